Source: an optimization exercise on an open RTL-to-GDS flow (aim: small area, a short achievable clock period and few clock cycles per item). Production flows keep margins and buffers that such runs may drop. Where RTL was checked, it was by simulation tests only, not by an equivalence proof against the original. The runs stand in the order in which they began. Some may have run side by side, so a run need not build on the results above it, and the first need not be the original design. Not every run is shown, and edits may drop behaviour that the tests do not exercise. Function not checked in runs 9 to 15: the RTL went through the layout flow alone. Power is estimated from default activity; no workload was simulated.

$ cat design.v
module Milestone1 (
		input logic Clock,
		input logic Resetn,
		input logic Start,
		output logic Stop,
		output logic   [17:0]   SRAM_address,
		output logic   [15:0]   SRAM_write_data,
		output logic            SRAM_we_n,
		input  logic   [15:0]   SRAM_read_data
);
typedef enum logic [5:0]{
	S_M1IDLE,
	S_LEADIN_0,
	S_LEADIN_1,
	S_LEADIN_2,
	S_LEADIN_3,
	S_LEADIN_4,
	S_LEADIN_5,
	S_LEADIN_6,
	S_LEADIN_7,
	S_LEADIN_8,
	S_LEADIN_9,
	S_LEADIN_10,
	S_LEADIN_11,
	S_LEADIN_12,
	S_CC_0,
	S_CC_1,
	S_CC_2,
	S_CC_3,
	S_CC_4,
	S_CC_5,
	S_LEADOUT_0,
	S_LEADOUT_1,
	S_LEADOUT_2,
	S_LEADOUT_3,
	S_LEADOUT_4,
	S_LEADOUT_5,
	S_FINISH,
	S_LEADOUT_6,
	S_LEADOUT_7
}M1_state_type;
M1_state_type M1_state;
logic [31:0] U_even_up;
logic [31:0] U_odd_up;
logic [31:0] V_even_up;
logic [31:0] V_odd_up;
logic [7:0] Y_even;
logic [7:0] Y_odd;
logic [31:0] RED;
logic [31:0] GREEN;
logic [31:0] BLUE;
logic [8:0]tempblue;
logic [7:0] red_even;
logic [7:0] green_even;
logic [7:0] blue_even;
logic [7:0] red_odd;
logic [7:0] green_odd;
logic [7:0] blue_odd;
logic [47:0] U_shift_register;
logic [47:0] V_shift_register;
logic [7:0] U_nextplacement;
logic [7:0] V_nextplacement;
logic flag1, flag2;  
logic [9:0] colcounter, rowcounter;
logic[31:0] Mult1_op1, Mult1_op2, Mult2_op1, Mult2_op2, Mult3_op1, Mult3_op2;
logic [63:0] Mult1_result_long, Mult2_result_long, Mult3_result_long;
logic [31:0] Mult1_result, Mult2_result, Mult3_result;
assign Mult1_result_long=Mult1_op1*Mult1_op2;
assign Mult1_result=Mult1_result_long[31:0];
assign Mult2_result_long=Mult2_op1*Mult2_op2;
assign Mult2_result=Mult2_result_long[31:0];
assign Mult3_result_long=Mult3_op1*Mult3_op2;
assign Mult3_result=Mult3_result_long[31:0];
logic[17:0] Y_base_address;
logic[17:0] U_base_address;
logic[17:0] V_base_address;
logic[17:0] RGB_base_address;
always @(posedge Clock or negedge Resetn) begin
	if (~Resetn) begin
		M1_state <= S_M1IDLE;
		SRAM_address<=18'd38400;  
		SRAM_write_data<=1'd0;
		SRAM_we_n<=1'd1;
		U_shift_register<=48'd0;
		V_shift_register<=48'd0;
		U_nextplacement<=8'd0;
		V_nextplacement<=8'd0;
		Y_base_address<=18'd0;
		U_base_address<=18'd38400;
		V_base_address<=18'd57600;
		RGB_base_address<=18'd146944;
		tempblue<=1'd0;
		flag1<=1'd0;
		flag2<=1'd0;
		colcounter<=10'd0;
		rowcounter<=10'd0;
		U_even_up<=32'd0;
		U_odd_up<=32'd0;
		V_even_up<=32'd0;
		V_odd_up<=32'd0;
		Y_even<=8'd0;
		Y_odd<=8'd0;
		RED<=32'd0;
		GREEN<=32'd0;
		BLUE<=32'd0;
		Stop<=1'd0;
	end else begin
		case (M1_state)
		S_M1IDLE: begin
				if(Start==1'd1)begin  
					SRAM_address<=U_base_address;
					U_base_address<=U_base_address+18'd1;
					M1_state <= S_LEADIN_0;
				end else begin
					M1_state <= S_M1IDLE;
				end
			end
			S_LEADIN_0: begin  
				SRAM_address<=U_base_address;
				U_base_address<=U_base_address+18'd1;
				M1_state<=S_LEADIN_1;
			end
			S_LEADIN_1: begin  
				SRAM_address <= V_base_address;
				V_base_address<=V_base_address+18'd1;
				M1_state <= S_LEADIN_2;
			end
			S_LEADIN_2: begin  
				U_shift_register[47:40]<=SRAM_read_data[15:8];
				U_shift_register[39:32]<=SRAM_read_data[15:8];
				U_shift_register[31:24]<=SRAM_read_data[15:8];
				U_shift_register[23:16]<=SRAM_read_data[15:8];
				U_shift_register[15:8]<=SRAM_read_data[15:8];
				U_shift_register[7:0]<=SRAM_read_data[7:0];
				SRAM_address <= V_base_address;
				V_base_address<=V_base_address+18'd1;
				M1_state <= S_LEADIN_3;
			end
			S_LEADIN_3:begin
				U_shift_register<= {U_shift_register[31:0],SRAM_read_data};  
				SRAM_address <= Y_base_address;
				Y_base_address<=Y_base_address+18'd1;
				M1_state <= S_LEADIN_4;
			end
			S_LEADIN_4:begin  
				V_shift_register[47:40]<=SRAM_read_data[15:8];
				V_shift_register[39:32]<=SRAM_read_data[15:8];
				V_shift_register[31:24]<=SRAM_read_data[15:8];
				V_shift_register[23:16]<=SRAM_read_data[15:8];
				V_shift_register[15:8]<=SRAM_read_data[15:8];
				V_shift_register[7:0]<=SRAM_read_data[7:0];
				M1_state <= S_LEADIN_5;
			end
			S_LEADIN_5:begin
				V_shift_register<= {V_shift_register[31:0],SRAM_read_data};  
				M1_state <= S_LEADIN_6;
			end
			S_LEADIN_6:begin
				Y_even<=SRAM_read_data[15:8];
				Y_odd<=SRAM_read_data[7:0];
				M1_state <= S_LEADIN_7;
			end
			S_LEADIN_7:begin  
				U_odd_up<=Mult1_result-Mult2_result+Mult3_result+32'd128;
				U_even_up<={24'd0,U_shift_register[31:24]};
				M1_state <= S_LEADIN_8;
				M1_state<=S_LEADIN_8;
			end
			S_LEADIN_8:begin  
				U_odd_up<={8'd0,U_odd_up[31:8]};  
				V_odd_up<=Mult1_result-Mult2_result+Mult3_result+32'd128;
				V_even_up<={24'd0,V_shift_register[31:24]};
				SRAM_address<=U_base_address;
				U_base_address<=U_base_address+18'd1;
				M1_state<=S_LEADIN_9;
			end
			S_LEADIN_9:begin  
				V_odd_up<={8'd0,V_odd_up[31:8]};
				RED <= Mult1_result+Mult2_result;
				GREEN <= Mult1_result-Mult3_result;
				BLUE <= Mult1_result;
				SRAM_address<=V_base_address;
				V_base_address<=V_base_address+18'd1;
				M1_state<=S_LEADIN_10;
			end
			S_LEADIN_10:begin
				GREEN <= GREEN - Mult2_result;
				BLUE<=BLUE +Mult3_result;
				SRAM_address<=Y_base_address;
				Y_base_address<=Y_base_address+18'd1;
				M1_state <=S_LEADIN_11;
			end
			S_LEADIN_11:begin  
				tempblue<=blue_even;
				SRAM_write_data<={red_even,green_even};
				SRAM_address<=RGB_base_address;
				RGB_base_address<=RGB_base_address+18'd1;
				U_shift_register<={U_shift_register[39:0], SRAM_read_data[15:8]};
				U_nextplacement<=SRAM_read_data[7:0];
				RED <= Mult1_result+Mult2_result;
				GREEN <= Mult1_result - Mult3_result;
				BLUE <= Mult1_result;
				SRAM_we_n<=1'd0;	
				M1_state<=S_LEADIN_12;
			end
			S_LEADIN_12:begin  
				SRAM_write_data<={tempblue,red_odd};
				SRAM_address<=RGB_base_address;
				RGB_base_address<=RGB_base_address+18'd1;
				GREEN <= GREEN - Mult2_result;
				BLUE <= BLUE + Mult3_result;
				V_shift_register<={V_shift_register[39:0], SRAM_read_data[15:8]};
				V_nextplacement<=SRAM_read_data[7:0];
				colcounter<=colcounter+10'd1;
				M1_state <= S_CC_0;
			end
			S_CC_0: begin  
				SRAM_write_data<={green_odd,blue_odd};
				SRAM_address<=RGB_base_address;
				RGB_base_address<=RGB_base_address+18'd1;
				U_odd_up<=Mult1_result-Mult2_result+Mult3_result+32'd128;
				U_even_up<={24'd0,U_shift_register[31:24]};
				Y_even<=SRAM_read_data[15:8];
				Y_odd<=SRAM_read_data[7:0];
				M1_state<=S_CC_1;  
			end
			S_CC_1: begin  
				U_odd_up<={8'd0,U_odd_up[31:8]};  
				V_odd_up<=Mult1_result-Mult2_result+Mult3_result+32'd128;
				V_even_up<={24'd0,V_shift_register[31:24]};
				if (flag1==1'd1) begin
				if(colcounter<10'd156) begin
				SRAM_address<=U_base_address;
				U_base_address<=U_base_address+18'd1;
				end
				end
				SRAM_we_n<=1'b1;
				M1_state<=S_CC_2; 
			end
			S_CC_2: begin
				V_odd_up<={8'd0,V_odd_up[31:8]};
				RED <= Mult1_result+Mult2_result;
				GREEN <= Mult1_result-Mult3_result;
				BLUE <= Mult1_result;
				if (flag1==1'd1) begin
				if (colcounter<10'd156) begin
				SRAM_address<=V_base_address;
				V_base_address<=V_base_address+18'd1;
				end
				end
				M1_state<=S_CC_3; 
			end
			S_CC_3: begin
				GREEN <= GREEN - Mult2_result;
				BLUE<=BLUE +Mult3_result;
				SRAM_address<=Y_base_address;
				Y_base_address<=Y_base_address+18'd1;
				M1_state<=S_CC_4; 
			end
			S_CC_4: begin
				tempblue<=blue_even;
				SRAM_write_data<={red_even,green_even};
				SRAM_we_n<=1'd0;
				SRAM_address<=RGB_base_address;
				RGB_base_address<=RGB_base_address+18'd1;
				RED <= Mult1_result+Mult2_result;
				GREEN <= Mult1_result - Mult3_result;
				BLUE <= Mult1_result;
				if (flag1==1'd1)begin
				if(colcounter<10'd156) begin
				U_shift_register<={U_shift_register[39:0], SRAM_read_data[15:8]};
				U_nextplacement<=SRAM_read_data[7:0];
				end
				end else begin
					U_shift_register<={U_shift_register[39:0], U_nextplacement};
				end
				M1_state<=S_CC_5; 
			end
			S_CC_5: begin
				SRAM_write_data<={tempblue,red_odd};
				SRAM_address<=RGB_base_address;
				RGB_base_address<=RGB_base_address+18'd1;
				GREEN <= GREEN - Mult2_result;
				BLUE <= BLUE + Mult3_result;
				if (flag1==1'd1)begin
					if (colcounter<10'd156) begin
					V_shift_register<={V_shift_register[39:0], SRAM_read_data[15:8]};
					V_nextplacement<=SRAM_read_data[7:0];
					flag1<=1'd0;		
					end
				end else begin
					V_shift_register<={V_shift_register[39:0], V_nextplacement};
					flag1<=1'd1;
				end
				colcounter<=colcounter+10'd1;
				if (colcounter<10'd155) begin 
					M1_state<= S_CC_0;
				end else begin
					M1_state <= S_LEADOUT_0; 
				end
			end
			S_LEADOUT_0: begin
				SRAM_address<=RGB_base_address;  
				RGB_base_address<=RGB_base_address+18'd1;
				SRAM_write_data<={green_odd,blue_odd};
				Y_even<=SRAM_read_data[15:8];
				Y_odd<=SRAM_read_data[7:0];
				U_odd_up<=Mult1_result-Mult2_result+Mult3_result+32'd128;
				U_even_up<={24'd0,U_shift_register[31:24]};
				M1_state<=S_LEADOUT_1;
			end
			S_LEADOUT_1: begin
				U_odd_up<={8'd0,U_odd_up[31:8]};  
				V_odd_up<=Mult1_result-Mult2_result+Mult3_result+32'd128;
				V_even_up<={24'd0,V_shift_register[31:24]};
				SRAM_we_n<=1'b1;
				M1_state<=S_LEADOUT_2;
			end
			S_LEADOUT_2: begin
				V_odd_up<={8'd0,V_odd_up[31:8]};
				RED <= Mult1_result+Mult2_result;
				GREEN <= Mult1_result-Mult3_result;
				BLUE <= Mult1_result;
				M1_state<=S_LEADOUT_3;
			end
			S_LEADOUT_3: begin
				GREEN <= GREEN - Mult2_result;
				BLUE<=BLUE +Mult3_result;
				if(colcounter<10'd159) begin
				SRAM_address<=Y_base_address;
				Y_base_address<=Y_base_address+18'd1;
				end
				M1_state<=S_LEADOUT_4;
			end
			S_LEADOUT_4: begin
				tempblue<=blue_even;
				SRAM_write_data<={red_even,green_even};
				SRAM_address<=RGB_base_address;
				RGB_base_address<=RGB_base_address+18'd1;
				RED <= Mult1_result+Mult2_result;
				GREEN <= Mult1_result - Mult3_result;
				BLUE <= Mult1_result;
				SRAM_we_n<=1'd0;	
				U_shift_register<={U_shift_register[39:0],U_shift_register[7:0]};
				M1_state<=S_LEADOUT_5;
			end
			S_LEADOUT_5: begin
				SRAM_write_data<={tempblue,red_odd};
				SRAM_address<=RGB_base_address;
				RGB_base_address<=RGB_base_address+18'd1;
				GREEN <= GREEN - Mult2_result;
				BLUE <= BLUE + Mult3_result;
				V_shift_register<={V_shift_register[39:0], V_shift_register[7:0]};
				colcounter<=colcounter+10'd1;
				if(colcounter==10'd159) begin
					M1_state<=S_LEADOUT_6;
				end else begin
					M1_state<=S_LEADOUT_0;
				end
			end
			S_LEADOUT_6: begin
				SRAM_write_data<={green_odd,blue_odd};
				SRAM_address<=RGB_base_address;
				RGB_base_address<=RGB_base_address+18'd1;
				M1_state<=S_LEADOUT_7;
			end
			S_LEADOUT_7: begin
			SRAM_we_n<=1'd1;
			flag1<=1'd0;
			if(rowcounter==18'd239) begin
				Stop<=1'd1;
				M1_state<=S_FINISH;
			end else begin
				U_shift_register<=48'd0;
				V_shift_register<=48'd0;
				RED<=32'd0;
				BLUE<=32'd0;
				GREEN<=32'd0;
				Y_even<=8'd0;
				Y_odd<=8'd0;
				U_even_up<=32'd0;
				U_odd_up<=32'd0;
				V_even_up<=32'd0;
				V_odd_up<=32'd0;
				rowcounter<=rowcounter+10'd1;
				colcounter<=10'd0;
				SRAM_address<=U_base_address;
				U_base_address<=U_base_address+18'd1;
				M1_state<=S_LEADIN_0;
			end
			end
			S_FINISH: begin
		SRAM_address<=18'd38400;  
		SRAM_write_data<=1'd0;
		SRAM_we_n<=1'd1;
		U_shift_register<=48'd0;
		V_shift_register<=48'd0;
		U_nextplacement<=8'd0;
		V_nextplacement<=8'd0;
		Y_base_address<=18'd0;
		U_base_address<=18'd38400;
		V_base_address<=18'd57600;
		RGB_base_address<=18'd146944;
		tempblue<=1'd0;
		flag1<=1'd0;
		flag2<=1'd0;
		colcounter<=10'd0;
		rowcounter<=10'd0;
		U_even_up<=32'd0;
		U_odd_up<=32'd0;
		V_even_up<=32'd0;
		V_odd_up<=32'd0;
		Y_even<=8'd0;
		Y_odd<=8'd0;
		RED<=32'd0;
		GREEN<=32'd0;
		BLUE<=32'd0;
		Stop<=1'd0;
				M1_state<=S_M1IDLE;
			end
		default: M1_state<=S_M1IDLE;
		endcase
	end
end
always_comb begin
	Mult1_op1=32'd0;
	Mult1_op2=32'd0;
	Mult2_op1=32'd0;
	Mult2_op2=32'd0;
	Mult3_op1=32'd0;
	Mult3_op2=32'd0;
	red_even=8'd0;
	red_odd=8'd0;
	green_even=8'd0;
	green_odd=8'd0;
	blue_even=8'd0;
	blue_odd=8'd0;
	case(M1_state)
	S_LEADIN_7: begin  
	Mult1_op1= U_shift_register[47:40]+U_shift_register[7:0];
	Mult1_op2= 32'd21;
	Mult2_op1=U_shift_register[39:32]+U_shift_register[15:8];
	Mult2_op2=32'd52;
	Mult3_op1=U_shift_register[31:24]+U_shift_register[23:16];
	Mult3_op2=32'd159;
	end
	S_LEADIN_8: begin  
	Mult1_op1= V_shift_register[47:40]+V_shift_register[7:0];
	Mult1_op2= 32'd21;
	Mult2_op1=V_shift_register[39:32]+V_shift_register[15:8];
	Mult2_op2=32'd52;
	Mult3_op1=V_shift_register[31:24]+V_shift_register[23:16];
	Mult3_op2=32'd159;
	end
	S_LEADIN_9: begin  
	Mult1_op1=32'd76284;
	Mult1_op2=Y_even-8'd16;
	Mult2_op1=32'd104595;
	Mult2_op2= V_even_up-32'd128;
	Mult3_op1=32'd25624; 
	Mult3_op2= U_even_up-32'd128;
	end
	S_LEADIN_10: begin  
	Mult2_op1=32'd53281;
	Mult2_op2= V_even_up-32'd128;
	Mult3_op1=32'd132251; 
	Mult3_op2= U_even_up-32'd128;
	end
	S_LEADIN_11: begin  
	if(RED[31])begin
		red_even = 8'd0;
	end else begin
		if(|RED[30:24])begin
			red_even = 8'b11111111;
		end else begin
			red_even = RED[23:16];
		end
	end
	if(GREEN[31])begin
		green_even = 8'd0;
	end else begin
		if(|GREEN[30:24])begin
			green_even = 8'b11111111;
		end else begin
			green_even = GREEN[23:16];
		end
	end
	if(BLUE[31])begin
		blue_even = 8'd0;
	end else begin
		if(|BLUE[30:24])begin
			blue_even = 8'b11111111;
		end else begin
			blue_even = BLUE[23:16];
		end
	end
	Mult1_op1=32'd76284;
	Mult1_op2=Y_odd-8'd16;
	Mult2_op1=32'd104595;
	Mult2_op2= $signed(V_odd_up)-32'd128;
	Mult3_op1=32'd25624; 
	Mult3_op2= $signed(U_odd_up)-32'd128;
	end
	S_LEADIN_12: begin  
	if(RED[31])begin
		red_odd = 8'd0;
	end else begin
		if(|RED[30:24])begin
			red_odd = 8'b11111111;
		end else begin
			red_odd = RED[23:16];
		end
	end
	Mult2_op1=32'd53281;
	Mult2_op2= $signed(V_odd_up)-32'd128;
	Mult3_op1=32'd132251; 
	Mult3_op2= $signed(U_odd_up)-32'd128;
	end
	S_CC_0: begin  
	if(GREEN[31])begin
		green_odd = 8'd0;
	end else begin
		if(|GREEN[30:24])begin
			green_odd = 8'b11111111;
		end else begin
			green_odd = GREEN[23:16];
		end
	end
	if(BLUE[31])begin
		blue_odd = 8'd0;
	end else begin
		if(|BLUE[30:24])begin
			blue_odd = 8'b11111111;
		end else begin
			blue_odd = BLUE[23:16];
		end
	end
	Mult1_op1= U_shift_register[47:40]+U_shift_register[7:0];
	Mult1_op2= 32'd21;
	Mult2_op1=U_shift_register[39:32]+U_shift_register[15:8];
	Mult2_op2=32'd52;
	Mult3_op1=U_shift_register[31:24]+U_shift_register[23:16];
	Mult3_op2=32'd159;
	end
	S_CC_1: begin  
	Mult1_op1= V_shift_register[47:40]+V_shift_register[7:0];
	Mult1_op2= 32'd21;
	Mult2_op1=V_shift_register[39:32]+V_shift_register[15:8];
	Mult2_op2=32'd52;
	Mult3_op1=V_shift_register[31:24]+V_shift_register[23:16];
	Mult3_op2=32'd159;
	end
	S_CC_2: begin  
	Mult1_op1=32'd76284;
	Mult1_op2= Y_even-8'd16;
	Mult2_op1=32'd104595;
	Mult2_op2= V_even_up-32'd128;
	Mult3_op1=32'd25624; 
	Mult3_op2= U_even_up-32'd128;
	end
	S_CC_3: begin  
	Mult2_op1=32'd53281;
	Mult2_op2= V_even_up-32'd128;
	Mult3_op1=32'd132251; 
	Mult3_op2= U_even_up-32'd128;
	end
	S_CC_4: begin  
	if(RED[31])begin
		red_even = 8'd0;
	end else begin
		if(|RED[30:24])begin
			red_even = 8'b11111111;
		end else begin
			red_even = RED[23:16];
		end
	end
	if(GREEN[31])begin
		green_even = 8'd0;
	end else begin
		if(|GREEN[30:24])begin
			green_even = 8'b11111111;
		end else begin
			green_even = GREEN[23:16];
		end
	end
	if(BLUE[31])begin
		blue_even = 8'd0;
	end else begin
		if(|BLUE[30:24])begin
			blue_even = 8'b11111111;
		end else begin
			blue_even = BLUE[23:16];
		end
	end
	Mult1_op1=32'd76284;
	Mult1_op2=Y_odd-8'd16;
	Mult2_op1=32'd104595;
	Mult2_op2= $signed(V_odd_up)-32'd128;
	Mult3_op1=32'd25624; 
	Mult3_op2= $signed(U_odd_up)-32'd128;
	end
	S_CC_5: begin  
	if(RED[31])begin
		red_odd = 8'd0;
	end else begin
		if(|RED[30:24])begin
			red_odd = 8'b11111111;
		end else begin
			red_odd = RED[23:16];
		end
	end
	Mult2_op1=32'd53281;
	Mult2_op2= $signed(V_odd_up)-32'd128;
	Mult3_op1=32'd132251; 
	Mult3_op2= $signed(U_odd_up)-32'd128;
	end
	S_LEADOUT_0: begin  
	if(GREEN[31])begin
		green_odd = 8'd0;
	end else begin
		if(|GREEN[30:24])begin
			green_odd = 8'b11111111;
		end else begin
			green_odd = GREEN[23:16];
		end
	end
	if(BLUE[31])begin
		blue_odd = 8'd0;
	end else begin
		if(|BLUE[30:24])begin
			blue_odd = 8'b11111111;
		end else begin
			blue_odd = BLUE[23:16];
		end
	end
	Mult1_op1= U_shift_register[47:40]+U_shift_register[7:0];
	Mult1_op2= 32'd21;
	Mult2_op1=U_shift_register[39:32]+U_shift_register[15:8];
	Mult2_op2=32'd52;
	Mult3_op1=U_shift_register[31:24]+U_shift_register[23:16];
	Mult3_op2=32'd159;
	end
	S_LEADOUT_1: begin  
	Mult1_op1= V_shift_register[47:40]+V_shift_register[7:0];
	Mult1_op2= 32'd21;
	Mult2_op1=V_shift_register[39:32]+V_shift_register[15:8];
	Mult2_op2=32'd52;
	Mult3_op1=V_shift_register[31:24]+V_shift_register[23:16];
	Mult3_op2=32'd159;
	end
	S_LEADOUT_2: begin  
	Mult1_op1=32'd76284;
	Mult1_op2= Y_even-8'd16;
	Mult2_op1=32'd104595;
	Mult2_op2= V_even_up-32'd128;
	Mult3_op1=32'd25624; 
	Mult3_op2= U_even_up-32'd128;
	end
	S_LEADOUT_3: begin  
	Mult2_op1=32'd53281;
	Mult2_op2= V_even_up-32'd128;
	Mult3_op1=32'd132251; 
	Mult3_op2= U_even_up-32'd128;
	end
	S_LEADOUT_4: begin  
	if(RED[31])begin
		red_even = 8'd0;
	end else begin
		if(|RED[30:24])begin
			red_even = 8'b11111111;
		end else begin
			red_even = RED[23:16];
		end
	end
	if(GREEN[31])begin
		green_even = 8'd0;
	end else begin
		if(|GREEN[30:24])begin
			green_even = 8'b11111111;
		end else begin
			green_even = GREEN[23:16];
		end
	end
	if(BLUE[31])begin
		blue_even = 8'd0;
	end else begin
		if(|BLUE[30:24])begin
			blue_even = 8'b11111111;
		end else begin
			blue_even = BLUE[23:16];
		end
	end
	Mult1_op1=32'd76284;
	Mult1_op2=Y_odd-8'd16;
	Mult2_op1=32'd104595;
	Mult2_op2= $signed(V_odd_up)-32'd128;
	Mult3_op1=32'd25624; 
	Mult3_op2= $signed(U_odd_up)-32'd128;
	end
	S_LEADOUT_5: begin  
	if(RED[31])begin
		red_odd = 8'd0;
	end else begin
		if(|RED[30:24])begin
			red_odd = 8'b11111111;
		end else begin
			red_odd = RED[23:16];
		end
	end
	Mult2_op1=32'd53281;
	Mult2_op2= $signed(V_odd_up)-32'd128;
	Mult3_op1=32'd132251; 
	Mult3_op2= $signed(U_odd_up)-32'd128;
	end
	S_LEADOUT_6: begin
		if(GREEN[31])begin
		green_odd = 8'd0;
	end else begin
		if(|GREEN[30:24])begin
			green_odd = 8'b11111111;
		end else begin
			green_odd = GREEN[23:16];
		end
	end
	if(BLUE[31])begin
		blue_odd = 8'd0;
	end else begin
		if(|BLUE[30:24])begin
			blue_odd = 8'b11111111;
		end else begin
			blue_odd = BLUE[23:16];
		end
	end
	end
	endcase
end
endmodule
$ cat run.sh
#!/bin/bash
# synth_recipe.tcl (not shown) runs the flow's synth.tcl, then flattens the netlist and writes it again
# the make line also repeats each setting of config.mk as NAME=value (left out here)
make -C /OpenROAD-flow-scripts/flow DESIGN_CONFIG=/design/flow/config.mk WORK_HOME=/design/flow/orfs CLKGATE_MAP_FILE= SYNTH_SCRIPT=/design/flow/synth_recipe.tcl finish
$ cat config.mk
export PLATFORM = sky130hd
export DESIGN_NAME = Milestone1
export DESIGN_NICKNAME = Milestone1
export VERILOG_FILES = /design/flow/design.v
export SDC_FILE = /design/flow/constraint.sdc
export NUM_CORES = 4
export LEC_CHECK = 0
export CAP_MARGIN = 20
export CORE_MARGIN = 2
export CORE_UTILIZATION = 30
export PLACE_DENSITY = 0.5
export SLEW_MARGIN = 20
$ cat constraint.sdc
create_clock -name core_clock -period 13.0 [get_ports {Clock}]
set_input_delay 2.6000 -clock core_clock [delete_from_list [all_inputs] [get_ports {Clock}]]
set_output_delay 2.6000 -clock core_clock [all_outputs]
set_load 0.01 [all_outputs]
==> results.toml, run 1 <==
[outcome]
status = "no timing/DRC/antenna violations"

[drt]
drtIter0Drc = 3445
avgViaCountPerCell = 5.01
vias = 46796
drc = 0
detail-route-antenna-nets = 0
drtPass1Iterations = 6
postRouteWirelength_um = 198000
wire_per_inst_um = 21.2

[placed_design]
placed_cell_area_mm2 = 0.0615
dp_hpwl_um = 163000
io_buffers = 54
place_congestion = 0.954

[sta]
tightestPinTransition_ps = 1210
finalSetupViolCount = 0
rsz0062_at_grt = "no"
post-route-period-util_pct = 92.8
clock_skew_ps = 55.3
slew_headroom_pct = 18.4
fin_crit_ps = 12060
hold_violations = 0
slew_violations = 0
max_freq_mhz = 82.9
tns_ps = 0
timing.hold.ws_ps = 463

[worst_setup_path]
cp.arrival_ps = 12600
cp_slowest_cell = "o21ai_0"
crit_start = "M1_state[4]$_DFF_PN0_"
critPathMaxFanout = 34
reg2reg_depth = 42
reg2reg_to = "V_odd_up[28]$_DFFE_PN0P_"
crit_path_frequent_cell = "fa_1"
required_ps = 13530
cp-start-kind = "flip-flop"
critPathKind = "flip-flop to flip-flop"
reg2reg_slack_ps = 940
r2r_start = "M1_state[4]$_DFF_PN0_"
max_stage_delay_ps = 940
cp-end-kind = "flip-flop"

[layout]
multiInputGateArea_mm2 = 0.0414
area_delta_synth_final_pct = 11.5
drive_gt1_share_pct = 5.12
seqCellArea_mm2 = 0.0108
fin_nets = 8047
fill_cells = 19619
stdcell_area_mm2 = 0.0634

[synth]
synth-seq-cells = 430
yosysWarnings = 1
yosys.area_share.simple_pct = 13.3
avgSynthCellArea_um2 = 8.60
yosysSeqAreaShare_pct = 19.0
yosys.cell_types.count = 105
netlist_instances = 6611
synthXorXnorAreaFrac_pct = 5.52
synth_largest_area_cell = "fa_1"
yosysTopAreaCellShare_pct = 23.5
synth_area_mm2 = 0.0568
synth-compound-area-share_pct = 16.3
synth_adder_area_share_pct = 35.6
ys_top_cells_by_count = "inv_1, fa_1, nor2_1"
async_reset_ff_share_pct = 100
synth_top_family_by_area = "adder cells"
muxShareOfSynthArea_pct = 0.493
synth.most_common_cell = "inv_1"
synth_top_cells_by_area = "fa_1, dfrtp_1, ha_1"
ys.flop_type = "dfrtp_1"
synth_edf_count = 0

[floorplanning]
design.die.area_mm2 = 0.193
num_rows = 159
die_h_um = 439
die_x_um = 439
ios = 55
initial_core_util_pct = 30.2
design.core.area_mm2 = 0.188

[clock_tree]
cts_tree = "built"
cts_max_level = 2
clk_pin_slew_ps = 60
clockRootBuffer = "clkbuf_16"
cts_setup_buffers = 0
hold_buffers = 0
cts_max_path_buffers = 3
cts.repair.resized = 0
numCtsBuffers = 53
clock-sinks = 430
clk_latency_ps = 680

[grt]
globalRoute.totalOverflow = 0
grt_pass1_wl_um = 304000
grt_start_max_net_pins = 156
track_usage_pct = 20.6
first_global_vias = 48622
antenna_found_initial = 2

[min_path]
min_path_cells = 2
hold_end = "Y_odd[4]$_DFFE_PN0P_"
hold_class = "flip-flop to flip-flop"
min_from = "Y_odd[4]$_DFFE_PN0P_"

[flow_run]
max_cap_violations = 0
## cells by family (layout without fill, tap and decap cells)
logic type                 Yosys count  after routing
adders and majority gates         1218           1218
and+or+nand+nor                   1686           1686
muxes                               27             27
DFF                                430            430
AOI/OAI and AO/OA                 1416           1416
other                                2            194
xor gates and xnor gates           356            356
buffers and inverters             1476           1527
## critical path: cells and delay by family, from the launching register on
family	cells	cell delay (ps)
fa+ha+maj	11	4800
compound gates	12	3260
simple gates	11	2390
buf+inv	7	850
flops	1	400
xor+xnor	1	220
## routing by layer
metal,vias to the layer above,wire [um],global-route usage (%),part of all wire (%)
met5,-,13,0,0.0066
met4,2,7220,6.43,3.6
met3,257,8310,1.73,4.2
met2,1169,96200,35.6,49
met1,23467,86600,27.2,44
li1,21901,-,-,-
## area by class of cell
type                       count  share of cell area, %
timing repair buffer         179                   2.38
sequential                   430                   17.0
antenna                        1                0.00395
multi-input combinational   4896                   65.2
clock buffer                  67                   2.33
tap                         2495                   4.92
clock inverter                29                  0.683
inverter                    1252                   7.41
## through the flow
step	setup slack, ps	util [%]	std cells
after detailed placement	1120	32.7	9252
after global placement	1160	32.7	9252
after CTS	1110	33.7	9348
after global routing	115	33.7	9348
final	936	33.7	9349
after floorplan	2160	-	6802
## worst max path at each step
stage          slack (ps)  cells after the start                  endpoint
4_1_cts              1110                     42  V_odd_up[28]$_DFFE_PN0P_
3_5_place_dp         1120                     42  V_odd_up[28]$_DFFE_PN0P_
3_3_place_gp         1160                     41  V_odd_up[31]$_DFFE_PN0P_
6_report              940                     42  V_odd_up[28]$_DFFE_PN0P_
2_1_floorplan        2160                     48  U_odd_up[28]$_DFFE_PN0P_
5_1_grt               120                     42  U_odd_up[28]$_DFFE_PN0P_
## sequential cells by signal (all words and copies together) (netlist names), 5 cells and up
signal and flops:
Y_even 8, RGB_base_address 18, GREEN 32, Y_odd 8, U_nextplacement 8, BLUE 32, V_even_up 8, RED 16
V_nextplacement 8, SRAM_write_data 16, rowcounter 10, V_odd_up 32, M1_state 5, Y_base_address 18, tempblue 8, U_even_up 8
SRAM_address 18, colcounter 10, U_base_address 18, V_shift_register 48, U_shift_register 48, U_odd_up 32, V_base_address 18
## cell usage in the layout, fill, tap and decap left out, types with 193 or more instances in the layout
cell / Yosys / routed
a21oi_1: 395 / 394
conb_1: 2 / 193
dfrtp_1: 411 / 410
fa_1: 667 / 667
ha_1: 549 / 549
inv_1: 1252 / 1251
nand2_1: 542 / 540
nor2_1: 619 / 611
o21ai_0: 321 / 318
xnor2_1: 235 / 235
Testbench counts, summed over its fixed seeds: cycles 930,248, frames 4.
Power of run 1 is not shown: default switching activity piles up to over one toggle a cycle in this logic, so the estimate is an artifact.
==> inputs of run 2 (changes only) <==
==> design.v (replaced) <==
module Milestone1 (
		input logic Clock,
		input logic Resetn,
		input logic Start,
		output logic Stop,
		output logic   [17:0]   SRAM_address,
		output logic   [15:0]   SRAM_write_data,
		output logic            SRAM_we_n,
		input  logic   [15:0]   SRAM_read_data
);
logic        running;       
logic        vrow;          
logic [4:0]  ph;            
logic [6:0]  c;             
logic [14:0] w;             
logic [2:0]  rdp;           
logic [17:0] rgb;           
wire adv     = running | Start;
wire real_r  = ~vrow;
wire lastrow = real_r & (w >= 15'd19120);
wire c76     = (c <= 7'd76);
wire c77     = (c == 7'd77);
wire c78     = (c == 7'd78);
wire c79     = (c == 7'd79);
wire bnd     = c79 & (ph >= 5'd6);    
wire upre    = (real_r & (c76 | c77)) | (c78 & ~lastrow);        
wire vpre    = (real_r & c76) | (c77 & ~lastrow);                
logic        n_rd, n_wr, n_isy, n_isv, n_yb;
logic [1:0]  n_k;
always_comb begin
	n_rd = 1'b0; n_wr = 1'b0; n_isy = 1'b0; n_isv = 1'b0; n_yb = 1'b0; n_k = 2'd0;
	case (ph)
		5'd0: begin n_rd = upre; n_k = 2'd2; end                         
		5'd1: begin n_rd = real_r; n_isy = 1'b1; n_yb = 1'b1; end         
		5'd2, 5'd3, 5'd7, 5'd8: n_wr = real_r;                            
		5'd4: n_wr = real_r;                                              
		5'd5: begin n_rd = vpre; n_isv = 1'b1; n_k = 2'd3; end            
		5'd6: begin
			if (c79) begin n_rd = ~lastrow; n_isv = 1'b1; n_k = 2'd2; end  
			else begin n_rd = real_r; n_isy = 1'b1; n_k = 2'd1; end       
		end
		5'd9: n_wr = real_r;                                              
		5'd10: begin n_rd = ~lastrow; n_k = 2'd2; end                      
		5'd12: begin n_rd = ~lastrow; n_isv = 1'b1; n_k = 2'd3; end        
		5'd13: begin n_rd = ~lastrow; n_isy = 1'b1; n_k = 2'd1; end        
		default: ;
	endcase
end
wire [14:0] wk   = w + {13'd0, n_k};
wire [17:0] a_uv = (n_isv ? 18'd57600 : 18'd38400) + {3'd0, wk};
wire [17:0] a_rd = n_isy ? {2'd0, wk, n_yb} : a_uv;
wire last_wr = lastrow & c79 & (ph == 5'd10);
always_ff @(posedge Clock or negedge Resetn) begin
	if (~Resetn) begin
		running <= 1'b0; vrow <= 1'b1; ph <= 5'd5; c <= 7'd77; w <= 15'h7ffd;
		rdp <= 3'd0; rgb <= 18'd146944;
		SRAM_address <= 18'd0; SRAM_we_n <= 1'b1; Stop <= 1'b0;
	end else begin
		Stop <= 1'b0;
		rdp <= {rdp[1:0], 1'b0};
		SRAM_we_n <= 1'b1;
		if (adv) begin
			running <= 1'b1;
			if (last_wr) begin
				running <= 1'b0; vrow <= 1'b1; ph <= 5'd5; c <= 7'd77; w <= 15'h7ffd;
				rgb <= 18'd146944;
			end else if ((ph == 5'd9 & ~c79) | ph == 5'd16) begin
				ph <= 5'd0;
				w <= w + 15'd1;
				if (c79) begin c <= 7'd0; vrow <= 1'b0; end
				else c <= c + 7'd1;
			end else ph <= ph + 5'd1;
			if (n_wr) begin
				SRAM_address <= rgb; rgb <= rgb + 18'd1; SRAM_we_n <= 1'b0;
			end else if (n_rd) begin
				SRAM_address <= a_rd;
			end
			rdp[0] <= n_rd & ~n_wr;
			if (lastrow & c79 & (ph == 5'd9)) Stop <= 1'b1;
		end
	end
end
logic [15:0] D;                  
logic [7:0]  pu_hi, pu_lo, pv_hi, pv_lo;
logic [7:0]  ch [0:10];          
logic [9:0]  vhold;              
logic [22:0] yt;                 
logic [8:0]  cu, cv;             
logic        nu, nv;
logic [23:0] o;                  
logic [7:0]  b0;
always_ff @(posedge Clock) begin
	if (rdp[2]) D <= SRAM_read_data;
end
logic        sh;
logic [2:0]  src;    
always_comb begin
	sh = 1'b0; src = 3'd0;
	if (bnd) begin
		sh = 1'b1;
		case (ph)
			5'd6:  src = 3'd3;
			5'd7:  src = 3'd2;
			5'd12: src = 3'd4;
			5'd13: src = 3'd1;
			5'd14: src = 3'd3;
			5'd15: src = 3'd2;
			5'd16: src = 3'd4;
			default: src = 3'd0;
		endcase
	end else begin
		case (ph)
			5'd0: begin sh = 1'b1; src = c79 ? 3'd0 : 3'd1; end
			5'd4: begin sh = 1'b1; src = (c78 | c79) ? 3'd0 : 3'd3; end
			5'd5: begin sh = 1'b1; src = (c78 | c79) ? 3'd0 : 3'd2; end
			5'd9: begin sh = 1'b1; src = (c78 | c79) ? 3'd0 : 3'd4; end
			default: ;
		endcase
	end
end
logic [7:0] chin;
always_comb begin
	case (src)
		3'd1: chin = pu_lo;
		3'd2: chin = pu_hi;
		3'd3: chin = pv_hi;
		3'd4: chin = pv_lo;
		default: chin = ch[1];
	endcase
end
wire ldu = ((ph == 5'd4) & upre) | (bnd & (ph == 5'd14));
wire ldv = ((ph == 5'd9) & vpre & ~c79) | (bnd & ((ph == 5'd12) | (ph == 5'd16)));
integer i;
always_ff @(posedge Clock) begin
	if (adv & sh) begin
		ch[0] <= chin;
		for (i = 1; i <= 10; i = i + 1) ch[i] <= ch[i-1];
	end
	if (adv & ldu) begin pu_hi <= D[15:8]; pu_lo <= D[7:0]; end
	if (adv & ldv) begin pv_hi <= D[15:8]; pv_lo <= D[7:0]; end
end
wire [7:0] ta = ch[10], tb = ch[8], tc = ch[6], td = ch[4], te = ch[2], tf = ch[0];
wire signed [18:0] fs = $signed({11'd0, ta} + {11'd0, tf}) * 19'sd21
                      - $signed({11'd0, tb} + {11'd0, te}) * 19'sd52
                      + $signed({11'd0, tc} + {11'd0, td}) * 19'sd159 + 19'sd128;
wire [9:0] fout = {fs[18], fs[16:8]};
wire odd = (ph == 5'd1) | (ph == 5'd6);
wire [7:0] Yv = odd ? D[7:0] : D[15:8];
always_ff @(posedge Clock) begin
	vhold <= fout;
	yt <= 23'd19071 * Yv;
	if (odd) begin
		cu <= fout[8:0]; nu <= fout[9];
		cv <= vhold[8:0]; nv <= vhold[9];
	end else begin
		cu <= {1'b0, ch[5]}; nu <= 1'b0;
		cv <= {1'b0, ch[6]}; nv <= 1'b0;
	end
end
function automatic [7:0] clip(input logic signed [27:0] x);
	clip = x[27] ? 8'd0 : (|x[26:24]) ? 8'd255 : x[23:16];
endfunction
wire signed [27:0] ys = $signed({3'd0, yt, 2'd0});
wire signed [27:0] us = $signed({19'd0, cu});
wire signed [27:0] vs = $signed({19'd0, cv});
wire signed [27:0] Rs = ys + vs * 28'sd104595 - 28'sd14608704;
wire signed [27:0] Gs = ys - us * 28'sd25624 - vs * 28'sd53281 + 28'sd8879296;
wire signed [27:0] Bs = ys + us * 28'sd132251 - 28'sd18148672;
wire [7:0] R8 = nv ? 8'd0 : clip(Rs);
wire [7:0] G8 = (nu | nv) ? 8'd0 : clip(Gs);
wire [7:0] B8 = nu ? 8'd0 : clip(Bs);
wire ldo = (ph == 5'd1) | (ph == 5'd2) | (ph == 5'd6) | (ph == 5'd7);
always_ff @(posedge Clock) begin
	if (ldo) o <= {R8, G8, B8};
	case (ph)
		5'd2, 5'd7: begin SRAM_write_data <= o[23:8]; b0 <= o[7:0]; end
		5'd3, 5'd8: SRAM_write_data <= {b0, o[23:16]};
		5'd4, 5'd9: SRAM_write_data <= o[15:0];
		default: ;
	endcase
end
endmodule
==> run 2 against run 1 <==
Against the previous run:
- fmax is 54% higher
- first-iteration DRC count is 68% lower
- global-route usage is 6.2 points lower
- clock skew is 21 ps lower
- worst setup slack better by 4200 ps
- largest cell class unchanged
- highest routed layer is now met4
==> results.toml, run 2 <==
[clock_tree]
cts_max_level = 2
numCtsBuffers = 37
cts_setup_buffers = 0
clk_pin_slew_ps = 70
cts_max_path_buffers = 3
cts_tree = "built"
clk_latency_ps = 590
clock-sinks = 307
cts.repair.resized = 0
hold_buffers = 0
clockRootBuffer = "clkbuf_16"

[sta]
tns_ps = 0
slew_violations = 0
post-route-period-util_pct = 60.1
clock_skew_ps = 34.0
rsz0062_at_grt = "no"
fin_crit_ps = 7820
hold_violations = 0
setup_ws_ps = 5180
slew_headroom_pct = 30.4
max_freq_mhz = 128
tightestPinTransition_ps = 1040
finalSetupViolCount = 0

[synth]
synth_largest_area_cell = "ha_1"
synth.most_common_cell = "ha_1"
avgSynthCellArea_um2 = 10.0
synth_edf_count = 184
ys.flop_type = "edfxtp_1"
yosysSeqAreaShare_pct = 28.4
ys_top_cells_by_count = "ha_1, inv_1, fa_1"
synth-seq-cells = 307
synth_area_mm2 = 0.0295
yosysTopAreaCellShare_pct = 23.2
netlist_instances = 2946
yosysWarnings = 2
yosys.cell_types.count = 84
synth_top_cells_by_area = "ha_1, edfxtp_1, fa_1"
async_reset_ff_share_pct = 22.8

[flow_run]
max_cap_violations = 0

[layout]
stdcell_count = 4326
seqCellArea_mm2 = 0.00837
final_cell_mix = "ha_1, inv_1, fa_1"
largest_reg_flops = 88
antennaDiodeCount = 0
regMostFlops = "ch"
reg.largest.list = "ch (88), o (24), yt (23)"
fill_cells = 9976
drive_gt1_share_pct = 6.12
final_common_cell = "ha_1"
fin_nets = 3762
final_util_pct = 33.6
area_delta_synth_final_pct = 11.7
multiInputGateArea_mm2 = 0.0191

[worst_setup_path]
critPathMaxFanout = 5
cp-start-kind = "flip-flop"
cp.arrival_ps = 8280
critPathKind = "flip-flop to flip-flop"
cp-end-kind = "flip-flop"
cp_slowest_cell = "o41ai_1"
max_stage_delay_ps = 580
crit_path_frequent_cell = "ha_1"
required_ps = 13460

[grt]
antenna_found_initial = 2
grt_start_max_net_pins = 78
grt_pass1_wl_um = 116000
globalRoute.totalOverflow = 0
track_usage_pct = 14.4
first_global_vias = 21205

[floorplanning]
die_h_um = 318
ios = 55
initial_core_util_pct = 30.1
die_x_um = 318
num_rows = 115
design.die.area_mm2 = 0.101
design.core.area_mm2 = 0.0980

[placed_design]
io_buffers = 54
dp_hpwl_um = 58500
dp_cells = 4258
place_congestion = 0.851
dp_slack_ps = 5190

[min_path]
hold_class = "flip-flop to flip-flop"

[drt]
wire_per_inst_um = 16.5
drtIter0Drc = 1107
avgViaCountPerCell = 4.73
detail-route-antenna-nets = 0
drc = 0
vias = 20464
drtPass1Iterations = 5
postRouteWirelength_um = 71400

[outcome]
status = "no timing/DRC/antenna violations"
run 2: cell families after synthesis:
kind of cell / after synthesis / share of synthesized area (%)
compound gates: 577 / 12.6
xor+xnor: 166 / 4.93
fa+ha+maj: 733 / 35.8
buf+inv: 531 / 6.88
flops: 307 / 28.4
mux: 54 / 2.08
simple gates: 578 / 9.31
run 2: final cells by class:
| class | instances | share of cell area, % |
|---|---|---|
| inverter | 489 | 5.57 |
| tap | 1287 | 4.88 |
| timing repair buffer | 67 | 1.93 |
| sequential | 307 | 25.4 |
| clock inverter | 24 | 1.12 |
| clock buffer | 44 | 3.04 |
| multi-input combinational | 2108 | 58.1 |
run 2: worst max-delay path: cells and delay by family (launching register included):
kind | cells | cell delay, ps
mux | 1 | 220
xor+xnor | 2 | 590
fa+ha+maj | 9 | 3480
compound gates | 7 | 1520
simple gates | 6 | 1070
buf+inv | 4 | 370
flops | 1 | 420
run 2: final timing paths:
path                       slack, ps                           to  depth (start not counted)               start
max                             5180                nu$_SDFF_PP0_                         29  ch[6][0]$_DFFE_PP_
min                              350             rdp[1]$_DFF_PN0_                          0    rdp[0]$_DFF_PN0_
max reg2reg                     5180                nu$_SDFF_PP0_                         29  ch[6][0]$_DFFE_PP_
min reg2reg                      350             rdp[1]$_DFF_PN0_                          0    rdp[0]$_DFF_PN0_
max in group asynchronous      10220            ph[1]$_DFFE_PN0P_                          1              Resetn
min in group asynchronous       2180  SRAM_address[6]$_DFFE_PN0P_                          1              Resetn
run 2: layer usage:
metal | wire [um] | track usage, % | vias up
met1 | 34700 | 19.7 | 9786
met3 | 2440 | 1.87 | 71
met4 | 1530 | 3.37 | 0
met2 | 32700 | 24.2 | 279
li1 | - | - | 10328
met5 | 0 | 0 | -
run 2: through the flow:
step           cell area [um^2]  hold WS, ps
3_5_place_dp              31600          335
3_3_place_gp              31600          334
2_1_floorplan             29500          331
5_1_grt                   33000          369
4_1_cts                   33000          357
6_report                  33000          354
Testbench counts for the RTL of run 2, summed over its fixed seeds: cycles 774,824, frames 4.
Power of run 2 is left out for the same reason.
==> inputs of run 3 (changes only) <==
--- a/design.v
+++ b/design.v
@@ -141,13 +141,332 @@
 end
 wire [7:0] ta = ch[10], tb = ch[8], tc = ch[6], td = ch[4], te = ch[2], tf = ch[0];
-wire signed [18:0] fs = $signed({11'd0, ta} + {11'd0, tf}) * 19'sd21
-                      - $signed({11'd0, tb} + {11'd0, te}) * 19'sd52
-                      + $signed({11'd0, tc} + {11'd0, td}) * 19'sd159 + 19'sd128;
+wire fl_1 = ta[5] ^ ta[3];
+wire fl_2 = ta[5] & ta[3];
+wire fl_3 = ta[6] ^ ta[4] ^ ta[2];
+wire fl_4 = (ta[6] & ta[4]) | (ta[6] & ta[2]) | (ta[4] & ta[2]);
+wire fl_5 = tf[6] ^ tf[4] ^ tf[2];
+wire fl_6 = (tf[6] & tf[4]) | (tf[6] & tf[2]) | (tf[4] & tf[2]);
+wire fl_7 = ta[7] ^ ta[5] ^ ta[3];
+wire fl_8 = (ta[7] & ta[5]) | (ta[7] & ta[3]) | (ta[5] & ta[3]);
+wire fl_9 = tf[7] ^ tf[5] ^ tf[3];
+wire fl_10 = (tf[7] & tf[5]) | (tf[7] & tf[3]) | (tf[5] & tf[3]);
+wire fl_11 = ~tb[5] ^ tb[3] ^ ~tb[1];
+wire fl_12 = (~tb[5] & tb[3]) | (~tb[5] & ~tb[1]) | (tb[3] & ~tb[1]);
+wire fl_13 = ~te[5] ^ te[3];
+wire fl_14 = ~te[5] & te[3];
+wire fl_15 = ta[6] ^ ta[4] ^ tf[6];
+wire fl_16 = (ta[6] & ta[4]) | (ta[6] & tf[6]) | (ta[4] & tf[6]);
+wire fl_17 = tf[4] ^ ~tb[6] ^ tb[4];
+wire fl_18 = (tf[4] & ~tb[6]) | (tf[4] & tb[4]) | (~tb[6] & tb[4]);
+wire fl_19 = ~tb[2] ^ ~te[6] ^ te[4];
+wire fl_20 = (~tb[2] & ~te[6]) | (~tb[2] & te[4]) | (~te[6] & te[4]);
+wire fl_21 = ta[7] ^ ta[5] ^ tf[7];
+wire fl_22 = (ta[7] & ta[5]) | (ta[7] & tf[7]) | (ta[5] & tf[7]);
+wire fl_23 = tf[5] ^ ~tb[7] ^ tb[5];
+wire fl_24 = (tf[5] & ~tb[7]) | (tf[5] & tb[5]) | (~tb[7] & tb[5]);
+wire fl_25 = ~tb[3] ^ ~te[7];
+wire fl_26 = ~tb[3] & ~te[7];
+wire fl_27 = ta[6] ^ tf[6];
+wire fl_28 = ta[6] & tf[6];
+wire fl_29 = ta[4] ^ ta[2] ^ ta[0];
+wire fl_30 = (ta[4] & ta[2]) | (ta[4] & ta[0]) | (ta[2] & ta[0]);
+wire fl_31 = tf[4] ^ tf[2];
+wire fl_32 = tf[4] & tf[2];
+wire fl_33 = fl_1 ^ ta[1] ^ tf[5];
+wire fl_34 = (fl_1 & ta[1]) | (fl_1 & tf[5]) | (ta[1] & tf[5]);
+wire fl_35 = tf[3] ^ tf[1] ^ ~tb[3];
+wire fl_36 = (tf[3] & tf[1]) | (tf[3] & ~tb[3]) | (tf[1] & ~tb[3]);
+wire fl_37 = tb[1] ^ ~te[3] ^ te[1];
+wire fl_38 = (tb[1] & ~te[3]) | (tb[1] & te[1]) | (~te[3] & te[1]);
+wire fl_39 = fl_2 ^ fl_3 ^ fl_5;
+wire fl_40 = (fl_2 & fl_3) | (fl_2 & fl_5) | (fl_3 & fl_5);
+wire fl_41 = ~tb[4] ^ tb[2] ^ ~tb[0];
+wire fl_42 = (~tb[4] & tb[2]) | (~tb[4] & ~tb[0]) | (tb[2] & ~tb[0]);
+wire fl_43 = ~te[4] ^ te[2] ^ ~te[0];
+wire fl_44 = (~te[4] & te[2]) | (~te[4] & ~te[0]) | (te[2] & ~te[0]);
+wire fl_45 = ~tc[6] ^ tc[1];
+wire fl_46 = ~tc[6] & tc[1];
+wire fl_47 = fl_4 ^ fl_6 ^ fl_7;
+wire fl_48 = (fl_4 & fl_6) | (fl_4 & fl_7) | (fl_6 & fl_7);
+wire fl_49 = fl_9 ^ fl_11 ^ fl_13;
+wire fl_50 = (fl_9 & fl_11) | (fl_9 & fl_13) | (fl_11 & fl_13);
+wire fl_51 = ~te[1] ^ ~tc[7] ^ tc[2];
+wire fl_52 = (~te[1] & ~tc[7]) | (~te[1] & tc[2]) | (~tc[7] & tc[2]);
+wire fl_53 = tc[0] ^ ~td[7] ^ td[2];
+wire fl_54 = (tc[0] & ~td[7]) | (tc[0] & td[2]) | (~td[7] & td[2]);
+wire fl_55 = fl_8 ^ fl_10 ^ fl_12;
+wire fl_56 = (fl_8 & fl_10) | (fl_8 & fl_12) | (fl_10 & fl_12);
+wire fl_57 = fl_14 ^ fl_15 ^ fl_17;
+wire fl_58 = (fl_14 & fl_15) | (fl_14 & fl_17) | (fl_15 & fl_17);
+wire fl_59 = fl_19 ^ ~te[2] ^ tc[3];
+wire fl_60 = (fl_19 & ~te[2]) | (fl_19 & tc[3]) | (~te[2] & tc[3]);
+wire fl_61 = tc[1] ^ td[3] ^ td[1];
+wire fl_62 = (tc[1] & td[3]) | (tc[1] & td[1]) | (td[3] & td[1]);
+wire fl_63 = fl_16 ^ fl_18 ^ fl_20;
+wire fl_64 = (fl_16 & fl_18) | (fl_16 & fl_20) | (fl_18 & fl_20);
+wire fl_65 = fl_21 ^ fl_23 ^ fl_25;
+wire fl_66 = (fl_21 & fl_23) | (fl_21 & fl_25) | (fl_23 & fl_25);
+wire fl_67 = te[5] ^ ~te[3] ^ tc[4];
+wire fl_68 = (te[5] & ~te[3]) | (te[5] & tc[4]) | (~te[3] & tc[4]);
+wire fl_69 = tc[2] ^ td[4] ^ td[2];
+wire fl_70 = (tc[2] & td[4]) | (tc[2] & td[2]) | (td[4] & td[2]);
+wire fl_71 = fl_22 ^ fl_24 ^ fl_26;
+wire fl_72 = (fl_22 & fl_24) | (fl_22 & fl_26) | (fl_24 & fl_26);
+wire fl_73 = fl_27 ^ tb[6] ^ ~tb[4];
+wire fl_74 = (fl_27 & tb[6]) | (fl_27 & ~tb[4]) | (tb[6] & ~tb[4]);
+wire fl_75 = te[6] ^ ~te[4] ^ tc[5];
+wire fl_76 = (te[6] & ~te[4]) | (te[6] & tc[5]) | (~te[4] & tc[5]);
+wire fl_77 = tc[3] ^ td[5] ^ td[3];
+wire fl_78 = (tc[3] & td[5]) | (tc[3] & td[3]) | (td[5] & td[3]);
+wire fl_79 = fl_28 ^ ta[7] ^ tf[7];
+wire fl_80 = (fl_28 & ta[7]) | (fl_28 & tf[7]) | (ta[7] & tf[7]);
+wire fl_81 = tb[7] ^ ~tb[5] ^ te[7];
+wire fl_82 = (tb[7] & ~tb[5]) | (tb[7] & te[7]) | (~tb[5] & te[7]);
+wire fl_83 = ~te[5] ^ tc[6] ^ tc[4];
+wire fl_84 = (~te[5] & tc[6]) | (~te[5] & tc[4]) | (tc[6] & tc[4]);
+wire fl_85 = ~tb[6] ^ ~te[6];
+wire fl_86 = ~tb[6] & ~te[6];
+wire fl_87 = ta[2] ^ ta[0] ^ tf[2];
+wire fl_88 = (ta[2] & ta[0]) | (ta[2] & tf[2]) | (ta[0] & tf[2]);
+wire fl_89 = ta[3] ^ ta[1] ^ tf[3];
+wire fl_90 = (ta[3] & ta[1]) | (ta[3] & tf[3]) | (ta[1] & tf[3]);
+wire fl_91 = tf[1] ^ ~tb[1] ^ ~te[1];
+wire fl_92 = (tf[1] & ~tb[1]) | (tf[1] & ~te[1]) | (~tb[1] & ~te[1]);
+wire fl_93 = fl_29 ^ fl_31 ^ tf[0];
+wire fl_94 = (fl_29 & fl_31) | (fl_29 & tf[0]) | (fl_31 & tf[0]);
+wire fl_95 = ~tb[2] ^ tb[0] ^ ~te[2];
+wire fl_96 = (~tb[2] & tb[0]) | (~tb[2] & ~te[2]) | (tb[0] & ~te[2]);
+wire fl_97 = te[0] ^ ~tc[4];
+wire fl_98 = te[0] & ~tc[4];
+wire fl_99 = fl_30 ^ fl_32 ^ fl_33;
+wire fl_100 = (fl_30 & fl_32) | (fl_30 & fl_33) | (fl_32 & fl_33);
+wire fl_101 = fl_35 ^ fl_37 ^ ~tc[5];
+wire fl_102 = (fl_35 & fl_37) | (fl_35 & ~tc[5]) | (fl_37 & ~tc[5]);
+wire fl_103 = tc[0] ^ ~td[5] ^ td[0];
+wire fl_104 = (tc[0] & ~td[5]) | (tc[0] & td[0]) | (~td[5] & td[0]);
+wire fl_105 = fl_34 ^ fl_36 ^ fl_38;
+wire fl_106 = (fl_34 & fl_36) | (fl_34 & fl_38) | (fl_36 & fl_38);
+wire fl_107 = fl_39 ^ fl_41 ^ fl_43;
+wire fl_108 = (fl_39 & fl_41) | (fl_39 & fl_43) | (fl_41 & fl_43);
+wire fl_109 = fl_45 ^ ~td[6] ^ td[1];
+wire fl_110 = (fl_45 & ~td[6]) | (fl_45 & td[1]) | (~td[6] & td[1]);
+wire fl_111 = fl_40 ^ fl_42 ^ fl_44;
+wire fl_112 = (fl_40 & fl_42) | (fl_40 & fl_44) | (fl_42 & fl_44);
+wire fl_113 = fl_46 ^ fl_47 ^ fl_49;
+wire fl_114 = (fl_46 & fl_47) | (fl_46 & fl_49) | (fl_47 & fl_49);
+wire fl_115 = fl_51 ^ fl_53 ^ td[0];
+wire fl_116 = (fl_51 & fl_53) | (fl_51 & td[0]) | (fl_53 & td[0]);
+wire fl_117 = fl_48 ^ fl_50 ^ fl_52;
+wire fl_118 = (fl_48 & fl_50) | (fl_48 & fl_52) | (fl_50 & fl_52);
+wire fl_119 = fl_54 ^ fl_55 ^ fl_57;
+wire fl_120 = (fl_54 & fl_55) | (fl_54 & fl_57) | (fl_55 & fl_57);
+wire fl_121 = fl_59 ^ fl_61 ^ 1'b1;
+wire fl_122 = (fl_59 & fl_61) | (fl_59 & 1'b1) | (fl_61 & 1'b1);
+wire fl_123 = fl_56 ^ fl_58 ^ fl_60;
+wire fl_124 = (fl_56 & fl_58) | (fl_56 & fl_60) | (fl_58 & fl_60);
+wire fl_125 = fl_62 ^ fl_63 ^ fl_65;
+wire fl_126 = (fl_62 & fl_63) | (fl_62 & fl_65) | (fl_63 & fl_65);
+wire fl_127 = fl_67 ^ fl_69 ^ 1'b1;
+wire fl_128 = (fl_67 & fl_69) | (fl_67 & 1'b1) | (fl_69 & 1'b1);
+wire fl_129 = fl_64 ^ fl_66 ^ fl_68;
+wire fl_130 = (fl_64 & fl_66) | (fl_64 & fl_68) | (fl_66 & fl_68);
+wire fl_131 = fl_70 ^ fl_71 ^ fl_73;
+wire fl_132 = (fl_70 & fl_71) | (fl_70 & fl_73) | (fl_71 & fl_73);
+wire fl_133 = fl_75 ^ fl_77 ^ 1'b1;
+wire fl_134 = (fl_75 & fl_77) | (fl_75 & 1'b1) | (fl_77 & 1'b1);
+wire fl_135 = fl_72 ^ fl_74 ^ fl_76;
+wire fl_136 = (fl_72 & fl_74) | (fl_72 & fl_76) | (fl_74 & fl_76);
+wire fl_137 = fl_78 ^ fl_79 ^ fl_81;
+wire fl_138 = (fl_78 & fl_79) | (fl_78 & fl_81) | (fl_79 & fl_81);
+wire fl_139 = fl_83 ^ td[6] ^ td[4];
+wire fl_140 = (fl_83 & td[6]) | (fl_83 & td[4]) | (td[6] & td[4]);
+wire fl_141 = fl_80 ^ fl_82 ^ fl_84;
+wire fl_142 = (fl_80 & fl_82) | (fl_80 & fl_84) | (fl_82 & fl_84);
+wire fl_143 = fl_85 ^ tc[7] ^ tc[5];
+wire fl_144 = (fl_85 & tc[7]) | (fl_85 & tc[5]) | (tc[7] & tc[5]);
+wire fl_145 = td[7] ^ td[5] ^ 1'b1;
+wire fl_146 = (td[7] & td[5]) | (td[7] & 1'b1) | (td[5] & 1'b1);
+wire fl_147 = fl_86 ^ ~tb[7] ^ ~te[7];
+wire fl_148 = (fl_86 & ~tb[7]) | (fl_86 & ~te[7]) | (~tb[7] & ~te[7]);
+wire fl_149 = tc[6] ^ td[6];
+wire fl_150 = tc[6] & td[6];
+wire fl_151 = ta[1] ^ tf[1];
+wire fl_152 = ta[1] & tf[1];
+wire fl_153 = fl_87 ^ tf[0] ^ ~tb[0];
+wire fl_154 = (fl_87 & tf[0]) | (fl_87 & ~tb[0]) | (tf[0] & ~tb[0]);
+wire fl_155 = ~te[0] ^ ~tc[2];
+wire fl_156 = ~te[0] & ~tc[2];
+wire fl_157 = fl_88 ^ fl_89 ^ fl_91;
+wire fl_158 = (fl_88 & fl_89) | (fl_88 & fl_91) | (fl_89 & fl_91);
+wire fl_159 = ~tc[3] ^ ~td[3] ^ 1'b1;
+wire fl_160 = (~tc[3] & ~td[3]) | (~tc[3] & 1'b1) | (~td[3] & 1'b1);
+wire fl_161 = fl_90 ^ fl_92 ^ fl_93;
+wire fl_162 = (fl_90 & fl_92) | (fl_90 & fl_93) | (fl_92 & fl_93);
+wire fl_163 = fl_95 ^ fl_97 ^ ~td[4];
+wire fl_164 = (fl_95 & fl_97) | (fl_95 & ~td[4]) | (fl_97 & ~td[4]);
+wire fl_165 = fl_94 ^ fl_96 ^ fl_98;
+wire fl_166 = (fl_94 & fl_96) | (fl_94 & fl_98) | (fl_96 & fl_98);
+wire fl_167 = fl_99 ^ fl_101 ^ fl_103;
+wire fl_168 = (fl_99 & fl_101) | (fl_99 & fl_103) | (fl_101 & fl_103);
+wire fl_169 = fl_100 ^ fl_102 ^ fl_104;
+wire fl_170 = (fl_100 & fl_102) | (fl_100 & fl_104) | (fl_102 & fl_104);
+wire fl_171 = fl_105 ^ fl_107 ^ fl_109;
+wire fl_172 = (fl_105 & fl_107) | (fl_105 & fl_109) | (fl_107 & fl_109);
+wire fl_173 = fl_106 ^ fl_108 ^ fl_110;
+wire fl_174 = (fl_106 & fl_108) | (fl_106 & fl_110) | (fl_108 & fl_110);
+wire fl_175 = fl_111 ^ fl_113 ^ fl_115;
+wire fl_176 = (fl_111 & fl_113) | (fl_111 & fl_115) | (fl_113 & fl_115);
+wire fl_177 = fl_112 ^ fl_114 ^ fl_116;
+wire fl_178 = (fl_112 & fl_114) | (fl_112 & fl_116) | (fl_114 & fl_116);
+wire fl_179 = fl_117 ^ fl_119 ^ fl_121;
+wire fl_180 = (fl_117 & fl_119) | (fl_117 & fl_121) | (fl_119 & fl_121);
+wire fl_181 = fl_118 ^ fl_120 ^ fl_122;
+wire fl_182 = (fl_118 & fl_120) | (fl_118 & fl_122) | (fl_120 & fl_122);
+wire fl_183 = fl_123 ^ fl_125 ^ fl_127;
+wire fl_184 = (fl_123 & fl_125) | (fl_123 & fl_127) | (fl_125 & fl_127);
+wire fl_185 = fl_124 ^ fl_126 ^ fl_128;
+wire fl_186 = (fl_124 & fl_126) | (fl_124 & fl_128) | (fl_126 & fl_128);
+wire fl_187 = fl_129 ^ fl_131 ^ fl_133;
+wire fl_188 = (fl_129 & fl_131) | (fl_129 & fl_133) | (fl_131 & fl_133);
+wire fl_189 = fl_130 ^ fl_132 ^ fl_134;
+wire fl_190 = (fl_130 & fl_132) | (fl_130 & fl_134) | (fl_132 & fl_134);
+wire fl_191 = fl_135 ^ fl_137 ^ fl_139;
+wire fl_192 = (fl_135 & fl_137) | (fl_135 & fl_139) | (fl_137 & fl_139);
+wire fl_193 = fl_136 ^ fl_138 ^ fl_140;
+wire fl_194 = (fl_136 & fl_138) | (fl_136 & fl_140) | (fl_138 & fl_140);
+wire fl_195 = fl_141 ^ fl_143 ^ fl_145;
+wire fl_196 = (fl_141 & fl_143) | (fl_141 & fl_145) | (fl_143 & fl_145);
+wire fl_197 = fl_142 ^ fl_144 ^ fl_146;
+wire fl_198 = (fl_142 & fl_144) | (fl_142 & fl_146) | (fl_144 & fl_146);
+wire fl_199 = fl_147 ^ fl_149 ^ 1'b1;
+wire fl_200 = (fl_147 & fl_149) | (fl_147 & 1'b1) | (fl_149 & 1'b1);
+wire fl_201 = fl_148 ^ fl_150 ^ tc[7];
+wire fl_202 = (fl_148 & fl_150) | (fl_148 & tc[7]) | (fl_150 & tc[7]);
+wire fl_203 = td[7] ^ 1'b1;
+wire fl_204 = td[7] & 1'b1;
+wire fl_205 = ta[0] ^ tf[0];
+wire fl_206 = ta[0] & tf[0];
+wire fl_207 = fl_151 ^ ~tc[1] ^ ~td[1];
+wire fl_208 = (fl_151 & ~tc[1]) | (fl_151 & ~td[1]) | (~tc[1] & ~td[1]);
+wire fl_209 = fl_152 ^ fl_153 ^ fl_155;
+wire fl_210 = (fl_152 & fl_153) | (fl_152 & fl_155) | (fl_153 & fl_155);
+wire fl_211 = fl_154 ^ fl_156 ^ fl_157;
+wire fl_212 = (fl_154 & fl_156) | (fl_154 & fl_157) | (fl_156 & fl_157);
+wire fl_213 = fl_158 ^ fl_160 ^ fl_161;
+wire fl_214 = (fl_158 & fl_160) | (fl_158 & fl_161) | (fl_160 & fl_161);
+wire fl_215 = fl_162 ^ fl_164 ^ fl_165;
+wire fl_216 = (fl_162 & fl_164) | (fl_162 & fl_165) | (fl_164 & fl_165);
+wire fl_217 = fl_166 ^ fl_168 ^ fl_169;
+wire fl_218 = (fl_166 & fl_168) | (fl_166 & fl_169) | (fl_168 & fl_169);
+wire fl_219 = fl_170 ^ fl_172 ^ fl_173;
+wire fl_220 = (fl_170 & fl_172) | (fl_170 & fl_173) | (fl_172 & fl_173);
+wire fl_221 = fl_174 ^ fl_176 ^ fl_177;
+wire fl_222 = (fl_174 & fl_176) | (fl_174 & fl_177) | (fl_176 & fl_177);
+wire fl_223 = fl_178 ^ fl_180 ^ fl_181;
+wire fl_224 = (fl_178 & fl_180) | (fl_178 & fl_181) | (fl_180 & fl_181);
+wire fl_225 = fl_182 ^ fl_184 ^ fl_185;
+wire fl_226 = (fl_182 & fl_184) | (fl_182 & fl_185) | (fl_184 & fl_185);
+wire fl_227 = fl_186 ^ fl_188 ^ fl_189;
+wire fl_228 = (fl_186 & fl_188) | (fl_186 & fl_189) | (fl_188 & fl_189);
+wire fl_229 = fl_190 ^ fl_192 ^ fl_193;
+wire fl_230 = (fl_190 & fl_192) | (fl_190 & fl_193) | (fl_192 & fl_193);
+wire fl_231 = fl_194 ^ fl_196 ^ fl_197;
+wire fl_232 = (fl_194 & fl_196) | (fl_194 & fl_197) | (fl_196 & fl_197);
+wire fl_233 = fl_198 ^ fl_200 ^ fl_201;
+wire fl_234 = (fl_198 & fl_200) | (fl_198 & fl_201) | (fl_200 & fl_201);
+wire fl_235 = fl_205 ^ ~tc[0];
+wire fl_236 = fl_205 & ~tc[0];
+wire fl_237 = fl_206 ^ fl_207 ^ 1'b1;
+wire fl_238 = (fl_206 & fl_207) | (fl_206 & 1'b1) | (fl_207 & 1'b1);
+wire fl_239 = fl_208 ^ fl_209 ^ ~td[2];
+wire fl_240 = (fl_208 & fl_209) | (fl_208 & ~td[2]) | (fl_209 & ~td[2]);
+wire fl_241 = fl_210 ^ fl_211 ^ fl_159;
+wire fl_242 = (fl_210 & fl_211) | (fl_210 & fl_159) | (fl_211 & fl_159);
+wire fl_243 = fl_212 ^ fl_213 ^ fl_163;
+wire fl_244 = (fl_212 & fl_213) | (fl_212 & fl_163) | (fl_213 & fl_163);
+wire fl_245 = fl_214 ^ fl_215 ^ fl_167;
+wire fl_246 = (fl_214 & fl_215) | (fl_214 & fl_167) | (fl_215 & fl_167);
+wire fl_247 = fl_216 ^ fl_217 ^ fl_171;
+wire fl_248 = (fl_216 & fl_217) | (fl_216 & fl_171) | (fl_217 & fl_171);
+wire fl_249 = fl_218 ^ fl_219 ^ fl_175;
+wire fl_250 = (fl_218 & fl_219) | (fl_218 & fl_175) | (fl_219 & fl_175);
+wire fl_251 = fl_220 ^ fl_221 ^ fl_179;
+wire fl_252 = (fl_220 & fl_221) | (fl_220 & fl_179) | (fl_221 & fl_179);
+wire fl_253 = fl_222 ^ fl_223 ^ fl_183;
+wire fl_254 = (fl_222 & fl_223) | (fl_222 & fl_183) | (fl_223 & fl_183);
+wire fl_255 = fl_224 ^ fl_225 ^ fl_187;
+wire fl_256 = (fl_224 & fl_225) | (fl_224 & fl_187) | (fl_225 & fl_187);
+wire fl_257 = fl_226 ^ fl_227 ^ fl_191;
+wire fl_258 = (fl_226 & fl_227) | (fl_226 & fl_191) | (fl_227 & fl_191);
+wire fl_259 = fl_228 ^ fl_229 ^ fl_195;
+wire fl_260 = (fl_228 & fl_229) | (fl_228 & fl_195) | (fl_229 & fl_195);
+wire fl_261 = fl_230 ^ fl_231 ^ fl_199;
+wire fl_262 = (fl_230 & fl_231) | (fl_230 & fl_199) | (fl_231 & fl_199);
+wire fl_263 = fl_232 ^ fl_233 ^ fl_203;
+wire fl_264 = (fl_232 & fl_233) | (fl_232 & fl_203) | (fl_233 & fl_203);
+wire fl_265 = fl_234 ^ fl_202 ^ fl_204;
+wire fl_266 = (fl_234 & fl_202) | (fl_234 & fl_204) | (fl_202 & fl_204);
+wire [18:0] fl_a = {1'b1, 1'b1, fl_266, fl_264, fl_262, fl_260, fl_258, fl_256, fl_254, fl_252, fl_250, fl_248, fl_246, fl_244, fl_242, fl_240, fl_238, fl_236, fl_235};
+wire [18:0] fl_b = {1'b0, 1'b0, 1'b1, fl_265, fl_263, fl_261, fl_259, fl_257, fl_255, fl_253, fl_251, fl_249, fl_247, fl_245, fl_243, fl_241, fl_239, fl_237, ~td[0]};
+wire [18:0] fs = fl_a + fl_b;
 wire [9:0] fout = {fs[18], fs[16:8]};
 wire odd = (ph == 5'd1) | (ph == 5'd6);
 wire [7:0] Yv = odd ? D[7:0] : D[15:8];
+wire [22:0] ytn;
+wire ym_1 = Yv[7] ^ Yv[5];
+wire ym_2 = Yv[7] & Yv[5];
+wire ym_3 = Yv[6] ^ Yv[4];
+wire ym_4 = Yv[6] & Yv[4];
+wire ym_5 = Yv[7] ^ Yv[5];
+wire ym_6 = Yv[7] & Yv[5];
+wire ym_7 = Yv[4] ^ Yv[2];
+wire ym_8 = Yv[4] & Yv[2];
+wire ym_9 = Yv[5] ^ Yv[3] ^ Yv[1];
+wire ym_10 = (Yv[5] & Yv[3]) | (Yv[5] & Yv[1]) | (Yv[3] & Yv[1]);
+wire ym_11 = Yv[6] ^ Yv[4] ^ Yv[2];
+wire ym_12 = (Yv[6] & Yv[4]) | (Yv[6] & Yv[2]) | (Yv[4] & Yv[2]);
+wire ym_13 = ym_1 ^ Yv[3] ^ Yv[0];
+wire ym_14 = (ym_1 & Yv[3]) | (ym_1 & Yv[0]) | (Yv[3] & Yv[0]);
+wire ym_15 = ym_2 ^ ym_3 ^ Yv[1];
+wire ym_16 = (ym_2 & ym_3) | (ym_2 & Yv[1]) | (ym_3 & Yv[1]);
+wire ym_17 = ym_4 ^ ym_5 ^ Yv[2];
+wire ym_18 = (ym_4 & ym_5) | (ym_4 & Yv[2]) | (ym_5 & Yv[2]);
+wire ym_19 = ym_6 ^ Yv[6] ^ Yv[3];
+wire ym_20 = (ym_6 & Yv[6]) | (ym_6 & Yv[3]) | (Yv[6] & Yv[3]);
+wire ym_21 = Yv[7] ^ Yv[4];
+wire ym_22 = Yv[7] & Yv[4];
+wire ym_23 = Yv[2] ^ Yv[0];
+wire ym_24 = Yv[2] & Yv[0];
+wire ym_25 = Yv[3] ^ Yv[1] ^ 1'b1;
+wire ym_26 = (Yv[3] & Yv[1]) | (Yv[3] & 1'b1) | (Yv[1] & 1'b1);
+wire ym_27 = ym_7 ^ Yv[0] ^ 1'b1;
+wire ym_28 = (ym_7 & Yv[0]) | (ym_7 & 1'b1) | (Yv[0] & 1'b1);
+wire ym_29 = ym_8 ^ ym_9 ^ 1'b1;
+wire ym_30 = (ym_8 & ym_9) | (ym_8 & 1'b1) | (ym_9 & 1'b1);
+wire ym_31 = ym_10 ^ ym_11 ^ 1'b1;
+wire ym_32 = (ym_10 & ym_11) | (ym_10 & 1'b1) | (ym_11 & 1'b1);
+wire ym_33 = ym_12 ^ ym_13 ^ 1'b1;
+wire ym_34 = (ym_12 & ym_13) | (ym_12 & 1'b1) | (ym_13 & 1'b1);
+wire ym_35 = ym_14 ^ ym_15 ^ 1'b1;
+wire ym_36 = (ym_14 & ym_15) | (ym_14 & 1'b1) | (ym_15 & 1'b1);
+wire ym_37 = ym_16 ^ ym_17 ^ 1'b1;
+wire ym_38 = (ym_16 & ym_17) | (ym_16 & 1'b1) | (ym_17 & 1'b1);
+wire ym_39 = ym_18 ^ ym_19 ^ 1'b1;
+wire ym_40 = (ym_18 & ym_19) | (ym_18 & 1'b1) | (ym_19 & 1'b1);
+wire ym_41 = ym_20 ^ ym_21 ^ 1'b1;
+wire ym_42 = (ym_20 & ym_21) | (ym_20 & 1'b1) | (ym_21 & 1'b1);
+wire ym_43 = ym_22 ^ Yv[5] ^ 1'b1;
+wire ym_44 = (ym_22 & Yv[5]) | (ym_22 & 1'b1) | (Yv[5] & 1'b1);
+wire ym_45 = Yv[6] ^ 1'b1;
+wire ym_46 = Yv[6] & 1'b1;
+wire ym_47 = Yv[7] ^ 1'b1;
+wire ym_48 = Yv[7] & 1'b1;
+wire [22:0] ym_a = {ym_48, ym_46, ym_44, ym_42, ym_40, ym_38, ym_36, ym_34, ym_32, ym_30, ym_28, ym_26, ym_24, ym_23, Yv[1], ~Yv[7], ~Yv[6], ~Yv[5], ~Yv[4], ~Yv[3], ~Yv[2], ~Yv[1], ~Yv[0]};
+wire [22:0] ym_b = {1'b1, ym_47, ym_45, ym_43, ym_41, ym_39, ym_37, ym_35, ym_33, ym_31, ym_29, ym_27, ym_25, 1'b1, 1'b1, Yv[0], 1'b0, 1'b0, 1'b0, 1'b0, 1'b0, 1'b0, 1'b1};
+wire [22:0] ytn_w = ym_a + ym_b;
+assign ytn = ytn_w;
 always_ff @(posedge Clock) begin
 	vhold <= fout;
-	yt <= 23'd19071 * Yv;
+	yt <= ytn;
 	if (odd) begin
 		cu <= fout[8:0]; nu <= fout[9];
@@ -158,13 +477,422 @@
 	end
 end
-function automatic [7:0] clip(input logic signed [27:0] x);
+function automatic [7:0] clip(input logic [27:0] x);
 	clip = x[27] ? 8'd0 : (|x[26:24]) ? 8'd255 : x[23:16];
 endfunction
-wire signed [27:0] ys = $signed({3'd0, yt, 2'd0});
-wire signed [27:0] us = $signed({19'd0, cu});
-wire signed [27:0] vs = $signed({19'd0, cv});
-wire signed [27:0] Rs = ys + vs * 28'sd104595 - 28'sd14608704;
-wire signed [27:0] Gs = ys - us * 28'sd25624 - vs * 28'sd53281 + 28'sd8879296;
-wire signed [27:0] Bs = ys + us * 28'sd132251 - 28'sd18148672;
+wire clr_1 = yt[4] ^ ~cv[6];
+wire clr_2 = yt[4] & ~cv[6];
+wire clr_3 = yt[5] ^ ~cv[7] ^ cv[5];
+wire clr_4 = (yt[5] & ~cv[7]) | (yt[5] & cv[5]) | (~cv[7] & cv[5]);
+wire clr_5 = cv[3] ^ cv[0];
+wire clr_6 = cv[3] & cv[0];
+wire clr_7 = yt[6] ^ ~cv[8] ^ cv[6];
+wire clr_8 = (yt[6] & ~cv[8]) | (yt[6] & cv[6]) | (~cv[8] & cv[6]);
+wire clr_9 = cv[4] ^ cv[1];
+wire clr_10 = cv[4] & cv[1];
+wire clr_11 = yt[7] ^ cv[7] ^ cv[5];
+wire clr_12 = (yt[7] & cv[7]) | (yt[7] & cv[5]) | (cv[7] & cv[5]);
+wire clr_13 = yt[8] ^ cv[8] ^ cv[6];
+wire clr_14 = (yt[8] & cv[8]) | (yt[8] & cv[6]) | (cv[8] & cv[6]);
+wire clr_15 = yt[9] ^ cv[7] ^ cv[4];
+wire clr_16 = (yt[9] & cv[7]) | (yt[9] & cv[4]) | (cv[7] & cv[4]);
+wire clr_17 = yt[10] ^ cv[8] ^ cv[5];
+wire clr_18 = (yt[10] & cv[8]) | (yt[10] & cv[5]) | (cv[8] & cv[5]);
+wire clr_19 = yt[11] ^ cv[6];
+wire clr_20 = yt[11] & cv[6];
+wire clr_21 = yt[12] ^ cv[7];
+wire clr_22 = yt[12] & cv[7];
+wire clr_23 = yt[13] ^ cv[8] ^ ~cv[4];
+wire clr_24 = (yt[13] & cv[8]) | (yt[13] & ~cv[4]) | (cv[8] & ~cv[4]);
+wire clr_25 = cv[2] ^ ~cv[0];
+wire clr_26 = cv[2] & ~cv[0];
+wire clr_27 = yt[14] ^ ~cv[5] ^ cv[3];
+wire clr_28 = (yt[14] & ~cv[5]) | (yt[14] & cv[3]) | (~cv[5] & cv[3]);
+wire clr_29 = ~cv[1] ^ 1'b1;
+wire clr_30 = ~cv[1] & 1'b1;
+wire clr_31 = yt[15] ^ ~cv[6] ^ cv[4];
+wire clr_32 = (yt[15] & ~cv[6]) | (yt[15] & cv[4]) | (~cv[6] & cv[4]);
+wire clr_33 = ~cv[2] ^ cv[0];
+wire clr_34 = ~cv[2] & cv[0];
+wire clr_35 = yt[16] ^ ~cv[7] ^ cv[5];
+wire clr_36 = (yt[16] & ~cv[7]) | (yt[16] & cv[5]) | (~cv[7] & cv[5]);
+wire clr_37 = ~cv[3] ^ cv[1];
+wire clr_38 = ~cv[3] & cv[1];
+wire clr_39 = yt[17] ^ ~cv[8] ^ cv[6];
+wire clr_40 = (yt[17] & ~cv[8]) | (yt[17] & cv[6]) | (~cv[8] & cv[6]);
+wire clr_41 = ~cv[4] ^ cv[2];
+wire clr_42 = ~cv[4] & cv[2];
+wire clr_43 = yt[18] ^ cv[7] ^ ~cv[5];
+wire clr_44 = (yt[18] & cv[7]) | (yt[18] & ~cv[5]) | (cv[7] & ~cv[5]);
+wire clr_45 = cv[3] ^ 1'b1;
+wire clr_46 = cv[3] & 1'b1;
+wire clr_47 = yt[19] ^ cv[8] ^ ~cv[6];
+wire clr_48 = (yt[19] & cv[8]) | (yt[19] & ~cv[6]) | (cv[8] & ~cv[6]);
+wire clr_49 = yt[2] ^ ~cv[4];
+wire clr_50 = yt[2] & ~cv[4];
+wire clr_51 = yt[3] ^ ~cv[5] ^ cv[3];
+wire clr_52 = (yt[3] & ~cv[5]) | (yt[3] & cv[3]) | (~cv[5] & cv[3]);
+wire clr_53 = clr_1 ^ cv[4] ^ cv[2];
+wire clr_54 = (clr_1 & cv[4]) | (clr_1 & cv[2]) | (cv[4] & cv[2]);
+wire clr_55 = clr_2 ^ clr_3 ^ clr_5;
+wire clr_56 = (clr_2 & clr_3) | (clr_2 & clr_5) | (clr_3 & clr_5);
+wire clr_57 = clr_4 ^ clr_6 ^ clr_7;
+wire clr_58 = (clr_4 & clr_6) | (clr_4 & clr_7) | (clr_6 & clr_7);
+wire clr_59 = clr_8 ^ clr_10 ^ clr_11;
+wire clr_60 = (clr_8 & clr_10) | (clr_8 & clr_11) | (clr_10 & clr_11);
+wire clr_61 = clr_12 ^ clr_13 ^ cv[3];
+wire clr_62 = (clr_12 & clr_13) | (clr_12 & cv[3]) | (clr_13 & cv[3]);
+wire clr_63 = clr_14 ^ clr_15 ^ ~cv[0];
+wire clr_64 = (clr_14 & clr_15) | (clr_14 & ~cv[0]) | (clr_15 & ~cv[0]);
+wire clr_65 = clr_16 ^ clr_17 ^ ~cv[1];
+wire clr_66 = (clr_16 & clr_17) | (clr_16 & ~cv[1]) | (clr_17 & ~cv[1]);
+wire clr_67 = clr_18 ^ clr_19 ^ ~cv[2];
+wire clr_68 = (clr_18 & clr_19) | (clr_18 & ~cv[2]) | (clr_19 & ~cv[2]);
+wire clr_69 = clr_20 ^ clr_21 ^ ~cv[3];
+wire clr_70 = (clr_20 & clr_21) | (clr_20 & ~cv[3]) | (clr_21 & ~cv[3]);
+wire clr_71 = clr_22 ^ clr_23 ^ clr_25;
+wire clr_72 = (clr_22 & clr_23) | (clr_22 & clr_25) | (clr_23 & clr_25);
+wire clr_73 = clr_24 ^ clr_26 ^ clr_27;
+wire clr_74 = (clr_24 & clr_26) | (clr_24 & clr_27) | (clr_26 & clr_27);
+wire clr_75 = clr_28 ^ clr_30 ^ clr_31;
+wire clr_76 = (clr_28 & clr_30) | (clr_28 & clr_31) | (clr_30 & clr_31);
+wire clr_77 = clr_32 ^ clr_34 ^ clr_35;
+wire clr_78 = (clr_32 & clr_34) | (clr_32 & clr_35) | (clr_34 & clr_35);
+wire clr_79 = clr_36 ^ clr_38 ^ clr_39;
+wire clr_80 = (clr_36 & clr_38) | (clr_36 & clr_39) | (clr_38 & clr_39);
+wire clr_81 = clr_40 ^ clr_42 ^ clr_43;
+wire clr_82 = (clr_40 & clr_42) | (clr_40 & clr_43) | (clr_42 & clr_43);
+wire clr_83 = clr_44 ^ clr_46 ^ clr_47;
+wire clr_84 = (clr_44 & clr_46) | (clr_44 & clr_47) | (clr_46 & clr_47);
+wire clr_85 = clr_48 ^ yt[20] ^ ~cv[7];
+wire clr_86 = (clr_48 & yt[20]) | (clr_48 & ~cv[7]) | (yt[20] & ~cv[7]);
+wire clr_87 = yt[21] ^ ~cv[8];
+wire clr_88 = yt[21] & ~cv[8];
+wire clr_89 = yt[0] ^ ~cv[2];
+wire clr_90 = yt[0] & ~cv[2];
+wire clr_91 = yt[1] ^ ~cv[3] ^ cv[1];
+wire clr_92 = (yt[1] & ~cv[3]) | (yt[1] & cv[1]) | (~cv[3] & cv[1]);
+wire clr_93 = clr_49 ^ cv[2] ^ cv[0];
+wire clr_94 = (clr_49 & cv[2]) | (clr_49 & cv[0]) | (cv[2] & cv[0]);
+wire clr_95 = clr_50 ^ clr_51 ^ cv[1];
+wire clr_96 = (clr_50 & clr_51) | (clr_50 & cv[1]) | (clr_51 & cv[1]);
+wire clr_97 = clr_52 ^ clr_53 ^ 1'b1;
+wire clr_98 = (clr_52 & clr_53) | (clr_52 & 1'b1) | (clr_53 & 1'b1);
+wire clr_99 = clr_54 ^ clr_55 ^ 1'b1;
+wire clr_100 = (clr_54 & clr_55) | (clr_54 & 1'b1) | (clr_55 & 1'b1);
+wire clr_101 = clr_56 ^ clr_57 ^ clr_9;
+wire clr_102 = (clr_56 & clr_57) | (clr_56 & clr_9) | (clr_57 & clr_9);
+wire clr_103 = clr_58 ^ clr_59 ^ cv[2];
+wire clr_104 = (clr_58 & clr_59) | (clr_58 & cv[2]) | (clr_59 & cv[2]);
+wire clr_105 = clr_60 ^ clr_61 ^ 1'b1;
+wire clr_106 = (clr_60 & clr_61) | (clr_60 & 1'b1) | (clr_61 & 1'b1);
+wire clr_107 = clr_62 ^ clr_63 ^ 1'b1;
+wire clr_108 = (clr_62 & clr_63) | (clr_62 & 1'b1) | (clr_63 & 1'b1);
+wire clr_109 = clr_64 ^ clr_65 ^ 1'b1;
+wire clr_110 = (clr_64 & clr_65) | (clr_64 & 1'b1) | (clr_65 & 1'b1);
+wire clr_111 = clr_66 ^ clr_67 ^ cv[0];
+wire clr_112 = (clr_66 & clr_67) | (clr_66 & cv[0]) | (clr_67 & cv[0]);
+wire clr_113 = clr_68 ^ clr_69 ^ cv[1];
+wire clr_114 = (clr_68 & clr_69) | (clr_68 & cv[1]) | (clr_69 & cv[1]);
+wire clr_115 = clr_70 ^ clr_71 ^ 1'b1;
+wire clr_116 = (clr_70 & clr_71) | (clr_70 & 1'b1) | (clr_71 & 1'b1);
+wire clr_117 = clr_72 ^ clr_73 ^ clr_29;
+wire clr_118 = (clr_72 & clr_73) | (clr_72 & clr_29) | (clr_73 & clr_29);
+wire clr_119 = clr_74 ^ clr_75 ^ clr_33;
+wire clr_120 = (clr_74 & clr_75) | (clr_74 & clr_33) | (clr_75 & clr_33);
+wire clr_121 = clr_76 ^ clr_77 ^ clr_37;
+wire clr_122 = (clr_76 & clr_77) | (clr_76 & clr_37) | (clr_77 & clr_37);
+wire clr_123 = clr_78 ^ clr_79 ^ clr_41;
+wire clr_124 = (clr_78 & clr_79) | (clr_78 & clr_41) | (clr_79 & clr_41);
+wire clr_125 = clr_80 ^ clr_81 ^ clr_45;
+wire clr_126 = (clr_80 & clr_81) | (clr_80 & clr_45) | (clr_81 & clr_45);
+wire clr_127 = clr_82 ^ clr_83 ^ cv[4];
+wire clr_128 = (clr_82 & clr_83) | (clr_82 & cv[4]) | (clr_83 & cv[4]);
+wire clr_129 = clr_84 ^ clr_85 ^ cv[5];
+wire clr_130 = (clr_84 & clr_85) | (clr_84 & cv[5]) | (clr_85 & cv[5]);
+wire clr_131 = clr_86 ^ clr_87 ^ cv[6];
+wire clr_132 = (clr_86 & clr_87) | (clr_86 & cv[6]) | (clr_87 & cv[6]);
+wire clr_133 = clr_88 ^ yt[22] ^ cv[7];
+wire clr_134 = (clr_88 & yt[22]) | (clr_88 & cv[7]) | (yt[22] & cv[7]);
+wire clr_135 = cv[8] ^ 1'b1;
+wire clr_136 = cv[8] & 1'b1;
+wire [27:0] clr_a = {1'b1, clr_136, clr_134, clr_132, clr_130, clr_128, clr_126, clr_124, clr_122, clr_120, clr_118, clr_116, clr_114, clr_112, clr_110, clr_108, clr_106, clr_104, clr_102, clr_100, clr_98, clr_96, clr_94, clr_92, clr_90, clr_89, ~cv[1], ~cv[0]};
+wire [27:0] clr_b = {1'b0, 1'b1, clr_135, clr_133, clr_131, clr_129, clr_127, clr_125, clr_123, clr_121, clr_119, clr_117, clr_115, clr_113, clr_111, clr_109, clr_107, clr_105, clr_103, clr_101, clr_99, clr_97, clr_95, clr_93, clr_91, cv[0], 1'b0, 1'b1};
+wire [27:0] Rs = clr_a + clr_b;
+wire clg_1 = yt[13] ^ ~cu[5];
+wire clg_2 = yt[13] & ~cu[5];
+wire clg_3 = yt[14] ^ ~cu[6] ^ cu[3];
+wire clg_4 = (yt[14] & ~cu[6]) | (yt[14] & cu[3]) | (~cu[6] & cu[3]);
+wire clg_5 = yt[15] ^ ~cu[7] ^ cu[4];
+wire clg_6 = (yt[15] & ~cu[7]) | (yt[15] & cu[4]) | (~cu[7] & cu[4]);
+wire clg_7 = yt[16] ^ ~cu[8] ^ cu[5];
+wire clg_8 = (yt[16] & ~cu[8]) | (yt[16] & cu[5]) | (~cu[8] & cu[5]);
+wire clg_9 = yt[17] ^ cu[6];
+wire clg_10 = yt[17] & cu[6];
+wire clg_11 = yt[18] ^ cu[7];
+wire clg_12 = yt[18] & cu[7];
+wire clg_13 = yt[19] ^ cu[8];
+wire clg_14 = yt[19] & cu[8];
+wire clg_15 = yt[3] ^ cu[2];
+wire clg_16 = yt[3] & cu[2];
+wire clg_17 = yt[4] ^ cu[3] ^ ~cu[1];
+wire clg_18 = (yt[4] & cu[3]) | (yt[4] & ~cu[1]) | (cu[3] & ~cu[1]);
+wire clg_19 = yt[5] ^ cu[4] ^ ~cu[2];
+wire clg_20 = (yt[5] & cu[4]) | (yt[5] & ~cu[2]) | (cu[4] & ~cu[2]);
+wire clg_21 = yt[6] ^ cu[5] ^ ~cu[3];
+wire clg_22 = (yt[6] & cu[5]) | (yt[6] & ~cu[3]) | (cu[5] & ~cu[3]);
+wire clg_23 = ~cv[8] ^ ~cv[3];
+wire clg_24 = ~cv[8] & ~cv[3];
+wire clg_25 = yt[7] ^ cu[6] ^ ~cu[4];
+wire clg_26 = (yt[7] & cu[6]) | (yt[7] & ~cu[4]) | (cu[6] & ~cu[4]);
+wire clg_27 = ~cv[4] ^ 1'b1;
+wire clg_28 = ~cv[4] & 1'b1;
+wire clg_29 = yt[8] ^ cu[7] ^ ~cu[5];
+wire clg_30 = (yt[8] & cu[7]) | (yt[8] & ~cu[5]) | (cu[7] & ~cu[5]);
+wire clg_31 = ~cu[0] ^ ~cv[5] ^ 1'b1;
+wire clg_32 = (~cu[0] & ~cv[5]) | (~cu[0] & 1'b1) | (~cv[5] & 1'b1);
+wire clg_33 = yt[9] ^ cu[8] ^ ~cu[6];
+wire clg_34 = (yt[9] & cu[8]) | (yt[9] & ~cu[6]) | (cu[8] & ~cu[6]);
+wire clg_35 = ~cu[1] ^ ~cv[6] ^ 1'b1;
+wire clg_36 = (~cu[1] & ~cv[6]) | (~cu[1] & 1'b1) | (~cv[6] & 1'b1);
+wire clg_37 = yt[10] ^ ~cu[7] ^ ~cu[2];
+wire clg_38 = (yt[10] & ~cu[7]) | (yt[10] & ~cu[2]) | (~cu[7] & ~cu[2]);
+wire clg_39 = ~cv[7] ^ ~cv[0];
+wire clg_40 = ~cv[7] & ~cv[0];
+wire clg_41 = yt[11] ^ ~cu[8] ^ ~cu[3];
+wire clg_42 = (yt[11] & ~cu[8]) | (yt[11] & ~cu[3]) | (~cu[8] & ~cu[3]);
+wire clg_43 = cu[0] ^ ~cv[8] ^ ~cv[1];
+wire clg_44 = (cu[0] & ~cv[8]) | (cu[0] & ~cv[1]) | (~cv[8] & ~cv[1]);
+wire clg_45 = yt[12] ^ ~cu[4] ^ cu[1];
+wire clg_46 = (yt[12] & ~cu[4]) | (yt[12] & cu[1]) | (~cu[4] & cu[1]);
+wire clg_47 = ~cv[2] ^ cv[0];
+wire clg_48 = ~cv[2] & cv[0];
+wire clg_49 = clg_1 ^ cu[2] ^ ~cu[0];
+wire clg_50 = (clg_1 & cu[2]) | (clg_1 & ~cu[0]) | (cu[2] & ~cu[0]);
+wire clg_51 = ~cv[3] ^ cv[1] ^ 1'b1;
+wire clg_52 = (~cv[3] & cv[1]) | (~cv[3] & 1'b1) | (cv[1] & 1'b1);
+wire clg_53 = clg_2 ^ clg_3 ^ ~cu[1];
+wire clg_54 = (clg_2 & clg_3) | (clg_2 & ~cu[1]) | (clg_3 & ~cu[1]);
+wire clg_55 = ~cv[4] ^ cv[2] ^ ~cv[0];
+wire clg_56 = (~cv[4] & cv[2]) | (~cv[4] & ~cv[0]) | (cv[2] & ~cv[0]);
+wire clg_57 = clg_4 ^ clg_5 ^ ~cu[2];
+wire clg_58 = (clg_4 & clg_5) | (clg_4 & ~cu[2]) | (clg_5 & ~cu[2]);
+wire clg_59 = ~cv[5] ^ cv[3] ^ ~cv[1];
+wire clg_60 = (~cv[5] & cv[3]) | (~cv[5] & ~cv[1]) | (cv[3] & ~cv[1]);
+wire clg_61 = clg_6 ^ clg_7 ^ ~cu[3];
+wire clg_62 = (clg_6 & clg_7) | (clg_6 & ~cu[3]) | (clg_7 & ~cu[3]);
+wire clg_63 = ~cv[6] ^ cv[4] ^ ~cv[2];
+wire clg_64 = (~cv[6] & cv[4]) | (~cv[6] & ~cv[2]) | (cv[4] & ~cv[2]);
+wire clg_65 = clg_8 ^ clg_9 ^ ~cu[4];
+wire clg_66 = (clg_8 & clg_9) | (clg_8 & ~cu[4]) | (clg_9 & ~cu[4]);
+wire clg_67 = ~cv[7] ^ cv[5] ^ ~cv[3];
+wire clg_68 = (~cv[7] & cv[5]) | (~cv[7] & ~cv[3]) | (cv[5] & ~cv[3]);
+wire clg_69 = clg_10 ^ clg_11 ^ ~cu[5];
+wire clg_70 = (clg_10 & clg_11) | (clg_10 & ~cu[5]) | (clg_11 & ~cu[5]);
+wire clg_71 = ~cv[8] ^ cv[6] ^ ~cv[4];
+wire clg_72 = (~cv[8] & cv[6]) | (~cv[8] & ~cv[4]) | (cv[6] & ~cv[4]);
+wire clg_73 = clg_12 ^ clg_13 ^ ~cu[6];
+wire clg_74 = (clg_12 & clg_13) | (clg_12 & ~cu[6]) | (clg_13 & ~cu[6]);
+wire clg_75 = cv[7] ^ ~cv[5] ^ 1'b1;
+wire clg_76 = (cv[7] & ~cv[5]) | (cv[7] & 1'b1) | (~cv[5] & 1'b1);
+wire clg_77 = clg_14 ^ yt[20] ^ ~cu[7];
+wire clg_78 = (clg_14 & yt[20]) | (clg_14 & ~cu[7]) | (yt[20] & ~cu[7]);
+wire clg_79 = cv[8] ^ ~cv[6] ^ 1'b1;
+wire clg_80 = (cv[8] & ~cv[6]) | (cv[8] & 1'b1) | (~cv[6] & 1'b1);
+wire clg_81 = yt[21] ^ ~cu[8];
+wire clg_82 = yt[21] & ~cu[8];
+wire clg_83 = clg_15 ^ ~cu[0];
+wire clg_84 = clg_15 & ~cu[0];
+wire clg_85 = clg_16 ^ clg_17 ^ ~cv[6];
+wire clg_86 = (clg_16 & clg_17) | (clg_16 & ~cv[6]) | (clg_17 & ~cv[6]);
+wire clg_87 = clg_18 ^ clg_19 ^ ~cv[7];
+wire clg_88 = (clg_18 & clg_19) | (clg_18 & ~cv[7]) | (clg_19 & ~cv[7]);
+wire clg_89 = clg_20 ^ clg_21 ^ clg_23;
+wire clg_90 = (clg_20 & clg_21) | (clg_20 & clg_23) | (clg_21 & clg_23);
+wire clg_91 = clg_22 ^ clg_24 ^ clg_25;
+wire clg_92 = (clg_22 & clg_24) | (clg_22 & clg_25) | (clg_24 & clg_25);
+wire clg_93 = clg_26 ^ clg_28 ^ clg_29;
+wire clg_94 = (clg_26 & clg_28) | (clg_26 & clg_29) | (clg_28 & clg_29);
+wire clg_95 = clg_30 ^ clg_32 ^ clg_33;
+wire clg_96 = (clg_30 & clg_32) | (clg_30 & clg_33) | (clg_32 & clg_33);
+wire clg_97 = clg_34 ^ clg_36 ^ clg_37;
+wire clg_98 = (clg_34 & clg_36) | (clg_34 & clg_37) | (clg_36 & clg_37);
+wire clg_99 = clg_38 ^ clg_40 ^ clg_41;
+wire clg_100 = (clg_38 & clg_40) | (clg_38 & clg_41) | (clg_40 & clg_41);
+wire clg_101 = clg_42 ^ clg_44 ^ clg_45;
+wire clg_102 = (clg_42 & clg_44) | (clg_42 & clg_45) | (clg_44 & clg_45);
+wire clg_103 = clg_46 ^ clg_48 ^ clg_49;
+wire clg_104 = (clg_46 & clg_48) | (clg_46 & clg_49) | (clg_48 & clg_49);
+wire clg_105 = clg_50 ^ clg_52 ^ clg_53;
+wire clg_106 = (clg_50 & clg_52) | (clg_50 & clg_53) | (clg_52 & clg_53);
+wire clg_107 = clg_54 ^ clg_56 ^ clg_57;
+wire clg_108 = (clg_54 & clg_56) | (clg_54 & clg_57) | (clg_56 & clg_57);
+wire clg_109 = clg_58 ^ clg_60 ^ clg_61;
+wire clg_110 = (clg_58 & clg_60) | (clg_58 & clg_61) | (clg_60 & clg_61);
+wire clg_111 = clg_62 ^ clg_64 ^ clg_65;
+wire clg_112 = (clg_62 & clg_64) | (clg_62 & clg_65) | (clg_64 & clg_65);
+wire clg_113 = clg_66 ^ clg_68 ^ clg_69;
+wire clg_114 = (clg_66 & clg_68) | (clg_66 & clg_69) | (clg_68 & clg_69);
+wire clg_115 = clg_70 ^ clg_72 ^ clg_73;
+wire clg_116 = (clg_70 & clg_72) | (clg_70 & clg_73) | (clg_72 & clg_73);
+wire clg_117 = clg_74 ^ clg_76 ^ clg_77;
+wire clg_118 = (clg_74 & clg_76) | (clg_74 & clg_77) | (clg_76 & clg_77);
+wire clg_119 = clg_78 ^ clg_80 ^ clg_81;
+wire clg_120 = (clg_78 & clg_80) | (clg_78 & clg_81) | (clg_80 & clg_81);
+wire clg_121 = clg_82 ^ yt[22] ^ ~cv[8];
+wire clg_122 = (clg_82 & yt[22]) | (clg_82 & ~cv[8]) | (yt[22] & ~cv[8]);
+wire clg_123 = yt[1] ^ cu[0];
+wire clg_124 = yt[1] & cu[0];
+wire clg_125 = yt[2] ^ cu[1] ^ ~cv[4];
+wire clg_126 = (yt[2] & cu[1]) | (yt[2] & ~cv[4]) | (cu[1] & ~cv[4]);
+wire clg_127 = clg_83 ^ ~cv[5] ^ ~cv[0];
+wire clg_128 = (clg_83 & ~cv[5]) | (clg_83 & ~cv[0]) | (~cv[5] & ~cv[0]);
+wire clg_129 = clg_84 ^ clg_85 ^ ~cv[1];
+wire clg_130 = (clg_84 & clg_85) | (clg_84 & ~cv[1]) | (clg_85 & ~cv[1]);
+wire clg_131 = clg_86 ^ clg_87 ^ ~cv[2];
+wire clg_132 = (clg_86 & clg_87) | (clg_86 & ~cv[2]) | (clg_87 & ~cv[2]);
+wire clg_133 = clg_88 ^ clg_89 ^ 1'b1;
+wire clg_134 = (clg_88 & clg_89) | (clg_88 & 1'b1) | (clg_89 & 1'b1);
+wire clg_135 = clg_90 ^ clg_91 ^ clg_27;
+wire clg_136 = (clg_90 & clg_91) | (clg_90 & clg_27) | (clg_91 & clg_27);
+wire clg_137 = clg_92 ^ clg_93 ^ clg_31;
+wire clg_138 = (clg_92 & clg_93) | (clg_92 & clg_31) | (clg_93 & clg_31);
+wire clg_139 = clg_94 ^ clg_95 ^ clg_35;
+wire clg_140 = (clg_94 & clg_95) | (clg_94 & clg_35) | (clg_95 & clg_35);
+wire clg_141 = clg_96 ^ clg_97 ^ clg_39;
+wire clg_142 = (clg_96 & clg_97) | (clg_96 & clg_39) | (clg_97 & clg_39);
+wire clg_143 = clg_98 ^ clg_99 ^ clg_43;
+wire clg_144 = (clg_98 & clg_99) | (clg_98 & clg_43) | (clg_99 & clg_43);
+wire clg_145 = clg_100 ^ clg_101 ^ clg_47;
+wire clg_146 = (clg_100 & clg_101) | (clg_100 & clg_47) | (clg_101 & clg_47);
+wire clg_147 = clg_102 ^ clg_103 ^ clg_51;
+wire clg_148 = (clg_102 & clg_103) | (clg_102 & clg_51) | (clg_103 & clg_51);
+wire clg_149 = clg_104 ^ clg_105 ^ clg_55;
+wire clg_150 = (clg_104 & clg_105) | (clg_104 & clg_55) | (clg_105 & clg_55);
+wire clg_151 = clg_106 ^ clg_107 ^ clg_59;
+wire clg_152 = (clg_106 & clg_107) | (clg_106 & clg_59) | (clg_107 & clg_59);
+wire clg_153 = clg_108 ^ clg_109 ^ clg_63;
+wire clg_154 = (clg_108 & clg_109) | (clg_108 & clg_63) | (clg_109 & clg_63);
+wire clg_155 = clg_110 ^ clg_111 ^ clg_67;
+wire clg_156 = (clg_110 & clg_111) | (clg_110 & clg_67) | (clg_111 & clg_67);
+wire clg_157 = clg_112 ^ clg_113 ^ clg_71;
+wire clg_158 = (clg_112 & clg_113) | (clg_112 & clg_71) | (clg_113 & clg_71);
+wire clg_159 = clg_114 ^ clg_115 ^ clg_75;
+wire clg_160 = (clg_114 & clg_115) | (clg_114 & clg_75) | (clg_115 & clg_75);
+wire clg_161 = clg_116 ^ clg_117 ^ clg_79;
+wire clg_162 = (clg_116 & clg_117) | (clg_116 & clg_79) | (clg_117 & clg_79);
+wire clg_163 = clg_118 ^ clg_119 ^ ~cv[7];
+wire clg_164 = (clg_118 & clg_119) | (clg_118 & ~cv[7]) | (clg_119 & ~cv[7]);
+wire clg_165 = clg_120 ^ clg_121 ^ 1'b1;
+wire clg_166 = (clg_120 & clg_121) | (clg_120 & 1'b1) | (clg_121 & 1'b1);
+wire [27:0] clg_a = {1'b1, 1'b1, clg_166, clg_164, clg_162, clg_160, clg_158, clg_156, clg_154, clg_152, clg_150, clg_148, clg_146, clg_144, clg_142, clg_140, clg_138, clg_136, clg_134, clg_132, clg_130, clg_128, clg_126, clg_124, clg_123, yt[0], ~cv[1], ~cv[0]};
+wire [27:0] clg_b = {1'b0, 1'b0, clg_122, clg_165, clg_163, clg_161, clg_159, clg_157, clg_155, clg_153, clg_151, clg_149, clg_147, clg_145, clg_143, clg_141, clg_139, clg_137, clg_135, clg_133, clg_131, clg_129, clg_127, clg_125, ~cv[3], ~cv[2], 1'b0, 1'b1};
+wire [27:0] Gs = clg_a + clg_b;
+wire clb_1 = yt[4] ^ ~cu[6];
+wire clb_2 = yt[4] & ~cu[6];
+wire clb_3 = yt[5] ^ ~cu[7] ^ ~cu[5];
+wire clb_4 = (yt[5] & ~cu[7]) | (yt[5] & ~cu[5]) | (~cu[7] & ~cu[5]);
+wire clb_5 = cu[2] ^ cu[0];
+wire clb_6 = cu[2] & cu[0];
+wire clb_7 = yt[6] ^ ~cu[8] ^ ~cu[6];
+wire clb_8 = (yt[6] & ~cu[8]) | (yt[6] & ~cu[6]) | (~cu[8] & ~cu[6]);
+wire clb_9 = cu[3] ^ cu[1];
+wire clb_10 = cu[3] & cu[1];
+wire clb_11 = yt[7] ^ ~cu[7] ^ cu[4];
+wire clb_12 = (yt[7] & ~cu[7]) | (yt[7] & cu[4]) | (~cu[7] & cu[4]);
+wire clb_13 = yt[8] ^ ~cu[8] ^ cu[5];
+wire clb_14 = (yt[8] & ~cu[8]) | (yt[8] & cu[5]) | (~cu[8] & cu[5]);
+wire clb_15 = yt[9] ^ cu[6] ^ cu[4];
+wire clb_16 = (yt[9] & cu[6]) | (yt[9] & cu[4]) | (cu[6] & cu[4]);
+wire clb_17 = yt[10] ^ cu[7];
+wire clb_18 = yt[10] & cu[7];
+wire clb_19 = yt[11] ^ cu[8];
+wire clb_20 = yt[11] & cu[8];
+wire clb_21 = yt[0] ^ ~cu[2];
+wire clb_22 = yt[0] & ~cu[2];
+wire clb_23 = yt[1] ^ ~cu[3];
+wire clb_24 = yt[1] & ~cu[3];
+wire clb_25 = yt[2] ^ ~cu[4];
+wire clb_26 = yt[2] & ~cu[4];
+wire clb_27 = yt[3] ^ ~cu[5] ^ ~cu[3];
+wire clb_28 = (yt[3] & ~cu[5]) | (yt[3] & ~cu[3]) | (~cu[5] & ~cu[3]);
+wire clb_29 = clb_1 ^ ~cu[4] ^ cu[1];
+wire clb_30 = (clb_1 & ~cu[4]) | (clb_1 & cu[1]) | (~cu[4] & cu[1]);
+wire clb_31 = clb_2 ^ clb_3 ^ clb_5;
+wire clb_32 = (clb_2 & clb_3) | (clb_2 & clb_5) | (clb_3 & clb_5);
+wire clb_33 = clb_4 ^ clb_6 ^ clb_7;
+wire clb_34 = (clb_4 & clb_6) | (clb_4 & clb_7) | (clb_6 & clb_7);
+wire clb_35 = clb_8 ^ clb_10 ^ clb_11;
+wire clb_36 = (clb_8 & clb_10) | (clb_8 & clb_11) | (clb_10 & clb_11);
+wire clb_37 = clb_12 ^ clb_13 ^ cu[3];
+wire clb_38 = (clb_12 & clb_13) | (clb_12 & cu[3]) | (clb_13 & cu[3]);
+wire clb_39 = clb_14 ^ clb_15 ^ cu[1];
+wire clb_40 = (clb_14 & clb_15) | (clb_14 & cu[1]) | (clb_15 & cu[1]);
+wire clb_41 = clb_16 ^ clb_17 ^ cu[5];
+wire clb_42 = (clb_16 & clb_17) | (clb_16 & cu[5]) | (clb_17 & cu[5]);
+wire clb_43 = clb_18 ^ clb_19 ^ cu[6];
+wire clb_44 = (clb_18 & clb_19) | (clb_18 & cu[6]) | (clb_19 & cu[6]);
+wire clb_45 = clb_20 ^ yt[12] ^ cu[7];
+wire clb_46 = (clb_20 & yt[12]) | (clb_20 & cu[7]) | (yt[12] & cu[7]);
+wire clb_47 = yt[13] ^ cu[8];
+wire clb_48 = yt[13] & cu[8];
+wire clb_49 = yt[14] ^ cu[6];
+wire clb_50 = yt[14] & cu[6];
+wire clb_51 = yt[15] ^ cu[7] ^ cu[0];
+wire clb_52 = (yt[15] & cu[7]) | (yt[15] & cu[0]) | (cu[7] & cu[0]);
+wire clb_53 = yt[16] ^ cu[8];
+wire clb_54 = yt[16] & cu[8];
+wire clb_55 = yt[17] ^ cu[2];
+wire clb_56 = yt[17] & cu[2];
+wire clb_57 = clb_21 ^ ~cu[0];
+wire clb_58 = clb_21 & ~cu[0];
+wire clb_59 = clb_22 ^ clb_23 ^ ~cu[1];
+wire clb_60 = (clb_22 & clb_23) | (clb_22 & ~cu[1]) | (clb_23 & ~cu[1]);
+wire clb_61 = clb_24 ^ clb_25 ^ ~cu[2];
+wire clb_62 = (clb_24 & clb_25) | (clb_24 & ~cu[2]) | (clb_25 & ~cu[2]);
+wire clb_63 = clb_26 ^ clb_27 ^ cu[0];
+wire clb_64 = (clb_26 & clb_27) | (clb_26 & cu[0]) | (clb_27 & cu[0]);
+wire clb_65 = clb_28 ^ clb_29 ^ 1'b1;
+wire clb_66 = (clb_28 & clb_29) | (clb_28 & 1'b1) | (clb_29 & 1'b1);
+wire clb_67 = clb_30 ^ clb_31 ^ 1'b1;
+wire clb_68 = (clb_30 & clb_31) | (clb_30 & 1'b1) | (clb_31 & 1'b1);
+wire clb_69 = clb_32 ^ clb_33 ^ clb_9;
+wire clb_70 = (clb_32 & clb_33) | (clb_32 & clb_9) | (clb_33 & clb_9);
+wire clb_71 = clb_34 ^ clb_35 ^ cu[2];
+wire clb_72 = (clb_34 & clb_35) | (clb_34 & cu[2]) | (clb_35 & cu[2]);
+wire clb_73 = clb_36 ^ clb_37 ^ cu[0];
+wire clb_74 = (clb_36 & clb_37) | (clb_36 & cu[0]) | (clb_37 & cu[0]);
+wire clb_75 = clb_38 ^ clb_39 ^ 1'b1;
+wire clb_76 = (clb_38 & clb_39) | (clb_38 & 1'b1) | (clb_39 & 1'b1);
+wire clb_77 = clb_40 ^ clb_41 ^ cu[2];
+wire clb_78 = (clb_40 & clb_41) | (clb_40 & cu[2]) | (clb_41 & cu[2]);
+wire clb_79 = clb_42 ^ clb_43 ^ cu[3];
+wire clb_80 = (clb_42 & clb_43) | (clb_42 & cu[3]) | (clb_43 & cu[3]);
+wire clb_81 = clb_44 ^ clb_45 ^ cu[4];
+wire clb_82 = (clb_44 & clb_45) | (clb_44 & cu[4]) | (clb_45 & cu[4]);
+wire clb_83 = clb_46 ^ clb_47 ^ cu[5];
+wire clb_84 = (clb_46 & clb_47) | (clb_46 & cu[5]) | (clb_47 & cu[5]);
+wire clb_85 = clb_48 ^ clb_49 ^ 1'b1;
+wire clb_86 = (clb_48 & clb_49) | (clb_48 & 1'b1) | (clb_49 & 1'b1);
+wire clb_87 = clb_50 ^ clb_51 ^ 1'b1;
+wire clb_88 = (clb_50 & clb_51) | (clb_50 & 1'b1) | (clb_51 & 1'b1);
+wire clb_89 = clb_52 ^ clb_53 ^ cu[1];
+wire clb_90 = (clb_52 & clb_53) | (clb_52 & cu[1]) | (clb_53 & cu[1]);
+wire clb_91 = clb_54 ^ clb_55 ^ 1'b1;
+wire clb_92 = (clb_54 & clb_55) | (clb_54 & 1'b1) | (clb_55 & 1'b1);
+wire clb_93 = clb_56 ^ yt[18] ^ cu[3];
+wire clb_94 = (clb_56 & yt[18]) | (clb_56 & cu[3]) | (yt[18] & cu[3]);
+wire clb_95 = yt[19] ^ cu[4] ^ 1'b1;
+wire clb_96 = (yt[19] & cu[4]) | (yt[19] & 1'b1) | (cu[4] & 1'b1);
+wire clb_97 = yt[20] ^ cu[5] ^ 1'b1;
+wire clb_98 = (yt[20] & cu[5]) | (yt[20] & 1'b1) | (cu[5] & 1'b1);
+wire clb_99 = yt[21] ^ cu[6] ^ 1'b1;
+wire clb_100 = (yt[21] & cu[6]) | (yt[21] & 1'b1) | (cu[6] & 1'b1);
+wire clb_101 = yt[22] ^ cu[7];
+wire clb_102 = yt[22] & cu[7];
+wire clb_103 = cu[8] ^ 1'b1;
+wire clb_104 = cu[8] & 1'b1;
+wire [27:0] clb_a = {1'b1, clb_104, clb_102, clb_100, clb_98, clb_96, clb_94, clb_92, clb_90, clb_88, clb_86, clb_84, clb_82, clb_80, clb_78, clb_76, clb_74, clb_72, clb_70, clb_68, clb_66, clb_64, clb_62, clb_60, clb_58, clb_57, ~cu[1], ~cu[0]};
+wire [27:0] clb_b = {1'b0, 1'b1, clb_103, clb_101, clb_99, clb_97, clb_95, clb_93, clb_91, clb_89, clb_87, clb_85, clb_83, clb_81, clb_79, clb_77, clb_75, clb_73, clb_71, clb_69, clb_67, clb_65, clb_63, clb_61, clb_59, 1'b1, 1'b0, 1'b1};
+wire [27:0] Bs = clb_a + clb_b;
 wire [7:0] R8 = nv ? 8'd0 : clip(Rs);
 wire [7:0] G8 = (nu | nv) ? 8'd0 : clip(Gs);
==> run 3 against run 2 <==
Against the previous run:
- non-clock buffer count is the same
- worst setup slack better by 2000 ps
- final area decreased by 17%
- first-iteration DRC count rose by 4.5%
- via count down 21%
- core utilization up 0.33 points
- critical path type unchanged
- critical endpoint is now yt[20]$_DFF_P_
- register-to-register slack improved by 2000 ps
- largest cell class unchanged
==> results.toml, run 3 <==
[synth]
synth_top_cells_by_area = "edfxtp_1, fa_1, ha_1"
muxShareOfSynthArea_pct = 2.31
synth.most_common_cell = "inv_1"
yosys.area_share.simple_pct = 8.61
synth_top_family_by_area = "adder cells"
synth_area_mm2 = 0.0245
yosysSeqAreaShare_pct = 34.2
synth-compound-area-share_pct = 11.2
yosysWarnings = 2
ys.flop_type = "edfxtp_1"
netlist_instances = 2294
yosys.cell_types.count = 92
yosysTopAreaCellShare_pct = 22.6
synth-seq-cells = 307
ys_top_cells_by_count = "inv_1, fa_1, ha_1"
async_reset_ff_share_pct = 22.8
avgSynthCellArea_um2 = 10.7
synth_adder_area_share_pct = 32.8
synth_edf_count = 184
synthXorXnorAreaFrac_pct = 2.90
synth_largest_area_cell = "edfxtp_1"

[drt]
drc = 0
wire_per_inst_um = 17.4
drtIter0Drc = 1157
vias = 16150
detail-route-antenna-nets = 0
drtPass1Iterations = 6
avgViaCountPerCell = 4.70
postRouteWirelength_um = 59800

[clock_tree]
cts_setup_buffers = 0
clockRootBuffer = "clkbuf_16"
cts_max_path_buffers = 3
numCtsBuffers = 36
cts.repair.resized = 0
clk_latency_ps = 570
clk_pin_slew_ps = 70
cts_tree = "built"
cts_max_level = 2
clock-sinks = 307
hold_buffers = 0

[layout]
regMostFlops = "ch"
largest_reg_flops = 88
area_delta_synth_final_pct = 12.1
final_common_cell = "inv_1"
fin_nets = 2851
final_cell_mix = "inv_1, fa_1, ha_1"
drive_gt1_share_pct = 7.07
antennaDiodeCount = 0
reg.largest.list = "ch (88), o (24), yt (23)"
final_util_pct = 34.0
fill_cells = 8116

[worst_setup_path]
max_stage_delay_ps = 740
cp-start-kind = "flip-flop"
cp-end-kind = "flip-flop"
required_ps = 13460
reg2reg_depth = 19
reg2reg_slack_ps = 7180
cp.arrival_ps = 6270
critPathKind = "flip-flop to flip-flop"
reg2reg_to = "yt[20]$_DFF_P_"
cp_slowest_cell = "nor2_4"
critPathMaxFanout = 38
crit_start = "ph[0]$_DFFE_PN1P_"
cp_cell_sequence = "ha_1, mux2i_1, buf_4, nor2_4, mux2i_1, inv_1, fa_1, inv_1, ha_1, inv_1, ha_1, nand2_1, o21ai_0, nor2b_1, a21oi_1, a31oi_1, a21o_1, a21oi_1, xnor2_1"
r2r_start = "ph[0]$_DFFE_PN1P_"
endpoint = "yt[20]$_DFF_P_"

[sta]
rsz0062_at_grt = "no"
clock_skew_ps = 37.4
hold_violations = 0
slew_headroom_pct = 27.1
tightestPinTransition_ps = 1090
tns_ps = 0
fin_crit_ps = 5820
post-route-period-util_pct = 44.8
slew_violations = 0
max_freq_mhz = 172
timing.hold.ws_ps = 338
setup_ws_ps = 7180
finalSetupViolCount = 0

[placed_design]
dp_slack_ps = 7200
dp_hpwl_um = 48000
place_congestion = 0.862
io_buffers = 54

[floorplanning]
ios = 55
die_h_um = 290
design.die.area_mm2 = 0.0838
num_rows = 104
initial_core_util_pct = 30.3
design.core.area_mm2 = 0.0807
die_x_um = 290

[min_path]
hold_class = "flip-flop to flip-flop"

[grt]
globalRoute.totalOverflow = 0
antenna_found_initial = 0
first_global_vias = 17195
grt_pass1_wl_um = 96700
grt_start_max_net_pins = 71
track_usage_pct = 14.7

[flow_run]
max_cap_violations = 0

[outcome]
status = "no timing/DRC/antenna violations"
-- run 3: changes by cell type in the layout (fill, tap and decap cells not counted), sizes merged, moves of 17 or more --
cell    change
o21ai      -17
xor2       -29
inv        -32
a31oi      -18
fa         +73
o21a       -33
o21bai     -22
nor2       -64
xnor2      -56
ha        -321
nor3       -20
a21oi      -30
-- run 3: cells by family (layout without fill, tap and decap cells) --
kind of cell / after synthesis / after routing
AND/OR/NAND/NOR: 430 / 430
buffers and inverters: 511 / 592
multiplexers: 52 / 52
XOR/XNOR: 81 / 81
adder cells (fa/ha/maj): 485 / 485
flip-flops: 307 / 307
AO/OA/AOI/OAI: 428 / 428
-- run 3: critical path: cells and delay by family (launching register included) --
family	cells	cell delay, ps
fa+ha+maj	4	1610
compound gates	5	990
buf+inv	4	510
flops	1	570
mux	2	830
xor+xnor	1	210
simple gates	3	990
-- run 3: how the worst min path moves through the flow --
| stage | from | to | depth (start not counted) |
|---|---|---|---|
| 2_1_floorplan | rdp[0]$_DFF_PN0_ | rdp[1]$_DFF_PN0_ | 0 |
| 3_3_place_gp | rdp[1]$_DFF_PN0_ | rdp[2]$_DFF_PN0_ | 0 |
| 3_5_place_dp | rdp[0]$_DFF_PN0_ | rdp[1]$_DFF_PN0_ | 0 |
| 4_1_cts | rdp[1]$_DFF_PN0_ | rdp[2]$_DFF_PN0_ | 0 |
| 5_1_grt | rdp[1]$_DFF_PN0_ | rdp[2]$_DFF_PN0_ | 0 |
| 6_report | rdp[1]$_DFF_PN0_ | rdp[2]$_DFF_PN0_ | 0 |
-- run 3: per-stage QoR --
stage	std cells	area, um^2
global route	3435	27400
finish	3435	27400
detailed placement	3369	26200
CTS	3435	27400
floorplan	2294	24500
global placement	3369	26200
-- run 3: cell type report --
class	instances	area (um^2)	area share, %
inverters	459	1720	6.29
flip-flops and latches	307	8370	30.5
well taps	1060	1330	4.84
repair buffers	67	633	2.31
multi-input cells	1476	14200	51.6
clock buffers	48	1040	3.78
clock inverters	18	166	0.607
-- run 3: layer usage --
metal  up-vias  global-route usage (%)  share of wire [%]
met5         -                       0                  0
met4         0                    3.09                1.7
li1       7794                       -                  -
met1      8004                    19.8                 46
met3        67                    2.09                3.7
met2       285                    25.2                 48
Testbench counts for the RTL of run 3, summed over its fixed seeds: cycles 774,824, frames 4.
Power of run 3 is left out for the same reason.
==> inputs of run 4 (changes only) <==
==> design.v (replaced) <==
module Milestone1 (
		input logic Clock,
		input logic Resetn,
		input logic Start,
		output logic Stop,
		output logic   [17:0]   SRAM_address,
		output logic   [15:0]   SRAM_write_data,
		output logic            SRAM_we_n,
		input  logic   [15:0]   SRAM_read_data
);
logic        running;       
logic        vrow;          
logic [4:0]  ph;            
logic [6:0]  c;             
logic [14:0] w;             
logic [2:0]  rdp;           
logic [17:0] rgb;           
logic        lastrow;       
logic        a_rd, a_wr, a_isy, a_isv, a_yb;    
logic [1:0]  a_k;
logic        k_odd, k_sh, k_ldu, k_ldv, k_ldo;
logic [5:0]  k_src;         
logic [2:0]  k_wsel;        
wire c79     = (c == 7'd79);
wire wrap    = ((ph == 5'd9) & ~c79) | (ph == 5'd16);
wire last_wr = running & lastrow & c79 & (ph == 5'd10);
wire [4:0] phN  = wrap ? 5'd0 : ph + 5'd1;
wire [6:0] cN   = wrap ? (c79 ? 7'd0 : c + 7'd1) : c;
wire       vrN  = (wrap & c79) ? 1'b0 : vrow;
logic        d_rd, d_wr, d_isy, d_isv, d_yb, d_odd, d_sh, d_ldu, d_ldv, d_ldo;
logic [1:0]  d_k;
logic [5:0]  d_src;
logic [2:0]  d_wsel;
always_comb begin
	logic real_r, le76, le77, le78, e77, e78, e79, upre, vpre, dupn;
	real_r = ~vrN;
	le76 = (cN <= 7'd76); le77 = (cN <= 7'd77); le78 = (cN <= 7'd78);
	e77 = (cN == 7'd77); e78 = (cN == 7'd78); e79 = (cN == 7'd79);
	upre = (real_r & le77) | (e78 & ~lastrow);
	vpre = (real_r & le76) | (e77 & ~lastrow);
	dupn = ~le77;
	d_rd = 1'b0; d_wr = 1'b0; d_isy = 1'b0; d_isv = 1'b0; d_yb = 1'b0; d_k = 2'd0;
	d_odd = 1'b0; d_sh = 1'b0; d_ldu = 1'b0; d_ldv = 1'b0; d_ldo = 1'b0; d_src = 6'd0; d_wsel = 3'd0;
	case (phN)
		5'd0: begin d_rd = upre; d_k = 2'd2; end
		5'd1: begin d_rd = real_r; d_isy = 1'b1; d_yb = 1'b1; end
		5'd2, 5'd3, 5'd4, 5'd7, 5'd8, 5'd9: d_wr = real_r;
		5'd5: begin d_rd = vpre; d_isv = 1'b1; d_k = 2'd3; end
		5'd6: begin
			if (e79) begin d_rd = ~lastrow; d_isv = 1'b1; d_k = 2'd2; end
			else begin d_rd = real_r & le78; d_isy = 1'b1; d_k = 2'd1; end
		end
		5'd10: begin d_rd = ~lastrow; d_k = 2'd2; end
		5'd11: begin d_rd = ~lastrow; d_isv = 1'b1; d_k = 2'd3; end
		5'd13: begin d_rd = ~lastrow; d_isy = 1'b1; d_k = 2'd1; end
		default: ;
	endcase
	d_odd = (phN == 5'd1) | (phN == 5'd6);
	d_ldo = (phN == 5'd1) | (phN == 5'd2) | (phN == 5'd6) | (phN == 5'd7);
	d_wsel[0] = (phN == 5'd2) | (phN == 5'd7);
	d_wsel[1] = (phN == 5'd3) | (phN == 5'd8);
	d_wsel[2] = (phN == 5'd4) | (phN == 5'd9);
	if (e79 & (phN >= 5'd5)) begin
		d_sh = 1'b1;
		case (phN)
			5'd5, 5'd13: d_src = 6'b000001;
			5'd11, 5'd15: d_src = 6'b000010;
			5'd6: d_src = 6'b000100;
			5'd12, 5'd16: d_src = 6'b001000;
			5'd14: d_src = 6'b010000;
			default: d_src = 6'b100000;
		endcase
	end else begin
		case (phN)
			5'd3: begin d_sh = 1'b1; d_src = dupn ? 6'b100000 : 6'b000001; end
			5'd4: begin d_sh = 1'b1; d_src = dupn ? 6'b100000 : 6'b010000; end
			5'd8: begin d_sh = 1'b1; d_src = dupn ? 6'b100000 : 6'b000010; end
			5'd9: begin d_sh = 1'b1; d_src = dupn ? 6'b100000 : 6'b001000; end
			default: ;
		endcase
	end
	d_ldu = ((phN == 5'd4) & upre) | (e79 & (phN == 5'd14));
	d_ldv = ((phN == 5'd9) & vpre) | (e79 & ((phN == 5'd12) | (phN == 5'd15)));
end
wire [14:0] wk   = w + {13'd0, a_k};
wire [17:0] a_uv = (a_isv ? 18'd57600 : 18'd38400) + {3'd0, wk};
wire [17:0] a_ad = a_isy ? {2'd0, wk, a_yb} : a_uv;
wire go = running & ~last_wr;
always_ff @(posedge Clock or negedge Resetn) begin
	if (~Resetn) begin
		running <= 1'b0; vrow <= 1'b1; ph <= 5'd4; c <= 7'd77; w <= 15'h7ffd;
		rdp <= 3'd0; rgb <= 18'd146944; lastrow <= 1'b0;
		SRAM_address <= 18'd0; SRAM_we_n <= 1'b1; Stop <= 1'b0;
		a_rd <= 1'b0; a_wr <= 1'b0; a_isy <= 1'b0; a_isv <= 1'b0; a_yb <= 1'b0; a_k <= 2'd0;
		k_odd <= 1'b0; k_sh <= 1'b0; k_ldu <= 1'b0; k_ldv <= 1'b0; k_ldo <= 1'b0;
		k_src <= 6'd0; k_wsel <= 3'd0;
	end else begin
		if (Start) running <= 1'b1;
		lastrow <= ~vrow & (w >= 15'd19120);
		Stop <= running & lastrow & c79 & (ph == 5'd9);
		if (running) begin
			ph <= phN; c <= cN; vrow <= vrN;
			if (wrap) w <= w + 15'd1;
		end
		if (last_wr) begin
			running <= 1'b0; vrow <= 1'b1; ph <= 5'd4; c <= 7'd77; w <= 15'h7ffd;
		end
		a_rd <= go & d_rd; a_wr <= go & d_wr; a_isy <= d_isy; a_isv <= d_isv; a_yb <= d_yb; a_k <= d_k;
		k_odd <= d_odd; k_sh <= go & d_sh; k_ldu <= go & d_ldu; k_ldv <= go & d_ldv; k_ldo <= go & d_ldo;
		k_src <= d_src; k_wsel <= d_wsel;
		rdp <= {rdp[1:0], a_rd};
		SRAM_we_n <= ~a_wr;
		if (a_wr) begin
			SRAM_address <= rgb; rgb <= rgb + 18'd1;
		end else if (a_rd) begin
			SRAM_address <= a_ad;
		end
		if (~running) rgb <= 18'd146944;
	end
end
logic [15:0] D;                  
logic [7:0]  pu_hi, pu_lo, pv_hi, pv_lo;
logic [7:0]  ch [0:10];          
logic [18:0] fa, fb;             
logic [9:0]  vhold;              
logic [22:0] yt;                 
logic [8:0]  cu, cv;             
logic [10:0] cu3, cv3;           
logic        nu, nv;
logic [23:0] o;                  
logic [7:0]  b0;
always_ff @(posedge Clock) begin
	if (rdp[2]) D <= SRAM_read_data;
end
logic [7:0] chin;
always_comb begin
	chin = ({8{k_src[0]}} & pv_hi) | ({8{k_src[1]}} & pv_lo) | ({8{k_src[2]}} & pu_hi)
	     | ({8{k_src[3]}} & pu_lo) | ({8{k_src[4]}} & D[15:8]) | ({8{k_src[5]}} & ch[1]);
end
integer i;
always_ff @(posedge Clock) begin
	if (k_sh) begin
		ch[0] <= chin;
		for (i = 1; i <= 10; i = i + 1) ch[i] <= ch[i-1];
	end
	if (k_ldu) begin pu_hi <= D[15:8]; pu_lo <= D[7:0]; end
	if (k_ldv) begin pv_hi <= D[15:8]; pv_lo <= D[7:0]; end
end
wire [8:0] fA = {1'b0, ch[10]} + {1'b0, ch[0]};
wire [8:0] fB = {1'b0, ch[8]} + {1'b0, ch[2]};
wire [8:0] fC = {1'b0, ch[6]} + {1'b0, ch[4]} + 9'd1;
wire fl_1 = fA[5] ^ fA[3] ^ fA[1];
wire fl_2 = (fA[5] & fA[3]) | (fA[5] & fA[1]) | (fA[3] & fA[1]);
wire fl_3 = fA[6] ^ fA[4] ^ fA[2];
wire fl_4 = (fA[6] & fA[4]) | (fA[6] & fA[2]) | (fA[4] & fA[2]);
wire fl_5 = ~fB[0] ^ fB[3];
wire fl_6 = ~fB[0] & fB[3];
wire fl_7 = fA[7] ^ fA[5] ^ fA[3];
wire fl_8 = (fA[7] & fA[5]) | (fA[7] & fA[3]) | (fA[5] & fA[3]);
wire fl_9 = ~fB[1] ^ fB[4] ^ fB[5];
wire fl_10 = (~fB[1] & fB[4]) | (~fB[1] & fB[5]) | (fB[4] & fB[5]);
wire fl_11 = fC[0] ^ fC[2];
wire fl_12 = fC[0] & fC[2];
wire fl_13 = fA[8] ^ fA[6] ^ fA[4];
wire fl_14 = (fA[8] & fA[6]) | (fA[8] & fA[4]) | (fA[6] & fA[4]);
wire fl_15 = ~fB[2] ^ fB[5] ^ fB[6];
wire fl_16 = (~fB[2] & fB[5]) | (~fB[2] & fB[6]) | (fB[5] & fB[6]);
wire fl_17 = fC[1] ^ fC[3] ^ ~fC[8];
wire fl_18 = (fC[1] & fC[3]) | (fC[1] & ~fC[8]) | (fC[3] & ~fC[8]);
wire fl_19 = fA[7] ^ fA[5] ^ ~fB[3];
wire fl_20 = (fA[7] & fA[5]) | (fA[7] & ~fB[3]) | (fA[5] & ~fB[3]);
wire fl_21 = fB[6] ^ fB[7] ^ fC[2];
wire fl_22 = (fB[6] & fB[7]) | (fB[6] & fC[2]) | (fB[7] & fC[2]);
wire fl_23 = fC[4] ^ 1'b1;
wire fl_24 = fC[4] & 1'b1;
wire fl_25 = fA[8] ^ fA[6] ^ ~fB[4];
wire fl_26 = (fA[8] & fA[6]) | (fA[8] & ~fB[4]) | (fA[6] & ~fB[4]);
wire fl_27 = fB[7] ^ fB[8] ^ fC[3];
wire fl_28 = (fB[7] & fB[8]) | (fB[7] & fC[3]) | (fB[8] & fC[3]);
wire fl_29 = fC[5] ^ 1'b1;
wire fl_30 = fC[5] & 1'b1;
wire fl_31 = fA[7] ^ ~fB[5] ^ fB[8];
wire fl_32 = (fA[7] & ~fB[5]) | (fA[7] & fB[8]) | (~fB[5] & fB[8]);
wire fl_33 = fC[4] ^ fC[6];
wire fl_34 = fC[4] & fC[6];
wire fl_35 = fA[8] ^ ~fB[6];
wire fl_36 = fA[8] & ~fB[6];
wire fl_37 = fA[3] ^ fA[1];
wire fl_38 = fA[3] & fA[1];
wire fl_39 = fA[4] ^ fA[2] ^ fA[0];
wire fl_40 = (fA[4] & fA[2]) | (fA[4] & fA[0]) | (fA[2] & fA[0]);
wire fl_41 = fB[1] ^ fB[2];
wire fl_42 = fB[1] & fB[2];
wire fl_43 = fl_1 ^ fB[2] ^ fB[3];
wire fl_44 = (fl_1 & fB[2]) | (fl_1 & fB[3]) | (fB[2] & fB[3]);
wire fl_45 = fC[0] ^ ~fC[5] ^ 1'b1;
wire fl_46 = (fC[0] & ~fC[5]) | (fC[0] & 1'b1) | (~fC[5] & 1'b1);
wire fl_47 = fl_2 ^ fl_3 ^ fl_5;
wire fl_48 = (fl_2 & fl_3) | (fl_2 & fl_5) | (fl_3 & fl_5);
wire fl_49 = fB[4] ^ fC[1] ^ ~fC[6];
wire fl_50 = (fB[4] & fC[1]) | (fB[4] & ~fC[6]) | (fC[1] & ~fC[6]);
wire fl_51 = fl_4 ^ fl_6 ^ fl_7;
wire fl_52 = (fl_4 & fl_6) | (fl_4 & fl_7) | (fl_6 & fl_7);
wire fl_53 = fl_9 ^ fl_11 ^ ~fC[7];
wire fl_54 = (fl_9 & fl_11) | (fl_9 & ~fC[7]) | (fl_11 & ~fC[7]);
wire fl_55 = fl_8 ^ fl_10 ^ fl_12;
wire fl_56 = (fl_8 & fl_10) | (fl_8 & fl_12) | (fl_10 & fl_12);
wire fl_57 = fl_13 ^ fl_15 ^ fl_17;
wire fl_58 = (fl_13 & fl_15) | (fl_13 & fl_17) | (fl_15 & fl_17);
wire fl_59 = fl_14 ^ fl_16 ^ fl_18;
wire fl_60 = (fl_14 & fl_16) | (fl_14 & fl_18) | (fl_16 & fl_18);
wire fl_61 = fl_19 ^ fl_21 ^ fl_23;
wire fl_62 = (fl_19 & fl_21) | (fl_19 & fl_23) | (fl_21 & fl_23);
wire fl_63 = fl_20 ^ fl_22 ^ fl_24;
wire fl_64 = (fl_20 & fl_22) | (fl_20 & fl_24) | (fl_22 & fl_24);
wire fl_65 = fl_25 ^ fl_27 ^ fl_29;
wire fl_66 = (fl_25 & fl_27) | (fl_25 & fl_29) | (fl_27 & fl_29);
wire fl_67 = fl_26 ^ fl_28 ^ fl_30;
wire fl_68 = (fl_26 & fl_28) | (fl_26 & fl_30) | (fl_28 & fl_30);
wire fl_69 = fl_31 ^ fl_33 ^ 1'b1;
wire fl_70 = (fl_31 & fl_33) | (fl_31 & 1'b1) | (fl_33 & 1'b1);
wire fl_71 = fl_32 ^ fl_34 ^ fl_35;
wire fl_72 = (fl_32 & fl_34) | (fl_32 & fl_35) | (fl_34 & fl_35);
wire fl_73 = fC[5] ^ fC[7] ^ 1'b1;
wire fl_74 = (fC[5] & fC[7]) | (fC[5] & 1'b1) | (fC[7] & 1'b1);
wire fl_75 = fl_36 ^ ~fB[7] ^ fC[6];
wire fl_76 = (fl_36 & ~fB[7]) | (fl_36 & fC[6]) | (~fB[7] & fC[6]);
wire fl_77 = fC[8] ^ 1'b1;
wire fl_78 = fC[8] & 1'b1;
wire fl_79 = ~fB[8] ^ fC[7];
wire fl_80 = ~fB[8] & fC[7];
wire fl_81 = fA[2] ^ fA[0];
wire fl_82 = fA[2] & fA[0];
wire fl_83 = fl_37 ^ fB[0] ^ fB[1];
wire fl_84 = (fl_37 & fB[0]) | (fl_37 & fB[1]) | (fB[0] & fB[1]);
wire fl_85 = fl_38 ^ fl_39 ^ fl_41;
wire fl_86 = (fl_38 & fl_39) | (fl_38 & fl_41) | (fl_39 & fl_41);
wire fl_87 = fl_40 ^ fl_42 ^ fl_43;
wire fl_88 = (fl_40 & fl_42) | (fl_40 & fl_43) | (fl_42 & fl_43);
wire fl_89 = fl_44 ^ fl_46 ^ fl_47;
wire fl_90 = (fl_44 & fl_46) | (fl_44 & fl_47) | (fl_46 & fl_47);
wire fl_91 = fl_48 ^ fl_50 ^ fl_51;
wire fl_92 = (fl_48 & fl_50) | (fl_48 & fl_51) | (fl_50 & fl_51);
wire fl_93 = fl_52 ^ fl_54 ^ fl_55;
wire fl_94 = (fl_52 & fl_54) | (fl_52 & fl_55) | (fl_54 & fl_55);
wire fl_95 = fl_56 ^ fl_58 ^ fl_59;
wire fl_96 = (fl_56 & fl_58) | (fl_56 & fl_59) | (fl_58 & fl_59);
wire fl_97 = fl_60 ^ fl_62 ^ fl_63;
wire fl_98 = (fl_60 & fl_62) | (fl_60 & fl_63) | (fl_62 & fl_63);
wire fl_99 = fl_64 ^ fl_66 ^ fl_67;
wire fl_100 = (fl_64 & fl_66) | (fl_64 & fl_67) | (fl_66 & fl_67);
wire fl_101 = fl_68 ^ fl_70 ^ fl_71;
wire fl_102 = (fl_68 & fl_70) | (fl_68 & fl_71) | (fl_70 & fl_71);
wire fl_103 = fl_72 ^ fl_74 ^ fl_75;
wire fl_104 = (fl_72 & fl_74) | (fl_72 & fl_75) | (fl_74 & fl_75);
wire fl_105 = fl_76 ^ fl_78 ^ fl_79;
wire fl_106 = (fl_76 & fl_78) | (fl_76 & fl_79) | (fl_78 & fl_79);
wire fl_107 = fA[1] ^ ~fC[1];
wire fl_108 = fA[1] & ~fC[1];
wire fl_109 = fl_81 ^ fB[0] ^ ~fC[2];
wire fl_110 = (fl_81 & fB[0]) | (fl_81 & ~fC[2]) | (fB[0] & ~fC[2]);
wire fl_111 = fl_82 ^ fl_83 ^ ~fC[3];
wire fl_112 = (fl_82 & fl_83) | (fl_82 & ~fC[3]) | (fl_83 & ~fC[3]);
wire fl_113 = fl_84 ^ fl_85 ^ ~fC[4];
wire fl_114 = (fl_84 & fl_85) | (fl_84 & ~fC[4]) | (fl_85 & ~fC[4]);
wire fl_115 = fl_86 ^ fl_87 ^ fl_45;
wire fl_116 = (fl_86 & fl_87) | (fl_86 & fl_45) | (fl_87 & fl_45);
wire fl_117 = fl_88 ^ fl_89 ^ fl_49;
wire fl_118 = (fl_88 & fl_89) | (fl_88 & fl_49) | (fl_89 & fl_49);
wire fl_119 = fl_90 ^ fl_91 ^ fl_53;
wire fl_120 = (fl_90 & fl_91) | (fl_90 & fl_53) | (fl_91 & fl_53);
wire fl_121 = fl_92 ^ fl_93 ^ fl_57;
wire fl_122 = (fl_92 & fl_93) | (fl_92 & fl_57) | (fl_93 & fl_57);
wire fl_123 = fl_94 ^ fl_95 ^ fl_61;
wire fl_124 = (fl_94 & fl_95) | (fl_94 & fl_61) | (fl_95 & fl_61);
wire fl_125 = fl_96 ^ fl_97 ^ fl_65;
wire fl_126 = (fl_96 & fl_97) | (fl_96 & fl_65) | (fl_97 & fl_65);
wire fl_127 = fl_98 ^ fl_99 ^ fl_69;
wire fl_128 = (fl_98 & fl_99) | (fl_98 & fl_69) | (fl_99 & fl_69);
wire fl_129 = fl_100 ^ fl_101 ^ fl_73;
wire fl_130 = (fl_100 & fl_101) | (fl_100 & fl_73) | (fl_101 & fl_73);
wire fl_131 = fl_102 ^ fl_103 ^ fl_77;
wire fl_132 = (fl_102 & fl_103) | (fl_102 & fl_77) | (fl_103 & fl_77);
wire fl_133 = fl_104 ^ fl_105 ^ 1'b1;
wire fl_134 = (fl_104 & fl_105) | (fl_104 & 1'b1) | (fl_105 & 1'b1);
wire fl_135 = fl_106 ^ fl_80 ^ fC[8];
wire fl_136 = (fl_106 & fl_80) | (fl_106 & fC[8]) | (fl_80 & fC[8]);
wire [18:0] fl_a = {1'b1, 1'b1, fl_136, fl_134, fl_132, fl_130, fl_128, fl_126, fl_124, fl_122, fl_120, fl_118, fl_116, fl_114, fl_112, fl_110, fl_108, fl_107, fA[0]};
wire [18:0] fl_b = {1'b0, 1'b0, 1'b1, fl_135, fl_133, fl_131, fl_129, fl_127, fl_125, fl_123, fl_121, fl_119, fl_117, fl_115, fl_113, fl_111, fl_109, 1'b1, ~fC[0]};
always_ff @(posedge Clock) begin
	fa <= fl_a; fb <= fl_b;
end
wire [18:0] fs = fa + fb;
wire [9:0]  fout = {fs[18], fs[16:8]};
wire [10:0] f3 = {2'd0, fs[16:8]} + {1'b0, fs[16:8], 1'b0};
wire [7:0]  eu = ch[6], ev = ch[7];
wire [10:0] eu3 = {3'd0, eu} + {2'd0, eu, 1'b0};
wire [10:0] ev3 = {3'd0, ev} + {2'd0, ev, 1'b0};
wire [10:0] vh3 = {2'd0, vhold[8:0]} + {1'b0, vhold[8:0], 1'b0};
wire [7:0] Yv = k_odd ? D[7:0] : D[15:8];
wire ym_1 = Yv[7] ^ Yv[5];
wire ym_2 = Yv[7] & Yv[5];
wire ym_3 = Yv[6] ^ Yv[4];
wire ym_4 = Yv[6] & Yv[4];
wire ym_5 = Yv[7] ^ Yv[5];
wire ym_6 = Yv[7] & Yv[5];
wire ym_7 = Yv[2] ^ Yv[0];
wire ym_8 = Yv[2] & Yv[0];
wire ym_9 = Yv[3] ^ Yv[1];
wire ym_10 = Yv[3] & Yv[1];
wire ym_11 = Yv[4] ^ Yv[2] ^ Yv[0];
wire ym_12 = (Yv[4] & Yv[2]) | (Yv[4] & Yv[0]) | (Yv[2] & Yv[0]);
wire ym_13 = Yv[5] ^ Yv[3] ^ Yv[1];
wire ym_14 = (Yv[5] & Yv[3]) | (Yv[5] & Yv[1]) | (Yv[3] & Yv[1]);
wire ym_15 = Yv[6] ^ Yv[4] ^ Yv[2];
wire ym_16 = (Yv[6] & Yv[4]) | (Yv[6] & Yv[2]) | (Yv[4] & Yv[2]);
wire ym_17 = ym_1 ^ Yv[3] ^ Yv[0];
wire ym_18 = (ym_1 & Yv[3]) | (ym_1 & Yv[0]) | (Yv[3] & Yv[0]);
wire ym_19 = ym_2 ^ ym_3 ^ Yv[1];
wire ym_20 = (ym_2 & ym_3) | (ym_2 & Yv[1]) | (ym_3 & Yv[1]);
wire ym_21 = ym_4 ^ ym_5 ^ Yv[2];
wire ym_22 = (ym_4 & ym_5) | (ym_4 & Yv[2]) | (ym_5 & Yv[2]);
wire ym_23 = ym_6 ^ Yv[6] ^ Yv[3];
wire ym_24 = (ym_6 & Yv[6]) | (ym_6 & Yv[3]) | (Yv[6] & Yv[3]);
wire ym_25 = Yv[7] ^ Yv[4];
wire ym_26 = Yv[7] & Yv[4];
wire [22:0] ym_a = {1'b0, Yv[7], Yv[6], ym_26, ym_24, ym_22, ym_20, ym_18, ym_16, ym_14, ym_12, ym_10, ym_8, ym_7, Yv[1], ~Yv[7], ~Yv[6], ~Yv[5], ~Yv[4], ~Yv[3], ~Yv[2], ~Yv[1], ~Yv[0]};
wire [22:0] ym_b = {1'b0, 1'b0, 1'b0, Yv[5], ym_25, ym_23, ym_21, ym_19, ym_17, ym_15, ym_13, ym_11, ym_9, 1'b1, 1'b1, Yv[0], 1'b0, 1'b0, 1'b0, 1'b0, 1'b0, 1'b0, 1'b1};
wire [22:0] ytn = ym_a + ym_b;
always_ff @(posedge Clock) begin
	vhold <= fout;
	yt <= ytn;
	if (k_odd) begin
		cu <= fout[8:0]; cu3 <= f3; nu <= fout[9];
		cv <= vhold[8:0]; cv3 <= vh3; nv <= vhold[9];
	end else begin
		cu <= {1'b0, eu}; cu3 <= eu3; nu <= 1'b0;
		cv <= {1'b0, ev}; cv3 <= ev3; nv <= 1'b0;
	end
end
function automatic [7:0] clip(input logic [27:0] x);
	clip = x[27] ? 8'd0 : (|x[26:24]) ? 8'd255 : x[23:16];
endfunction
wire clr_1 = yt[5] ^ cv3[7];
wire clr_2 = yt[5] & cv3[7];
wire clr_3 = yt[6] ^ cv3[8];
wire clr_4 = yt[6] & cv3[8];
wire clr_5 = yt[7] ^ cv3[9] ^ cv[2];
wire clr_6 = (yt[7] & cv3[9]) | (yt[7] & cv[2]) | (cv3[9] & cv[2]);
wire clr_7 = yt[8] ^ cv3[10] ^ cv[3];
wire clr_8 = (yt[8] & cv3[10]) | (yt[8] & cv[3]) | (cv3[10] & cv[3]);
wire clr_9 = yt[9] ^ cv3[0];
wire clr_10 = yt[9] & cv3[0];
wire clr_11 = yt[10] ^ cv3[1];
wire clr_12 = yt[10] & cv3[1];
wire clr_13 = yt[4] ^ cv3[6];
wire clr_14 = yt[4] & cv3[6];
wire clr_15 = clr_1 ^ cv[0] ^ cv[3];
wire clr_16 = (clr_1 & cv[0]) | (clr_1 & cv[3]) | (cv[0] & cv[3]);
wire clr_17 = clr_2 ^ clr_3 ^ cv[1];
wire clr_18 = (clr_2 & clr_3) | (clr_2 & cv[1]) | (clr_3 & cv[1]);
wire clr_19 = clr_4 ^ clr_5 ^ cv[5];
wire clr_20 = (clr_4 & clr_5) | (clr_4 & cv[5]) | (clr_5 & cv[5]);
wire clr_21 = clr_6 ^ clr_7 ^ cv[6];
wire clr_22 = (clr_6 & clr_7) | (clr_6 & cv[6]) | (clr_7 & cv[6]);
wire clr_23 = clr_8 ^ clr_9 ^ cv[4];
wire clr_24 = (clr_8 & clr_9) | (clr_8 & cv[4]) | (clr_9 & cv[4]);
wire clr_25 = clr_10 ^ clr_11 ^ cv[5];
wire clr_26 = (clr_10 & clr_11) | (clr_10 & cv[5]) | (clr_11 & cv[5]);
wire clr_27 = clr_12 ^ yt[11] ^ cv3[2];
wire clr_28 = (clr_12 & yt[11]) | (clr_12 & cv3[2]) | (yt[11] & cv3[2]);
wire clr_29 = yt[12] ^ cv3[3];
wire clr_30 = yt[12] & cv3[3];
wire clr_31 = yt[13] ^ cv3[0] ^ cv3[4];
wire clr_32 = (yt[13] & cv3[0]) | (yt[13] & cv3[4]) | (cv3[0] & cv3[4]);
wire clr_33 = yt[14] ^ cv3[1] ^ cv3[5];
wire clr_34 = (yt[14] & cv3[1]) | (yt[14] & cv3[5]) | (cv3[1] & cv3[5]);
wire clr_35 = yt[15] ^ cv3[2];
wire clr_36 = yt[15] & cv3[2];
wire clr_37 = yt[16] ^ cv3[3];
wire clr_38 = yt[16] & cv3[3];
wire clr_39 = yt[17] ^ cv3[4];
wire clr_40 = yt[17] & cv3[4];
wire clr_41 = yt[18] ^ cv3[5];
wire clr_42 = yt[18] & cv3[5];
wire clr_43 = yt[19] ^ cv3[6] ^ cv3[10];
wire clr_44 = (yt[19] & cv3[6]) | (yt[19] & cv3[10]) | (cv3[6] & cv3[10]);
wire clr_45 = yt[2] ^ cv3[4];
wire clr_46 = yt[2] & cv3[4];
wire clr_47 = yt[3] ^ cv3[5] ^ cv[1];
wire clr_48 = (yt[3] & cv3[5]) | (yt[3] & cv[1]) | (cv3[5] & cv[1]);
wire clr_49 = clr_13 ^ cv[2] ^ 1'b1;
wire clr_50 = (clr_13 & cv[2]) | (clr_13 & 1'b1) | (cv[2] & 1'b1);
wire clr_51 = clr_14 ^ clr_15 ^ 1'b1;
wire clr_52 = (clr_14 & clr_15) | (clr_14 & 1'b1) | (clr_15 & 1'b1);
wire clr_53 = clr_16 ^ clr_17 ^ cv[4];
wire clr_54 = (clr_16 & clr_17) | (clr_16 & cv[4]) | (clr_17 & cv[4]);
wire clr_55 = clr_18 ^ clr_19 ^ 1'b1;
wire clr_56 = (clr_18 & clr_19) | (clr_18 & 1'b1) | (clr_19 & 1'b1);
wire clr_57 = clr_20 ^ clr_21 ^ 1'b1;
wire clr_58 = (clr_20 & clr_21) | (clr_20 & 1'b1) | (clr_21 & 1'b1);
wire clr_59 = clr_22 ^ clr_23 ^ cv[7];
wire clr_60 = (clr_22 & clr_23) | (clr_22 & cv[7]) | (clr_23 & cv[7]);
wire clr_61 = clr_24 ^ clr_25 ^ cv[8];
wire clr_62 = (clr_24 & clr_25) | (clr_24 & cv[8]) | (clr_25 & cv[8]);
wire clr_63 = clr_26 ^ clr_27 ^ cv[6];
wire clr_64 = (clr_26 & clr_27) | (clr_26 & cv[6]) | (clr_27 & cv[6]);
wire clr_65 = clr_28 ^ clr_29 ^ cv[7];
wire clr_66 = (clr_28 & clr_29) | (clr_28 & cv[7]) | (clr_29 & cv[7]);
wire clr_67 = clr_30 ^ clr_31 ^ cv[8];
wire clr_68 = (clr_30 & clr_31) | (clr_30 & cv[8]) | (clr_31 & cv[8]);
wire clr_69 = clr_32 ^ clr_33 ^ 1'b1;
wire clr_70 = (clr_32 & clr_33) | (clr_32 & 1'b1) | (clr_33 & 1'b1);
wire clr_71 = clr_34 ^ clr_35 ^ cv3[6];
wire clr_72 = (clr_34 & clr_35) | (clr_34 & cv3[6]) | (clr_35 & cv3[6]);
wire clr_73 = clr_36 ^ clr_37 ^ cv3[7];
wire clr_74 = (clr_36 & clr_37) | (clr_36 & cv3[7]) | (clr_37 & cv3[7]);
wire clr_75 = clr_38 ^ clr_39 ^ cv3[8];
wire clr_76 = (clr_38 & clr_39) | (clr_38 & cv3[8]) | (clr_39 & cv3[8]);
wire clr_77 = clr_40 ^ clr_41 ^ cv3[9];
wire clr_78 = (clr_40 & clr_41) | (clr_40 & cv3[9]) | (clr_41 & cv3[9]);
wire clr_79 = clr_42 ^ clr_43 ^ 1'b1;
wire clr_80 = (clr_42 & clr_43) | (clr_42 & 1'b1) | (clr_43 & 1'b1);
wire clr_81 = clr_44 ^ yt[20] ^ cv3[7];
wire clr_82 = (clr_44 & yt[20]) | (clr_44 & cv3[7]) | (yt[20] & cv3[7]);
wire clr_83 = yt[21] ^ cv3[8];
wire clr_84 = yt[21] & cv3[8];
wire clr_85 = yt[22] ^ cv3[9] ^ 1'b1;
wire clr_86 = (yt[22] & cv3[9]) | (yt[22] & 1'b1) | (cv3[9] & 1'b1);
wire clr_87 = cv3[10] ^ 1'b1;
wire clr_88 = cv3[10] & 1'b1;
wire [27:0] clr_a = {1'b1, clr_88, clr_86, clr_84, clr_82, clr_80, clr_78, clr_76, clr_74, clr_72, clr_70, clr_68, clr_66, clr_64, clr_62, clr_60, clr_58, clr_56, clr_54, clr_52, clr_50, clr_48, clr_46, clr_45, yt[1], yt[0], cv3[1], cv3[0]};
wire [27:0] clr_b = {1'b0, 1'b1, clr_87, clr_85, clr_83, clr_81, clr_79, clr_77, clr_75, clr_73, clr_71, clr_69, clr_67, clr_65, clr_63, clr_61, clr_59, clr_57, clr_55, clr_53, clr_51, clr_49, clr_47, cv[0], cv3[3], cv3[2], 1'b0, 1'b0};
wire [27:0] Rs = clr_a + clr_b;
wire clg_1 = yt[3] ^ ~cu3[2];
wire clg_2 = yt[3] & ~cu3[2];
wire clg_3 = yt[4] ^ ~cu3[3] ^ ~cv[1];
wire clg_4 = (yt[4] & ~cu3[3]) | (yt[4] & ~cv[1]) | (~cu3[3] & ~cv[1]);
wire clg_5 = yt[5] ^ ~cu3[4] ^ ~cv[2];
wire clg_6 = (yt[5] & ~cu3[4]) | (yt[5] & ~cv[2]) | (~cu3[4] & ~cv[2]);
wire clg_7 = yt[6] ^ ~cu3[5];
wire clg_8 = yt[6] & ~cu3[5];
wire clg_9 = yt[7] ^ ~cu3[6];
wire clg_10 = yt[7] & ~cu3[6];
wire clg_11 = yt[8] ^ ~cu3[7] ^ ~cu[0];
wire clg_12 = (yt[8] & ~cu3[7]) | (yt[8] & ~cu[0]) | (~cu3[7] & ~cu[0]);
wire clg_13 = yt[9] ^ ~cu3[8] ^ ~cu[1];
wire clg_14 = (yt[9] & ~cu3[8]) | (yt[9] & ~cu[1]) | (~cu3[8] & ~cu[1]);
wire clg_15 = yt[10] ^ ~cu3[9] ^ ~cu[2];
wire clg_16 = (yt[10] & ~cu3[9]) | (yt[10] & ~cu[2]) | (~cu3[9] & ~cu[2]);
wire clg_17 = ~cv[0] ^ ~cv[7];
wire clg_18 = ~cv[0] & ~cv[7];
wire clg_19 = yt[11] ^ ~cu3[0] ^ ~cu3[10];
wire clg_20 = (yt[11] & ~cu3[0]) | (yt[11] & ~cu3[10]) | (~cu3[0] & ~cu3[10]);
wire clg_21 = ~cu[3] ^ ~cv[1] ^ ~cv[8];
wire clg_22 = (~cu[3] & ~cv[1]) | (~cu[3] & ~cv[8]) | (~cv[1] & ~cv[8]);
wire clg_23 = yt[12] ^ ~cu3[1] ^ ~cu[4];
wire clg_24 = (yt[12] & ~cu3[1]) | (yt[12] & ~cu[4]) | (~cu3[1] & ~cu[4]);
wire clg_25 = ~cv3[0] ^ ~cv[2] ^ 1'b1;
wire clg_26 = (~cv3[0] & ~cv[2]) | (~cv3[0] & 1'b1) | (~cv[2] & 1'b1);
wire clg_27 = yt[13] ^ ~cu3[2] ^ ~cu[5];
wire clg_28 = (yt[13] & ~cu3[2]) | (yt[13] & ~cu[5]) | (~cu3[2] & ~cu[5]);
wire clg_29 = ~cv3[1] ^ ~cv[3];
wire clg_30 = ~cv3[1] & ~cv[3];
wire clg_31 = yt[14] ^ ~cu3[3] ^ ~cu[6];
wire clg_32 = (yt[14] & ~cu3[3]) | (yt[14] & ~cu[6]) | (~cu3[3] & ~cu[6]);
wire clg_33 = ~cv3[2] ^ ~cv[4] ^ 1'b1;
wire clg_34 = (~cv3[2] & ~cv[4]) | (~cv3[2] & 1'b1) | (~cv[4] & 1'b1);
wire clg_35 = yt[15] ^ ~cu3[4] ^ ~cu[7];
wire clg_36 = (yt[15] & ~cu3[4]) | (yt[15] & ~cu[7]) | (~cu3[4] & ~cu[7]);
wire clg_37 = ~cv3[3] ^ ~cv[5] ^ 1'b1;
wire clg_38 = (~cv3[3] & ~cv[5]) | (~cv3[3] & 1'b1) | (~cv[5] & 1'b1);
wire clg_39 = yt[16] ^ ~cu3[5] ^ ~cu[8];
wire clg_40 = (yt[16] & ~cu3[5]) | (yt[16] & ~cu[8]) | (~cu3[5] & ~cu[8]);
wire clg_41 = ~cv3[4] ^ ~cv[6] ^ 1'b1;
wire clg_42 = (~cv3[4] & ~cv[6]) | (~cv3[4] & 1'b1) | (~cv[6] & 1'b1);
wire clg_43 = yt[17] ^ ~cu3[6] ^ ~cv3[5];
wire clg_44 = (yt[17] & ~cu3[6]) | (yt[17] & ~cv3[5]) | (~cu3[6] & ~cv3[5]);
wire clg_45 = ~cv[7] ^ 1'b1;
wire clg_46 = ~cv[7] & 1'b1;
wire clg_47 = yt[18] ^ ~cu3[7] ^ ~cv3[6];
wire clg_48 = (yt[18] & ~cu3[7]) | (yt[18] & ~cv3[6]) | (~cu3[7] & ~cv3[6]);
wire clg_49 = ~cv[8] ^ 1'b1;
wire clg_50 = ~cv[8] & 1'b1;
wire clg_51 = yt[19] ^ ~cu3[8];
wire clg_52 = yt[19] & ~cu3[8];
wire clg_53 = yt[20] ^ ~cu3[9];
wire clg_54 = yt[20] & ~cu3[9];
wire clg_55 = yt[1] ^ ~cu3[0];
wire clg_56 = yt[1] & ~cu3[0];
wire clg_57 = yt[2] ^ ~cu3[1];
wire clg_58 = yt[2] & ~cu3[1];
wire clg_59 = clg_1 ^ ~cv[0] ^ ~cv[5];
wire clg_60 = (clg_1 & ~cv[0]) | (clg_1 & ~cv[5]) | (~cv[0] & ~cv[5]);
wire clg_61 = clg_2 ^ clg_3 ^ ~cv[6];
wire clg_62 = (clg_2 & clg_3) | (clg_2 & ~cv[6]) | (clg_3 & ~cv[6]);
wire clg_63 = clg_4 ^ clg_5 ^ ~cv[7];
wire clg_64 = (clg_4 & clg_5) | (clg_4 & ~cv[7]) | (clg_5 & ~cv[7]);
wire clg_65 = clg_6 ^ clg_7 ^ ~cv[3];
wire clg_66 = (clg_6 & clg_7) | (clg_6 & ~cv[3]) | (clg_7 & ~cv[3]);
wire clg_67 = clg_8 ^ clg_9 ^ ~cv[4];
wire clg_68 = (clg_8 & clg_9) | (clg_8 & ~cv[4]) | (clg_9 & ~cv[4]);
wire clg_69 = clg_10 ^ clg_11 ^ ~cv[5];
wire clg_70 = (clg_10 & clg_11) | (clg_10 & ~cv[5]) | (clg_11 & ~cv[5]);
wire clg_71 = clg_12 ^ clg_13 ^ ~cv[6];
wire clg_72 = (clg_12 & clg_13) | (clg_12 & ~cv[6]) | (clg_13 & ~cv[6]);
wire clg_73 = clg_14 ^ clg_15 ^ clg_17;
wire clg_74 = (clg_14 & clg_15) | (clg_14 & clg_17) | (clg_15 & clg_17);
wire clg_75 = clg_16 ^ clg_18 ^ clg_19;
wire clg_76 = (clg_16 & clg_18) | (clg_16 & clg_19) | (clg_18 & clg_19);
wire clg_77 = clg_20 ^ clg_22 ^ clg_23;
wire clg_78 = (clg_20 & clg_22) | (clg_20 & clg_23) | (clg_22 & clg_23);
wire clg_79 = clg_24 ^ clg_26 ^ clg_27;
wire clg_80 = (clg_24 & clg_26) | (clg_24 & clg_27) | (clg_26 & clg_27);
wire clg_81 = clg_28 ^ clg_30 ^ clg_31;
wire clg_82 = (clg_28 & clg_30) | (clg_28 & clg_31) | (clg_30 & clg_31);
wire clg_83 = clg_32 ^ clg_34 ^ clg_35;
wire clg_84 = (clg_32 & clg_34) | (clg_32 & clg_35) | (clg_34 & clg_35);
wire clg_85 = clg_36 ^ clg_38 ^ clg_39;
wire clg_86 = (clg_36 & clg_38) | (clg_36 & clg_39) | (clg_38 & clg_39);
wire clg_87 = clg_40 ^ clg_42 ^ clg_43;
wire clg_88 = (clg_40 & clg_42) | (clg_40 & clg_43) | (clg_42 & clg_43);
wire clg_89 = clg_44 ^ clg_46 ^ clg_47;
wire clg_90 = (clg_44 & clg_46) | (clg_44 & clg_47) | (clg_46 & clg_47);
wire clg_91 = clg_48 ^ clg_50 ^ clg_51;
wire clg_92 = (clg_48 & clg_50) | (clg_48 & clg_51) | (clg_50 & clg_51);
wire clg_93 = clg_52 ^ clg_53 ^ ~cv3[8];
wire clg_94 = (clg_52 & clg_53) | (clg_52 & ~cv3[8]) | (clg_53 & ~cv3[8]);
wire clg_95 = clg_54 ^ yt[21] ^ ~cu3[10];
wire clg_96 = (clg_54 & yt[21]) | (clg_54 & ~cu3[10]) | (yt[21] & ~cu3[10]);
wire clg_97 = yt[22] ^ ~cv3[10];
wire clg_98 = yt[22] & ~cv3[10];
wire clg_99 = clg_55 ^ ~cv[3];
wire clg_100 = clg_55 & ~cv[3];
wire clg_101 = clg_56 ^ clg_57 ^ ~cv[4];
wire clg_102 = (clg_56 & clg_57) | (clg_56 & ~cv[4]) | (clg_57 & ~cv[4]);
wire clg_103 = clg_58 ^ clg_59 ^ 1'b1;
wire clg_104 = (clg_58 & clg_59) | (clg_58 & 1'b1) | (clg_59 & 1'b1);
wire clg_105 = clg_60 ^ clg_61 ^ 1'b1;
wire clg_106 = (clg_60 & clg_61) | (clg_60 & 1'b1) | (clg_61 & 1'b1);
wire clg_107 = clg_62 ^ clg_63 ^ 1'b1;
wire clg_108 = (clg_62 & clg_63) | (clg_62 & 1'b1) | (clg_63 & 1'b1);
wire clg_109 = clg_64 ^ clg_65 ^ ~cv[8];
wire clg_110 = (clg_64 & clg_65) | (clg_64 & ~cv[8]) | (clg_65 & ~cv[8]);
wire clg_111 = clg_66 ^ clg_67 ^ 1'b1;
wire clg_112 = (clg_66 & clg_67) | (clg_66 & 1'b1) | (clg_67 & 1'b1);
wire clg_113 = clg_68 ^ clg_69 ^ 1'b1;
wire clg_114 = (clg_68 & clg_69) | (clg_68 & 1'b1) | (clg_69 & 1'b1);
wire clg_115 = clg_70 ^ clg_71 ^ 1'b1;
wire clg_116 = (clg_70 & clg_71) | (clg_70 & 1'b1) | (clg_71 & 1'b1);
wire clg_117 = clg_72 ^ clg_73 ^ 1'b1;
wire clg_118 = (clg_72 & clg_73) | (clg_72 & 1'b1) | (clg_73 & 1'b1);
wire clg_119 = clg_74 ^ clg_75 ^ clg_21;
wire clg_120 = (clg_74 & clg_75) | (clg_74 & clg_21) | (clg_75 & clg_21);
wire clg_121 = clg_76 ^ clg_77 ^ clg_25;
wire clg_122 = (clg_76 & clg_77) | (clg_76 & clg_25) | (clg_77 & clg_25);
wire clg_123 = clg_78 ^ clg_79 ^ clg_29;
wire clg_124 = (clg_78 & clg_79) | (clg_78 & clg_29) | (clg_79 & clg_29);
wire clg_125 = clg_80 ^ clg_81 ^ clg_33;
wire clg_126 = (clg_80 & clg_81) | (clg_80 & clg_33) | (clg_81 & clg_33);
wire clg_127 = clg_82 ^ clg_83 ^ clg_37;
wire clg_128 = (clg_82 & clg_83) | (clg_82 & clg_37) | (clg_83 & clg_37);
wire clg_129 = clg_84 ^ clg_85 ^ clg_41;
wire clg_130 = (clg_84 & clg_85) | (clg_84 & clg_41) | (clg_85 & clg_41);
wire clg_131 = clg_86 ^ clg_87 ^ clg_45;
wire clg_132 = (clg_86 & clg_87) | (clg_86 & clg_45) | (clg_87 & clg_45);
wire clg_133 = clg_88 ^ clg_89 ^ clg_49;
wire clg_134 = (clg_88 & clg_89) | (clg_88 & clg_49) | (clg_89 & clg_49);
wire clg_135 = clg_90 ^ clg_91 ^ ~cv3[7];
wire clg_136 = (clg_90 & clg_91) | (clg_90 & ~cv3[7]) | (clg_91 & ~cv3[7]);
wire clg_137 = clg_92 ^ clg_93 ^ 1'b1;
wire clg_138 = (clg_92 & clg_93) | (clg_92 & 1'b1) | (clg_93 & 1'b1);
wire clg_139 = clg_94 ^ clg_95 ^ ~cv3[9];
wire clg_140 = (clg_94 & clg_95) | (clg_94 & ~cv3[9]) | (clg_95 & ~cv3[9]);
wire clg_141 = clg_96 ^ clg_97 ^ 1'b1;
wire clg_142 = (clg_96 & clg_97) | (clg_96 & 1'b1) | (clg_97 & 1'b1);
wire [27:0] clg_a = {1'b1, 1'b1, clg_142, clg_140, clg_138, clg_136, clg_134, clg_132, clg_130, clg_128, clg_126, clg_124, clg_122, clg_120, clg_118, clg_116, clg_114, clg_112, clg_110, clg_108, clg_106, clg_104, clg_102, clg_100, clg_99, yt[0], ~cv[1], ~cv[0]};
wire [27:0] clg_b = {1'b0, 1'b0, clg_98, clg_141, clg_139, clg_137, clg_135, clg_133, clg_131, clg_129, clg_127, clg_125, clg_123, clg_121, clg_119, clg_117, clg_115, clg_113, clg_111, clg_109, clg_107, clg_105, clg_103, clg_101, 1'b1, ~cv[2], 1'b0, 1'b1};
wire [27:0] Gs = clg_a + clg_b;
wire clb_1 = yt[5] ^ cu[0];
wire clb_2 = yt[5] & cu[0];
wire clb_3 = yt[6] ^ cu[1];
wire clb_4 = yt[6] & cu[1];
wire clb_5 = yt[7] ^ cu[2] ^ cu3[6];
wire clb_6 = (yt[7] & cu[2]) | (yt[7] & cu3[6]) | (cu[2] & cu3[6]);
wire clb_7 = yt[8] ^ cu[0] ^ cu[3];
wire clb_8 = (yt[8] & cu[0]) | (yt[8] & cu[3]) | (cu[0] & cu[3]);
wire clb_9 = yt[9] ^ cu[1];
wire clb_10 = yt[9] & cu[1];
wire clb_11 = yt[10] ^ cu[2];
wire clb_12 = yt[10] & cu[2];
wire clb_13 = yt[11] ^ cu[3];
wire clb_14 = yt[11] & cu[3];
wire clb_15 = yt[4] ^ cu3[3];
wire clb_16 = yt[4] & cu3[3];
wire clb_17 = clb_1 ^ cu3[4] ^ cu3[7];
wire clb_18 = (clb_1 & cu3[4]) | (clb_1 & cu3[7]) | (cu3[4] & cu3[7]);
wire clb_19 = clb_2 ^ clb_3 ^ cu3[5];
wire clb_20 = (clb_2 & clb_3) | (clb_2 & cu3[5]) | (clb_3 & cu3[5]);
wire clb_21 = clb_4 ^ clb_5 ^ cu3[9];
wire clb_22 = (clb_4 & clb_5) | (clb_4 & cu3[9]) | (clb_5 & cu3[9]);
wire clb_23 = clb_6 ^ clb_7 ^ cu3[7];
wire clb_24 = (clb_6 & clb_7) | (clb_6 & cu3[7]) | (clb_7 & cu3[7]);
wire clb_25 = clb_8 ^ clb_9 ^ cu[4];
wire clb_26 = (clb_8 & clb_9) | (clb_8 & cu[4]) | (clb_9 & cu[4]);
wire clb_27 = clb_10 ^ clb_11 ^ cu[5];
wire clb_28 = (clb_10 & clb_11) | (clb_10 & cu[5]) | (clb_11 & cu[5]);
wire clb_29 = clb_12 ^ clb_13 ^ cu[6];
wire clb_30 = (clb_12 & clb_13) | (clb_12 & cu[6]) | (clb_13 & cu[6]);
wire clb_31 = clb_14 ^ yt[12] ^ cu[4];
wire clb_32 = (clb_14 & yt[12]) | (clb_14 & cu[4]) | (yt[12] & cu[4]);
wire clb_33 = yt[13] ^ cu[5];
wire clb_34 = yt[13] & cu[5];
wire clb_35 = yt[14] ^ cu[6];
wire clb_36 = yt[14] & cu[6];
wire clb_37 = yt[15] ^ cu[0] ^ cu[7];
wire clb_38 = (yt[15] & cu[0]) | (yt[15] & cu[7]) | (cu[0] & cu[7]);
wire clb_39 = yt[16] ^ cu[1];
wire clb_40 = yt[16] & cu[1];
wire clb_41 = yt[17] ^ cu[2];
wire clb_42 = yt[17] & cu[2];
wire clb_43 = yt[1] ^ cu3[0];
wire clb_44 = yt[1] & cu3[0];
wire clb_45 = yt[2] ^ cu3[1] ^ cu3[4];
wire clb_46 = (yt[2] & cu3[1]) | (yt[2] & cu3[4]) | (cu3[1] & cu3[4]);
wire clb_47 = yt[3] ^ cu3[2] ^ cu3[5];
wire clb_48 = (yt[3] & cu3[2]) | (yt[3] & cu3[5]) | (cu3[2] & cu3[5]);
wire clb_49 = clb_15 ^ cu3[6] ^ 1'b1;
wire clb_50 = (clb_15 & cu3[6]) | (clb_15 & 1'b1) | (cu3[6] & 1'b1);
wire clb_51 = clb_16 ^ clb_17 ^ 1'b1;
wire clb_52 = (clb_16 & clb_17) | (clb_16 & 1'b1) | (clb_17 & 1'b1);
wire clb_53 = clb_18 ^ clb_19 ^ cu3[8];
wire clb_54 = (clb_18 & clb_19) | (clb_18 & cu3[8]) | (clb_19 & cu3[8]);
wire clb_55 = clb_20 ^ clb_21 ^ 1'b1;
wire clb_56 = (clb_20 & clb_21) | (clb_20 & 1'b1) | (clb_21 & 1'b1);
wire clb_57 = clb_22 ^ clb_23 ^ cu3[10];
wire clb_58 = (clb_22 & clb_23) | (clb_22 & cu3[10]) | (clb_23 & cu3[10]);
wire clb_59 = clb_24 ^ clb_25 ^ cu3[8];
wire clb_60 = (clb_24 & clb_25) | (clb_24 & cu3[8]) | (clb_25 & cu3[8]);
wire clb_61 = clb_26 ^ clb_27 ^ cu3[9];
wire clb_62 = (clb_26 & clb_27) | (clb_26 & cu3[9]) | (clb_27 & cu3[9]);
wire clb_63 = clb_28 ^ clb_29 ^ cu3[10];
wire clb_64 = (clb_28 & clb_29) | (clb_28 & cu3[10]) | (clb_29 & cu3[10]);
wire clb_65 = clb_30 ^ clb_31 ^ cu[7];
wire clb_66 = (clb_30 & clb_31) | (clb_30 & cu[7]) | (clb_31 & cu[7]);
wire clb_67 = clb_32 ^ clb_33 ^ cu[8];
wire clb_68 = (clb_32 & clb_33) | (clb_32 & cu[8]) | (clb_33 & cu[8]);
wire clb_69 = clb_34 ^ clb_35 ^ 1'b1;
wire clb_70 = (clb_34 & clb_35) | (clb_34 & 1'b1) | (clb_35 & 1'b1);
wire clb_71 = clb_36 ^ clb_37 ^ 1'b1;
wire clb_72 = (clb_36 & clb_37) | (clb_36 & 1'b1) | (clb_37 & 1'b1);
wire clb_73 = clb_38 ^ clb_39 ^ cu[8];
wire clb_74 = (clb_38 & clb_39) | (clb_38 & cu[8]) | (clb_39 & cu[8]);
wire clb_75 = clb_40 ^ clb_41 ^ 1'b1;
wire clb_76 = (clb_40 & clb_41) | (clb_40 & 1'b1) | (clb_41 & 1'b1);
wire clb_77 = clb_42 ^ yt[18] ^ cu[3];
wire clb_78 = (clb_42 & yt[18]) | (clb_42 & cu[3]) | (yt[18] & cu[3]);
wire clb_79 = yt[19] ^ cu[4] ^ 1'b1;
wire clb_80 = (yt[19] & cu[4]) | (yt[19] & 1'b1) | (cu[4] & 1'b1);
wire clb_81 = yt[20] ^ cu[5] ^ 1'b1;
wire clb_82 = (yt[20] & cu[5]) | (yt[20] & 1'b1) | (cu[5] & 1'b1);
wire clb_83 = yt[21] ^ cu[6] ^ 1'b1;
wire clb_84 = (yt[21] & cu[6]) | (yt[21] & 1'b1) | (cu[6] & 1'b1);
wire clb_85 = yt[22] ^ cu[7];
wire clb_86 = yt[22] & cu[7];
wire clb_87 = cu[8] ^ 1'b1;
wire clb_88 = cu[8] & 1'b1;
wire [27:0] clb_a = {1'b1, clb_88, clb_86, clb_84, clb_82, clb_80, clb_78, clb_76, clb_74, clb_72, clb_70, clb_68, clb_66, clb_64, clb_62, clb_60, clb_58, clb_56, clb_54, clb_52, clb_50, clb_48, clb_46, clb_44, clb_43, yt[0], cu3[1], cu3[0]};
wire [27:0] clb_b = {1'b0, 1'b1, clb_87, clb_85, clb_83, clb_81, clb_79, clb_77, clb_75, clb_73, clb_71, clb_69, clb_67, clb_65, clb_63, clb_61, clb_59, clb_57, clb_55, clb_53, clb_51, clb_49, clb_47, clb_45, cu3[3], cu3[2], 1'b0, 1'b0};
wire [27:0] Bs = clb_a + clb_b;
wire [7:0] R8 = nv ? 8'd0 : clip(Rs);
wire [7:0] G8 = (nu | nv) ? 8'd0 : clip(Gs);
wire [7:0] B8 = nu ? 8'd0 : clip(Bs);
always_ff @(posedge Clock) begin
	if (k_ldo) o <= {R8, G8, B8};
	b0 <= o[7:0];
	SRAM_write_data <= ({16{k_wsel[0]}} & o[23:8]) | ({16{k_wsel[1]}} & {b0, o[23:16]})
	                 | ({16{k_wsel[2]}} & o[15:0]);
end
endmodule
==> run 4 against run 3 <==
Against the previous run:
- first-iteration DRC count decreased by 0.26%
- clock skew down 9.0 ps
- largest cell class unchanged
- highest routed layer unchanged
- fmax up 15%
- still clean on timing, DRC and antenna
- count of clock-buffer cells in the layout grew 9
- area after synthesis grew 0.60%
- via count grew 1.1%
- die area increased by 0.59%
- final area grew 1.3%
- cell count grew 0.76%
- worst setup slack better by 740 ps
==> results.toml, run 4 <==
[clock_tree]
numCtsBuffers = 44
hold_buffers = 0
clockRootBuffer = "clkbuf_16"
clk_latency_ps = 600
cts_max_path_buffers = 3
cts_max_level = 2
clock-sinks = 381
clk_pin_slew_ps = 60
cts.repair.resized = 0
cts_tree = "built"
cts_setup_buffers = 0

[floorplanning]
initial_core_util_pct = 30.2
design.core.area_mm2 = 0.0816
die_h_um = 290
die_x_um = 290
num_rows = 105
design.die.area_mm2 = 0.0843
ios = 55

[drt]
postRouteWirelength_um = 59400
wire_per_inst_um = 17.1
vias = 16326
avgViaCountPerCell = 4.72
drc = 0
drtIter0Drc = 1154
drtPass1Iterations = 5
detail-route-antenna-nets = 0

[synth]
yosys.cell_types.count = 83
synth_area_mm2 = 0.0246
synth_largest_area_cell = "edfxtp_1"
synthXorXnorAreaFrac_pct = 4.76
synth-compound-area-share_pct = 12.2
synth_top_family_by_area = "adder cells"
synth.most_common_cell = "inv_1"
muxShareOfSynthArea_pct = 1.64
yosys.area_share.simple_pct = 8.37
avgSynthCellArea_um2 = 10.7
ys_top_cells_by_count = "inv_1, ha_1, edfxtp_1"
ys.flop_type = "edfxtp_1"
synth-seq-cells = 381
synth_top_cells_by_area = "edfxtp_1, ha_1, fa_1"
synth_edf_count = 160
yosysWarnings = 2
yosysSeqAreaShare_pct = 39.5
yosysTopAreaCellShare_pct = 19.5
synth_adder_area_share_pct = 26.6
async_reset_ff_share_pct = 24.1
netlist_instances = 2296

[layout]
fin_nets = 2802
reg.largest.list = "ch (88), o (24), yt (23)"
final_common_cell = "inv_1"
drive_gt1_share_pct = 6.02
final_cell_mix = "inv_1, ha_1, edfxtp_1"
antennaDiodeCount = 0
largest_reg_flops = 88
regMostFlops = "ch"
area_delta_synth_final_pct = 12.9

[grt]
grt_start_max_net_pins = 84
track_usage_pct = 14.3
antenna_found_initial = 0
globalRoute.totalOverflow = 0
first_global_vias = 17218
grt_pass1_wl_um = 96100

[sta]
slew_violations = 0
clock_skew_ps = 28.4
fin_crit_ps = 5080
max_freq_mhz = 197
finalSetupViolCount = 0
tightestPinTransition_ps = 1050
slew_headroom_pct = 30.2
hold_violations = 0
tns_ps = 0
rsz0062_at_grt = "no"
post-route-period-util_pct = 39.1

[placed_design]
place_congestion = 0.857
io_buffers = 54
dp_hpwl_um = 46800

[worst_setup_path]
cp-end-kind = "flip-flop"
cp.arrival_ps = 5520
required_ps = 13440
critPathMaxFanout = 8
cp-start-kind = "flip-flop"
critPathKind = "flip-flop to flip-flop"

[min_path]
hold_class = "flip-flop to flip-flop"

[outcome]
status = "no timing/DRC/antenna violations"

[flow_run]
max_cap_violations = 0
run 4: cells by family (layout without fill, tap and decap cells):
family,after synthesis,in the layout
multiplexers,38,38
buffers and inverters,446,541
AO/OA/AOI/OAI,455,455
AND/OR/NAND/NOR,416,416
adder cells (fa/ha/maj),428,428
XOR/XNOR,132,132
flip-flops,381,381
run 4: per-stage QoR:
| stage | area [um^2] | setup slack (ps) | hold slack, ps | cells | util [%] |
|---|---|---|---|---|---|
| after floorplan | 24600 | 8490 | 331 | 2296 | - |
| after global placement | 26300 | 8030 | 337 | 3379 | 32.3 |
| after detailed placement | 26300 | 7930 | 336 | 3379 | 32.3 |
| after CTS | 27800 | 7860 | 349 | 3461 | 34.0 |
| after global routing | 27800 | 7630 | 355 | 3461 | 34.0 |
| final | 27800 | 7920 | 347 | 3461 | 34.0 |
run 4: per-layer routing:
layer / GRT usage [%] / routed length, um / share of wire, % / vias up
met2: 23.5 / 27300 / 46 / 299
met3: 2.18 / 2360 / 4.0 / 89
li1: - / - / - / 7935
met4: 4.05 / 1460 / 2.5 / 0
met5: 0 / 0 / 0 / -
met1: 19.6 / 28300 / 48 / 8003
run 4: area by class of cell:
| type | instances | area [um^2] |
|---|---|---|
| clock buffers | 57 | 1210 |
| clock inverters | 25 | 219 |
| fillers | 8113 | 53800 |
| inverters | 397 | 1490 |
| multi-input cells | 1469 | 13200 |
| flip-flops and latches | 381 | 9730 |
| well taps | 1070 | 1340 |
| repair buffers | 62 | 598 |
run 4: worst max-delay path: stages (launching register included):
cell and delay (ps):
dfxtp_1 500, inv_1 110, fa_1 420, fa_1 440
fa_1 500, ha_1 330, a21o_1 190, a21o_1 170
a221o_1 410, nor4_2 300, nor3_1 150, or4_1 510
o21ai_1 120, mux2i_1 560, o21a_1 230
run 4: final timing paths:
check / start / slack, ps / end / depth (start not counted)
max: cv[1]$_DFF_P_ / 7920 / o[13]$_SDFFCE_PP0P_ / 14
min: rdp[0]$_DFF_PN0_ / 350 / rdp[1]$_DFF_PN0_ / 0
max in group asynchronous: Resetn / 9870 / k_sh$_DFF_PN0_ / 2
max reg2reg: cv[1]$_DFF_P_ / 7920 / o[13]$_SDFFCE_PP0P_ / 14
min reg2reg: rdp[0]$_DFF_PN0_ / 350 / rdp[1]$_DFF_PN0_ / 0
min in group asynchronous: Resetn / 1950 / rgb[8]$_DFFE_PN0P_ / 1
Testbench counts for the RTL of run 4, summed over its fixed seeds: cycles 774,832, frames 4.
Power of run 4 is left out for the same reason.
==> inputs of run 5 (changes only) <==
==> flow/run.sh (new file) <==
#!/bin/bash
set -euo pipefail
export SETUP_SLACK_MARGIN=9.3
export BUFFER_PORTS_ARGS="-buffer_cell sky130_fd_sc_hd__buf_4"
bash standard.sh > standard.log 2>&1
==> standard.sh (new file) <==
#!/bin/bash
# synth_recipe.tcl (not shown) runs the flow's synth.tcl, then flattens the netlist and writes it again
# the make line also repeats each setting of config.mk as NAME=value (left out here)
make -C /OpenROAD-flow-scripts/flow DESIGN_CONFIG=/design/flow/config.mk WORK_HOME=/design/flow/orfs CLKGATE_MAP_FILE= SYNTH_SCRIPT=/design/flow/synth_recipe.tcl "${@:-finish}"
removed: run.sh
==> run 5 against run 4 <==
Against the previous run:
- die area stayed put
- sequential share of layout area is 1.5 points lower
- synthesized cell count stayed put
- worst setup slack better by 820 ps
- critical endpoint is now o[10]$_SDFFCE_PP0P_
- fmax is 19% higher
- cell count is 1.8% higher
- routed wire length is 3.9% higher
- sequential cell count stayed put
==> results.toml, run 5 <==
[outcome]
status = "no timing/DRC/antenna violations"

[synth]
avgSynthCellArea_um2 = 10.7
yosysSeqAreaShare_pct = 39.5
yosys.area_share.simple_pct = 8.37
synth_top_cells_by_area = "edfxtp_1, ha_1, fa_1"
synth_top_family_by_area = "adder cells"
synth.most_common_cell = "inv_1"
muxShareOfSynthArea_pct = 1.64
ys.flop_type = "edfxtp_1"
synthXorXnorAreaFrac_pct = 4.76
synth_area_mm2 = 0.0246
yosys.cell_types.count = 83
synth-compound-area-share_pct = 12.2
synth_edf_count = 160
ys_top_cells_by_count = "inv_1, ha_1, edfxtp_1"
synth_largest_area_cell = "edfxtp_1"
netlist_instances = 2296
yosysTopAreaCellShare_pct = 19.5
synth-seq-cells = 381
yosysWarnings = 2
synth_adder_area_share_pct = 26.6
async_reset_ff_share_pct = 24.1

[placed_design]
dp_hpwl_um = 47500
place_congestion = 0.873
io_buffers = 54

[drt]
detail-route-antenna-nets = 0
avgViaCountPerCell = 4.73
drtPass1Iterations = 9
vias = 16653
postRouteWirelength_um = 61700
wire_per_inst_um = 17.5
drtIter0Drc = 884
drc = 0

[layout]
reg.largest.list = "ch (88), o (24), yt (23)"
fill_cells = 7963
drive_gt1_share_pct = 19.6
antennaDiodeCount = 0
final_cell_mix = "inv_1, ha_1, edfxtp_1"
largest_reg_flops = 88
fin_nets = 2865
final_common_cell = "inv_1"
regMostFlops = "ch"
area_delta_synth_final_pct = 18.8

[worst_setup_path]
max_stage_delay_ps = 540
cp_cell_sequence = "inv_1, fa_1, inv_1, fa_1, fa_1, ha_1, or2_2, nand2b_1, o22ai_2, nor3_2, or4_4, o211ai_1, a2111oi_4, buf_4, o21a_1"
cp-start-kind = "flip-flop"
cpLargestDelayFamily = "adder cells"
critPathKind = "flip-flop to flip-flop"
critical_path.n_buffers_inverters = 3
critPathMaxFanout = 8
cp_slowest_cell = "fa_1"
crit_path_frequent_cell = "fa_1"
cp-end-kind = "flip-flop"
cp.arrival_ps = 4590
required_ps = 13330

[sta]
rsz0062_at_grt = "yes"
tightestPinTransition_ps = 890
post-route-period-util_pct = 32.8
slew_violations = 0
clock_skew_ps = 35.8
fin_crit_ps = 4260
finalSetupViolCount = 0
tns_ps = 0
max_freq_mhz = 235
hold_violations = 0
slew_headroom_pct = 40.6

[grt]
grt_start_max_net_pins = 85
grt_pass1_wl_um = 98300
grt_use_met1_pct = 19.7
globalRoute.totalOverflow = 0
met2_usage_pct = 24.7
antenna_found_initial = 4
busiest_layer = "met2"
first_global_vias = 17586
track_usage_pct = 14.7
use_met3_pct = 1.98

[clock_tree]
clockRootBuffer = "clkbuf_16"
cts_tree = "built"
clock-sinks = 381
numCtsBuffers = 45
cts_max_level = 2
cts_max_path_buffers = 3
clk_latency_ps = 590
clk_pin_slew_ps = 60

[floorplanning]
num_rows = 105
die_x_um = 290
die_h_um = 290
design.core.area_mm2 = 0.0816
ios = 55
design.die.area_mm2 = 0.0843
initial_core_util_pct = 30.2

[min_path]
hold_class = "flip-flop to flip-flop"

[flow_run]
max_cap_violations = 0
==> run 5: final timing paths <==
path                                   from                      endpoint  slack (ps)  depth (start not counted)
hold reg to reg            rdp[0]$_DFF_PN0_              rdp[1]$_DFF_PN0_         350                          0
max in group asynchronous            Resetn               k_odd$_DFF_PN0_        9840                          2
hold / removal             rdp[0]$_DFF_PN0_              rdp[1]$_DFF_PN0_         350                          0
setup / recovery             yt[15]$_DFF_P_           o[10]$_SDFFCE_PP0P_        8740                         15
min in group asynchronous            Resetn  SRAM_address[12]$_DFFE_PN0P_        1930                          1
setup reg to reg             yt[15]$_DFF_P_           o[10]$_SDFFCE_PP0P_        8740                         15
==> run 5: metrics by stage <==
stage          std cells  hold slack, ps  setup slack (ps)  instance area [um^2]  util, %
2_1_floorplan       2296             331              8990                 24800        -
3_3_place_gp        3380             340              8560                 26500     32.4
3_5_place_dp        3380             339              8470                 26500     32.4
4_1_cts             3507             351              8730                 28800     35.3
5_1_grt             3524             357              8630                 29200     35.8
6_report            3524             351              8740                 29200     35.8
==> run 5: what timing repair did <==
| action | CTS | global route |
|---|---|---|
| setup buffers | 44 | 16 |
| pin swaps | 61 | 71 |
| hold buffers | 0 | 0 |
| resized for setup | 142 | 76 |
| setup endpoints to repair | 75 | 81 |
| gates cloned | 0 | 0 |
==> run 5: final cells by class <==
class	count	area [um^2]	area share, %
tap	1070	1340	4.58
multi-input combinational	1469	14000	47.9
inverter	397	1500	5.11
clock inverter	23	293	1.00
clock buffer	60	1260	4.32
sequential	381	9790	33.5
timing repair buffer	124	1050	3.59
==> run 5: per-layer routing <==
layer	vias up	share of wire, %
met2	320	48
li1	8042	-
met4	0	2.4
met1	8197	46
met5	-	0
met3	94	3.6
==> run 5: cells by family after synthesis <==
logic type | count (synthesis)
flip-flops | 381
adder cells (fa/ha/maj) | 428
AO/OA/AOI/OAI | 455
XOR/XNOR | 132
multiplexers | 38
buffers and inverters | 446
AND/OR/NAND/NOR | 416
Power of run 5 is left out for the same reason.
==> inputs of run 6 (changes only) <==
--- a/design.v
+++ b/design.v
@@ -19,5 +19,5 @@
 logic        a_rd, a_wr, a_isy, a_isv, a_yb;    
 logic [1:0]  a_k;
-logic        k_odd, k_sh, k_ldu, k_ldv, k_ldo;
+logic        k_odd, k_eveny, k_sh, k_ldu, k_ldv, k_ldo;
 logic [5:0]  k_src;         
 logic [2:0]  k_wsel;        
@@ -83,7 +83,16 @@
 	d_ldv = ((phN == 5'd9) & vpre) | (e79 & ((phN == 5'd12) | (phN == 5'd15)));
 end
-wire [14:0] wk   = w + {13'd0, a_k};
-wire [17:0] a_uv = (a_isv ? 18'd57600 : 18'd38400) + {3'd0, wk};
-wire [17:0] a_ad = a_isy ? {2'd0, wk, a_yb} : a_uv;
+wire [17:0] a_x = a_isy ? {{2{vrow}}, w, 1'b0} : {{3{vrow}}, w};
+logic [17:0] a_c;
+always_comb begin
+	case ({a_isy, a_isv, a_k[0]})
+		3'b100: a_c = 18'd1;            
+		3'b101: a_c = 18'd2;            
+		3'b010: a_c = 18'd57602;
+		3'b011: a_c = 18'd57603;
+		default: a_c = 18'd38402;
+	endcase
+end
+wire [17:0] a_ad = a_x + a_c;
 wire go = running & ~last_wr;
 always_ff @(posedge Clock or negedge Resetn) begin
@@ -93,5 +102,5 @@
 		SRAM_address <= 18'd0; SRAM_we_n <= 1'b1; Stop <= 1'b0;
 		a_rd <= 1'b0; a_wr <= 1'b0; a_isy <= 1'b0; a_isv <= 1'b0; a_yb <= 1'b0; a_k <= 2'd0;
-		k_odd <= 1'b0; k_sh <= 1'b0; k_ldu <= 1'b0; k_ldv <= 1'b0; k_ldo <= 1'b0;
+		k_odd <= 1'b0; k_eveny <= 1'b1; k_sh <= 1'b0; k_ldu <= 1'b0; k_ldv <= 1'b0; k_ldo <= 1'b0;
 		k_src <= 6'd0; k_wsel <= 3'd0;
 	end else begin
@@ -107,5 +116,5 @@
 		end
 		a_rd <= go & d_rd; a_wr <= go & d_wr; a_isy <= d_isy; a_isv <= d_isv; a_yb <= d_yb; a_k <= d_k;
-		k_odd <= d_odd; k_sh <= go & d_sh; k_ldu <= go & d_ldu; k_ldv <= go & d_ldv; k_ldo <= go & d_ldo;
+		k_odd <= d_odd; k_eveny <= ~d_odd; k_sh <= go & d_sh; k_ldu <= go & d_ldu; k_ldv <= go & d_ldv; k_ldo <= go & d_ldo;
 		k_src <= d_src; k_wsel <= d_wsel;
 		rdp <= {rdp[1:0], a_rd};
@@ -122,5 +131,4 @@
 logic [7:0]  pu_hi, pu_lo, pv_hi, pv_lo;
 logic [7:0]  ch [0:10];          
-logic [18:0] fa, fb;             
 logic [9:0]  vhold;              
 logic [22:0] yt;                 
@@ -128,5 +136,4 @@
 logic [10:0] cu3, cv3;           
 logic        nu, nv;
-logic [23:0] o;                  
 logic [7:0]  b0;
 always_ff @(posedge Clock) begin
@@ -147,7 +154,10 @@
 	if (k_ldv) begin pv_hi <= D[15:8]; pv_lo <= D[7:0]; end
 end
-wire [8:0] fA = {1'b0, ch[10]} + {1'b0, ch[0]};
-wire [8:0] fB = {1'b0, ch[8]} + {1'b0, ch[2]};
-wire [8:0] fC = {1'b0, ch[6]} + {1'b0, ch[4]} + 9'd1;
+logic [8:0] fA, fB, fC;
+always_ff @(posedge Clock) begin
+	fA <= {1'b0, ch[9]} + {1'b0, chin};
+	fB <= {1'b0, ch[7]} + {1'b0, ch[1]};
+	fC <= {1'b0, ch[5]} + {1'b0, ch[3]} + 9'd1;
+end
 wire fl_1 = fA[5] ^ fA[3] ^ fA[1];
 wire fl_2 = (fA[5] & fA[3]) | (fA[5] & fA[1]) | (fA[3] & fA[1]);
@@ -288,15 +298,16 @@
 wire [18:0] fl_a = {1'b1, 1'b1, fl_136, fl_134, fl_132, fl_130, fl_128, fl_126, fl_124, fl_122, fl_120, fl_118, fl_116, fl_114, fl_112, fl_110, fl_108, fl_107, fA[0]};
 wire [18:0] fl_b = {1'b0, 1'b0, 1'b1, fl_135, fl_133, fl_131, fl_129, fl_127, fl_125, fl_123, fl_121, fl_119, fl_117, fl_115, fl_113, fl_111, fl_109, 1'b1, ~fC[0]};
+logic [18:0] fa, fb;             
 always_ff @(posedge Clock) begin
 	fa <= fl_a; fb <= fl_b;
 end
 wire [18:0] fs = fa + fb;
-wire [9:0]  fout = {fs[18], fs[16:8]};
-wire [10:0] f3 = {2'd0, fs[16:8]} + {1'b0, fs[16:8], 1'b0};
+wire [9:0]  fr = {fs[18], fs[16:8]};    
+wire [10:0] f3 = {2'd0, fr[8:0]} + {1'b0, fr[8:0], 1'b0};
 wire [7:0]  eu = ch[6], ev = ch[7];
 wire [10:0] eu3 = {3'd0, eu} + {2'd0, eu, 1'b0};
 wire [10:0] ev3 = {3'd0, ev} + {2'd0, ev, 1'b0};
 wire [10:0] vh3 = {2'd0, vhold[8:0]} + {1'b0, vhold[8:0], 1'b0};
-wire [7:0] Yv = k_odd ? D[7:0] : D[15:8];
+wire [7:0] Yv = k_eveny ? D[15:8] : D[7:0];
 wire ym_1 = Yv[7] ^ Yv[5];
 wire ym_2 = Yv[7] & Yv[5];
@@ -329,8 +340,8 @@
 wire [22:0] ytn = ym_a + ym_b;
 always_ff @(posedge Clock) begin
-	vhold <= fout;
+	vhold <= fr;
 	yt <= ytn;
 	if (k_odd) begin
-		cu <= fout[8:0]; cu3 <= f3; nu <= fout[9];
+		cu <= fr[8:0]; cu3 <= f3; nu <= fr[9];
 		cv <= vhold[8:0]; cv3 <= vh3; nv <= vhold[9];
 	end else begin
@@ -339,7 +350,4 @@
 	end
 end
-function automatic [7:0] clip(input logic [27:0] x);
-	clip = x[27] ? 8'd0 : (|x[26:24]) ? 8'd255 : x[23:16];
-endfunction
 wire clr_1 = yt[5] ^ cv3[7];
 wire clr_2 = yt[5] & cv3[7];
@@ -669,12 +677,17 @@
 wire [27:0] clb_b = {1'b0, 1'b1, clb_87, clb_85, clb_83, clb_81, clb_79, clb_77, clb_75, clb_73, clb_71, clb_69, clb_67, clb_65, clb_63, clb_61, clb_59, clb_57, clb_55, clb_53, clb_51, clb_49, clb_47, clb_45, cu3[3], cu3[2], 1'b0, 1'b0};
 wire [27:0] Bs = clb_a + clb_b;
-wire [7:0] R8 = nv ? 8'd0 : clip(Rs);
-wire [7:0] G8 = (nu | nv) ? 8'd0 : clip(Gs);
-wire [7:0] B8 = nu ? 8'd0 : clip(Bs);
+logic [29:0] o;                  
+wire [9:0] Rq = {Rs[27] | nv, |Rs[26:24], Rs[23:16]};
+wire [9:0] Gq = {Gs[27] | nu | nv, |Gs[26:24], Gs[23:16]};
+wire [9:0] Bq = {Bs[27] | nu, |Bs[26:24], Bs[23:16]};
+function automatic [7:0] clip(input logic [9:0] q);
+	clip = q[9] ? 8'd0 : q[8] ? 8'd255 : q[7:0];
+endfunction
+wire [7:0] oR = clip(o[29:20]), oG = clip(o[19:10]), oB = clip(o[9:0]);
 always_ff @(posedge Clock) begin
-	if (k_ldo) o <= {R8, G8, B8};
-	b0 <= o[7:0];
-	SRAM_write_data <= ({16{k_wsel[0]}} & o[23:8]) | ({16{k_wsel[1]}} & {b0, o[23:16]})
-	                 | ({16{k_wsel[2]}} & o[15:0]);
+	if (k_ldo) o <= {Rq, Gq, Bq};
+	b0 <= oB;
+	SRAM_write_data <= ({16{k_wsel[0]}} & {oR, oG}) | ({16{k_wsel[1]}} & {b0, oR})
+	                 | ({16{k_wsel[2]}} & {oG, oB});
 end
 endmodule
==> run 6 against run 5 <==
Against the previous run:
- still clean on timing, DRC and antenna
- routed wire length fell by 0.29%
- worst setup slack improved by 330 ps
- non-clock buffer count fell by 6
- sequential share of layout area rose by 1.0 points
- global-route usage fell by 0.16 points
- final area rose by 1.5%
- synthesized cell count rose by 2.6%
- first-iteration DRC count rose by 0.23%
- critical endpoint is now o[16]$_DFFE_PP_
- largest cell class unchanged
==> results.toml, run 6 <==
[grt]
grt_start_max_net_pins = 81
antenna_found_initial = 0
grt_pass1_wl_um = 99300
globalRoute.totalOverflow = 0
first_global_vias = 17905
track_usage_pct = 14.5

[synth]
yosysTopAreaCellShare_pct = 18.8
ys_top_cells_by_count = "inv_1, ha_1, edfxtp_1, fa_1, dfxtp_1"
yosys.area_share.simple_pct = 8.69
synth_adder_area_share_pct = 25.8
synth_edf_count = 158
synth_top_cells_by_area = "edfxtp_1, ha_1, fa_1"
yosysWarnings = 2
avgSynthCellArea_um2 = 10.7
yosysSeqAreaShare_pct = 40.4
synth_top_family_by_area = "adder cells"
synth-seq-cells = 405
synthXorXnorAreaFrac_pct = 4.62
async_reset_ff_share_pct = 22.5
ys.flop_type = "edfxtp_1"
muxShareOfSynthArea_pct = 2.22
netlist_instances = 2356
synth_largest_area_cell = "edfxtp_1"
synth-compound-area-share_pct = 11.3
yosys.cell_types.count = 87
synth.most_common_cell = "inv_1"
synth_area_mm2 = 0.0252

[clock_tree]
cts_max_level = 2
clockRootBuffer = "clkbuf_16"
clk_pin_slew_ps = 60
clk_latency_ps = 620
numCtsBuffers = 48
clock-sinks = 405
cts_max_path_buffers = 3
cts_tree = "built"

[sta]
finalSetupViolCount = 0
slew_headroom_pct = 29.8
tns_ps = 0
tightestPinTransition_ps = 1040
slew_violations = 0
rsz0062_at_grt = "yes"
clock_skew_ps = 50.5
hold_violations = 0
fin_crit_ps = 3930
timing.hold.ws_ps = 349
max_freq_mhz = 254
post-route-period-util_pct = 30.2

[worst_setup_path]
critical_path.n_buffers_inverters = 2
cp.arrival_ps = 4280
reg2reg_depth = 14
reg2reg_slack_ps = 9070
r2r_start = "yt[12]$_DFF_P_"
required_ps = 13350
worst-path-stages = 14
max_stage_delay_ps = 560
cpLargestDelayFamily = "adder cells"
cp-end-kind = "flip-flop"
cp-start-kind = "flip-flop"
cp_slowest_cell = "fa_1"
crit_path_frequent_cell = "fa_1"
critPathMaxFanout = 3
cp_cell_sequence = "inv_4, fa_1, inv_1, fa_1, fa_1, ha_4, nand3_2, a211oi_2, nand2_2, a21oi_4, o211ai_1, a21boi_2, nor4_2, a311o_1"
crit_start = "yt[12]$_DFF_P_"
critPathKind = "flip-flop to flip-flop"

[drt]
vias = 16841
avgViaCountPerCell = 4.69
detail-route-antenna-nets = 0
wire_per_inst_um = 17.1
postRouteWirelength_um = 61500
drc = 0
drtPass1Iterations = 5
drtIter0Drc = 886

[min_path]
min_from = "rdp[1]$_DFF_PN0_"
min_path_cells = 0
hold_class = "flip-flop to flip-flop"

[placed_design]
place_congestion = 0.884
io_buffers = 54
dp_hpwl_um = 47500

[layout]
largest_reg_flops = 80
fin_nets = 2918
antennaDiodeCount = 0
drive_gt1_share_pct = 15.2
reg.largest.list = "ch (80), o (30), yt (23)"
final_cell_mix = "inv_1, ha_1, edfxtp_1"
regMostFlops = "ch"
area_delta_synth_final_pct = 17.7
final_common_cell = "inv_1"

[floorplanning]
design.core.area_mm2 = 0.0834
ios = 55
design.die.area_mm2 = 0.0864
num_rows = 106
initial_core_util_pct = 30.2
die_x_um = 294
die_h_um = 294

[outcome]
status = "no timing/DRC/antenna violations"

[flow_run]
max_cap_violations = 0
[run 6: cell count changes after synthesis, moves of 11 or more]
cell | before | now
a22oi_1 | 26 | 37
o21ai_0 | 81 | 93
dfxtp_1 | 129 | 156
o21a_1 | 29 | 12
a21o_1 | 50 | 37
nor2_1 | 107 | 125
a21oi_1 | 132 | 109
nand2_1 | 120 | 135
[run 6: per-layer routing]
| layer | routed length (um) | track usage [%] | up-vias |
|---|---|---|---|
| li1 | - | - | 8209 |
| met5 | 0 | 0 | - |
| met2 | 28600 | 23.9 | 354 |
| met3 | 2440 | 2.15 | 99 |
| met1 | 28800 | 19.7 | 8179 |
| met4 | 1700 | 4.49 | 0 |
[run 6: metrics by stage]
| stage | worst slack [ps] | instances | cell area [um^2] | utilization (%) |
|---|---|---|---|---|
| global route | 8930 | 3593 | 29700 | 35.6 |
| floorplan | 9290 | 2356 | 25300 | - |
| finish | 9070 | 3593 | 29700 | 35.6 |
| CTS | 9090 | 3563 | 29200 | 35.0 |
| detailed placement | 8800 | 3444 | 26800 | 32.2 |
| global placement | 8870 | 3444 | 26800 | 32.2 |
[run 6: cells by family after synthesis]
group	Yosys count
simple gates	454
buf+inv	453
compound gates	433
xor+xnor	132
mux	53
flops	405
fa+ha+maj	426
[run 6: worst paths after layout]
| check | to |
|---|---|
| worst max-delay path | o[16]$_DFFE_PP_ |
| worst min-delay path | rdp[2]$_DFF_PN0_ |
| worst max register to register | o[16]$_DFFE_PP_ |
| worst min register to register | rdp[2]$_DFF_PN0_ |
| max in group asynchronous | k_sh$_DFF_PN0_ |
| min in group asynchronous | rgb[8]$_DFFE_PN0P_ |
[run 6: area by class of cell]
cell class,count,area (um^2)
fill,8153,53700
multi-input combinational,1498,13800
sequential,405,10200
inverter,402,1510
tap,1080,1350
clock buffer,58,1270
timing repair buffer,118,973
clock inverter,32,532
[run 6: repair_timing]
action                                  4_1_cts  5_1_grt
gates resized for setup                      92       67
buffers inserted                             29       29
endpoints found under the setup margin       54       56
endpoints found under the hold margin         0        0
hold buffers                                  0        0
pin swaps                                    34       42
[run 6: worst reg2reg max path, stage by stage (launching register included)]
cell	delay, ps
dfxtp_2	350
inv_4	50
fa_1	530
inv_1	50
fa_1	560
fa_1	470
ha_4	310
nand3_2	70
a211oi_2	270
nand2_2	120
a21oi_4	160
o211ai_1	160
a21boi_2	240
nor4_2	80
a311o_1	270
Testbench counts for the RTL of run 6, summed over its fixed seeds: cycles 774,832, frames 4.
Power of run 6 is left out for the same reason.
==> inputs of run 7 (changes only) <==
==> design.v (replaced) <==
module Milestone1 (
		input logic Clock,
		input logic Resetn,
		input logic Start,
		output logic Stop,
		output logic   [17:0]   SRAM_address,
		output logic   [15:0]   SRAM_write_data,
		output logic            SRAM_we_n,
		input  logic   [15:0]   SRAM_read_data
);
logic        running;       
logic        vrow;          
logic [4:0]  ph;            
logic [6:0]  c;             
logic [14:0] w;             
logic [2:0]  rdp;           
logic [17:0] rgb;           
logic        lastrow;       
logic        a_rd, a_wr, a_isy, a_isv, a_yb;    
logic [1:0]  a_k;
logic        k_odd, k_eveny, k_sh, k_ldu, k_ldv, k_ldo;
logic [5:0]  k_src;         
logic [2:0]  k_wsel;        
logic        fle76, fe77, fe78, fe79;    
wire c79     = fe79;
wire wrap    = ((ph == 5'd9) & ~c79) | (ph == 5'd16);
wire last_wr = running & lastrow & c79 & (ph == 5'd10);
wire [4:0] phN  = wrap ? 5'd0 : ph + 5'd1;
wire [6:0] cN   = wrap ? (c79 ? 7'd0 : c + 7'd1) : c;
wire       vrN  = (wrap & c79) ? 1'b0 : vrow;
wire nle76 = wrap ? ((c <= 7'd75) | c79) : fle76;
wire ne77  = wrap ? (c == 7'd76) : fe77;
wire ne78  = wrap ? fe77 : fe78;
wire ne79  = wrap ? fe78 : fe79;
logic        d_rd, d_wr, d_isy, d_isv, d_yb, d_odd, d_sh, d_ldu, d_ldv, d_ldo;
logic [1:0]  d_k;
logic [5:0]  d_src;
logic [2:0]  d_wsel;
always_comb begin
	logic real_r, le76, le77, le78, e77, e78, e79, upre, vpre, dupn;
	real_r = ~vrN;
	le76 = nle76; le77 = nle76 | ne77; le78 = le77 | ne78;
	e77 = ne77; e78 = ne78; e79 = ne79;
	upre = (real_r & le77) | (e78 & ~lastrow);
	vpre = (real_r & le76) | (e77 & ~lastrow);
	dupn = ~le77;
	d_rd = 1'b0; d_wr = 1'b0; d_isy = 1'b0; d_isv = 1'b0; d_yb = 1'b0; d_k = 2'd0;
	d_odd = 1'b0; d_sh = 1'b0; d_ldu = 1'b0; d_ldv = 1'b0; d_ldo = 1'b0; d_src = 6'd0; d_wsel = 3'd0;
	case (phN)
		5'd0: begin d_rd = upre; d_k = 2'd2; end
		5'd1: begin d_rd = real_r; d_isy = 1'b1; d_yb = 1'b1; end
		5'd2, 5'd3, 5'd4, 5'd7, 5'd8, 5'd9: d_wr = real_r;
		5'd5: begin d_rd = vpre; d_isv = 1'b1; d_k = 2'd3; end
		5'd6: begin
			if (e79) begin d_rd = ~lastrow; d_isv = 1'b1; d_k = 2'd2; end
			else begin d_rd = real_r & le78; d_isy = 1'b1; d_k = 2'd1; end
		end
		5'd10: begin d_rd = ~lastrow; d_k = 2'd2; end
		5'd11: begin d_rd = ~lastrow; d_isv = 1'b1; d_k = 2'd3; end
		5'd13: begin d_rd = ~lastrow; d_isy = 1'b1; d_k = 2'd1; end
		default: ;
	endcase
	d_odd = (phN == 5'd1) | (phN == 5'd6);
	d_ldo = (phN == 5'd1) | (phN == 5'd2) | (phN == 5'd6) | (phN == 5'd7);
	d_wsel[0] = (phN == 5'd2) | (phN == 5'd7);
	d_wsel[1] = (phN == 5'd3) | (phN == 5'd8);
	d_wsel[2] = (phN == 5'd4) | (phN == 5'd9);
	if (e79 & (phN >= 5'd5)) begin
		d_sh = 1'b1;
		case (phN)
			5'd5, 5'd13: d_src = 6'b000001;
			5'd11, 5'd15: d_src = 6'b000010;
			5'd6: d_src = 6'b000100;
			5'd12, 5'd16: d_src = 6'b001000;
			5'd14: d_src = 6'b010000;
			default: d_src = 6'b100000;
		endcase
	end else begin
		case (phN)
			5'd3: begin d_sh = 1'b1; d_src = dupn ? 6'b100000 : 6'b000001; end
			5'd4: begin d_sh = 1'b1; d_src = dupn ? 6'b100000 : 6'b010000; end
			5'd8: begin d_sh = 1'b1; d_src = dupn ? 6'b100000 : 6'b000010; end
			5'd9: begin d_sh = 1'b1; d_src = dupn ? 6'b100000 : 6'b001000; end
			default: ;
		endcase
	end
	d_ldu = ((phN == 5'd4) & upre) | (e79 & (phN == 5'd14));
	d_ldv = ((phN == 5'd9) & vpre) | (e79 & ((phN == 5'd12) | (phN == 5'd15)));
end
wire [17:0] a_x = a_isy ? {{2{vrow}}, w, 1'b0} : {{3{vrow}}, w};
logic [17:0] a_c;
always_comb begin
	case ({a_isy, a_isv, a_k[0]})
		3'b100: a_c = 18'd1;            
		3'b101: a_c = 18'd2;            
		3'b010: a_c = 18'd57602;
		3'b011: a_c = 18'd57603;
		default: a_c = 18'd38402;
	endcase
end
wire [17:0] a_ad = a_x + a_c;
wire go = running & ~last_wr;
always_ff @(posedge Clock or negedge Resetn) begin
	if (~Resetn) begin
		running <= 1'b0; vrow <= 1'b1; ph <= 5'd4; c <= 7'd77; w <= 15'h7ffd;
		fle76 <= 1'b0; fe77 <= 1'b1; fe78 <= 1'b0; fe79 <= 1'b0;
		rdp <= 3'd0; rgb <= 18'd146944; lastrow <= 1'b0;
		SRAM_address <= 18'd0; SRAM_we_n <= 1'b1; Stop <= 1'b0;
		a_rd <= 1'b0; a_wr <= 1'b0; a_isy <= 1'b0; a_isv <= 1'b0; a_yb <= 1'b0; a_k <= 2'd0;
		k_odd <= 1'b0; k_eveny <= 1'b1; k_sh <= 1'b0; k_ldu <= 1'b0; k_ldv <= 1'b0; k_ldo <= 1'b0;
		k_src <= 6'd0; k_wsel <= 3'd0;
	end else begin
		if (Start) running <= 1'b1;
		lastrow <= ~vrow & (w >= 15'd19120);
		Stop <= running & lastrow & c79 & (ph == 5'd9);
		if (running) begin
			ph <= phN; c <= cN; vrow <= vrN;
			fle76 <= nle76; fe77 <= ne77; fe78 <= ne78; fe79 <= ne79;
			if (wrap) w <= w + 15'd1;
		end
		if (last_wr) begin
			running <= 1'b0; vrow <= 1'b1; ph <= 5'd4; c <= 7'd77; w <= 15'h7ffd;
			fle76 <= 1'b0; fe77 <= 1'b1; fe78 <= 1'b0; fe79 <= 1'b0;
		end
		a_rd <= go & d_rd; a_wr <= go & d_wr; a_isy <= d_isy; a_isv <= d_isv; a_yb <= d_yb; a_k <= d_k;
		k_odd <= d_odd; k_eveny <= ~d_odd; k_sh <= go & d_sh; k_ldu <= go & d_ldu; k_ldv <= go & d_ldv; k_ldo <= go & d_ldo;
		k_src <= d_src; k_wsel <= d_wsel;
		rdp <= {rdp[1:0], a_rd};
		SRAM_we_n <= ~a_wr;
		if (a_wr) begin
			SRAM_address <= rgb; rgb <= rgb + 18'd1;
		end else if (a_rd) begin
			SRAM_address <= a_ad;
		end
		if (~running) rgb <= 18'd146944;
	end
end
logic [15:0] D;                  
logic [7:0]  pu_hi, pu_lo, pv_hi, pv_lo;
logic [7:0]  ch [0:10];          
logic [9:0]  vhold;              
logic [22:0] yt;                 
logic [8:0]  cu, cv;             
logic [10:0] cu3, cv3;           
logic        nu, nv;
logic [7:0]  b0;
always_ff @(posedge Clock) begin
	if (rdp[2]) D <= SRAM_read_data;
end
logic [7:0] chin;
always_comb begin
	chin = ({8{k_src[0]}} & pv_hi) | ({8{k_src[1]}} & pv_lo) | ({8{k_src[2]}} & pu_hi)
	     | ({8{k_src[3]}} & pu_lo) | ({8{k_src[4]}} & D[15:8]) | ({8{k_src[5]}} & ch[1]);
end
integer i;
always_ff @(posedge Clock) begin
	if (k_sh) begin
		ch[0] <= chin;
		for (i = 1; i <= 10; i = i + 1) ch[i] <= ch[i-1];
	end
	if (k_ldu) begin pu_hi <= D[15:8]; pu_lo <= D[7:0]; end
	if (k_ldv) begin pv_hi <= D[15:8]; pv_lo <= D[7:0]; end
end
logic [8:0] fA, fB, fC;
always_ff @(posedge Clock) begin
	fA <= {1'b0, ch[9]} + {1'b0, chin};
	fB <= {1'b0, ch[7]} + {1'b0, ch[1]};
	fC <= {1'b0, ch[5]} + {1'b0, ch[3]} + 9'd1;
end
wire fl_1 = fA[5] ^ fA[3] ^ fA[1];
wire fl_2 = (fA[5] & fA[3]) | (fA[5] & fA[1]) | (fA[3] & fA[1]);
wire fl_3 = fA[6] ^ fA[4] ^ fA[2];
wire fl_4 = (fA[6] & fA[4]) | (fA[6] & fA[2]) | (fA[4] & fA[2]);
wire fl_5 = ~fB[0] ^ fB[3];
wire fl_6 = ~fB[0] & fB[3];
wire fl_7 = fA[7] ^ fA[5] ^ fA[3];
wire fl_8 = (fA[7] & fA[5]) | (fA[7] & fA[3]) | (fA[5] & fA[3]);
wire fl_9 = ~fB[1] ^ fB[4] ^ fB[5];
wire fl_10 = (~fB[1] & fB[4]) | (~fB[1] & fB[5]) | (fB[4] & fB[5]);
wire fl_11 = fC[0] ^ fC[2];
wire fl_12 = fC[0] & fC[2];
wire fl_13 = fA[8] ^ fA[6] ^ fA[4];
wire fl_14 = (fA[8] & fA[6]) | (fA[8] & fA[4]) | (fA[6] & fA[4]);
wire fl_15 = ~fB[2] ^ fB[5] ^ fB[6];
wire fl_16 = (~fB[2] & fB[5]) | (~fB[2] & fB[6]) | (fB[5] & fB[6]);
wire fl_17 = fC[1] ^ fC[3] ^ ~fC[8];
wire fl_18 = (fC[1] & fC[3]) | (fC[1] & ~fC[8]) | (fC[3] & ~fC[8]);
wire fl_19 = fA[7] ^ fA[5] ^ ~fB[3];
wire fl_20 = (fA[7] & fA[5]) | (fA[7] & ~fB[3]) | (fA[5] & ~fB[3]);
wire fl_21 = fB[6] ^ fB[7] ^ fC[2];
wire fl_22 = (fB[6] & fB[7]) | (fB[6] & fC[2]) | (fB[7] & fC[2]);
wire fl_23 = fC[4] ^ 1'b1;
wire fl_24 = fC[4] & 1'b1;
wire fl_25 = fA[8] ^ fA[6] ^ ~fB[4];
wire fl_26 = (fA[8] & fA[6]) | (fA[8] & ~fB[4]) | (fA[6] & ~fB[4]);
wire fl_27 = fB[7] ^ fB[8] ^ fC[3];
wire fl_28 = (fB[7] & fB[8]) | (fB[7] & fC[3]) | (fB[8] & fC[3]);
wire fl_29 = fC[5] ^ 1'b1;
wire fl_30 = fC[5] & 1'b1;
wire fl_31 = fA[7] ^ ~fB[5] ^ fB[8];
wire fl_32 = (fA[7] & ~fB[5]) | (fA[7] & fB[8]) | (~fB[5] & fB[8]);
wire fl_33 = fC[4] ^ fC[6];
wire fl_34 = fC[4] & fC[6];
wire fl_35 = fA[8] ^ ~fB[6];
wire fl_36 = fA[8] & ~fB[6];
wire fl_37 = fA[3] ^ fA[1];
wire fl_38 = fA[3] & fA[1];
wire fl_39 = fA[4] ^ fA[2] ^ fA[0];
wire fl_40 = (fA[4] & fA[2]) | (fA[4] & fA[0]) | (fA[2] & fA[0]);
wire fl_41 = fB[1] ^ fB[2];
wire fl_42 = fB[1] & fB[2];
wire fl_43 = fl_1 ^ fB[2] ^ fB[3];
wire fl_44 = (fl_1 & fB[2]) | (fl_1 & fB[3]) | (fB[2] & fB[3]);
wire fl_45 = fC[0] ^ ~fC[5] ^ 1'b1;
wire fl_46 = (fC[0] & ~fC[5]) | (fC[0] & 1'b1) | (~fC[5] & 1'b1);
wire fl_47 = fl_2 ^ fl_3 ^ fl_5;
wire fl_48 = (fl_2 & fl_3) | (fl_2 & fl_5) | (fl_3 & fl_5);
wire fl_49 = fB[4] ^ fC[1] ^ ~fC[6];
wire fl_50 = (fB[4] & fC[1]) | (fB[4] & ~fC[6]) | (fC[1] & ~fC[6]);
wire fl_51 = fl_4 ^ fl_6 ^ fl_7;
wire fl_52 = (fl_4 & fl_6) | (fl_4 & fl_7) | (fl_6 & fl_7);
wire fl_53 = fl_9 ^ fl_11 ^ ~fC[7];
wire fl_54 = (fl_9 & fl_11) | (fl_9 & ~fC[7]) | (fl_11 & ~fC[7]);
wire fl_55 = fl_8 ^ fl_10 ^ fl_12;
wire fl_56 = (fl_8 & fl_10) | (fl_8 & fl_12) | (fl_10 & fl_12);
wire fl_57 = fl_13 ^ fl_15 ^ fl_17;
wire fl_58 = (fl_13 & fl_15) | (fl_13 & fl_17) | (fl_15 & fl_17);
wire fl_59 = fl_14 ^ fl_16 ^ fl_18;
wire fl_60 = (fl_14 & fl_16) | (fl_14 & fl_18) | (fl_16 & fl_18);
wire fl_61 = fl_19 ^ fl_21 ^ fl_23;
wire fl_62 = (fl_19 & fl_21) | (fl_19 & fl_23) | (fl_21 & fl_23);
wire fl_63 = fl_20 ^ fl_22 ^ fl_24;
wire fl_64 = (fl_20 & fl_22) | (fl_20 & fl_24) | (fl_22 & fl_24);
wire fl_65 = fl_25 ^ fl_27 ^ fl_29;
wire fl_66 = (fl_25 & fl_27) | (fl_25 & fl_29) | (fl_27 & fl_29);
wire fl_67 = fl_26 ^ fl_28 ^ fl_30;
wire fl_68 = (fl_26 & fl_28) | (fl_26 & fl_30) | (fl_28 & fl_30);
wire fl_69 = fl_31 ^ fl_33 ^ 1'b1;
wire fl_70 = (fl_31 & fl_33) | (fl_31 & 1'b1) | (fl_33 & 1'b1);
wire fl_71 = fl_32 ^ fl_34 ^ fl_35;
wire fl_72 = (fl_32 & fl_34) | (fl_32 & fl_35) | (fl_34 & fl_35);
wire fl_73 = fC[5] ^ fC[7] ^ 1'b1;
wire fl_74 = (fC[5] & fC[7]) | (fC[5] & 1'b1) | (fC[7] & 1'b1);
wire fl_75 = fl_36 ^ ~fB[7] ^ fC[6];
wire fl_76 = (fl_36 & ~fB[7]) | (fl_36 & fC[6]) | (~fB[7] & fC[6]);
wire fl_77 = fC[8] ^ 1'b1;
wire fl_78 = fC[8] & 1'b1;
wire fl_79 = ~fB[8] ^ fC[7];
wire fl_80 = ~fB[8] & fC[7];
wire fl_81 = fA[2] ^ fA[0];
wire fl_82 = fA[2] & fA[0];
wire fl_83 = fl_37 ^ fB[0] ^ fB[1];
wire fl_84 = (fl_37 & fB[0]) | (fl_37 & fB[1]) | (fB[0] & fB[1]);
wire fl_85 = fl_38 ^ fl_39 ^ fl_41;
wire fl_86 = (fl_38 & fl_39) | (fl_38 & fl_41) | (fl_39 & fl_41);
wire fl_87 = fl_40 ^ fl_42 ^ fl_43;
wire fl_88 = (fl_40 & fl_42) | (fl_40 & fl_43) | (fl_42 & fl_43);
wire fl_89 = fl_44 ^ fl_46 ^ fl_47;
wire fl_90 = (fl_44 & fl_46) | (fl_44 & fl_47) | (fl_46 & fl_47);
wire fl_91 = fl_48 ^ fl_50 ^ fl_51;
wire fl_92 = (fl_48 & fl_50) | (fl_48 & fl_51) | (fl_50 & fl_51);
wire fl_93 = fl_52 ^ fl_54 ^ fl_55;
wire fl_94 = (fl_52 & fl_54) | (fl_52 & fl_55) | (fl_54 & fl_55);
wire fl_95 = fl_56 ^ fl_58 ^ fl_59;
wire fl_96 = (fl_56 & fl_58) | (fl_56 & fl_59) | (fl_58 & fl_59);
wire fl_97 = fl_60 ^ fl_62 ^ fl_63;
wire fl_98 = (fl_60 & fl_62) | (fl_60 & fl_63) | (fl_62 & fl_63);
wire fl_99 = fl_64 ^ fl_66 ^ fl_67;
wire fl_100 = (fl_64 & fl_66) | (fl_64 & fl_67) | (fl_66 & fl_67);
wire fl_101 = fl_68 ^ fl_70 ^ fl_71;
wire fl_102 = (fl_68 & fl_70) | (fl_68 & fl_71) | (fl_70 & fl_71);
wire fl_103 = fl_72 ^ fl_74 ^ fl_75;
wire fl_104 = (fl_72 & fl_74) | (fl_72 & fl_75) | (fl_74 & fl_75);
wire fl_105 = fl_76 ^ fl_78 ^ fl_79;
wire fl_106 = (fl_76 & fl_78) | (fl_76 & fl_79) | (fl_78 & fl_79);
wire fl_107 = fA[1] ^ ~fC[1];
wire fl_108 = fA[1] & ~fC[1];
wire fl_109 = fl_81 ^ fB[0] ^ ~fC[2];
wire fl_110 = (fl_81 & fB[0]) | (fl_81 & ~fC[2]) | (fB[0] & ~fC[2]);
wire fl_111 = fl_82 ^ fl_83 ^ ~fC[3];
wire fl_112 = (fl_82 & fl_83) | (fl_82 & ~fC[3]) | (fl_83 & ~fC[3]);
wire fl_113 = fl_84 ^ fl_85 ^ ~fC[4];
wire fl_114 = (fl_84 & fl_85) | (fl_84 & ~fC[4]) | (fl_85 & ~fC[4]);
wire fl_115 = fl_86 ^ fl_87 ^ fl_45;
wire fl_116 = (fl_86 & fl_87) | (fl_86 & fl_45) | (fl_87 & fl_45);
wire fl_117 = fl_88 ^ fl_89 ^ fl_49;
wire fl_118 = (fl_88 & fl_89) | (fl_88 & fl_49) | (fl_89 & fl_49);
wire fl_119 = fl_90 ^ fl_91 ^ fl_53;
wire fl_120 = (fl_90 & fl_91) | (fl_90 & fl_53) | (fl_91 & fl_53);
wire fl_121 = fl_92 ^ fl_93 ^ fl_57;
wire fl_122 = (fl_92 & fl_93) | (fl_92 & fl_57) | (fl_93 & fl_57);
wire fl_123 = fl_94 ^ fl_95 ^ fl_61;
wire fl_124 = (fl_94 & fl_95) | (fl_94 & fl_61) | (fl_95 & fl_61);
wire fl_125 = fl_96 ^ fl_97 ^ fl_65;
wire fl_126 = (fl_96 & fl_97) | (fl_96 & fl_65) | (fl_97 & fl_65);
wire fl_127 = fl_98 ^ fl_99 ^ fl_69;
wire fl_128 = (fl_98 & fl_99) | (fl_98 & fl_69) | (fl_99 & fl_69);
wire fl_129 = fl_100 ^ fl_101 ^ fl_73;
wire fl_130 = (fl_100 & fl_101) | (fl_100 & fl_73) | (fl_101 & fl_73);
wire fl_131 = fl_102 ^ fl_103 ^ fl_77;
wire fl_132 = (fl_102 & fl_103) | (fl_102 & fl_77) | (fl_103 & fl_77);
wire fl_133 = fl_104 ^ fl_105 ^ 1'b1;
wire fl_134 = (fl_104 & fl_105) | (fl_104 & 1'b1) | (fl_105 & 1'b1);
wire fl_135 = fl_106 ^ fl_80 ^ fC[8];
wire fl_136 = (fl_106 & fl_80) | (fl_106 & fC[8]) | (fl_80 & fC[8]);
wire [18:0] fl_a = {1'b1, 1'b1, fl_136, fl_134, fl_132, fl_130, fl_128, fl_126, fl_124, fl_122, fl_120, fl_118, fl_116, fl_114, fl_112, fl_110, fl_108, fl_107, fA[0]};
wire [18:0] fl_b = {1'b0, 1'b0, 1'b1, fl_135, fl_133, fl_131, fl_129, fl_127, fl_125, fl_123, fl_121, fl_119, fl_117, fl_115, fl_113, fl_111, fl_109, 1'b1, ~fC[0]};
logic [18:0] fa, fb;             
always_ff @(posedge Clock) begin
	fa <= fl_a; fb <= fl_b;
end
wire [18:0] fs = fa + fb;
wire [9:0]  fr = {fs[18], fs[16:8]};    
wire [10:0] f3 = {2'd0, fr[8:0]} + {1'b0, fr[8:0], 1'b0};
wire [7:0]  eu = ch[6], ev = ch[7];
wire [10:0] eu3 = {3'd0, eu} + {2'd0, eu, 1'b0};
wire [10:0] ev3 = {3'd0, ev} + {2'd0, ev, 1'b0};
wire [10:0] vh3 = {2'd0, vhold[8:0]} + {1'b0, vhold[8:0], 1'b0};
wire [7:0] Yv = k_eveny ? D[15:8] : D[7:0];
wire ym_1 = Yv[5] ^ Yv[3];
wire ym_2 = Yv[5] & Yv[3];
wire ym_3 = Yv[6] ^ Yv[4] ^ Yv[2];
wire ym_4 = (Yv[6] & Yv[4]) | (Yv[6] & Yv[2]) | (Yv[4] & Yv[2]);
wire ym_5 = Yv[7] ^ Yv[5] ^ Yv[3];
wire ym_6 = (Yv[7] & Yv[5]) | (Yv[7] & Yv[3]) | (Yv[5] & Yv[3]);
wire ym_7 = Yv[6] ^ Yv[4] ^ Yv[1];
wire ym_8 = (Yv[6] & Yv[4]) | (Yv[6] & Yv[1]) | (Yv[4] & Yv[1]);
wire ym_9 = Yv[7] ^ Yv[5];
wire ym_10 = Yv[7] & Yv[5];
wire ym_11 = Yv[6] ^ Yv[3];
wire ym_12 = Yv[6] & Yv[3];
wire ym_13 = ~Yv[7] ^ Yv[0];
wire ym_14 = ~Yv[7] & Yv[0];
wire ym_15 = Yv[3] ^ Yv[1];
wire ym_16 = Yv[3] & Yv[1];
wire ym_17 = Yv[4] ^ Yv[2] ^ Yv[0];
wire ym_18 = (Yv[4] & Yv[2]) | (Yv[4] & Yv[0]) | (Yv[2] & Yv[0]);
wire ym_19 = ym_1 ^ Yv[1] ^ 1'b1;
wire ym_20 = (ym_1 & Yv[1]) | (ym_1 & 1'b1) | (Yv[1] & 1'b1);
wire ym_21 = ym_2 ^ ym_3 ^ 1'b1;
wire ym_22 = (ym_2 & ym_3) | (ym_2 & 1'b1) | (ym_3 & 1'b1);
wire ym_23 = ym_4 ^ ym_5 ^ Yv[0];
wire ym_24 = (ym_4 & ym_5) | (ym_4 & Yv[0]) | (ym_5 & Yv[0]);
wire ym_25 = ym_6 ^ ym_7 ^ 1'b1;
wire ym_26 = (ym_6 & ym_7) | (ym_6 & 1'b1) | (ym_7 & 1'b1);
wire ym_27 = ym_8 ^ ym_9 ^ Yv[2];
wire ym_28 = (ym_8 & ym_9) | (ym_8 & Yv[2]) | (ym_9 & Yv[2]);
wire ym_29 = ym_10 ^ ym_11 ^ 1'b1;
wire ym_30 = (ym_10 & ym_11) | (ym_10 & 1'b1) | (ym_11 & 1'b1);
wire ym_31 = ym_12 ^ Yv[7] ^ Yv[4];
wire ym_32 = (ym_12 & Yv[7]) | (ym_12 & Yv[4]) | (Yv[7] & Yv[4]);
wire [22:0] ym_a = {1'b0, Yv[7], Yv[6], ym_32, ym_30, ym_28, ym_26, ym_24, ym_22, ym_20, ym_18, ym_16, ym_15, Yv[2], ym_14, ym_13, ~Yv[6], ~Yv[5], ~Yv[4], ~Yv[3], ~Yv[2], ~Yv[1], ~Yv[0]};
wire [22:0] ym_b = {1'b0, 1'b0, 1'b0, Yv[5], ym_31, ym_29, ym_27, ym_25, ym_23, ym_21, ym_19, ym_17, 1'b1, Yv[0], Yv[1], 1'b1, 1'b0, 1'b1, 1'b1, 1'b0, 1'b0, 1'b0, 1'b1};
wire [22:0] ytn = ym_a + ym_b;
always_ff @(posedge Clock) begin
	vhold <= fr;
	yt <= ytn;
	if (k_odd) begin
		cu <= fr[8:0]; cu3 <= f3; nu <= fr[9];
		cv <= vhold[8:0]; cv3 <= vh3; nv <= vhold[9];
	end else begin
		cu <= {1'b0, eu}; cu3 <= eu3; nu <= 1'b0;
		cv <= {1'b0, ev}; cv3 <= ev3; nv <= 1'b0;
	end
end
wire clr_1 = yt[5] ^ cv3[7];
wire clr_2 = yt[5] & cv3[7];
wire clr_3 = yt[6] ^ cv3[8] ^ cv[1];
wire clr_4 = (yt[6] & cv3[8]) | (yt[6] & cv[1]) | (cv3[8] & cv[1]);
wire clr_5 = yt[7] ^ cv3[9] ^ cv[2];
wire clr_6 = (yt[7] & cv3[9]) | (yt[7] & cv[2]) | (cv3[9] & cv[2]);
wire clr_7 = yt[8] ^ cv3[10] ^ cv[3];
wire clr_8 = (yt[8] & cv3[10]) | (yt[8] & cv[3]) | (cv3[10] & cv[3]);
wire clr_9 = yt[9] ^ cv3[0] ^ cv[4];
wire clr_10 = (yt[9] & cv3[0]) | (yt[9] & cv[4]) | (cv3[0] & cv[4]);
wire clr_11 = yt[10] ^ cv3[1] ^ cv[5];
wire clr_12 = (yt[10] & cv3[1]) | (yt[10] & cv[5]) | (cv3[1] & cv[5]);
wire clr_13 = yt[11] ^ cv3[2];
wire clr_14 = yt[11] & cv3[2];
wire clr_15 = yt[12] ^ cv3[3] ^ cv[7];
wire clr_16 = (yt[12] & cv3[3]) | (yt[12] & cv[7]) | (cv3[3] & cv[7]);
wire clr_17 = yt[13] ^ cv3[0] ^ cv3[4];
wire clr_18 = (yt[13] & cv3[0]) | (yt[13] & cv3[4]) | (cv3[0] & cv3[4]);
wire clr_19 = yt[14] ^ cv3[1];
wire clr_20 = yt[14] & cv3[1];
wire clr_21 = yt[15] ^ cv3[2] ^ cv3[6];
wire clr_22 = (yt[15] & cv3[2]) | (yt[15] & cv3[6]) | (cv3[2] & cv3[6]);
wire clr_23 = yt[16] ^ cv3[3] ^ cv3[7];
wire clr_24 = (yt[16] & cv3[3]) | (yt[16] & cv3[7]) | (cv3[3] & cv3[7]);
wire clr_25 = yt[17] ^ cv3[4];
wire clr_26 = yt[17] & cv3[4];
wire clr_27 = yt[18] ^ cv3[5] ^ cv3[9];
wire clr_28 = (yt[18] & cv3[5]) | (yt[18] & cv3[9]) | (cv3[5] & cv3[9]);
wire clr_29 = yt[19] ^ cv3[6];
wire clr_30 = yt[19] & cv3[6];
wire clr_31 = yt[2] ^ cv3[4];
wire clr_32 = yt[2] & cv3[4];
wire clr_33 = yt[3] ^ cv3[5] ^ cv[1];
wire clr_34 = (yt[3] & cv3[5]) | (yt[3] & cv[1]) | (cv3[5] & cv[1]);
wire clr_35 = yt[4] ^ cv3[6] ^ cv[2];
wire clr_36 = (yt[4] & cv3[6]) | (yt[4] & cv[2]) | (cv3[6] & cv[2]);
wire clr_37 = clr_1 ^ cv[0] ^ cv[3];
wire clr_38 = (clr_1 & cv[0]) | (clr_1 & cv[3]) | (cv[0] & cv[3]);
wire clr_39 = clr_2 ^ clr_3 ^ cv[4];
wire clr_40 = (clr_2 & clr_3) | (clr_2 & cv[4]) | (clr_3 & cv[4]);
wire clr_41 = clr_4 ^ clr_5 ^ cv[5];
wire clr_42 = (clr_4 & clr_5) | (clr_4 & cv[5]) | (clr_5 & cv[5]);
wire clr_43 = clr_6 ^ clr_7 ^ cv[6];
wire clr_44 = (clr_6 & clr_7) | (clr_6 & cv[6]) | (clr_7 & cv[6]);
wire clr_45 = clr_8 ^ clr_9 ^ cv[7];
wire clr_46 = (clr_8 & clr_9) | (clr_8 & cv[7]) | (clr_9 & cv[7]);
wire clr_47 = clr_10 ^ clr_11 ^ cv[8];
wire clr_48 = (clr_10 & clr_11) | (clr_10 & cv[8]) | (clr_11 & cv[8]);
wire clr_49 = clr_12 ^ clr_13 ^ cv[6];
wire clr_50 = (clr_12 & clr_13) | (clr_12 & cv[6]) | (clr_13 & cv[6]);
wire clr_51 = clr_14 ^ clr_15 ^ 1'b1;
wire clr_52 = (clr_14 & clr_15) | (clr_14 & 1'b1) | (clr_15 & 1'b1);
wire clr_53 = clr_16 ^ clr_17 ^ cv[8];
wire clr_54 = (clr_16 & clr_17) | (clr_16 & cv[8]) | (clr_17 & cv[8]);
wire clr_55 = clr_18 ^ clr_19 ^ cv3[5];
wire clr_56 = (clr_18 & clr_19) | (clr_18 & cv3[5]) | (clr_19 & cv3[5]);
wire clr_57 = clr_20 ^ clr_21 ^ 1'b1;
wire clr_58 = (clr_20 & clr_21) | (clr_20 & 1'b1) | (clr_21 & 1'b1);
wire clr_59 = clr_22 ^ clr_23 ^ 1'b1;
wire clr_60 = (clr_22 & clr_23) | (clr_22 & 1'b1) | (clr_23 & 1'b1);
wire clr_61 = clr_24 ^ clr_25 ^ cv3[8];
wire clr_62 = (clr_24 & clr_25) | (clr_24 & cv3[8]) | (clr_25 & cv3[8]);
wire clr_63 = clr_26 ^ clr_27 ^ 1'b1;
wire clr_64 = (clr_26 & clr_27) | (clr_26 & 1'b1) | (clr_27 & 1'b1);
wire clr_65 = clr_28 ^ clr_29 ^ cv3[10];
wire clr_66 = (clr_28 & clr_29) | (clr_28 & cv3[10]) | (clr_29 & cv3[10]);
wire clr_67 = clr_30 ^ yt[20] ^ cv3[7];
wire clr_68 = (clr_30 & yt[20]) | (clr_30 & cv3[7]) | (yt[20] & cv3[7]);
wire clr_69 = yt[21] ^ cv3[8];
wire clr_70 = yt[21] & cv3[8];
wire clr_71 = yt[22] ^ cv3[9] ^ 1'b1;
wire clr_72 = (yt[22] & cv3[9]) | (yt[22] & 1'b1) | (cv3[9] & 1'b1);
wire clr_73 = cv3[10] ^ 1'b1;
wire clr_74 = cv3[10] & 1'b1;
wire [27:0] clr_a = {1'b1, clr_74, clr_72, clr_70, clr_68, clr_66, clr_64, clr_62, clr_60, clr_58, clr_56, clr_54, clr_52, clr_50, clr_48, clr_46, clr_44, clr_42, clr_40, clr_38, clr_36, clr_34, clr_32, clr_31, yt[1], yt[0], cv3[1], cv3[0]};
wire [27:0] clr_b = {1'b0, 1'b1, clr_73, clr_71, clr_69, clr_67, clr_65, clr_63, clr_61, clr_59, clr_57, clr_55, clr_53, clr_51, clr_49, clr_47, clr_45, clr_43, clr_41, clr_39, clr_37, clr_35, clr_33, cv[0], cv3[3], cv3[2], 1'b0, 1'b0};
wire [27:0] Rs = clr_a + clr_b;
wire clg_1 = yt[3] ^ ~cu3[2];
wire clg_2 = yt[3] & ~cu3[2];
wire clg_3 = yt[4] ^ ~cu3[3];
wire clg_4 = yt[4] & ~cu3[3];
wire clg_5 = yt[5] ^ ~cu3[4];
wire clg_6 = yt[5] & ~cu3[4];
wire clg_7 = yt[6] ^ ~cu3[5];
wire clg_8 = yt[6] & ~cu3[5];
wire clg_9 = yt[9] ^ ~cu3[8];
wire clg_10 = yt[9] & ~cu3[8];
wire clg_11 = yt[10] ^ ~cu3[9] ^ ~cu[2];
wire clg_12 = (yt[10] & ~cu3[9]) | (yt[10] & ~cu[2]) | (~cu3[9] & ~cu[2]);
wire clg_13 = ~cv[0] ^ ~cv[7];
wire clg_14 = ~cv[0] & ~cv[7];
wire clg_15 = yt[11] ^ ~cu3[0] ^ ~cu3[10];
wire clg_16 = (yt[11] & ~cu3[0]) | (yt[11] & ~cu3[10]) | (~cu3[0] & ~cu3[10]);
wire clg_17 = ~cu[3] ^ ~cv[1] ^ ~cv[8];
wire clg_18 = (~cu[3] & ~cv[1]) | (~cu[3] & ~cv[8]) | (~cv[1] & ~cv[8]);
wire clg_19 = yt[12] ^ ~cu3[1] ^ ~cu[4];
wire clg_20 = (yt[12] & ~cu3[1]) | (yt[12] & ~cu[4]) | (~cu3[1] & ~cu[4]);
wire clg_21 = ~cv3[0] ^ ~cv[2];
wire clg_22 = ~cv3[0] & ~cv[2];
wire clg_23 = yt[13] ^ ~cu3[2] ^ ~cu[5];
wire clg_24 = (yt[13] & ~cu3[2]) | (yt[13] & ~cu[5]) | (~cu3[2] & ~cu[5]);
wire clg_25 = ~cv3[1] ^ ~cv[3] ^ 1'b1;
wire clg_26 = (~cv3[1] & ~cv[3]) | (~cv3[1] & 1'b1) | (~cv[3] & 1'b1);
wire clg_27 = yt[14] ^ ~cu3[3] ^ ~cu[6];
wire clg_28 = (yt[14] & ~cu3[3]) | (yt[14] & ~cu[6]) | (~cu3[3] & ~cu[6]);
wire clg_29 = ~cv3[2] ^ ~cv[4];
wire clg_30 = ~cv3[2] & ~cv[4];
wire clg_31 = yt[15] ^ ~cu3[4] ^ ~cu[7];
wire clg_32 = (yt[15] & ~cu3[4]) | (yt[15] & ~cu[7]) | (~cu3[4] & ~cu[7]);
wire clg_33 = ~cv3[3] ^ ~cv[5];
wire clg_34 = ~cv3[3] & ~cv[5];
wire clg_35 = yt[16] ^ ~cu3[5] ^ ~cu[8];
wire clg_36 = (yt[16] & ~cu3[5]) | (yt[16] & ~cu[8]) | (~cu3[5] & ~cu[8]);
wire clg_37 = ~cv3[4] ^ ~cv[6] ^ 1'b1;
wire clg_38 = (~cv3[4] & ~cv[6]) | (~cv3[4] & 1'b1) | (~cv[6] & 1'b1);
wire clg_39 = yt[17] ^ ~cu3[6] ^ ~cv3[5];
wire clg_40 = (yt[17] & ~cu3[6]) | (yt[17] & ~cv3[5]) | (~cu3[6] & ~cv3[5]);
wire clg_41 = yt[18] ^ ~cu3[7] ^ ~cv3[6];
wire clg_42 = (yt[18] & ~cu3[7]) | (yt[18] & ~cv3[6]) | (~cu3[7] & ~cv3[6]);
wire clg_43 = yt[1] ^ ~cu3[0];
wire clg_44 = yt[1] & ~cu3[0];
wire clg_45 = yt[2] ^ ~cu3[1];
wire clg_46 = yt[2] & ~cu3[1];
wire clg_47 = clg_1 ^ ~cv[0] ^ ~cv[5];
wire clg_48 = (clg_1 & ~cv[0]) | (clg_1 & ~cv[5]) | (~cv[0] & ~cv[5]);
wire clg_49 = clg_2 ^ clg_3 ^ ~cv[1];
wire clg_50 = (clg_2 & clg_3) | (clg_2 & ~cv[1]) | (clg_3 & ~cv[1]);
wire clg_51 = clg_4 ^ clg_5 ^ ~cv[2];
wire clg_52 = (clg_4 & clg_5) | (clg_4 & ~cv[2]) | (clg_5 & ~cv[2]);
wire clg_53 = clg_6 ^ clg_7 ^ ~cv[3];
wire clg_54 = (clg_6 & clg_7) | (clg_6 & ~cv[3]) | (clg_7 & ~cv[3]);
wire clg_55 = clg_8 ^ yt[7] ^ ~cu3[6];
wire clg_56 = (clg_8 & yt[7]) | (clg_8 & ~cu3[6]) | (yt[7] & ~cu3[6]);
wire clg_57 = yt[8] ^ ~cu3[7] ^ ~cu[0];
wire clg_58 = (yt[8] & ~cu3[7]) | (yt[8] & ~cu[0]) | (~cu3[7] & ~cu[0]);
wire clg_59 = clg_9 ^ ~cu[1] ^ ~cv[6];
wire clg_60 = (clg_9 & ~cu[1]) | (clg_9 & ~cv[6]) | (~cu[1] & ~cv[6]);
wire clg_61 = clg_10 ^ clg_11 ^ clg_13;
wire clg_62 = (clg_10 & clg_11) | (clg_10 & clg_13) | (clg_11 & clg_13);
wire clg_63 = clg_12 ^ clg_14 ^ clg_15;
wire clg_64 = (clg_12 & clg_14) | (clg_12 & clg_15) | (clg_14 & clg_15);
wire clg_65 = clg_16 ^ clg_18 ^ clg_19;
wire clg_66 = (clg_16 & clg_18) | (clg_16 & clg_19) | (clg_18 & clg_19);
wire clg_67 = clg_20 ^ clg_22 ^ clg_23;
wire clg_68 = (clg_20 & clg_22) | (clg_20 & clg_23) | (clg_22 & clg_23);
wire clg_69 = clg_24 ^ clg_26 ^ clg_27;
wire clg_70 = (clg_24 & clg_26) | (clg_24 & clg_27) | (clg_26 & clg_27);
wire clg_71 = clg_28 ^ clg_30 ^ clg_31;
wire clg_72 = (clg_28 & clg_30) | (clg_28 & clg_31) | (clg_30 & clg_31);
wire clg_73 = clg_32 ^ clg_34 ^ clg_35;
wire clg_74 = (clg_32 & clg_34) | (clg_32 & clg_35) | (clg_34 & clg_35);
wire clg_75 = clg_36 ^ clg_38 ^ clg_39;
wire clg_76 = (clg_36 & clg_38) | (clg_36 & clg_39) | (clg_38 & clg_39);
wire clg_77 = clg_40 ^ clg_41 ^ ~cv[8];
wire clg_78 = (clg_40 & clg_41) | (clg_40 & ~cv[8]) | (clg_41 & ~cv[8]);
wire clg_79 = clg_42 ^ yt[19] ^ ~cu3[8];
wire clg_80 = (clg_42 & yt[19]) | (clg_42 & ~cu3[8]) | (yt[19] & ~cu3[8]);
wire clg_81 = yt[20] ^ ~cu3[9] ^ ~cv3[8];
wire clg_82 = (yt[20] & ~cu3[9]) | (yt[20] & ~cv3[8]) | (~cu3[9] & ~cv3[8]);
wire clg_83 = yt[21] ^ ~cu3[10];
wire clg_84 = yt[21] & ~cu3[10];
wire clg_85 = yt[22] ^ ~cv3[10];
wire clg_86 = yt[22] & ~cv3[10];
wire clg_87 = clg_43 ^ ~cv[3];
wire clg_88 = clg_43 & ~cv[3];
wire clg_89 = clg_44 ^ clg_45 ^ ~cv[4];
wire clg_90 = (clg_44 & clg_45) | (clg_44 & ~cv[4]) | (clg_45 & ~cv[4]);
wire clg_91 = clg_46 ^ clg_47 ^ 1'b1;
wire clg_92 = (clg_46 & clg_47) | (clg_46 & 1'b1) | (clg_47 & 1'b1);
wire clg_93 = clg_48 ^ clg_49 ^ ~cv[6];
wire clg_94 = (clg_48 & clg_49) | (clg_48 & ~cv[6]) | (clg_49 & ~cv[6]);
wire clg_95 = clg_50 ^ clg_51 ^ ~cv[7];
wire clg_96 = (clg_50 & clg_51) | (clg_50 & ~cv[7]) | (clg_51 & ~cv[7]);
wire clg_97 = clg_52 ^ clg_53 ^ ~cv[8];
wire clg_98 = (clg_52 & clg_53) | (clg_52 & ~cv[8]) | (clg_53 & ~cv[8]);
wire clg_99 = clg_54 ^ clg_55 ^ ~cv[4];
wire clg_100 = (clg_54 & clg_55) | (clg_54 & ~cv[4]) | (clg_55 & ~cv[4]);
wire clg_101 = clg_56 ^ clg_57 ^ ~cv[5];
wire clg_102 = (clg_56 & clg_57) | (clg_56 & ~cv[5]) | (clg_57 & ~cv[5]);
wire clg_103 = clg_58 ^ clg_59 ^ 1'b1;
wire clg_104 = (clg_58 & clg_59) | (clg_58 & 1'b1) | (clg_59 & 1'b1);
wire clg_105 = clg_60 ^ clg_61 ^ 1'b1;
wire clg_106 = (clg_60 & clg_61) | (clg_60 & 1'b1) | (clg_61 & 1'b1);
wire clg_107 = clg_62 ^ clg_63 ^ clg_17;
wire clg_108 = (clg_62 & clg_63) | (clg_62 & clg_17) | (clg_63 & clg_17);
wire clg_109 = clg_64 ^ clg_65 ^ clg_21;
wire clg_110 = (clg_64 & clg_65) | (clg_64 & clg_21) | (clg_65 & clg_21);
wire clg_111 = clg_66 ^ clg_67 ^ clg_25;
wire clg_112 = (clg_66 & clg_67) | (clg_66 & clg_25) | (clg_67 & clg_25);
wire clg_113 = clg_68 ^ clg_69 ^ clg_29;
wire clg_114 = (clg_68 & clg_69) | (clg_68 & clg_29) | (clg_69 & clg_29);
wire clg_115 = clg_70 ^ clg_71 ^ clg_33;
wire clg_116 = (clg_70 & clg_71) | (clg_70 & clg_33) | (clg_71 & clg_33);
wire clg_117 = clg_72 ^ clg_73 ^ clg_37;
wire clg_118 = (clg_72 & clg_73) | (clg_72 & clg_37) | (clg_73 & clg_37);
wire clg_119 = clg_74 ^ clg_75 ^ ~cv[7];
wire clg_120 = (clg_74 & clg_75) | (clg_74 & ~cv[7]) | (clg_75 & ~cv[7]);
wire clg_121 = clg_76 ^ clg_77 ^ 1'b1;
wire clg_122 = (clg_76 & clg_77) | (clg_76 & 1'b1) | (clg_77 & 1'b1);
wire clg_123 = clg_78 ^ clg_79 ^ ~cv3[7];
wire clg_124 = (clg_78 & clg_79) | (clg_78 & ~cv3[7]) | (clg_79 & ~cv3[7]);
wire clg_125 = clg_80 ^ clg_81 ^ 1'b1;
wire clg_126 = (clg_80 & clg_81) | (clg_80 & 1'b1) | (clg_81 & 1'b1);
wire clg_127 = clg_82 ^ clg_83 ^ ~cv3[9];
wire clg_128 = (clg_82 & clg_83) | (clg_82 & ~cv3[9]) | (clg_83 & ~cv3[9]);
wire clg_129 = clg_84 ^ clg_85 ^ 1'b1;
wire clg_130 = (clg_84 & clg_85) | (clg_84 & 1'b1) | (clg_85 & 1'b1);
wire [27:0] clg_a = {1'b1, 1'b1, clg_130, clg_128, clg_126, clg_124, clg_122, clg_120, clg_118, clg_116, clg_114, clg_112, clg_110, clg_108, clg_106, clg_104, clg_102, clg_100, clg_98, clg_96, clg_94, clg_92, clg_90, clg_88, clg_87, yt[0], ~cv[1], ~cv[0]};
wire [27:0] clg_b = {1'b0, 1'b0, clg_86, clg_129, clg_127, clg_125, clg_123, clg_121, clg_119, clg_117, clg_115, clg_113, clg_111, clg_109, clg_107, clg_105, clg_103, clg_101, clg_99, clg_97, clg_95, clg_93, clg_91, clg_89, 1'b1, ~cv[2], 1'b0, 1'b1};
wire [27:0] Gs = clg_a + clg_b;
wire clb_1 = yt[8] ^ cu[0] ^ cu[3];
wire clb_2 = (yt[8] & cu[0]) | (yt[8] & cu[3]) | (cu[0] & cu[3]);
wire clb_3 = yt[9] ^ cu[1] ^ cu[4];
wire clb_4 = (yt[9] & cu[1]) | (yt[9] & cu[4]) | (cu[1] & cu[4]);
wire clb_5 = yt[10] ^ cu[2] ^ cu[5];
wire clb_6 = (yt[10] & cu[2]) | (yt[10] & cu[5]) | (cu[2] & cu[5]);
wire clb_7 = yt[11] ^ cu[3] ^ cu[6];
wire clb_8 = (yt[11] & cu[3]) | (yt[11] & cu[6]) | (cu[3] & cu[6]);
wire clb_9 = yt[5] ^ cu[0];
wire clb_10 = yt[5] & cu[0];
wire clb_11 = yt[6] ^ cu[1] ^ cu3[5];
wire clb_12 = (yt[6] & cu[1]) | (yt[6] & cu3[5]) | (cu[1] & cu3[5]);
wire clb_13 = yt[7] ^ cu[2] ^ cu3[6];
wire clb_14 = (yt[7] & cu[2]) | (yt[7] & cu3[6]) | (cu[2] & cu3[6]);
wire clb_15 = clb_1 ^ cu3[7] ^ cu3[10];
wire clb_16 = (clb_1 & cu3[7]) | (clb_1 & cu3[10]) | (cu3[7] & cu3[10]);
wire clb_17 = clb_2 ^ clb_3 ^ cu3[8];
wire clb_18 = (clb_2 & clb_3) | (clb_2 & cu3[8]) | (clb_3 & cu3[8]);
wire clb_19 = clb_4 ^ clb_5 ^ cu3[9];
wire clb_20 = (clb_4 & clb_5) | (clb_4 & cu3[9]) | (clb_5 & cu3[9]);
wire clb_21 = clb_6 ^ clb_7 ^ cu3[10];
wire clb_22 = (clb_6 & clb_7) | (clb_6 & cu3[10]) | (clb_7 & cu3[10]);
wire clb_23 = clb_8 ^ yt[12] ^ cu[4];
wire clb_24 = (clb_8 & yt[12]) | (clb_8 & cu[4]) | (yt[12] & cu[4]);
wire clb_25 = yt[13] ^ cu[5];
wire clb_26 = yt[13] & cu[5];
wire clb_27 = yt[1] ^ cu3[0];
wire clb_28 = yt[1] & cu3[0];
wire clb_29 = yt[2] ^ cu3[1] ^ cu3[4];
wire clb_30 = (yt[2] & cu3[1]) | (yt[2] & cu3[4]) | (cu3[1] & cu3[4]);
wire clb_31 = yt[3] ^ cu3[2] ^ cu3[5];
wire clb_32 = (yt[3] & cu3[2]) | (yt[3] & cu3[5]) | (cu3[2] & cu3[5]);
wire clb_33 = yt[4] ^ cu3[3] ^ cu3[6];
wire clb_34 = (yt[4] & cu3[3]) | (yt[4] & cu3[6]) | (cu3[3] & cu3[6]);
wire clb_35 = clb_9 ^ cu3[4] ^ cu3[7];
wire clb_36 = (clb_9 & cu3[4]) | (clb_9 & cu3[7]) | (cu3[4] & cu3[7]);
wire clb_37 = clb_10 ^ clb_11 ^ cu3[8];
wire clb_38 = (clb_10 & clb_11) | (clb_10 & cu3[8]) | (clb_11 & cu3[8]);
wire clb_39 = clb_12 ^ clb_13 ^ cu3[9];
wire clb_40 = (clb_12 & clb_13) | (clb_12 & cu3[9]) | (clb_13 & cu3[9]);
wire clb_41 = clb_14 ^ clb_15 ^ 1'b1;
wire clb_42 = (clb_14 & clb_15) | (clb_14 & 1'b1) | (clb_15 & 1'b1);
wire clb_43 = clb_16 ^ clb_17 ^ 1'b1;
wire clb_44 = (clb_16 & clb_17) | (clb_16 & 1'b1) | (clb_17 & 1'b1);
wire clb_45 = clb_18 ^ clb_19 ^ 1'b1;
wire clb_46 = (clb_18 & clb_19) | (clb_18 & 1'b1) | (clb_19 & 1'b1);
wire clb_47 = clb_20 ^ clb_21 ^ 1'b1;
wire clb_48 = (clb_20 & clb_21) | (clb_20 & 1'b1) | (clb_21 & 1'b1);
wire clb_49 = clb_22 ^ clb_23 ^ cu[7];
wire clb_50 = (clb_22 & clb_23) | (clb_22 & cu[7]) | (clb_23 & cu[7]);
wire clb_51 = clb_24 ^ clb_25 ^ cu[8];
wire clb_52 = (clb_24 & clb_25) | (clb_24 & cu[8]) | (clb_25 & cu[8]);
wire clb_53 = clb_26 ^ yt[14] ^ cu[6];
wire clb_54 = (clb_26 & yt[14]) | (clb_26 & cu[6]) | (yt[14] & cu[6]);
wire clb_55 = yt[15] ^ cu[0] ^ cu[7];
wire clb_56 = (yt[15] & cu[0]) | (yt[15] & cu[7]) | (cu[0] & cu[7]);
wire clb_57 = yt[16] ^ cu[1] ^ cu[8];
wire clb_58 = (yt[16] & cu[1]) | (yt[16] & cu[8]) | (cu[1] & cu[8]);
wire clb_59 = yt[17] ^ cu[2];
wire clb_60 = yt[17] & cu[2];
wire clb_61 = yt[18] ^ cu[3];
wire clb_62 = yt[18] & cu[3];
wire clb_63 = yt[19] ^ cu[4] ^ 1'b1;
wire clb_64 = (yt[19] & cu[4]) | (yt[19] & 1'b1) | (cu[4] & 1'b1);
wire clb_65 = yt[20] ^ cu[5] ^ 1'b1;
wire clb_66 = (yt[20] & cu[5]) | (yt[20] & 1'b1) | (cu[5] & 1'b1);
wire clb_67 = yt[21] ^ cu[6] ^ 1'b1;
wire clb_68 = (yt[21] & cu[6]) | (yt[21] & 1'b1) | (cu[6] & 1'b1);
wire clb_69 = yt[22] ^ cu[7];
wire clb_70 = yt[22] & cu[7];
wire clb_71 = cu[8] ^ 1'b1;
wire clb_72 = cu[8] & 1'b1;
wire [27:0] clb_a = {1'b1, clb_72, clb_70, clb_68, clb_66, clb_64, clb_62, clb_60, clb_58, clb_56, clb_54, clb_52, clb_50, clb_48, clb_46, clb_44, clb_42, clb_40, clb_38, clb_36, clb_34, clb_32, clb_30, clb_28, clb_27, yt[0], cu3[1], cu3[0]};
wire [27:0] clb_b = {1'b0, 1'b1, clb_71, clb_69, clb_67, clb_65, clb_63, clb_61, clb_59, clb_57, clb_55, clb_53, clb_51, clb_49, clb_47, clb_45, clb_43, clb_41, clb_39, clb_37, clb_35, clb_33, clb_31, clb_29, cu3[3], cu3[2], 1'b0, 1'b0};
wire [27:0] Bs = clb_a + clb_b;
logic [29:0] o;                  
wire [9:0] Rq = {Rs[27] | nv, |Rs[26:24], Rs[23:16]};
wire [9:0] Gq = {Gs[27] | nu | nv, |Gs[26:24], Gs[23:16]};
wire [9:0] Bq = {Bs[27] | nu, |Bs[26:24], Bs[23:16]};
function automatic [7:0] clip(input logic [9:0] q);
	clip = q[9] ? 8'd0 : q[8] ? 8'd255 : q[7:0];
endfunction
wire [7:0] oR = clip(o[29:20]), oG = clip(o[19:10]), oB = clip(o[9:0]);
logic [15:0] gb;
always_ff @(posedge Clock) begin
	o <= {Rq, Gq, Bq};
	b0 <= oB;
	gb <= {oG, oB};
	SRAM_write_data <= ({16{k_wsel[0]}} & {oR, oG}) | ({16{k_wsel[1]}} & {b0, oR})
	                 | ({16{k_wsel[2]}} & gb);
end
endmodule
==> run 7 against run 6 <==
Against the previous run:
- critical path depth shrank 13
- routed wire length down 4.9%
- sequential share of layout area rose by 1.2 points
- still clean
- via count down 5.1%
- sequential cell count grew 11
- synthesized cell count down 3.6%
==> results.toml, run 7 <==
[floorplanning]
initial_core_util_pct = 30.4
design.core.area_mm2 = 0.0807
ios = 55
die_x_um = 290
die_h_um = 290
num_rows = 104
design.die.area_mm2 = 0.0840

[drt]
vias = 15981
drtPass1Iterations = 7
avgViaCountPerCell = 4.62
wire_per_inst_um = 16.9
drc = 0
drtIter0Drc = 879
postRouteWirelength_um = 58500
detail-route-antenna-nets = 0

[worst_setup_path]
required_ps = 10400
reg2reg_to = "yt[20]$_DFF_P_"
cp_cell_sequence = "buf_6"
cp-start-kind = "flip-flop"
worst-path-stages = 1
cp-end-kind = "primary output"
cp_slowest_cell = "dfstp_2"
max_stage_delay_ps = 530
critPathMaxFanout = 1
critical_path.n_buffers_inverters = 1
r2r_start = "k_eveny$_DFF_PN1_"
cp.arrival_ps = 1200
critPathKind = "flip-flop to primary output"
reg2reg_slack_ps = 9360
reg2reg_depth = 14
cpLargestDelayFamily = "flip-flops"

[synth]
synth-seq-cells = 416
yosys.cell_types.count = 87
avgSynthCellArea_um2 = 10.8
ys_top_cells_by_count = "inv_1, ha_1, dfxtp_1"
synth_edf_count = 128
synth_largest_area_cell = "dfxtp_1"
yosysSeqAreaShare_pct = 41.3
synth_area_mm2 = 0.0245
ys.flop_type = "dfxtp_1"
yosysTopAreaCellShare_pct = 15.8
synth.most_common_cell = "inv_1"
synth_top_cells_by_area = "dfxtp_1, edfxtp_1, ha_1"
async_reset_ff_share_pct = 22.6
yosysWarnings = 2
netlist_instances = 2272

[layout]
drive_gt1_share_pct = 13.7
antennaDiodeCount = 0
final_common_cell = "inv_1"
fin_nets = 2791
fill_cells = 8029
final_cell_mix = "inv_1, ha_1, dfxtp_1"
area_delta_synth_final_pct = 16.1
largest_reg_flops = 80
regMostFlops = "ch"
reg.largest.list = "ch (80), o (30), yt (23)"

[clock_tree]
cts_max_path_buffers = 3
clock-sinks = 416
clk_latency_ps = 580
hold_buffers = 0
cts_tree = "built"
clockRootBuffer = "clkbuf_16"
clk_pin_slew_ps = 60
cts_max_level = 2
numCtsBuffers = 47

[grt]
grt_start_max_net_pins = 81
grt_pass1_wl_um = 93100
track_usage_pct = 13.9
globalRoute.totalOverflow = 0
antenna_found_initial = 0
first_global_vias = 16778

[min_path]
hold_class = "flip-flop to flip-flop"
min_from = "rdp[0]$_DFF_PN0_"
min_path_cells = 0
hold_end = "rdp[1]$_DFF_PN0_"

[sta]
slew_headroom_pct = 28.1
rsz0062_at_grt = "yes"
hold_violations = 0
max_freq_mhz = 263
slew_violations = 0
post-route-period-util_pct = 29.2
clock_skew_ps = 26.3
finalSetupViolCount = 0
tightestPinTransition_ps = 1080
tns_ps = 0
setup_ws_ps = 9200
fin_crit_ps = 3800

[placed_design]
io_buffers = 54
place_congestion = 0.908
dp_slack_ps = 8810
dp_hpwl_um = 45800

[flow_run]
max_cap_violations = 0

[outcome]
status = "no timing/DRC/antenna violations"
[run 7: changes by cell type after synthesis, moves of 6 or more]
cell	before	now
nor4_1	7	1
o21ai_0	93	82
edfxtp_1	158	128
a21oi_1	109	103
a222oi_1	8	16
and2_1	13	21
xor2_1	45	39
and3_1	10	20
a22oi_1	37	28
dfxtp_1	156	194
nor2_1	125	132
inv_1	401	363
nor3_1	29	20
ha_1	268	252
[run 7: timing repair]
item                                    in CTS  in global routing
buffers inserted                            14                 18
resized for setup                           60                 69
pin swaps                                   11                 33
endpoints found under the setup margin      41                 46
[run 7: metal layers]
metal | vias to the layer above | GRT usage (%) | part of all wire, %
met1 | 7818 | 18.0 | 45
met3 | 90 | 2.77 | 4.4
met2 | 242 | 23.3 | 47
met5 | - | 0 | 0
li1 | 7831 | - | -
met4 | 0 | 4.61 | 3.0
[run 7: kinds of logic after synthesis]
kind of cell	after synthesis	synth area share (%)
xor+xnor	131	4.77
fa+ha+maj	408	25.6
mux	53	2.31
buf+inv	411	6.39
compound gates	402	10.9
simple gates	451	8.75
flops	416	41.3
[run 7: worst max path at each step]
stage                     endpoint                 from  slack (ps)
global route             SRAM_we_n  SRAM_we_n$_DFF_PN1_        9150
CTS                      SRAM_we_n  SRAM_we_n$_DFF_PN1_        9160
finish                   SRAM_we_n  SRAM_we_n$_DFF_PN1_        9200
global placement    yt[20]$_DFF_P_    k_eveny$_DFF_PN1_        8930
floorplan           yt[18]$_DFF_P_    k_eveny$_DFF_PN1_        9300
detailed placement  yt[20]$_DFF_P_    k_eveny$_DFF_PN1_        8810
[run 7: cell type report]
cell class	instances	area (um^2)	area share [%]
multi-input cells	1445	13200	46.5
flip-flops and latches	416	10200	35.7
repair buffers	91	773	2.72
well taps	1060	1330	4.66
clock buffers	67	1380	4.85
clock inverters	18	209	0.734
inverters	363	1360	4.79
[run 7: through the flow]
| step | area (um^2) | util, % | hold slack (ps) | instances |
|---|---|---|---|---|
| after floorplan | 24500 | - | 331 | 2272 |
| after global placement | 26100 | 32.3 | 337 | 3343 |
| after global routing | 28500 | 35.3 | 366 | 3460 |
| after detailed placement | 26100 | 32.3 | 340 | 3343 |
| final | 28500 | 35.3 | 349 | 3460 |
| after CTS | 28000 | 34.7 | 353 | 3442 |
Testbench counts for the RTL of run 7, summed over its fixed seeds: cycles 774,832, frames 4.
Power of run 7 is left out for the same reason.
==> inputs of run 8 (changes only) <==
==> flow/run.sh (replaced) <==
#!/bin/bash
set -euo pipefail
export SETUP_SLACK_MARGIN=9.3
export TNS_END_PERCENT=10
export BUFFER_PORTS_ARGS="-buffer_cell sky130_fd_sc_hd__buf_4"
bash standard.sh > standard.log 2>&1
==> run 8 against run 7 <==
Against the previous run:
- area after synthesis did not move
- fmax rose by 0.15%
- sequential cell count did not move
- via count fell by 0.38%
- register-to-register slack got worse by 130 ps
- count of clock-buffer cells in the layout did not move
- cell count fell by 0.55%
==> results.toml, run 8 <==
[worst_setup_path]
cp-end-kind = "primary output"
max_stage_delay_ps = 520
cp_cell_sequence = "buf_6"
cp_slowest_cell = "dfstp_2"
cpLargestDelayFamily = "flip-flops"
critical_path.n_buffers_inverters = 1
critPathKind = "flip-flop to primary output"
cp-start-kind = "flip-flop"
critPathMaxFanout = 1
cp.arrival_ps = 1200
required_ps = 10400

[layout]
area_delta_synth_final_pct = 14.3
multiInputGateArea_mm2 = 0.0131
final_cell_mix = "inv_1, ha_1, dfxtp_1"
final_util_pct = 34.8
reg.largest.list = "ch (80), o (30), yt (23)"
seqCellArea_mm2 = 0.0101
antennaDiodeCount = 0
fin_nets = 2772
regMostFlops = "ch"
largest_reg_flops = 80
final_common_cell = "inv_1"
drive_gt1_share_pct = 11.7
fill_cells = 8061

[floorplanning]
die_x_um = 290
num_rows = 104
die_h_um = 290
design.core.area_mm2 = 0.0807
initial_core_util_pct = 30.4
design.die.area_mm2 = 0.0840
ios = 55

[sta]
fin_crit_ps = 3800
setup_ws_ps = 9200
tightestPinTransition_ps = 1080
slew_violations = 0
tns_ps = 0
rsz0062_at_grt = "yes"
hold_violations = 0
post-route-period-util_pct = 29.2
slew_headroom_pct = 28.1
max_freq_mhz = 263
clock_skew_ps = 25.1
finalSetupViolCount = 0

[clock_tree]
cts_max_level = 2
cts_tree = "built"
cts_max_path_buffers = 3
numCtsBuffers = 47
clk_pin_slew_ps = 60
clock-sinks = 416
clk_latency_ps = 580
clockRootBuffer = "clkbuf_16"

[drt]
postRouteWirelength_um = 58000
detail-route-antenna-nets = 0
drc = 0
vias = 15920
avgViaCountPerCell = 4.63
wire_per_inst_um = 16.9
drtPass1Iterations = 6
drtIter0Drc = 994

[placed_design]
dp_hpwl_um = 45800
io_buffers = 54
place_congestion = 0.908
dp_slack_ps = 8810

[synth]
synth-seq-cells = 416
yosys.cell_types.count = 87
ys.flop_type = "dfxtp_1"
avgSynthCellArea_um2 = 10.8
synth.most_common_cell = "inv_1"
yosysWarnings = 2
yosysSeqAreaShare_pct = 41.3
synth_area_mm2 = 0.0245
ys_top_cells_by_count = "inv_1, ha_1, dfxtp_1"
async_reset_ff_share_pct = 22.6
synth_top_cells_by_area = "dfxtp_1, edfxtp_1, ha_1"
synth_edf_count = 128
netlist_instances = 2272
synth_largest_area_cell = "dfxtp_1"
yosysTopAreaCellShare_pct = 15.8

[grt]
antenna_found_initial = 0
track_usage_pct = 13.9
grt_start_max_net_pins = 81
first_global_vias = 16731
grt_pass1_wl_um = 92900
globalRoute.totalOverflow = 0

[flow_run]
max_cap_violations = 0

[min_path]
hold_class = "flip-flop to flip-flop"

[outcome]
status = "no timing/DRC/antenna violations"
==> run 8: final timing paths <==
path / startpoint / end / slack (ps) / depth (start not counted)
worst max-delay path: SRAM_we_n$_DFF_PN1_ / SRAM_we_n / 9200 / 1
worst min-delay path: rdp[0]$_DFF_PN0_ / rdp[1]$_DFF_PN0_ / 350 / 0
worst max register to register: k_eveny$_DFF_PN1_ / yt[20]$_DFF_P_ / 9230 / 12
worst min register to register: rdp[0]$_DFF_PN0_ / rdp[1]$_DFF_PN0_ / 350 / 0
max in group asynchronous: Resetn / k_sh$_DFF_PN0_ / 9830 / 2
min in group asynchronous: Resetn / SRAM_address[12]$_DFFE_PN0P_ / 1970 / 1
==> run 8: cell type report <==
| type | count | area share (%) |
|---|---|---|
| Multi-Input combinational cell | 1445 | 46.6 |
| Sequential cell | 416 | 36.2 |
| Clock buffer | 67 | 4.93 |
| Inverter | 363 | 4.86 |
| Tap cell | 1060 | 4.73 |
| Timing Repair Buffer | 72 | 1.94 |
| Clock inverter | 18 | 0.745 |
==> run 8: timing repair <==
action                                  in CTS  in global routing
hold buffers                                 0                  0
resized for setup                           35                 30
buffers inserted                            10                  3
endpoints found under the hold margin        0                  0
pin swaps                                   10                 10
endpoints found under the setup margin      41                 47
==> run 8: logic make-up after synthesis <==
| group | synth area share [%] |
|---|---|
| muxes | 2.31 |
| DFF | 41.3 |
| adders and majority gates | 25.6 |
| and+or+nand+nor | 8.75 |
| AOI/OAI and AO/OA | 10.9 |
| buffers and inverters | 6.39 |
| xor gates and xnor gates | 4.77 |
==> run 8: per-layer routing <==
layer	part of all wire (%)	global-route usage [%]	up-vias	wire (um)
met2	47	23.3	274	27300
li1	-	-	7790	-
met3	4.4	2.72	94	2560
met4	3.1	4.61	0	1810
met1	45	17.9	7762	26300
met5	0	0	-	0
==> run 8: per-stage QoR <==
stage,cell area (um^2),std cells,hold slack [ps]
after global routing,28000,3441,366
after floorplan,24500,2272,331
after detailed placement,26100,3343,340
final,28000,3441,349
after CTS,27900,3438,353
after global placement,26100,3343,337
Power of run 8 is left out for the same reason.
==> inputs of run 9 (changes only) <==
--- a/design.v
+++ b/design.v
@@ -19,5 +19,5 @@
 logic        a_rd, a_wr, a_isy, a_isv, a_yb;    
 logic [1:0]  a_k;
-logic        k_odd, k_eveny, k_sh, k_ldu, k_ldv, k_ldo;
+logic        k_odd, k_eveny, k_sh, k_ldu, k_ldv;
 logic [5:0]  k_src;         
 logic [2:0]  k_wsel;        
@@ -108,5 +108,5 @@
 		SRAM_address <= 18'd0; SRAM_we_n <= 1'b1; Stop <= 1'b0;
 		a_rd <= 1'b0; a_wr <= 1'b0; a_isy <= 1'b0; a_isv <= 1'b0; a_yb <= 1'b0; a_k <= 2'd0;
-		k_odd <= 1'b0; k_eveny <= 1'b1; k_sh <= 1'b0; k_ldu <= 1'b0; k_ldv <= 1'b0; k_ldo <= 1'b0;
+		k_odd <= 1'b0; k_eveny <= 1'b1; k_sh <= 1'b0; k_ldu <= 1'b0; k_ldv <= 1'b0;
 		k_src <= 6'd0; k_wsel <= 3'd0;
 	end else begin
@@ -124,5 +124,5 @@
 		end
 		a_rd <= go & d_rd; a_wr <= go & d_wr; a_isy <= d_isy; a_isv <= d_isv; a_yb <= d_yb; a_k <= d_k;
-		k_odd <= d_odd; k_eveny <= ~d_odd; k_sh <= go & d_sh; k_ldu <= go & d_ldu; k_ldv <= go & d_ldv; k_ldo <= go & d_ldo;
+		k_odd <= d_odd; k_eveny <= ~d_odd; k_sh <= go & d_sh; k_ldu <= go & d_ldu; k_ldv <= go & d_ldv;
 		k_src <= d_src; k_wsel <= d_wsel;
 		rdp <= {rdp[1:0], a_rd};
@@ -314,7 +314,7 @@
 wire [10:0] f3 = {2'd0, fr[8:0]} + {1'b0, fr[8:0], 1'b0};
 wire [7:0]  eu = ch[6], ev = ch[7];
+wire [8:0]  vsel = k_odd ? vhold[8:0] : {1'b0, ev};
+wire [10:0] vs3 = {2'd0, vsel} + {1'b0, vsel, 1'b0};
 wire [10:0] eu3 = {3'd0, eu} + {2'd0, eu, 1'b0};
-wire [10:0] ev3 = {3'd0, ev} + {2'd0, ev, 1'b0};
-wire [10:0] vh3 = {2'd0, vhold[8:0]} + {1'b0, vhold[8:0], 1'b0};
 wire [7:0] Yv = k_eveny ? D[15:8] : D[7:0];
 wire ym_1 = Yv[5] ^ Yv[3];
@@ -358,8 +358,8 @@
 	if (k_odd) begin
 		cu <= fr[8:0]; cu3 <= f3; nu <= fr[9];
-		cv <= vhold[8:0]; cv3 <= vh3; nv <= vhold[9];
+		cv <= vhold[8:0]; cv3 <= vs3; nv <= vhold[9];
 	end else begin
 		cu <= {1'b0, eu}; cu3 <= eu3; nu <= 1'b0;
-		cv <= {1'b0, ev}; cv3 <= ev3; nv <= 1'b0;
+		cv <= {1'b0, ev}; cv3 <= vs3; nv <= 1'b0;
 	end
 end
--- a/config.mk
+++ b/config.mk
@@ -8,5 +8,5 @@
 export CAP_MARGIN = 20
 export CORE_MARGIN = 2
-export CORE_UTILIZATION = 30
-export PLACE_DENSITY = 0.5
+export CORE_UTILIZATION = 55
+export PLACE_DENSITY = 0.75
 export SLEW_MARGIN = 20
==> run 9 against run 8 <==
Against the previous run:
- final area fell by 4.1%
- synthesized cell count fell by 2.8%
- core utilization rose by 28 points
- still clean on timing, DRC and antenna
- fmax fell by 0.58%
- sequential cell count unchanged
- area after synthesis is 2.1% lower
- via count decreased by 0.35%
- worst setup slack got worse by 22 ps
==> results.toml, run 9 <==
[sta]
finalSetupViolCount = 0
fin_crit_ps = 3820
slew_headroom_pct = 31.5
post-route-period-util_pct = 29.4
tns_ps = 0
rsz0062_at_grt = "yes"
slew_violations = 0
hold_violations = 0
clock_skew_ps = 20.8
max_freq_mhz = 262
tightestPinTransition_ps = 1030

[placed_design]
dp_hpwl_um = 40700
io_buffers = 54
place_congestion = 0.926

[worst_setup_path]
required_ps = 13460
cpLargestDelayFamily = "adder cells"
cp-start-kind = "flip-flop"
critPathKind = "flip-flop to flip-flop"
cp-end-kind = "flip-flop"
max_stage_delay_ps = 550
critical_path.n_buffers_inverters = 3
cp.arrival_ps = 4280
cp_slowest_cell = "fa_1"
reg2reg_slack_ps = 9180
cp_cell_sequence = "fa_1, inv_1, fa_1, inv_1, fa_1, inv_2, ha_4, nand4_1, o311ai_4, nand3_2, and2_4, o31ai_4, o211ai_2, a211o_1"
crit_path_frequent_cell = "fa_1"
critPathMaxFanout = 6

[synth]
synth-seq-cells = 416
yosysSeqAreaShare_pct = 42.1
avgSynthCellArea_um2 = 10.9
ys_top_cells_by_count = "inv_1, ha_1, dfxtp_1"
synth_largest_area_cell = "dfxtp_1"
synth_area_mm2 = 0.0240
synth_edf_count = 128
yosysTopAreaCellShare_pct = 16.2
netlist_instances = 2209
yosysWarnings = 2
yosys.cell_types.count = 77
ys.flop_type = "dfxtp_1"
async_reset_ff_share_pct = 22.6
synth.most_common_cell = "inv_1"
synth_top_cells_by_area = "dfxtp_1, edfxtp_1, fa_1"

[drt]
wire_per_inst_um = 18.5
drtPass1Iterations = 5
vias = 15864
detail-route-antenna-nets = 0
avgViaCountPerCell = 5.49
drtIter0Drc = 1167
postRouteWirelength_um = 53500
drc = 0

[layout]
final_cell_mix = "inv_1, ha_1, dfxtp_1"
drive_gt1_share_pct = 11.7
fin_nets = 2687
reg.largest.list = "ch (80), o (30), yt (23)"
antennaDiodeCount = 0
final_common_cell = "inv_1"
regMostFlops = "ch"
largest_reg_flops = 80
area_delta_synth_final_pct = 12.0

[floorplanning]
initial_core_util_pct = 55.7
num_rows = 76
design.core.area_mm2 = 0.0431
die_h_um = 213
die_x_um = 213
ios = 55
design.die.area_mm2 = 0.0453

[grt]
first_global_vias = 16246
grt_start_max_net_pins = 81
antenna_found_initial = 0
globalRoute.totalOverflow = 0
grt_pass1_wl_um = 84800
track_usage_pct = 24.3

[clock_tree]
clockRootBuffer = "clkbuf_16"
cts_tree = "built"
cts_max_level = 2
cts_max_path_buffers = 3
clock-sinks = 416
clk_pin_slew_ps = 60
numCtsBuffers = 43
clk_latency_ps = 580

[min_path]
hold_class = "flip-flop to flip-flop"

[outcome]
status = "no timing/DRC/antenna violations"

[flow_run]
max_cap_violations = 0
==> run 9: timing repair <==
action                     4_1_cts  5_1_grt
pin swaps                        2       27
hold endpoints to repair         0        0
hold buffers                     0        0
setup endpoints to repair       48       57
gates cloned                     0        0
buffers inserted                 1       10
gates resized for setup         15       76
==> run 9: layout make-up <==
type                    count  area [um^2]
fillers                  3334        16200
multi-input cells        1390        12700
flip-flops and latches    416        10200
inverters                 347         1310
clock buffers              63         1260
well taps                 585          732
repair buffers             72          541
clock inverters            15          168
==> run 9: per-stage QoR <==
stage	utilization (%)	hold WS, ps	cells	setup WS [ps]	cell area [um^2]
after global placement	58.0	335	2799	8780	25000
after floorplan	-	331	2209	9280	24000
after global routing	62.5	359	2888	9040	26900
after detailed placement	58.0	337	2799	8740	25000
after CTS	61.4	358	2878	9050	26500
final	62.5	354	2888	9180	26900
==> run 9: per-layer routing <==
metal  vias to the layer above  share of wire [%]  global-route usage [%]
li1                       7558                  -                       -
met1                      7808                 45                    33.0
met2                       397                 47                    39.8
met3                       101                5.0                    3.90
met4                         0                3.2                    8.01
met5                         -                  0                       0
==> run 9: path summary, 6_finish.rpt <==
path,startpoint,endpoint,cells past startpoint
worst min register to register,rdp[0]$_DFF_PN0_,rdp[1]$_DFF_PN0_,0
max in group asynchronous,Resetn,k_sh$_DFF_PN0_,2
min in group asynchronous,Resetn,SRAM_address[14]$_DFFE_PN0P_,1
worst max-delay path,cu[0]$_DFF_P_,o[19]$_DFF_P_,14
worst min-delay path,rdp[0]$_DFF_PN0_,rdp[1]$_DFF_PN0_,0
worst max register to register,cu[0]$_DFF_P_,o[19]$_DFF_P_,14
==> run 9: kinds of logic (layout without fill, tap and decap cells) <==
group	Yosys count	after routing	synth area share, %
flip-flops	416	416	42.1
adder cells (fa/ha/maj)	398	398	25.6
buffers and inverters	403	497	6.35
AO/OA/AOI/OAI	379	379	10.5
XOR/XNOR	125	125	4.56
AND/OR/NAND/NOR	438	438	8.70
multiplexers	50	50	2.19
Power of run 9 is left out for the same reason.
==> inputs of run 10 (changes only) <==
--- a/design.v
+++ b/design.v
@@ -17,4 +17,6 @@
 logic [17:0] rgb;           
 logic        lastrow;       
+logic        we;            
+assign SRAM_we_n = ~we;
 logic        a_rd, a_wr, a_isy, a_isv, a_yb;    
 logic [1:0]  a_k;
@@ -106,5 +108,5 @@
 		fle76 <= 1'b0; fe77 <= 1'b1; fe78 <= 1'b0; fe79 <= 1'b0;
 		rdp <= 3'd0; rgb <= 18'd146944; lastrow <= 1'b0;
-		SRAM_address <= 18'd0; SRAM_we_n <= 1'b1; Stop <= 1'b0;
+		SRAM_address <= 18'd0; we <= 1'b0; Stop <= 1'b0;
 		a_rd <= 1'b0; a_wr <= 1'b0; a_isy <= 1'b0; a_isv <= 1'b0; a_yb <= 1'b0; a_k <= 2'd0;
 		k_odd <= 1'b0; k_eveny <= 1'b1; k_sh <= 1'b0; k_ldu <= 1'b0; k_ldv <= 1'b0;
@@ -127,5 +129,5 @@
 		k_src <= d_src; k_wsel <= d_wsel;
 		rdp <= {rdp[1:0], a_rd};
-		SRAM_we_n <= ~a_wr;
+		we <= a_wr;
 		if (a_wr) begin
 			SRAM_address <= rgb; rgb <= rgb + 18'd1;
--- a/config.mk
+++ b/config.mk
@@ -6,7 +6,8 @@
 export NUM_CORES = 4
 export LEC_CHECK = 0
+export ABC_AREA = 1
 export CAP_MARGIN = 20
 export CORE_MARGIN = 2
-export CORE_UTILIZATION = 55
-export PLACE_DENSITY = 0.75
+export CORE_UTILIZATION = 30
+export PLACE_DENSITY = 0.5
 export SLEW_MARGIN = 20
==> run 10 against run 9 <==
Against the previous run:
- via count grew 19%
- clock skew grew 23 ps
- register-to-register slack gained 240 ps
- sequential share of layout area shrank 3.9 points
- highest routed layer unchanged
- still clean
- die area grew 98%
==> results.toml, run 10 <==
[outcome]
status = "no timing/DRC/antenna violations"

[drt]
detail-route-antenna-nets = 0
postRouteWirelength_um = 65500
drtIter0Drc = 984
drtPass1Iterations = 5
avgViaCountPerCell = 4.46
drc = 0
vias = 18913
wire_per_inst_um = 15.5

[placed_design]
place_congestion = 0.873
dp_hpwl_um = 53400
dp_cells = 4148
io_buffers = 54

[worst_setup_path]
critPathKind = "flip-flop to primary output"
reg2reg_depth = 13
critical_path.n_buffers_inverters = 1
max_stage_delay_ps = 410
cp_cell_sequence = "buf_4"
reg2reg_to = "o[16]$_DFF_P_"
cp.arrival_ps = 1180
cp-end-kind = "primary output"
cp-start-kind = "flip-flop"
critPathMaxFanout = 2
cp_slowest_cell = "dfrtp_1"
reg2reg_slack_ps = 9420
required_ps = 10400
r2r_start = "cu[0]$_DFF_P_"
cpLargestDelayFamily = "flip-flops"

[flow_run]
max_cap_violations = 0

[synth]
avgSynthCellArea_um2 = 8.83
netlist_instances = 2975
synth-seq-cells = 416
synth.most_common_cell = "nand2_1"
ys_top_cells_by_count = "nand2_1, inv_1, ha_1"
synth_edf_count = 128
yosysWarnings = 2
synth_top_cells_by_area = "dfxtp_1, edfxtp_1, fa_1"
ys.flop_type = "dfxtp_1"
yosysTopAreaCellShare_pct = 14.8
synth_area_mm2 = 0.0263
synth_largest_area_cell = "dfxtp_1"
yosysSeqAreaShare_pct = 38.5
async_reset_ff_share_pct = 22.6
yosys.cell_types.count = 58

[grt]
track_usage_pct = 14.8
first_global_vias = 19380
antenna_found_initial = 1
globalRoute.totalOverflow = 0
grt_pass1_wl_um = 105000
grt_start_max_net_pins = 81

[sta]
rsz0062_at_grt = "yes"
tns_ps = 0
tightestPinTransition_ps = 1040
fin_crit_ps = 3780
clock_skew_ps = 44.1
finalSetupViolCount = 0
max_freq_mhz = 265
post-route-period-util_pct = 29.1
slew_violations = 0
slew_headroom_pct = 30.8
hold_violations = 0

[layout]
regMostFlops = "ch"
largest_reg_flops = 80
reg.largest.list = "ch (80), o (30), yt (23)"
stdcell_count = 4238
drive_gt1_share_pct = 8.63
final_common_cell = "nand2_1"
area_delta_synth_final_pct = 13.8
final_cell_mix = "nand2_1, inv_1, ha_1"
antennaDiodeCount = 0
fin_nets = 3461

[pwr]
power.density_mw_per_mm2 = 103
vdd.ir_drop.worst_v = 0.0000903
p_leak_nw = 14.3

[clock_tree]
cts_max_path_buffers = 3
cts_max_level = 2
clk_latency_ps = 610
cts_tree = "built"
clockRootBuffer = "clkbuf_16"
clock-sinks = 416
clk_pin_slew_ps = 60
numCtsBuffers = 48

[min_path]
hold_end = "rdp[2]$_DFF_PN0_"
min_path_cells = 0
hold_class = "flip-flop to flip-flop"
min_from = "rdp[1]$_DFF_PN0_"

[floorplanning]
design.die.area_mm2 = 0.0900
design.core.area_mm2 = 0.0868
initial_core_util_pct = 30.3
ios = 55
num_rows = 108
die_x_um = 300
die_h_um = 300
## run 10: cell families (layout without fill, tap and decap cells)
logic type,count (synthesis),in the layout,synth area share (%)
AOI/OAI and AO/OA,427,427,9.40
buffers and inverters,580,688,8.38
DFF,416,416,38.5
adders and majority gates,398,398,23.4
xor gates and xnor gates,78,78,2.60
and+or+nand+nor,1076,1076,17.7
## run 10: metal layers
layer	up-vias	GRT usage [%]	part of all wire (%)
met5	-	0	0
met2	270	24.6	46
met1	8807	20.4	49
li1	9760	-	-
met4	0	3.21	1.9
met3	76	1.98	3.5
## run 10: how the worst max path moves through the flow
stage / start / end / slack (ps) / depth (start not counted)
final: SRAM_address[3]$_DFFE_PN0P_ / SRAM_address[3] / 9220 / 1
after global routing: yt[16]$_DFF_P_ / o[17]$_DFF_P_ / 9150 / 13
after CTS: SRAM_address[1]$_DFFE_PN0P_ / SRAM_address[1] / 9170 / 1
after detailed placement: k_eveny$_DFF_PN1_ / yt[19]$_DFF_P_ / 9020 / 12
after global placement: k_eveny$_DFF_PN1_ / yt[19]$_DFF_P_ / 9080 / 12
after floorplan: k_eveny$_DFF_PN1_ / yt[19]$_DFF_P_ / 9660 / 12
## run 10: timing repair
item / 4_1_cts / 5_1_grt
setup endpoints to repair: 29 / 41
buffers inserted: 1 / 0
hold buffers: 0 / 0
gates resized for setup: 1 / 27
cloned: 0 / 0
## run 10: report_power, final
part           leakage [nW]  switching (mW)  internal, mW
combinational          9.29          0.0976        0.0672
clock                 0.894           0.582         0.937
sequential             4.09          0.0182          1.38
total                  14.3           0.698          2.38
## run 10: final cells by class
type | count | area, um^2
timing repair buffer | 59 | 454
sequential | 416 | 10100
clock inverter | 26 | 453
clock buffer | 63 | 1380
tap | 1155 | 1450
fill | 8965 | 56800
multi-input combinational | 1979 | 14000
inverter | 540 | 2030
## run 10: per-stage QoR
stage / total power [mW] / cell area, um^2 / utilization [%] / setup slack (ps) / hold slack (ps)
finish: 3.08 / 29900 / 34.5 / 9220 / 355
global route: 3.20 / 29900 / 34.5 / 9150 / 355
CTS: 3.13 / 29800 / 34.4 / 9170 / 353
detailed placement: 1.59 / 28000 / 32.3 / 9020 / 342
global placement: 1.59 / 28000 / 32.3 / 9080 / 339
floorplan: 1.52 / 26300 / - / 9660 / 331
==> inputs of run 11 (changes only) <==
--- a/config.mk
+++ b/config.mk
@@ -10,4 +10,6 @@
 export CORE_MARGIN = 2
 export CORE_UTILIZATION = 30
+export CTS_CLUSTER_DIAMETER = 150
+export CTS_CLUSTER_SIZE = 30
 export PLACE_DENSITY = 0.5
 export SLEW_MARGIN = 20
==> run 11 against run 10 <==
Against the previous run:
- clock skew is 15 ps lower
- count of clock-buffer cells in the layout is 38 lower
- still clean
- sequential cell count stayed put
- area after synthesis stayed put
- fmax is 0.19% higher
- largest cell class unchanged
- worst setup slack better by 7.1 ps
- highest routed layer unchanged
- critical path depth stayed put
==> results.toml, run 11 <==
[layout]
stdcell_area_mm2 = 0.0286
antennaDiodeCount = 0
reg.largest.list = "ch (80), o (30), yt (23)"
area_delta_synth_final_pct = 8.95
final_cell_mix = "nand2_1, inv_1, ha_1"
fin_nets = 3432
final_common_cell = "nand2_1"
fill_cells = 9078
largest_reg_flops = 80
drive_gt1_share_pct = 6.81
regMostFlops = "ch"

[floorplanning]
die_h_um = 300
design.die.area_mm2 = 0.0900
ios = 55
initial_core_util_pct = 30.3
num_rows = 108
die_x_um = 300
design.core.area_mm2 = 0.0868

[grt]
antenna_found_initial = 1
globalRoute.totalOverflow = 0
track_usage_pct = 14.5
first_global_vias = 18991
grt_start_max_net_pins = 81
grt_pass1_wl_um = 104000

[drt]
drtPass1Iterations = 5
avgViaCountPerCell = 4.46
detail-route-antenna-nets = 0
vias = 18635
drc = 0
drtIter0Drc = 881
postRouteWirelength_um = 64800
wire_per_inst_um = 15.5

[sta]
tightestPinTransition_ps = 1050
finalSetupViolCount = 0
max_freq_mhz = 265
setup_ws_ps = 9230
slew_headroom_pct = 30.0
rsz0062_at_grt = "yes"
clock_skew_ps = 29.4
fin_crit_ps = 3770
tns_ps = 0
post-route-period-util_pct = 29.0
hold_violations = 0
slew_violations = 0

[synth]
ys.flop_type = "dfxtp_1"
synth-seq-cells = 416
avgSynthCellArea_um2 = 8.83
yosysTopAreaCellShare_pct = 14.8
synth_area_mm2 = 0.0263
yosysWarnings = 2
netlist_instances = 2975
synth_largest_area_cell = "dfxtp_1"
yosys.cell_types.count = 58
synth_edf_count = 128
async_reset_ff_share_pct = 22.6
synth.most_common_cell = "nand2_1"
ys_top_cells_by_count = "nand2_1, inv_1, ha_1"
synth_top_cells_by_area = "dfxtp_1, edfxtp_1, fa_1"
yosysSeqAreaShare_pct = 38.5

[worst_setup_path]
required_ps = 10400
critPathKind = "flip-flop to primary output"
cp_slowest_cell = "dfrtp_1"
critical_path.n_buffers_inverters = 1
reg2reg_depth = 13
cp-start-kind = "flip-flop"
r2r_start = "yt[12]$_DFF_P_"
cp.arrival_ps = 1170
reg2reg_slack_ps = 9420
cpLargestDelayFamily = "flip-flops"
reg2reg_to = "o[17]$_DFF_P_"
max_stage_delay_ps = 450
critPathMaxFanout = 2
cp-end-kind = "primary output"
cp_cell_sequence = "buf_6"

[min_path]
min_path_cells = 0
min_from = "rdp[0]$_DFF_PN0_"
hold_class = "flip-flop to flip-flop"
hold_end = "rdp[1]$_DFF_PN0_"

[pwr]
p_leak_nw = 13.6
vdd.ir_drop.worst_v = 0.0000764
power.density_mw_per_mm2 = 79.0
total_power_mw = 2.26

[clock_tree]
cts_max_path_buffers = 3
clock-sinks = 416
hold_buffers = 0
numCtsBuffers = 18
cts_tree = "built"
clk_latency_ps = 570
clk_pin_slew_ps = 120
clockRootBuffer = "clkbuf_16"
cts_max_level = 1

[outcome]
status = "no timing/DRC/antenna violations"

[placed_design]
placed_cell_area_mm2 = 0.0280
dp_hpwl_um = 53400
place_congestion = 0.873
io_buffers = 54
dp_slack_ps = 9020

[flow_run]
max_cap_violations = 0
## run 11: cell counts after synthesis
No cell type changed its count.
## run 11: kinds of logic (layout without fill, tap and decap cells)
| logic type | count (synthesis) | in the layout | share of synthesized area (%) |
|---|---|---|---|
| adder cells (fa/ha/maj) | 398 | 398 | 23.4 |
| flip-flops | 416 | 416 | 38.5 |
| buffers and inverters | 580 | 630 | 8.38 |
| AO/OA/AOI/OAI | 427 | 427 | 9.40 |
| XOR/XNOR | 78 | 78 | 2.60 |
| AND/OR/NAND/NOR | 1076 | 1076 | 17.7 |
## run 11: worst max-delay path by stage
| stage | from | end | cells after the start |
|---|---|---|---|
| floorplan | k_eveny$_DFF_PN1_ | yt[19]$_DFF_P_ | 12 |
| global placement | k_eveny$_DFF_PN1_ | yt[19]$_DFF_P_ | 12 |
| detailed placement | k_eveny$_DFF_PN1_ | yt[19]$_DFF_P_ | 12 |
| CTS | SRAM_address[0]$_DFFE_PN0P_ | SRAM_address[0] | 1 |
| global route | cu3[3]$_DFF_P_ | o[17]$_DFF_P_ | 12 |
| finish | SRAM_address[0]$_DFFE_PN0P_ | SRAM_address[0] | 1 |
## run 11: power by group
part | leakage [nW] | total, mW | internal [mW] | switching [mW]
clock network | 0.259 | 0.703 | 0.270 | 0.433
logic | 9.29 | 0.166 | 0.0677 | 0.0980
registers | 4.09 | 1.39 | 1.37 | 0.0181
## run 11: routing by layer
layer	GRT usage, %	share of wire [%]	up-vias	routed length, um
li1	-	-	9662	-
met1	20.4	49	8679	31900
met2	24.6	46	252	29800
met3	1.47	3.2	42	2100
met4	2.18	1.5	0	960
met5	0	0	-	0
## run 11: area by class of cell
type | instances | area, um^2 | area share [%]
repair inverters | 1 | 5.00 | 0.0175
multi-input cells | 1979 | 14000 | 49.0
clock inverters | 5 | 56.3 | 0.197
clock buffers | 25 | 477 | 1.67
well taps | 1155 | 1450 | 5.05
flip-flops and latches | 416 | 10100 | 35.4
inverters | 540 | 2040 | 7.11
repair buffers | 59 | 458 | 1.60
## run 11: stage by stage
| stage | utilization (%) | std cells | hold slack, ps |
|---|---|---|---|
| final | 33.0 | 4180 | 378 |
| after floorplan | - | 2975 | 331 |
| after CTS | 32.9 | 4179 | 381 |
| after detailed placement | 32.3 | 4148 | 342 |
| after global routing | 33.0 | 4180 | 389 |
| after global placement | 32.3 | 4148 | 339 |
## run 11: repair_timing
item	4_1_cts	5_1_grt
gates resized for setup	3	28
setup buffers	1	0
endpoints found under the setup margin	29	41
gates cloned	0	1
==> inputs of run 12 (changes only) <==
--- a/design.v
+++ b/design.v
@@ -130,9 +130,6 @@
 		rdp <= {rdp[1:0], a_rd};
 		we <= a_wr;
-		if (a_wr) begin
-			SRAM_address <= rgb; rgb <= rgb + 18'd1;
-		end else if (a_rd) begin
-			SRAM_address <= a_ad;
-		end
+		SRAM_address <= a_rd ? a_ad : rgb;
+		if (a_wr) rgb <= rgb + 18'd1;
 		if (~running) rgb <= 18'd146944;
 	end
--- a/config.mk
+++ b/config.mk
@@ -6,10 +6,9 @@
 export NUM_CORES = 4
 export LEC_CHECK = 0
-export ABC_AREA = 1
 export CAP_MARGIN = 20
 export CORE_MARGIN = 2
 export CORE_UTILIZATION = 30
-export CTS_CLUSTER_DIAMETER = 150
-export CTS_CLUSTER_SIZE = 30
+export CTS_CLUSTER_DIAMETER = 140
+export CTS_CLUSTER_SIZE = 24
 export PLACE_DENSITY = 0.5
 export SLEW_MARGIN = 20
==> run 12 against run 11 <==
Against the previous run:
- core utilization is 0.53 points higher
- worst setup slack worse by 200 ps
- cell count is 21% lower
- global-route usage is 0.87 points lower
- non-clock buffer count is 21 higher
- largest cell class unchanged
- area after synthesis is 8.9% lower
==> results.toml, run 12 <==
[outcome]
status = "no timing/DRC/antenna violations"

[grt]
first_global_vias = 16191
grt_start_max_net_pins = 81
busiest_layer = "met2"
track_usage_pct = 13.7
globalRoute.totalOverflow = 0
antenna_found_initial = 0
met2_usage_pct = 24.0
grt_pass1_wl_um = 88800
use_met3_pct = 1.55
grt_use_met1_pct = 17.6

[synth]
yosysSeqAreaShare_pct = 42.3
yosysTopAreaCellShare_pct = 16.2
synth_top_cells_by_area = "dfxtp_1, edfxtp_1, fa_1"
async_reset_ff_share_pct = 22.6
ys.flop_type = "dfxtp_1"
synth.most_common_cell = "inv_1"
synth-seq-cells = 416
netlist_instances = 2191
yosysWarnings = 2
ys_top_cells_by_count = "inv_1, ha_1, dfxtp_1"
synth_edf_count = 128
avgSynthCellArea_um2 = 10.9
synth_area_mm2 = 0.0239
synth_largest_area_cell = "dfxtp_1"
yosys.cell_types.count = 79

[placed_design]
dp_hpwl_um = 43800
place_congestion = 0.906
io_buffers = 54

[drt]
drtIter0Drc = 820
postRouteWirelength_um = 55500
wire_per_inst_um = 16.8
avgViaCountPerCell = 4.64
vias = 15344
drc = 0
detail-route-antenna-nets = 0
drtPass1Iterations = 7

[layout]
drive_gt1_share_pct = 10.4
regMostFlops = "ch"
fill_cells = 7968
seqCellArea_mm2 = 0.0101
final_common_cell = "inv_1"
final_util_pct = 33.5
multiInputGateArea_mm2 = 0.0125
fin_nets = 2660
largest_reg_flops = 80
reg.largest.list = "ch (80), o (30), yt (23)"
area_delta_synth_final_pct = 10.7
final_cell_mix = "inv_1, ha_1, dfxtp_1"

[sta]
clock_skew_ps = 15.0
hold_violations = 0
slew_headroom_pct = 30.1
tns_ps = 0
finalSetupViolCount = 0
fin_crit_ps = 3970
post-route-period-util_pct = 30.5
slew_violations = 0
max_freq_mhz = 252
tightestPinTransition_ps = 1050
rsz0062_at_grt = "yes"

[worst_setup_path]
reg2reg_to = "o[18]$_DFF_P_"
r2r_start = "yt[11]$_DFF_P_"
max_stage_delay_ps = 540
cp-end-kind = "flip-flop"
reg2reg_depth = 15
crit_path_frequent_cell = "fa_1"
reg2reg_slack_ps = 9030
required_ps = 13450
cp.arrival_ps = 4420
cp-start-kind = "flip-flop"
cp_slowest_cell = "fa_1"
critPathKind = "flip-flop to flip-flop"
critPathMaxFanout = 3
cp_cell_sequence = "inv_2, fa_1, inv_1, fa_1, inv_1, fa_1, inv_2, ha_4, or3_4, o41ai_4, a21oi_2, a221o_1, a41o_1, a31o_1, mux2i_1"

[floorplanning]
ios = 55
die_x_um = 286
num_rows = 103
design.core.area_mm2 = 0.0790
die_h_um = 286
initial_core_util_pct = 30.3
design.die.area_mm2 = 0.0820

[clock_tree]
hold_buffers = 0
cts_max_level = 1
clk_pin_slew_ps = 100
cts_tree = "built"
cts_max_path_buffers = 3
numCtsBuffers = 21
clk_latency_ps = 570
clockRootBuffer = "clkbuf_16"
clock-sinks = 416

[min_path]
min_path_cells = 0
hold_class = "flip-flop to flip-flop"
hold_end = "rdp[2]$_DFF_PN0_"
min_from = "rdp[1]$_DFF_PN0_"

[flow_run]
max_cap_violations = 0
run 12: metal layers:
| metal | vias to the layer above | wire [um] |
|---|---|---|
| li1 | 7473 | - |
| met1 | 7582 | 25000 |
| met2 | 212 | 27200 |
| met3 | 77 | 1750 |
| met4 | 0 | 1620 |
| met5 | - | 0 |
run 12: cell families after synthesis:
| kind of cell | after synthesis | synth area share [%] |
|---|---|---|
| muxes | 52 | 2.34 |
| xor gates and xnor gates | 116 | 4.31 |
| buffers and inverters | 406 | 6.44 |
| AOI/OAI and AO/OA | 373 | 10.3 |
| DFF | 416 | 42.3 |
| adders and majority gates | 398 | 25.7 |
| and+or+nand+nor | 430 | 8.66 |
run 12: worst max-delay path, delay by kind of cell (launching register included):
family	cells	cell delay, ps
flip-flops	1	380
adder cells (fa/ha/maj)	4	1640
buffers and inverters	4	210
AND/OR/NAND/NOR	1	350
AO/OA/AOI/OAI	5	1150
multiplexers	1	120
run 12: worst max-delay path by stage:
stage / from / end / slack [ps] / depth (start not counted)
6_report: yt[11]$_DFF_P_ / o[18]$_DFF_P_ / 9030 / 15
5_1_grt: fa[5]$_DFF_P_ / cu3[9]$_DFF_P_ / 8860 / 17
4_1_cts: fa[5]$_DFF_P_ / cu3[9]$_DFF_P_ / 9000 / 17
3_5_place_dp: k_eveny$_DFF_PN1_ / yt[20]$_DFF_P_ / 8680 / 10
3_3_place_gp: k_eveny$_DFF_PN1_ / yt[20]$_DFF_P_ / 8650 / 10
2_1_floorplan: yt[11]$_DFF_P_ / o[18]$_DFF_P_ / 9290 / 15
run 12: layout make-up:
class	instances	share of cell area, %
Clock buffer	32	2.14
Clock inverter	3	0.109
Timing Repair Buffer	80	2.27
Multi-Input combinational cell	1369	47.2
Inverter	355	5.04
Sequential cell	416	38.3
Tap cell	1050	4.96
Antenna cell	1	0.00945
run 12: metrics by stage:
step	instances	setup slack (ps)	hold WS, ps	area, um^2
6_report	3306	9030	356	26500
2_1_floorplan	2191	9290	331	23900
4_1_cts	3300	9000	360	26400
3_3_place_gp	3249	8650	337	25500
3_5_place_dp	3249	8680	338	25500
5_1_grt	3305	8860	370	26500
run 12: repair_timing:
| item | CTS | global route |
|---|---|---|
| resized for setup | 42 | 16 |
| hold endpoints to repair | 0 | 0 |
| setup endpoints to repair | 46 | 54 |
| buffers inserted | 16 | 5 |
| pin swaps | 8 | 7 |
| gates cloned | 0 | 0 |
Power of run 12 is not shown: default switching activity piles up to over one toggle a cycle in this logic, so the estimate is an artifact.
==> inputs of run 13 (changes only) <==
--- a/config.mk
+++ b/config.mk
@@ -9,6 +9,6 @@
 export CORE_MARGIN = 2
 export CORE_UTILIZATION = 30
-export CTS_CLUSTER_DIAMETER = 140
-export CTS_CLUSTER_SIZE = 24
+export CTS_CLUSTER_DIAMETER = 120
+export CTS_CLUSTER_SIZE = 20
 export PLACE_DENSITY = 0.5
 export SLEW_MARGIN = 20
==> run 13 against run 12 <==
Against the previous run:
- final area grew 0.68%
- global-route usage is essentially flat
- sequential share of layout area shrank 0.25 points
- worst setup slack gained 3.5 ps
- register-to-register slack is essentially flat
- count of clock-buffer cells in the layout grew 6
- critical path depth is the same
- clock skew grew 2.6 ps
- die area is the same
- first-iteration DRC count shrank 4.0%
- non-clock buffer count grew 1
- fmax is essentially flat
==> results.toml, run 13 <==
[sta]
fin_crit_ps = 3960
rsz0062_at_grt = "yes"
clock_skew_ps = 17.6
max_freq_mhz = 252
timing.hold.ws_ps = 352
tightestPinTransition_ps = 1060
hold_violations = 0
setup_ws_ps = 9040
slew_headroom_pct = 29.6
finalSetupViolCount = 0
slew_violations = 0
post-route-period-util_pct = 30.5
tns_ps = 0

[layout]
fill_cells = 7932
seqCellArea_mm2 = 0.0101
final_util_pct = 33.8
multiInputGateArea_mm2 = 0.0125
reg.largest.list = "ch (80), o (30), yt (23)"
regMostFlops = "ch"
fin_nets = 2665
area_delta_synth_final_pct = 11.5
drive_gt1_share_pct = 11.1
antennaDiodeCount = 0
final_cell_mix = "inv_1, ha_1, dfxtp_1"
final_common_cell = "inv_1"
largest_reg_flops = 80

[floorplanning]
ios = 55
die_h_um = 286
num_rows = 103
design.die.area_mm2 = 0.0820
die_x_um = 286
design.core.area_mm2 = 0.0790
initial_core_util_pct = 30.3

[placed_design]
place_congestion = 0.906
dp_hpwl_um = 43800
dp_slack_ps = 8680
io_buffers = 54

[clock_tree]
hold_buffers = 0
cts_max_level = 1
clockRootBuffer = "clkbuf_16"
clk_pin_slew_ps = 90
cts_max_path_buffers = 3
clock-sinks = 416
numCtsBuffers = 25
clk_latency_ps = 590
cts_tree = "built"

[drt]
drc = 0
drtPass1Iterations = 6
avgViaCountPerCell = 4.61
vias = 15284
drtIter0Drc = 787
detail-route-antenna-nets = 0
postRouteWirelength_um = 55600
wire_per_inst_um = 16.8

[synth]
synth.most_common_cell = "inv_1"
yosys.cell_types.count = 79
synth_edf_count = 128
ys_top_cells_by_count = "inv_1, ha_1, dfxtp_1"
synth_largest_area_cell = "dfxtp_1"
ys.flop_type = "dfxtp_1"
synth-seq-cells = 416
yosysSeqAreaShare_pct = 42.3
async_reset_ff_share_pct = 22.6
synth_area_mm2 = 0.0239
yosysWarnings = 2
avgSynthCellArea_um2 = 10.9
netlist_instances = 2191
synth_top_cells_by_area = "dfxtp_1, edfxtp_1, fa_1"
yosysTopAreaCellShare_pct = 16.2

[grt]
grt_pass1_wl_um = 88900
globalRoute.totalOverflow = 0
antenna_found_initial = 0
first_global_vias = 16161
track_usage_pct = 13.7
grt_start_max_net_pins = 81

[outcome]
status = "no timing/DRC/antenna violations"

[flow_run]
max_cap_violations = 0

[worst_setup_path]
cp-start-kind = "flip-flop"
critPathMaxFanout = 3
cp-end-kind = "flip-flop"
cp_cell_sequence = "inv_2, fa_1, inv_2, fa_1, inv_1, fa_1, inv_2, ha_4, or3_4, o41ai_4, a21oi_2, a221o_1, a41o_1, a31o_1, a31oi_1"
critical_path.n_buffers_inverters = 4
cp.arrival_ps = 4470
crit_start = "yt[11]$_DFF_P_"
endpoint = "o[19]$_DFF_P_"
cp_slowest_cell = "fa_1"
cpLargestDelayFamily = "adder cells"
r2r_start = "yt[11]$_DFF_P_"
worst-path-stages = 15
critPathKind = "flip-flop to flip-flop"
max_stage_delay_ps = 550
required_ps = 13510
reg2reg_to = "o[19]$_DFF_P_"
reg2reg_depth = 15
reg2reg_slack_ps = 9040

[min_path]
hold_class = "flip-flop to flip-flop"
==> run 13: cell counts after synthesis <==
No cell type changed its count.
==> run 13: how the worst min path moves through the flow <==
stage	start	end	depth (start not counted)
floorplan	rdp[0]$_DFF_PN0_	rdp[1]$_DFF_PN0_	0
global placement	rdp[1]$_DFF_PN0_	rdp[2]$_DFF_PN0_	0
detailed placement	rdp[1]$_DFF_PN0_	rdp[2]$_DFF_PN0_	0
CTS	rdp[1]$_DFF_PN0_	rdp[2]$_DFF_PN0_	0
global route	rdp[0]$_DFF_PN0_	rdp[1]$_DFF_PN0_	0
finish	rdp[0]$_DFF_PN0_	rdp[1]$_DFF_PN0_	0
==> run 13: kinds of logic (layout without fill, tap and decap cells) <==
group / count (synthesis) / count (layout) / synth area share, %
compound gates: 373 / 373 / 10.3
simple gates: 430 / 430 / 8.66
buf+inv: 406 / 477 / 6.44
mux: 52 / 52 / 2.34
flops: 416 / 416 / 42.3
fa+ha+maj: 398 / 398 / 25.7
xor+xnor: 116 / 116 / 4.31
==> run 13: layout make-up <==
class | instances | share of cell area, %
inverters | 355 | 5.01
flip-flops and latches | 416 | 38.1
well taps | 1050 | 4.93
multi-input cells | 1369 | 47.0
clock inverters | 3 | 0.183
clock buffers | 38 | 2.53
repair buffers | 81 | 2.31
==> run 13: per-stage QoR <==
step	std cells	area, um^2
2_1_floorplan	2191	23900
3_5_place_dp	3249	25500
3_3_place_gp	3249	25500
5_1_grt	3312	26700
6_report	3312	26700
4_1_cts	3305	26500
==> run 13: timing repair <==
action | in CTS | in global routing
pin swaps | 8 | 17
resized for setup | 41 | 31
buffers inserted | 15 | 7
setup endpoints to repair | 46 | 53
==> run 13: routing by layer <==
metal | global-route usage, % | wire length, um
met5 | 0 | 0
met2 | 24.3 | 27300
met4 | 3.80 | 1590
met1 | 17.6 | 25000
met3 | 1.46 | 1650
Power of run 13 is left out for the same reason.
==> inputs of run 14 (changes only) <==
--- a/design.v
+++ b/design.v
@@ -107,12 +107,8 @@
 		running <= 1'b0; vrow <= 1'b1; ph <= 5'd4; c <= 7'd77; w <= 15'h7ffd;
 		fle76 <= 1'b0; fe77 <= 1'b1; fe78 <= 1'b0; fe79 <= 1'b0;
-		rdp <= 3'd0; rgb <= 18'd146944; lastrow <= 1'b0;
+		rgb <= 18'd146944;
 		SRAM_address <= 18'd0; we <= 1'b0; Stop <= 1'b0;
-		a_rd <= 1'b0; a_wr <= 1'b0; a_isy <= 1'b0; a_isv <= 1'b0; a_yb <= 1'b0; a_k <= 2'd0;
-		k_odd <= 1'b0; k_eveny <= 1'b1; k_sh <= 1'b0; k_ldu <= 1'b0; k_ldv <= 1'b0;
-		k_src <= 6'd0; k_wsel <= 3'd0;
 	end else begin
 		if (Start) running <= 1'b1;
-		lastrow <= ~vrow & (w >= 15'd19120);
 		Stop <= running & lastrow & c79 & (ph == 5'd9);
 		if (running) begin
@@ -125,8 +121,4 @@
 			fle76 <= 1'b0; fe77 <= 1'b1; fe78 <= 1'b0; fe79 <= 1'b0;
 		end
-		a_rd <= go & d_rd; a_wr <= go & d_wr; a_isy <= d_isy; a_isv <= d_isv; a_yb <= d_yb; a_k <= d_k;
-		k_odd <= d_odd; k_eveny <= ~d_odd; k_sh <= go & d_sh; k_ldu <= go & d_ldu; k_ldv <= go & d_ldv;
-		k_src <= d_src; k_wsel <= d_wsel;
-		rdp <= {rdp[1:0], a_rd};
 		we <= a_wr;
 		SRAM_address <= a_rd ? a_ad : rgb;
@@ -135,4 +127,11 @@
 	end
 end
+always_ff @(posedge Clock) begin
+	lastrow <= ~vrow & (w >= 15'd19120);
+	a_rd <= go & d_rd; a_wr <= go & d_wr; a_isy <= d_isy; a_isv <= d_isv; a_yb <= d_yb; a_k <= d_k;
+	k_odd <= d_odd; k_eveny <= ~d_odd; k_sh <= go & d_sh; k_ldu <= go & d_ldu; k_ldv <= go & d_ldv;
+	k_src <= d_src; k_wsel <= d_wsel;
+	rdp <= {rdp[1:0], a_rd};
+end
 logic [15:0] D;                  
 logic [7:0]  pu_hi, pu_lo, pv_hi, pv_lo;
--- a/config.mk
+++ b/config.mk
@@ -9,6 +9,6 @@
 export CORE_MARGIN = 2
 export CORE_UTILIZATION = 30
-export CTS_CLUSTER_DIAMETER = 120
-export CTS_CLUSTER_SIZE = 20
+export CTS_CLUSTER_DIAMETER = 140
+export CTS_CLUSTER_SIZE = 24
 export PLACE_DENSITY = 0.5
 export SLEW_MARGIN = 20
==> run 14 against run 13 <==
Against the previous run:
- still clean on timing, DRC and antenna
- cell count about the same
- hold slack got worse by 15 ps
- sequential cell count unchanged
- die area decreased by 0.44%
- count of clock-buffer cells in the layout decreased by 5
- synthesized cell count increased by 0.37%
==> results.toml, run 14 <==
[sta]
tns_ps = 0
finalSetupViolCount = 0
fin_crit_ps = 3810
rsz0062_at_grt = "yes"
slew_violations = 0
hold_violations = 0
max_freq_mhz = 262
slew_headroom_pct = 28.9
clock_skew_ps = 24.6
tightestPinTransition_ps = 1070
post-route-period-util_pct = 29.3
timing.hold.ws_ps = 338

[synth]
synth_largest_area_cell = "dfxtp_1"
yosysWarnings = 2
yosys.area_share.simple_pct = 8.27
avgSynthCellArea_um2 = 10.8
netlist_instances = 2199
yosysSeqAreaShare_pct = 42.0
ys_top_cells_by_count = "inv_1, ha_1, dfxtp_1"
synth_adder_area_share_pct = 25.8
muxShareOfSynthArea_pct = 2.35
synth.most_common_cell = "inv_1"
synth_area_mm2 = 0.0238
synth_top_cells_by_area = "dfxtp_1, edfxtp_1, fa_1"
synthXorXnorAreaFrac_pct = 4.41
synth-compound-area-share_pct = 10.6
synth-seq-cells = 416
ys.flop_type = "dfxtp_1"
synth_top_family_by_area = "adder cells"
yosys.cell_types.count = 80
async_reset_ff_share_pct = 17.1
synth_edf_count = 128
yosysTopAreaCellShare_pct = 18.2

[clock_tree]
clk_latency_ps = 570
cts_tree = "built"
cts_max_level = 1
cts_max_path_buffers = 3
numCtsBuffers = 21
hold_buffers = 0
clockRootBuffer = "clkbuf_16"
clk_pin_slew_ps = 110
clock-sinks = 416

[worst_setup_path]
cp.arrival_ps = 4250
cp-start-kind = "flip-flop"
critPathKind = "flip-flop to flip-flop"
cp-end-kind = "flip-flop"
critPathMaxFanout = 5
required_ps = 13430

[placed_design]
place_congestion = 0.861
io_buffers = 54
dp_hpwl_um = 44200

[min_path]
hold_class = "flip-flop to flip-flop"

[grt]
track_usage_pct = 13.7
first_global_vias = 15865
antenna_found_initial = 0
globalRoute.totalOverflow = 0
grt_pass1_wl_um = 88800
grt_start_max_net_pins = 81

[floorplanning]
initial_core_util_pct = 30.3
design.die.area_mm2 = 0.0817
design.core.area_mm2 = 0.0787
die_x_um = 286
num_rows = 103
die_h_um = 286
ios = 55

[drt]
detail-route-antenna-nets = 0
drc = 0
vias = 15168
avgViaCountPerCell = 4.58
drtPass1Iterations = 7
drtIter0Drc = 979
wire_per_inst_um = 16.9
postRouteWirelength_um = 55900

[flow_run]
max_cap_violations = 0

[layout]
area_delta_synth_final_pct = 11.0
antennaDiodeCount = 0
fin_nets = 2664
largest_reg_flops = 80
drive_gt1_share_pct = 10.7
final_common_cell = "inv_1"
final_cell_mix = "inv_1, ha_1, dfxtp_1"
regMostFlops = "ch"
reg.largest.list = "ch (80), o (30), yt (23)"
final_util_pct = 33.6

[outcome]
status = "no timing/DRC/antenna violations"
run 14: worst max-delay path, cell delays in order (launching register included):
cell and delay, ps:
dfxtp_4 380, fa_1 590, inv_2 50, fa_1 490, inv_1 50, fa_1 490
inv_2 50, ha_4 260, nand4_1 90, nor2_1 150, o21ai_2 100, a31oi_4 220
nand3_4 130, a21oi_4 170, a211oi_1 80, or4_1 390
run 14: logic make-up (layout without fill, tap and decap cells):
family          after synthesis  count (layout)
simple gates                421             421
flops                       416             416
buf+inv                     415             476
fa+ha+maj                   398             398
compound gates              377             377
xor+xnor                    120             120
mux                          52              52
run 14: worst paths after layout:
path,endpoint,slack [ps],cells after the start,start
max in group asynchronous,fle76$_DFFE_PN0P_,10240,1,Resetn
min in group asynchronous,rgb[5]$_DFFE_PN0P_,2160,1,Resetn
setup reg to reg,o[19]$_DFF_P_,9190,15,cu[0]$_DFF_P_
hold / removal,rdp[2]$_DFF_P_,340,0,rdp[1]$_DFF_P_
setup / recovery,o[19]$_DFF_P_,9190,15,cu[0]$_DFF_P_
hold reg to reg,rdp[2]$_DFF_P_,340,0,rdp[1]$_DFF_P_
run 14: layout make-up:
type,instances,area (um^2)
Clock buffer,33,571
Clock inverter,3,28.8
Fill cell,7886,52300
Inverter,362,1360
Multi-Input combinational cell,1368,12500
Sequential cell,416,10000
Tap cell,1050,1310
Timing Repair Buffer,78,582
run 14: stage by stage:
step	setup slack, ps	std cells	instance area, um^2
6_report	9190	3310	26400
5_1_grt	9030	3310	26400
4_1_cts	9150	3304	26300
3_5_place_dp	8820	3255	25400
3_3_place_gp	8880	3255	25400
2_1_floorplan	9310	2199	23800
run 14: what timing repair did:
action,4_1_cts,5_1_grt
cloned,0,0
buffers inserted,13,6
hold endpoints to repair,0,0
gates resized for setup,41,31
pin swaps,13,4
endpoints found under the setup margin,45,52
run 14: routing by layer:
metal | track usage, % | part of all wire, % | vias to the layer above
li1 | - | - | 7440
met1 | 17.9 | 45 | 7457
met2 | 24.5 | 50 | 218
met3 | 1.04 | 2.8 | 53
met4 | 3.49 | 2.3 | 0
met5 | 0 | 0 | -
Power of run 14 is left out for the same reason.
==> inputs of run 15 (changes only) <==
--- a/design.v
+++ b/design.v
@@ -304,10 +304,12 @@
 wire [18:0] fl_a = {1'b1, 1'b1, fl_136, fl_134, fl_132, fl_130, fl_128, fl_126, fl_124, fl_122, fl_120, fl_118, fl_116, fl_114, fl_112, fl_110, fl_108, fl_107, fA[0]};
 wire [18:0] fl_b = {1'b0, 1'b0, 1'b1, fl_135, fl_133, fl_131, fl_129, fl_127, fl_125, fl_123, fl_121, fl_119, fl_117, fl_115, fl_113, fl_111, fl_109, 1'b1, ~fC[0]};
-logic [18:0] fa, fb;             
+wire [8:0]  fl_lo = {1'b0, fl_a[7:0]} + {1'b0, fl_b[7:0]};
+logic [10:0] fa, fb;
+logic        fc8;
 always_ff @(posedge Clock) begin
-	fa <= fl_a; fb <= fl_b;
+	fa <= fl_a[18:8]; fb <= fl_b[18:8]; fc8 <= fl_lo[8];
 end
-wire [18:0] fs = fa + fb;
-wire [9:0]  fr = {fs[18], fs[16:8]};    
+wire [10:0] fs = fa + fb + {10'd0, fc8};
+wire [9:0]  fr = {fs[10], fs[8:0]};    
 wire [10:0] f3 = {2'd0, fr[8:0]} + {1'b0, fr[8:0], 1'b0};
 wire [7:0]  eu = ch[6], ev = ch[7];
==> run 15 against run 14 <==
Against the previous run:
- still clean
- worst setup slack worse by 130 ps
- non-clock buffer count down 1
- via count up 1.6%
- sequential share of layout area down 0.82 points
- global-route usage up 0.38 points
- fmax down 3.4%
- count of clock-buffer cells in the layout down 1
- core utilization down 0.20 points
- cell count up 0.51%
==> results.toml, run 15 <==
[placed_design]
dp_hpwl_um = 45200
place_congestion = 0.874
io_buffers = 54

[layout]
final_cell_mix = "inv_1, ha_1, dfxtp_1"
area_delta_synth_final_pct = 10.6
reg.largest.list = "ch (80), o (30), yt (23)"
regMostFlops = "ch"
multiInputGateArea_mm2 = 0.0127
largest_reg_flops = 80
antennaDiodeCount = 0
final_common_cell = "inv_1"
drive_gt1_share_pct = 10.2
fin_nets = 2682
seqCellArea_mm2 = 0.00976
fill_cells = 7919

[synth]
ys_top_cells_by_count = "inv_1, ha_1, dfxtp_1"
synth-seq-cells = 402
async_reset_ff_share_pct = 17.7
avgSynthCellArea_um2 = 10.7
synth.most_common_cell = "inv_1"
synth_largest_area_cell = "dfxtp_1"
ys.flop_type = "dfxtp_1"
yosysSeqAreaShare_pct = 40.9
yosysTopAreaCellShare_pct = 17.1
netlist_instances = 2214
yosysWarnings = 2
synth_edf_count = 128
synth_area_mm2 = 0.0238
synth_top_cells_by_area = "dfxtp_1, edfxtp_1, fa_1"
yosys.cell_types.count = 77

[floorplanning]
die_h_um = 285
design.die.area_mm2 = 0.0815
initial_core_util_pct = 30.2
ios = 55
num_rows = 103
design.core.area_mm2 = 0.0787
die_x_um = 285

[drt]
drtIter0Drc = 923
vias = 15417
avgViaCountPerCell = 4.63
postRouteWirelength_um = 56900
drtPass1Iterations = 7
detail-route-antenna-nets = 0
wire_per_inst_um = 17.1
drc = 0

[worst_setup_path]
critPathKind = "flip-flop to flip-flop"
max_stage_delay_ps = 550
cpLargestDelayFamily = "adder cells"
cp_slowest_cell = "fa_1"
reg2reg_to = "o[17]$_DFF_P_"
r2r_start = "cu[0]$_DFF_P_"
cp-end-kind = "flip-flop"
reg2reg_slack_ps = 9050
required_ps = 13490
critPathMaxFanout = 3
cp_cell_sequence = "fa_1, inv_2, fa_1, inv_2, fa_1, inv_2, ha_4, and3_4, a221oi_2, o211ai_1, o311a_1, o21a_1, buf_4, buf_4, nor2_1, xnor2_1"
cp.arrival_ps = 4440
cp-start-kind = "flip-flop"
reg2reg_depth = 16
critical_path.n_buffers_inverters = 5

[min_path]
hold_class = "flip-flop to flip-flop"
min_path_cells = 0
hold_end = "rdp[1]$_DFF_P_"
min_from = "rdp[0]$_DFF_P_"

[sta]
max_freq_mhz = 253
rsz0062_at_grt = "yes"
fin_crit_ps = 3950
post-route-period-util_pct = 30.4
finalSetupViolCount = 0
tns_ps = 0
slew_violations = 0
tightestPinTransition_ps = 1020
hold_violations = 0
slew_headroom_pct = 32.1
clock_skew_ps = 22.5

[grt]
first_global_vias = 16397
track_usage_pct = 14.1
grt_pass1_wl_um = 92000
grt_start_max_net_pins = 81
globalRoute.totalOverflow = 0
antenna_found_initial = 0

[outcome]
status = "no timing/DRC/antenna violations"

[clock_tree]
cts_max_level = 1
clk_latency_ps = 570
clk_pin_slew_ps = 110
clock-sinks = 402
cts_tree = "built"
cts_max_path_buffers = 3
numCtsBuffers = 20
clockRootBuffer = "clkbuf_16"

[flow_run]
max_cap_violations = 0
==> run 15: timing repair <==
item | CTS | global route
hold buffers | 0 | 0
pin swaps | 15 | 14
setup buffers | 10 | 7
endpoints found under the setup margin | 46 | 53
resized for setup | 42 | 18
==> run 15: cell type report <==
| class | instances | area share [%] |
|---|---|---|
| Clock buffer | 32 | 2.08 |
| Multi-Input combinational cell | 1398 | 48.2 |
| Timing Repair Buffer | 77 | 2.25 |
| Inverter | 365 | 5.21 |
| Clock inverter | 3 | 0.100 |
| Tap cell | 1050 | 5.00 |
| Sequential cell | 402 | 37.2 |
==> run 15: stage by stage <==
stage	area (um^2)	util, %	cells	setup WS (ps)	hold WS [ps]
3_3_place_gp	25400	32.2	3274	8850	313
4_1_cts	26200	33.2	3319	9060	337
2_1_floorplan	23800	-	2214	9210	310
3_5_place_dp	25400	32.2	3274	8780	314
5_1_grt	26300	33.4	3327	8890	343
6_report	26300	33.4	3327	9050	337
==> run 15: kinds of logic after synthesis <==
family                   share of synthesized area, %
adder cells (fa/ha/maj)                          26.0
flip-flops                                       40.9
XOR/XNOR                                         4.20
multiplexers                                     2.45
AND/OR/NAND/NOR                                  8.61
buffers and inverters                            6.59
AO/OA/AOI/OAI                                    11.3
==> run 15: worst max-delay path by stage <==
stage	start	cells past startpoint	to	slack, ps
2_1_floorplan	yt[16]$_DFF_P_	14	o[19]$_DFF_P_	9210
3_3_place_gp	k_eveny$_DFF_P_	13	yt[21]$_DFF_P_	8850
3_5_place_dp	yt[13]$_DFF_P_	13	o[19]$_DFF_P_	8780
4_1_cts	yt[11]$_DFF_P_	16	o[19]$_DFF_P_	9060
5_1_grt	cu[0]$_DFF_P_	15	o[19]$_DFF_P_	8890
6_report	cu[0]$_DFF_P_	16	o[17]$_DFF_P_	9050
==> run 15: routing by layer <==
metal	wire [um]	share of wire [%]	track usage, %	up-vias
li1	-	-	-	7568
met1	26700	47	19.0	7619
met2	28200	50	25.3	195
met3	1430	2.5	1.11	35
met4	595	1.0	1.95	0
met5	0	0	0	-
Power of run 15 is left out for the same reason.
==> inputs of run 16 (changes only) <==
--- a/design.v
+++ b/design.v
@@ -21,5 +21,5 @@
 logic        a_rd, a_wr, a_isy, a_isv, a_yb;    
 logic [1:0]  a_k;
-logic        k_odd, k_eveny, k_sh, k_ldu, k_ldv;
+logic        k_odd, k_ybus, k_sh, k_ldu, k_ldv;
 logic [5:0]  k_src;         
 logic [2:0]  k_wsel;        
@@ -35,5 +35,5 @@
 wire ne78  = wrap ? fe77 : fe78;
 wire ne79  = wrap ? fe78 : fe79;
-logic        d_rd, d_wr, d_isy, d_isv, d_yb, d_odd, d_sh, d_ldu, d_ldv, d_ldo;
+logic        d_rd, d_wr, d_isy, d_isv, d_yb, d_odd, d_ybus, d_sh, d_ldu, d_ldv, d_ldo;
 logic [1:0]  d_k;
 logic [5:0]  d_src;
@@ -64,4 +64,5 @@
 	endcase
 	d_odd = (phN == 5'd1) | (phN == 5'd6);
+	d_ybus = (phN == 5'd4) | (phN == 5'd9) | (e79 & (phN == 5'd16));
 	d_ldo = (phN == 5'd1) | (phN == 5'd2) | (phN == 5'd6) | (phN == 5'd7);
 	d_wsel[0] = (phN == 5'd2) | (phN == 5'd7);
@@ -130,5 +131,5 @@
 	lastrow <= ~vrow & (w >= 15'd19120);
 	a_rd <= go & d_rd; a_wr <= go & d_wr; a_isy <= d_isy; a_isv <= d_isv; a_yb <= d_yb; a_k <= d_k;
-	k_odd <= d_odd; k_eveny <= ~d_odd; k_sh <= go & d_sh; k_ldu <= go & d_ldu; k_ldv <= go & d_ldv;
+	k_odd <= d_odd; k_ybus <= d_ybus; k_sh <= go & d_sh; k_ldu <= go & d_ldu; k_ldv <= go & d_ldv;
 	k_src <= d_src; k_wsel <= d_wsel;
 	rdp <= {rdp[1:0], a_rd};
@@ -317,5 +318,8 @@
 wire [10:0] vs3 = {2'd0, vsel} + {1'b0, vsel, 1'b0};
 wire [10:0] eu3 = {3'd0, eu} + {2'd0, eu, 1'b0};
-wire [7:0] Yv = k_eveny ? D[15:8] : D[7:0];
+logic [7:0] Yv;
+always_ff @(posedge Clock) begin
+	Yv <= k_ybus ? SRAM_read_data[15:8] : D[7:0];
+end
 wire ym_1 = Yv[5] ^ Yv[3];
 wire ym_2 = Yv[5] & Yv[3];
@@ -649,15 +653,12 @@
 wire [27:0] clb_b = {1'b0, 1'b1, clb_71, clb_69, clb_67, clb_65, clb_63, clb_61, clb_59, clb_57, clb_55, clb_53, clb_51, clb_49, clb_47, clb_45, clb_43, clb_41, clb_39, clb_37, clb_35, clb_33, clb_31, clb_29, cu3[3], cu3[2], 1'b0, 1'b0};
 wire [27:0] Bs = clb_a + clb_b;
-logic [29:0] o;                  
-wire [9:0] Rq = {Rs[27] | nv, |Rs[26:24], Rs[23:16]};
-wire [9:0] Gq = {Gs[27] | nu | nv, |Gs[26:24], Gs[23:16]};
-wire [9:0] Bq = {Bs[27] | nu, |Bs[26:24], Bs[23:16]};
-function automatic [7:0] clip(input logic [9:0] q);
-	clip = q[9] ? 8'd0 : q[8] ? 8'd255 : q[7:0];
+logic [37:0] o;                  
+always_ff @(posedge Clock) o <= {Rs[27:16], Gs[27:16], Bs[27:16], nu, nv};
+function automatic [7:0] clip(input logic [11:0] x, input logic z);
+	clip = (z | x[11]) ? 8'd0 : (|x[10:8]) ? 8'd255 : x[7:0];
 endfunction
-wire [7:0] oR = clip(o[29:20]), oG = clip(o[19:10]), oB = clip(o[9:0]);
+wire [7:0] oR = clip(o[37:26], o[0]), oG = clip(o[25:14], o[1] | o[0]), oB = clip(o[13:2], o[1]);
 logic [15:0] gb;
 always_ff @(posedge Clock) begin
-	o <= {Rq, Gq, Bq};
 	b0 <= oB;
 	gb <= {oG, oB};
==> run 16 against run 15 <==
Against the previous run:
- still clean on timing, DRC and antenna
- non-clock buffer count shrank 9
- sequential cell count is 16 higher
- final area up 3.0%
- via count up 3.8%
- register-to-register slack improved by 320 ps
- largest cell class unchanged
- highest routed layer unchanged
==> results.toml, run 16 <==
[outcome]
status = "no timing/DRC/antenna violations"

[worst_setup_path]
critical_path.n_buffers_inverters = 1
critPathMaxFanout = 1
critPathKind = "flip-flop to primary output"
cp.arrival_ps = 1120
cp-end-kind = "primary output"
r2r_start = "yt[12]$_DFF_P_"
cpLargestDelayFamily = "flip-flops"
crit_start = "SRAM_address[17]$_DFF_PN0_"
cp_slowest_cell = "dfrtp_1"
required_ps = 10400
cp_cell_sequence = "buf_6"
cp-start-kind = "flip-flop"
max_stage_delay_ps = 420

[synth]
synth_top_cells_by_area = "dfxtp_1, edfxtp_1, fa_1"
synth_edf_count = 128
yosysWarnings = 2
synth_area_mm2 = 0.0246
synth-seq-cells = 418
async_reset_ff_share_pct = 17.0
ys.flop_type = "dfxtp_1"
yosys.cell_types.count = 88
synth_largest_area_cell = "dfxtp_1"
ys_top_cells_by_count = "inv_1, ha_1, dfxtp_1"
yosysSeqAreaShare_pct = 40.9
yosysTopAreaCellShare_pct = 17.8
synth.most_common_cell = "inv_1"
avgSynthCellArea_um2 = 10.8
netlist_instances = 2268

[sta]
finalSetupViolCount = 0
tns_ps = 0
rsz0062_at_grt = "yes"
post-route-period-util_pct = 28.6
fin_crit_ps = 3720
clock_skew_ps = 18.0
slew_headroom_pct = 29.3
max_freq_mhz = 269
slew_violations = 0
hold_violations = 0
tightestPinTransition_ps = 1060

[clock_tree]
numCtsBuffers = 22
clock-sinks = 418
clk_latency_ps = 570
cts_tree = "built"
clockRootBuffer = "clkbuf_16"
clk_pin_slew_ps = 100
cts_max_path_buffers = 3
cts_max_level = 1

[floorplanning]
design.die.area_mm2 = 0.0842
die_h_um = 290
initial_core_util_pct = 30.4
num_rows = 104
die_x_um = 290
ios = 55
design.core.area_mm2 = 0.0808

[drt]
drtIter0Drc = 936
vias = 16002
drtPass1Iterations = 5
postRouteWirelength_um = 59300
wire_per_inst_um = 17.5
detail-route-antenna-nets = 0
drc = 0
avgViaCountPerCell = 4.74

[layout]
fin_nets = 2723
area_delta_synth_final_pct = 10.1
final_common_cell = "inv_1"
antennaDiodeCount = 0
final_cell_mix = "inv_1, ha_1, dfxtp_1"
largest_reg_flops = 80
reg.largest.list = "ch (80), o (38), yt (23)"
regMostFlops = "ch"
drive_gt1_share_pct = 10.3

[placed_design]
dp_hpwl_um = 46900
io_buffers = 54
place_congestion = 0.896

[flow_run]
max_cap_violations = 0

[grt]
antenna_found_initial = 1
first_global_vias = 16888
grt_start_max_net_pins = 81
track_usage_pct = 14.0
grt_pass1_wl_um = 94400
globalRoute.totalOverflow = 0

[min_path]
hold_class = "flip-flop to flip-flop"
min_from = "rdp[0]$_DFF_P_"
-- run 16: changes by cell type after synthesis, sizes merged, moves of 11 or more --
cell,before,now
xor2,45,56
a222oi,16,0
nand2,94,105
o21ai,68,80
a21oi,100,116
or3,8,20
nor2,158,102
dfxtp,203,219
inv,365,346
o211ai,6,17
-- run 16: layer usage --
layer	vias up	track usage (%)	share of wire [%]
met3	63	1.15	2.8
met1	7861	18.2	45
met5	-	0	0
met2	261	25.2	50
met4	0	3.19	2.0
li1	7817	-	-
-- run 16: kinds of logic after synthesis --
| kind of cell | after synthesis | synth area share, % |
|---|---|---|
| multiplexers | 52 | 2.32 |
| XOR/XNOR | 124 | 4.45 |
| AO/OA/AOI/OAI | 451 | 12.4 |
| flip-flops | 418 | 40.9 |
| AND/OR/NAND/NOR | 422 | 8.68 |
| adder cells (fa/ha/maj) | 399 | 25.1 |
| buffers and inverters | 402 | 6.21 |
-- run 16: per-stage QoR --
stage	hold slack, ps	utilization (%)	setup slack (ps)	cells	instance area, um^2
after floorplan	310	-	9330	2268	24600
after global placement	315	32.3	8970	3331	26100
after detailed placement	315	32.3	8950	3331	26100
after CTS	331	33.2	9200	3370	26800
after global routing	332	33.5	9160	3378	27100
final	330	33.5	9280	3378	27100
-- run 16: layout make-up --
| type | instances | area, um^2 |
|---|---|---|
| Clock buffer | 32 | 588 |
| Clock inverter | 5 | 62.6 |
| Fill cell | 8026 | 53800 |
| Inverter | 347 | 1310 |
| Multi-Input combinational cell | 1448 | 13200 |
| Sequential cell | 418 | 10100 |
| Tap cell | 1060 | 1330 |
| Timing Repair Buffer | 68 | 522 |
-- run 16: what timing repair did --
| item | 4_1_cts | 5_1_grt |
|---|---|---|
| pin swaps | 3 | 18 |
| endpoints found under the setup margin | 35 | 42 |
| hold buffers | 0 | 0 |
| resized for setup | 23 | 50 |
| buffers inserted | 2 | 7 |
-- run 16: path summary, 6_finish.rpt --
check / end / slack, ps / cells after the start
max: SRAM_address[17] / 9280 / 1
min: rdp[1]$_DFF_P_ / 330 / 0
max reg2reg: o[15]$_DFF_P_ / 9370 / 12
min reg2reg: rdp[1]$_DFF_P_ / 330 / 0
max in group asynchronous: ph[1]$_DFFE_PN0P_ / 10260 / 1
min in group asynchronous: rgb[0]$_DFFE_PN0P_ / 2160 / 1
Testbench counts for the RTL of run 16, summed over its fixed seeds: cycles 774,832, frames 4.
Power of run 16 is left out for the same reason.
==> inputs of run 17 (changes only) <==
--- a/config.mk
+++ b/config.mk
@@ -8,7 +8,7 @@
 export CAP_MARGIN = 20
 export CORE_MARGIN = 2
-export CORE_UTILIZATION = 30
+export CORE_UTILIZATION = 55
 export CTS_CLUSTER_DIAMETER = 140
 export CTS_CLUSTER_SIZE = 24
-export PLACE_DENSITY = 0.5
+export PLACE_DENSITY = 0.75
 export SLEW_MARGIN = 20
==> run 17 against run 16 <==
Against the previous run:
- hold slack gained 6.9 ps
- worst setup slack lost 56 ps
- largest cell class unchanged
- critical path depth up 12
- sequential share of layout area rose by 1.0 points
- first-iteration DRC count rose by 3.8%
- global-route usage increased by 9.5 points
- clock skew barely moved
- non-clock buffer count decreased by 6
- routed wire length is 9.9% lower
- still clean on timing, DRC and antenna
==> results.toml, run 17 <==
[floorplanning]
design.die.area_mm2 = 0.0464
initial_core_util_pct = 55.7
ios = 55
design.core.area_mm2 = 0.0441
num_rows = 77
die_h_um = 215
die_x_um = 215

[worst_setup_path]
r2r_start = "cu[3]$_DFF_P_"
cp-start-kind = "flip-flop"
critPathKind = "flip-flop to flip-flop"
critPathMaxFanout = 4
required_ps = 13460
reg2reg_to = "o[12]$_DFF_P_"
cp.arrival_ps = 4240
reg2reg_slack_ps = 9220
cp-end-kind = "flip-flop"
reg2reg_depth = 13

[synth]
ys_top_cells_by_count = "inv_1, ha_1, dfxtp_1"
ys.flop_type = "dfxtp_1"
synth.most_common_cell = "inv_1"
netlist_instances = 2268
synth_top_cells_by_area = "dfxtp_1, edfxtp_1, fa_1"
avgSynthCellArea_um2 = 10.8
synth_largest_area_cell = "dfxtp_1"
synth-seq-cells = 418
yosys.cell_types.count = 88
yosysWarnings = 2
synth_edf_count = 128
async_reset_ff_share_pct = 17.0
synth_area_mm2 = 0.0246
yosysTopAreaCellShare_pct = 17.8
yosysSeqAreaShare_pct = 40.9

[flow_run]
max_cap_violations = 0

[sta]
hold_violations = 0
rsz0062_at_grt = "yes"
slew_violations = 0
clock_skew_ps = 18.1
max_freq_mhz = 265
post-route-period-util_pct = 29.0
tightestPinTransition_ps = 1030
tns_ps = 0
fin_crit_ps = 3780
finalSetupViolCount = 0
slew_headroom_pct = 31.0

[drt]
vias = 16391
postRouteWirelength_um = 53400
drtIter0Drc = 972
drc = 0
wire_per_inst_um = 18.4
drtPass1Iterations = 5
avgViaCountPerCell = 5.65
detail-route-antenna-nets = 0

[clock_tree]
cts_tree = "built"
numCtsBuffers = 21
cts_max_path_buffers = 3
clk_latency_ps = 560
cts_max_level = 1
clockRootBuffer = "clkbuf_16"
clock-sinks = 418
clk_pin_slew_ps = 100

[min_path]
min_path_cells = 0
min_from = "rdp[1]$_DFF_P_"
hold_end = "rdp[2]$_DFF_P_"
hold_class = "flip-flop to flip-flop"

[layout]
largest_reg_flops = 80
antennaDiodeCount = 0
drive_gt1_share_pct = 9.39
regMostFlops = "ch"
fill_cells = 3642
fin_nets = 2716
area_delta_synth_final_pct = 7.01
final_cell_mix = "inv_1, ha_1, dfxtp_1"
reg.largest.list = "ch (80), o (38), yt (23)"
final_common_cell = "inv_1"

[grt]
first_global_vias = 16740
grt_pass1_wl_um = 87800
globalRoute.totalOverflow = 0
antenna_found_initial = 0
grt_start_max_net_pins = 81
track_usage_pct = 23.5

[outcome]
status = "no timing/DRC/antenna violations"

[placed_design]
place_congestion = 0.956
io_buffers = 54
dp_hpwl_um = 42800
==> run 17: cell counts after synthesis <==
Identical to the previous run, type by type.
==> run 17: stage by stage <==
step / instances / setup WS [ps] / hold WS [ps] / util, % / cell area [um^2]
4_1_cts: 2900 / 9250 / 335 / 59.3 / 26200
3_3_place_gp: 2863 / 8890 / 312 / 57.9 / 25500
3_5_place_dp: 2863 / 8850 / 312 / 57.9 / 25500
5_1_grt: 2902 / 9150 / 342 / 59.6 / 26300
6_report: 2902 / 9220 / 337 / 59.6 / 26300
2_1_floorplan: 2268 / 9330 / 310 / - / 24600
==> run 17: final cells by class <==
type | count | area (um^2) | area share [%]
Sequential cell | 418 | 10100 | 38.3
Tap cell | 592 | 741 | 2.82
Multi-Input combinational cell | 1448 | 13100 | 49.8
Inverter | 347 | 1310 | 4.96
Clock inverter | 2 | 25.0 | 0.0952
Clock buffer | 33 | 571 | 2.17
Timing Repair Buffer | 62 | 465 | 1.77
==> run 17: what timing repair did <==
item | in CTS | in global routing
hold buffers | 0 | 0
cloned | 0 | 0
resized for setup | 21 | 39
pin swaps | 4 | 11
endpoints found under the setup margin | 22 | 34
hold endpoints to repair | 0 | 0
setup buffers | 2 | 2
==> run 17: worst max-delay path by stage <==
stage	start	to	slack, ps
detailed placement	cu3[5]$_DFF_P_	o[23]$_DFF_P_	8850
global placement	cu3[5]$_DFF_P_	o[23]$_DFF_P_	8890
global route	yt[10]$_DFF_P_	o[8]$_DFF_P_	9150
CTS	yt[11]$_DFF_P_	o[22]$_DFF_P_	9250
finish	cu[3]$_DFF_P_	o[12]$_DFF_P_	9220
floorplan	cu[3]$_DFF_P_	o[8]$_DFF_P_	9330
==> run 17: layer usage <==
layer,routed length [um],up-vias,track usage [%]
li1,-,7809,-
met1,24000,8057,32.3
met2,25800,426,40.3
met3,2210,99,2.09
met4,1440,0,6.28
met5,0,-,0
==> run 17: critical path: stages, from the launching register on <==
cell and delay (ps):
dfxtp_4 390, fa_1 500, inv_1 50, fa_1 350, inv_1 80, fa_1 420
ha_1 340, and3_1 200, o21bai_1 150, o211a_1 220, a21oi_1 100, a21bo_2 270
or4_1 410, and3_1 180
==> run 17: cell families (layout without fill, tap and decap cells) <==
logic type / Yosys count / count (layout) / synth area share [%]
compound gates: 451 / 451 / 12.4
simple gates: 422 / 422 / 8.68
flops: 418 / 418 / 40.9
buf+inv: 402 / 444 / 6.21
fa+ha+maj: 399 / 399 / 25.1
xor+xnor: 124 / 124 / 4.45
mux: 52 / 52 / 2.32
Power of run 17 is left out for the same reason.
==> inputs of run 18 (changes only) <==
==> flow/run.sh (replaced) <==
#!/bin/bash
set -euo pipefail
export SETUP_SLACK_MARGIN=9.3
export TNS_END_PERCENT=10
export BUFFER_PORTS_ARGS="-buffer_cell sky130_fd_sc_hd__buf_2"
bash standard.sh > standard.log 2>&1
--- a/config.mk
+++ b/config.mk
@@ -8,7 +8,7 @@
 export CAP_MARGIN = 20
 export CORE_MARGIN = 2
-export CORE_UTILIZATION = 55
+export CORE_UTILIZATION = 30
 export CTS_CLUSTER_DIAMETER = 140
 export CTS_CLUSTER_SIZE = 24
-export PLACE_DENSITY = 0.75
+export PLACE_DENSITY = 0.5
 export SLEW_MARGIN = 20
==> run 18 against run 17 <==
Against the previous run:
- sequential cell count unchanged
- synthesized cell count unchanged
- count of clock-buffer cells in the layout fell by 1
- non-clock buffer count grew 9
- via count is 2.0% lower
- fmax increased by 1.1%
==> results.toml, run 18 <==
[layout]
regMostFlops = "ch"
largest_reg_flops = 80
final_common_cell = "inv_1"
antennaDiodeCount = 0
fill_cells = 8060
final_util_pct = 33.2
area_delta_synth_final_pct = 9.31
drive_gt1_share_pct = 10.1
fin_nets = 2725
reg.largest.list = "ch (80), o (38), yt (23)"
final_cell_mix = "inv_1, ha_1, dfxtp_1"

[clock_tree]
clk_pin_slew_ps = 100
numCtsBuffers = 21
cts_tree = "built"
clk_latency_ps = 580
cts_max_level = 1
clockRootBuffer = "clkbuf_16"
clock-sinks = 418
cts_max_path_buffers = 3

[synth]
synth.most_common_cell = "inv_1"
avgSynthCellArea_um2 = 10.8
yosys.cell_types.count = 88
synth_largest_area_cell = "dfxtp_1"
async_reset_ff_share_pct = 17.0
synth_area_mm2 = 0.0246
netlist_instances = 2268
yosysTopAreaCellShare_pct = 17.8
synth_edf_count = 128
ys.flop_type = "dfxtp_1"
ys_top_cells_by_count = "inv_1, ha_1, dfxtp_1"
synth-seq-cells = 418
yosysSeqAreaShare_pct = 40.9
synth_top_cells_by_area = "dfxtp_1, edfxtp_1, fa_1"
yosysWarnings = 2

[worst_setup_path]
reg2reg_depth = 13
critPathMaxFanout = 1
crit_start = "SRAM_address[17]$_DFF_PN0_"
critical_path.n_buffers_inverters = 1
cp-end-kind = "primary output"
cp-start-kind = "flip-flop"
worst-path-stages = 1
max_stage_delay_ps = 410
required_ps = 10400
cp_cell_sequence = "buf_2"
cp_slowest_cell = "dfrtp_1"
cpLargestDelayFamily = "flip-flops"
reg2reg_to = "o[12]$_DFF_P_"
reg2reg_slack_ps = 9350
critPathKind = "flip-flop to primary output"
cp.arrival_ps = 1130
r2r_start = "yt[11]$_DFF_P_"

[sta]
clock_skew_ps = 25.2
hold_violations = 0
max_freq_mhz = 268
slew_violations = 0
finalSetupViolCount = 0
tightestPinTransition_ps = 1030
post-route-period-util_pct = 28.7
fin_crit_ps = 3730
slew_headroom_pct = 31.5
rsz0062_at_grt = "yes"
tns_ps = 0

[grt]
grt_start_max_net_pins = 81
grt_pass1_wl_um = 94200
first_global_vias = 16786
antenna_found_initial = 0
globalRoute.totalOverflow = 0
track_usage_pct = 13.9

[drt]
drtIter0Drc = 782
route.met3.wl_um = 1560
postRouteWirelength_um = 58900
drc = 0
detail-route-antenna-nets = 0
drtPass1Iterations = 5
avgViaCountPerCell = 4.76
wl_met2_um = 29100
wire_per_inst_um = 17.4
wl_met1_um = 26900
top_layer_used = "met4"
vias = 16069

[floorplanning]
design.die.area_mm2 = 0.0842
design.core.area_mm2 = 0.0808
num_rows = 104
die_h_um = 290
die_x_um = 290
ios = 55
initial_core_util_pct = 30.4

[flow_run]
max_cap_violations = 0

[min_path]
hold_class = "flip-flop to flip-flop"
hold_end = "rdp[2]$_DFF_P_"
min_from = "rdp[1]$_DFF_P_"
min_path_cells = 0

[placed_design]
dp_hpwl_um = 46800
io_buffers = 54
place_congestion = 0.896

[outcome]
status = "no timing/DRC/antenna violations"
run 18: timing repair:
item,CTS,global route
resized for setup,14,49
setup buffers,1,9
pin swaps,1,13
hold buffers,0,0
endpoints found under the setup margin,36,44
run 18: kinds of logic (layout without fill, tap and decap cells):
group                      Yosys count  after routing  synth area share, %
adders and majority gates          399            399                 25.1
xor gates and xnor gates           124            124                 4.45
buffers and inverters              402            453                 6.21
muxes                               52             52                 2.32
and+or+nand+nor                    422            422                 8.68
DFF                                418            418                 40.9
AOI/OAI and AO/OA                  451            451                 12.4
run 18: how the worst max path moves through the flow:
stage                             endpoint  slack [ps]
after floorplan               o[8]$_DFF_P_        9330
after global placement       o[23]$_DFF_P_        8960
after detailed placement     o[23]$_DFF_P_        8900
after CTS                    o[21]$_DFF_P_        9170
after global routing         o[31]$_DFF_P_        9210
final                     SRAM_address[17]        9270
run 18: per-layer routing:
metal	global-route usage, %	vias up
li1	-	7812
met1	18.2	7948
met2	25.1	240
met3	1.06	69
met4	3.07	0
met5	0	-
run 18: layout make-up:
class / instances / area, um^2 / share of cell area [%]
Inverter: 347 / 1300 / 4.85
Tap cell: 1060 / 1330 / 4.94
Sequential cell: 418 / 10100 / 37.5
Multi-Input combinational cell: 1448 / 13200 / 49.0
Clock inverter: 3 / 26.3 / 0.0978
Timing Repair Buffer: 71 / 405 / 1.51
Clock buffer: 32 / 567 / 2.11
run 18: stage by stage:
| step | setup WS (ps) | instances | hold WS (ps) | instance area [um^2] |
|---|---|---|---|---|
| 6_report | 9270 | 3379 | 333 | 26900 |
| 5_1_grt | 9210 | 3379 | 353 | 26900 |
| 4_1_cts | 9170 | 3368 | 339 | 26600 |
| 3_5_place_dp | 8900 | 3332 | 318 | 26000 |
| 3_3_place_gp | 8960 | 3332 | 316 | 26000 |
| 2_1_floorplan | 9330 | 2268 | 310 | 24600 |
Power of run 18 is left out for the same reason.
==> inputs of run 19 (changes only) <==
==> flow/run.sh (replaced) <==
#!/bin/bash
set -euo pipefail
export SETUP_SLACK_MARGIN=9.3
export TNS_END_PERCENT=100
export BUFFER_PORTS_ARGS="-buffer_cell sky130_fd_sc_hd__buf_4"
bash standard.sh > standard.log 2>&1
==> run 19 against run 18 <==
Against the previous run:
- fmax rose by 0.38%
- hold slack got worse by 2.9 ps
- synthesized cell count did not move
- first-iteration DRC count rose by 29%
- sequential share of layout area fell by 0.37 points
- still clean
- die area did not move
- register-to-register slack improved by 20 ps
- area after synthesis did not move
- critical path depth did not move
- global-route usage rose by 0.080 points
==> results.toml, run 19 <==
[outcome]
status = "no timing/DRC/antenna violations"

[synth]
ys_top_cells_by_count = "inv_1, ha_1, dfxtp_1"
yosysSeqAreaShare_pct = 40.9
ys.flop_type = "dfxtp_1"
avgSynthCellArea_um2 = 10.8
synth_edf_count = 128
yosys.cell_types.count = 88
yosysTopAreaCellShare_pct = 17.8
yosysWarnings = 2
synth.most_common_cell = "inv_1"
async_reset_ff_share_pct = 17.0
synth-seq-cells = 418
synth_largest_area_cell = "dfxtp_1"
netlist_instances = 2268
synth_top_cells_by_area = "dfxtp_1, edfxtp_1, fa_1"
synth_area_mm2 = 0.0246

[worst_setup_path]
cp-end-kind = "primary output"
max_stage_delay_ps = 420
crit_start = "SRAM_address[17]$_DFF_PN0_"
endpoint = "SRAM_address[17]"
required_ps = 10400
reg2reg_depth = 13
worst-path-stages = 1
critPathKind = "flip-flop to primary output"
cpLargestDelayFamily = "flip-flops"
cp.arrival_ps = 1120
reg2reg_to = "o[12]$_DFF_P_"
reg2reg_slack_ps = 9370
r2r_start = "yt[11]$_DFF_P_"
cp_cell_sequence = "buf_6"
critPathMaxFanout = 1
cp_slowest_cell = "dfrtp_1"
critical_path.n_buffers_inverters = 1
cp-start-kind = "flip-flop"

[sta]
tightestPinTransition_ps = 1060
slew_violations = 0
max_freq_mhz = 269
rsz0062_at_grt = "yes"
setup_ws_ps = 9280
finalSetupViolCount = 0
tns_ps = 0
slew_headroom_pct = 29.3
hold_violations = 0
fin_crit_ps = 3720
post-route-period-util_pct = 28.6
clock_skew_ps = 18.6

[layout]
final_cell_mix = "inv_1, ha_1, dfxtp_1"
largest_reg_flops = 80
reg.largest.list = "ch (80), o (38), yt (23)"
seqCellArea_mm2 = 0.0101
regMostFlops = "ch"
area_delta_synth_final_pct = 10.6
stdcell_count = 3379
stdcell_area_mm2 = 0.0272
antennaDiodeCount = 0
final_common_cell = "inv_1"
multiInputGateArea_mm2 = 0.0132
fin_nets = 2724
drive_gt1_share_pct = 10.9
fill_cells = 8021

[placed_design]
place_congestion = 0.896
io_buffers = 54
dp_hpwl_um = 46900
dp_cells = 3331
placed_cell_area_mm2 = 0.0261
dp_slack_ps = 8950

[floorplanning]
die_x_um = 290
die_h_um = 290
ios = 55
design.core.area_mm2 = 0.0808
initial_core_util_pct = 30.4
design.die.area_mm2 = 0.0842
num_rows = 104

[drt]
drtPass1Iterations = 5
detail-route-antenna-nets = 0
avgViaCountPerCell = 4.75
postRouteWirelength_um = 59300
drc = 0
wire_per_inst_um = 17.6
vias = 16065
drtIter0Drc = 1006

[grt]
grt_start_max_net_pins = 81
antenna_found_initial = 1
grt_pass1_wl_um = 94500
first_global_vias = 16922
globalRoute.totalOverflow = 0
track_usage_pct = 14.0

[clock_tree]
clockRootBuffer = "clkbuf_16"
hold_buffers = 0
clk_latency_ps = 570
clock-sinks = 418
clk_pin_slew_ps = 100
cts_max_path_buffers = 3
numCtsBuffers = 22
cts_max_level = 1
cts_tree = "built"

[flow_run]
max_cap_violations = 0

[min_path]
min_path_cells = 0
hold_class = "flip-flop to flip-flop"
[run 19: changes by cell type in the layout (fill, tap and decap cells not counted), sizes merged]
cell and change:
clkinv +2, buf -2
[run 19: stage by stage]
| step | hold slack, ps | utilization, % |
|---|---|---|
| final | 330 | 33.6 |
| after global routing | 332 | 33.6 |
| after CTS | 331 | 33.3 |
| after detailed placement | 315 | 32.3 |
| after global placement | 315 | 32.3 |
| after floorplan | 310 | - |
[run 19: kinds of logic (layout without fill, tap and decap cells)]
kind of cell	Yosys count	in the layout	synth area share (%)
AOI/OAI and AO/OA	451	451	12.4
and+or+nand+nor	422	422	8.68
DFF	418	418	40.9
buffers and inverters	402	453	6.21
adders and majority gates	399	399	25.1
xor gates and xnor gates	124	124	4.45
muxes	52	52	2.32
[run 19: worst register-to-register path, cell delays in order (launching register included)]
cell and delay, ps:
dfxtp_4 370, fa_2 570, inv_1 50, fa_2 330, inv_2 60, fa_1 450, ha_4 270, and3_1 170
o21bai_1 180, o211a_4 220, a21oi_2 60, a21bo_2 250, or4_1 390, and3_1 160
[run 19: repair_timing]
action                     4_1_cts  5_1_grt
setup endpoints to repair       35       41
resized for setup               48       60
cloned                           0        0
buffers inserted                 4        7
pin swaps                        7       20
[run 19: how the worst min path moves through the flow]
stage	from	endpoint
after floorplan	nv$_SDFF_PN0_	o[0]$_DFF_P_
after global placement	rdp[0]$_DFF_P_	rdp[1]$_DFF_P_
after detailed placement	rdp[0]$_DFF_P_	rdp[1]$_DFF_P_
after CTS	rdp[0]$_DFF_P_	rdp[1]$_DFF_P_
after global routing	rdp[0]$_DFF_P_	rdp[1]$_DFF_P_
final	rdp[0]$_DFF_P_	rdp[1]$_DFF_P_
[run 19: final cells by class]
| cell class | count | share of cell area [%] |
|---|---|---|
| Timing Repair Buffer | 69 | 2.18 |
| Clock inverter | 5 | 0.230 |
| Inverter | 347 | 4.80 |
| Multi-Input combinational cell | 1448 | 48.6 |
| Tap cell | 1060 | 4.88 |
| Sequential cell | 418 | 37.2 |
| Clock buffer | 32 | 2.16 |
[run 19: layer usage]
| layer | track usage (%) | wire length, um |
|---|---|---|
| met2 | 25.2 | 29500 |
| met5 | 0 | 0 |
| met4 | 3.29 | 1310 |
| met3 | 1.19 | 1690 |
| met1 | 18.2 | 26800 |
Power of run 19 is left out for the same reason.
==> inputs of run 20 (changes only) <==
--- a/design.v
+++ b/design.v
@@ -14,12 +14,12 @@
 logic [6:0]  c;             
 logic [14:0] w;             
-logic [2:0]  rdp;           
 logic [17:0] rgb;           
 logic        lastrow;       
 logic        we;            
 assign SRAM_we_n = ~we;
-logic        a_rd, a_wr, a_isy, a_isv, a_yb;    
+logic        a_rd, a_wr, a_isy, a_isv;    
 logic [1:0]  a_k;
-logic        k_odd, k_ybus, k_sh, k_ldu, k_ldv;
+logic        k_odd, k_ybus, k_sh, k_puhl;
+logic [3:0]  k_ld;          
 logic [5:0]  k_src;         
 logic [2:0]  k_wsel;        
@@ -35,5 +35,6 @@
 wire ne78  = wrap ? fe77 : fe78;
 wire ne79  = wrap ? fe78 : fe79;
-logic        d_rd, d_wr, d_isy, d_isv, d_yb, d_odd, d_ybus, d_sh, d_ldu, d_ldv, d_ldo;
+logic        d_rd, d_wr, d_isy, d_isv, d_odd, d_ybus, d_sh, d_pulo;
+logic [3:0]  d_ld;
 logic [1:0]  d_k;
 logic [5:0]  d_src;
@@ -47,9 +48,9 @@
 	vpre = (real_r & le76) | (e77 & ~lastrow);
 	dupn = ~le77;
-	d_rd = 1'b0; d_wr = 1'b0; d_isy = 1'b0; d_isv = 1'b0; d_yb = 1'b0; d_k = 2'd0;
-	d_odd = 1'b0; d_sh = 1'b0; d_ldu = 1'b0; d_ldv = 1'b0; d_ldo = 1'b0; d_src = 6'd0; d_wsel = 3'd0;
+	d_rd = 1'b0; d_wr = 1'b0; d_isy = 1'b0; d_isv = 1'b0; d_k = 2'd0;
+	d_odd = 1'b0; d_sh = 1'b0; d_src = 6'd0; d_wsel = 3'd0; d_ld = 4'd0; d_pulo = 1'b0;
 	case (phN)
 		5'd0: begin d_rd = upre; d_k = 2'd2; end
-		5'd1: begin d_rd = real_r; d_isy = 1'b1; d_yb = 1'b1; end
+		5'd1: begin d_rd = real_r; d_isy = 1'b1; end
 		5'd2, 5'd3, 5'd4, 5'd7, 5'd8, 5'd9: d_wr = real_r;
 		5'd5: begin d_rd = vpre; d_isv = 1'b1; d_k = 2'd3; end
@@ -65,5 +66,4 @@
 	d_odd = (phN == 5'd1) | (phN == 5'd6);
 	d_ybus = (phN == 5'd4) | (phN == 5'd9) | (e79 & (phN == 5'd16));
-	d_ldo = (phN == 5'd1) | (phN == 5'd2) | (phN == 5'd6) | (phN == 5'd7);
 	d_wsel[0] = (phN == 5'd2) | (phN == 5'd7);
 	d_wsel[1] = (phN == 5'd3) | (phN == 5'd8);
@@ -73,5 +73,6 @@
 		case (phN)
 			5'd5, 5'd13: d_src = 6'b000001;
-			5'd11, 5'd15: d_src = 6'b000010;
+			5'd11: d_src = 6'b000010;
+			5'd15: d_src = 6'b000100;
 			5'd6: d_src = 6'b000100;
 			5'd12, 5'd16: d_src = 6'b001000;
@@ -88,6 +89,9 @@
 		endcase
 	end
-	d_ldu = ((phN == 5'd4) & upre) | (e79 & (phN == 5'd14));
-	d_ldv = ((phN == 5'd9) & vpre) | (e79 & ((phN == 5'd12) | (phN == 5'd15)));
+	d_ld[0] = ((phN == 5'd4) & upre) | (e79 & (phN == 5'd10));                        
+	d_ld[1] = ((phN == 5'd4) & upre) | (e79 & (phN == 5'd14));                        
+	d_ld[2] = ((phN == 5'd9) & vpre) | (e79 & ((phN == 5'd10) | (phN == 5'd15)));     
+	d_ld[3] = ((phN == 5'd9) & vpre) | (e79 & (phN == 5'd15));                        
+	d_pulo = e79 & (phN == 5'd10);
 end
 wire [17:0] a_x = a_isy ? {{2{vrow}}, w, 1'b0} : {{3{vrow}}, w};
@@ -130,8 +134,7 @@
 always_ff @(posedge Clock) begin
 	lastrow <= ~vrow & (w >= 15'd19120);
-	a_rd <= go & d_rd; a_wr <= go & d_wr; a_isy <= d_isy; a_isv <= d_isv; a_yb <= d_yb; a_k <= d_k;
-	k_odd <= d_odd; k_ybus <= d_ybus; k_sh <= go & d_sh; k_ldu <= go & d_ldu; k_ldv <= go & d_ldv;
+	a_rd <= go & d_rd; a_wr <= go & d_wr; a_isy <= d_isy; a_isv <= d_isv; a_k <= d_k;
+	k_odd <= d_odd; k_ybus <= d_ybus; k_sh <= go & d_sh; k_ld <= {4{go}} & d_ld; k_puhl <= d_pulo;
 	k_src <= d_src; k_wsel <= d_wsel;
-	rdp <= {rdp[1:0], a_rd};
 end
 logic [15:0] D;                  
@@ -145,5 +148,5 @@
 logic [7:0]  b0;
 always_ff @(posedge Clock) begin
-	if (rdp[2]) D <= SRAM_read_data;
+	D <= SRAM_read_data;
 end
 logic [7:0] chin;
@@ -158,6 +161,8 @@
 		for (i = 1; i <= 10; i = i + 1) ch[i] <= ch[i-1];
 	end
-	if (k_ldu) begin pu_hi <= D[15:8]; pu_lo <= D[7:0]; end
-	if (k_ldv) begin pv_hi <= D[15:8]; pv_lo <= D[7:0]; end
+	if (k_ld[0]) pu_hi <= k_puhl ? D[7:0] : D[15:8];
+	if (k_ld[1]) pu_lo <= D[7:0];
+	if (k_ld[2]) pv_hi <= D[15:8];
+	if (k_ld[3]) pv_lo <= D[7:0];
 end
 logic [8:0] fA, fB, fC;
==> flow/run.sh (replaced) <==
#!/bin/bash
set -euo pipefail
export SETUP_SLACK_MARGIN=9.3
export TNS_END_PERCENT=10
export BUFFER_PORTS_ARGS="-buffer_cell sky130_fd_sc_hd__buf_4"
bash standard.sh > standard.log 2>&1
==> run 20 against run 19 <==
Against the previous run:
- sequential cell count is the same
- worst setup slack lost 97 ps
- fmax shrank 2.5%
- still clean on timing, DRC and antenna
- core utilization shrank 0.24 points
==> results.toml, run 20 <==
[outcome]
status = "no timing/DRC/antenna violations"

[worst_setup_path]
cp-start-kind = "flip-flop"
cp.arrival_ps = 4310
max_stage_delay_ps = 520
cp_cell_sequence = "inv_1, fa_1, inv_1, fa_1, fa_1, inv_1, ha_1, a211oi_2, o21ai_1, a21oi_2, o31ai_4, a311o_1, a31oi_4, xnor2_1"
cp-end-kind = "flip-flop"
critPathMaxFanout = 4
reg2reg_slack_ps = 9180
cp_slowest_cell = "fa_1"
required_ps = 13490
crit_start = "cu[6]$_DFF_P_"
reg2reg_depth = 14
r2r_start = "cu[6]$_DFF_P_"
reg2reg_to = "o[23]$_DFF_P_"
critPathKind = "flip-flop to flip-flop"
endpoint = "o[23]$_DFF_P_"

[sta]
finalSetupViolCount = 0
fin_crit_ps = 3820
max_freq_mhz = 262
slew_violations = 0
tns_ps = 0
rsz0062_at_grt = "yes"
setup_ws_ps = 9180
post-route-period-util_pct = 29.4
slew_headroom_pct = 28.4
timing.hold.ws_ps = 338
clock_skew_ps = 51.7
tightestPinTransition_ps = 1070
hold_violations = 0

[synth]
yosysWarnings = 2
async_reset_ff_share_pct = 17.0
synth_largest_area_cell = "dfxtp_1"
avgSynthCellArea_um2 = 10.8
yosysTopAreaCellShare_pct = 19.5
ys.flop_type = "dfxtp_1"
yosysSeqAreaShare_pct = 41.0
ys_top_cells_by_count = "inv_1, ha_1, dfxtp_1"
netlist_instances = 2230
yosys.cell_types.count = 86
synth_area_mm2 = 0.0241
synth-seq-cells = 418
synth_edf_count = 112
synth.most_common_cell = "inv_1"
synth_top_cells_by_area = "dfxtp_1, edfxtp_1, fa_1"

[placed_design]
io_buffers = 54
place_congestion = 0.898
dp_hpwl_um = 46400
dp_slack_ps = 8880

[clock_tree]
cts_max_level = 1
numCtsBuffers = 22
clk_latency_ps = 610
clockRootBuffer = "clkbuf_16"
clk_pin_slew_ps = 110
clock-sinks = 418
cts_max_path_buffers = 3
cts_tree = "built"

[layout]
drive_gt1_share_pct = 9.82
antennaDiodeCount = 0
area_delta_synth_final_pct = 9.88
fin_nets = 2684
regMostFlops = "ch"
reg.largest.list = "ch (80), o (38), yt (23)"
final_util_pct = 33.4
final_cell_mix = "inv_1, ha_1, dfxtp_1"
final_common_cell = "inv_1"
largest_reg_flops = 80

[drt]
drc = 0
detail-route-antenna-nets = 0
drtIter0Drc = 819
drtPass1Iterations = 5
avgViaCountPerCell = 4.64
postRouteWirelength_um = 58300
wire_per_inst_um = 17.5
vias = 15452

[flow_run]
max_cap_violations = 0

[floorplanning]
num_rows = 103
design.core.area_mm2 = 0.0793
die_h_um = 287
design.die.area_mm2 = 0.0826
die_x_um = 287
initial_core_util_pct = 30.4
ios = 55

[grt]
grt_start_max_net_pins = 81
first_global_vias = 16087
globalRoute.totalOverflow = 0
track_usage_pct = 14.3
busiest_layer = "met2"
met2_usage_pct = 24.7
grt_use_met1_pct = 18.5
use_met3_pct = 1.53
grt_pass1_wl_um = 92100
antenna_found_initial = 1

[min_path]
min_from = "nu$_SDFF_PN0_"
hold_class = "flip-flop to flip-flop"
## run 20: per-layer routing
metal | share of wire (%) | up-vias | wire length, um
met4 | 3.7 | 0 | 2160
met5 | 0 | - | 0
met2 | 48 | 265 | 28100
li1 | - | 7543 | -
met1 | 45 | 7563 | 26300
met3 | 2.9 | 81 | 1690
## run 20: area by class of cell
cell class / instances / area [um^2]
multi-input cells: 1387 / 12700
fillers: 8071 / 52800
inverters: 373 / 1400
well taps: 1050 / 1310
flip-flops and latches: 418 / 9910
clock inverters: 5 / 75.1
repair buffers: 64 / 480
clock buffers: 33 / 592
## run 20: worst max-delay path: cells and delay by family (launching register included)
family | cells | cell delay [ps]
buffers and inverters | 3 | 220
adders and majority gates | 4 | 1710
DFF | 1 | 400
AOI/OAI and AO/OA | 6 | 1250
xor gates and xnor gates | 1 | 140
## run 20: cells by family (layout without fill, tap and decap cells)
group | Yosys count | count (layout) | share of synthesized area, %
AOI/OAI and AO/OA | 412 | 412 | 11.4
xor gates and xnor gates | 123 | 123 | 4.50
adders and majority gates | 399 | 399 | 25.6
buffers and inverters | 425 | 475 | 6.71
DFF | 418 | 418 | 41.0
muxes | 57 | 57 | 2.64
and+or+nand+nor | 396 | 396 | 8.10
## run 20: per-stage QoR
stage                     std cells  instance area [um^2]
after floorplan                2230                 24100
after global placement         3287                 25600
after detailed placement       3287                 25600
after CTS                      3328                 26400
after global routing           3330                 26500
final                          3330                 26500
## run 20: worst min-delay path by stage
stage / to / slack [ps] / depth (start not counted)
floorplan: o[0]$_DFF_P_ / 310 / 0
global placement: o[1]$_DFF_P_ / 320 / 0
detailed placement: o[1]$_DFF_P_ / 310 / 0
CTS: o[1]$_DFF_P_ / 340 / 0
global route: o[1]$_DFF_P_ / 350 / 0
finish: o[1]$_DFF_P_ / 340 / 0
## run 20: repair_timing
item	CTS	global route
endpoints found under the setup margin	42	44
pin swaps	6	5
hold buffers	0	0
buffers inserted	3	2
resized for setup	20	19
Testbench counts for the RTL of run 20, summed over its fixed seeds: cycles 774,832, frames 4.
Power of run 20 is left out for the same reason.
==> inputs of run 21 (changes only) <==
==> flow/run.sh (replaced) <==
#!/bin/bash
set -euo pipefail
export SETUP_SLACK_MARGIN=9.3
export TNS_END_PERCENT=10
export BUFFER_PORTS_ARGS="-buffer_cell sky130_fd_sc_hd__buf_2"
bash standard.sh > standard.log 2>&1
--- a/config.mk
+++ b/config.mk
@@ -8,7 +8,7 @@
 export CAP_MARGIN = 20
 export CORE_MARGIN = 2
-export CORE_UTILIZATION = 30
+export CORE_UTILIZATION = 55
 export CTS_CLUSTER_DIAMETER = 140
 export CTS_CLUSTER_SIZE = 24
-export PLACE_DENSITY = 0.5
+export PLACE_DENSITY = 0.75
 export SLEW_MARGIN = 20
==> run 21 against run 20 <==
Against the previous run:
- still clean
- routed wire length shrank 10%
- first-iteration DRC count grew 26%
- worst setup slack gained 75 ps
- via count grew 1.5%
- synthesized cell count is the same
- clock skew shrank 32 ps
- core utilization grew 26 points
- largest cell class unchanged
- highest routed layer unchanged
==> results.toml, run 21 <==
[synth]
ys_top_cells_by_count = "inv_1, ha_1, dfxtp_1"
synth_edf_count = 112
synth_largest_area_cell = "dfxtp_1"
ys.flop_type = "dfxtp_1"
synth.most_common_cell = "inv_1"
yosysWarnings = 2
synth-seq-cells = 418
yosysSeqAreaShare_pct = 41.0
synth_area_mm2 = 0.0241
synth_top_cells_by_area = "dfxtp_1, edfxtp_1, fa_1"
avgSynthCellArea_um2 = 10.8
yosysTopAreaCellShare_pct = 19.5
yosys.cell_types.count = 86
netlist_instances = 2230
async_reset_ff_share_pct = 17.0

[sta]
setup_ws_ps = 9260
tightestPinTransition_ps = 1010
hold_violations = 0
tns_ps = 0
finalSetupViolCount = 0
fin_crit_ps = 3740
slew_headroom_pct = 32.5
clock_skew_ps = 19.6
slew_violations = 0
rsz0062_at_grt = "yes"
post-route-period-util_pct = 28.8
max_freq_mhz = 267

[worst_setup_path]
cp-start-kind = "flip-flop"
critPathKind = "flip-flop to flip-flop"
cp.arrival_ps = 4200
required_ps = 13450
critPathMaxFanout = 5
r2r_start = "yt[16]$_DFF_P_"
cp_cell_sequence = "inv_1, fa_1, fa_1, inv_1, fa_1, ha_4, a21oi_1, o21ai_0, a21o_1, and2_1, a311o_1, and2_4, xor2_1"
cp-end-kind = "flip-flop"
cp_slowest_cell = "fa_1"
crit_path_frequent_cell = "fa_1"
max_stage_delay_ps = 560
crit_start = "yt[16]$_DFF_P_"

[grt]
first_global_vias = 16444
globalRoute.totalOverflow = 0
track_usage_pct = 24.0
antenna_found_initial = 0
grt_start_max_net_pins = 81
grt_pass1_wl_um = 85300

[layout]
area_delta_synth_final_pct = 7.27
reg.largest.list = "ch (80), o (38), yt (23)"
regMostFlops = "ch"
antennaDiodeCount = 0
final_common_cell = "inv_1"
largest_reg_flops = 80
fin_nets = 2690
drive_gt1_share_pct = 11.0
fill_cells = 3439
final_cell_mix = "inv_1, ha_1, dfxtp_1"

[clock_tree]
clk_latency_ps = 570
hold_buffers = 0
clk_pin_slew_ps = 100
numCtsBuffers = 21
cts_tree = "built"
cts_max_path_buffers = 3
clock-sinks = 418
cts_max_level = 1
clockRootBuffer = "clkbuf_16"

[drt]
avgViaCountPerCell = 5.47
drtPass1Iterations = 7
postRouteWirelength_um = 52400
vias = 15684
drc = 0
wire_per_inst_um = 18.3
detail-route-antenna-nets = 0
drtIter0Drc = 1033

[placed_design]
dp_slack_ps = 9020
place_congestion = 0.955
io_buffers = 54
dp_hpwl_um = 41100

[floorplanning]
design.die.area_mm2 = 0.0455
design.core.area_mm2 = 0.0432
num_rows = 76
die_h_um = 213
die_x_um = 213
ios = 55
initial_core_util_pct = 55.8

[flow_run]
max_cap_violations = 0

[outcome]
status = "no timing/DRC/antenna violations"

[min_path]
min_from = "nu$_SDFF_PN0_"
hold_class = "flip-flop to flip-flop"
## run 21: logic make-up (layout without fill, tap and decap cells)
family                   count (synthesis)  after routing  share of synthesized area, %
flip-flops                             418            418                          41.0
AO/OA/AOI/OAI                          412            412                          11.4
XOR/XNOR                               123            123                          4.50
AND/OR/NAND/NOR                        396            396                          8.10
adder cells (fa/ha/maj)                399            399                          25.6
multiplexers                            57             57                          2.64
buffers and inverters                  425            479                          6.71
## run 21: timing repair
item                                    in CTS  in global routing
buffers inserted                             6                  6
pin swaps                                    7                 14
endpoints found under the setup margin      20                 39
gates resized for setup                     25                 50
## run 21: per-stage QoR
| step | hold slack [ps] | instances | area, um^2 | util (%) |
|---|---|---|---|---|
| after detailed placement | 312 | 2821 | 24900 | 57.7 |
| after global routing | 349 | 2869 | 25800 | 59.9 |
| after CTS | 343 | 2862 | 25700 | 59.4 |
| after global placement | 311 | 2821 | 24900 | 57.7 |
| final | 339 | 2869 | 25800 | 59.9 |
| after floorplan | 310 | 2230 | 24100 | - |
## run 21: critical path: cells and delay by family, from the launching register on
kind	cells	cell delay, ps
flip-flops	1	380
XOR/XNOR	1	140
adder cells (fa/ha/maj)	4	1830
AO/OA/AOI/OAI	4	790
buffers and inverters	2	130
AND/OR/NAND/NOR	2	360
## run 21: final cells by class
| type | count | area [um^2] | area share (%) |
|---|---|---|---|
| Multi-Input combinational cell | 1387 | 12800 | 49.4 |
| Timing Repair Buffer | 71 | 399 | 1.54 |
| Clock buffer | 33 | 581 | 2.25 |
| Sequential cell | 418 | 9930 | 38.4 |
| Inverter | 373 | 1400 | 5.43 |
| Clock inverter | 2 | 25.0 | 0.0968 |
| Tap cell | 585 | 732 | 2.83 |
## run 21: per-layer routing
metal / GRT usage (%) / up-vias / share of wire, %
met5: 0 / - / 0
met4: 7.47 / 0 / 3.0
met3: 2.66 / 76 / 4.2
met2: 40.9 / 314 / 48
met1: 32.3 / 7751 / 45
li1: - / 7543 / -
## run 21: final timing paths
| kind | cells after the start | slack (ps) | endpoint |
|---|---|---|---|
| worst max-delay path | 13 | 9260 | o[22]$_DFF_P_ |
| worst min-delay path | 0 | 340 | o[1]$_DFF_P_ |
| worst max register to register | 13 | 9260 | o[22]$_DFF_P_ |
| worst min register to register | 0 | 340 | o[1]$_DFF_P_ |
| max in group asynchronous | 2 | 10220 | ph[0]$_DFFE_PN0P_ |
| min in group asynchronous | 2 | 2220 | SRAM_address[14]$_DFF_PN0_ |
Power of run 21 is left out for the same reason.
==> inputs of run 22 (changes only) <==
==> design.v (replaced) <==
module Milestone1 (
		input logic Clock,
		input logic Resetn,
		input logic Start,
		output logic Stop,
		output logic   [17:0]   SRAM_address,
		output logic   [15:0]   SRAM_write_data,
		output logic            SRAM_we_n,
		input  logic   [15:0]   SRAM_read_data
);
logic        running;       
logic        vrow;          
logic [4:0]  ph;            
logic [6:0]  c;             
logic [14:0] w;             
logic [17:0] rgb;           
logic        lastrow;       
logic        we;            
assign SRAM_we_n = ~we;
logic        a_rd, a_wr, a_isy, a_isv;    
logic [1:0]  a_k;
logic        k_odd, k_ybus, k_sh, k_puhl;
logic [3:0]  k_ld;          
logic [5:0]  k_src;         
logic [2:0]  k_wsel;        
logic        fle76, fe77, fe78, fe79;    
wire c79     = fe79;
wire wrap    = ((ph == 5'd9) & ~c79) | (ph == 5'd16);
wire last_wr = running & lastrow & c79 & (ph == 5'd10);
wire [4:0] phN  = wrap ? 5'd0 : ph + 5'd1;
wire [6:0] cN   = wrap ? (c79 ? 7'd0 : c + 7'd1) : c;
wire       vrN  = (wrap & c79) ? 1'b0 : vrow;
wire nle76 = wrap ? ((c <= 7'd75) | c79) : fle76;
wire ne77  = wrap ? (c == 7'd76) : fe77;
wire ne78  = wrap ? fe77 : fe78;
wire ne79  = wrap ? fe78 : fe79;
logic        d_rd, d_wr, d_isy, d_isv, d_odd, d_ybus, d_sh, d_pulo;
logic [3:0]  d_ld;
logic [1:0]  d_k;
logic [5:0]  d_src;
logic [2:0]  d_wsel;
always_comb begin
	logic real_r, le76, le77, le78, e77, e78, e79, upre, vpre, dupn;
	real_r = ~vrN;
	le76 = nle76; le77 = nle76 | ne77; le78 = le77 | ne78;
	e77 = ne77; e78 = ne78; e79 = ne79;
	upre = (real_r & le77) | (e78 & ~lastrow);
	vpre = (real_r & le76) | (e77 & ~lastrow);
	dupn = ~le77;
	d_rd = 1'b0; d_wr = 1'b0; d_isy = 1'b0; d_isv = 1'b0; d_k = 2'd0;
	d_odd = 1'b0; d_sh = 1'b0; d_src = 6'd0; d_wsel = 3'd0; d_ld = 4'd0; d_pulo = 1'b0;
	case (phN)
		5'd0: begin d_rd = upre; d_k = 2'd2; end
		5'd1: begin d_rd = real_r; d_isy = 1'b1; end
		5'd2, 5'd3, 5'd4, 5'd7, 5'd8, 5'd9: d_wr = real_r;
		5'd5: begin d_rd = vpre; d_isv = 1'b1; d_k = 2'd3; end
		5'd6: begin
			if (e79) begin d_rd = ~lastrow; d_isv = 1'b1; d_k = 2'd2; end
			else begin d_rd = real_r & le78; d_isy = 1'b1; d_k = 2'd1; end
		end
		5'd10: begin d_rd = ~lastrow; d_k = 2'd2; end
		5'd11: begin d_rd = ~lastrow; d_isv = 1'b1; d_k = 2'd3; end
		5'd13: begin d_rd = ~lastrow; d_isy = 1'b1; d_k = 2'd1; end
		default: ;
	endcase
	d_odd = (phN == 5'd1) | (phN == 5'd6);
	d_ybus = (phN == 5'd4) | (phN == 5'd9) | (e79 & (phN == 5'd16));
	d_wsel[0] = (phN == 5'd2) | (phN == 5'd7);
	d_wsel[1] = (phN == 5'd3) | (phN == 5'd8);
	d_wsel[2] = (phN == 5'd4) | (phN == 5'd9);
	if (e79 & (phN >= 5'd5)) begin
		d_sh = 1'b1;
		case (phN)
			5'd5, 5'd13: d_src = 6'b000001;
			5'd11: d_src = 6'b000010;
			5'd15: d_src = 6'b000100;
			5'd6: d_src = 6'b000100;
			5'd12, 5'd16: d_src = 6'b001000;
			5'd14: d_src = 6'b010000;
			default: d_src = 6'b100000;
		endcase
	end else begin
		case (phN)
			5'd3: begin d_sh = 1'b1; d_src = dupn ? 6'b100000 : 6'b000001; end
			5'd4: begin d_sh = 1'b1; d_src = dupn ? 6'b100000 : 6'b010000; end
			5'd8: begin d_sh = 1'b1; d_src = dupn ? 6'b100000 : 6'b000010; end
			5'd9: begin d_sh = 1'b1; d_src = dupn ? 6'b100000 : 6'b001000; end
			default: ;
		endcase
	end
	d_ld[0] = ((phN == 5'd4) & upre) | (e79 & (phN == 5'd10));                        
	d_ld[1] = ((phN == 5'd4) & upre) | (e79 & (phN == 5'd14));                        
	d_ld[2] = ((phN == 5'd9) & vpre) | (e79 & ((phN == 5'd10) | (phN == 5'd15)));     
	d_ld[3] = ((phN == 5'd9) & vpre) | (e79 & (phN == 5'd15));                        
	d_pulo = e79 & (phN == 5'd10);
end
wire [17:0] a_x = a_isy ? {{2{vrow}}, w, 1'b0} : {{3{vrow}}, w};
logic [17:0] a_c;
always_comb begin
	case ({a_isy, a_isv, a_k[0]})
		3'b100: a_c = 18'd1;            
		3'b101: a_c = 18'd2;            
		3'b010: a_c = 18'd57602;
		3'b011: a_c = 18'd57603;
		default: a_c = 18'd38402;
	endcase
end
wire [17:0] a_ad = a_x + a_c;
wire go = running & ~last_wr;
always_ff @(posedge Clock or negedge Resetn) begin
	if (~Resetn) begin
		running <= 1'b0; vrow <= 1'b1; ph <= 5'd4; c <= 7'd77; w <= 15'h7ffd;
		fle76 <= 1'b0; fe77 <= 1'b1; fe78 <= 1'b0; fe79 <= 1'b0;
		rgb <= 18'd146944;
		SRAM_address <= 18'd0; we <= 1'b0; Stop <= 1'b0;
	end else begin
		if (Start) running <= 1'b1;
		Stop <= running & lastrow & c79 & (ph == 5'd9);
		if (running) begin
			ph <= phN; c <= cN; vrow <= vrN;
			fle76 <= nle76; fe77 <= ne77; fe78 <= ne78; fe79 <= ne79;
			if (wrap) w <= w + 15'd1;
		end
		if (last_wr) begin
			running <= 1'b0; vrow <= 1'b1; ph <= 5'd4; c <= 7'd77; w <= 15'h7ffd;
			fle76 <= 1'b0; fe77 <= 1'b1; fe78 <= 1'b0; fe79 <= 1'b0;
		end
		we <= a_wr;
		SRAM_address <= a_rd ? a_ad : rgb;
		if (a_wr) rgb <= rgb + 18'd1;
		if (~running) rgb <= 18'd146944;
	end
end
always_ff @(posedge Clock) begin
	lastrow <= ~vrow & (w >= 15'd19120);
	a_rd <= go & d_rd; a_wr <= go & d_wr; a_isy <= d_isy; a_isv <= d_isv; a_k <= d_k;
	k_odd <= d_odd; k_ybus <= d_ybus; k_sh <= go & d_sh; k_ld <= {4{go}} & d_ld; k_puhl <= d_pulo;
	k_src <= d_src; k_wsel <= d_wsel;
end
logic [15:0] D;                  
logic [7:0]  pu_hi, pu_lo, pv_hi, pv_lo;
logic [7:0]  ch [0:10];          
logic [9:0]  vhold;              
logic [22:0] yt;                 
logic [8:0]  cu, cv;             
logic [10:0] cu3, cv3;           
logic        nu, nv;
logic [7:0]  b0;
always_ff @(posedge Clock) begin
	D <= SRAM_read_data;
end
logic [7:0] chin;
always_comb begin
	chin = ({8{k_src[0]}} & pv_hi) | ({8{k_src[1]}} & pv_lo) | ({8{k_src[2]}} & pu_hi)
	     | ({8{k_src[3]}} & pu_lo) | ({8{k_src[4]}} & D[15:8]) | ({8{k_src[5]}} & ch[1]);
end
integer i;
always_ff @(posedge Clock) begin
	if (k_sh) begin
		ch[0] <= chin;
		for (i = 1; i <= 10; i = i + 1) ch[i] <= ch[i-1];
	end
	if (k_ld[0]) pu_hi <= k_puhl ? D[7:0] : D[15:8];
	if (k_ld[1]) pu_lo <= D[7:0];
	if (k_ld[2]) pv_hi <= D[15:8];
	if (k_ld[3]) pv_lo <= D[7:0];
end
logic [8:0] fA, fB, fC;
always_ff @(posedge Clock) begin
	fA <= {1'b0, ch[9]} + {1'b0, chin};
	fB <= {1'b0, ch[7]} + {1'b0, ch[1]};
	fC <= {1'b0, ch[5]} + {1'b0, ch[3]} + 9'd1;
end
wire fl_1, fl_2;
csa_fa fl_1_i (.a(fA[5]), .b(fA[3]), .c(fA[1]), .s(fl_1), .co(fl_2));
wire fl_3, fl_4;
csa_fa fl_3_i (.a(fA[6]), .b(fA[4]), .c(fA[2]), .s(fl_3), .co(fl_4));
wire fl_5, fl_6;
csa_ha fl_5_i (.a(~fB[0]), .b(fB[3]), .s(fl_5), .co(fl_6));
wire fl_7, fl_8;
csa_fa fl_7_i (.a(fA[7]), .b(fA[5]), .c(fA[3]), .s(fl_7), .co(fl_8));
wire fl_9, fl_10;
csa_fa fl_9_i (.a(~fB[1]), .b(fB[4]), .c(fB[5]), .s(fl_9), .co(fl_10));
wire fl_11, fl_12;
csa_ha fl_11_i (.a(fC[0]), .b(fC[2]), .s(fl_11), .co(fl_12));
wire fl_13, fl_14;
csa_fa fl_13_i (.a(fA[8]), .b(fA[6]), .c(fA[4]), .s(fl_13), .co(fl_14));
wire fl_15, fl_16;
csa_fa fl_15_i (.a(~fB[2]), .b(fB[5]), .c(fB[6]), .s(fl_15), .co(fl_16));
wire fl_17, fl_18;
csa_fa fl_17_i (.a(fC[1]), .b(fC[3]), .c(~fC[8]), .s(fl_17), .co(fl_18));
wire fl_19, fl_20;
csa_fa fl_19_i (.a(fA[7]), .b(fA[5]), .c(~fB[3]), .s(fl_19), .co(fl_20));
wire fl_21, fl_22;
csa_fa fl_21_i (.a(fB[6]), .b(fB[7]), .c(fC[2]), .s(fl_21), .co(fl_22));
wire fl_23, fl_24;
csa_ha fl_23_i (.a(fC[4]), .b(1'b1), .s(fl_23), .co(fl_24));
wire fl_25, fl_26;
csa_fa fl_25_i (.a(fA[8]), .b(fA[6]), .c(~fB[4]), .s(fl_25), .co(fl_26));
wire fl_27, fl_28;
csa_fa fl_27_i (.a(fB[7]), .b(fB[8]), .c(fC[3]), .s(fl_27), .co(fl_28));
wire fl_29, fl_30;
csa_ha fl_29_i (.a(fC[5]), .b(1'b1), .s(fl_29), .co(fl_30));
wire fl_31, fl_32;
csa_fa fl_31_i (.a(fA[7]), .b(~fB[5]), .c(fB[8]), .s(fl_31), .co(fl_32));
wire fl_33, fl_34;
csa_ha fl_33_i (.a(fC[4]), .b(fC[6]), .s(fl_33), .co(fl_34));
wire fl_35, fl_36;
csa_ha fl_35_i (.a(fA[8]), .b(~fB[6]), .s(fl_35), .co(fl_36));
wire fl_37, fl_38;
csa_ha fl_37_i (.a(fA[3]), .b(fA[1]), .s(fl_37), .co(fl_38));
wire fl_39, fl_40;
csa_fa fl_39_i (.a(fA[4]), .b(fA[2]), .c(fA[0]), .s(fl_39), .co(fl_40));
wire fl_41, fl_42;
csa_ha fl_41_i (.a(fB[1]), .b(fB[2]), .s(fl_41), .co(fl_42));
wire fl_43, fl_44;
csa_fa fl_43_i (.a(fl_1), .b(fB[2]), .c(fB[3]), .s(fl_43), .co(fl_44));
wire fl_45, fl_46;
csa_fa fl_45_i (.a(fC[0]), .b(~fC[5]), .c(1'b1), .s(fl_45), .co(fl_46));
wire fl_47, fl_48;
csa_fa fl_47_i (.a(fl_2), .b(fl_3), .c(fl_5), .s(fl_47), .co(fl_48));
wire fl_49, fl_50;
csa_fa fl_49_i (.a(fB[4]), .b(fC[1]), .c(~fC[6]), .s(fl_49), .co(fl_50));
wire fl_51, fl_52;
csa_fa fl_51_i (.a(fl_4), .b(fl_6), .c(fl_7), .s(fl_51), .co(fl_52));
wire fl_53, fl_54;
csa_fa fl_53_i (.a(fl_9), .b(fl_11), .c(~fC[7]), .s(fl_53), .co(fl_54));
wire fl_55, fl_56;
csa_fa fl_55_i (.a(fl_8), .b(fl_10), .c(fl_12), .s(fl_55), .co(fl_56));
wire fl_57, fl_58;
csa_fa fl_57_i (.a(fl_13), .b(fl_15), .c(fl_17), .s(fl_57), .co(fl_58));
wire fl_59, fl_60;
csa_fa fl_59_i (.a(fl_14), .b(fl_16), .c(fl_18), .s(fl_59), .co(fl_60));
wire fl_61, fl_62;
csa_fa fl_61_i (.a(fl_19), .b(fl_21), .c(fl_23), .s(fl_61), .co(fl_62));
wire fl_63, fl_64;
csa_fa fl_63_i (.a(fl_20), .b(fl_22), .c(fl_24), .s(fl_63), .co(fl_64));
wire fl_65, fl_66;
csa_fa fl_65_i (.a(fl_25), .b(fl_27), .c(fl_29), .s(fl_65), .co(fl_66));
wire fl_67, fl_68;
csa_fa fl_67_i (.a(fl_26), .b(fl_28), .c(fl_30), .s(fl_67), .co(fl_68));
wire fl_69, fl_70;
csa_fa fl_69_i (.a(fl_31), .b(fl_33), .c(1'b1), .s(fl_69), .co(fl_70));
wire fl_71, fl_72;
csa_fa fl_71_i (.a(fl_32), .b(fl_34), .c(fl_35), .s(fl_71), .co(fl_72));
wire fl_73, fl_74;
csa_fa fl_73_i (.a(fC[5]), .b(fC[7]), .c(1'b1), .s(fl_73), .co(fl_74));
wire fl_75, fl_76;
csa_fa fl_75_i (.a(fl_36), .b(~fB[7]), .c(fC[6]), .s(fl_75), .co(fl_76));
wire fl_77, fl_78;
csa_ha fl_77_i (.a(fC[8]), .b(1'b1), .s(fl_77), .co(fl_78));
wire fl_79, fl_80;
csa_ha fl_79_i (.a(~fB[8]), .b(fC[7]), .s(fl_79), .co(fl_80));
wire fl_81, fl_82;
csa_ha fl_81_i (.a(fA[2]), .b(fA[0]), .s(fl_81), .co(fl_82));
wire fl_83, fl_84;
csa_fa fl_83_i (.a(fl_37), .b(fB[0]), .c(fB[1]), .s(fl_83), .co(fl_84));
wire fl_85, fl_86;
csa_fa fl_85_i (.a(fl_38), .b(fl_39), .c(fl_41), .s(fl_85), .co(fl_86));
wire fl_87, fl_88;
csa_fa fl_87_i (.a(fl_40), .b(fl_42), .c(fl_43), .s(fl_87), .co(fl_88));
wire fl_89, fl_90;
csa_fa fl_89_i (.a(fl_44), .b(fl_46), .c(fl_47), .s(fl_89), .co(fl_90));
wire fl_91, fl_92;
csa_fa fl_91_i (.a(fl_48), .b(fl_50), .c(fl_51), .s(fl_91), .co(fl_92));
wire fl_93, fl_94;
csa_fa fl_93_i (.a(fl_52), .b(fl_54), .c(fl_55), .s(fl_93), .co(fl_94));
wire fl_95, fl_96;
csa_fa fl_95_i (.a(fl_56), .b(fl_58), .c(fl_59), .s(fl_95), .co(fl_96));
wire fl_97, fl_98;
csa_fa fl_97_i (.a(fl_60), .b(fl_62), .c(fl_63), .s(fl_97), .co(fl_98));
wire fl_99, fl_100;
csa_fa fl_99_i (.a(fl_64), .b(fl_66), .c(fl_67), .s(fl_99), .co(fl_100));
wire fl_101, fl_102;
csa_fa fl_101_i (.a(fl_68), .b(fl_70), .c(fl_71), .s(fl_101), .co(fl_102));
wire fl_103, fl_104;
csa_fa fl_103_i (.a(fl_72), .b(fl_74), .c(fl_75), .s(fl_103), .co(fl_104));
wire fl_105, fl_106;
csa_fa fl_105_i (.a(fl_76), .b(fl_78), .c(fl_79), .s(fl_105), .co(fl_106));
wire fl_107, fl_108;
csa_ha fl_107_i (.a(fA[1]), .b(~fC[1]), .s(fl_107), .co(fl_108));
wire fl_109, fl_110;
csa_fa fl_109_i (.a(fl_81), .b(fB[0]), .c(~fC[2]), .s(fl_109), .co(fl_110));
wire fl_111, fl_112;
csa_fa fl_111_i (.a(fl_82), .b(fl_83), .c(~fC[3]), .s(fl_111), .co(fl_112));
wire fl_113, fl_114;
csa_fa fl_113_i (.a(fl_84), .b(fl_85), .c(~fC[4]), .s(fl_113), .co(fl_114));
wire fl_115, fl_116;
csa_fa fl_115_i (.a(fl_86), .b(fl_87), .c(fl_45), .s(fl_115), .co(fl_116));
wire fl_117, fl_118;
csa_fa fl_117_i (.a(fl_88), .b(fl_89), .c(fl_49), .s(fl_117), .co(fl_118));
wire fl_119, fl_120;
csa_fa fl_119_i (.a(fl_90), .b(fl_91), .c(fl_53), .s(fl_119), .co(fl_120));
wire fl_121, fl_122;
csa_fa fl_121_i (.a(fl_92), .b(fl_93), .c(fl_57), .s(fl_121), .co(fl_122));
wire fl_123, fl_124;
csa_fa fl_123_i (.a(fl_94), .b(fl_95), .c(fl_61), .s(fl_123), .co(fl_124));
wire fl_125, fl_126;
csa_fa fl_125_i (.a(fl_96), .b(fl_97), .c(fl_65), .s(fl_125), .co(fl_126));
wire fl_127, fl_128;
csa_fa fl_127_i (.a(fl_98), .b(fl_99), .c(fl_69), .s(fl_127), .co(fl_128));
wire fl_129, fl_130;
csa_fa fl_129_i (.a(fl_100), .b(fl_101), .c(fl_73), .s(fl_129), .co(fl_130));
wire fl_131, fl_132;
csa_fa fl_131_i (.a(fl_102), .b(fl_103), .c(fl_77), .s(fl_131), .co(fl_132));
wire fl_133, fl_134;
csa_fa fl_133_i (.a(fl_104), .b(fl_105), .c(1'b1), .s(fl_133), .co(fl_134));
wire fl_135, fl_136;
csa_fa fl_135_i (.a(fl_106), .b(fl_80), .c(fC[8]), .s(fl_135), .co(fl_136));
wire [18:0] fl_a = {1'b1, 1'b1, fl_136, fl_134, fl_132, fl_130, fl_128, fl_126, fl_124, fl_122, fl_120, fl_118, fl_116, fl_114, fl_112, fl_110, fl_108, fl_107, fA[0]};
wire [18:0] fl_b = {1'b0, 1'b0, 1'b1, fl_135, fl_133, fl_131, fl_129, fl_127, fl_125, fl_123, fl_121, fl_119, fl_117, fl_115, fl_113, fl_111, fl_109, 1'b1, ~fC[0]};
wire [8:0]  fl_lo = {1'b0, fl_a[7:0]} + {1'b0, fl_b[7:0]};
logic [10:0] fa, fb;
logic        fc8;
always_ff @(posedge Clock) begin
	fa <= fl_a[18:8]; fb <= fl_b[18:8]; fc8 <= fl_lo[8];
end
wire [10:0] fs = fa + fb + {10'd0, fc8};
wire [9:0]  fr = {fs[10], fs[8:0]};    
wire [10:0] f3 = {2'd0, fr[8:0]} + {1'b0, fr[8:0], 1'b0};
wire [7:0]  eu = ch[6], ev = ch[7];
wire [8:0]  vsel = k_odd ? vhold[8:0] : {1'b0, ev};
wire [10:0] vs3 = {2'd0, vsel} + {1'b0, vsel, 1'b0};
wire [10:0] eu3 = {3'd0, eu} + {2'd0, eu, 1'b0};
logic [7:0] Yv;
always_ff @(posedge Clock) begin
	Yv <= k_ybus ? SRAM_read_data[15:8] : D[7:0];
end
wire ym_1, ym_2;
csa_ha ym_1_i (.a(Yv[5]), .b(Yv[3]), .s(ym_1), .co(ym_2));
wire ym_3, ym_4;
csa_fa ym_3_i (.a(Yv[6]), .b(Yv[4]), .c(Yv[2]), .s(ym_3), .co(ym_4));
wire ym_5, ym_6;
csa_fa ym_5_i (.a(Yv[7]), .b(Yv[5]), .c(Yv[3]), .s(ym_5), .co(ym_6));
wire ym_7, ym_8;
csa_fa ym_7_i (.a(Yv[6]), .b(Yv[4]), .c(Yv[1]), .s(ym_7), .co(ym_8));
wire ym_9, ym_10;
csa_ha ym_9_i (.a(Yv[7]), .b(Yv[5]), .s(ym_9), .co(ym_10));
wire ym_11, ym_12;
csa_ha ym_11_i (.a(Yv[6]), .b(Yv[3]), .s(ym_11), .co(ym_12));
wire ym_13, ym_14;
csa_ha ym_13_i (.a(~Yv[7]), .b(Yv[0]), .s(ym_13), .co(ym_14));
wire ym_15, ym_16;
csa_ha ym_15_i (.a(Yv[3]), .b(Yv[1]), .s(ym_15), .co(ym_16));
wire ym_17, ym_18;
csa_fa ym_17_i (.a(Yv[4]), .b(Yv[2]), .c(Yv[0]), .s(ym_17), .co(ym_18));
wire ym_19, ym_20;
csa_fa ym_19_i (.a(ym_1), .b(Yv[1]), .c(1'b1), .s(ym_19), .co(ym_20));
wire ym_21, ym_22;
csa_fa ym_21_i (.a(ym_2), .b(ym_3), .c(1'b1), .s(ym_21), .co(ym_22));
wire ym_23, ym_24;
csa_fa ym_23_i (.a(ym_4), .b(ym_5), .c(Yv[0]), .s(ym_23), .co(ym_24));
wire ym_25, ym_26;
csa_fa ym_25_i (.a(ym_6), .b(ym_7), .c(1'b1), .s(ym_25), .co(ym_26));
wire ym_27, ym_28;
csa_fa ym_27_i (.a(ym_8), .b(ym_9), .c(Yv[2]), .s(ym_27), .co(ym_28));
wire ym_29, ym_30;
csa_fa ym_29_i (.a(ym_10), .b(ym_11), .c(1'b1), .s(ym_29), .co(ym_30));
wire ym_31, ym_32;
csa_fa ym_31_i (.a(ym_12), .b(Yv[7]), .c(Yv[4]), .s(ym_31), .co(ym_32));
wire [22:0] ym_a = {1'b0, Yv[7], Yv[6], ym_32, ym_30, ym_28, ym_26, ym_24, ym_22, ym_20, ym_18, ym_16, ym_15, Yv[2], ym_14, ym_13, ~Yv[6], ~Yv[5], ~Yv[4], ~Yv[3], ~Yv[2], ~Yv[1], ~Yv[0]};
wire [22:0] ym_b = {1'b0, 1'b0, 1'b0, Yv[5], ym_31, ym_29, ym_27, ym_25, ym_23, ym_21, ym_19, ym_17, 1'b1, Yv[0], Yv[1], 1'b1, 1'b0, 1'b1, 1'b1, 1'b0, 1'b0, 1'b0, 1'b1};
wire [22:0] ytn = ym_a + ym_b;
always_ff @(posedge Clock) begin
	vhold <= fr;
	yt <= ytn;
	if (k_odd) begin
		cu <= fr[8:0]; cu3 <= f3; nu <= fr[9];
		cv <= vhold[8:0]; cv3 <= vs3; nv <= vhold[9];
	end else begin
		cu <= {1'b0, eu}; cu3 <= eu3; nu <= 1'b0;
		cv <= {1'b0, ev}; cv3 <= vs3; nv <= 1'b0;
	end
end
wire clr_1, clr_2;
csa_ha clr_1_i (.a(yt[5]), .b(cv3[7]), .s(clr_1), .co(clr_2));
wire clr_3, clr_4;
csa_fa clr_3_i (.a(yt[6]), .b(cv3[8]), .c(cv[1]), .s(clr_3), .co(clr_4));
wire clr_5, clr_6;
csa_fa clr_5_i (.a(yt[7]), .b(cv3[9]), .c(cv[2]), .s(clr_5), .co(clr_6));
wire clr_7, clr_8;
csa_fa clr_7_i (.a(yt[8]), .b(cv3[10]), .c(cv[3]), .s(clr_7), .co(clr_8));
wire clr_9, clr_10;
csa_fa clr_9_i (.a(yt[9]), .b(cv3[0]), .c(cv[4]), .s(clr_9), .co(clr_10));
wire clr_11, clr_12;
csa_fa clr_11_i (.a(yt[10]), .b(cv3[1]), .c(cv[5]), .s(clr_11), .co(clr_12));
wire clr_13, clr_14;
csa_ha clr_13_i (.a(yt[11]), .b(cv3[2]), .s(clr_13), .co(clr_14));
wire clr_15, clr_16;
csa_fa clr_15_i (.a(yt[12]), .b(cv3[3]), .c(cv[7]), .s(clr_15), .co(clr_16));
wire clr_17, clr_18;
csa_fa clr_17_i (.a(yt[13]), .b(cv3[0]), .c(cv3[4]), .s(clr_17), .co(clr_18));
wire clr_19, clr_20;
csa_ha clr_19_i (.a(yt[14]), .b(cv3[1]), .s(clr_19), .co(clr_20));
wire clr_21, clr_22;
csa_fa clr_21_i (.a(yt[15]), .b(cv3[2]), .c(cv3[6]), .s(clr_21), .co(clr_22));
wire clr_23, clr_24;
csa_fa clr_23_i (.a(yt[16]), .b(cv3[3]), .c(cv3[7]), .s(clr_23), .co(clr_24));
wire clr_25, clr_26;
csa_ha clr_25_i (.a(yt[17]), .b(cv3[4]), .s(clr_25), .co(clr_26));
wire clr_27, clr_28;
csa_fa clr_27_i (.a(yt[18]), .b(cv3[5]), .c(cv3[9]), .s(clr_27), .co(clr_28));
wire clr_29, clr_30;
csa_ha clr_29_i (.a(yt[19]), .b(cv3[6]), .s(clr_29), .co(clr_30));
wire clr_31, clr_32;
csa_ha clr_31_i (.a(yt[2]), .b(cv3[4]), .s(clr_31), .co(clr_32));
wire clr_33, clr_34;
csa_fa clr_33_i (.a(yt[3]), .b(cv3[5]), .c(cv[1]), .s(clr_33), .co(clr_34));
wire clr_35, clr_36;
csa_fa clr_35_i (.a(yt[4]), .b(cv3[6]), .c(cv[2]), .s(clr_35), .co(clr_36));
wire clr_37, clr_38;
csa_fa clr_37_i (.a(clr_1), .b(cv[0]), .c(cv[3]), .s(clr_37), .co(clr_38));
wire clr_39, clr_40;
csa_fa clr_39_i (.a(clr_2), .b(clr_3), .c(cv[4]), .s(clr_39), .co(clr_40));
wire clr_41, clr_42;
csa_fa clr_41_i (.a(clr_4), .b(clr_5), .c(cv[5]), .s(clr_41), .co(clr_42));
wire clr_43, clr_44;
csa_fa clr_43_i (.a(clr_6), .b(clr_7), .c(cv[6]), .s(clr_43), .co(clr_44));
wire clr_45, clr_46;
csa_fa clr_45_i (.a(clr_8), .b(clr_9), .c(cv[7]), .s(clr_45), .co(clr_46));
wire clr_47, clr_48;
csa_fa clr_47_i (.a(clr_10), .b(clr_11), .c(cv[8]), .s(clr_47), .co(clr_48));
wire clr_49, clr_50;
csa_fa clr_49_i (.a(clr_12), .b(clr_13), .c(cv[6]), .s(clr_49), .co(clr_50));
wire clr_51, clr_52;
csa_fa clr_51_i (.a(clr_14), .b(clr_15), .c(1'b1), .s(clr_51), .co(clr_52));
wire clr_53, clr_54;
csa_fa clr_53_i (.a(clr_16), .b(clr_17), .c(cv[8]), .s(clr_53), .co(clr_54));
wire clr_55, clr_56;
csa_fa clr_55_i (.a(clr_18), .b(clr_19), .c(cv3[5]), .s(clr_55), .co(clr_56));
wire clr_57, clr_58;
csa_fa clr_57_i (.a(clr_20), .b(clr_21), .c(1'b1), .s(clr_57), .co(clr_58));
wire clr_59, clr_60;
csa_fa clr_59_i (.a(clr_22), .b(clr_23), .c(1'b1), .s(clr_59), .co(clr_60));
wire clr_61, clr_62;
csa_fa clr_61_i (.a(clr_24), .b(clr_25), .c(cv3[8]), .s(clr_61), .co(clr_62));
wire clr_63, clr_64;
csa_fa clr_63_i (.a(clr_26), .b(clr_27), .c(1'b1), .s(clr_63), .co(clr_64));
wire clr_65, clr_66;
csa_fa clr_65_i (.a(clr_28), .b(clr_29), .c(cv3[10]), .s(clr_65), .co(clr_66));
wire clr_67, clr_68;
csa_fa clr_67_i (.a(clr_30), .b(yt[20]), .c(cv3[7]), .s(clr_67), .co(clr_68));
wire clr_69, clr_70;
csa_ha clr_69_i (.a(yt[21]), .b(cv3[8]), .s(clr_69), .co(clr_70));
wire clr_71, clr_72;
csa_fa clr_71_i (.a(yt[22]), .b(cv3[9]), .c(1'b1), .s(clr_71), .co(clr_72));
wire clr_73, clr_74;
csa_ha clr_73_i (.a(cv3[10]), .b(1'b1), .s(clr_73), .co(clr_74));
wire [27:0] clr_a = {1'b1, clr_74, clr_72, clr_70, clr_68, clr_66, clr_64, clr_62, clr_60, clr_58, clr_56, clr_54, clr_52, clr_50, clr_48, clr_46, clr_44, clr_42, clr_40, clr_38, clr_36, clr_34, clr_32, clr_31, yt[1], yt[0], cv3[1], cv3[0]};
wire [27:0] clr_b = {1'b0, 1'b1, clr_73, clr_71, clr_69, clr_67, clr_65, clr_63, clr_61, clr_59, clr_57, clr_55, clr_53, clr_51, clr_49, clr_47, clr_45, clr_43, clr_41, clr_39, clr_37, clr_35, clr_33, cv[0], cv3[3], cv3[2], 1'b0, 1'b0};
wire [27:0] Rs = clr_a + clr_b;
wire clg_1, clg_2;
csa_ha clg_1_i (.a(yt[3]), .b(~cu3[2]), .s(clg_1), .co(clg_2));
wire clg_3, clg_4;
csa_ha clg_3_i (.a(yt[4]), .b(~cu3[3]), .s(clg_3), .co(clg_4));
wire clg_5, clg_6;
csa_ha clg_5_i (.a(yt[5]), .b(~cu3[4]), .s(clg_5), .co(clg_6));
wire clg_7, clg_8;
csa_ha clg_7_i (.a(yt[6]), .b(~cu3[5]), .s(clg_7), .co(clg_8));
wire clg_9, clg_10;
csa_ha clg_9_i (.a(yt[9]), .b(~cu3[8]), .s(clg_9), .co(clg_10));
wire clg_11, clg_12;
csa_fa clg_11_i (.a(yt[10]), .b(~cu3[9]), .c(~cu[2]), .s(clg_11), .co(clg_12));
wire clg_13, clg_14;
csa_ha clg_13_i (.a(~cv[0]), .b(~cv[7]), .s(clg_13), .co(clg_14));
wire clg_15, clg_16;
csa_fa clg_15_i (.a(yt[11]), .b(~cu3[0]), .c(~cu3[10]), .s(clg_15), .co(clg_16));
wire clg_17, clg_18;
csa_fa clg_17_i (.a(~cu[3]), .b(~cv[1]), .c(~cv[8]), .s(clg_17), .co(clg_18));
wire clg_19, clg_20;
csa_fa clg_19_i (.a(yt[12]), .b(~cu3[1]), .c(~cu[4]), .s(clg_19), .co(clg_20));
wire clg_21, clg_22;
csa_ha clg_21_i (.a(~cv3[0]), .b(~cv[2]), .s(clg_21), .co(clg_22));
wire clg_23, clg_24;
csa_fa clg_23_i (.a(yt[13]), .b(~cu3[2]), .c(~cu[5]), .s(clg_23), .co(clg_24));
wire clg_25, clg_26;
csa_fa clg_25_i (.a(~cv3[1]), .b(~cv[3]), .c(1'b1), .s(clg_25), .co(clg_26));
wire clg_27, clg_28;
csa_fa clg_27_i (.a(yt[14]), .b(~cu3[3]), .c(~cu[6]), .s(clg_27), .co(clg_28));
wire clg_29, clg_30;
csa_ha clg_29_i (.a(~cv3[2]), .b(~cv[4]), .s(clg_29), .co(clg_30));
wire clg_31, clg_32;
csa_fa clg_31_i (.a(yt[15]), .b(~cu3[4]), .c(~cu[7]), .s(clg_31), .co(clg_32));
wire clg_33, clg_34;
csa_ha clg_33_i (.a(~cv3[3]), .b(~cv[5]), .s(clg_33), .co(clg_34));
wire clg_35, clg_36;
csa_fa clg_35_i (.a(yt[16]), .b(~cu3[5]), .c(~cu[8]), .s(clg_35), .co(clg_36));
wire clg_37, clg_38;
csa_fa clg_37_i (.a(~cv3[4]), .b(~cv[6]), .c(1'b1), .s(clg_37), .co(clg_38));
wire clg_39, clg_40;
csa_fa clg_39_i (.a(yt[17]), .b(~cu3[6]), .c(~cv3[5]), .s(clg_39), .co(clg_40));
wire clg_41, clg_42;
csa_fa clg_41_i (.a(yt[18]), .b(~cu3[7]), .c(~cv3[6]), .s(clg_41), .co(clg_42));
wire clg_43, clg_44;
csa_ha clg_43_i (.a(yt[1]), .b(~cu3[0]), .s(clg_43), .co(clg_44));
wire clg_45, clg_46;
csa_ha clg_45_i (.a(yt[2]), .b(~cu3[1]), .s(clg_45), .co(clg_46));
wire clg_47, clg_48;
csa_fa clg_47_i (.a(clg_1), .b(~cv[0]), .c(~cv[5]), .s(clg_47), .co(clg_48));
wire clg_49, clg_50;
csa_fa clg_49_i (.a(clg_2), .b(clg_3), .c(~cv[1]), .s(clg_49), .co(clg_50));
wire clg_51, clg_52;
csa_fa clg_51_i (.a(clg_4), .b(clg_5), .c(~cv[2]), .s(clg_51), .co(clg_52));
wire clg_53, clg_54;
csa_fa clg_53_i (.a(clg_6), .b(clg_7), .c(~cv[3]), .s(clg_53), .co(clg_54));
wire clg_55, clg_56;
csa_fa clg_55_i (.a(clg_8), .b(yt[7]), .c(~cu3[6]), .s(clg_55), .co(clg_56));
wire clg_57, clg_58;
csa_fa clg_57_i (.a(yt[8]), .b(~cu3[7]), .c(~cu[0]), .s(clg_57), .co(clg_58));
wire clg_59, clg_60;
csa_fa clg_59_i (.a(clg_9), .b(~cu[1]), .c(~cv[6]), .s(clg_59), .co(clg_60));
wire clg_61, clg_62;
csa_fa clg_61_i (.a(clg_10), .b(clg_11), .c(clg_13), .s(clg_61), .co(clg_62));
wire clg_63, clg_64;
csa_fa clg_63_i (.a(clg_12), .b(clg_14), .c(clg_15), .s(clg_63), .co(clg_64));
wire clg_65, clg_66;
csa_fa clg_65_i (.a(clg_16), .b(clg_18), .c(clg_19), .s(clg_65), .co(clg_66));
wire clg_67, clg_68;
csa_fa clg_67_i (.a(clg_20), .b(clg_22), .c(clg_23), .s(clg_67), .co(clg_68));
wire clg_69, clg_70;
csa_fa clg_69_i (.a(clg_24), .b(clg_26), .c(clg_27), .s(clg_69), .co(clg_70));
wire clg_71, clg_72;
csa_fa clg_71_i (.a(clg_28), .b(clg_30), .c(clg_31), .s(clg_71), .co(clg_72));
wire clg_73, clg_74;
csa_fa clg_73_i (.a(clg_32), .b(clg_34), .c(clg_35), .s(clg_73), .co(clg_74));
wire clg_75, clg_76;
csa_fa clg_75_i (.a(clg_36), .b(clg_38), .c(clg_39), .s(clg_75), .co(clg_76));
wire clg_77, clg_78;
csa_fa clg_77_i (.a(clg_40), .b(clg_41), .c(~cv[8]), .s(clg_77), .co(clg_78));
wire clg_79, clg_80;
csa_fa clg_79_i (.a(clg_42), .b(yt[19]), .c(~cu3[8]), .s(clg_79), .co(clg_80));
wire clg_81, clg_82;
csa_fa clg_81_i (.a(yt[20]), .b(~cu3[9]), .c(~cv3[8]), .s(clg_81), .co(clg_82));
wire clg_83, clg_84;
csa_ha clg_83_i (.a(yt[21]), .b(~cu3[10]), .s(clg_83), .co(clg_84));
wire clg_85, clg_86;
csa_ha clg_85_i (.a(yt[22]), .b(~cv3[10]), .s(clg_85), .co(clg_86));
wire clg_87, clg_88;
csa_ha clg_87_i (.a(clg_43), .b(~cv[3]), .s(clg_87), .co(clg_88));
wire clg_89, clg_90;
csa_fa clg_89_i (.a(clg_44), .b(clg_45), .c(~cv[4]), .s(clg_89), .co(clg_90));
wire clg_91, clg_92;
csa_fa clg_91_i (.a(clg_46), .b(clg_47), .c(1'b1), .s(clg_91), .co(clg_92));
wire clg_93, clg_94;
csa_fa clg_93_i (.a(clg_48), .b(clg_49), .c(~cv[6]), .s(clg_93), .co(clg_94));
wire clg_95, clg_96;
csa_fa clg_95_i (.a(clg_50), .b(clg_51), .c(~cv[7]), .s(clg_95), .co(clg_96));
wire clg_97, clg_98;
csa_fa clg_97_i (.a(clg_52), .b(clg_53), .c(~cv[8]), .s(clg_97), .co(clg_98));
wire clg_99, clg_100;
csa_fa clg_99_i (.a(clg_54), .b(clg_55), .c(~cv[4]), .s(clg_99), .co(clg_100));
wire clg_101, clg_102;
csa_fa clg_101_i (.a(clg_56), .b(clg_57), .c(~cv[5]), .s(clg_101), .co(clg_102));
wire clg_103, clg_104;
csa_fa clg_103_i (.a(clg_58), .b(clg_59), .c(1'b1), .s(clg_103), .co(clg_104));
wire clg_105, clg_106;
csa_fa clg_105_i (.a(clg_60), .b(clg_61), .c(1'b1), .s(clg_105), .co(clg_106));
wire clg_107, clg_108;
csa_fa clg_107_i (.a(clg_62), .b(clg_63), .c(clg_17), .s(clg_107), .co(clg_108));
wire clg_109, clg_110;
csa_fa clg_109_i (.a(clg_64), .b(clg_65), .c(clg_21), .s(clg_109), .co(clg_110));
wire clg_111, clg_112;
csa_fa clg_111_i (.a(clg_66), .b(clg_67), .c(clg_25), .s(clg_111), .co(clg_112));
wire clg_113, clg_114;
csa_fa clg_113_i (.a(clg_68), .b(clg_69), .c(clg_29), .s(clg_113), .co(clg_114));
wire clg_115, clg_116;
csa_fa clg_115_i (.a(clg_70), .b(clg_71), .c(clg_33), .s(clg_115), .co(clg_116));
wire clg_117, clg_118;
csa_fa clg_117_i (.a(clg_72), .b(clg_73), .c(clg_37), .s(clg_117), .co(clg_118));
wire clg_119, clg_120;
csa_fa clg_119_i (.a(clg_74), .b(clg_75), .c(~cv[7]), .s(clg_119), .co(clg_120));
wire clg_121, clg_122;
csa_fa clg_121_i (.a(clg_76), .b(clg_77), .c(1'b1), .s(clg_121), .co(clg_122));
wire clg_123, clg_124;
csa_fa clg_123_i (.a(clg_78), .b(clg_79), .c(~cv3[7]), .s(clg_123), .co(clg_124));
wire clg_125, clg_126;
csa_fa clg_125_i (.a(clg_80), .b(clg_81), .c(1'b1), .s(clg_125), .co(clg_126));
wire clg_127, clg_128;
csa_fa clg_127_i (.a(clg_82), .b(clg_83), .c(~cv3[9]), .s(clg_127), .co(clg_128));
wire clg_129, clg_130;
csa_fa clg_129_i (.a(clg_84), .b(clg_85), .c(1'b1), .s(clg_129), .co(clg_130));
wire [27:0] clg_a = {1'b1, 1'b1, clg_130, clg_128, clg_126, clg_124, clg_122, clg_120, clg_118, clg_116, clg_114, clg_112, clg_110, clg_108, clg_106, clg_104, clg_102, clg_100, clg_98, clg_96, clg_94, clg_92, clg_90, clg_88, clg_87, yt[0], ~cv[1], ~cv[0]};
wire [27:0] clg_b = {1'b0, 1'b0, clg_86, clg_129, clg_127, clg_125, clg_123, clg_121, clg_119, clg_117, clg_115, clg_113, clg_111, clg_109, clg_107, clg_105, clg_103, clg_101, clg_99, clg_97, clg_95, clg_93, clg_91, clg_89, 1'b1, ~cv[2], 1'b0, 1'b1};
wire [27:0] Gs = clg_a + clg_b;
wire clb_1, clb_2;
csa_fa clb_1_i (.a(yt[8]), .b(cu[0]), .c(cu[3]), .s(clb_1), .co(clb_2));
wire clb_3, clb_4;
csa_fa clb_3_i (.a(yt[9]), .b(cu[1]), .c(cu[4]), .s(clb_3), .co(clb_4));
wire clb_5, clb_6;
csa_fa clb_5_i (.a(yt[10]), .b(cu[2]), .c(cu[5]), .s(clb_5), .co(clb_6));
wire clb_7, clb_8;
csa_fa clb_7_i (.a(yt[11]), .b(cu[3]), .c(cu[6]), .s(clb_7), .co(clb_8));
wire clb_9, clb_10;
csa_ha clb_9_i (.a(yt[5]), .b(cu[0]), .s(clb_9), .co(clb_10));
wire clb_11, clb_12;
csa_fa clb_11_i (.a(yt[6]), .b(cu[1]), .c(cu3[5]), .s(clb_11), .co(clb_12));
wire clb_13, clb_14;
csa_fa clb_13_i (.a(yt[7]), .b(cu[2]), .c(cu3[6]), .s(clb_13), .co(clb_14));
wire clb_15, clb_16;
csa_fa clb_15_i (.a(clb_1), .b(cu3[7]), .c(cu3[10]), .s(clb_15), .co(clb_16));
wire clb_17, clb_18;
csa_fa clb_17_i (.a(clb_2), .b(clb_3), .c(cu3[8]), .s(clb_17), .co(clb_18));
wire clb_19, clb_20;
csa_fa clb_19_i (.a(clb_4), .b(clb_5), .c(cu3[9]), .s(clb_19), .co(clb_20));
wire clb_21, clb_22;
csa_fa clb_21_i (.a(clb_6), .b(clb_7), .c(cu3[10]), .s(clb_21), .co(clb_22));
wire clb_23, clb_24;
csa_fa clb_23_i (.a(clb_8), .b(yt[12]), .c(cu[4]), .s(clb_23), .co(clb_24));
wire clb_25, clb_26;
csa_ha clb_25_i (.a(yt[13]), .b(cu[5]), .s(clb_25), .co(clb_26));
wire clb_27, clb_28;
csa_ha clb_27_i (.a(yt[1]), .b(cu3[0]), .s(clb_27), .co(clb_28));
wire clb_29, clb_30;
csa_fa clb_29_i (.a(yt[2]), .b(cu3[1]), .c(cu3[4]), .s(clb_29), .co(clb_30));
wire clb_31, clb_32;
csa_fa clb_31_i (.a(yt[3]), .b(cu3[2]), .c(cu3[5]), .s(clb_31), .co(clb_32));
wire clb_33, clb_34;
csa_fa clb_33_i (.a(yt[4]), .b(cu3[3]), .c(cu3[6]), .s(clb_33), .co(clb_34));
wire clb_35, clb_36;
csa_fa clb_35_i (.a(clb_9), .b(cu3[4]), .c(cu3[7]), .s(clb_35), .co(clb_36));
wire clb_37, clb_38;
csa_fa clb_37_i (.a(clb_10), .b(clb_11), .c(cu3[8]), .s(clb_37), .co(clb_38));
wire clb_39, clb_40;
csa_fa clb_39_i (.a(clb_12), .b(clb_13), .c(cu3[9]), .s(clb_39), .co(clb_40));
wire clb_41, clb_42;
csa_fa clb_41_i (.a(clb_14), .b(clb_15), .c(1'b1), .s(clb_41), .co(clb_42));
wire clb_43, clb_44;
csa_fa clb_43_i (.a(clb_16), .b(clb_17), .c(1'b1), .s(clb_43), .co(clb_44));
wire clb_45, clb_46;
csa_fa clb_45_i (.a(clb_18), .b(clb_19), .c(1'b1), .s(clb_45), .co(clb_46));
wire clb_47, clb_48;
csa_fa clb_47_i (.a(clb_20), .b(clb_21), .c(1'b1), .s(clb_47), .co(clb_48));
wire clb_49, clb_50;
csa_fa clb_49_i (.a(clb_22), .b(clb_23), .c(cu[7]), .s(clb_49), .co(clb_50));
wire clb_51, clb_52;
csa_fa clb_51_i (.a(clb_24), .b(clb_25), .c(cu[8]), .s(clb_51), .co(clb_52));
wire clb_53, clb_54;
csa_fa clb_53_i (.a(clb_26), .b(yt[14]), .c(cu[6]), .s(clb_53), .co(clb_54));
wire clb_55, clb_56;
csa_fa clb_55_i (.a(yt[15]), .b(cu[0]), .c(cu[7]), .s(clb_55), .co(clb_56));
wire clb_57, clb_58;
csa_fa clb_57_i (.a(yt[16]), .b(cu[1]), .c(cu[8]), .s(clb_57), .co(clb_58));
wire clb_59, clb_60;
csa_ha clb_59_i (.a(yt[17]), .b(cu[2]), .s(clb_59), .co(clb_60));
wire clb_61, clb_62;
csa_ha clb_61_i (.a(yt[18]), .b(cu[3]), .s(clb_61), .co(clb_62));
wire clb_63, clb_64;
csa_fa clb_63_i (.a(yt[19]), .b(cu[4]), .c(1'b1), .s(clb_63), .co(clb_64));
wire clb_65, clb_66;
csa_fa clb_65_i (.a(yt[20]), .b(cu[5]), .c(1'b1), .s(clb_65), .co(clb_66));
wire clb_67, clb_68;
csa_fa clb_67_i (.a(yt[21]), .b(cu[6]), .c(1'b1), .s(clb_67), .co(clb_68));
wire clb_69, clb_70;
csa_ha clb_69_i (.a(yt[22]), .b(cu[7]), .s(clb_69), .co(clb_70));
wire clb_71, clb_72;
csa_ha clb_71_i (.a(cu[8]), .b(1'b1), .s(clb_71), .co(clb_72));
wire [27:0] clb_a = {1'b1, clb_72, clb_70, clb_68, clb_66, clb_64, clb_62, clb_60, clb_58, clb_56, clb_54, clb_52, clb_50, clb_48, clb_46, clb_44, clb_42, clb_40, clb_38, clb_36, clb_34, clb_32, clb_30, clb_28, clb_27, yt[0], cu3[1], cu3[0]};
wire [27:0] clb_b = {1'b0, 1'b1, clb_71, clb_69, clb_67, clb_65, clb_63, clb_61, clb_59, clb_57, clb_55, clb_53, clb_51, clb_49, clb_47, clb_45, clb_43, clb_41, clb_39, clb_37, clb_35, clb_33, clb_31, clb_29, cu3[3], cu3[2], 1'b0, 1'b0};
wire [27:0] Bs = clb_a + clb_b;
logic [37:0] o;                  
always_ff @(posedge Clock) o <= {Rs[27:16], Gs[27:16], Bs[27:16], nu, nv};
function automatic [7:0] clip(input logic [11:0] x, input logic z);
	clip = (z | x[11]) ? 8'd0 : (|x[10:8]) ? 8'd255 : x[7:0];
endfunction
wire [7:0] oR = clip(o[37:26], o[0]), oG = clip(o[25:14], o[1] | o[0]), oB = clip(o[13:2], o[1]);
logic [15:0] gb;
always_ff @(posedge Clock) begin
	b0 <= oB;
	gb <= {oG, oB};
	SRAM_write_data <= ({16{k_wsel[0]}} & {oR, oG}) | ({16{k_wsel[1]}} & {b0, oR})
	                 | ({16{k_wsel[2]}} & gb);
end
endmodule
module csa_fa (input logic a, input logic b, input logic c, output logic s, output logic co);
	assign s = a ^ b ^ c;
	assign co = (a & b) | (a & c) | (b & c);
endmodule
module csa_ha (input logic a, input logic b, output logic s, output logic co);
	assign s = a ^ b;
	assign co = a & b;
endmodule
==> flow/run.sh (replaced) <==
#!/bin/bash
set -euo pipefail
export SETUP_SLACK_MARGIN=9.3
export TNS_END_PERCENT=10
export BUFFER_PORTS_ARGS="-buffer_cell sky130_fd_sc_hd__buf_4"
bash standard.sh > standard.log 2>&1
--- a/config.mk
+++ b/config.mk
@@ -8,7 +8,8 @@
 export CAP_MARGIN = 20
 export CORE_MARGIN = 2
-export CORE_UTILIZATION = 55
+export CORE_UTILIZATION = 30
 export CTS_CLUSTER_DIAMETER = 140
 export CTS_CLUSTER_SIZE = 24
-export PLACE_DENSITY = 0.75
+export PLACE_DENSITY = 0.5
 export SLEW_MARGIN = 20
+export SYNTH_HIERARCHICAL = 1
==> run 22 against run 21 <==
Against the previous run:
- hold slack hardly changed
- fmax grew 0.54%
- area after synthesis fell by 2.4%
- critical path type is now flip-flop to primary output
- global-route usage fell by 10 points
- final area grew 0.46%
- die area increased by 77%
- sequential cell count unchanged
- still clean
- register-to-register slack improved by 100 ps
- routed wire length grew 5.6%
- count of clock-buffer cells in the layout stayed put
- worst setup slack better by 20 ps
==> results.toml, run 22 <==
[worst_setup_path]
crit_start = "we$_DFF_PN0_"
cp-start-kind = "flip-flop"
worst-path-stages = 2
reg2reg_depth = 13
critPathKind = "flip-flop to primary output"
cp_cell_sequence = "inv_1, buf_4"
critPathMaxFanout = 1
required_ps = 10400
cp-end-kind = "primary output"
cp_slowest_cell = "dfrtp_1"
cp.arrival_ps = 1120
critical_path.n_buffers_inverters = 2
cpLargestDelayFamily = "flip-flops"
reg2reg_to = "o[17]$_DFF_P_"
endpoint = "SRAM_we_n"
max_stage_delay_ps = 390
reg2reg_slack_ps = 9360
r2r_start = "cv3[0]$_DFF_P_"

[sta]
tightestPinTransition_ps = 1070
clock_skew_ps = 23.3
tns_ps = 0
fin_crit_ps = 3720
hold_violations = 0
slew_violations = 0
slew_headroom_pct = 29.0
max_freq_mhz = 269
rsz0062_at_grt = "yes"
post-route-period-util_pct = 28.6
finalSetupViolCount = 0

[synth]
ys_top_cells_by_count = "dfxtp_1, ha_1, fa_1"
synth_area_mm2 = 0.0235
synth.most_common_cell = "dfxtp_1"
yosys.cell_types.count = 81
yosysSeqAreaShare_pct = 42.0
avgSynthCellArea_um2 = 11.8
ys.flop_type = "dfxtp_1"
yosysTopAreaCellShare_pct = 20.0
async_reset_ff_share_pct = 17.0
yosysWarnings = 8
netlist_instances = 1988
synth_edf_count = 112
synth-seq-cells = 418
synth_largest_area_cell = "dfxtp_1"
synth_top_cells_by_area = "dfxtp_1, fa_1, edfxtp_1"

[drt]
postRouteWirelength_um = 55300
drtIter0Drc = 835
detail-route-antenna-nets = 0
vias = 14540
drtPass1Iterations = 7
avgViaCountPerCell = 4.67
drc = 0
wire_per_inst_um = 17.8

[layout]
largest_reg_flops = 80
drive_gt1_share_pct = 11.4
final_util_pct = 33.5
regMostFlops = "ch"
fill_cells = 7755
reg.largest.list = "ch (80), o (38), yt (23)"
stdcell_area_mm2 = 0.0260
final_cell_mix = "ha_1, dfxtp_1, fa_1"
final_common_cell = "ha_1"
fin_nets = 2478
antennaDiodeCount = 0
area_delta_synth_final_pct = 10.4

[clock_tree]
clockRootBuffer = "clkbuf_16"
clock-sinks = 418
numCtsBuffers = 21
clk_latency_ps = 560
cts_max_path_buffers = 3
cts_max_level = 1
clk_pin_slew_ps = 100
cts_tree = "built"

[placed_design]
io_buffers = 54
placed_cell_area_mm2 = 0.0251
place_congestion = 0.863
dp_hpwl_um = 44200

[grt]
globalRoute.totalOverflow = 0
antenna_found_initial = 0
first_global_vias = 15509
grt_pass1_wl_um = 88100
track_usage_pct = 13.7
grt_start_max_net_pins = 81

[floorplanning]
die_h_um = 284
ios = 55
die_x_um = 284
design.core.area_mm2 = 0.0776
design.die.area_mm2 = 0.0806
initial_core_util_pct = 30.3
num_rows = 102

[flow_run]
max_cap_violations = 0

[min_path]
hold_class = "flip-flop to flip-flop"

[outcome]
status = "no timing/DRC/antenna violations"
## run 22: changes by cell type in the layout (fill, tap and decap cells not counted), moves of 8 or more
cell,change
a21oi_1,+22
and3_1,+8
buf_2,-54
buf_4,+46
conb_1,+33
fa_1,+30
ha_1,-23
inv_1,-234
inv_2,-10
mux2i_1,+8
nor2_1,-13
o21ai_1,-19
## run 22: worst min-delay path by stage
stage                       start            to  slack [ps]  depth (start not counted)
floorplan           nv$_SDFF_PN0_  o[0]$_DFF_P_         310                          0
global placement    nu$_SDFF_PN0_  o[1]$_DFF_P_         310                          0
detailed placement  nv$_SDFF_PN0_  o[0]$_DFF_P_         320                          0
CTS                 nv$_SDFF_PN0_  o[0]$_DFF_P_         340                          0
global route        nv$_SDFF_PN0_  o[0]$_DFF_P_         350                          0
finish              nv$_SDFF_PN0_  o[0]$_DFF_P_         340                          0
## run 22: metal layers
layer  vias to the layer above  routed length, um  global-route usage, %  share of wire, %
met5                         -                  0                      0                 0
met4                         0                989                   2.93               1.8
met3                        56               1570                   1.45               2.8
met2                       190              27000                   24.1                49
met1                      7217              25700                   18.3                47
li1                       7077                  -                      -                 -
## run 22: what timing repair did
action / 4_1_cts / 5_1_grt
setup buffers: 2 / 3
endpoints found under the setup margin: 53 / 51
pin swaps: 8 / 12
resized for setup: 28 / 32
hold buffers: 0 / 0
## run 22: modules after synthesis (local to each module, per instance)
module | cell area [um^2] | times used | cells | flops+latches
Milestone1 | 19400 | 1 | 1766 | 418
csa_fa | 20.0 | 176 | 1 | 0
csa_ha | 12.5 | 46 | 1 | 0
## run 22: logic make-up after synthesis
group,share of synthesized area (%)
AOI/OAI and AO/OA,11.3
xor gates and xnor gates,4.54
adders and majority gates,27.2
buffers and inverters,3.08
DFF,42.0
muxes,3.06
other,0.0159
and+or+nand+nor,8.73
## run 22: cell type report
class | instances | area, um^2 | share of cell area [%]
multi-input combinational | 1427 | 13200 | 50.8
sequential | 418 | 9930 | 38.2
tap | 1040 | 1300 | 5.01
clock buffer | 33 | 571 | 2.20
inverter | 129 | 484 | 1.87
timing repair buffer | 61 | 458 | 1.76
clock inverter | 3 | 42.5 | 0.164
## run 22: metrics by stage
step | cells | hold slack (ps) | setup WS (ps)
final | 3111 | 338 | 9280
after global routing | 3111 | 347 | 9170
after CTS | 3108 | 341 | 9120
after detailed placement | 3070 | 318 | 8890
after global placement | 3070 | 314 | 8900
after floorplan | 2020 | 310 | 9460
Testbench counts for the RTL of run 22, summed over its fixed seeds: cycles 774,832, frames 4.
Power of run 22 is left out for the same reason.
==> inputs of run 23 (changes only) <==
--- a/design.v
+++ b/design.v
@@ -194,12 +194,12 @@
 wire fl_21, fl_22;
 csa_fa fl_21_i (.a(fB[6]), .b(fB[7]), .c(fC[2]), .s(fl_21), .co(fl_22));
-wire fl_23, fl_24;
-csa_ha fl_23_i (.a(fC[4]), .b(1'b1), .s(fl_23), .co(fl_24));
+wire fl_23 = ~fC[4];
+wire fl_24 = fC[4];
 wire fl_25, fl_26;
 csa_fa fl_25_i (.a(fA[8]), .b(fA[6]), .c(~fB[4]), .s(fl_25), .co(fl_26));
 wire fl_27, fl_28;
 csa_fa fl_27_i (.a(fB[7]), .b(fB[8]), .c(fC[3]), .s(fl_27), .co(fl_28));
-wire fl_29, fl_30;
-csa_ha fl_29_i (.a(fC[5]), .b(1'b1), .s(fl_29), .co(fl_30));
+wire fl_29 = ~fC[5];
+wire fl_30 = fC[5];
 wire fl_31, fl_32;
 csa_fa fl_31_i (.a(fA[7]), .b(~fB[5]), .c(fB[8]), .s(fl_31), .co(fl_32));
@@ -216,6 +216,6 @@
 wire fl_43, fl_44;
 csa_fa fl_43_i (.a(fl_1), .b(fB[2]), .c(fB[3]), .s(fl_43), .co(fl_44));
-wire fl_45, fl_46;
-csa_fa fl_45_i (.a(fC[0]), .b(~fC[5]), .c(1'b1), .s(fl_45), .co(fl_46));
+wire fl_45 = ~(fC[0] ^ ~fC[5]);
+wire fl_46 = fC[0] | ~fC[5];
 wire fl_47, fl_48;
 csa_fa fl_47_i (.a(fl_2), .b(fl_3), .c(fl_5), .s(fl_47), .co(fl_48));
@@ -240,14 +240,14 @@
 wire fl_67, fl_68;
 csa_fa fl_67_i (.a(fl_26), .b(fl_28), .c(fl_30), .s(fl_67), .co(fl_68));
-wire fl_69, fl_70;
-csa_fa fl_69_i (.a(fl_31), .b(fl_33), .c(1'b1), .s(fl_69), .co(fl_70));
+wire fl_69 = ~(fl_31 ^ fl_33);
+wire fl_70 = fl_31 | fl_33;
 wire fl_71, fl_72;
 csa_fa fl_71_i (.a(fl_32), .b(fl_34), .c(fl_35), .s(fl_71), .co(fl_72));
-wire fl_73, fl_74;
-csa_fa fl_73_i (.a(fC[5]), .b(fC[7]), .c(1'b1), .s(fl_73), .co(fl_74));
+wire fl_73 = ~(fC[5] ^ fC[7]);
+wire fl_74 = fC[5] | fC[7];
 wire fl_75, fl_76;
 csa_fa fl_75_i (.a(fl_36), .b(~fB[7]), .c(fC[6]), .s(fl_75), .co(fl_76));
-wire fl_77, fl_78;
-csa_ha fl_77_i (.a(fC[8]), .b(1'b1), .s(fl_77), .co(fl_78));
+wire fl_77 = ~fC[8];
+wire fl_78 = fC[8];
 wire fl_79, fl_80;
 csa_ha fl_79_i (.a(~fB[8]), .b(fC[7]), .s(fl_79), .co(fl_80));
@@ -304,6 +304,6 @@
 wire fl_131, fl_132;
 csa_fa fl_131_i (.a(fl_102), .b(fl_103), .c(fl_77), .s(fl_131), .co(fl_132));
-wire fl_133, fl_134;
-csa_fa fl_133_i (.a(fl_104), .b(fl_105), .c(1'b1), .s(fl_133), .co(fl_134));
+wire fl_133 = ~(fl_104 ^ fl_105);
+wire fl_134 = fl_104 | fl_105;
 wire fl_135, fl_136;
 csa_fa fl_135_i (.a(fl_106), .b(fl_80), .c(fC[8]), .s(fl_135), .co(fl_136));
@@ -345,16 +345,16 @@
 wire ym_17, ym_18;
 csa_fa ym_17_i (.a(Yv[4]), .b(Yv[2]), .c(Yv[0]), .s(ym_17), .co(ym_18));
-wire ym_19, ym_20;
-csa_fa ym_19_i (.a(ym_1), .b(Yv[1]), .c(1'b1), .s(ym_19), .co(ym_20));
-wire ym_21, ym_22;
-csa_fa ym_21_i (.a(ym_2), .b(ym_3), .c(1'b1), .s(ym_21), .co(ym_22));
+wire ym_19 = ~(ym_1 ^ Yv[1]);
+wire ym_20 = ym_1 | Yv[1];
+wire ym_21 = ~(ym_2 ^ ym_3);
+wire ym_22 = ym_2 | ym_3;
 wire ym_23, ym_24;
 csa_fa ym_23_i (.a(ym_4), .b(ym_5), .c(Yv[0]), .s(ym_23), .co(ym_24));
-wire ym_25, ym_26;
-csa_fa ym_25_i (.a(ym_6), .b(ym_7), .c(1'b1), .s(ym_25), .co(ym_26));
+wire ym_25 = ~(ym_6 ^ ym_7);
+wire ym_26 = ym_6 | ym_7;
 wire ym_27, ym_28;
 csa_fa ym_27_i (.a(ym_8), .b(ym_9), .c(Yv[2]), .s(ym_27), .co(ym_28));
-wire ym_29, ym_30;
-csa_fa ym_29_i (.a(ym_10), .b(ym_11), .c(1'b1), .s(ym_29), .co(ym_30));
+wire ym_29 = ~(ym_10 ^ ym_11);
+wire ym_30 = ym_10 | ym_11;
 wire ym_31, ym_32;
 csa_fa ym_31_i (.a(ym_12), .b(Yv[7]), .c(Yv[4]), .s(ym_31), .co(ym_32));
@@ -423,18 +423,18 @@
 wire clr_49, clr_50;
 csa_fa clr_49_i (.a(clr_12), .b(clr_13), .c(cv[6]), .s(clr_49), .co(clr_50));
-wire clr_51, clr_52;
-csa_fa clr_51_i (.a(clr_14), .b(clr_15), .c(1'b1), .s(clr_51), .co(clr_52));
+wire clr_51 = ~(clr_14 ^ clr_15);
+wire clr_52 = clr_14 | clr_15;
 wire clr_53, clr_54;
 csa_fa clr_53_i (.a(clr_16), .b(clr_17), .c(cv[8]), .s(clr_53), .co(clr_54));
 wire clr_55, clr_56;
 csa_fa clr_55_i (.a(clr_18), .b(clr_19), .c(cv3[5]), .s(clr_55), .co(clr_56));
-wire clr_57, clr_58;
-csa_fa clr_57_i (.a(clr_20), .b(clr_21), .c(1'b1), .s(clr_57), .co(clr_58));
-wire clr_59, clr_60;
-csa_fa clr_59_i (.a(clr_22), .b(clr_23), .c(1'b1), .s(clr_59), .co(clr_60));
+wire clr_57 = ~(clr_20 ^ clr_21);
+wire clr_58 = clr_20 | clr_21;
+wire clr_59 = ~(clr_22 ^ clr_23);
+wire clr_60 = clr_22 | clr_23;
 wire clr_61, clr_62;
 csa_fa clr_61_i (.a(clr_24), .b(clr_25), .c(cv3[8]), .s(clr_61), .co(clr_62));
-wire clr_63, clr_64;
-csa_fa clr_63_i (.a(clr_26), .b(clr_27), .c(1'b1), .s(clr_63), .co(clr_64));
+wire clr_63 = ~(clr_26 ^ clr_27);
+wire clr_64 = clr_26 | clr_27;
 wire clr_65, clr_66;
 csa_fa clr_65_i (.a(clr_28), .b(clr_29), .c(cv3[10]), .s(clr_65), .co(clr_66));
@@ -443,8 +443,8 @@
 wire clr_69, clr_70;
 csa_ha clr_69_i (.a(yt[21]), .b(cv3[8]), .s(clr_69), .co(clr_70));
-wire clr_71, clr_72;
-csa_fa clr_71_i (.a(yt[22]), .b(cv3[9]), .c(1'b1), .s(clr_71), .co(clr_72));
-wire clr_73, clr_74;
-csa_ha clr_73_i (.a(cv3[10]), .b(1'b1), .s(clr_73), .co(clr_74));
+wire clr_71 = ~(yt[22] ^ cv3[9]);
+wire clr_72 = yt[22] | cv3[9];
+wire clr_73 = ~cv3[10];
+wire clr_74 = cv3[10];
 wire [27:0] clr_a = {1'b1, clr_74, clr_72, clr_70, clr_68, clr_66, clr_64, clr_62, clr_60, clr_58, clr_56, clr_54, clr_52, clr_50, clr_48, clr_46, clr_44, clr_42, clr_40, clr_38, clr_36, clr_34, clr_32, clr_31, yt[1], yt[0], cv3[1], cv3[0]};
 wire [27:0] clr_b = {1'b0, 1'b1, clr_73, clr_71, clr_69, clr_67, clr_65, clr_63, clr_61, clr_59, clr_57, clr_55, clr_53, clr_51, clr_49, clr_47, clr_45, clr_43, clr_41, clr_39, clr_37, clr_35, clr_33, cv[0], cv3[3], cv3[2], 1'b0, 1'b0};
@@ -474,6 +474,6 @@
 wire clg_23, clg_24;
 csa_fa clg_23_i (.a(yt[13]), .b(~cu3[2]), .c(~cu[5]), .s(clg_23), .co(clg_24));
-wire clg_25, clg_26;
-csa_fa clg_25_i (.a(~cv3[1]), .b(~cv[3]), .c(1'b1), .s(clg_25), .co(clg_26));
+wire clg_25 = ~(~cv3[1] ^ ~cv[3]);
+wire clg_26 = ~cv3[1] | ~cv[3];
 wire clg_27, clg_28;
 csa_fa clg_27_i (.a(yt[14]), .b(~cu3[3]), .c(~cu[6]), .s(clg_27), .co(clg_28));
@@ -486,6 +486,6 @@
 wire clg_35, clg_36;
 csa_fa clg_35_i (.a(yt[16]), .b(~cu3[5]), .c(~cu[8]), .s(clg_35), .co(clg_36));
-wire clg_37, clg_38;
-csa_fa clg_37_i (.a(~cv3[4]), .b(~cv[6]), .c(1'b1), .s(clg_37), .co(clg_38));
+wire clg_37 = ~(~cv3[4] ^ ~cv[6]);
+wire clg_38 = ~cv3[4] | ~cv[6];
 wire clg_39, clg_40;
 csa_fa clg_39_i (.a(yt[17]), .b(~cu3[6]), .c(~cv3[5]), .s(clg_39), .co(clg_40));
@@ -540,6 +540,6 @@
 wire clg_89, clg_90;
 csa_fa clg_89_i (.a(clg_44), .b(clg_45), .c(~cv[4]), .s(clg_89), .co(clg_90));
-wire clg_91, clg_92;
-csa_fa clg_91_i (.a(clg_46), .b(clg_47), .c(1'b1), .s(clg_91), .co(clg_92));
+wire clg_91 = ~(clg_46 ^ clg_47);
+wire clg_92 = clg_46 | clg_47;
 wire clg_93, clg_94;
 csa_fa clg_93_i (.a(clg_48), .b(clg_49), .c(~cv[6]), .s(clg_93), .co(clg_94));
@@ -552,8 +552,8 @@
 wire clg_101, clg_102;
 csa_fa clg_101_i (.a(clg_56), .b(clg_57), .c(~cv[5]), .s(clg_101), .co(clg_102));
-wire clg_103, clg_104;
-csa_fa clg_103_i (.a(clg_58), .b(clg_59), .c(1'b1), .s(clg_103), .co(clg_104));
-wire clg_105, clg_106;
-csa_fa clg_105_i (.a(clg_60), .b(clg_61), .c(1'b1), .s(clg_105), .co(clg_106));
+wire clg_103 = ~(clg_58 ^ clg_59);
+wire clg_104 = clg_58 | clg_59;
+wire clg_105 = ~(clg_60 ^ clg_61);
+wire clg_106 = clg_60 | clg_61;
 wire clg_107, clg_108;
 csa_fa clg_107_i (.a(clg_62), .b(clg_63), .c(clg_17), .s(clg_107), .co(clg_108));
@@ -570,14 +570,14 @@
 wire clg_119, clg_120;
 csa_fa clg_119_i (.a(clg_74), .b(clg_75), .c(~cv[7]), .s(clg_119), .co(clg_120));
-wire clg_121, clg_122;
-csa_fa clg_121_i (.a(clg_76), .b(clg_77), .c(1'b1), .s(clg_121), .co(clg_122));
+wire clg_121 = ~(clg_76 ^ clg_77);
+wire clg_122 = clg_76 | clg_77;
 wire clg_123, clg_124;
 csa_fa clg_123_i (.a(clg_78), .b(clg_79), .c(~cv3[7]), .s(clg_123), .co(clg_124));
-wire clg_125, clg_126;
-csa_fa clg_125_i (.a(clg_80), .b(clg_81), .c(1'b1), .s(clg_125), .co(clg_126));
+wire clg_125 = ~(clg_80 ^ clg_81);
+wire clg_126 = clg_80 | clg_81;
 wire clg_127, clg_128;
 csa_fa clg_127_i (.a(clg_82), .b(clg_83), .c(~cv3[9]), .s(clg_127), .co(clg_128));
-wire clg_129, clg_130;
-csa_fa clg_129_i (.a(clg_84), .b(clg_85), .c(1'b1), .s(clg_129), .co(clg_130));
+wire clg_129 = ~(clg_84 ^ clg_85);
+wire clg_130 = clg_84 | clg_85;
 wire [27:0] clg_a = {1'b1, 1'b1, clg_130, clg_128, clg_126, clg_124, clg_122, clg_120, clg_118, clg_116, clg_114, clg_112, clg_110, clg_108, clg_106, clg_104, clg_102, clg_100, clg_98, clg_96, clg_94, clg_92, clg_90, clg_88, clg_87, yt[0], ~cv[1], ~cv[0]};
 wire [27:0] clg_b = {1'b0, 1'b0, clg_86, clg_129, clg_127, clg_125, clg_123, clg_121, clg_119, clg_117, clg_115, clg_113, clg_111, clg_109, clg_107, clg_105, clg_103, clg_101, clg_99, clg_97, clg_95, clg_93, clg_91, clg_89, 1'b1, ~cv[2], 1'b0, 1'b1};
@@ -623,12 +623,12 @@
 wire clb_39, clb_40;
 csa_fa clb_39_i (.a(clb_12), .b(clb_13), .c(cu3[9]), .s(clb_39), .co(clb_40));
-wire clb_41, clb_42;
-csa_fa clb_41_i (.a(clb_14), .b(clb_15), .c(1'b1), .s(clb_41), .co(clb_42));
-wire clb_43, clb_44;
-csa_fa clb_43_i (.a(clb_16), .b(clb_17), .c(1'b1), .s(clb_43), .co(clb_44));
-wire clb_45, clb_46;
-csa_fa clb_45_i (.a(clb_18), .b(clb_19), .c(1'b1), .s(clb_45), .co(clb_46));
-wire clb_47, clb_48;
-csa_fa clb_47_i (.a(clb_20), .b(clb_21), .c(1'b1), .s(clb_47), .co(clb_48));
+wire clb_41 = ~(clb_14 ^ clb_15);
+wire clb_42 = clb_14 | clb_15;
+wire clb_43 = ~(clb_16 ^ clb_17);
+wire clb_44 = clb_16 | clb_17;
+wire clb_45 = ~(clb_18 ^ clb_19);
+wire clb_46 = clb_18 | clb_19;
+wire clb_47 = ~(clb_20 ^ clb_21);
+wire clb_48 = clb_20 | clb_21;
 wire clb_49, clb_50;
 csa_fa clb_49_i (.a(clb_22), .b(clb_23), .c(cu[7]), .s(clb_49), .co(clb_50));
@@ -645,14 +645,14 @@
 wire clb_61, clb_62;
 csa_ha clb_61_i (.a(yt[18]), .b(cu[3]), .s(clb_61), .co(clb_62));
-wire clb_63, clb_64;
-csa_fa clb_63_i (.a(yt[19]), .b(cu[4]), .c(1'b1), .s(clb_63), .co(clb_64));
-wire clb_65, clb_66;
-csa_fa clb_65_i (.a(yt[20]), .b(cu[5]), .c(1'b1), .s(clb_65), .co(clb_66));
-wire clb_67, clb_68;
-csa_fa clb_67_i (.a(yt[21]), .b(cu[6]), .c(1'b1), .s(clb_67), .co(clb_68));
+wire clb_63 = ~(yt[19] ^ cu[4]);
+wire clb_64 = yt[19] | cu[4];
+wire clb_65 = ~(yt[20] ^ cu[5]);
+wire clb_66 = yt[20] | cu[5];
+wire clb_67 = ~(yt[21] ^ cu[6]);
+wire clb_68 = yt[21] | cu[6];
 wire clb_69, clb_70;
 csa_ha clb_69_i (.a(yt[22]), .b(cu[7]), .s(clb_69), .co(clb_70));
-wire clb_71, clb_72;
-csa_ha clb_71_i (.a(cu[8]), .b(1'b1), .s(clb_71), .co(clb_72));
+wire clb_71 = ~cu[8];
+wire clb_72 = cu[8];
 wire [27:0] clb_a = {1'b1, clb_72, clb_70, clb_68, clb_66, clb_64, clb_62, clb_60, clb_58, clb_56, clb_54, clb_52, clb_50, clb_48, clb_46, clb_44, clb_42, clb_40, clb_38, clb_36, clb_34, clb_32, clb_30, clb_28, clb_27, yt[0], cu3[1], cu3[0]};
 wire [27:0] clb_b = {1'b0, 1'b1, clb_71, clb_69, clb_67, clb_65, clb_63, clb_61, clb_59, clb_57, clb_55, clb_53, clb_51, clb_49, clb_47, clb_45, clb_43, clb_41, clb_39, clb_37, clb_35, clb_33, clb_31, clb_29, cu3[3], cu3[2], 1'b0, 1'b0};
==> run 23 against run 22 <==
Against the previous run:
- still clean
- cell count is 4.0% higher
- sequential cell count stayed put
- via count is 4.7% higher
- routed wire length is 5.1% higher
- global-route usage is 0.60 points higher
- fmax is 0.12% higher
- sequential share of layout area is 0.26 points lower
- hold slack better by 2.0 ps
==> results.toml, run 23 <==
[outcome]
status = "no timing/DRC/antenna violations"

[placed_design]
place_congestion = 0.884
io_buffers = 54
dp_hpwl_um = 46200

[grt]
grt_pass1_wl_um = 91700
first_global_vias = 16091
globalRoute.totalOverflow = 0
track_usage_pct = 14.3
grt_start_max_net_pins = 81
antenna_found_initial = 0

[floorplanning]
initial_core_util_pct = 30.1
num_rows = 103
design.die.area_mm2 = 0.0812
ios = 55
die_x_um = 285
die_h_um = 285
design.core.area_mm2 = 0.0786

[drt]
avgViaCountPerCell = 4.70
wire_per_inst_um = 18.0
postRouteWirelength_um = 58200
vias = 15219
drc = 0
drtPass1Iterations = 7
drtIter0Drc = 884
detail-route-antenna-nets = 0

[sta]
slew_violations = 0
post-route-period-util_pct = 28.6
timing.hold.ws_ps = 340
max_freq_mhz = 269
finalSetupViolCount = 0
slew_headroom_pct = 29.3
tightestPinTransition_ps = 1060
tns_ps = 0
hold_violations = 0
fin_crit_ps = 3720
rsz0062_at_grt = "yes"
clock_skew_ps = 40.9

[synth]
yosys.area_share.simple_pct = 8.59
synth_top_family_by_area = "adder cells"
muxShareOfSynthArea_pct = 2.58
async_reset_ff_share_pct = 17.0
netlist_instances = 2123
yosysWarnings = 8
yosys.cell_types.count = 76
synth_top_cells_by_area = "dfxtp_1, edfxtp_1, fa_1"
synth_adder_area_share_pct = 26.0
ys.flop_type = "dfxtp_1"
synthXorXnorAreaFrac_pct = 4.84
synth-seq-cells = 418
synth_area_mm2 = 0.0237
ys_top_cells_by_count = "ha_1, inv_1, dfxtp_1"
synth.most_common_cell = "ha_1"
yosysSeqAreaShare_pct = 41.7
synth-compound-area-share_pct = 11.6
yosysTopAreaCellShare_pct = 19.9
synth_edf_count = 112
synth_largest_area_cell = "dfxtp_1"
avgSynthCellArea_um2 = 11.2

[layout]
regMostFlops = "ch"
area_delta_synth_final_pct = 10.5
drive_gt1_share_pct = 11.2
fin_nets = 2589
final_cell_mix = "ha_1, inv_1, dfxtp_1"
largest_reg_flops = 80
antennaDiodeCount = 0
reg.largest.list = "ch (80), o (38), yt (23)"
final_common_cell = "ha_1"
fill_cells = 7891

[clock_tree]
cts_max_path_buffers = 3
cts_max_level = 1
numCtsBuffers = 21
clockRootBuffer = "clkbuf_16"
clk_pin_slew_ps = 90
cts_tree = "built"
clock-sinks = 418
clk_latency_ps = 590
hold_buffers = 0

[worst_setup_path]
cp.arrival_ps = 4190
cp-start-kind = "flip-flop"
crit_path_frequent_cell = "fa_1"
reg2reg_depth = 14
required_ps = 13470
r2r_start = "cu3[3]$_DFF_P_"
cpLargestDelayFamily = "adder cells"
reg2reg_slack_ps = 9280
critPathKind = "flip-flop to flip-flop"
cp_cell_sequence = "inv_4, ha_4, fa_1, fa_1, ha_2, or3_1, a311o_1, a211o_1, nand4_2, a31oi_4, a41o_1, buf_4, nor3_1, nor2_1"
critPathMaxFanout = 4
cp_slowest_cell = "fa_1"
critical_path.n_buffers_inverters = 2
max_stage_delay_ps = 560
reg2reg_to = "o[23]$_DFF_P_"
cp-end-kind = "flip-flop"
crit_start = "cu3[3]$_DFF_P_"

[min_path]
hold_end = "o[0]$_DFF_P_"
min_path_cells = 0
hold_class = "flip-flop to flip-flop"
min_from = "nv$_SDFF_PN0_"

[flow_run]
max_cap_violations = 0
-- run 23: cell types whose count changed in the layout (fill, tap and decap cells not counted), moves of 12 or more --
| cell | before | now |
|---|---|---|
| inv_1 | 125 | 235 |
| nor2_1 | 81 | 99 |
| buf_4 | 61 | 76 |
| fa_1 | 185 | 152 |
| conb_1 | 33 | 0 |
| xnor2_1 | 74 | 86 |
| ha_1 | 215 | 236 |
-- run 23: per-stage QoR --
step	setup WS [ps]	utilization (%)	std cells	instance area (um^2)
after floorplan	9410	-	2123	23700
after global placement	9060	32.1	3181	25200
after detailed placement	9040	32.1	3181	25200
after CTS	9200	33.0	3220	26000
after global routing	9160	33.3	3235	26200
final	9280	33.3	3235	26200
-- run 23: layout make-up --
class | instances | area, um^2 | share of cell area, %
timing repair buffer | 76 | 571 | 2.18
tap | 1050 | 1310 | 5.02
inverter | 239 | 902 | 3.45
sequential | 418 | 9940 | 38.0
clock buffer | 33 | 581 | 2.22
clock inverter | 3 | 25.0 | 0.0956
multi-input combinational | 1416 | 12800 | 49.1
-- run 23: worst register-to-register path: stages, from the launching register on --
cell and delay (ps):
dfxtp_2 360, inv_4 50, ha_4 210, fa_1 560
fa_1 450, ha_2 220, or3_1 310, a311o_1 340
a211o_1 320, nand4_2 120, a31oi_4 120, a41o_1 220
buf_4 140, nor3_1 130, nor2_1 60
-- run 23: modules after synthesis (local to each module, per instance) --
module	area, um^2	flip-flops and latches	times used	cells
Milestone1	20200	418	1	1934
csa_fa	20.0	0	148	1
csa_ha	12.5	0	41	1
-- run 23: worst max-delay path by stage --
stage / to / slack [ps] / cells after the start
global placement: o[23]$_DFF_P_ / 9060 / 13
finish: o[23]$_DFF_P_ / 9280 / 14
detailed placement: o[12]$_DFF_P_ / 9040 / 12
floorplan: o[23]$_DFF_P_ / 9410 / 13
CTS: o[12]$_DFF_P_ / 9200 / 12
global route: o[12]$_DFF_P_ / 9160 / 14
-- run 23: cells by family after synthesis --
family	after synthesis
compound gates	414
mux	56
flops	418
fa+ha+maj	398
simple gates	417
buf+inv	289
xor+xnor	131
-- run 23: timing repair --
action / 4_1_cts / 5_1_grt
pin swaps: 10 / 24
resized for setup: 37 / 39
setup endpoints to repair: 36 / 44
buffers inserted: 3 / 15
-- run 23: metal layers --
metal / track usage (%) / part of all wire (%) / vias to the layer above
met5: 0 / 0 / -
met4: 3.87 / 2.5 / 0
met3: 1.82 / 3.4 / 72
met2: 24.9 / 48 / 272
met1: 18.8 / 46 / 7496
li1: - / - / 7379
Testbench counts for the RTL of run 23, summed over its fixed seeds: cycles 774,832, frames 4.
Power of run 23 is left out for the same reason.
==> inputs of run 24 (changes only) <==
==> flow/run.sh (replaced) <==
#!/bin/bash
set -euo pipefail
export SETUP_SLACK_MARGIN=9.3
export TNS_END_PERCENT=10
export BUFFER_PORTS_ARGS="-buffer_cell sky130_fd_sc_hd__buf_2"
bash standard.sh > standard.log 2>&1
--- a/config.mk
+++ b/config.mk
@@ -8,8 +8,8 @@
 export CAP_MARGIN = 20
 export CORE_MARGIN = 2
-export CORE_UTILIZATION = 30
+export CORE_UTILIZATION = 55
 export CTS_CLUSTER_DIAMETER = 140
 export CTS_CLUSTER_SIZE = 24
-export PLACE_DENSITY = 0.5
+export PLACE_DENSITY = 0.75
 export SLEW_MARGIN = 20
 export SYNTH_HIERARCHICAL = 1
==> run 24 against run 23 <==
Against the previous run:
- first-iteration DRC count increased by 20%
- area after synthesis unchanged
- global-route usage rose by 10 points
- cell count is 16% lower
- clock skew decreased by 16 ps
- non-clock buffer count is 13 lower
- final area fell by 3.4%
- critical path depth shrank 2
- count of clock-buffer cells in the layout grew 1
- die area down 45%
- sequential share of layout area up 1.3 points
- critical endpoint is now o[12]$_DFF_P_
- largest cell class unchanged
==> results.toml, run 24 <==
[outcome]
status = "no timing/DRC/antenna violations"

[synth]
yosysWarnings = 8
yosysSeqAreaShare_pct = 41.7
synth.most_common_cell = "ha_1"
synth_top_cells_by_area = "dfxtp_1, edfxtp_1, fa_1"
synth_edf_count = 112
synth-seq-cells = 418
synth_largest_area_cell = "dfxtp_1"
async_reset_ff_share_pct = 17.0
avgSynthCellArea_um2 = 11.2
synth_area_mm2 = 0.0237
ys.flop_type = "dfxtp_1"
yosysTopAreaCellShare_pct = 19.9
netlist_instances = 2123
yosys.cell_types.count = 76
ys_top_cells_by_count = "ha_1, inv_1, dfxtp_1"

[sta]
finalSetupViolCount = 0
fin_crit_ps = 3720
hold_violations = 0
slew_headroom_pct = 31.4
tns_ps = 0
max_freq_mhz = 269
rsz0062_at_grt = "yes"
clock_skew_ps = 24.6
slew_violations = 0
post-route-period-util_pct = 28.6
tightestPinTransition_ps = 1030

[layout]
multiInputGateArea_mm2 = 0.0128
largest_reg_flops = 80
stdcell_count = 2719
reg.largest.list = "ch (80), o (38), yt (23)"
area_delta_synth_final_pct = 6.71
fill_cells = 3510
fin_nets = 2576
stdcell_area_mm2 = 0.0253
seqCellArea_mm2 = 0.00993
regMostFlops = "ch"
drive_gt1_share_pct = 10.0
final_cell_mix = "inv_1, ha_1, dfxtp_1"

[worst_setup_path]
critPathMaxFanout = 3
reg2reg_depth = 12
reg2reg_to = "o[12]$_DFF_P_"
cp.arrival_ps = 4170
cp-end-kind = "flip-flop"
critPathKind = "flip-flop to flip-flop"
reg2reg_slack_ps = 9280
required_ps = 13450
r2r_start = "yt[11]$_DFF_P_"
cp-start-kind = "flip-flop"

[floorplanning]
die_h_um = 212
num_rows = 76
ios = 55
die_x_um = 212
initial_core_util_pct = 55.4
design.die.area_mm2 = 0.0447
design.core.area_mm2 = 0.0428

[drt]
vias = 15495
postRouteWirelength_um = 53000
detail-route-antenna-nets = 0
avgViaCountPerCell = 5.70
drtPass1Iterations = 6
drtIter0Drc = 1065
wire_per_inst_um = 19.5
drc = 0

[flow_run]
max_cap_violations = 0

[grt]
grt_pass1_wl_um = 85100
antenna_found_initial = 2
globalRoute.totalOverflow = 0
first_global_vias = 16245
grt_start_max_net_pins = 81
track_usage_pct = 24.4

[min_path]
min_path_cells = 0
hold_end = "o[1]$_DFF_P_"
min_from = "nu$_SDFF_PN0_"
hold_class = "flip-flop to flip-flop"

[placed_design]
io_buffers = 54
dp_cells = 2677
placed_cell_area_mm2 = 0.0245
place_congestion = 0.925
dp_hpwl_um = 42200

[clock_tree]
clock-sinks = 418
cts_max_level = 1
numCtsBuffers = 21
cts_tree = "built"
cts_max_path_buffers = 3
clockRootBuffer = "clkbuf_16"
clk_latency_ps = 560
clk_pin_slew_ps = 100
-- run 24: cell types whose count changed in the layout (fill, tap and decap cells not counted), moves of 3 or more --
cell,delta
o21ai_0,+5
dfxtp_1,+8
dfxtp_2,-6
a21oi_2,+3
o21ai_1,-3
buf_4,-67
buf_2,+54
-- run 24: per-module statistics from Yosys (local to each module, per instance) --
| module | cells inside | cell area (um^2) | flops+latches | copies in the design |
|---|---|---|---|---|
| csa_ha | 1 | 12.5 | 0 | 41 |
| Milestone1 | 1934 | 20200 | 418 | 1 |
| csa_fa | 1 | 20.0 | 0 | 148 |
-- run 24: routing by layer --
metal	part of all wire, %	up-vias	global-route usage [%]
li1	-	7377	-
met1	44	7693	31.8
met2	50	351	43.4
met3	4.2	74	2.86
met4	2.4	0	6.14
met5	0	-	0
-- run 24: layout make-up --
class | count | share of cell area [%]
clock buffer | 34 | 2.27
clock inverter | 2 | 0.0990
timing repair buffer | 63 | 1.34
multi-input combinational | 1416 | 50.7
tap | 546 | 2.70
sequential | 418 | 39.3
antenna | 1 | 0.00990
inverter | 239 | 3.56
-- run 24: critical path: stages, from the launching register on --
cell and delay, ps:
dfxtp_2 440, fa_2 470, fa_1 440, fa_1 500, ha_1 360, a21oi_2 160, nand2_1 80, a21oi_2 150
a211oi_2 100, a211o_1 330, a211oi_2 320, o21bai_1 120, xnor2_1 130
-- run 24: cell families after synthesis --
group           Yosys count  share of synthesized area (%)
mux                      56                           2.58
xor+xnor                131                           4.84
simple gates            417                           8.59
fa+ha+maj               398                           26.0
buf+inv                 289                           4.65
compound gates          414                           11.6
flops                   418                           41.7
-- run 24: worst max-delay path by stage --
| stage | startpoint | endpoint | cells after the start |
|---|---|---|---|
| after global placement | cu[0]$_DFF_P_ | o[23]$_DFF_P_ | 13 |
| after global routing | cv3[8]$_DFF_P_ | o[33]$_DFF_P_ | 11 |
| after floorplan | cu[0]$_DFF_P_ | o[23]$_DFF_P_ | 13 |
| after detailed placement | yt[11]$_DFF_P_ | o[12]$_DFF_P_ | 12 |
| final | yt[11]$_DFF_P_ | o[12]$_DFF_P_ | 12 |
| after CTS | cu[0]$_DFF_P_ | o[22]$_DFF_P_ | 13 |
-- run 24: metrics by stage --
stage	hold WS [ps]	setup slack (ps)	util (%)
2_1_floorplan	310	9410	-
3_3_place_gp	322	9130	57.2
3_5_place_dp	330	9060	57.2
4_1_cts	351	9070	58.6
5_1_grt	358	9120	59.1
6_report	343	9280	59.1
-- run 24: timing repair --
item	in CTS	in global routing
buffers inserted	0	5
pin swaps	0	18
gates resized for setup	3	53
hold endpoints to repair	0	0
hold buffers	0	0
setup endpoints to repair	18	41
Power of run 24 is left out for the same reason.
==> inputs of run 25 (changes only) <==
==> design.v: back to that of run 22 <==
==> run 25 against run 24 <==
Against the previous run:
- area after synthesis is 0.71% lower
- synthesized cell count is 6.4% lower
- sequential cell count stayed put
- global-route usage is 0.91 points lower
- highest routed layer is now met5
- first-iteration DRC count is 17% lower
- die area is 0.70% lower
- core utilization is 0.81 points higher
- hold slack better by 3.0 ps
- clock skew is 2.1 ps higher
==> results.toml, run 25 <==
[outcome]
status = "no timing/DRC/antenna violations"

[clock_tree]
clk_latency_ps = 550
numCtsBuffers = 21
clock-sinks = 418
clk_pin_slew_ps = 90
cts_max_level = 1
hold_buffers = 0
cts_max_path_buffers = 3
clockRootBuffer = "clkbuf_16"
cts_tree = "built"

[synth]
synth_top_cells_by_area = "dfxtp_1, fa_1, edfxtp_1"
yosys.area_share.simple_pct = 8.73
synth_top_family_by_area = "adder cells"
yosysWarnings = 8
synth_adder_area_share_pct = 27.2
synthXorXnorAreaFrac_pct = 4.54
synth_largest_area_cell = "dfxtp_1"
yosysTopAreaCellShare_pct = 20.0
muxShareOfSynthArea_pct = 3.06
synth-seq-cells = 418
yosys.cell_types.count = 81
synth_area_mm2 = 0.0235
synth_edf_count = 112
synth-compound-area-share_pct = 11.3
netlist_instances = 1988
synth.most_common_cell = "dfxtp_1"
ys_top_cells_by_count = "dfxtp_1, ha_1, fa_1"
avgSynthCellArea_um2 = 11.8
async_reset_ff_share_pct = 17.0
ys.flop_type = "dfxtp_1"
yosysSeqAreaShare_pct = 42.0

[sta]
post-route-period-util_pct = 28.4
tightestPinTransition_ps = 1090
clock_skew_ps = 26.7
hold_violations = 0
slew_violations = 0
rsz0062_at_grt = "yes"
max_freq_mhz = 271
finalSetupViolCount = 0
slew_headroom_pct = 27.3
tns_ps = 0
fin_crit_ps = 3690

[worst_setup_path]
cp_cell_sequence = "buf_2"
required_ps = 10400
cp_slowest_cell = "dfrtp_1"
critPathKind = "flip-flop to primary output"
critical_path.n_buffers_inverters = 1
cp.arrival_ps = 1090
critPathMaxFanout = 1
cp-start-kind = "flip-flop"
cp-end-kind = "primary output"
cpLargestDelayFamily = "flip-flops"
max_stage_delay_ps = 410

[grt]
antenna_found_initial = 3
track_usage_pct = 23.5
globalRoute.totalOverflow = 0
grt_pass1_wl_um = 81800
first_global_vias = 15569
grt_start_max_net_pins = 81

[flow_run]
max_cap_violations = 0

[layout]
fill_cells = 3403
fin_nets = 2478
regMostFlops = "ch"
final_util_pct = 59.9
drive_gt1_share_pct = 11.2
final_common_cell = "ha_1"
final_cell_mix = "ha_1, dfxtp_1, fa_1"
stdcell_count = 2613
area_delta_synth_final_pct = 7.04
largest_reg_flops = 80
reg.largest.list = "ch (80), o (38), yt (23)"
seqCellArea_mm2 = 0.00993
multiInputGateArea_mm2 = 0.0132

[floorplanning]
initial_core_util_pct = 55.9
ios = 55
num_rows = 75
die_h_um = 211
design.core.area_mm2 = 0.0420
design.die.area_mm2 = 0.0444
die_x_um = 211

[drt]
detail-route-antenna-nets = 0
drc = 0
drtPass1Iterations = 7
avgViaCountPerCell = 5.71
wire_per_inst_um = 19.4
postRouteWirelength_um = 50700
vias = 14920
drtIter0Drc = 880

[min_path]
hold_class = "flip-flop to flip-flop"

[placed_design]
dp_cells = 2570
io_buffers = 54
dp_hpwl_um = 40000
place_congestion = 0.943
[run 25: timing repair]
| action | 4_1_cts | 5_1_grt |
|---|---|---|
| setup buffers | 3 | 1 |
| gates resized for setup | 19 | 38 |
| hold endpoints to repair | 0 | 0 |
| pin swaps | 7 | 8 |
| setup endpoints to repair | 29 | 33 |
[run 25: per-module statistics from Yosys (local to each module, per instance)]
module | times used | cells inside | area [um^2] | flops+latches
Milestone1 | 1 | 1766 | 19400 | 418
csa_fa | 176 | 1 | 20.0 | 0
csa_ha | 46 | 1 | 12.5 | 0
[run 25: cell type report]
| class | instances | share of cell area, % |
|---|---|---|
| flip-flops and latches | 418 | 39.4 |
| clock inverters | 2 | 0.0994 |
| clock buffers | 34 | 2.28 |
| multi-input cells | 1427 | 52.3 |
| well taps | 539 | 2.68 |
| inverters | 129 | 1.92 |
| diodes | 3 | 0.0298 |
| repair buffers | 61 | 1.28 |
[run 25: cells by family after synthesis]
family | after synthesis
AO/OA/AOI/OAI | 404
AND/OR/NAND/NOR | 401
buffers and inverters | 175
adder cells (fa/ha/maj) | 401
XOR/XNOR | 122
multiplexers | 66
other | 1
flip-flops | 418
[run 25: through the flow]
| stage | hold WS [ps] | instance area, um^2 | worst slack, ps |
|---|---|---|---|
| 2_1_floorplan | 310 | 23600 | 9460 |
| 3_3_place_gp | 314 | 24400 | 9040 |
| 3_5_place_dp | 325 | 24400 | 8960 |
| 4_1_cts | 348 | 25000 | 9150 |
| 5_1_grt | 351 | 25200 | 9160 |
| 6_report | 346 | 25200 | 9310 |
[run 25: worst paths after layout]
path                       slack, ps                         to  depth (start not counted)                       from
setup / recovery                9310            SRAM_address[0]                          1  SRAM_address[0]$_DFF_PN0_
hold / removal                   350               o[0]$_DFF_P_                          0              nv$_SDFF_PN0_
setup reg to reg                9380              o[13]$_DFF_P_                         12              cu[0]$_DFF_P_
hold reg to reg                  350               o[0]$_DFF_P_                          0              nv$_SDFF_PN0_
max in group asynchronous      10170        rgb[15]$_DFFE_PN0P_                          2                     Resetn
min in group asynchronous       2250  SRAM_address[0]$_DFF_PN0_                          2                     Resetn
[run 25: routing by layer]
metal  up-vias  part of all wire (%)  global-route usage [%]  wire length [um]
met5         -                 0.026                       0                13
met4         2                   2.1                    5.49              1070
met3        74                   4.7                    2.96              2380
met2       334                    48                    40.0             24500
met1      7450                    45                    32.2             22700
li1       7060                     -                       -                 -
Testbench counts for the RTL of run 25, summed over its fixed seeds: cycles 774,832, frames 4.
Power of run 25 is left out for the same reason.
==> inputs of run 26 (changes only) <==
==> flow/run.sh (replaced) <==
#!/bin/bash
set -euo pipefail
export SETUP_SLACK_MARGIN=9.5
export TNS_END_PERCENT=10
export BUFFER_PORTS_ARGS="-buffer_cell sky130_fd_sc_hd__buf_2"
bash standard.sh > standard.log 2>&1
==> run 26 against run 25 <==
Against the previous run:
- first-iteration DRC count up 15%
- die area unchanged
- sequential share of layout area down 0.50 points
- fmax down 0.44%
- critical endpoint unchanged
- worst setup slack worse by 16 ps
- register-to-register slack worse by 70 ps
- hold slack better by 6.2 ps
- final area up 1.7%
- largest cell class unchanged
- still clean on timing, DRC and antenna
- non-clock buffer count up 17
- highest routed layer is now met4
- critical path type unchanged
==> results.toml, run 26 <==
[outcome]
status = "no timing/DRC/antenna violations"

[drt]
drc = 0
avgViaCountPerCell = 5.73
drtPass1Iterations = 5
vias = 15063
detail-route-antenna-nets = 0
drtIter0Drc = 1016
postRouteWirelength_um = 51400
wire_per_inst_um = 19.6

[worst_setup_path]
critPathMaxFanout = 1
max_stage_delay_ps = 410
cp_slowest_cell = "dfrtp_1"
cp-end-kind = "primary output"
cp-start-kind = "flip-flop"
critPathKind = "flip-flop to primary output"
critical_path.n_buffers_inverters = 1
required_ps = 10400
cpLargestDelayFamily = "flip-flops"
cp.arrival_ps = 1100
cp_cell_sequence = "buf_2"

[synth]
synth_top_cells_by_area = "dfxtp_1, fa_1, edfxtp_1"
avgSynthCellArea_um2 = 11.8
synth-seq-cells = 418
ys.flop_type = "dfxtp_1"
synth_largest_area_cell = "dfxtp_1"
synth_area_mm2 = 0.0235
netlist_instances = 1988
yosys.cell_types.count = 81
synth_edf_count = 112
yosysTopAreaCellShare_pct = 20.0
async_reset_ff_share_pct = 17.0
yosysSeqAreaShare_pct = 42.0
ys_top_cells_by_count = "dfxtp_1, ha_1, fa_1"
synth.most_common_cell = "dfxtp_1"
yosysWarnings = 8

[layout]
fin_nets = 2495
regMostFlops = "ch"
fill_cells = 3390
largest_reg_flops = 80
reg.largest.list = "ch (80), o (38), yt (23)"
drive_gt1_share_pct = 14.9
antennaDiodeCount = 0
final_common_cell = "ha_1"
final_cell_mix = "ha_1, dfxtp_1, fa_1"
area_delta_synth_final_pct = 8.89
seqCellArea_mm2 = 0.00997
multiInputGateArea_mm2 = 0.0134

[sta]
tightestPinTransition_ps = 1070
clock_skew_ps = 18.2
finalSetupViolCount = 0
fin_crit_ps = 3700
slew_violations = 0
slew_headroom_pct = 28.4
rsz0062_at_grt = "yes"
post-route-period-util_pct = 28.5
hold_violations = 0
tns_ps = 0
max_freq_mhz = 270

[clock_tree]
clockRootBuffer = "clkbuf_16"
cts_tree = "built"
clk_latency_ps = 550
hold_buffers = 0
cts_max_level = 1
cts_max_path_buffers = 3
numCtsBuffers = 21
clock-sinks = 418
clk_pin_slew_ps = 100

[floorplanning]
initial_core_util_pct = 55.9
design.die.area_mm2 = 0.0444
die_h_um = 211
die_x_um = 211
num_rows = 75
design.core.area_mm2 = 0.0420
ios = 55

[flow_run]
max_cap_violations = 0

[min_path]
hold_class = "flip-flop to flip-flop"

[placed_design]
dp_hpwl_um = 40100
place_congestion = 0.926
io_buffers = 54

[grt]
globalRoute.totalOverflow = 0
track_usage_pct = 23.5
grt_pass1_wl_um = 82100
grt_start_max_net_pins = 81
antenna_found_initial = 0
first_global_vias = 15424
==> run 26: final timing paths <==
path / start / end / slack [ps] / depth (start not counted)
setup reg to reg: yt[8]$_DFF_P_ / o[12]$_DFF_P_ / 9310 / 12
hold / removal: nu$_SDFF_PN0_ / o[1]$_DFF_P_ / 350 / 0
min in group asynchronous: Resetn / SRAM_address[0]$_DFF_PN0_ / 2250 / 2
setup / recovery: SRAM_address[0]$_DFF_PN0_ / SRAM_address[0] / 9300 / 1
hold reg to reg: nu$_SDFF_PN0_ / o[1]$_DFF_P_ / 350 / 0
max in group asynchronous: Resetn / rgb[16]$_DFFE_PN0P_ / 10200 / 2
==> run 26: timing repair <==
item / 4_1_cts / 5_1_grt
setup endpoints to repair: 75 / 76
pin swaps: 11 / 51
setup buffers: 4 / 16
gates resized for setup: 34 / 104
==> run 26: logic make-up (layout without fill, tap and decap cells) <==
| logic type | after synthesis | count (layout) | synth area share, % |
|---|---|---|---|
| AO/OA/AOI/OAI | 404 | 404 | 11.3 |
| multiplexers | 66 | 66 | 3.06 |
| other | 1 | 33 | 0.0159 |
| adder cells (fa/ha/maj) | 401 | 401 | 27.2 |
| flip-flops | 418 | 418 | 42.0 |
| buffers and inverters | 175 | 244 | 3.08 |
| XOR/XNOR | 122 | 122 | 4.54 |
| AND/OR/NAND/NOR | 401 | 401 | 8.73 |
==> run 26: per-stage QoR <==
stage / std cells / hold slack, ps / area (um^2) / util, % / setup slack (ps)
2_1_floorplan: 2020 / 310 / 23600 / - / 9500
3_3_place_gp: 2571 / 317 / 24400 / 58.0 / 9110
3_5_place_dp: 2571 / 317 / 24400 / 58.0 / 9050
4_1_cts: 2612 / 356 / 25100 / 59.7 / 9260
5_1_grt: 2628 / 359 / 25600 / 60.9 / 9210
6_report: 2628 / 352 / 25600 / 60.9 / 9300
==> run 26: per-layer routing <==
metal / up-vias / track usage [%] / part of all wire, %
li1: 7109 / - / -
met1: 7550 / 32.9 / 45
met2: 356 / 40.6 / 49
met3: 48 / 1.84 / 4.4
met4: 0 / 4.32 / 1.6
met5: - / 0 / 0
==> run 26: area by class of cell <==
cell class,count,area share (%)
multi-input combinational,1427,52.4
inverter,129,1.91
clock buffer,34,2.24
tap,539,2.63
sequential,418,38.9
timing repair buffer,78,1.76
clock inverter,3,0.103
==> run 26: per-module statistics from Yosys (local to each module, per instance) <==
module	area (um^2)	times used
csa_ha	12.5	46
csa_fa	20.0	176
Milestone1	19400	1
Power of run 26 is left out for the same reason.

[what the ideal ports hide]
No port has a modelled driver above. Below, the same layouts with a new extraction and two added sets of constraints.
Step 1: set_driving_cell puts a clkbuf_16 on Clock and a buf_2 on each other input, an assumption about the parent block.
Step 2 times the ports against the registers' clock, not the clock port: input delays grow and output delays shrink by t, the midpoint of the rising clock arrivals with the driver on.
a / b / c = ideal ports / drivers / drivers and shift; a / b = the first two.
run	t (ns)	slack for setup (ns)	pins driven straight from the clock port
run 1	0.736	0.936 / 0.936 / 0.936	1
run 2	0.641	5.185 / 5.185 / 5.185	1
run 3	0.613	7.182 / 7.182 / 7.182	1
run 4	0.641	7.923 / 7.923 / 7.923	1
run 5	0.641	8.739 / 8.739 / 8.739	1
run 6	0.656	9.069 / 9.069 / 9.069	1
run 7	0.631	9.198 / 9.137 / 9.223	1
run 8	0.631	9.204 / 9.143 / 9.231	1
run 9	0.621	9.182 / 9.170 / 9.182	1
run 10	0.664	9.222 / 9.152 / 9.322	1
run 11	0.625	9.229 / 9.166 / 9.346	1
run 12	0.617	9.033 / 9.033 / 9.033	1
run 13	0.640	9.037 / 9.037 / 9.037	1
run 14	0.617	9.185 / 9.185 / 9.185	1
run 15	0.617	9.052 / 9.052 / 9.052	1
run 16	0.625	9.280 / 9.222 / 9.366	1
run 17	0.604	9.225 / 9.225 / 9.225	1
run 18	0.623	9.265 / 9.204 / 9.354	1
run 19	0.625	9.279 / 9.221 / 9.372	1
run 20	0.641	9.182 / 9.182 / 9.182	1
run 21	0.615	9.257 / 9.232 / 9.257	1
run 22	0.611	9.278 / 9.221 / 9.362	1
run 23	0.629	9.282 / 9.222 / 9.282	1
run 24	0.603	9.281 / 9.252 / 9.281	1
run 25	0.595	9.313 / 9.259 / 9.378	1
run 26	0.597	9.297 / 9.242 / 9.308	1
After both steps every run listed still meets setup and hold. The worst setup slack also covers recovery checks on asynchronous resets.
